From an optimization exercise on the open Yosys and OpenROAD flow, aimed at small area, a short achievable clock period and few clock cycles per item; shortcuts taken in it are not production practice. Where RTL was checked, it was by simulation tests only, not by an equivalence proof against the original. The runs stand in the order in which they began. Some may have run side by side, so a run need not build on the results above it, and the first need not be the original design. The series may have gaps, and a smaller design here may also do less where the tests do not look. Function not checked in runs 2 to 9, 13, 22 and 23: the RTL went through the layout flow alone. Power and IR drop assume default switching activity.

**flow/run.sh**
```bash
#!/bin/bash
# synth_recipe.tcl (not shown) runs the flow's synth.tcl, then flattens the netlist and writes it again
# the make line also repeats each setting of config.mk as NAME=value (left out here)
make -C /OpenROAD-flow-scripts/flow DESIGN_CONFIG=/design/flow/config.mk WORK_HOME=/design/flow/orfs CLKGATE_MAP_FILE= SYNTH_SCRIPT=/design/flow/synth_recipe.tcl finish
```
**flow/config.mk**
```make
export PLATFORM = sky130hd
export DESIGN_NAME = cordic_top
export DESIGN_NICKNAME = cordic_top
export VERILOG_FILES = /design/flow/design.v
export SDC_FILE = /design/flow/constraint.sdc
export NUM_CORES = 4
export LEC_CHECK = 0
export CAP_MARGIN = 20
export CORE_MARGIN = 2
export CORE_UTILIZATION = 40
export PLACE_DENSITY = 0.6
export SLEW_MARGIN = 20
```
**flow/constraint.sdc**
```tcl
create_clock -name core_clock -period 6.0 [get_ports {clk}]
set_input_delay 1.2000 -clock core_clock [delete_from_list [all_inputs] [get_ports {clk}]]
set_output_delay 1.2000 -clock core_clock [all_outputs]
set_load 0.01 [all_outputs]
```
**flow/design.v**
```verilog
module fifo #(
	parameter FIFO_DATA_WIDTH = 32,
	parameter FIFO_BUFFER_SIZE = 1024) 
(
	input  logic reset,
	input  logic wr_clk,
	input  logic wr_en,
	input  logic [FIFO_DATA_WIDTH-1:0] din,
	output logic full,
	input  logic rd_clk,
	input  logic rd_en,
	output logic [FIFO_DATA_WIDTH-1:0] dout,
	output logic empty
);
	function automatic logic [FIFO_DATA_WIDTH-1:0] to01( input logic [FIFO_DATA_WIDTH-1:0] data );
		logic [FIFO_DATA_WIDTH-1:0] result;
		for ( int i=0; i < $bits(data); i++ ) begin
			case ( data[i] )  
				0: result[i] = 1'b0;
				1: result[i] = 1'b1;
				default: result[i] = 1'b0;
			endcase
		end
		to01 = result;
	endfunction
	localparam FIFO_ADDR_WIDTH = $clog2(FIFO_BUFFER_SIZE) + 1;
	logic [FIFO_DATA_WIDTH-1:0] fifo_buf [FIFO_BUFFER_SIZE-1:0];
	logic [FIFO_ADDR_WIDTH-1:0] wr_addr, wr_addr_c;
	logic [FIFO_ADDR_WIDTH-1:0] rd_addr, rd_addr_c;
	logic full_c, empty_c;
	always_ff @(posedge wr_clk) 
	begin : p_write_buffer
		if ( (wr_en == 1'b1) && (full_c == 1'b0) ) begin
			fifo_buf[$unsigned(wr_addr[FIFO_ADDR_WIDTH-2:0])] <= din;
		end
	end
	always_ff @(posedge wr_clk, posedge reset) 
	begin : p_wr_addr
		if ( reset == 1'b1 ) 
			wr_addr <= '0;
		else
			wr_addr <= wr_addr_c;
	end
	always_ff @(posedge rd_clk) 
	begin : p_rd_buffer
		dout <= to01(fifo_buf[$unsigned(rd_addr_c[FIFO_ADDR_WIDTH-2:0])]);
	end
	always_ff @(posedge rd_clk, posedge reset) 
	begin : p_rd_addr
		if ( reset == 1'b1 ) 
			rd_addr <= '0;
		else
			rd_addr <= rd_addr_c;
	end
	always_ff @(posedge rd_clk, posedge reset) 
	begin : p_empty
		if ( reset == 1'b1 ) 
			empty <= '1;
		else
			empty <= (wr_addr == rd_addr_c) ? 1'b1 : 1'b0;
	end
	assign rd_addr_c = (rd_en == 1'b1 && empty_c == 1'b0) ? ($unsigned(rd_addr) + 'h1) : rd_addr;
	assign wr_addr_c = (wr_en == 1'b1 && full_c == 1'b0) ? ($unsigned(wr_addr) + 'h1) : wr_addr;
	assign empty_c = (wr_addr == rd_addr) ? 1'b1 : 1'b0;
	assign full_c = (wr_addr[FIFO_ADDR_WIDTH-2:0] == rd_addr[FIFO_ADDR_WIDTH-2:0]) &&
		(wr_addr[FIFO_ADDR_WIDTH-1] != rd_addr[FIFO_ADDR_WIDTH-1]) ? 1'b1 : 1'b0;
	assign full = full_c;
endmodule
module cordic_stage
(
	input logic clk,
	input logic rst,
	input logic sh_en,
	input logic signed [ 15:0 ] x_in,
	input logic signed [ 15:0 ] y_in,
	input logic signed [ 15:0 ] z_in,
	input logic signed [ 15:0 ] k,
	input logic signed [ 15:0 ] c,
	output logic signed [ 15:0 ] x_out,
	output logic signed [ 15:0 ] y_out,
	output logic signed [ 15:0 ] z_out
);
	logic signed [ 15:0 ] x_c, y_c, z_c;
	logic sgn;
	logic signed [ 15:0 ] xtanc, ytanc;
	logic [ 15:0 ] sgnmsk;
	always_ff @ ( posedge clk, posedge rst )
	begin
		if ( rst )
		begin
			x_out <= 'h0;
			y_out <= 'h0;
			z_out <= 'h0;
		end
		else if ( sh_en )
		begin
			x_out <= x_c;
			y_out <= y_c;
			z_out <= z_c;
		end
	end
	always_comb
	begin
		sgn = z_in[ 15 ];
		sgnmsk = { 16{ sgn } };
		xtanc = x_in >>> k;
		ytanc = y_in >>> k;
		x_c = x_in - ( ( ytanc ^ sgnmsk ) + ( sgn ) );
		y_c = y_in + ( ( xtanc ^ sgnmsk ) + ( sgn ) ) ;
		z_c = z_in - ( ( c     ^ sgnmsk ) + ( sgn ) ) ;
	end
endmodule
module cordic #(
	parameter FRAC_WIDTH = 16'd14,
	parameter PI = 32'sd51472,  
	parameter K  = 32'sd26981   
)
(
	input clk,
	input rst,
	input logic signed [ 31:0 ] in_dout,
	input logic in_empty,
	input logic out_full,
	output logic in_re,
	output logic signed [ 1:0 ] [ 15:0 ] out_din,
	output logic out_we
);
	localparam STAGE_CNT = 16;
	localparam I_SIN = 0;
	localparam I_COS = 1;
	localparam logic signed [ 31:0 ]
		TWO_PI  = PI << 1,
		HALF_PI = PI >> 1,
		K_INV   = ( ( 32'sd01<<FRAC_WIDTH ) << FRAC_WIDTH ) / K;
	typedef enum logic { FALSE = 1'b0, TRUE = 1'b1 } bool_t;
	logic [ 0:STAGE_CNT-1 ] [ 15:0 ] CORDIC_TABLE;
	assign CORDIC_TABLE =
		{
			16'h3243, 16'h1DAC, 16'h0FAD, 16'h07F5,
			16'h03FE, 16'h01FF, 16'h00FF, 16'h007F, 
			16'h003F, 16'h001F, 16'h000F, 16'h0007,
			16'h0003, 16'h0001, 16'h0000, 16'h0000
		};
	bool_t sh_en;
	logic signed [ 31:0 ] rad, rad_c;
	bool_t rad_large, rad_small;
	logic signed [ STAGE_CNT-1:0 ] [ 15:0 ] x_out, y_out, z_out;
	logic signed [ 15:0 ] 
		x_in, x_in_c,
		y_in;
	logic signed [ STAGE_CNT-1:0 ] [ 15:0 ] x_stg_in, y_stg_in, z_stg_in;
	genvar i;
	generate
		for ( i=0; i<STAGE_CNT; i=i+1 )
		begin : g_stage
			localparam logic signed [ 15:0 ] STG_K = i;
			logic signed [ 15:0 ] stg_c;
			assign stg_c = CORDIC_TABLE[i];
			if ( i==0 )
			begin : g_first
				assign x_stg_in[i] = x_in;
				assign y_stg_in[i] = y_in;
				assign z_stg_in[i] = rad[ 15:0 ];
			end
			else
			begin : g_rest
				assign x_stg_in[i] = x_out[i-1];
				assign y_stg_in[i] = y_out[i-1];
				assign z_stg_in[i] = z_out[i-1];
			end
			cordic_stage
			cordic_stage_inst (
				.clk( clk ),
				.rst( rst ),
				.sh_en( sh_en ),
				.x_in( x_stg_in[i] ),
				.y_in( y_stg_in[i] ),
				.z_in( z_stg_in[i] ),
				.k( STG_K ),
				.c( stg_c ),
				.x_out( x_out[i] ),
				.y_out( y_out[i] ),
				.z_out( z_out[i] )
			);
		end
	endgenerate
	always_ff @ ( posedge clk, posedge rst )
	begin
		if ( rst )
		begin
			rad <= 'h0;
			x_in <= K_INV;
		end
		else
		begin
			rad <= rad_c;
			x_in <= x_in_c;
		end
	end
	always_comb
	begin
		out_din[ I_COS ] = x_out[ STAGE_CNT-1 ];
		out_din[ I_SIN ] = y_out[ STAGE_CNT-1 ];
		in_re = FALSE;
		out_we = FALSE;
		x_in_c = x_in;
		y_in = 'h0;
		rad_c = rad;
		rad_large = rad > HALF_PI ? TRUE : FALSE;
		rad_small = rad < -HALF_PI ? TRUE : FALSE;
		sh_en = ( | { rad_large, rad_small, in_empty, out_full } ) ? FALSE : TRUE;
		if ( sh_en )
		begin
			rad_c = in_dout;
			x_in_c = K_INV;
			in_re = TRUE;
			out_we = TRUE;
		end
		if ( rad_c > PI )
		begin
			rad_c -= TWO_PI;
		end
		else if ( rad_c < -PI )
		begin
			rad_c += TWO_PI;
		end
		else if ( rad_c > HALF_PI )
		begin
			rad_c -= PI;
			x_in_c = -x_in_c;
		end
		else if ( rad_c < -HALF_PI )
		begin
			rad_c += PI;
			x_in_c = -x_in_c;
		end
	end
endmodule
module cordic_top (
	input logic clk,
	input logic rst,
	input logic signed [ 31:0 ] in_din,
	input logic in_we,
	input logic out_re,
	output logic in_full,
	output logic signed [ 1:0 ] [ 15:0 ] out_dout,
	output logic out_empty
);
	logic signed [ 31:0 ] in_dout;
	logic in_empty;
	logic out_full;
	logic in_re;
	logic signed [ 1:0 ] [ 15:0 ] out_din;
	logic out_we;
	localparam FIFO_DEPTH = 32;
	cordic
	cordic_inst(
		.clk( clk ),
		.rst( rst ),
		.in_dout( in_dout ),
		.in_empty( in_empty ),
		.out_full( out_full ),
		.in_re( in_re ),
		.out_din( out_din ),
		.out_we( out_we )
	);
	fifo #(
		.FIFO_DATA_WIDTH( 32 ),
		.FIFO_BUFFER_SIZE( FIFO_DEPTH )
	)
	rad_fifo_inst(
		.reset( rst ),
		.wr_clk( clk ),
		.wr_en( in_we ),
		.din( in_din ),
		.full( in_full ),
		.rd_clk( clk ),
		.rd_en( in_re ),
		.dout( in_dout ),
		.empty( in_empty )
	);
	fifo #(
		.FIFO_DATA_WIDTH( 32 ),
		.FIFO_BUFFER_SIZE( FIFO_DEPTH )
	)
	sincos_fifo_inst(
		.reset( rst ),
		.wr_clk( clk ),
		.wr_en( out_we ),
		.din( out_din ),
		.full( out_full ),
		.rd_clk( clk ),
		.rd_en( out_re ),
		.dout( out_dout ),
		.empty( out_empty )
	);
endmodule
```
==> flow_summary.toml, run 1 <==
[setup_path]
critPathMaxStageDelay_ns = 0.58
cp.required_ns = 6.76
cp_slowest_cell = "mux2i_1"
worstSetupEndpointType = "flip-flop"
r2r-start = "cordic_inst.rad[20]"
rrSetupSlack_ns = 0.39
timing.rr.end = "cordic_inst.rad[24]"
path_buf_inv = 2
reg2reg_depth = 18
crit_top_cell = "a21oi_1"
cpLargestDelayFamily = "compound AO/OA/AOI/OAI gates"
crit_chain = "or4_4 -> or3_1 -> a211o_1 -> o21ai_2 -> a21oi_1 -> a21oi_1 -> inv_1 -> ha_1 -> a31oi_1 -> or3_1 -> a21oi_1 -> o31ai_1 -> o31ai_1 -> mux2i_1 -> buf_4 -> nor2_1 -> o32a_1 -> xor2_1"
path_max_fanout = 8
critPathKind = "reg -> reg"
worstPathArrival_ns = 6.37
cp-start-kind = "flip-flop"

[pwr]
p_int_mw = 37.94
p_sw_share_pct = 28.49
seqPwrFrac_pct = 42.3
comb_power_share_pct = 20.0
p_per_area_mw_per_mm2 = 309.2
power_frac_clock_pct = 37.7
peakVddDrop_v = 0.0005048
p_sw_mw = 15.12
p_leak_nw = 68.74

[outcome]
outcome = "timing/DRC/antenna clean"

[cts]
post_cts_buffers = 0
clock_latency_ns = 0.95
ctsHtreeMaxLevel = 5
cts.reportedPaths.clkPinSlew_ns = 0.06
clockBufferDepth = 4
cts_buffers = 322
ctsResizeCount = 0
cts-root-buf = "clkbuf_16"
cts_tree = "done"
cts_num_sinks = 2921
holdBufCountCts = 0

[detailed_routing]
drt-vias-per-instance = 5.344
drtIter0Drc = 8420
dr.pass1.iters = 5
drc = 0
vias = 104400
drtAntennaViolNets = 0
wl_per_cell_um = 19.76
routed_wl_um = 385900

[die]
dieArea_mm2 = 0.3872
die_w_um = 622.2
core_mm2 = 0.3814
io-pin-count = 70
initial_core_util_pct = 40.08
row_count = 227
die_h_um = 622.2

[layout]
nNetsFinal = 15390
final_util_pct = 44.98
drive_above_1_share_pct = 7.248
nFillCells = 35300
areaGrowthSynthToFinish_pct = 12.24
finalInstanceArea_mm2 = 0.1716

[global_route]
grt_max_degree = 235
grt_pass1_vias = 100900
track_usage_pct = 19.46
grt_antenna_before_repair = 10
grt_pass1_wl_um = 595400
overflow = 0

[run]
drv_cap = 0

[synthesis]
syn_nets = 15400
synthDistinctLibCells = 95
ys_ff_latch = 2921
synth_warnings = 3
dominantRegCellSynth = "edfxtp_1"
synth-edff-count = 2048
synth-async-reset-ratio_pct = 27.70
syn_inst = 14230
syn-cell-area_mm2 = 0.1529
avgSynthCellArea_um2 = 10.75
synth_seq_area_share_pct = 54.32

[placed_design]
placement.io_buffers = 69
placed_area_mm2 = 0.1608
dp_hpwl_um = 236600
gp_congestion = 0.9051

[sta]
hold_violations = 0
fmax_mhz = 178.3
slew_viol_final = 0
setup_viol = 0
finalSetupTns_ns = 0
finalCriticalPeriod_ns = 5.607
maxSlewHeadroom_pct = 20.79
fin_skew_ns = 0.1026
post-route-period-util_pct = 93.45
max_slew.worst_pin.slew_ns = 1.188
rsz0062_at_grt = "false"
whs_ns = 0.4752

[hold_path]
hold_path.class = "reg -> reg"
hold_depth = 2
## layout by cell type (no fill, tap or decap), drive strengths merged, types with 365 or more instances in the layout
cell,n
nand2,2337
edfxtp,2048
inv,1416
ha,1093
o21ai,948
dfrtp,798
xor2,485
nor2,471
a21oi,455
clkbuf,449
a31oi,376
xnor2,365
## cell usage after synthesis (34+ instances only)
cell type,count,area (µm²)
o211ai_1,45,337.8
nand2_1,2334,8761
nor2_1,470,1764
a21oi_1,454,2272
or2_2,41,256.5
ha_1,1093,13680
o31ai_1,105,788.3
a32oi_1,189,1655
and3_1,353,2208
a21boi_0,42,315.3
mux4_2,64,1441
nand3_1,203,1016
buf_2,111,555.5
a21o_1,128,960.9
dfrtp_1,798,19970
nand3b_1,34,255.2
o21bai_1,77,578.1
fa_1,41,820.8
o22ai_1,272,1702
xnor2_1,364,3188
inv_1,1407,5281
a211oi_1,41,307.8
o21ai_0,946,4735
nor3_1,274,1371
dfxtp_1,64,1281
xor2_1,485,4248
buf_1,53,198.9
a31oi_1,376,2352
edfxtp_1,2048,61500
mux2_2,70,788.3
nand2b_1,86,538.0
or3_1,70,437.9
nor2b_1,65,406.6
o21a_1,69,518.0
clkbuf_1,448,1682
mux2i_1,184,1842
## worst register-to-register path, stage by stage (launching register included)
cell and delay (ns):
dfrtp_1 0.46, or4_4 0.55, or3_1 0.40, a211o_1 0.31, o21ai_2 0.18, a21oi_1 0.08, a21oi_1 0.39, inv_1 0.13
ha_1 0.32, a31oi_1 0.18, or3_1 0.12, a21oi_1 0.08, o31ai_1 0.49, o31ai_1 0.17, mux2i_1 0.58, buf_4 0.31
nor2_1 0.12, o32a_1 0.40, xor2_1 0.15
## stage by stage
| stage | power [mW] | setup slack, ns | instances |
|---|---|---|---|
| finish | 53.06 | 0.3929 | 19530 |
| global route | 55.29 | 0.1225 | 19530 |
| CTS | 53.53 | 0.5781 | 19520 |
| detailed placement | 33.52 | 0.6398 | 18930 |
| global placement | 33.38 | 0.5967 | 18930 |
| floorplan | 30.04 | -6.298 | 14230 |
## final cells by class
cell class | count | area [µm²] | share of cell area (%)
well taps | 5038 | 6304 | 3.674
repair buffers | 288 | 3336 | 1.944
multi-input cells | 9274 | 62740 | 36.56
flip-flops and latches | 2921 | 83050 | 48.40
clock buffers | 448 | 9126 | 5.319
diodes | 5 | 12.51 | 0.007292
inverters | 1411 | 5324 | 3.103
clock inverters | 144 | 1700 | 0.9909
## metal layers
layer  vias up  share of wire, %  GRT usage, %
li1      50510                 -             -
met1     50500                43         25.65
met2      2706                49         33.69
met3       649               5.7         2.412
met4         4               2.7         5.260
met5         -            0.0088             0
## cells by family (layout without fill, tap and decap cells)
logic type | count (synthesis) | after routing | synth area share, %
adder cells (fa/ha/maj) | 1134 | 1134 | 9.482
other | 0 | 5 | 0
AND/OR/NAND/NOR | 4058 | 4058 | 11.73
AO/OA/AOI/OAI | 2913 | 2913 | 11.82
multiplexers | 319 | 319 | 2.671
buffers and inverters | 2031 | 2291 | 5.105
flip-flops | 2921 | 2921 | 54.32
XOR/XNOR | 850 | 850 | 4.875
## power by group through the flow
stage / combinational (mW) / clock (mW) / sequential, mW
6_report: 10.6 / 20.0 / 22.4
5_1_grt: 11.7 / 21.2 / 22.5
4_1_cts: 10.7 / 20.4 / 22.4
3_5_place_dp: 10.7 / 0 / 22.8
3_3_place_gp: 10.6 / 0 / 22.8
2_1_floorplan: 7.34 / 0 / 22.7
## sequential cells by signal (all words and copies together) (netlist names)
signal / cells
sincos_fifo_inst.fifo_buf: 1024
rad_fifo_inst.fifo_buf: 1024
rad_fifo_inst.wr_addr: 6
cordic_inst.rad: 32
cordic_inst.g_stage.cordic_stage_inst.y_out: 256
sincos_fifo_inst.rd_addr: 6
rad_fifo_inst.empty: 1
rad_fifo_inst.dout: 32
sincos_fifo_inst.dout: 32
sincos_fifo_inst.wr_addr: 6
rad_fifo_inst.rd_addr: 6
cordic_inst.g_stage.cordic_stage_inst.x_out: 256
cordic_inst.g_stage.cordic_stage_inst.z_out: 223
sincos_fifo_inst.empty: 1
cordic_inst.x_in: 16
## worst max path at each step
stage / start / to / cells past startpoint
2_1_floorplan: rst / asynchronous set/reset pin / 1
3_3_place_gp: cordic_inst.rad[24] / cordic_inst.rad[15] / 19
3_5_place_dp: cordic_inst.rad[24] / cordic_inst.rad[15] / 19
4_1_cts: cordic_inst.rad[20] / cordic_inst.rad[24] / 18
5_1_grt: cordic_inst.rad[20] / cordic_inst.x_in[4] / 18
6_report: cordic_inst.rad[20] / cordic_inst.rad[24] / 18
Testbench counts, summed over its fixed seeds: cycles 10,279, items 8,192.
==> inputs of run 2 (changes only) <==
==> flow/design.v (replaced) <==
module fifo (
	input  logic clk,
	input  logic rst,
	input  logic put,           
	input  logic take,          
	input  logic [ 16:0 ] din,
	output logic [ 16:0 ] dout,
	output logic full,
	output logic full_c         
);
	always_ff @( posedge clk ) begin
		if ( put )
			dout <= din;
	end
	assign full_c = put | ( full & ~take );
	always_ff @( posedge clk, posedge rst ) begin
		if ( rst )
			full <= 1'b0;
		else
			full <= full_c;
	end
endmodule
module cordic_xy #(
	parameter SH = 0
)
(
	input  logic sgn,
	input  logic [ 15:0 ] x_in,
	input  logic [ 15:0 ] y_in,
	output logic [ 15:0 ] x_out,
	output logic [ 15:0 ] y_out
);
	logic signed [ 15:0 ] xt, yt;
	assign xt = $signed( x_in ) >>> SH;
	assign yt = $signed( y_in ) >>> SH;
	assign x_out = x_in + ( yt ^ { 16{ ~sgn } } ) + { 15'd0, ~sgn };
	assign y_out = y_in + ( xt ^ { 16{ sgn } } ) + { 15'd0, sgn };
endmodule
module cordic (
	input  logic clk,
	input  logic adv,
	input  logic in_f,
	input  logic [ 15:0 ] in_z,
	output logic [ 31:0 ] res
);
	logic [0:0] p1_f;
	logic [15:0] p1_z;
	logic c1_s0;
	logic [14:0] c1_z1;
	logic c1_s1;
	logic [13:0] c1_z2;
	logic [0:0] p2_f;
	logic [0:0] p2_s0;
	logic [0:0] p2_s1;
	logic [13:0] p2_z;
	logic c2_s2;
	logic [12:0] c2_z3;
	logic c2_s3;
	logic [11:0] c2_z4;
	logic [0:0] p3_f;
	logic [0:0] p3_s0;
	logic [0:0] p3_s1;
	logic [0:0] p3_s2;
	logic [0:0] p3_s3;
	logic [11:0] p3_z;
	logic c3_s4;
	logic [10:0] c3_z5;
	logic c3_s5;
	logic [9:0] c3_z6;
	logic [0:0] p4_f;
	logic [0:0] p4_s0;
	logic [0:0] p4_s1;
	logic [0:0] p4_s2;
	logic [0:0] p4_s3;
	logic [0:0] p4_s4;
	logic [0:0] p4_s5;
	logic [9:0] p4_z;
	logic c4_s6;
	logic [8:0] c4_z7;
	logic c4_s7;
	logic [8:0] c4_z8;
	logic [0:0] p5_f;
	logic [0:0] p5_s0;
	logic [0:0] p5_s1;
	logic [0:0] p5_s2;
	logic [0:0] p5_s3;
	logic [0:0] p5_s4;
	logic [0:0] p5_s5;
	logic [0:0] p5_s6;
	logic [0:0] p5_s7;
	logic [8:0] p5_z;
	logic c5_s8;
	logic [7:0] c5_z9;
	logic c5_s9;
	logic [6:0] c5_z10;
	logic [0:0] p6_f;
	logic [0:0] p6_s0;
	logic [0:0] p6_s1;
	logic [0:0] p6_s2;
	logic [0:0] p6_s3;
	logic [0:0] p6_s4;
	logic [0:0] p6_s5;
	logic [0:0] p6_s6;
	logic [0:0] p6_s7;
	logic [0:0] p6_s8;
	logic [0:0] p6_s9;
	logic [6:0] p6_z;
	logic c6_s10;
	logic [5:0] c6_z11;
	logic c6_s11;
	logic [4:0] c6_z12;
	logic [0:0] p7_f;
	logic [0:0] p7_s0;
	logic [0:0] p7_s1;
	logic [0:0] p7_s2;
	logic [0:0] p7_s3;
	logic [0:0] p7_s4;
	logic [0:0] p7_s5;
	logic [0:0] p7_s6;
	logic [0:0] p7_s7;
	logic [0:0] p7_s8;
	logic [0:0] p7_s9;
	logic [0:0] p7_s10;
	logic [0:0] p7_s11;
	logic [4:0] p7_z;
	logic c7_s12;
	logic [4:0] c7_z13;
	logic c7_s13;
	logic [4:0] c7_z14;
	logic c7_s14;
	logic [0:0] p8_f;
	logic [0:0] p8_s0;
	logic [0:0] p8_s1;
	logic [0:0] p8_s2;
	logic [0:0] p8_s3;
	logic [0:0] p8_s4;
	logic [0:0] p8_s5;
	logic [0:0] p8_s6;
	logic [0:0] p8_s7;
	logic [0:0] p8_s8;
	logic [0:0] p8_s9;
	logic [0:0] p8_s10;
	logic [0:0] p8_s11;
	logic [0:0] p8_s12;
	logic [0:0] p8_s13;
	logic [0:0] p8_s14;
	logic [0:0] p9_f;
	logic [0:0] p9_s0;
	logic [0:0] p9_s1;
	logic [0:0] p9_s2;
	logic [0:0] p9_s3;
	logic [0:0] p9_s4;
	logic [0:0] p9_s5;
	logic [0:0] p9_s6;
	logic [0:0] p9_s7;
	logic [0:0] p9_s8;
	logic [0:0] p9_s9;
	logic [0:0] p9_s10;
	logic [0:0] p9_s11;
	logic [0:0] p9_s12;
	logic [0:0] p9_s13;
	logic [0:0] p9_s14;
	logic [0:0] p10_f;
	logic [0:0] p10_s0;
	logic [0:0] p10_s1;
	logic [0:0] p10_s2;
	logic [0:0] p10_s3;
	logic [0:0] p10_s4;
	logic [0:0] p10_s5;
	logic [0:0] p10_s6;
	logic [0:0] p10_s7;
	logic [0:0] p10_s8;
	logic [0:0] p10_s9;
	logic [0:0] p10_s10;
	logic [0:0] p10_s11;
	logic [0:0] p10_s12;
	logic [0:0] p10_s13;
	logic [0:0] p10_s14;
	logic [5:0] c10_rom_a;
	logic [31:0] c10_rom_d;
	logic [0:0] p11_s5;
	logic [0:0] p11_s6;
	logic [0:0] p11_s7;
	logic [0:0] p11_s8;
	logic [0:0] p11_s9;
	logic [0:0] p11_s10;
	logic [0:0] p11_s11;
	logic [0:0] p11_s12;
	logic [0:0] p11_s13;
	logic [0:0] p11_s14;
	logic [15:0] p11_x;
	logic [15:0] p11_y;
	logic [0:0] p12_s5;
	logic [0:0] p12_s6;
	logic [0:0] p12_s7;
	logic [0:0] p12_s8;
	logic [0:0] p12_s9;
	logic [0:0] p12_s10;
	logic [0:0] p12_s11;
	logic [0:0] p12_s12;
	logic [0:0] p12_s13;
	logic [0:0] p12_s14;
	logic [15:0] p12_x;
	logic [15:0] p12_y;
	logic [15:0] c12_x6, c12_y6;
	logic [15:0] c12_x7, c12_y7;
	logic [0:0] p13_s7;
	logic [0:0] p13_s8;
	logic [0:0] p13_s9;
	logic [0:0] p13_s10;
	logic [0:0] p13_s11;
	logic [0:0] p13_s12;
	logic [0:0] p13_s13;
	logic [0:0] p13_s14;
	logic [15:0] p13_x;
	logic [15:0] p13_y;
	logic [15:0] c13_x8, c13_y8;
	logic [15:0] c13_x9, c13_y9;
	logic [0:0] p14_s9;
	logic [0:0] p14_s10;
	logic [0:0] p14_s11;
	logic [0:0] p14_s12;
	logic [0:0] p14_s13;
	logic [0:0] p14_s14;
	logic [15:0] p14_x;
	logic [15:0] p14_y;
	logic [15:0] c14_x10, c14_y10;
	logic [15:0] c14_x11, c14_y11;
	logic [15:0] c14_x12, c14_y12;
	logic [0:0] p15_s12;
	logic [0:0] p15_s13;
	logic [0:0] p15_s14;
	logic [15:0] p15_x;
	logic [15:0] p15_y;
	logic [15:0] c15_x13, c15_y13;
	logic [15:0] c15_x14, c15_y14;
	logic [15:0] c15_x15, c15_y15;
	logic [0:0] p16_s14;
	logic [15:0] p16_x;
	logic [15:0] p16_y;
	logic [15:0] c16_x16, c16_y16;
	always_ff @( posedge clk ) if ( adv ) begin p1_f <= in_f; p1_z <= in_z; end
	assign c1_s0 = p1_z[15];
	assign c1_z1 = c1_s0 ? p1_z[14:0] + 15'd12867 : p1_z[14:0] - 15'd12867;
	assign c1_s1 = c1_z1[14];
	assign c1_z2 = c1_s1 ? c1_z1[13:0] + 14'd7596 : c1_z1[13:0] - 14'd7596;
	always_ff @( posedge clk ) if ( adv ) begin p2_f <= p1_f; p2_s0 <= c1_s0; p2_s1 <= c1_s1; p2_z <= c1_z2[13:0]; end
	assign c2_s2 = p2_z[13];
	assign c2_z3 = c2_s2 ? p2_z[12:0] + 13'd4013 : p2_z[12:0] - 13'd4013;
	assign c2_s3 = c2_z3[12];
	assign c2_z4 = c2_s3 ? c2_z3[11:0] + 12'd2037 : c2_z3[11:0] - 12'd2037;
	always_ff @( posedge clk ) if ( adv ) begin p3_f <= p2_f; p3_s0 <= p2_s0; p3_s1 <= p2_s1; p3_s2 <= c2_s2; p3_s3 <= c2_s3; p3_z <= c2_z4[11:0]; end
	assign c3_s4 = p3_z[11];
	assign c3_z5 = c3_s4 ? p3_z[10:0] + 11'd1022 : p3_z[10:0] - 11'd1022;
	assign c3_s5 = c3_z5[10];
	assign c3_z6 = c3_s5 ? c3_z5[9:0] + 10'd511 : c3_z5[9:0] - 10'd511;
	always_ff @( posedge clk ) if ( adv ) begin p4_f <= p3_f; p4_s0 <= p3_s0; p4_s1 <= p3_s1; p4_s2 <= p3_s2; p4_s3 <= p3_s3; p4_s4 <= c3_s4; p4_s5 <= c3_s5; p4_z <= c3_z6[9:0]; end
	assign c4_s6 = p4_z[9];
	assign c4_z7 = c4_s6 ? p4_z[8:0] + 9'd255 : p4_z[8:0] - 9'd255;
	assign c4_s7 = c4_z7[8];
	assign c4_z8 = c4_s7 ? c4_z7[8:0] + 9'd127 : c4_z7[8:0] - 9'd127;
	always_ff @( posedge clk ) if ( adv ) begin p5_f <= p4_f; p5_s0 <= p4_s0; p5_s1 <= p4_s1; p5_s2 <= p4_s2; p5_s3 <= p4_s3; p5_s4 <= p4_s4; p5_s5 <= p4_s5; p5_s6 <= c4_s6; p5_s7 <= c4_s7; p5_z <= c4_z8[8:0]; end
	assign c5_s8 = p5_z[8];
	assign c5_z9 = c5_s8 ? p5_z[7:0] + 8'd63 : p5_z[7:0] - 8'd63;
	assign c5_s9 = c5_z9[7];
	assign c5_z10 = c5_s9 ? c5_z9[6:0] + 7'd31 : c5_z9[6:0] - 7'd31;
	always_ff @( posedge clk ) if ( adv ) begin p6_f <= p5_f; p6_s0 <= p5_s0; p6_s1 <= p5_s1; p6_s2 <= p5_s2; p6_s3 <= p5_s3; p6_s4 <= p5_s4; p6_s5 <= p5_s5; p6_s6 <= p5_s6; p6_s7 <= p5_s7; p6_s8 <= c5_s8; p6_s9 <= c5_s9; p6_z <= c5_z10[6:0]; end
	assign c6_s10 = p6_z[6];
	assign c6_z11 = c6_s10 ? p6_z[5:0] + 6'd15 : p6_z[5:0] - 6'd15;
	assign c6_s11 = c6_z11[5];
	assign c6_z12 = c6_s11 ? c6_z11[4:0] + 5'd7 : c6_z11[4:0] - 5'd7;
	always_ff @( posedge clk ) if ( adv ) begin p7_f <= p6_f; p7_s0 <= p6_s0; p7_s1 <= p6_s1; p7_s2 <= p6_s2; p7_s3 <= p6_s3; p7_s4 <= p6_s4; p7_s5 <= p6_s5; p7_s6 <= p6_s6; p7_s7 <= p6_s7; p7_s8 <= p6_s8; p7_s9 <= p6_s9; p7_s10 <= c6_s10; p7_s11 <= c6_s11; p7_z <= c6_z12[4:0]; end
	assign c7_s12 = p7_z[4];
	assign c7_z13 = c7_s12 ? p7_z[4:0] + 5'd3 : p7_z[4:0] - 5'd3;
	assign c7_s13 = c7_z13[4];
	assign c7_z14 = c7_s13 ? c7_z13[4:0] + 5'd1 : c7_z13[4:0] - 5'd1;
	assign c7_s14 = c7_z14[4];
	always_ff @( posedge clk ) if ( adv ) begin p8_f <= p7_f; p8_s0 <= p7_s0; p8_s1 <= p7_s1; p8_s2 <= p7_s2; p8_s3 <= p7_s3; p8_s4 <= p7_s4; p8_s5 <= p7_s5; p8_s6 <= p7_s6; p8_s7 <= p7_s7; p8_s8 <= p7_s8; p8_s9 <= p7_s9; p8_s10 <= p7_s10; p8_s11 <= p7_s11; p8_s12 <= c7_s12; p8_s13 <= c7_s13; p8_s14 <= c7_s14; end
	always_ff @( posedge clk ) if ( adv ) begin p9_f <= p8_f; p9_s0 <= p8_s0; p9_s1 <= p8_s1; p9_s2 <= p8_s2; p9_s3 <= p8_s3; p9_s4 <= p8_s4; p9_s5 <= p8_s5; p9_s6 <= p8_s6; p9_s7 <= p8_s7; p9_s8 <= p8_s8; p9_s9 <= p8_s9; p9_s10 <= p8_s10; p9_s11 <= p8_s11; p9_s12 <= p8_s12; p9_s13 <= p8_s13; p9_s14 <= p8_s14; end
	always_ff @( posedge clk ) if ( adv ) begin p10_f <= p9_f; p10_s0 <= p9_s0; p10_s1 <= p9_s1; p10_s2 <= p9_s2; p10_s3 <= p9_s3; p10_s4 <= p9_s4; p10_s5 <= p9_s5; p10_s6 <= p9_s6; p10_s7 <= p9_s7; p10_s8 <= p9_s8; p10_s9 <= p9_s9; p10_s10 <= p9_s10; p10_s11 <= p9_s11; p10_s12 <= p9_s12; p10_s13 <= p9_s13; p10_s14 <= p9_s14; end
	assign c10_rom_a = { p10_s4, p10_s3, p10_s2, p10_s1, p10_s0, p10_f };
	always_comb
		case ( c10_rom_a )
			6'd0: c10_rom_d = 32'hf8fd3f90;
			6'd1: c10_rom_d = 32'h0707c06c;
			6'd2: c10_rom_d = 32'h3f940705;
			6'd3: c10_rom_d = 32'hc070f8f9;
			6'd4: c10_rom_d = 32'h2ea62bc2;
			6'd5: c10_rom_d = 32'hd15cd43e;
			6'd6: c10_rom_d = 32'h2bc2d15a;
			6'd7: c10_rom_d = 32'hd43e2ea4;
			6'd8: c10_rom_d = 32'h17b83b65;
			6'd9: c10_rom_d = 32'he849c499;
			6'd10: c10_rom_d = 32'h3b67e847;
			6'd11: c10_rom_d = 32'hc49b17b8;
			6'd12: c10_rom_d = 32'h3dbf10a9;
			6'd13: c10_rom_d = 32'hc240ef57;
			6'd14: c10_rom_d = 32'h10a9c241;
			6'd15: c10_rom_d = 32'hef573dbf;
			6'd16: c10_rom_d = 32'h08d93f57;
			6'd17: c10_rom_d = 32'hf729c0a8;
			6'd18: c10_rom_d = 32'h3f59f727;
			6'd19: c10_rom_d = 32'hc0a908d7;
			6'd20: c10_rom_d = 32'h37fb1eee;
			6'd21: c10_rom_d = 32'hc805e111;
			6'd22: c10_rom_d = 32'h1eeec805;
			6'd23: c10_rom_d = 32'he11137fb;
			6'd24: c10_rom_d = 32'h259c33ba;
			6'd25: c10_rom_d = 32'hda64cc46;
			6'd26: c10_rom_d = 32'h33bada62;
			6'd27: c10_rom_d = 32'hcc46259c;
			6'd28: c10_rom_d = 32'h3ff200f5;
			6'd29: c10_rom_d = 32'hc00cff0d;
			6'd30: c10_rom_d = 32'h00f3c00e;
			6'd31: c10_rom_d = 32'hff0d3ff4;
			6'd32: c10_rom_d = 32'h00f53ff2;
			6'd33: c10_rom_d = 32'hff0dc00c;
			6'd34: c10_rom_d = 32'h3ff4ff0d;
			6'd35: c10_rom_d = 32'hc00e00f3;
			6'd36: c10_rom_d = 32'h33ba259c;
			6'd37: c10_rom_d = 32'hcc46da64;
			6'd38: c10_rom_d = 32'h259ccc46;
			6'd39: c10_rom_d = 32'hda6233ba;
			6'd40: c10_rom_d = 32'h1eee37fb;
			6'd41: c10_rom_d = 32'he111c805;
			6'd42: c10_rom_d = 32'h37fbe111;
			6'd43: c10_rom_d = 32'hc8051eee;
			6'd44: c10_rom_d = 32'h3f5708d9;
			6'd45: c10_rom_d = 32'hc0a8f729;
			6'd46: c10_rom_d = 32'h08d7c0a9;
			6'd47: c10_rom_d = 32'hf7273f59;
			6'd48: c10_rom_d = 32'h10a93dbf;
			6'd49: c10_rom_d = 32'hef57c240;
			6'd50: c10_rom_d = 32'h3dbfef57;
			6'd51: c10_rom_d = 32'hc24110a9;
			6'd52: c10_rom_d = 32'h3b6517b8;
			6'd53: c10_rom_d = 32'hc499e849;
			6'd54: c10_rom_d = 32'h17b8c49b;
			6'd55: c10_rom_d = 32'he8473b67;
			6'd56: c10_rom_d = 32'h2bc22ea6;
			6'd57: c10_rom_d = 32'hd43ed15c;
			6'd58: c10_rom_d = 32'h2ea4d43e;
			6'd59: c10_rom_d = 32'hd15a2bc2;
			6'd60: c10_rom_d = 32'h3f90f8fd;
			6'd61: c10_rom_d = 32'hc06c0707;
			6'd62: c10_rom_d = 32'hf8f9c070;
			6'd63: c10_rom_d = 32'h07053f94;
			default: c10_rom_d = 32'h0;
		endcase
	always_ff @( posedge clk ) if ( adv ) begin p11_s5 <= p10_s5; p11_s6 <= p10_s6; p11_s7 <= p10_s7; p11_s8 <= p10_s8; p11_s9 <= p10_s9; p11_s10 <= p10_s10; p11_s11 <= p10_s11; p11_s12 <= p10_s12; p11_s13 <= p10_s13; p11_s14 <= p10_s14; p11_x <= c10_rom_d[31:16]; p11_y <= c10_rom_d[15:0]; end
	always_ff @( posedge clk ) if ( adv ) begin p12_s5 <= p11_s5; p12_s6 <= p11_s6; p12_s7 <= p11_s7; p12_s8 <= p11_s8; p12_s9 <= p11_s9; p12_s10 <= p11_s10; p12_s11 <= p11_s11; p12_s12 <= p11_s12; p12_s13 <= p11_s13; p12_s14 <= p11_s14; p12_x <= p11_x; p12_y <= p11_y; end
	cordic_xy #( .SH( 5 ) ) u_c12_xy5 ( .sgn( p12_s5 ), .x_in( p12_x ), .y_in( p12_y ), .x_out( c12_x6 ), .y_out( c12_y6 ) );
	cordic_xy #( .SH( 6 ) ) u_c12_xy6 ( .sgn( p12_s6 ), .x_in( c12_x6 ), .y_in( c12_y6 ), .x_out( c12_x7 ), .y_out( c12_y7 ) );
	always_ff @( posedge clk ) if ( adv ) begin p13_s7 <= p12_s7; p13_s8 <= p12_s8; p13_s9 <= p12_s9; p13_s10 <= p12_s10; p13_s11 <= p12_s11; p13_s12 <= p12_s12; p13_s13 <= p12_s13; p13_s14 <= p12_s14; p13_x <= c12_x7; p13_y <= c12_y7; end
	cordic_xy #( .SH( 7 ) ) u_c13_xy7 ( .sgn( p13_s7 ), .x_in( p13_x ), .y_in( p13_y ), .x_out( c13_x8 ), .y_out( c13_y8 ) );
	cordic_xy #( .SH( 8 ) ) u_c13_xy8 ( .sgn( p13_s8 ), .x_in( c13_x8 ), .y_in( c13_y8 ), .x_out( c13_x9 ), .y_out( c13_y9 ) );
	always_ff @( posedge clk ) if ( adv ) begin p14_s9 <= p13_s9; p14_s10 <= p13_s10; p14_s11 <= p13_s11; p14_s12 <= p13_s12; p14_s13 <= p13_s13; p14_s14 <= p13_s14; p14_x <= c13_x9; p14_y <= c13_y9; end
	cordic_xy #( .SH( 9 ) ) u_c14_xy9 ( .sgn( p14_s9 ), .x_in( p14_x ), .y_in( p14_y ), .x_out( c14_x10 ), .y_out( c14_y10 ) );
	cordic_xy #( .SH( 10 ) ) u_c14_xy10 ( .sgn( p14_s10 ), .x_in( c14_x10 ), .y_in( c14_y10 ), .x_out( c14_x11 ), .y_out( c14_y11 ) );
	cordic_xy #( .SH( 11 ) ) u_c14_xy11 ( .sgn( p14_s11 ), .x_in( c14_x11 ), .y_in( c14_y11 ), .x_out( c14_x12 ), .y_out( c14_y12 ) );
	always_ff @( posedge clk ) if ( adv ) begin p15_s12 <= p14_s12; p15_s13 <= p14_s13; p15_s14 <= p14_s14; p15_x <= c14_x12; p15_y <= c14_y12; end
	cordic_xy #( .SH( 12 ) ) u_c15_xy12 ( .sgn( p15_s12 ), .x_in( p15_x ), .y_in( p15_y ), .x_out( c15_x13 ), .y_out( c15_y13 ) );
	cordic_xy #( .SH( 13 ) ) u_c15_xy13 ( .sgn( p15_s13 ), .x_in( c15_x13 ), .y_in( c15_y13 ), .x_out( c15_x14 ), .y_out( c15_y14 ) );
	cordic_xy #( .SH( 14 ) ) u_c15_xy14 ( .sgn( p15_s14 ), .x_in( c15_x14 ), .y_in( c15_y14 ), .x_out( c15_x15 ), .y_out( c15_y15 ) );
	always_ff @( posedge clk ) if ( adv ) begin p16_s14 <= p15_s14; p16_x <= c15_x15; p16_y <= c15_y15; end
	cordic_xy #( .SH( 15 ) ) u_c16_xy15 ( .sgn( p16_s14 ), .x_in( p16_x ), .y_in( p16_y ), .x_out( c16_x16 ), .y_out( c16_y16 ) );
	assign res = { c16_x16, c16_y16 };
endmodule
module cordic_top (
	input logic clk,
	input logic rst,
	input logic signed [ 31:0 ] in_din,
	input logic in_we,
	input logic out_re,
	output logic in_full,
	output logic signed [ 1:0 ] [ 15:0 ] out_dout,
	output logic out_empty
);
	localparam logic signed [ 31:0 ]
		PI       = 32'sd51472,
		TWO_PI   = 32'sd102944,
		HALF_PI  = 32'sd25736,
		THREE_HALF_PI = 32'sd77208;
	localparam logic [ 15:0 ] PI_LO = 16'd51472, TWO_PI_LO = 16'd37408;  
	localparam logic [ 31:0 ] RES_ZERO = { 16'sd16383, 16'sd2 };
	logic accept, adv, stuck;
	logic signed [ 31:0 ] r, r_step;
	logic busy, busy_c, far_in, far_step;
	assign r_step = r[ 31 ] ? r + TWO_PI : r - TWO_PI;
	assign far_in = ( in_din > TWO_PI ) || ( in_din < -TWO_PI );
	assign far_step = ( r_step > TWO_PI ) || ( r_step < -TWO_PI );
	always_ff @( posedge clk ) begin
		if ( accept )
			r <= in_din;
		else if ( busy )
			r <= r_step;
	end
	assign busy_c = accept ? far_in : ( busy & far_step );
	logic signed [ 17:0 ] rs;
	logic gt_h, lt_h, ge_3h, le_3h;
	logic [ 15:0 ] z_red;
	logic f_red;
	assign rs = r[ 17:0 ];
	assign gt_h  = rs > HALF_PI;
	assign lt_h  = rs < -HALF_PI;
	assign ge_3h = rs >= THREE_HALF_PI;
	assign le_3h = rs <= -THREE_HALF_PI;
	always_comb begin
		if ( ge_3h )
			z_red = r[ 15:0 ] - TWO_PI_LO;
		else if ( gt_h )
			z_red = r[ 15:0 ] - PI_LO;
		else if ( le_3h )
			z_red = r[ 15:0 ] + TWO_PI_LO;
		else if ( lt_h )
			z_red = r[ 15:0 ] + PI_LO;
		else
			z_red = r[ 15:0 ];
	end
	assign f_red = ( gt_h & ~ge_3h ) | ( lt_h & ~le_3h );
	logic [ 16:0 ] e_dout;
	logic e_full, e_full_c;
	logic p_f;
	logic [ 15:0 ] p_z;
	logic [ 31:0 ] res;
	assign stuck = ~out_empty & ~out_re;
	assign accept = in_we & ~in_full;
	assign adv = ( accept | e_full ) & ~stuck;
	fifo
	hold_inst (
		.clk( clk ),
		.rst( rst ),
		.put( accept & stuck ),
		.take( adv ),
		.din( { f_red, z_red } ),
		.dout( e_dout ),
		.full( e_full ),
		.full_c( e_full_c )
	);
	assign { p_f, p_z } = e_full ? e_dout : { f_red, z_red };
	cordic
	cordic_inst (
		.clk( clk ),
		.adv( adv ),
		.in_f( p_f ),
		.in_z( p_z ),
		.res( res )
	);
	logic [ 4:0 ] cnt;       
	logic word_zero, word_res0;
	always_ff @( posedge clk, posedge rst ) begin
		if ( rst )
			cnt <= 5'd0;
		else if ( adv && cnt != 5'd17 )
			cnt <= cnt + 5'd1;
	end
	assign word_zero = cnt < 5'd16;
	assign word_res0 = cnt == 5'd16;
	always_ff @( posedge clk ) begin
		if ( adv ) begin
			if ( word_zero )
				out_dout <= 32'h0;
			else if ( word_res0 )
				out_dout <= RES_ZERO;
			else
				out_dout <= res;
		end
	end
	always_ff @( posedge clk, posedge rst ) begin
		if ( rst ) begin
			out_empty <= 1'b1;
			busy <= 1'b0;
			in_full <= 1'b0;
		end
		else begin
			if ( adv )
				out_empty <= 1'b0;
			else if ( out_re )
				out_empty <= 1'b1;
			busy <= busy_c;
			in_full <= busy_c | e_full_c;
		end
	end
endmodule
==> run 2 against run 1 <==
  * The layout now fails its checks (negative setup slack)
  * Via count fell by 67%
  * Register-to-register slack got worse by 1.6 ns
  * Hold slack got worse by 0.094 ns
  * Non-clock buffer count rose by 616
  * Cell count fell by 67%
  * Critical endpoint is now cordic_inst.p16_x[9]
==> flow_summary.toml, run 2 <==
[outcome]
outcome = "complete, but fails checks"
violations = "negative setup slack"

[global_route]
track_usage_pct = 18.33
overflow = 0
grt_antenna_before_repair = 0
grt_pass1_vias = 33070
grt_max_degree = 148
grt_pass1_wl_um = 164100

[synthesis]
syn_nets = 4775
synth-edff-count = 477
synthTopCellsByArea = "edfxtp_1 (35%), ha_1 (13%), xnor2_1 (8.5%)"
synth_most_common_cell = "edfxtp_1"
dominantRegCellSynth = "edfxtp_1"
avgSynthCellArea_um2 = 9.684
syn_inst = 4272
ys_ff_latch = 486
synth_top_area_share_pct = 34.62
synth_warnings = 3
synth_seq_area_share_pct = 35.17
synth.largest_area_cell = "edfxtp_1"
synth_common_cells = "edfxtp_1 (477), ha_1 (436), xnor2_1 (401)"
synth-async-reset-ratio_pct = 1.852
syn-cell-area_mm2 = 0.04137
synthDistinctLibCells = 126

[cts]
clockBufferDepth = 3
cts-root-buf = "clkbuf_16"
cts_buffers = 58
ctsHtreeMaxLevel = 2
cts.reportedPaths.clkPinSlew_ns = 0.07
holdBufCountCts = 0
cts_num_sinks = 486
cts_tree = "done"
clock_latency_ns = 0.67

[layout]
instances_no_fill = 6530
final_cell_mix = "buf_4 (779), edfxtp_1 (477), ha_1 (414), xnor2_1 (357), a21oi_1 (307)"
drive_above_1_share_pct = 25.73
nNetsFinal = 5618
areaGrowthSynthToFinish_pct = 29.88
final_common_cell = "buf_4"
final_util_pct = 52.59
antenna_cells = 0

[setup_path]
startpoint = "cordic_inst.p15_s12"
reg2reg_depth = 39
timing.rr.end = "cordic_inst.p16_x[9]"
cp-start-kind = "flip-flop"
path_max_fanout = 8
rrSetupSlack_ns = -1.26
r2r-start = "cordic_inst.p15_s12"
cp.required_ns = 6.42
critPathKind = "reg -> reg"
worstPathArrival_ns = 7.68
critPathMaxStageDelay_ns = 0.42
cp-endpoint = "cordic_inst.p16_x[9]"
cp_slowest_cell = "edfxtp_1"
worstSetupEndpointType = "flip-flop"

[sta]
post-route-period-util_pct = 120.9
rsz0062_at_grt = "true"
fin_ws_ns = -1.256
fmax_mhz = 137.8
slew_viol_final = 0
finalCriticalPeriod_ns = 7.256
maxSlewHeadroom_pct = 33.92
fin_skew_ns = 0.05904
setup_viol = 55
hold_violations = 0
max_slew.worst_pin.slew_ns = 0.9881

[die]
die_w_um = 325.6
dieArea_mm2 = 0.1060
initial_core_util_pct = 40.49
core_mm2 = 0.1022
io-pin-count = 70
die_h_um = 325.6
row_count = 117

[detailed_routing]
drt-vias-per-instance = 5.251
drc = 0
drtIter0Drc = 2133
dr.pass1.iters = 6
wl_per_cell_um = 15.43
routed_wl_um = 100800
drtAntennaViolNets = 0
vias = 34290

[placed_design]
dp_hpwl_um = 74780
placement.io_buffers = 69
gp_congestion = 0.8772
dp.cells = 6295
preCtsSetupSlack_ns = -1.279

[run]
drv_cap = 0

[hold_path]
hold_depth = 0
hold_path.class = "reg -> reg"
-- run 2: cell families (layout without fill, tap and decap cells) --
family	after synthesis	count (layout)	share of synthesized area, %
multiplexers	48	48	1.261
flip-flops	486	486	35.17
AO/OA/AOI/OAI	1264	1264	20.43
buffers and inverters	368	1258	3.505
AND/OR/NAND/NOR	1056	1056	12.28
adder cells (fa/ha/maj)	478	478	14.96
XOR/XNOR	572	572	12.40
-- run 2: cell type report --
type,count,area (µm²)
Fill cell,9234,48450
Multi-Input combinational cell,3418,27220
Sequential cell,486,14550
Timing Repair Buffer,904,7283
Tap cell,1368,1712
Clock buffer,62,1466
Inverter,247,947.2
Clock inverter,45,558.0
-- run 2: critical path, delay by kind of cell (launching register included) --
kind	cells	cell delay, ns
and+or+nand+nor	7	0.97
adders and majority gates	3	0.86
AOI/OAI and AO/OA	19	3.39
xor gates and xnor gates	4	0.52
DFF	1	0.42
buffers and inverters	6	0.81
-- run 2: worst min-delay path by stage --
stage / from / endpoint
after floorplan: cordic_inst.p9_f / cordic_inst.p10_f
final: cordic_inst.p11_s11 / cordic_inst.p12_s11
after global routing: cordic_inst.p11_s11 / cordic_inst.p12_s11
after global placement: cordic_inst.p11_y[12] / cordic_inst.p12_y[12]
after detailed placement: cordic_inst.p9_s10 / cordic_inst.p10_s10
after CTS: cordic_inst.p11_s11 / cordic_inst.p12_s11
-- run 2: timing repair --
| item | 4_1_cts | 5_1_grt |
|---|---|---|
| endpoints found under the setup margin | 57 | 83 |
| cloned | 0 | 1 |
| resized for setup | 127 | 199 |
| setup buffers | 102 | 50 |
| pin swaps | 141 | 150 |
| endpoints found under the hold margin | 0 | 0 |
-- run 2: stage by stage --
stage	area, µm²	setup TNS, ns	hold WS (ns)
6_report	53730	-43.27	0.3815
5_1_grt	53730	-66.02	0.3770
4_1_cts	52500	-39.72	0.3719
3_5_place_dp	49220	-39.31	0.4045
3_3_place_gp	49220	-35.15	0.4005
2_1_floorplan	42030	-986.61	0.4003
-- run 2: per-layer routing --
metal | up-vias | GRT usage (%) | routed length, µm
li1 | 17450 | - | -
met1 | 16070 | 24.54 | 46220
met2 | 592 | 31.06 | 48270
met3 | 170 | 2.259 | 3520
met4 | 0 | 5.229 | 2768
met5 | - | 0 | 0
Power of run 2 is not shown: default switching activity piles up to over one toggle a cycle in this logic, so the estimate is an artifact.
==> inputs of run 3 (changes only) <==
==> flow/design.v (replaced) <==
module fifo (
	input  logic clk,
	input  logic rst,
	input  logic put,           
	input  logic take,          
	input  logic [ 16:0 ] din,
	output logic [ 16:0 ] dout,
	output logic full,
	output logic full_c         
);
	always_ff @( posedge clk ) begin
		if ( put )
			dout <= din;
	end
	assign full_c = put | ( full & ~take );
	always_ff @( posedge clk, posedge rst ) begin
		if ( rst )
			full <= 1'b0;
		else
			full <= full_c;
	end
endmodule
module cordic_xy #( parameter SH = 0 ) (
	input  logic sgn, input  logic [ 15:0 ] x_in, input  logic [ 15:0 ] y_in,
	output logic [ 15:0 ] x_out, output logic [ 15:0 ] y_out);
	logic signed [ 15:0 ] xt, yt;
	logic [ 16:0 ] xs, ys;
	assign xt = $signed( x_in ) >>> SH;
	assign yt = $signed( y_in ) >>> SH;
	assign xs = { x_in, 1'b1 } + { yt ^ { 16{ ~sgn } }, ~sgn };
	assign ys = { y_in, 1'b1 } + { xt ^ { 16{ sgn } }, sgn };
	assign x_out = xs[ 16:1 ];
	assign y_out = ys[ 16:1 ];
endmodule
module cordic (
	input  logic clk,
	input  logic adv,
	input  logic in_f,
	input  logic [ 15:0 ] in_z,
	output logic [ 31:0 ] res
);
	logic [0:0] p1_f;
	logic [15:0] p1_z;
	logic c1_s0;
	logic [14:0] c1_z1;
	logic [0:0] p2_f;
	logic [0:0] p2_s0;
	logic [14:0] p2_z;
	logic c2_s1;
	logic [13:0] c2_z2;
	logic [0:0] p3_f;
	logic [0:0] p3_s0;
	logic [0:0] p3_s1;
	logic [13:0] p3_z;
	logic c3_s2;
	logic [12:0] c3_z3;
	logic [0:0] p4_f;
	logic [0:0] p4_s0;
	logic [0:0] p4_s1;
	logic [0:0] p4_s2;
	logic [12:0] p4_z;
	logic c4_s3;
	logic [11:0] c4_z4;
	logic [0:0] p5_f;
	logic [0:0] p5_s0;
	logic [0:0] p5_s1;
	logic [0:0] p5_s2;
	logic [0:0] p5_s3;
	logic [11:0] p5_z;
	logic c5_s4;
	logic [10:0] c5_z5;
	logic [0:0] p6_f;
	logic [0:0] p6_s0;
	logic [0:0] p6_s1;
	logic [0:0] p6_s2;
	logic [0:0] p6_s3;
	logic [0:0] p6_s4;
	logic [10:0] p6_z;
	logic c6_s5;
	logic [9:0] c6_z6;
	logic [6:0] c6_rom_a;
	logic [31:0] c6_rom_d;
	logic [9:0] p7_z;
	logic [15:0] p7_x;
	logic [15:0] p7_y;
	logic c7_s6;
	logic [8:0] c7_z7;
	logic [15:0] c7_x7, c7_y7;
	logic [8:0] p8_z;
	logic [15:0] p8_x;
	logic [15:0] p8_y;
	logic c8_s7;
	logic [8:0] c8_z8;
	logic [15:0] c8_x8, c8_y8;
	logic [8:0] p9_z;
	logic [15:0] p9_x;
	logic [15:0] p9_y;
	logic c9_s8;
	logic [7:0] c9_z9;
	logic [15:0] c9_x9, c9_y9;
	logic [7:0] p10_z;
	logic [15:0] p10_x;
	logic [15:0] p10_y;
	logic c10_s9;
	logic [6:0] c10_z10;
	logic [15:0] c10_x10, c10_y10;
	logic [6:0] p11_z;
	logic [15:0] p11_x;
	logic [15:0] p11_y;
	logic c11_s10;
	logic [5:0] c11_z11;
	logic [15:0] c11_x11, c11_y11;
	logic [5:0] p12_z;
	logic [15:0] p12_x;
	logic [15:0] p12_y;
	logic c12_s11;
	logic [4:0] c12_z12;
	logic [15:0] c12_x12, c12_y12;
	logic [4:0] p13_z;
	logic [15:0] p13_x;
	logic [15:0] p13_y;
	logic c13_s12;
	logic [4:0] c13_z13;
	logic [15:0] c13_x13, c13_y13;
	logic [4:0] p14_z;
	logic [15:0] p14_x;
	logic [15:0] p14_y;
	logic c14_s13;
	logic [4:0] c14_z14;
	logic c14_s14;
	logic [15:0] c14_x14, c14_y14;
	logic [0:0] p15_s14;
	logic [15:0] p15_x;
	logic [15:0] p15_y;
	logic [15:0] c15_x15, c15_y15;
	logic [0:0] p16_s14;
	logic [15:0] p16_x;
	logic [15:0] p16_y;
	logic [15:0] c16_x16, c16_y16;
	always_ff @( posedge clk ) if ( adv ) begin p1_f <= in_f; p1_z <= in_z; end
	assign c1_s0 = p1_z[15];
	assign c1_z1 = c1_s0 ? p1_z[14:0] + 15'd12867 : p1_z[14:0] - 15'd12867;
	always_ff @( posedge clk ) if ( adv ) begin p2_f <= p1_f; p2_s0 <= c1_s0; p2_z <= c1_z1[14:0]; end
	assign c2_s1 = p2_z[14];
	assign c2_z2 = c2_s1 ? p2_z[13:0] + 14'd7596 : p2_z[13:0] - 14'd7596;
	always_ff @( posedge clk ) if ( adv ) begin p3_f <= p2_f; p3_s0 <= p2_s0; p3_s1 <= c2_s1; p3_z <= c2_z2[13:0]; end
	assign c3_s2 = p3_z[13];
	assign c3_z3 = c3_s2 ? p3_z[12:0] + 13'd4013 : p3_z[12:0] - 13'd4013;
	always_ff @( posedge clk ) if ( adv ) begin p4_f <= p3_f; p4_s0 <= p3_s0; p4_s1 <= p3_s1; p4_s2 <= c3_s2; p4_z <= c3_z3[12:0]; end
	assign c4_s3 = p4_z[12];
	assign c4_z4 = c4_s3 ? p4_z[11:0] + 12'd2037 : p4_z[11:0] - 12'd2037;
	always_ff @( posedge clk ) if ( adv ) begin p5_f <= p4_f; p5_s0 <= p4_s0; p5_s1 <= p4_s1; p5_s2 <= p4_s2; p5_s3 <= c4_s3; p5_z <= c4_z4[11:0]; end
	assign c5_s4 = p5_z[11];
	assign c5_z5 = c5_s4 ? p5_z[10:0] + 11'd1022 : p5_z[10:0] - 11'd1022;
	always_ff @( posedge clk ) if ( adv ) begin p6_f <= p5_f; p6_s0 <= p5_s0; p6_s1 <= p5_s1; p6_s2 <= p5_s2; p6_s3 <= p5_s3; p6_s4 <= c5_s4; p6_z <= c5_z5[10:0]; end
	assign c6_s5 = p6_z[10];
	assign c6_z6 = c6_s5 ? p6_z[9:0] + 10'd511 : p6_z[9:0] - 10'd511;
	assign c6_rom_a = { c6_s5, p6_s4, p6_s3, p6_s2, p6_s1, p6_s0, p6_f };
	localparam logic [ 4095:0 ] C6_ROM_TAB = {
		32'h09013f5c, 32'hf6fcc0a9, 32'hc0a40904, 32'h3f57f701,
		32'hd2b82d38, 32'h2d45d2c9, 32'hd2c8d2bb, 32'h2d372d48,
		32'hea223c25, 32'h15dcc3de, 32'hc3dbea25, 32'h3c2215dd,
		32'hc2c61297, 32'h3d39ed6a, 32'hed69c2c6, 32'h12963d3a,
		32'hf9213fa0, 32'h06dcc063, 32'hc061f924, 32'h3f9d06df,
		32'hc8fc20ae, 32'h3703df52, 32'hdf51c8fd, 32'h20ad3704,
		32'hdbff34e7, 32'h23fecb1a, 32'hcb19dc02, 32'h34e623ff,
		32'hc01502f3, 32'h3fecfd0e, 32'hfd0dc014, 32'h02f43feb,
		32'h010c3ffc, 32'hfef3c007, 32'hc004010d, 32'h3ff9fef6,
		32'hcd72273a, 32'h328dd8c5, 32'hd8c6cd73, 32'h2739328e,
		32'he2d038f3, 32'h1d2ec70e, 32'hc70de2d1, 32'h38f21d2f,
		32'hc0ef0ad2, 32'h3f12f52d, 32'hf52ec0ef, 32'h0ad33f11,
		32'hf1443e45, 32'h0ebbc1bc, 32'hc1baf145, 32'h3e440ebc,
		32'hc5581994, 32'h3aa9e66c, 32'he66dc557, 32'h19933aa8,
		32'hd5b33003, 32'h2a4ccffc, 32'hcffdd5b4, 32'h30042a4d,
		32'hc037faf6, 32'h3fcc0509, 32'h050ac034, 32'hfaf93fc9,
		32'h05093fcc, 32'hfaf6c037, 32'hc034050a, 32'h3fc9faf9,
		32'hcffc2a4c, 32'h3003d5b3, 32'hd5b4cffd, 32'h2a4d3004,
		32'he66c3aa9, 32'h1994c558, 32'hc557e66d, 32'h3aa81993,
		32'hc1bc0ebb, 32'h3e45f144, 32'hf145c1ba, 32'h0ebc3e44,
		32'hf52d3f12, 32'h0ad2c0ef, 32'hc0eff52e, 32'h3f110ad3,
		32'hc70e1d2e, 32'h38f3e2d0, 32'he2d1c70d, 32'h1d2f38f2,
		32'hd8c5328d, 32'h273acd72, 32'hcd73d8c6, 32'h328e2739,
		32'hc007fef3, 32'h3ffc010c, 32'h010dc004, 32'hfef63ff9,
		32'hfd0e3fec, 32'h02f3c015, 32'hc014fd0d, 32'h3feb02f4,
		32'hcb1a23fe, 32'h34e7dbff, 32'hdc02cb19, 32'h23ff34e6,
		32'hdf523703, 32'h20aec8fc, 32'hc8fddf51, 32'h370420ad,
		32'hc06306dc, 32'h3fa0f921, 32'hf924c061, 32'h06df3f9d,
		32'hed6a3d39, 32'h1297c2c6, 32'hc2c6ed69, 32'h3d3a1296,
		32'hc3de15dc, 32'h3c25ea22, 32'hea25c3db, 32'h15dd3c22,
		32'hd2c92d45, 32'h2d38d2b8, 32'hd2bbd2c8, 32'h2d482d37,
		32'hc0a9f6fc, 32'h3f5c0901, 32'h0904c0a4, 32'hf7013f57
	};
	assign c6_rom_d = C6_ROM_TAB[ c6_rom_a * 32 +: 32 ];
	always_ff @( posedge clk ) if ( adv ) begin p7_z <= c6_z6[9:0]; p7_x <= c6_rom_d[31:16]; p7_y <= c6_rom_d[15:0]; end
	assign c7_s6 = p7_z[9];
	assign c7_z7 = c7_s6 ? p7_z[8:0] + 9'd255 : p7_z[8:0] - 9'd255;
	cordic_xy #( .SH( 6 ) ) u_c7_xy6 ( .sgn( c7_s6 ), .x_in( p7_x ), .y_in( p7_y ), .x_out( c7_x7 ), .y_out( c7_y7 ) );
	always_ff @( posedge clk ) if ( adv ) begin p8_z <= c7_z7[8:0]; p8_x <= c7_x7; p8_y <= c7_y7; end
	assign c8_s7 = p8_z[8];
	assign c8_z8 = c8_s7 ? p8_z[8:0] + 9'd127 : p8_z[8:0] - 9'd127;
	cordic_xy #( .SH( 7 ) ) u_c8_xy7 ( .sgn( c8_s7 ), .x_in( p8_x ), .y_in( p8_y ), .x_out( c8_x8 ), .y_out( c8_y8 ) );
	always_ff @( posedge clk ) if ( adv ) begin p9_z <= c8_z8[8:0]; p9_x <= c8_x8; p9_y <= c8_y8; end
	assign c9_s8 = p9_z[8];
	assign c9_z9 = c9_s8 ? p9_z[7:0] + 8'd63 : p9_z[7:0] - 8'd63;
	cordic_xy #( .SH( 8 ) ) u_c9_xy8 ( .sgn( c9_s8 ), .x_in( p9_x ), .y_in( p9_y ), .x_out( c9_x9 ), .y_out( c9_y9 ) );
	always_ff @( posedge clk ) if ( adv ) begin p10_z <= c9_z9[7:0]; p10_x <= c9_x9; p10_y <= c9_y9; end
	assign c10_s9 = p10_z[7];
	assign c10_z10 = c10_s9 ? p10_z[6:0] + 7'd31 : p10_z[6:0] - 7'd31;
	cordic_xy #( .SH( 9 ) ) u_c10_xy9 ( .sgn( c10_s9 ), .x_in( p10_x ), .y_in( p10_y ), .x_out( c10_x10 ), .y_out( c10_y10 ) );
	always_ff @( posedge clk ) if ( adv ) begin p11_z <= c10_z10[6:0]; p11_x <= c10_x10; p11_y <= c10_y10; end
	assign c11_s10 = p11_z[6];
	assign c11_z11 = c11_s10 ? p11_z[5:0] + 6'd15 : p11_z[5:0] - 6'd15;
	cordic_xy #( .SH( 10 ) ) u_c11_xy10 ( .sgn( c11_s10 ), .x_in( p11_x ), .y_in( p11_y ), .x_out( c11_x11 ), .y_out( c11_y11 ) );
	always_ff @( posedge clk ) if ( adv ) begin p12_z <= c11_z11[5:0]; p12_x <= c11_x11; p12_y <= c11_y11; end
	assign c12_s11 = p12_z[5];
	assign c12_z12 = c12_s11 ? p12_z[4:0] + 5'd7 : p12_z[4:0] - 5'd7;
	cordic_xy #( .SH( 11 ) ) u_c12_xy11 ( .sgn( c12_s11 ), .x_in( p12_x ), .y_in( p12_y ), .x_out( c12_x12 ), .y_out( c12_y12 ) );
	always_ff @( posedge clk ) if ( adv ) begin p13_z <= c12_z12[4:0]; p13_x <= c12_x12; p13_y <= c12_y12; end
	assign c13_s12 = p13_z[4];
	assign c13_z13 = c13_s12 ? p13_z[4:0] + 5'd3 : p13_z[4:0] - 5'd3;
	cordic_xy #( .SH( 12 ) ) u_c13_xy12 ( .sgn( c13_s12 ), .x_in( p13_x ), .y_in( p13_y ), .x_out( c13_x13 ), .y_out( c13_y13 ) );
	always_ff @( posedge clk ) if ( adv ) begin p14_z <= c13_z13[4:0]; p14_x <= c13_x13; p14_y <= c13_y13; end
	assign c14_s13 = p14_z[4];
	assign c14_z14 = c14_s13 ? p14_z[4:0] + 5'd1 : p14_z[4:0] - 5'd1;
	assign c14_s14 = c14_z14[4];
	cordic_xy #( .SH( 13 ) ) u_c14_xy13 ( .sgn( c14_s13 ), .x_in( p14_x ), .y_in( p14_y ), .x_out( c14_x14 ), .y_out( c14_y14 ) );
	always_ff @( posedge clk ) if ( adv ) begin p15_s14 <= c14_s14; p15_x <= c14_x14; p15_y <= c14_y14; end
	cordic_xy #( .SH( 14 ) ) u_c15_xy14 ( .sgn( p15_s14 ), .x_in( p15_x ), .y_in( p15_y ), .x_out( c15_x15 ), .y_out( c15_y15 ) );
	always_ff @( posedge clk ) if ( adv ) begin p16_s14 <= p15_s14; p16_x <= c15_x15; p16_y <= c15_y15; end
	cordic_xy #( .SH( 15 ) ) u_c16_xy15 ( .sgn( p16_s14 ), .x_in( p16_x ), .y_in( p16_y ), .x_out( c16_x16 ), .y_out( c16_y16 ) );
	assign res = { c16_x16, c16_y16 };
endmodule
module cordic_top (
	input logic clk,
	input logic rst,
	input logic signed [ 31:0 ] in_din,
	input logic in_we,
	input logic out_re,
	output logic in_full,
	output logic signed [ 1:0 ] [ 15:0 ] out_dout,
	output logic out_empty
);
	localparam logic signed [ 31:0 ]
		PI       = 32'sd51472,
		TWO_PI   = 32'sd102944,
		HALF_PI  = 32'sd25736,
		THREE_HALF_PI = 32'sd77208;
	localparam logic [ 15:0 ] PI_LO = 16'd51472, TWO_PI_LO = 16'd37408;  
	localparam logic [ 31:0 ] RES_ZERO = { 16'sd16383, 16'sd2 };
	logic accept, adv, stuck;
	logic signed [ 31:0 ] r, r_step;
	logic busy, busy_c, far_in, far_step;
	assign r_step = r[ 31 ] ? r + TWO_PI : r - TWO_PI;
	assign far_in = ( in_din > TWO_PI ) || ( in_din < -TWO_PI );
	assign far_step = ( r_step > TWO_PI ) || ( r_step < -TWO_PI );
	always_ff @( posedge clk ) begin
		if ( accept )
			r <= in_din;
		else if ( busy )
			r <= r_step;
	end
	assign busy_c = accept ? far_in : ( busy & far_step );
	logic signed [ 17:0 ] rs;
	logic gt_h, lt_h, ge_3h, le_3h;
	logic [ 15:0 ] z_red;
	logic f_red;
	assign rs = r[ 17:0 ];
	assign gt_h  = rs > HALF_PI;
	assign lt_h  = rs < -HALF_PI;
	assign ge_3h = rs >= THREE_HALF_PI;
	assign le_3h = rs <= -THREE_HALF_PI;
	always_comb begin
		if ( ge_3h )
			z_red = r[ 15:0 ] - TWO_PI_LO;
		else if ( gt_h )
			z_red = r[ 15:0 ] - PI_LO;
		else if ( le_3h )
			z_red = r[ 15:0 ] + TWO_PI_LO;
		else if ( lt_h )
			z_red = r[ 15:0 ] + PI_LO;
		else
			z_red = r[ 15:0 ];
	end
	assign f_red = ( gt_h & ~ge_3h ) | ( lt_h & ~le_3h );
	logic [ 16:0 ] e_dout;
	logic e_full, e_full_c;
	logic p_f;
	logic [ 15:0 ] p_z;
	logic [ 31:0 ] res;
	assign stuck = ~out_empty & ~out_re;
	assign accept = in_we & ~in_full;
	assign adv = ( accept | e_full ) & ~stuck;
	fifo
	hold_inst (
		.clk( clk ),
		.rst( rst ),
		.put( accept & stuck ),
		.take( adv ),
		.din( { f_red, z_red } ),
		.dout( e_dout ),
		.full( e_full ),
		.full_c( e_full_c )
	);
	assign { p_f, p_z } = e_full ? e_dout : { f_red, z_red };
	cordic
	cordic_inst (
		.clk( clk ),
		.adv( adv ),
		.in_f( p_f ),
		.in_z( p_z ),
		.res( res )
	);
	logic [ 4:0 ] cnt;       
	logic word_zero, word_res0;
	always_ff @( posedge clk, posedge rst ) begin
		if ( rst )
			cnt <= 5'd0;
		else if ( adv && cnt != 5'd17 )
			cnt <= cnt + 5'd1;
	end
	assign word_zero = cnt < 5'd16;
	assign word_res0 = cnt == 5'd16;
	always_ff @( posedge clk ) begin
		if ( adv ) begin
			if ( word_zero )
				out_dout <= 32'h0;
			else if ( word_res0 )
				out_dout <= RES_ZERO;
			else
				out_dout <= res;
		end
	end
	always_ff @( posedge clk, posedge rst ) begin
		if ( rst ) begin
			out_empty <= 1'b1;
			busy <= 1'b0;
			in_full <= 1'b0;
		end
		else begin
			if ( adv )
				out_empty <= 1'b0;
			else if ( out_re )
				out_empty <= 1'b1;
			busy <= busy_c;
			in_full <= busy_c | e_full_c;
		end
	end
endmodule
--- a/flow/config.mk
+++ b/flow/config.mk
@@ -11,2 +11,3 @@
 export PLACE_DENSITY = 0.6
+export SETUP_SLACK_MARGIN = 3.0
 export SLEW_MARGIN = 20
==> run 3 against run 2 <==
  * Now clean on timing, DRC and antenna
  * Worst setup slack gained 3.7 ns
  * Count of clock-buffer cells in the layout grew 26
  * Register-to-register slack gained 3.7 ns
  * Via count grew 2.7%
  * Die area increased by 3.2%
  * Non-clock buffer count fell by 349
  * Cell count shrank 4.6%
  * Critical path depth down 25
  * Flip-flop and latch count increased by 85
  * Clock skew is 0.020 ns lower
  * Cell area up 2.4%
  * First-iteration DRC count grew 41%
==> flow_summary.toml, run 3 <==
[outcome]
outcome = "timing/DRC/antenna clean"

[die]
row_count = 119
initial_core_util_pct = 40.46
core_mm2 = 0.1056
die_w_um = 330.8
die_h_um = 330.8
io-pin-count = 70
dieArea_mm2 = 0.1094

[layout]
nNetsFinal = 5278
instances_no_fill = 6231
areaGrowthSynthToFinish_pct = 28.87
drive_above_1_share_pct = 23.93
antenna_cells = 0
final_common_cell = "edfxtp_1"
final_cell_mix = "edfxtp_1 (562), ha_1 (364), buf_4 (364), xnor2_1 (352), nor2_1 (350)"

[synthesis]
synthTopCellsByArea = "edfxtp_1 (40%), ha_1 (13%), xnor2_1 (8.0%)"
synth_warnings = 3
syn-cell-area_mm2 = 0.04271
synth_xor_area_share_pct = 10.77
synth_common_cells = "edfxtp_1 (562), ha_1 (440), xnor2_1 (392)"
synth-async-reset-ratio_pct = 1.576
synthDistinctLibCells = 96
syn_nets = 4795
synth_seq_area_share_pct = 40.05
avgSynthCellArea_um2 = 9.921
synth_most_common_cell = "edfxtp_1"
dominantRegCellSynth = "edfxtp_1"
synth_top_family_by_area = "compound AO/OA/AOI/OAI gates"
synthAdderAreaFrac_pct = 13.59
synth_compound_area_share_pct = 18.66
synthSimpleGateAreaFrac_pct = 12.71
syn_inst = 4305
synth.largest_area_cell = "edfxtp_1"
synth_top_area_share_pct = 39.51
ys_ff_latch = 571
synthMuxAreaShare_pct = 1.266
synth-edff-count = 562

[sta]
fin_skew_ns = 0.03912
hold_violations = 0
whs_ns = 0.4158
rsz0062_at_grt = "true"
finalSetupTns_ns = 0
max_slew.worst_pin.slew_ns = 0.8920
slew_viol_final = 0
setup_viol = 0
maxSlewHeadroom_pct = 40.32
finalCriticalPeriod_ns = 3.545
fmax_mhz = 282.1
post-route-period-util_pct = 59.08

[setup_path]
critPathKind = "reg -> reg"
timing.rr.end = "in_full"
crit_top_cell = "o211ai_1"
crit_chain = "clkinvlp_4 -> buf_6 -> ha_4 -> o211ai_1 -> o211ai_1 -> a211oi_2 -> buf_4 -> nor3_2 -> o211ai_1 -> a311oi_2 -> nor3_2 -> and4_1 -> o31ai_2 -> or2_1"
worstSetupEndpointType = "flip-flop"
rrSetupSlack_ns = 2.45
cpLargestDelayFamily = "compound AO/OA/AOI/OAI gates"
cp_slowest_cell = "edfxtp_1"
cp-start-kind = "flip-flop"
reg2reg_depth = 14
cp_num_cells = 14
path_max_fanout = 9
cp.required_ns = 6.52
r2r-start = "r[31]"
path_buf_inv = 3
critPathMaxStageDelay_ns = 0.43
worstPathArrival_ns = 4.06

[detailed_routing]
drtAntennaViolNets = 0
vias = 35200
drc = 0
drtIter0Drc = 3017
routed_wl_um = 120000
dr.pass1.iters = 6
drt-vias-per-instance = 5.649
wl_per_cell_um = 19.26

[placed_design]
gp_congestion = 0.9488
placement.io_buffers = 69
dp_hpwl_um = 78540
dp.cells = 5676

[cts]
cts_num_sinks = 571
clockBufferDepth = 3
ctsHtreeMaxLevel = 3
cts-root-buf = "clkbuf_16"
cts_buffers = 71
cts.reportedPaths.clkPinSlew_ns = 0.06
clock_latency_ns = 0.65
cts_tree = "done"

[hold_path]
hold_path.class = "reg -> reg"
whs_endpoint = "cordic_inst.p2_f"
hold_depth = 0
hold_start = "cordic_inst.p1_f"

[global_route]
grt_antenna_before_repair = 0
grt_max_degree = 101
grt_pass1_wl_um = 183800
track_usage_pct = 20.83
overflow = 0
grt_pass1_vias = 34130

[run]
drv_cap = 0
run 3: cell count changes after synthesis, moves of 24 or more:
cell,before,now
a21o_1,115,82
clkbuf_1,86,110
edfxtp_1,477,562
inv_1,234,180
nand3_1,74,116
nor2_1,301,372
o21bai_1,93,59
xor2_1,162,133
run 3: layout make-up:
class / count / area, µm²
clock buffers: 88 / 1841
clock inverters: 37 / 445.4
fillers: 9146 / 50530
inverters: 181 / 711.9
multi-input cells: 3406 / 27990
flip-flops and latches: 571 / 17100
well taps: 1391 / 1740
repair buffers: 555 / 5190
repair inverters: 2 / 15.01
run 3: cell families after synthesis:
logic type	after synthesis
AOI/OAI and AO/OA	1217
and+or+nand+nor	1164
DFF	571
xor gates and xnor gates	525
adders and majority gates	456
buffers and inverters	329
muxes	43
run 3: metrics by stage:
step | util, % | cell area (µm²) | setup WS [ns]
final | 52.14 | 55040 | 2.455
after global routing | 52.14 | 55040 | 2.356
after CTS | 48.96 | 51680 | 2.610
after detailed placement | 42.85 | 45240 | 1.766
after global placement | 42.85 | 45240 | 1.774
after floorplan | - | 42970 | -4.027
run 3: worst reg2reg max path: stages, from the launching register on:
cell	delay (ns)
edfxtp_1	0.43
clkinvlp_4	0.16
buf_6	0.18
ha_4	0.24
o211ai_1	0.21
o211ai_1	0.17
a211oi_2	0.35
buf_4	0.18
nor3_2	0.05
o211ai_1	0.35
a311oi_2	0.19
nor3_2	0.34
and4_1	0.28
o31ai_2	0.08
or2_1	0.21
run 3: how the worst max path moves through the flow:
stage / start / to / slack, ns
2_1_floorplan: in_we / cnt[1] / -4.03
3_5_place_dp: in_we / cordic_inst.p2_z[11] / 1.77
5_1_grt: r[31] / in_full / 2.36
4_1_cts: r[13] / in_full / 2.61
6_report: r[31] / in_full / 2.45
3_3_place_gp: in_we / cordic_inst.p2_z[11] / 1.77
run 3: timing repair:
item / in CTS / in global routing
pin swaps: 237 / 248
gates resized for setup: 415 / 409
gates cloned: 4 / 8
setup buffers: 268 / 150
hold buffers: 0 / 0
endpoints found under the setup margin: 727 / 396
run 3: layer usage:
layer	share of wire (%)	global-route usage [%]
met5	0	0
met4	3.6	7.525
met3	4.8	2.988
met2	47	34.19
met1	44	27.97
Power of run 3 is left out for the same reason.
==> inputs of run 4 (changes only) <==
--- a/flow/config.mk
+++ b/flow/config.mk
@@ -11,3 +11,2 @@
 export PLACE_DENSITY = 0.6
-export SETUP_SLACK_MARGIN = 3.0
 export SLEW_MARGIN = 20
==> run 4 against run 3 <==
  * Count of clock-buffer cells in the layout decreased by 5
  * Die area unchanged
  * Clock skew decreased by 0.010 ns
  * Maximum frequency decreased by 22%
  * Hold slack got worse by 0.0048 ns
  * Via count decreased by 7.2%
  * Utilization decreased by 7.3 points
  * Cell area decreased by 14%
  * Critical path depth decreased by 6
  * Synthesized cell count unchanged
  * Synthesized area unchanged
  * Routed wire length decreased by 12%
  * Critical path type unchanged
==> flow_summary.toml, run 4 <==
[synthesis]
synth_most_common_cell = "edfxtp_1"
syn-cell-area_mm2 = 0.04271
synth_warnings = 3
synth_common_cells = "edfxtp_1 (562), ha_1 (440), xnor2_1 (392)"
syn_inst = 4305
syn_nets = 4795
avgSynthCellArea_um2 = 9.921
synth-edff-count = 562
synth.largest_area_cell = "edfxtp_1"
synth_top_area_share_pct = 39.51
synthSimpleGateAreaFrac_pct = 12.71
synthDistinctLibCells = 96
synth_compound_area_share_pct = 18.66
synth_top_family_by_area = "compound AO/OA/AOI/OAI gates"
ys_ff_latch = 571
synthMuxAreaShare_pct = 1.266
synth_xor_area_share_pct = 10.77
synthAdderAreaFrac_pct = 13.59
synth-async-reset-ratio_pct = 1.576
dominantRegCellSynth = "edfxtp_1"
synthTopCellsByArea = "edfxtp_1 (40%), ha_1 (13%), xnor2_1 (8.0%)"
synth_seq_area_share_pct = 40.05

[detailed_routing]
drtAntennaViolNets = 0
drc = 0
drt-vias-per-instance = 5.640
wl_per_cell_um = 18.19
routed_wl_um = 105400
drtIter0Drc = 2837
dr.pass1.iters = 7
vias = 32680

[sta]
fin_ws_ns = 1.465
post-route-period-util_pct = 75.59
rsz0062_at_grt = "false"
slew_viol_final = 0
setup_viol = 0
fin_skew_ns = 0.02899
finalSetupTns_ns = 0
max_slew.worst_pin.slew_ns = 1.056
finalCriticalPeriod_ns = 4.535
hold_violations = 0
maxSlewHeadroom_pct = 29.37
fmax_mhz = 220.5

[die]
die_w_um = 330.8
io-pin-count = 70
initial_core_util_pct = 40.46
core_mm2 = 0.1056
die_h_um = 330.8
dieArea_mm2 = 0.1094
row_count = 119

[layout]
areaGrowthSynthToFinish_pct = 10.78
nNetsFinal = 4837
instances_no_fill = 5794
antenna_cells = 0
drive_above_1_share_pct = 5.496
final_cell_mix = "edfxtp_1 (562), ha_1 (439), xnor2_1 (392), nor2_1 (370), a21oi_1 (365)"
regArea_mm2 = 0.01710
final_common_cell = "edfxtp_1"
multi_input_area_mm2 = 0.02437
nFillCells = 9925
final_util_pct = 44.82

[cts]
cts_tree = "done"
cts.reportedPaths.clkPinSlew_ns = 0.06
clockBufferDepth = 3
cts_buffers = 71
cts-root-buf = "clkbuf_16"
holdBufCountCts = 0
cts_num_sinks = 571
post_cts_buffers = 0
ctsHtreeMaxLevel = 3
clock_latency_ns = 0.64
ctsResizeCount = 0

[setup_path]
critPathMaxStageDelay_ns = 1.05
cp_slowest_cell = "edfxtp_1"
cp-start-kind = "flip-flop"
reg2reg_depth = 8
timing.rr.end = "cordic_inst.p7_x[10]"
cpLargestDelayFamily = "flip-flops"
worstSetupEndpointType = "flip-flop"
path_max_fanout = 36
crit_chain = "inv_1 -> ha_2 -> and2_0 -> nor2_1 -> a211oi_1 -> a211oi_1 -> a31oi_1 -> o21ai_0"
startpoint = "cordic_inst.p6_f"
critPathKind = "reg -> reg"
r2r-start = "cordic_inst.p6_f"
path_buf_inv = 1
crit_top_cell = "a211oi_1"
rrSetupSlack_ns = 1.46
cp.required_ns = 6.35
worstPathArrival_ns = 4.89

[placed_design]
placement.io_buffers = 69
gp_congestion = 0.9840
dp.cells = 5665
dp_hpwl_um = 76410
preCtsSetupSlack_ns = 1.740

[global_route]
track_usage_pct = 19.02
grt_pass1_wl_um = 168100
grt_pass1_vias = 30930
overflow = 0
grt_antenna_before_repair = 1
grt_max_degree = 122

[hold_path]
whs_endpoint = "cordic_inst.p2_f"
hold_depth = 0
hold_path.class = "reg -> reg"
hold_start = "cordic_inst.p1_f"

[outcome]
outcome = "timing/DRC/antenna clean"

[run]
drv_cap = 0
run 4: cell types whose count changed in the layout (fill, tap and decap cells not counted), sizes merged:
cell	before	now
buf	478	48
bufbuf	2	0
clkinv	25	32
clkinvlp	6	8
clkbuf	93	83
nand2b	50	49
clkdlybuf4s50	68	69
bufinv	8	3
dlygate4sd2	1	0
inv	181	184
clkdlybuf4s15	1	0
run 4: final cells by class:
type | instances | share of cell area, %
well taps | 1391 | 3.679
multi-input cells | 3405 | 51.51
clock buffers | 83 | 3.980
flip-flops and latches | 571 | 36.15
clock inverters | 46 | 0.8938
repair buffers | 117 | 2.354
inverters | 181 | 1.436
run 4: how the worst max path moves through the flow:
stage / to / slack [ns] / cells past startpoint
detailed placement: cordic_inst.p9_z[8] / 1.74 / 7
global placement: cordic_inst.p9_z[8] / 1.74 / 7
global route: cordic_inst.p7_x[10] / 1.43 / 8
finish: cordic_inst.p7_x[10] / 1.46 / 8
CTS: cordic_inst.p7_x[10] / 1.79 / 8
floorplan: cnt[1] / -4.03 / 6
run 4: layer usage:
| metal | up-vias | GRT usage (%) | routed length, µm |
|---|---|---|---|
| met4 | 2 | 6.148 | 3346 |
| met3 | 239 | 2.923 | 6036 |
| met1 | 15240 | 26.46 | 48610 |
| met5 | - | 0 | 12 |
| met2 | 1069 | 30.30 | 47410 |
| li1 | 16130 | - | - |
run 4: kinds of logic (layout without fill, tap and decap cells):
| family | count (synthesis) | count (layout) |
|---|---|---|
| AOI/OAI and AO/OA | 1217 | 1217 |
| buffers and inverters | 329 | 427 |
| xor gates and xnor gates | 525 | 525 |
| DFF | 571 | 571 |
| and+or+nand+nor | 1164 | 1164 |
| adders and majority gates | 456 | 456 |
| muxes | 43 | 43 |
run 4: metrics by stage:
step	area [µm²]	hold WS, ns
after detailed placement	45010	0.4045
after global placement	45000	0.4014
final	47310	0.4110
after floorplan	42730	0.4003
after global routing	47310	0.4071
after CTS	47310	0.3999
Power of run 4 is left out for the same reason.
==> inputs of run 5 (changes only) <==
--- a/flow/design.v
+++ b/flow/design.v
@@ -250,3 +250,3 @@
 	logic accept, adv, stuck;
-	logic signed [ 31:0 ] r, r_step;
+	logic signed [ 31:0 ] r, r_step, src;
 	logic busy, busy_c, far_in, far_step;
@@ -254,3 +254,3 @@
 	assign far_in = ( in_din > TWO_PI ) || ( in_din < -TWO_PI );
-	assign far_step = ( r_step > TWO_PI ) || ( r_step < -TWO_PI );
+	assign far_step = r[ 31 ] ? ( r < -( TWO_PI <<< 1 ) ) : ( r > ( TWO_PI <<< 1 ) );
 	always_ff @( posedge clk ) begin
@@ -263,23 +263,17 @@
 	logic signed [ 17:0 ] rs;
-	logic gt_h, lt_h, ge_3h, le_3h;
-	logic [ 15:0 ] z_red;
+	logic sub2, sub1, add2, add1;
+	logic [ 15:0 ] z_k, z_red;
 	logic f_red;
-	assign rs = r[ 17:0 ];
-	assign gt_h  = rs > HALF_PI;
-	assign lt_h  = rs < -HALF_PI;
-	assign ge_3h = rs >= THREE_HALF_PI;
-	assign le_3h = rs <= -THREE_HALF_PI;
-	always_comb begin
-		if ( ge_3h )
-			z_red = r[ 15:0 ] - TWO_PI_LO;
-		else if ( gt_h )
-			z_red = r[ 15:0 ] - PI_LO;
-		else if ( le_3h )
-			z_red = r[ 15:0 ] + TWO_PI_LO;
-		else if ( lt_h )
-			z_red = r[ 15:0 ] + PI_LO;
-		else
-			z_red = r[ 15:0 ];
+	assign src = accept ? in_din : r;
+	assign rs = src[ 17:0 ];
+	always_ff @( posedge clk ) begin
+		sub2 <= rs >= THREE_HALF_PI;
+		sub1 <= ( rs > HALF_PI ) && ( rs < THREE_HALF_PI );
+		add2 <= rs <= -THREE_HALF_PI;
+		add1 <= ( rs < -HALF_PI ) && ( rs > -THREE_HALF_PI );
 	end
-	assign f_red = ( gt_h & ~ge_3h ) | ( lt_h & ~le_3h );
+	assign z_k = ( { 16{ sub2 } } & ( -TWO_PI_LO ) ) | ( { 16{ sub1 } } & ( -PI_LO ) ) |
+		( { 16{ add2 } } & TWO_PI_LO ) | ( { 16{ add1 } } & PI_LO );
+	assign z_red = r[ 15:0 ] + z_k;
+	assign f_red = sub1 | add1;
 	logic [ 16:0 ] e_dout;
@@ -344,3 +338,3 @@
 			busy <= busy_c;
-			in_full <= busy_c | e_full_c;
+			in_full <= busy_c | busy | e_full_c;
 		end
--- a/flow/config.mk
+++ b/flow/config.mk
@@ -11,2 +11,3 @@
 export PLACE_DENSITY = 0.6
+export SETUP_SLACK_MARGIN = 3.5
 export SLEW_MARGIN = 20
==> run 5 against run 4 <==
  * First-iteration DRC count rose by 10%
  * Critical path type unchanged
  * Synthesized cell count is 2.4% higher
  * Count of clock-buffer cells in the layout stayed put
  * Critical endpoint is now cordic_inst.p9_x[15]
  * Routed wire length increased by 25%
  * Die area is 1.8% higher
==> flow_summary.toml, run 5 <==
[run]
drv_cap = 0

[die]
die_w_um = 333.7
die_h_um = 333.7
core_mm2 = 0.1075
io-pin-count = 70
dieArea_mm2 = 0.1114
row_count = 120
initial_core_util_pct = 40.45

[detailed_routing]
drtIter0Drc = 3125
drc = 0
drt-vias-per-instance = 5.707
vias = 37960
wl_per_cell_um = 19.80
dr.pass1.iters = 7
routed_wl_um = 131700
drtAntennaViolNets = 0

[cts]
cts.reportedPaths.clkPinSlew_ns = 0.06
cts_tree = "done"
clockBufferDepth = 3
cts_buffers = 72
cts-root-buf = "clkbuf_16"
holdBufCountCts = 0
clock_latency_ns = 0.63
cts_num_sinks = 575
ctsHtreeMaxLevel = 3

[setup_path]
critPathMaxStageDelay_ns = 0.39
cp_slowest_cell = "edfxtp_1"
crit_chain = "buf_6 -> buf_6 -> buf_6 -> xnor2_4 -> ha_4 -> o21a_1 -> o21ai_2 -> a31oi_4 -> o31ai_4 -> a21oi_2 -> a41o_1 -> o41ai_4 -> xnor2_1"
crit_top_cell = "buf_6"
cp.required_ns = 6.36
critPathKind = "reg -> reg"
worstPathArrival_ns = 3.39
worstSetupEndpointType = "flip-flop"
cpLargestDelayFamily = "compound AO/OA/AOI/OAI gates"
path_buf_inv = 3
cp-start-kind = "flip-flop"
path_max_fanout = 6

[synthesis]
avgSynthCellArea_um2 = 9.866
dominantRegCellSynth = "edfxtp_1"
synth_xor_area_share_pct = 9.768
synth_warnings = 3
synth_top_area_share_pct = 38.81
syn-cell-area_mm2 = 0.04349
synthTopCellsByArea = "edfxtp_1 (39%), ha_1 (13%), xnor2_1 (6.6%)"
synthSimpleGateAreaFrac_pct = 12.89
synth_top_family_by_area = "compound AO/OA/AOI/OAI gates"
synth-async-reset-ratio_pct = 1.565
synthAdderAreaFrac_pct = 13.69
synthMuxAreaShare_pct = 1.476
ys_ff_latch = 575
synth_most_common_cell = "edfxtp_1"
syn_nets = 4911
syn_inst = 4408
synth_seq_area_share_pct = 39.51
synth-edff-count = 562
synth.largest_area_cell = "edfxtp_1"
synth_compound_area_share_pct = 19.82
synth_common_cells = "edfxtp_1 (562), ha_1 (452), a21oi_1 (379)"
synthDistinctLibCells = 94

[sta]
fin_skew_ns = 0.02795
setup_viol = 0
rsz0062_at_grt = "true"
maxSlewHeadroom_pct = 36.80
max_slew.worst_pin.slew_ns = 0.9480
hold_violations = 0
slew_viol_final = 0
finalCriticalPeriod_ns = 3.029
fmax_mhz = 330.2
post-route-period-util_pct = 50.48

[layout]
final_common_cell = "edfxtp_1"
finalInstanceArea_mm2 = 0.06171
drive_above_1_share_pct = 34.81
areaGrowthSynthToFinish_pct = 41.89
final_cell_mix = "edfxtp_1 (562), buf_4 (502), nor2_1 (301), ha_1 (290), xnor2_1 (275)"
nFillCells = 8685
nNetsFinal = 5698
antenna_cells = 0

[placed_design]
placed_area_mm2 = 0.04663
placement.io_buffers = 69
gp_congestion = 0.9584
dp_hpwl_um = 79770

[outcome]
outcome = "timing/DRC/antenna clean"

[global_route]
grt_pass1_wl_um = 196100
grt_pass1_vias = 36440
track_usage_pct = 21.60
overflow = 0
grt_max_degree = 92
grt_antenna_before_repair = 0

[hold_path]
hold_path.class = "reg -> reg"
-- run 5: cell types whose count changed in the layout (fill, tap and decap cells not counted), sizes merged, moves of 32 or more --
| cell | delta |
|---|---|
| nand2 | -32 |
| xnor2 | -62 |
| buf | +708 |
| a21o | +39 |
| clkdlybuf4s50 | -47 |
| o21ai | +40 |
-- run 5: kinds of logic (layout without fill, tap and decap cells) --
| family | count (synthesis) | after routing |
|---|---|---|
| AND/OR/NAND/NOR | 1173 | 1175 |
| adder cells (fa/ha/maj) | 467 | 467 |
| XOR/XNOR | 485 | 485 |
| AO/OA/AOI/OAI | 1334 | 1334 |
| multiplexers | 53 | 53 |
| buffers and inverters | 321 | 1160 |
| flip-flops | 575 | 575 |
-- run 5: metrics by stage --
stage / hold slack [ns] / utilization (%) / worst slack (ns) / TNS (ns) / cells
detailed placement: 0.4065 / 43.38 / 1.914 / 0 / 5816
CTS: 0.4163 / 52.44 / 3.027 / 0 / 6383
finish: 0.4158 / 57.40 / 2.971 / 0 / 6652
global route: 0.4141 / 57.40 / 2.888 / 0 / 6652
floorplan: 0.4003 / - / -4.509 / -1884.03 / 4408
global placement: 0.4027 / 43.38 / 1.924 / 0 / 5816
-- run 5: cell type report --
type / count / area (µm²) / share of cell area [%]
well taps: 1403 / 1755 / 2.845
multi-input cells: 3514 / 31330 / 50.77
clock buffers: 83 / 1928 / 3.125
repair inverters: 1 / 5.005 / 0.008111
flip-flops and latches: 575 / 17190 / 27.85
repair buffers: 838 / 8278 / 13.42
clock inverters: 45 / 456.7 / 0.7401
inverters: 193 / 769.5 / 1.247
-- run 5: timing repair --
action | CTS | global route
pin swaps | 396 | 488
setup buffers | 422 | 262
gates resized for setup | 874 | 648
endpoints found under the setup margin | 877 | 277
gates cloned | 17 | 7
-- run 5: worst register-to-register path: stages (launching register included) --
cell      delay [ns]
edfxtp_1        0.39
buf_6           0.17
buf_6           0.12
buf_6           0.11
xnor2_4         0.17
ha_4            0.23
o21a_1          0.18
o21ai_2         0.23
a31oi_4         0.07
o31ai_4         0.30
a21oi_2         0.11
a41o_1          0.26
o41ai_4         0.30
xnor2_1         0.12
-- run 5: worst paths after layout --
check                                     from                   end  slack, ns  cells after the start
max                        cordic_inst.p8_z[8]  cordic_inst.p9_x[15]       2.97                     13
min                        cordic_inst.p5_z[0]   cordic_inst.p6_z[0]       0.42                      0
max reg2reg                cordic_inst.p8_z[8]  cordic_inst.p9_x[15]       2.97                     13
min reg2reg                cordic_inst.p5_z[0]   cordic_inst.p6_z[0]       0.42                      0
max in group asynchronous                  rst               in_full       4.74                      2
min in group asynchronous                  rst        hold_inst.full       0.90                      2
-- run 5: routing by layer --
layer  global-route usage [%]  wire length, µm
met3                    2.673             6535
met2                    37.34            65030
met1                    27.73            54820
met5                        0                0
met4                    7.782             5303
Power of run 5 is left out for the same reason.
==> inputs of run 6 (changes only) <==
--- a/flow/config.mk
+++ b/flow/config.mk
@@ -9,4 +9,4 @@
 export CORE_MARGIN = 2
-export CORE_UTILIZATION = 40
-export PLACE_DENSITY = 0.6
+export CORE_UTILIZATION = 60
+export PLACE_DENSITY = 0.75
 export SETUP_SLACK_MARGIN = 3.5
==> run 6 against run 5 <==
  * Largest cell class unchanged
  * Worst setup slack lost 0.51 ns
  * Hold slack lost 0.0023 ns
  * Die area shrank 33%
  * Global-route usage grew 14 points
  * Non-clock buffer count grew 33
  * Highest routed layer is now met5
  * Register-to-register slack lost 0.51 ns
  * Synthesized cell count is the same
  * Cell count shrank 6.3%
  * Count of clock-buffer cells in the layout grew 1
  * Utilization grew 29 points
  * Clock skew shrank 0.0018 ns
==> flow_summary.toml, run 6 <==
[outcome]
outcome = "timing/DRC/antenna clean"

[synthesis]
synth_seq_area_share_pct = 39.51
syn_inst = 4408
synth_most_common_cell = "edfxtp_1"
synthTopCellsByArea = "edfxtp_1 (39%), ha_1 (13%), xnor2_1 (6.6%)"
synthDistinctLibCells = 94
syn_nets = 4911
ys_ff_latch = 575
synth-edff-count = 562
synth.largest_area_cell = "edfxtp_1"
syn-cell-area_mm2 = 0.04349
synth-async-reset-ratio_pct = 1.565
synth_warnings = 3
avgSynthCellArea_um2 = 9.866
synth_top_area_share_pct = 38.81
synth_common_cells = "edfxtp_1 (562), ha_1 (452), a21oi_1 (379)"
dominantRegCellSynth = "edfxtp_1"

[layout]
final_common_cell = "edfxtp_1"
areaGrowthSynthToFinish_pct = 41.60
final_cell_mix = "edfxtp_1 (562), buf_4 (526), nor2_1 (300), ha_1 (293), xnor2_1 (271)"
nNetsFinal = 5731
instances_no_fill = 6234
drive_above_1_share_pct = 35.70
finalInstanceArea_mm2 = 0.06158

[run]
drv_cap = 0

[detailed_routing]
routed_wl_um = 185500
drt-vias-per-instance = 7.310
met3_length_um = 22620
routed.top_layer = "met5"
drc = 0
wl_met1_um = 62560
drtIter0Drc = 7481
wl_per_cell_um = 29.76
vias = 45570
wl_met2_um = 83310
dr.pass1.iters = 9
drtAntennaViolNets = 0

[die]
dieArea_mm2 = 0.07465
row_count = 98
core_mm2 = 0.07161
die_w_um = 273.2
io-pin-count = 70
initial_core_util_pct = 60.73
die_h_um = 273.2

[setup_path]
path_buf_inv = 4
cp_slowest_cell = "o21ai_0"
cp.required_ns = 6.24
worstPathArrival_ns = 3.78
crit_chain = "buf_12 -> buf_12 -> xor2_4 -> buf_6 -> buf_4 -> ha_1 -> o21ai_0 -> nor3_1 -> a21oi_1 -> nand4_1"
cp_num_cells = 10
startpoint = "cordic_inst.p13_z[4]"
crit_top_cell = "buf_12"
critPathKind = "reg -> reg"
cp-start-kind = "flip-flop"
worstSetupEndpointType = "flip-flop"
reg2reg_depth = 10
cpLargestDelayFamily = "compound AO/OA/AOI/OAI gates"
r2r-start = "cordic_inst.p13_z[4]"
path_max_fanout = 8
critPathMaxStageDelay_ns = 0.63

[cts]
ctsHtreeMaxLevel = 3
cts.reportedPaths.clkPinSlew_ns = 0.07
holdBufCountCts = 0
clock_latency_ns = 0.68
clockBufferDepth = 3
cts_buffers = 68
cts-root-buf = "clkbuf_16"
cts_num_sinks = 575
cts_tree = "done"

[sta]
post-route-period-util_pct = 58.99
slew_viol_final = 0
fmax_mhz = 282.6
rsz0062_at_grt = "true"
setup_viol = 0
max_slew.worst_pin.slew_ns = 1.114
fin_skew_ns = 0.02616
finalCriticalPeriod_ns = 3.539
hold_violations = 0
maxSlewHeadroom_pct = 25.77

[global_route]
grt_pass1_vias = 39180
grt_max_degree = 75
track_usage_pct = 35.28
grt_antenna_before_repair = 2
overflow = 0
grt_pass1_wl_um = 211400

[placed_design]
placed_area_mm2 = 0.04602
gp_congestion = 0.9788
dp_hpwl_um = 76730
placement.io_buffers = 69
dp.cells = 5351

[hold_path]
hold_path.class = "reg -> reg"
hold_start = "cordic_inst.p4_s2"
hold_depth = 0
[run 6: cell counts after synthesis]
Identical to the previous run, type by type.
[run 6: worst paths after layout]
check	end	slack (ns)
setup reg to reg	cordic_inst.p14_y[14]	2.46
hold / removal	cordic_inst.p5_s2	0.41
max in group asynchronous	out_empty	4.78
hold reg to reg	cordic_inst.p5_s2	0.41
setup / recovery	cordic_inst.p14_y[14]	2.46
min in group asynchronous	cnt[1]	0.88
[run 6: logic make-up after synthesis]
logic type | share of synthesized area, %
AO/OA/AOI/OAI | 19.82
AND/OR/NAND/NOR | 12.89
flip-flops | 39.51
XOR/XNOR | 9.768
adder cells (fa/ha/maj) | 13.69
buffers and inverters | 2.840
multiplexers | 1.476
[run 6: repair_timing]
action | CTS | global route
resized for setup | 782 | 771
pin swaps | 365 | 514
cloned | 24 | 3
setup endpoints to repair | 870 | 457
buffers inserted | 467 | 263
[run 6: through the flow]
step / hold slack (ns) / TNS, ns / setup WS [ns] / utilization, %
finish: 0.4135 / 0 / 2.461 / 86.00
detailed placement: 0.4066 / 0 / 1.960 / 64.27
global route: 0.4296 / 0 / 2.401 / 85.99
global placement: 0.4027 / 0 / 1.447 / 64.20
CTS: 0.4179 / 0 / 3.033 / 77.94
floorplan: 0.4003 / -1884.03 / -4.509 / -
[run 6: layout make-up]
type,count,area [µm²]
Multi-Input combinational cell,3515,31610
Sequential cell,575,17190
Fill cell,2858,10030
Timing Repair Buffer,871,8463
Clock buffer,84,1804
Tap cell,950,1189
Inverter,193,772.0
Clock inverter,41,521.8
Timing Repair inverter,4,28.78
Antenna cell,1,2.502
[run 6: worst register-to-register path, cell delays in order, from the launching register on]
cell and delay, ns:
edfxtp_1 0.44, buf_12 0.20, buf_12 0.15, xor2_4 0.20, buf_6 0.17, buf_4 0.17, ha_1 0.32, o21ai_0 0.63
nor3_1 0.18, a21oi_1 0.22, nand4_1 0.45
[run 6: metal layers]
metal | track usage (%) | vias up
met5 | 0 | -
met4 | 15.43 | 2
met3 | 5.342 | 1630
met2 | 58.64 | 4507
met1 | 45.84 | 21230
li1 | - | 18200
Power of run 6 is left out for the same reason.
==> inputs of run 7 (changes only) <==
--- a/flow/design.v
+++ b/flow/design.v
@@ -22,13 +22,56 @@
 endmodule
-module cordic_xy #( parameter SH = 0 ) (
-	input  logic sgn, input  logic [ 15:0 ] x_in, input  logic [ 15:0 ] y_in,
-	output logic [ 15:0 ] x_out, output logic [ 15:0 ] y_out);
+module cordic_xy #(
+	parameter SH = 0
+)
+(
+	input  logic sgn,
+	input  logic nsgn,
+	input  logic [ 15:0 ] x_in,
+	input  logic [ 15:0 ] y_in,
+	output logic [ 15:0 ] x_out,
+	output logic [ 15:0 ] y_out
+);
 	logic signed [ 15:0 ] xt, yt;
-	logic [ 16:0 ] xs, ys;
 	assign xt = $signed( x_in ) >>> SH;
 	assign yt = $signed( y_in ) >>> SH;
-	assign xs = { x_in, 1'b1 } + { yt ^ { 16{ ~sgn } }, ~sgn };
-	assign ys = { y_in, 1'b1 } + { xt ^ { 16{ sgn } }, sgn };
-	assign x_out = xs[ 16:1 ];
-	assign y_out = ys[ 16:1 ];
+	cordic_add #( .W( 16 ) ) u_x ( .a( x_in ), .b( yt ^ { 16{ nsgn } } ), .cin( nsgn ), .s( x_out ) );
+	cordic_add #( .W( 16 ) ) u_y ( .a( y_in ), .b( xt ^ { 16{ sgn } } ), .cin( sgn ), .s( y_out ) );
+endmodule
+module cordic_add #(
+	parameter W = 16
+)
+(
+	input  logic [ W-1:0 ] a,
+	input  logic [ W-1:0 ] b,
+	input  logic cin,
+	output logic [ W-1:0 ] s
+);
+	localparam L = $clog2( W );
+	logic [ W-1:0 ] g0, p0;
+	logic [ W-1:0 ] g [ 0:L ];
+	logic [ W-1:0 ] p [ 0:L ];
+	assign p0 = a ^ b;
+	assign g0 = a & b;
+	assign g[ 0 ] = { g0[ W-1:1 ], g0[ 0 ] | ( p0[ 0 ] & cin ) };
+	assign p[ 0 ] = p0;
+	genvar l, i;
+	for ( l = 0; l < L; l = l + 1 ) begin : g_lvl
+		for ( i = 0; i < W; i = i + 1 ) begin : g_bit
+			if ( i & ( 1 << l ) ) begin : g_op
+				localparam int J = ( ( i >> l ) << l ) - 1;
+				assign g[ l + 1 ][ i ] = g[ l ][ i ] | ( p[ l ][ i ] & g[ l ][ J ] );
+				assign p[ l + 1 ][ i ] = p[ l ][ i ] & p[ l ][ J ];
+			end
+			else begin : g_pass
+				assign g[ l + 1 ][ i ] = g[ l ][ i ];
+				assign p[ l + 1 ][ i ] = p[ l ][ i ];
+			end
+		end
+	end
+	if ( W > 1 ) begin : g_sum
+		assign s = p0 ^ { g[ L ][ W-2:0 ], cin };
+	end
+	else begin : g_sum1
+		assign s = p0 ^ cin;
+	end
 endmodule
@@ -85,2 +128,3 @@
 	logic [15:0] p7_y;
+	logic [0:0] p7_n;
 	logic c7_s6;
@@ -91,2 +135,3 @@
 	logic [15:0] p8_y;
+	logic [0:0] p8_n;
 	logic c8_s7;
@@ -97,2 +142,3 @@
 	logic [15:0] p9_y;
+	logic [0:0] p9_n;
 	logic c9_s8;
@@ -103,2 +149,3 @@
 	logic [15:0] p10_y;
+	logic [0:0] p10_n;
 	logic c10_s9;
@@ -109,2 +156,3 @@
 	logic [15:0] p11_y;
+	logic [0:0] p11_n;
 	logic c11_s10;
@@ -115,2 +163,3 @@
 	logic [15:0] p12_y;
+	logic [0:0] p12_n;
 	logic c12_s11;
@@ -121,2 +170,3 @@
 	logic [15:0] p13_y;
+	logic [0:0] p13_n;
 	logic c13_s12;
@@ -127,2 +177,3 @@
 	logic [15:0] p14_y;
+	logic [0:0] p14_n;
 	logic c14_s13;
@@ -134,2 +185,3 @@
 	logic [15:0] p15_y;
+	logic [0:0] p15_n;
 	logic [15:0] c15_x15, c15_y15;
@@ -138,2 +190,3 @@
 	logic [15:0] p16_y;
+	logic [0:0] p16_n;
 	logic [15:0] c16_x16, c16_y16;
@@ -141,18 +194,18 @@
 	assign c1_s0 = p1_z[15];
-	assign c1_z1 = c1_s0 ? p1_z[14:0] + 15'd12867 : p1_z[14:0] - 15'd12867;
+	cordic_add #( .W( 15 ) ) u_c1_z1 ( .a( p1_z[14:0] ), .b( 15'd12867 ^ { 15{ ~c1_s0 } } ), .cin( ~c1_s0 ), .s( c1_z1 ) );
 	always_ff @( posedge clk ) if ( adv ) begin p2_f <= p1_f; p2_s0 <= c1_s0; p2_z <= c1_z1[14:0]; end
 	assign c2_s1 = p2_z[14];
-	assign c2_z2 = c2_s1 ? p2_z[13:0] + 14'd7596 : p2_z[13:0] - 14'd7596;
+	cordic_add #( .W( 14 ) ) u_c2_z2 ( .a( p2_z[13:0] ), .b( 14'd7596 ^ { 14{ ~c2_s1 } } ), .cin( ~c2_s1 ), .s( c2_z2 ) );
 	always_ff @( posedge clk ) if ( adv ) begin p3_f <= p2_f; p3_s0 <= p2_s0; p3_s1 <= c2_s1; p3_z <= c2_z2[13:0]; end
 	assign c3_s2 = p3_z[13];
-	assign c3_z3 = c3_s2 ? p3_z[12:0] + 13'd4013 : p3_z[12:0] - 13'd4013;
+	cordic_add #( .W( 13 ) ) u_c3_z3 ( .a( p3_z[12:0] ), .b( 13'd4013 ^ { 13{ ~c3_s2 } } ), .cin( ~c3_s2 ), .s( c3_z3 ) );
 	always_ff @( posedge clk ) if ( adv ) begin p4_f <= p3_f; p4_s0 <= p3_s0; p4_s1 <= p3_s1; p4_s2 <= c3_s2; p4_z <= c3_z3[12:0]; end
 	assign c4_s3 = p4_z[12];
-	assign c4_z4 = c4_s3 ? p4_z[11:0] + 12'd2037 : p4_z[11:0] - 12'd2037;
+	cordic_add #( .W( 12 ) ) u_c4_z4 ( .a( p4_z[11:0] ), .b( 12'd2037 ^ { 12{ ~c4_s3 } } ), .cin( ~c4_s3 ), .s( c4_z4 ) );
 	always_ff @( posedge clk ) if ( adv ) begin p5_f <= p4_f; p5_s0 <= p4_s0; p5_s1 <= p4_s1; p5_s2 <= p4_s2; p5_s3 <= c4_s3; p5_z <= c4_z4[11:0]; end
 	assign c5_s4 = p5_z[11];
-	assign c5_z5 = c5_s4 ? p5_z[10:0] + 11'd1022 : p5_z[10:0] - 11'd1022;
+	cordic_add #( .W( 11 ) ) u_c5_z5 ( .a( p5_z[10:0] ), .b( 11'd1022 ^ { 11{ ~c5_s4 } } ), .cin( ~c5_s4 ), .s( c5_z5 ) );
 	always_ff @( posedge clk ) if ( adv ) begin p6_f <= p5_f; p6_s0 <= p5_s0; p6_s1 <= p5_s1; p6_s2 <= p5_s2; p6_s3 <= p5_s3; p6_s4 <= c5_s4; p6_z <= c5_z5[10:0]; end
 	assign c6_s5 = p6_z[10];
-	assign c6_z6 = c6_s5 ? p6_z[9:0] + 10'd511 : p6_z[9:0] - 10'd511;
+	cordic_add #( .W( 10 ) ) u_c6_z6 ( .a( p6_z[9:0] ), .b( 10'd511 ^ { 10{ ~c6_s5 } } ), .cin( ~c6_s5 ), .s( c6_z6 ) );
 	assign c6_rom_a = { c6_s5, p6_s4, p6_s3, p6_s2, p6_s1, p6_s0, p6_f };
@@ -193,39 +246,39 @@
 	assign c6_rom_d = C6_ROM_TAB[ c6_rom_a * 32 +: 32 ];
-	always_ff @( posedge clk ) if ( adv ) begin p7_z <= c6_z6[9:0]; p7_x <= c6_rom_d[31:16]; p7_y <= c6_rom_d[15:0]; end
+	always_ff @( posedge clk ) if ( adv ) begin p7_z <= c6_z6[9:0]; p7_x <= c6_rom_d[31:16]; p7_y <= c6_rom_d[15:0]; p7_n <= ~c6_z6[9]; end
 	assign c7_s6 = p7_z[9];
-	assign c7_z7 = c7_s6 ? p7_z[8:0] + 9'd255 : p7_z[8:0] - 9'd255;
-	cordic_xy #( .SH( 6 ) ) u_c7_xy6 ( .sgn( c7_s6 ), .x_in( p7_x ), .y_in( p7_y ), .x_out( c7_x7 ), .y_out( c7_y7 ) );
-	always_ff @( posedge clk ) if ( adv ) begin p8_z <= c7_z7[8:0]; p8_x <= c7_x7; p8_y <= c7_y7; end
+	cordic_add #( .W( 9 ) ) u_c7_z7 ( .a( p7_z[8:0] ), .b( 9'd255 ^ { 9{ ~c7_s6 } } ), .cin( ~c7_s6 ), .s( c7_z7 ) );
+	cordic_xy #( .SH( 6 ) ) u_c7_xy6 ( .sgn( c7_s6 ), .nsgn( p7_n ), .x_in( p7_x ), .y_in( p7_y ), .x_out( c7_x7 ), .y_out( c7_y7 ) );
+	always_ff @( posedge clk ) if ( adv ) begin p8_z <= c7_z7[8:0]; p8_x <= c7_x7; p8_y <= c7_y7; p8_n <= ~c7_z7[8]; end
 	assign c8_s7 = p8_z[8];
-	assign c8_z8 = c8_s7 ? p8_z[8:0] + 9'd127 : p8_z[8:0] - 9'd127;
-	cordic_xy #( .SH( 7 ) ) u_c8_xy7 ( .sgn( c8_s7 ), .x_in( p8_x ), .y_in( p8_y ), .x_out( c8_x8 ), .y_out( c8_y8 ) );
-	always_ff @( posedge clk ) if ( adv ) begin p9_z <= c8_z8[8:0]; p9_x <= c8_x8; p9_y <= c8_y8; end
+	cordic_add #( .W( 9 ) ) u_c8_z8 ( .a( p8_z[8:0] ), .b( 9'd127 ^ { 9{ ~c8_s7 } } ), .cin( ~c8_s7 ), .s( c8_z8 ) );
+	cordic_xy #( .SH( 7 ) ) u_c8_xy7 ( .sgn( c8_s7 ), .nsgn( p8_n ), .x_in( p8_x ), .y_in( p8_y ), .x_out( c8_x8 ), .y_out( c8_y8 ) );
+	always_ff @( posedge clk ) if ( adv ) begin p9_z <= c8_z8[8:0]; p9_x <= c8_x8; p9_y <= c8_y8; p9_n <= ~c8_z8[8]; end
 	assign c9_s8 = p9_z[8];
-	assign c9_z9 = c9_s8 ? p9_z[7:0] + 8'd63 : p9_z[7:0] - 8'd63;
-	cordic_xy #( .SH( 8 ) ) u_c9_xy8 ( .sgn( c9_s8 ), .x_in( p9_x ), .y_in( p9_y ), .x_out( c9_x9 ), .y_out( c9_y9 ) );
-	always_ff @( posedge clk ) if ( adv ) begin p10_z <= c9_z9[7:0]; p10_x <= c9_x9; p10_y <= c9_y9; end
+	cordic_add #( .W( 8 ) ) u_c9_z9 ( .a( p9_z[7:0] ), .b( 8'd63 ^ { 8{ ~c9_s8 } } ), .cin( ~c9_s8 ), .s( c9_z9 ) );
+	cordic_xy #( .SH( 8 ) ) u_c9_xy8 ( .sgn( c9_s8 ), .nsgn( p9_n ), .x_in( p9_x ), .y_in( p9_y ), .x_out( c9_x9 ), .y_out( c9_y9 ) );
+	always_ff @( posedge clk ) if ( adv ) begin p10_z <= c9_z9[7:0]; p10_x <= c9_x9; p10_y <= c9_y9; p10_n <= ~c9_z9[7]; end
 	assign c10_s9 = p10_z[7];
-	assign c10_z10 = c10_s9 ? p10_z[6:0] + 7'd31 : p10_z[6:0] - 7'd31;
-	cordic_xy #( .SH( 9 ) ) u_c10_xy9 ( .sgn( c10_s9 ), .x_in( p10_x ), .y_in( p10_y ), .x_out( c10_x10 ), .y_out( c10_y10 ) );
-	always_ff @( posedge clk ) if ( adv ) begin p11_z <= c10_z10[6:0]; p11_x <= c10_x10; p11_y <= c10_y10; end
+	cordic_add #( .W( 7 ) ) u_c10_z10 ( .a( p10_z[6:0] ), .b( 7'd31 ^ { 7{ ~c10_s9 } } ), .cin( ~c10_s9 ), .s( c10_z10 ) );
+	cordic_xy #( .SH( 9 ) ) u_c10_xy9 ( .sgn( c10_s9 ), .nsgn( p10_n ), .x_in( p10_x ), .y_in( p10_y ), .x_out( c10_x10 ), .y_out( c10_y10 ) );
+	always_ff @( posedge clk ) if ( adv ) begin p11_z <= c10_z10[6:0]; p11_x <= c10_x10; p11_y <= c10_y10; p11_n <= ~c10_z10[6]; end
 	assign c11_s10 = p11_z[6];
-	assign c11_z11 = c11_s10 ? p11_z[5:0] + 6'd15 : p11_z[5:0] - 6'd15;
-	cordic_xy #( .SH( 10 ) ) u_c11_xy10 ( .sgn( c11_s10 ), .x_in( p11_x ), .y_in( p11_y ), .x_out( c11_x11 ), .y_out( c11_y11 ) );
-	always_ff @( posedge clk ) if ( adv ) begin p12_z <= c11_z11[5:0]; p12_x <= c11_x11; p12_y <= c11_y11; end
+	cordic_add #( .W( 6 ) ) u_c11_z11 ( .a( p11_z[5:0] ), .b( 6'd15 ^ { 6{ ~c11_s10 } } ), .cin( ~c11_s10 ), .s( c11_z11 ) );
+	cordic_xy #( .SH( 10 ) ) u_c11_xy10 ( .sgn( c11_s10 ), .nsgn( p11_n ), .x_in( p11_x ), .y_in( p11_y ), .x_out( c11_x11 ), .y_out( c11_y11 ) );
+	always_ff @( posedge clk ) if ( adv ) begin p12_z <= c11_z11[5:0]; p12_x <= c11_x11; p12_y <= c11_y11; p12_n <= ~c11_z11[5]; end
 	assign c12_s11 = p12_z[5];
-	assign c12_z12 = c12_s11 ? p12_z[4:0] + 5'd7 : p12_z[4:0] - 5'd7;
-	cordic_xy #( .SH( 11 ) ) u_c12_xy11 ( .sgn( c12_s11 ), .x_in( p12_x ), .y_in( p12_y ), .x_out( c12_x12 ), .y_out( c12_y12 ) );
-	always_ff @( posedge clk ) if ( adv ) begin p13_z <= c12_z12[4:0]; p13_x <= c12_x12; p13_y <= c12_y12; end
+	cordic_add #( .W( 5 ) ) u_c12_z12 ( .a( p12_z[4:0] ), .b( 5'd7 ^ { 5{ ~c12_s11 } } ), .cin( ~c12_s11 ), .s( c12_z12 ) );
+	cordic_xy #( .SH( 11 ) ) u_c12_xy11 ( .sgn( c12_s11 ), .nsgn( p12_n ), .x_in( p12_x ), .y_in( p12_y ), .x_out( c12_x12 ), .y_out( c12_y12 ) );
+	always_ff @( posedge clk ) if ( adv ) begin p13_z <= c12_z12[4:0]; p13_x <= c12_x12; p13_y <= c12_y12; p13_n <= ~c12_z12[4]; end
 	assign c13_s12 = p13_z[4];
-	assign c13_z13 = c13_s12 ? p13_z[4:0] + 5'd3 : p13_z[4:0] - 5'd3;
-	cordic_xy #( .SH( 12 ) ) u_c13_xy12 ( .sgn( c13_s12 ), .x_in( p13_x ), .y_in( p13_y ), .x_out( c13_x13 ), .y_out( c13_y13 ) );
-	always_ff @( posedge clk ) if ( adv ) begin p14_z <= c13_z13[4:0]; p14_x <= c13_x13; p14_y <= c13_y13; end
+	cordic_add #( .W( 5 ) ) u_c13_z13 ( .a( p13_z[4:0] ), .b( 5'd3 ^ { 5{ ~c13_s12 } } ), .cin( ~c13_s12 ), .s( c13_z13 ) );
+	cordic_xy #( .SH( 12 ) ) u_c13_xy12 ( .sgn( c13_s12 ), .nsgn( p13_n ), .x_in( p13_x ), .y_in( p13_y ), .x_out( c13_x13 ), .y_out( c13_y13 ) );
+	always_ff @( posedge clk ) if ( adv ) begin p14_z <= c13_z13[4:0]; p14_x <= c13_x13; p14_y <= c13_y13; p14_n <= ~c13_z13[4]; end
 	assign c14_s13 = p14_z[4];
-	assign c14_z14 = c14_s13 ? p14_z[4:0] + 5'd1 : p14_z[4:0] - 5'd1;
+	cordic_add #( .W( 5 ) ) u_c14_z14 ( .a( p14_z[4:0] ), .b( 5'd1 ^ { 5{ ~c14_s13 } } ), .cin( ~c14_s13 ), .s( c14_z14 ) );
 	assign c14_s14 = c14_z14[4];
-	cordic_xy #( .SH( 13 ) ) u_c14_xy13 ( .sgn( c14_s13 ), .x_in( p14_x ), .y_in( p14_y ), .x_out( c14_x14 ), .y_out( c14_y14 ) );
-	always_ff @( posedge clk ) if ( adv ) begin p15_s14 <= c14_s14; p15_x <= c14_x14; p15_y <= c14_y14; end
-	cordic_xy #( .SH( 14 ) ) u_c15_xy14 ( .sgn( p15_s14 ), .x_in( p15_x ), .y_in( p15_y ), .x_out( c15_x15 ), .y_out( c15_y15 ) );
-	always_ff @( posedge clk ) if ( adv ) begin p16_s14 <= p15_s14; p16_x <= c15_x15; p16_y <= c15_y15; end
-	cordic_xy #( .SH( 15 ) ) u_c16_xy15 ( .sgn( p16_s14 ), .x_in( p16_x ), .y_in( p16_y ), .x_out( c16_x16 ), .y_out( c16_y16 ) );
+	cordic_xy #( .SH( 13 ) ) u_c14_xy13 ( .sgn( c14_s13 ), .nsgn( p14_n ), .x_in( p14_x ), .y_in( p14_y ), .x_out( c14_x14 ), .y_out( c14_y14 ) );
+	always_ff @( posedge clk ) if ( adv ) begin p15_s14 <= c14_s14; p15_x <= c14_x14; p15_y <= c14_y14; p15_n <= ~c14_s14; end
+	cordic_xy #( .SH( 14 ) ) u_c15_xy14 ( .sgn( p15_s14 ), .nsgn( p15_n ), .x_in( p15_x ), .y_in( p15_y ), .x_out( c15_x15 ), .y_out( c15_y15 ) );
+	always_ff @( posedge clk ) if ( adv ) begin p16_s14 <= p15_s14; p16_x <= c15_x15; p16_y <= c15_y15; p16_n <= ~p15_s14; end
+	cordic_xy #( .SH( 15 ) ) u_c16_xy15 ( .sgn( p16_s14 ), .nsgn( p16_n ), .x_in( p16_x ), .y_in( p16_y ), .x_out( c16_x16 ), .y_out( c16_y16 ) );
 	assign res = { c16_x16, c16_y16 };
@@ -252,3 +305,3 @@
 	logic busy, busy_c, far_in, far_step;
-	assign r_step = r[ 31 ] ? r + TWO_PI : r - TWO_PI;
+	cordic_add #( .W( 32 ) ) u_step ( .a( r ), .b( r[ 31 ] ? TWO_PI : -TWO_PI ), .cin( 1'b0 ), .s( r_step ) );
 	assign far_in = ( in_din > TWO_PI ) || ( in_din < -TWO_PI );
@@ -276,3 +329,3 @@
 		( { 16{ add2 } } & TWO_PI_LO ) | ( { 16{ add1 } } & PI_LO );
-	assign z_red = r[ 15:0 ] + z_k;
+	cordic_add #( .W( 16 ) ) u_red ( .a( r[ 15:0 ] ), .b( z_k ), .cin( 1'b0 ), .s( z_red ) );
 	assign f_red = sub1 | add1;
--- a/flow/config.mk
+++ b/flow/config.mk
@@ -9,4 +9,4 @@
 export CORE_MARGIN = 2
-export CORE_UTILIZATION = 60
-export PLACE_DENSITY = 0.75
+export CORE_UTILIZATION = 40
+export PLACE_DENSITY = 0.6
 export SETUP_SLACK_MARGIN = 3.5
==> run 7 against run 6 <==
  * Count of clock-buffer cells in the layout increased by 6
  * Cell area down 13%
  * Die area grew 39%
  * Hold slack better by 0.0038 ns
  * Routed wire length down 42%
  * Utilization down 32 points
  * Register-to-register slack better by 0.47 ns
  * First-iteration DRC count fell by 71%
  * Critical path type unchanged
==> flow_summary.toml, run 7 <==
[outcome]
outcome = "timing/DRC/antenna clean"

[global_route]
grt_max_degree = 75
track_usage_pct = 20.12
grt_antenna_before_repair = 1
grt_pass1_vias = 29430
grt_pass1_wl_um = 163800
overflow = 0

[die]
io-pin-count = 70
die_w_um = 322.1
row_count = 116
core_mm2 = 0.1001
dieArea_mm2 = 0.1037
initial_core_util_pct = 40.40
die_h_um = 322.1

[synthesis]
syn_nets = 4237
synth.largest_area_cell = "edfxtp_1"
synthDistinctLibCells = 85
synth_seq_area_share_pct = 43.21
syn-cell-area_mm2 = 0.04046
synth_top_area_share_pct = 42.45
synthTopCellsByArea = "edfxtp_1 (42%), ha_1 (13%), fa_1 (6.2%)"
synth_common_cells = "edfxtp_1 (572), ha_1 (411), inv_1 (319)"
synth_most_common_cell = "edfxtp_1"
ys_ff_latch = 585
syn_inst = 3664
synth-async-reset-ratio_pct = 1.538
synth-edff-count = 572
dominantRegCellSynth = "edfxtp_1"
synth_warnings = 42
avgSynthCellArea_um2 = 11.04

[layout]
finalInstanceArea_mm2 = 0.05358
nNetsFinal = 4730
drive_above_1_share_pct = 30.61
areaGrowthSynthToFinish_pct = 32.41
instances_no_fill = 5510
final_cell_mix = "edfxtp_1 (572), ha_1 (325), inv_1 (291), buf_4 (281), xnor2_1 (204)"
final_common_cell = "edfxtp_1"

[setup_path]
worstPathArrival_ns = 3.43
cp.required_ns = 6.36
critPathKind = "reg -> reg"
worstSetupEndpointType = "flip-flop"
cp-start-kind = "flip-flop"
path_max_fanout = 5

[placed_design]
placed_area_mm2 = 0.04337
gp_congestion = 0.9174
placement.io_buffers = 69
dp.cells = 4953
dp_hpwl_um = 68290

[cts]
cts_buffers = 71
cts_num_sinks = 585
clock_latency_ns = 0.64
clockBufferDepth = 3
cts_tree = "done"
ctsHtreeMaxLevel = 3
cts-root-buf = "clkbuf_16"
cts.reportedPaths.clkPinSlew_ns = 0.06

[detailed_routing]
drt-vias-per-instance = 5.421
dr.pass1.iters = 6
vias = 29870
drtAntennaViolNets = 0
drtIter0Drc = 2166
routed_wl_um = 107700
wl_per_cell_um = 19.54
drc = 0

[sta]
finalCriticalPeriod_ns = 3.072
finalSetupTns_ns = 0
slew_viol_final = 0
post-route-period-util_pct = 51.20
setup_viol = 0
maxSlewHeadroom_pct = 38.35
fmax_mhz = 325.5
hold_violations = 0
rsz0062_at_grt = "true"
fin_skew_ns = 0.03566
max_slew.worst_pin.slew_ns = 0.9248

[hold_path]
hold_path.class = "reg -> reg"

[run]
drv_cap = 0
==> run 7: cell types whose count changed in the layout (fill, tap and decap cells not counted), sizes merged, moves of 40 or more <==
cell    before  now
a21o       121   52
a21oi      381  194
buf        792  456
fa          15  126
ha         452  411
inv        191  320
nand2      251  192
nand3      101   48
nor2       367  245
nor3       123   63
o21ai      293  207
o21bai      51   11
xnor2      331  241
xor2       155  203
==> run 7: area by class of cell <==
cell class / instances / area [µm²]
diodes: 1 / 2.502
repair buffers: 527 / 5430
repair inverters: 4 / 33.78
multi-input cells: 2646 / 25410
clock inverters: 37 / 392.9
clock buffers: 90 / 1891
well taps: 1298 / 1624
fillers: 8513 / 46570
inverters: 322 / 1311
flip-flops and latches: 585 / 17490
==> run 7: cell families (layout without fill, tap and decap cells) <==
group           Yosys count  count (layout)  share of synthesized area (%)
xor+xnor                444             444                          9.610
buf+inv                 435             980                          4.094
mux                      59              59                          1.855
compound gates          799             799                          12.72
simple gates            805             807                          9.567
flops                   585             585                          43.21
other cells               0               1                              0
fa+ha+maj               537             537                          18.94
==> run 7: repair_timing <==
item	in CTS	in global routing
buffers inserted	276	130
resized for setup	740	405
hold buffers	0	0
pin swaps	293	310
gates cloned	17	6
setup endpoints to repair	945	440
==> run 7: through the flow <==
stage	hold WS [ns]	util (%)	setup WS (ns)
floorplan	0.4003	-	-4.744
global placement	0.4009	43.31	1.726
detailed placement	0.4045	43.31	1.649
CTS	0.4187	50.72	2.975
global route	0.4211	53.50	2.869
finish	0.4173	53.50	2.928
==> run 7: worst paths after layout <==
path,end,cells after the start,slack (ns),startpoint
min in group asynchronous,cnt[3],2,0.87,rst
hold reg to reg,cordic_inst.p3_s0,0,0.42,cordic_inst.p2_s0
max in group asynchronous,out_empty,2,4.77,rst
setup / recovery,r[23],12,2.93,r[31]
hold / removal,cordic_inst.p3_s0,0,0.42,cordic_inst.p2_s0
setup reg to reg,r[23],12,2.93,r[31]
==> run 7: layer usage <==
metal	track usage, %	wire length, µm	vias to the layer above
li1	-	-	14160
met1	26.35	45210	14530
met2	33.33	51840	904
met3	2.899	6038	274
met4	8.453	4555	2
met5	0	8	-
==> run 7: critical path, stage by stage (launching register included) <==
cell        delay, ns
edfxtp_1         0.47
clkinvlp_4       0.17
buf_6            0.15
buf_4            0.13
ha_1             0.17
or2_2            0.30
a211o_4          0.30
and3_4           0.19
or2_4            0.26
a41oi_4          0.22
o21bai_1         0.14
xnor2_1          0.21
a21oi_1          0.09
Power of run 7 is left out for the same reason.
==> inputs of run 8 (changes only) <==
--- a/flow/design.v
+++ b/flow/design.v
@@ -304,4 +304,15 @@
 	logic signed [ 31:0 ] r, r_step, src;
+	logic [ 16:0 ] e_dout;
+	logic e_full, e_full_c;
 	logic busy, busy_c, far_in, far_step;
-	cordic_add #( .W( 32 ) ) u_step ( .a( r ), .b( r[ 31 ] ? TWO_PI : -TWO_PI ), .cin( 1'b0 ), .s( r_step ) );
+	logic [ 17:0 ] step_lo;
+	logic [ 14:0 ] hi_inc, hi_dec;
+	localparam logic [ 16:0 ] TWO_PI_17 = 17'd102944, M_TWO_PI_17 = 17'd28128;  
+	cordic_add #( .W( 18 ) ) u_step ( .a( { 1'b0, r[ 16:0 ] } ), .b( { 1'b0, r[ 31 ] ? TWO_PI_17 : M_TWO_PI_17 } ),
+		.cin( 1'b0 ), .s( step_lo ) );
+	assign hi_inc = r[ 31:17 ] + 15'd1;
+	assign hi_dec = r[ 31:17 ] - 15'd1;
+	assign r_step[ 16:0 ] = step_lo[ 16:0 ];
+	assign r_step[ 31:17 ] = r[ 31 ] ? ( step_lo[ 17 ] ? hi_inc : r[ 31:17 ] )
+		: ( step_lo[ 17 ] ? r[ 31:17 ] : hi_dec );
 	assign far_in = ( in_din > TWO_PI ) || ( in_din < -TWO_PI );
@@ -329,6 +340,5 @@
 		( { 16{ add2 } } & TWO_PI_LO ) | ( { 16{ add1 } } & PI_LO );
-	cordic_add #( .W( 16 ) ) u_red ( .a( r[ 15:0 ] ), .b( z_k ), .cin( 1'b0 ), .s( z_red ) );
-	assign f_red = sub1 | add1;
-	logic [ 16:0 ] e_dout;
-	logic e_full, e_full_c;
+	cordic_add #( .W( 16 ) ) u_red ( .a( e_full ? e_dout[ 15:0 ] : r[ 15:0 ] ), .b( e_full ? 16'd0 : z_k ),
+		.cin( 1'b0 ), .s( z_red ) );
+	assign f_red = e_full ? e_dout[ 16 ] : ( sub1 | add1 );
 	logic p_f;
@@ -350,3 +360,3 @@
 	);
-	assign { p_f, p_z } = e_full ? e_dout : { f_red, z_red };
+	assign { p_f, p_z } = { f_red, z_red };
 	cordic
==> run 8 against run 7 <==
  * Die area up 1.5%
  * Critical path depth up 1
  * Count of clock-buffer cells in the layout down 3
  * Critical path type unchanged
  * Synthesized area up 1.5%
  * First-iteration DRC count up 2.9%
  * Critical endpoint is now r[20]
==> flow_summary.toml, run 8 <==
[outcome]
outcome = "timing/DRC/antenna clean"

[placed_design]
placed_area_mm2 = 0.04388
placement.io_buffers = 69
preCtsSetupSlack_ns = 1.575
dp_hpwl_um = 65190
gp_congestion = 0.9365

[cts]
ctsHtreeMaxLevel = 3
clock_latency_ns = 0.63
cts_num_sinks = 585
cts-root-buf = "clkbuf_16"
cts.reportedPaths.clkPinSlew_ns = 0.06
cts_buffers = 72
holdBufCountCts = 0
cts_tree = "done"
clockBufferDepth = 3

[synthesis]
synthDistinctLibCells = 88
dominantRegCellSynth = "edfxtp_1"
syn-cell-area_mm2 = 0.04108
synth-async-reset-ratio_pct = 1.538
synthTopCellsByArea = "edfxtp_1 (42%), ha_1 (12%), fa_1 (6.1%)"
ys_ff_latch = 585
synth_common_cells = "edfxtp_1 (572), ha_1 (389), inv_1 (341)"
synth.largest_area_cell = "edfxtp_1"
avgSynthCellArea_um2 = 10.84
synth-edff-count = 572
synth_warnings = 42
syn_nets = 4342
synth_top_area_share_pct = 41.81
syn_inst = 3791
synth_most_common_cell = "edfxtp_1"
synth_seq_area_share_pct = 42.55

[detailed_routing]
wl_per_cell_um = 18.69
routed_wl_um = 107200
drt-vias-per-instance = 5.438
dr.pass1.iters = 6
drc = 0
drtIter0Drc = 2228
vias = 31180
drtAntennaViolNets = 0

[sta]
finalSetupTns_ns = 0
hold_violations = 0
maxSlewHeadroom_pct = 41.92
fin_skew_ns = 0.02647
max_slew.worst_pin.slew_ns = 0.8681
slew_viol_final = 0
fmax_mhz = 271.0
fin_ws_ns = 2.309
setup_viol = 0
post-route-period-util_pct = 61.51
finalCriticalPeriod_ns = 3.691
rsz0062_at_grt = "true"

[die]
dieArea_mm2 = 0.1053
die_w_um = 324.5
core_mm2 = 0.1019
io-pin-count = 70
row_count = 117
die_h_um = 324.5
initial_core_util_pct = 40.32

[run]
drv_cap = 0

[global_route]
grt_max_degree = 124
grt_antenna_before_repair = 0
grt_pass1_wl_um = 163300
overflow = 0
grt_pass1_vias = 31180
track_usage_pct = 19.15

[hold_path]
hold_depth = 0
whs_endpoint = "cordic_inst.p3_z[1]"
hold_start = "cordic_inst.p2_z[1]"
hold_path.class = "reg -> reg"

[setup_path]
crit_chain = "inv_8 -> ha_4 -> a21o_1 -> a21o_1 -> a2111oi_4 -> o21ai_1 -> a31oi_1 -> o21bai_1 -> fa_2 -> or2_4 -> or3_1 -> mux4_2 -> a31oi_1"
cpLargestDelayFamily = "compound AO/OA/AOI/OAI gates"
timing.rr.end = "r[20]"
critPathMaxStageDelay_ns = 0.49
path_max_fanout = 4
worstPathArrival_ns = 4.17
startpoint = "r[31]"
cp.required_ns = 6.48
cp_slowest_cell = "edfxtp_1"
reg2reg_depth = 13
r2r-start = "r[31]"
rrSetupSlack_ns = 2.31
cp-start-kind = "flip-flop"
critPathKind = "reg -> reg"
worstSetupEndpointType = "flip-flop"
path_buf_inv = 1

[layout]
finalInstanceArea_mm2 = 0.05503
areaGrowthSynthToFinish_pct = 33.95
final_common_cell = "edfxtp_1"
nFillCells = 8656
final_cell_mix = "edfxtp_1 (572), inv_1 (312), buf_4 (311), ha_1 (294), xnor2_1 (222)"
drive_above_1_share_pct = 31.82
nNetsFinal = 4858
run 8: metal layers:
| layer | wire length, µm | track usage [%] | part of all wire (%) |
|---|---|---|---|
| met1 | 39940 | 21.42 | 37 |
| met2 | 55570 | 35.01 | 52 |
| met3 | 6116 | 3.462 | 5.7 |
| met4 | 5540 | 9.118 | 5.2 |
| met5 | 0 | 0 | 0 |
run 8: kinds of logic (layout without fill, tap and decap cells):
family                     count (synthesis)  count (layout)  share of synthesized area, %
adders and majority gates                515             515                         17.99
DFF                                      585             585                         42.55
buffers and inverters                    485            1056                         4.510
muxes                                     48              48                         1.313
xor gates and xnor gates                 433             433                         9.231
and+or+nand+nor                          788             791                         9.511
other                                      0               1                             0
AOI/OAI and AO/OA                        937             937                         14.90
run 8: final cells by class:
cell class	count	area (µm²)	share of cell area (%)
Timing Repair Buffer	578	5796	10.53
Clock buffer	87	1879	3.415
Sequential cell	585	17480	31.77
Clock inverter	45	404.1	0.7343
Inverter	345	1376	2.501
Tap cell	1368	1712	3.110
Timing Repair inverter	1	8.758	0.01591
Antenna cell	1	2.502	0.004547
Multi-Input combinational cell	2724	26370	47.92
run 8: repair_timing:
item                                    CTS  global route
gates resized for setup                 735           470
pin swaps                               310           325
endpoints found under the setup margin  950           515
gates cloned                             14             6
setup buffers                           307           150
run 8: through the flow:
step / hold slack [ns] / utilization [%] / instances
after floorplan: 0.4003 / - / 3791
after global placement: 0.4033 / 43.06 / 5123
after detailed placement: 0.4045 / 43.07 / 5124
after CTS: 0.4226 / 50.84 / 5577
after global routing: 0.4300 / 54.01 / 5733
final: 0.4206 / 54.01 / 5734
run 8: worst max path at each step:
stage          slack (ns)  cells after the start           end
6_report             2.31                     13         r[20]
5_1_grt              2.15                     13         r[20]
4_1_cts              2.36                     13         r[20]
3_5_place_dp         1.57                      7  out_dout[21]
3_3_place_gp         1.58                      7  out_dout[21]
2_1_floorplan       -4.69                      8        cnt[1]
Power of run 8 is left out for the same reason.
==> inputs of run 9 (changes only) <==
--- a/flow/design.v
+++ b/flow/design.v
@@ -303,25 +303,41 @@
 	logic accept, adv, stuck;
-	logic signed [ 31:0 ] r, r_step, src;
+	logic signed [ 31:0 ] r, src;
 	logic [ 16:0 ] e_dout;
 	logic e_full, e_full_c;
-	logic busy, busy_c, far_in, far_step;
-	logic [ 17:0 ] step_lo;
-	logic [ 14:0 ] hi_inc, hi_dec;
-	localparam logic [ 16:0 ] TWO_PI_17 = 17'd102944, M_TWO_PI_17 = 17'd28128;  
-	cordic_add #( .W( 18 ) ) u_step ( .a( { 1'b0, r[ 16:0 ] } ), .b( { 1'b0, r[ 31 ] ? TWO_PI_17 : M_TWO_PI_17 } ),
-		.cin( 1'b0 ), .s( step_lo ) );
-	assign hi_inc = r[ 31:17 ] + 15'd1;
-	assign hi_dec = r[ 31:17 ] - 15'd1;
-	assign r_step[ 16:0 ] = step_lo[ 16:0 ];
-	assign r_step[ 31:17 ] = r[ 31 ] ? ( step_lo[ 17 ] ? hi_inc : r[ 31:17 ] )
-		: ( step_lo[ 17 ] ? r[ 31:17 ] : hi_dec );
+	logic busy, busy_c, far_in, far_r, ph, big, cy, step_lo_en;
+	logic [ 20:0 ] lo_sum;
+	logic [ 19:0 ] k_lo;
+	localparam logic [ 19:0 ]
+		K2  = 20'd102944,      
+		K8  = 20'd411776,      
+		K2N = 20'd945632,      
+		K8N = 20'd636800;      
 	assign far_in = ( in_din > TWO_PI ) || ( in_din < -TWO_PI );
-	assign far_step = r[ 31 ] ? ( r < -( TWO_PI <<< 1 ) ) : ( r > ( TWO_PI <<< 1 ) );
+	assign far_r = ( r > TWO_PI ) || ( r < -TWO_PI );
+	assign big = r[ 31 ] ? ( r[ 30:20 ] != 11'h7ff ) : ( r[ 30:20 ] != 11'h0 );
+	assign k_lo = r[ 31 ] ? ( big ? K8 : K2 ) : ( big ? K8N : K2N );
+	cordic_add #( .W( 21 ) ) u_step ( .a( { 1'b0, r[ 19:0 ] } ), .b( { 1'b0, k_lo } ), .cin( 1'b0 ), .s( lo_sum ) );
+	assign step_lo_en = busy & ~ph & far_r;
 	always_ff @( posedge clk ) begin
 		if ( accept )
-			r <= in_din;
-		else if ( busy )
-			r <= r_step;
+			r[ 19:0 ] <= in_din[ 19:0 ];
+		else if ( step_lo_en )
+			r[ 19:0 ] <= lo_sum[ 19:0 ];
 	end
-	assign busy_c = accept ? far_in : ( busy & far_step );
+	always_ff @( posedge clk ) begin
+		if ( accept )
+			r[ 31:20 ] <= in_din[ 31:20 ];
+		else if ( busy & ph )
+			r[ 31:20 ] <= r[ 31 ] ? r[ 31:20 ] + { 11'd0, cy } : r[ 31:20 ] - { 11'd0, ~cy };
+	end
+	always_ff @( posedge clk ) begin
+		cy <= lo_sum[ 20 ];
+	end
+	always_ff @( posedge clk, posedge rst ) begin
+		if ( rst )
+			ph <= 1'b0;
+		else
+			ph <= step_lo_en;
+	end
+	assign busy_c = accept ? far_in : ( busy & ( ph | far_r ) );
 	logic signed [ 17:0 ] rs;
@@ -346,4 +362,2 @@
 	logic [ 31:0 ] res;
-	assign stuck = ~out_empty & ~out_re;
-	assign accept = in_we & ~in_full;
 	assign adv = ( accept | e_full ) & ~stuck;
@@ -389,2 +403,5 @@
 	end
+	logic out_valid, in_open;
+	assign stuck = out_valid & ~out_re;
+	assign accept = in_we & in_open;
 	always_ff @( posedge clk, posedge rst ) begin
@@ -392,12 +409,19 @@
 			out_empty <= 1'b1;
+			out_valid <= 1'b0;
 			busy <= 1'b0;
 			in_full <= 1'b0;
+			in_open <= 1'b1;
 		end
 		else begin
-			if ( adv )
+			if ( adv ) begin
 				out_empty <= 1'b0;
-			else if ( out_re )
+				out_valid <= 1'b1;
+			end
+			else if ( out_re ) begin
 				out_empty <= 1'b1;
+				out_valid <= 1'b0;
+			end
 			busy <= busy_c;
 			in_full <= busy_c | busy | e_full_c;
+			in_open <= ~( busy_c | busy | e_full_c );
 		end
==> run 9 against run 8 <==
  * Routed wire length shrank 3.4%
  * Non-clock buffer count shrank 30
  * Cell area shrank 0.25%
  * Hold slack lost 0.027 ns
  * Utilization shrank 1.0 points
  * Clock skew grew 0.0020 ns
  * Maximum frequency grew 14%
  * Critical path depth grew 1
  * Cell count grew 2.8%
  * Largest cell class unchanged
==> flow_summary.toml, run 9 <==
[sta]
whs_ns = 0.3938
rsz0062_at_grt = "true"
fin_skew_ns = 0.02845
maxSlewHeadroom_pct = 43.39
finalCriticalPeriod_ns = 3.224
post-route-period-util_pct = 53.73
setup_viol = 0
max_slew.worst_pin.slew_ns = 0.8491
hold_violations = 0
fmax_mhz = 310.2
slew_viol_final = 0
fin_ws_ns = 2.776

[detailed_routing]
drc = 0
drt-vias-per-instance = 5.391
routed_wl_um = 103500
wl_per_cell_um = 17.57
dr.pass1.iters = 6
vias = 31760
drtIter0Drc = 2168
drtAntennaViolNets = 0

[synthesis]
syn_nets = 4528
dominantRegCellSynth = "edfxtp_1"
synthDistinctLibCells = 85
synth_warnings = 42
synthTopCellsByArea = "edfxtp_1 (41%), ha_1 (12%), fa_1 (6.1%)"
synth_common_cells = "edfxtp_1 (572), ha_1 (414), inv_1 (353)"
synth-edff-count = 572
syn-cell-area_mm2 = 0.04184
synth_most_common_cell = "edfxtp_1"
avgSynthCellArea_um2 = 10.59
synth.largest_area_cell = "edfxtp_1"
ys_ff_latch = 589
synth-async-reset-ratio_pct = 2.037
synth_top_area_share_pct = 41.05
synth_seq_area_share_pct = 42.01
syn_inst = 3951

[hold_path]
hold_path.class = "reg -> reg"
hold_depth = 0

[cts]
clockBufferDepth = 3
ctsHtreeMaxLevel = 3
clock_latency_ns = 0.65
holdBufCountCts = 0
cts.reportedPaths.clkPinSlew_ns = 0.07
cts_tree = "done"
cts_buffers = 72
cts_num_sinks = 589
cts-root-buf = "clkbuf_16"

[setup_path]
cp_slowest_cell = "edfxtp_1"
cp-start-kind = "flip-flop"
cp.required_ns = 6.38
crit_chain = "buf_4 -> nor4_4 -> nand3_2 -> o21ai_4 -> ha_4 -> ha_4 -> a21oi_4 -> o21ai_4 -> a2111oi_4 -> o31a_1 -> o22ai_2 -> or3_1 -> nand2_1 -> o21ai_1"
critPathKind = "reg -> reg"
path_max_fanout = 3
worstSetupEndpointType = "flip-flop"
worstPathArrival_ns = 3.61
cpLargestDelayFamily = "compound AO/OA/AOI/OAI gates"
critPathMaxStageDelay_ns = 0.41
reg2reg_depth = 14
path_buf_inv = 1
cp_num_cells = 14

[placed_design]
preCtsSetupSlack_ns = 1.681
dp.cells = 5313
dp_hpwl_um = 66320
placement.io_buffers = 69
gp_congestion = 0.9241
placed_area_mm2 = 0.04476

[layout]
nNetsFinal = 5032
final_cell_mix = "edfxtp_1 (572), ha_1 (351), inv_1 (319), buf_4 (304), nor2_1 (267)"
nFillCells = 8875
final_common_cell = "edfxtp_1"
finalInstanceArea_mm2 = 0.05490
instances_no_fill = 5892
antenna_cells = 0
drive_above_1_share_pct = 28.30
areaGrowthSynthToFinish_pct = 31.20

[die]
dieArea_mm2 = 0.1072
die_w_um = 327.4
io-pin-count = 70
core_mm2 = 0.1036
initial_core_util_pct = 40.37
die_h_um = 327.4
row_count = 118

[global_route]
grt_antenna_before_repair = 0
grt_max_degree = 148
track_usage_pct = 18.57
grt_pass1_wl_um = 161500
overflow = 0
grt_pass1_vias = 31290

[run]
drv_cap = 0

[pwr]
p_leak_nw = 21.69
power.total_mw = 17.45
p_per_area_mw_per_mm2 = 317.8
peakVddDrop_v = 0.0002287

[outcome]
outcome = "timing/DRC/antenna clean"
[run 9: changes by cell type in the layout (fill, tap and decap cells not counted), sizes merged, moves of 19 or more]
| cell | delta |
|---|---|
| o211ai | -21 |
| nand2 | +71 |
| nor4 | +23 |
| buf | -22 |
| nor2 | +97 |
| and2 | -38 |
| nor3 | +19 |
| xnor2 | -21 |
| ha | +25 |
| or2 | -20 |
| a21oi | +77 |
[run 9: worst paths after layout]
path,from,end,slack [ns]
worst max-delay path,r[26],r[19],2.78
worst min-delay path,cordic_inst.p5_s2,cordic_inst.p6_s2,0.39
min in group asynchronous,rst,ph,0.94
worst max register to register,r[26],r[19],2.78
max in group asynchronous,rst,hold_inst.full,4.59
worst min register to register,cordic_inst.p5_s2,cordic_inst.p6_s2,0.39
[run 9: area by class of cell]
cell class / count / area (µm²) / area share (%)
inverter: 358 / 1436 / 2.616
multi-input combinational: 2886 / 26540 / 48.35
timing repair buffer: 548 / 5419 / 9.871
sequential: 589 / 17580 / 32.03
tap: 1380 / 1727 / 3.145
clock inverter: 37 / 242.7 / 0.4422
clock buffer: 94 / 1948 / 3.549
[run 9: per-stage QoR]
stage / setup TNS [ns] / utilization [%]
after floorplan: -1899.64 / -
after detailed placement: 0 / 43.19
after global placement: 0 / 43.19
after global routing: 0 / 52.97
after CTS: 0 / 50.28
final: 0 / 52.97
[run 9: report_power, final]
part           internal (mW)  switching (mW)  leakage (nW)
Clock                   2.37            1.75          1.08
Sequential              5.42           0.377          5.39
Combinational           3.60            3.93          15.2
[run 9: routing by layer]
metal	global-route usage [%]	routed length, µm	vias to the layer above
li1	-	-	15290
met1	21.58	40330	15280
met2	33.22	52990	853
met3	2.955	5010	332
met4	9.015	5202	0
met5	0	0	-
[run 9: logic make-up after synthesis]
| kind of cell | Yosys count | synth area share [%] |
|---|---|---|
| AO/OA/AOI/OAI | 944 | 14.54 |
| AND/OR/NAND/NOR | 943 | 10.67 |
| flip-flops | 589 | 42.01 |
| adder cells (fa/ha/maj) | 541 | 18.46 |
| buffers and inverters | 478 | 4.425 |
| XOR/XNOR | 401 | 8.393 |
| multiplexers | 55 | 1.507 |
[run 9: timing repair]
action	CTS	global route
resized for setup	633	406
setup endpoints to repair	915	757
buffers inserted	314	122
pin swaps	294	234
hold endpoints to repair	0	0
gates cloned	9	3
==> inputs of run 10 (changes only) <==
--- a/flow/design.v
+++ b/flow/design.v
@@ -33,5 +33,7 @@
 );
-	logic signed [ 15:0 ] xt, yt;
-	assign xt = $signed( x_in ) >>> SH;
-	assign yt = $signed( y_in ) >>> SH;
+	logic signed [ 15:0 ] xi, yi, xt, yt;
+	assign xi = x_in;
+	assign yi = y_in;
+	assign xt = xi >>> SH;
+	assign yt = yi >>> SH;
 	cordic_add #( .W( 16 ) ) u_x ( .a( x_in ), .b( yt ^ { 16{ nsgn } } ), .cin( nsgn ), .s( x_out ) );
@@ -303,41 +305,14 @@
 	logic accept, adv, stuck;
-	logic signed [ 31:0 ] r, src;
-	logic [ 16:0 ] e_dout;
-	logic e_full, e_full_c;
-	logic busy, busy_c, far_in, far_r, ph, big, cy, step_lo_en;
-	logic [ 20:0 ] lo_sum;
-	logic [ 19:0 ] k_lo;
-	localparam logic [ 19:0 ]
-		K2  = 20'd102944,      
-		K8  = 20'd411776,      
-		K2N = 20'd945632,      
-		K8N = 20'd636800;      
+	logic signed [ 31:0 ] r, r_step, src;
+	logic busy, busy_c, far_in, far_step;
+	cordic_add #( .W( 32 ) ) u_step ( .a( r ), .b( r[ 31 ] ? TWO_PI : -TWO_PI ), .cin( 1'b0 ), .s( r_step ) );
 	assign far_in = ( in_din > TWO_PI ) || ( in_din < -TWO_PI );
-	assign far_r = ( r > TWO_PI ) || ( r < -TWO_PI );
-	assign big = r[ 31 ] ? ( r[ 30:20 ] != 11'h7ff ) : ( r[ 30:20 ] != 11'h0 );
-	assign k_lo = r[ 31 ] ? ( big ? K8 : K2 ) : ( big ? K8N : K2N );
-	cordic_add #( .W( 21 ) ) u_step ( .a( { 1'b0, r[ 19:0 ] } ), .b( { 1'b0, k_lo } ), .cin( 1'b0 ), .s( lo_sum ) );
-	assign step_lo_en = busy & ~ph & far_r;
+	assign far_step = r[ 31 ] ? ( r < -( TWO_PI <<< 1 ) ) : ( r > ( TWO_PI <<< 1 ) );
 	always_ff @( posedge clk ) begin
 		if ( accept )
-			r[ 19:0 ] <= in_din[ 19:0 ];
-		else if ( step_lo_en )
-			r[ 19:0 ] <= lo_sum[ 19:0 ];
-	end
-	always_ff @( posedge clk ) begin
-		if ( accept )
-			r[ 31:20 ] <= in_din[ 31:20 ];
-		else if ( busy & ph )
-			r[ 31:20 ] <= r[ 31 ] ? r[ 31:20 ] + { 11'd0, cy } : r[ 31:20 ] - { 11'd0, ~cy };
-	end
-	always_ff @( posedge clk ) begin
-		cy <= lo_sum[ 20 ];
+			r <= in_din;
+		else if ( busy )
+			r <= r_step;
 	end
-	always_ff @( posedge clk, posedge rst ) begin
-		if ( rst )
-			ph <= 1'b0;
-		else
-			ph <= step_lo_en;
-	end
-	assign busy_c = accept ? far_in : ( busy & ( ph | far_r ) );
+	assign busy_c = accept ? far_in : ( busy & far_step );
 	logic signed [ 17:0 ] rs;
@@ -356,5 +331,6 @@
 		( { 16{ add2 } } & TWO_PI_LO ) | ( { 16{ add1 } } & PI_LO );
-	cordic_add #( .W( 16 ) ) u_red ( .a( e_full ? e_dout[ 15:0 ] : r[ 15:0 ] ), .b( e_full ? 16'd0 : z_k ),
-		.cin( 1'b0 ), .s( z_red ) );
-	assign f_red = e_full ? e_dout[ 16 ] : ( sub1 | add1 );
+	cordic_add #( .W( 16 ) ) u_red ( .a( r[ 15:0 ] ), .b( z_k ), .cin( 1'b0 ), .s( z_red ) );
+	assign f_red = sub1 | add1;
+	logic [ 16:0 ] e_dout;
+	logic e_full, e_full_c;
 	logic p_f;
@@ -362,2 +338,4 @@
 	logic [ 31:0 ] res;
+	assign stuck = ~out_empty & ~out_re;
+	assign accept = in_we & ~in_full;
 	assign adv = ( accept | e_full ) & ~stuck;
@@ -374,3 +352,3 @@
 	);
-	assign { p_f, p_z } = { f_red, z_red };
+	assign { p_f, p_z } = e_full ? e_dout : { f_red, z_red };
 	cordic
@@ -403,5 +381,2 @@
 	end
-	logic out_valid, in_open;
-	assign stuck = out_valid & ~out_re;
-	assign accept = in_we & in_open;
 	always_ff @( posedge clk, posedge rst ) begin
@@ -409,19 +384,12 @@
 			out_empty <= 1'b1;
-			out_valid <= 1'b0;
 			busy <= 1'b0;
 			in_full <= 1'b0;
-			in_open <= 1'b1;
 		end
 		else begin
-			if ( adv ) begin
+			if ( adv )
 				out_empty <= 1'b0;
-				out_valid <= 1'b1;
-			end
-			else if ( out_re ) begin
+			else if ( out_re )
 				out_empty <= 1'b1;
-				out_valid <= 1'b0;
-			end
 			busy <= busy_c;
 			in_full <= busy_c | busy | e_full_c;
-			in_open <= ~( busy_c | busy | e_full_c );
 		end
==> run 10 against run 9 <==
  * Routed wire length is 4.0% higher
  * Maximum frequency up 5.0%
  * Worst setup slack improved by 0.15 ns
  * Clock skew rose by 0.0072 ns
  * Sequential share of layout area increased by 0.61 points
  * Highest routed layer is now met5
==> flow_summary.toml, run 10 <==
[outcome]
outcome = "timing/DRC/antenna clean"

[placed_design]
placement.io_buffers = 69
dp_hpwl_um = 68290
gp_congestion = 0.9174

[cts]
ctsHtreeMaxLevel = 3
clock_latency_ns = 0.64
cts.reportedPaths.clkPinSlew_ns = 0.06
cts_tree = "done"
cts_num_sinks = 585
cts-root-buf = "clkbuf_16"
cts_buffers = 71
clockBufferDepth = 3
holdBufCountCts = 0

[hold_path]
hold_depth = 0
whs_endpoint = "cordic_inst.p3_s0"
hold_start = "cordic_inst.p2_s0"
hold_path.class = "reg -> reg"

[sta]
maxSlewHeadroom_pct = 38.35
fmax_mhz = 325.5
post-route-period-util_pct = 51.20
finalSetupTns_ns = 0
finalCriticalPeriod_ns = 3.072
fin_skew_ns = 0.03566
rsz0062_at_grt = "true"
max_slew.worst_pin.slew_ns = 0.9248
setup_viol = 0
hold_violations = 0
slew_viol_final = 0

[setup_path]
worstPathArrival_ns = 3.43
cp-start-kind = "flip-flop"
timing.rr.end = "r[23]"
worstSetupEndpointType = "flip-flop"
r2r-start = "r[31]"
path_max_fanout = 5
reg2reg_depth = 12
cp.required_ns = 6.36
critPathKind = "reg -> reg"
rrSetupSlack_ns = 2.93

[synthesis]
synth_most_common_cell = "edfxtp_1"
synth-async-reset-ratio_pct = 1.538
dominantRegCellSynth = "edfxtp_1"
syn-cell-area_mm2 = 0.04046
ys_ff_latch = 585
avgSynthCellArea_um2 = 11.04
synth-edff-count = 572
synth_common_cells = "edfxtp_1 (572), ha_1 (411), inv_1 (319)"
synth_seq_area_share_pct = 43.21
synth.largest_area_cell = "edfxtp_1"
synth_warnings = 42
synth_top_area_share_pct = 42.45
synthTopCellsByArea = "edfxtp_1 (42%), ha_1 (13%), fa_1 (6.2%)"
syn_nets = 4237
syn_inst = 3664
synthDistinctLibCells = 85

[detailed_routing]
drt-vias-per-instance = 5.421
wl_per_cell_um = 19.54
routed_wl_um = 107700
drtIter0Drc = 2166
vias = 29870
drtAntennaViolNets = 0
dr.pass1.iters = 6
drc = 0

[global_route]
grt_pass1_wl_um = 163800
overflow = 0
grt_antenna_before_repair = 1
grt_pass1_vias = 29430
grt_max_degree = 75
track_usage_pct = 20.12

[run]
drv_cap = 0

[layout]
nNetsFinal = 4730
drive_above_1_share_pct = 30.61
final_util_pct = 53.50
areaGrowthSynthToFinish_pct = 32.41
final_common_cell = "edfxtp_1"
final_cell_mix = "edfxtp_1 (572), ha_1 (325), inv_1 (291), buf_4 (281), xnor2_1 (204)"

[die]
initial_core_util_pct = 40.40
core_mm2 = 0.1001
dieArea_mm2 = 0.1037
die_h_um = 322.1
row_count = 116
io-pin-count = 70
die_w_um = 322.1
[run 10: cell count changes in the layout (fill, tap and decap cells not counted), sizes merged, moves of 26 or more]
cell / before / now
nor4: 39 / 13
inv: 354 / 320
a21oi: 275 / 194
and2: 13 / 43
nand2: 229 / 192
nor2: 323 / 245
o21ai: 237 / 207
[run 10: worst max-delay path by stage]
stage               start              endpoint  slack, ns
floorplan           in_we                cnt[1]      -4.74
global placement    in_we                cnt[1]       1.73
detailed placement  in_we                cnt[1]       1.65
CTS                  sub1  cordic_inst.p1_z[15]       2.98
global route        r[31]                 r[23]       2.87
finish              r[31]                 r[23]       2.93
[run 10: worst max-delay path: stages, from the launching register on]
cell and delay (ns):
edfxtp_1 0.47, clkinvlp_4 0.17, buf_6 0.15, buf_4 0.13, ha_1 0.17, or2_2 0.30
a211o_4 0.30, and3_4 0.19, or2_4 0.26, a41oi_4 0.22, o21bai_1 0.14, xnor2_1 0.21
a21oi_1 0.09
[run 10: stage by stage]
step	area, µm²	hold slack (ns)	worst slack (ns)	instances
after floorplan	41270	0.4003	-4.744	3664
after global placement	43370	0.4009	1.726	4953
after detailed placement	43370	0.4045	1.649	4953
after CTS	50800	0.4187	2.975	5373
after global routing	53580	0.4211	2.869	5509
final	53580	0.4173	2.928	5510
[run 10: layout make-up]
class / count / area [µm²]
diodes: 1 / 2.502
fillers: 8513 / 46570
inverters: 322 / 1311
clock inverters: 37 / 392.9
repair buffers: 527 / 5430
well taps: 1298 / 1624
multi-input cells: 2646 / 25410
clock buffers: 90 / 1891
flip-flops and latches: 585 / 17490
repair inverters: 4 / 33.78
[run 10: layer usage]
| metal | vias up | track usage, % | part of all wire, % |
|---|---|---|---|
| met5 | - | 0 | 0.0074 |
| met4 | 2 | 8.453 | 4.2 |
| met2 | 904 | 33.33 | 48 |
| met1 | 14530 | 26.35 | 42 |
| li1 | 14160 | - | - |
| met3 | 274 | 2.899 | 5.6 |
[run 10: cell families after synthesis]
logic type	share of synthesized area (%)
compound gates	12.72
xor+xnor	9.610
fa+ha+maj	18.94
buf+inv	4.094
flops	43.21
mux	1.855
simple gates	9.567
[run 10: timing repair]
| item | CTS | global route |
|---|---|---|
| setup buffers | 276 | 130 |
| endpoints found under the setup margin | 945 | 440 |
| pin swaps | 293 | 310 |
| cloned | 17 | 6 |
| hold endpoints to repair | 0 | 0 |
| resized for setup | 740 | 405 |
Testbench counts for the RTL of run 10, summed over its fixed seeds: cycles 8,192, items 8,192.
Power of run 10 is left out: the tool's default activity adds up to more than one toggle a clock period on the data nets, which glitch-free logic cannot reach.
==> inputs of run 11 (changes only) <==
--- a/flow/design.v
+++ b/flow/design.v
@@ -305,14 +305,50 @@
 	logic accept, adv, stuck;
-	logic signed [ 31:0 ] r, r_step, src;
-	logic busy, busy_c, far_in, far_step;
-	cordic_add #( .W( 32 ) ) u_step ( .a( r ), .b( r[ 31 ] ? TWO_PI : -TWO_PI ), .cin( 1'b0 ), .s( r_step ) );
+	logic signed [ 31:0 ] r, src;
+	logic [ 16:0 ] e_dout;
+	logic e_full, e_full_c;
+	logic busy, busy_c, far_in, far_q, big_q, cy, step_lo_en;
+	logic [ 1:0 ] ph;
+	logic [ 20:0 ] lo_sum;
+	logic [ 19:0 ] k_lo;
+	localparam logic [ 19:0 ]
+		K2  = 20'd102944,      
+		K8  = 20'd411776,      
+		K2N = 20'd945632,      
+		K8N = 20'd636800;      
 	assign far_in = ( in_din > TWO_PI ) || ( in_din < -TWO_PI );
-	assign far_step = r[ 31 ] ? ( r < -( TWO_PI <<< 1 ) ) : ( r > ( TWO_PI <<< 1 ) );
+	assign k_lo = r[ 31 ] ? ( big_q ? K8 : K2 ) : ( big_q ? K8N : K2N );
+	cordic_add #( .W( 21 ) ) u_step ( .a( { 1'b0, r[ 19:0 ] } ), .b( { 1'b0, k_lo } ), .cin( 1'b0 ), .s( lo_sum ) );
+	assign step_lo_en = busy & ( ph == 2'd0 ) & far_q;
 	always_ff @( posedge clk ) begin
 		if ( accept )
-			r <= in_din;
-		else if ( busy )
-			r <= r_step;
+			r[ 19:0 ] <= in_din[ 19:0 ];
+		else if ( step_lo_en )
+			r[ 19:0 ] <= lo_sum[ 19:0 ];
+	end
+	always_ff @( posedge clk ) begin
+		if ( accept )
+			r[ 31:20 ] <= in_din[ 31:20 ];
+		else if ( busy && ph == 2'd1 )
+			r[ 31:20 ] <= r[ 31 ] ? r[ 31:20 ] + { 11'd0, cy } : r[ 31:20 ] - { 11'd0, ~cy };
+	end
+	always_ff @( posedge clk ) begin
+		cy <= lo_sum[ 20 ];
+		if ( accept ) begin
+			far_q <= far_in;
+			big_q <= ( in_din >= 32'sd1048576 ) || ( in_din < -32'sd1048576 );
+		end
+		else if ( ph == 2'd2 ) begin
+			far_q <= ( r > TWO_PI ) || ( r < -TWO_PI );
+			big_q <= ( r >= 32'sd1048576 ) || ( r < -32'sd1048576 );
+		end
 	end
-	assign busy_c = accept ? far_in : ( busy & far_step );
+	always_ff @( posedge clk, posedge rst ) begin
+		if ( rst )
+			ph <= 2'd0;
+		else if ( accept )
+			ph <= 2'd0;
+		else if ( step_lo_en || ph != 2'd0 )
+			ph <= ( ph == 2'd2 ) ? 2'd0 : ph + 2'd1;
+	end
+	assign busy_c = accept ? far_in : ( busy & ( ph != 2'd0 || far_q ) );
 	logic signed [ 17:0 ] rs;
@@ -331,6 +367,5 @@
 		( { 16{ add2 } } & TWO_PI_LO ) | ( { 16{ add1 } } & PI_LO );
-	cordic_add #( .W( 16 ) ) u_red ( .a( r[ 15:0 ] ), .b( z_k ), .cin( 1'b0 ), .s( z_red ) );
-	assign f_red = sub1 | add1;
-	logic [ 16:0 ] e_dout;
-	logic e_full, e_full_c;
+	cordic_add #( .W( 16 ) ) u_red ( .a( e_full ? e_dout[ 15:0 ] : r[ 15:0 ] ), .b( e_full ? 16'd0 : z_k ),
+		.cin( 1'b0 ), .s( z_red ) );
+	assign f_red = e_full ? e_dout[ 16 ] : ( sub1 | add1 );
 	logic p_f;
@@ -338,4 +373,2 @@
 	logic [ 31:0 ] res;
-	assign stuck = ~out_empty & ~out_re;
-	assign accept = in_we & ~in_full;
 	assign adv = ( accept | e_full ) & ~stuck;
@@ -352,3 +385,3 @@
 	);
-	assign { p_f, p_z } = e_full ? e_dout : { f_red, z_red };
+	assign { p_f, p_z } = { f_red, z_red };
 	cordic
@@ -381,2 +414,5 @@
 	end
+	logic out_valid, in_open;
+	assign stuck = out_valid & ~out_re;
+	assign accept = in_we & in_open;
 	always_ff @( posedge clk, posedge rst ) begin
@@ -384,12 +420,19 @@
 			out_empty <= 1'b1;
+			out_valid <= 1'b0;
 			busy <= 1'b0;
 			in_full <= 1'b0;
+			in_open <= 1'b1;
 		end
 		else begin
-			if ( adv )
+			if ( adv ) begin
 				out_empty <= 1'b0;
-			else if ( out_re )
+				out_valid <= 1'b1;
+			end
+			else if ( out_re ) begin
 				out_empty <= 1'b1;
+				out_valid <= 1'b0;
+			end
 			busy <= busy_c;
 			in_full <= busy_c | busy | e_full_c;
+			in_open <= ~( busy_c | busy | e_full_c );
 		end
==> run 11 against run 10 <==
  * Still clean on timing, DRC and antenna
  * Global-route usage decreased by 0.19 points
  * Non-clock buffer count increased by 15
  * Worst setup slack improved by 0.13 ns
  * Sequential share of layout area about the same
  * Critical path depth unchanged
  * Clock skew decreased by 0.012 ns
  * Synthesized area decreased by 0.48%
  * Via count decreased by 0.41%
  * Flip-flop and latch count increased by 7
  * Routed wire length decreased by 0.98%
  * Hold slack got worse by 0.0024 ns
  * Synthesized cell count decreased by 3.2%
  * Critical endpoint is now cordic_inst.p1_z[12]
==> flow_summary.toml, run 11 <==
[outcome]
outcome = "timing/DRC/antenna clean"

[cts]
cts.reportedPaths.clkPinSlew_ns = 0.06
cts_buffers = 70
cts-root-buf = "clkbuf_16"
clockBufferDepth = 3
cts_tree = "done"
ctsHtreeMaxLevel = 3
clock_latency_ns = 0.64
cts_num_sinks = 592

[synthesis]
avgSynthCellArea_um2 = 11.36
syn_inst = 3546
ys_ff_latch = 592
synth_seq_area_share_pct = 43.86
synth_top_area_share_pct = 42.80
synthTopCellsByArea = "edfxtp_1 (43%), ha_1 (13%), fa_1 (6.3%)"
synth-edff-count = 574
synth_most_common_cell = "edfxtp_1"
syn-cell-area_mm2 = 0.04027
synth_common_cells = "edfxtp_1 (574), ha_1 (414), xor2_1 (278)"
synth-async-reset-ratio_pct = 2.196
synth.largest_area_cell = "edfxtp_1"
synthDistinctLibCells = 88
synth_warnings = 42
syn_nets = 4123
dominantRegCellSynth = "edfxtp_1"

[setup_path]
cp-start-kind = "flip-flop"
cp.required_ns = 6.36
path_max_fanout = 4
worstPathArrival_ns = 3.31
worstSetupEndpointType = "flip-flop"
timing.rr.end = "cordic_inst.p1_z[12]"
rrSetupSlack_ns = 3.05
cp-endpoint = "cordic_inst.p1_z[12]"
reg2reg_depth = 12
critPathKind = "reg -> reg"
startpoint = "hold_inst.full"
r2r-start = "hold_inst.full"

[die]
dieArea_mm2 = 0.1032
die_w_um = 321.3
core_mm2 = 0.1000
io-pin-count = 70
die_h_um = 321.3
initial_core_util_pct = 40.27
row_count = 116

[sta]
hold_violations = 0
post-route-period-util_pct = 49.11
slew_viol_final = 0
rsz0062_at_grt = "true"
maxSlewHeadroom_pct = 50.42
fmax_mhz = 339.4
max_slew.worst_pin.slew_ns = 0.7419
fin_skew_ns = 0.02397
finalCriticalPeriod_ns = 2.946
setup_viol = 0

[detailed_routing]
wl_per_cell_um = 19.70
dr.pass1.iters = 7
drc = 0
vias = 29750
routed_wl_um = 106600
drtAntennaViolNets = 0
drt-vias-per-instance = 5.498
drtIter0Drc = 1930

[layout]
antenna_cells = 0
nNetsFinal = 4633
areaGrowthSynthToFinish_pct = 34.45
final_common_cell = "edfxtp_1"
final_cell_mix = "edfxtp_1 (574), ha_1 (315), buf_4 (287), xor2_1 (223), inv_1 (174)"
finalInstanceArea_mm2 = 0.05414
instances_no_fill = 5410
drive_above_1_share_pct = 32.73

[global_route]
overflow = 0
grt_antenna_before_repair = 0
grt_pass1_vias = 29570
grt_max_degree = 101
track_usage_pct = 19.93
grt_pass1_wl_um = 162900

[run]
drv_cap = 0

[placed_design]
gp_congestion = 0.9489
placement.io_buffers = 69
dp.cells = 4851
placed_area_mm2 = 0.04317
dp_hpwl_um = 69230

[hold_path]
hold_path.class = "reg -> reg"
run 11: cell types whose count changed after synthesis, moves of 18 or more:
cell | before | now
inv_1 | 319 | 202
xor2_1 | 203 | 278
xnor2_1 | 241 | 179
nor2_1 | 245 | 210
nor2b_1 | 75 | 40
a21oi_1 | 194 | 227
nand2b_1 | 32 | 65
and2_1 | 42 | 17
a21boi_0 | 41 | 17
o21ai_0 | 203 | 181
a31oi_1 | 27 | 46
o31a_1 | 2 | 20
run 11: cells by family (layout without fill, tap and decap cells):
family,Yosys count,after routing,share of synthesized area [%]
AND/OR/NAND/NOR,745,748,8.898
adder cells (fa/ha/maj),541,541,19.18
multiplexers,53,53,1.647
XOR/XNOR,457,457,9.939
flip-flops,592,592,43.86
AO/OA/AOI/OAI,844,844,13.43
buffers and inverters,314,877,3.042
run 11: area by class of cell:
| class | count | area [µm²] |
|---|---|---|
| timing repair buffer | 542 | 5351 |
| clock buffer | 87 | 1878 |
| fill | 8233 | 45860 |
| timing repair inverter | 2 | 16.27 |
| clock inverter | 41 | 454.2 |
| tap | 1298 | 1624 |
| inverter | 205 | 842.1 |
| multi-input combinational | 2643 | 26310 |
| sequential | 592 | 17670 |
run 11: worst max-delay path: stages, from the launching register on:
cell and delay (ns):
dfrtp_2 0.42, buf_12 0.14, mux2_4 0.30, ha_4 0.16, fa_2 0.33, a21o_1 0.18
a21o_1 0.20, a2111oi_4 0.36, buf_4 0.17, nor2_2 0.04, a21oi_2 0.16, buf_4 0.14
xnor2_2 0.07
run 11: routing by layer:
layer	vias to the layer above	track usage [%]	part of all wire, %
met4	0	8.152	4.1
li1	13990	-	-
met1	14590	25.40	41
met5	-	0	0
met3	291	3.362	5.3
met2	871	33.61	49
run 11: timing repair:
action                     CTS  global route
hold buffers                 0             0
gates cloned                 8             4
setup endpoints to repair  957           733
setup buffers              297           122
gates resized for setup    714           504
pin swaps                  272           311
run 11: per-stage QoR:
stage               hold WS [ns]  setup WS [ns]  util [%]  TNS [ns]
finish                    0.4149          3.054     54.14         0
CTS                       0.4171          3.026     50.88         0
floorplan                 0.4003         -4.402         -  -2057.60
global placement          0.4011          1.541     43.17         0
detailed placement        0.4045          1.499     43.17         0
global route              0.4254          2.948     54.14         0
run 11: worst min-delay path by stage:
stage                                to  slack [ns]                start  cells past startpoint
floorplan              cordic_inst.p2_f        0.40     cordic_inst.p1_f                      0
global placement    cordic_inst.p3_z[0]        0.40  cordic_inst.p2_z[0]                      0
detailed placement     cordic_inst.p2_f        0.40     cordic_inst.p1_f                      0
CTS                 cordic_inst.p3_z[1]        0.42  cordic_inst.p2_z[1]                      0
global route          cordic_inst.p5_s2        0.43    cordic_inst.p4_s2                      0
finish              cordic_inst.p3_z[1]        0.41  cordic_inst.p2_z[1]                      0
Testbench counts for the RTL of run 11, summed over its fixed seeds: cycles 8,192, items 8,192.
Power of run 11 is left out for the same reason.
==> inputs of run 12 (changes only) <==
--- a/flow/config.mk
+++ b/flow/config.mk
@@ -11,3 +11,3 @@
 export PLACE_DENSITY = 0.6
-export SETUP_SLACK_MARGIN = 3.5
+export SETUP_SLACK_MARGIN = 2.7
 export SLEW_MARGIN = 20
==> run 12 against run 11 <==
  * Synthesized area did not move
  * Synthesized cell count is the same
  * Via count fell by 9.4%
  * Flip-flop and latch count unchanged
  * Die area did not move
  * Largest cell class unchanged
  * Highest routed layer unchanged
==> flow_summary.toml, run 12 <==
[outcome]
outcome = "timing/DRC/antenna clean"

[sta]
hold_violations = 0
setup_viol = 0
post-route-period-util_pct = 54.57
max_slew.worst_pin.slew_ns = 0.9773
slew_viol_final = 0
fin_ws_ns = 2.726
fmax_mhz = 305.4
whs_ns = 0.4171
fin_skew_ns = 0.05185
maxSlewHeadroom_pct = 34.62
rsz0062_at_grt = "true"
finalCriticalPeriod_ns = 3.274

[cts]
cts_tree = "done"
ctsHtreeMaxLevel = 3
cts-root-buf = "clkbuf_16"
cts_num_sinks = 592
cts_buffers = 72
clock_latency_ns = 0.64
clockBufferDepth = 3
cts.reportedPaths.clkPinSlew_ns = 0.06

[synthesis]
synth-edff-count = 574
syn_nets = 4123
avgSynthCellArea_um2 = 11.36
synth_seq_area_share_pct = 43.86
syn-cell-area_mm2 = 0.04027
synthDistinctLibCells = 88
syn_inst = 3546
synth-async-reset-ratio_pct = 2.196
synth_most_common_cell = "edfxtp_1"
synth_top_area_share_pct = 42.80
ys_ff_latch = 592
synthTopCellsByArea = "edfxtp_1 (43%), ha_1 (13%), fa_1 (6.3%)"
synth.largest_area_cell = "edfxtp_1"
dominantRegCellSynth = "edfxtp_1"
synth_common_cells = "edfxtp_1 (574), ha_1 (414), xor2_1 (278)"
synth_warnings = 42

[run]
drv_cap = 0

[detailed_routing]
dr.pass1.iters = 7
drtAntennaViolNets = 0
routed_wl_um = 89580
drtIter0Drc = 1932
drt-vias-per-instance = 5.362
drc = 0
vias = 26940
wl_per_cell_um = 17.83

[placed_design]
placement.io_buffers = 69
dp_hpwl_um = 66300
gp_congestion = 0.9946
preCtsSetupSlack_ns = 1.836

[global_route]
grt_pass1_wl_um = 143500
overflow = 0
grt_antenna_before_repair = 1
grt_max_degree = 86
track_usage_pct = 17.36
grt_pass1_vias = 26930

[setup_path]
critPathKind = "reg -> reg"
path_max_fanout = 25
cp.required_ns = 6.39
worstPathArrival_ns = 3.67
cp-start-kind = "flip-flop"
worstSetupEndpointType = "flip-flop"

[layout]
final_cell_mix = "edfxtp_1 (574), ha_1 (411), xor2_1 (265), a21oi_1 (224), nor2_1 (204)"
final_common_cell = "edfxtp_1"
regArea_mm2 = 0.01767
drive_above_1_share_pct = 7.705
multi_input_area_mm2 = 0.02163
nNetsFinal = 4246
nFillCells = 9137
areaGrowthSynthToFinish_pct = 13.16

[die]
row_count = 116
initial_core_util_pct = 40.27
die_w_um = 321.3
die_h_um = 321.3
dieArea_mm2 = 0.1032
core_mm2 = 0.1000
io-pin-count = 70

[hold_path]
hold_path.class = "reg -> reg"
==> run 12: changes by cell type in the layout (fill, tap and decap cells not counted), moves of 66 or more <==
cell / previous run / this run
ha_1: 315 / 411
ha_4: 68 / 1
o21ai_0: 114 / 180
a21oi_2: 83 / 3
a21oi_1: 134 / 224
buf_4: 287 / 73
buf_6: 137 / 4
==> run 12: final cells by class <==
class                   count  area share, %
flip-flops and latches    592          38.77
multi-input cells        2640          47.47
clock buffers              89          4.094
repair buffers            158          3.339
inverters                 205          1.702
clock inverters            41          1.054
well taps                1298          3.564
diodes                      1       0.005491
==> run 12: what timing repair did <==
item | 4_1_cts | 5_1_grt
resized for setup | 19 | 25
hold endpoints to repair | 0 | 0
endpoints found under the setup margin | 499 | 231
hold buffers | 0 | 0
pin swaps | 1 | 4
setup buffers | 21 | 23
==> run 12: kinds of logic (layout without fill, tap and decap cells) <==
family | Yosys count | after routing | share of synthesized area (%)
muxes | 53 | 53 | 1.647
adders and majority gates | 541 | 541 | 19.18
DFF | 592 | 592 | 43.86
and+or+nand+nor | 745 | 745 | 8.898
AOI/OAI and AO/OA | 844 | 844 | 13.43
buffers and inverters | 314 | 493 | 3.042
xor gates and xnor gates | 457 | 457 | 9.939
other | 0 | 1 | 0
==> run 12: worst paths after layout <==
kind	start	end	slack, ns	cells after the start
setup / recovery	cordic_inst.p6_f	cordic_inst.p7_x[7]	2.73	9
hold / removal	cordic_inst.p2_s0	cordic_inst.p3_s0	0.42	0
setup reg to reg	cordic_inst.p6_f	cordic_inst.p7_x[7]	2.73	9
hold reg to reg	cordic_inst.p2_s0	cordic_inst.p3_s0	0.42	0
max in group asynchronous	rst	hold_inst.full	4.54	2
min in group asynchronous	rst	out_valid	0.97	2
==> run 12: per-stage QoR <==
step	TNS, ns	util, %	cell area (µm²)	cells
final	0	45.57	45570	5024
after global routing	0	45.57	45570	5023
after CTS	0	45.28	45280	5000
after detailed placement	0	42.67	42670	4849
after global placement	0	42.67	42670	4849
after floorplan	-2065.25	-	40360	3546
==> run 12: metal layers <==
metal / global-route usage (%) / part of all wire [%]
met4: 6.989 / 4.1
met1: 21.93 / 43
met2: 29.73 / 48
met5: 0 / 0
met3: 2.682 / 5.1
==> run 12: worst max-delay path: stages (launching register included) <==
cell and delay, ns:
edfxtp_1 0.32, buf_4 0.30, inv_1 0.25, ha_4 0.45
and2_2 0.33, nor2_1 0.07, nor2_1 0.38, nor2_1 0.13
mux4_2 0.47, o21ai_0 0.34
Power of run 12 is left out for the same reason.
==> inputs of run 13 (changes only) <==
--- a/flow/design.v
+++ b/flow/design.v
@@ -130,3 +130,2 @@
 	logic [15:0] p7_y;
-	logic [0:0] p7_n;
 	logic c7_s6;
@@ -137,3 +136,2 @@
 	logic [15:0] p8_y;
-	logic [0:0] p8_n;
 	logic c8_s7;
@@ -144,3 +142,2 @@
 	logic [15:0] p9_y;
-	logic [0:0] p9_n;
 	logic c9_s8;
@@ -151,3 +148,2 @@
 	logic [15:0] p10_y;
-	logic [0:0] p10_n;
 	logic c10_s9;
@@ -158,3 +154,2 @@
 	logic [15:0] p11_y;
-	logic [0:0] p11_n;
 	logic c11_s10;
@@ -165,3 +160,2 @@
 	logic [15:0] p12_y;
-	logic [0:0] p12_n;
 	logic c12_s11;
@@ -172,3 +166,2 @@
 	logic [15:0] p13_y;
-	logic [0:0] p13_n;
 	logic c13_s12;
@@ -179,3 +172,2 @@
 	logic [15:0] p14_y;
-	logic [0:0] p14_n;
 	logic c14_s13;
@@ -187,3 +179,2 @@
 	logic [15:0] p15_y;
-	logic [0:0] p15_n;
 	logic [15:0] c15_x15, c15_y15;
@@ -192,3 +183,2 @@
 	logic [15:0] p16_y;
-	logic [0:0] p16_n;
 	logic [15:0] c16_x16, c16_y16;
@@ -248,31 +238,31 @@
 	assign c6_rom_d = C6_ROM_TAB[ c6_rom_a * 32 +: 32 ];
-	always_ff @( posedge clk ) if ( adv ) begin p7_z <= c6_z6[9:0]; p7_x <= c6_rom_d[31:16]; p7_y <= c6_rom_d[15:0]; p7_n <= ~c6_z6[9]; end
+	always_ff @( posedge clk ) if ( adv ) begin p7_z <= c6_z6[9:0]; p7_x <= c6_rom_d[31:16]; p7_y <= c6_rom_d[15:0]; end
 	assign c7_s6 = p7_z[9];
 	cordic_add #( .W( 9 ) ) u_c7_z7 ( .a( p7_z[8:0] ), .b( 9'd255 ^ { 9{ ~c7_s6 } } ), .cin( ~c7_s6 ), .s( c7_z7 ) );
-	cordic_xy #( .SH( 6 ) ) u_c7_xy6 ( .sgn( c7_s6 ), .nsgn( p7_n ), .x_in( p7_x ), .y_in( p7_y ), .x_out( c7_x7 ), .y_out( c7_y7 ) );
-	always_ff @( posedge clk ) if ( adv ) begin p8_z <= c7_z7[8:0]; p8_x <= c7_x7; p8_y <= c7_y7; p8_n <= ~c7_z7[8]; end
+	cordic_xy #( .SH( 6 ) ) u_c7_xy6 ( .sgn( c7_s6 ), .nsgn( ~c7_s6 ), .x_in( p7_x ), .y_in( p7_y ), .x_out( c7_x7 ), .y_out( c7_y7 ) );
+	always_ff @( posedge clk ) if ( adv ) begin p8_z <= c7_z7[8:0]; p8_x <= c7_x7; p8_y <= c7_y7; end
 	assign c8_s7 = p8_z[8];
 	cordic_add #( .W( 9 ) ) u_c8_z8 ( .a( p8_z[8:0] ), .b( 9'd127 ^ { 9{ ~c8_s7 } } ), .cin( ~c8_s7 ), .s( c8_z8 ) );
-	cordic_xy #( .SH( 7 ) ) u_c8_xy7 ( .sgn( c8_s7 ), .nsgn( p8_n ), .x_in( p8_x ), .y_in( p8_y ), .x_out( c8_x8 ), .y_out( c8_y8 ) );
-	always_ff @( posedge clk ) if ( adv ) begin p9_z <= c8_z8[8:0]; p9_x <= c8_x8; p9_y <= c8_y8; p9_n <= ~c8_z8[8]; end
+	cordic_xy #( .SH( 7 ) ) u_c8_xy7 ( .sgn( c8_s7 ), .nsgn( ~c8_s7 ), .x_in( p8_x ), .y_in( p8_y ), .x_out( c8_x8 ), .y_out( c8_y8 ) );
+	always_ff @( posedge clk ) if ( adv ) begin p9_z <= c8_z8[8:0]; p9_x <= c8_x8; p9_y <= c8_y8; end
 	assign c9_s8 = p9_z[8];
 	cordic_add #( .W( 8 ) ) u_c9_z9 ( .a( p9_z[7:0] ), .b( 8'd63 ^ { 8{ ~c9_s8 } } ), .cin( ~c9_s8 ), .s( c9_z9 ) );
-	cordic_xy #( .SH( 8 ) ) u_c9_xy8 ( .sgn( c9_s8 ), .nsgn( p9_n ), .x_in( p9_x ), .y_in( p9_y ), .x_out( c9_x9 ), .y_out( c9_y9 ) );
-	always_ff @( posedge clk ) if ( adv ) begin p10_z <= c9_z9[7:0]; p10_x <= c9_x9; p10_y <= c9_y9; p10_n <= ~c9_z9[7]; end
+	cordic_xy #( .SH( 8 ) ) u_c9_xy8 ( .sgn( c9_s8 ), .nsgn( ~c9_s8 ), .x_in( p9_x ), .y_in( p9_y ), .x_out( c9_x9 ), .y_out( c9_y9 ) );
+	always_ff @( posedge clk ) if ( adv ) begin p10_z <= c9_z9[7:0]; p10_x <= c9_x9; p10_y <= c9_y9; end
 	assign c10_s9 = p10_z[7];
 	cordic_add #( .W( 7 ) ) u_c10_z10 ( .a( p10_z[6:0] ), .b( 7'd31 ^ { 7{ ~c10_s9 } } ), .cin( ~c10_s9 ), .s( c10_z10 ) );
-	cordic_xy #( .SH( 9 ) ) u_c10_xy9 ( .sgn( c10_s9 ), .nsgn( p10_n ), .x_in( p10_x ), .y_in( p10_y ), .x_out( c10_x10 ), .y_out( c10_y10 ) );
-	always_ff @( posedge clk ) if ( adv ) begin p11_z <= c10_z10[6:0]; p11_x <= c10_x10; p11_y <= c10_y10; p11_n <= ~c10_z10[6]; end
+	cordic_xy #( .SH( 9 ) ) u_c10_xy9 ( .sgn( c10_s9 ), .nsgn( ~c10_s9 ), .x_in( p10_x ), .y_in( p10_y ), .x_out( c10_x10 ), .y_out( c10_y10 ) );
+	always_ff @( posedge clk ) if ( adv ) begin p11_z <= c10_z10[6:0]; p11_x <= c10_x10; p11_y <= c10_y10; end
 	assign c11_s10 = p11_z[6];
 	cordic_add #( .W( 6 ) ) u_c11_z11 ( .a( p11_z[5:0] ), .b( 6'd15 ^ { 6{ ~c11_s10 } } ), .cin( ~c11_s10 ), .s( c11_z11 ) );
-	cordic_xy #( .SH( 10 ) ) u_c11_xy10 ( .sgn( c11_s10 ), .nsgn( p11_n ), .x_in( p11_x ), .y_in( p11_y ), .x_out( c11_x11 ), .y_out( c11_y11 ) );
-	always_ff @( posedge clk ) if ( adv ) begin p12_z <= c11_z11[5:0]; p12_x <= c11_x11; p12_y <= c11_y11; p12_n <= ~c11_z11[5]; end
+	cordic_xy #( .SH( 10 ) ) u_c11_xy10 ( .sgn( c11_s10 ), .nsgn( ~c11_s10 ), .x_in( p11_x ), .y_in( p11_y ), .x_out( c11_x11 ), .y_out( c11_y11 ) );
+	always_ff @( posedge clk ) if ( adv ) begin p12_z <= c11_z11[5:0]; p12_x <= c11_x11; p12_y <= c11_y11; end
 	assign c12_s11 = p12_z[5];
 	cordic_add #( .W( 5 ) ) u_c12_z12 ( .a( p12_z[4:0] ), .b( 5'd7 ^ { 5{ ~c12_s11 } } ), .cin( ~c12_s11 ), .s( c12_z12 ) );
-	cordic_xy #( .SH( 11 ) ) u_c12_xy11 ( .sgn( c12_s11 ), .nsgn( p12_n ), .x_in( p12_x ), .y_in( p12_y ), .x_out( c12_x12 ), .y_out( c12_y12 ) );
-	always_ff @( posedge clk ) if ( adv ) begin p13_z <= c12_z12[4:0]; p13_x <= c12_x12; p13_y <= c12_y12; p13_n <= ~c12_z12[4]; end
+	cordic_xy #( .SH( 11 ) ) u_c12_xy11 ( .sgn( c12_s11 ), .nsgn( ~c12_s11 ), .x_in( p12_x ), .y_in( p12_y ), .x_out( c12_x12 ), .y_out( c12_y12 ) );
+	always_ff @( posedge clk ) if ( adv ) begin p13_z <= c12_z12[4:0]; p13_x <= c12_x12; p13_y <= c12_y12; end
 	assign c13_s12 = p13_z[4];
 	cordic_add #( .W( 5 ) ) u_c13_z13 ( .a( p13_z[4:0] ), .b( 5'd3 ^ { 5{ ~c13_s12 } } ), .cin( ~c13_s12 ), .s( c13_z13 ) );
-	cordic_xy #( .SH( 12 ) ) u_c13_xy12 ( .sgn( c13_s12 ), .nsgn( p13_n ), .x_in( p13_x ), .y_in( p13_y ), .x_out( c13_x13 ), .y_out( c13_y13 ) );
-	always_ff @( posedge clk ) if ( adv ) begin p14_z <= c13_z13[4:0]; p14_x <= c13_x13; p14_y <= c13_y13; p14_n <= ~c13_z13[4]; end
+	cordic_xy #( .SH( 12 ) ) u_c13_xy12 ( .sgn( c13_s12 ), .nsgn( ~c13_s12 ), .x_in( p13_x ), .y_in( p13_y ), .x_out( c13_x13 ), .y_out( c13_y13 ) );
+	always_ff @( posedge clk ) if ( adv ) begin p14_z <= c13_z13[4:0]; p14_x <= c13_x13; p14_y <= c13_y13; end
 	assign c14_s13 = p14_z[4];
@@ -280,7 +270,7 @@
 	assign c14_s14 = c14_z14[4];
-	cordic_xy #( .SH( 13 ) ) u_c14_xy13 ( .sgn( c14_s13 ), .nsgn( p14_n ), .x_in( p14_x ), .y_in( p14_y ), .x_out( c14_x14 ), .y_out( c14_y14 ) );
-	always_ff @( posedge clk ) if ( adv ) begin p15_s14 <= c14_s14; p15_x <= c14_x14; p15_y <= c14_y14; p15_n <= ~c14_s14; end
-	cordic_xy #( .SH( 14 ) ) u_c15_xy14 ( .sgn( p15_s14 ), .nsgn( p15_n ), .x_in( p15_x ), .y_in( p15_y ), .x_out( c15_x15 ), .y_out( c15_y15 ) );
-	always_ff @( posedge clk ) if ( adv ) begin p16_s14 <= p15_s14; p16_x <= c15_x15; p16_y <= c15_y15; p16_n <= ~p15_s14; end
-	cordic_xy #( .SH( 15 ) ) u_c16_xy15 ( .sgn( p16_s14 ), .nsgn( p16_n ), .x_in( p16_x ), .y_in( p16_y ), .x_out( c16_x16 ), .y_out( c16_y16 ) );
+	cordic_xy #( .SH( 13 ) ) u_c14_xy13 ( .sgn( c14_s13 ), .nsgn( ~c14_s13 ), .x_in( p14_x ), .y_in( p14_y ), .x_out( c14_x14 ), .y_out( c14_y14 ) );
+	always_ff @( posedge clk ) if ( adv ) begin p15_s14 <= c14_s14; p15_x <= c14_x14; p15_y <= c14_y14; end
+	cordic_xy #( .SH( 14 ) ) u_c15_xy14 ( .sgn( p15_s14 ), .nsgn( ~p15_s14 ), .x_in( p15_x ), .y_in( p15_y ), .x_out( c15_x15 ), .y_out( c15_y15 ) );
+	always_ff @( posedge clk ) if ( adv ) begin p16_s14 <= p15_s14; p16_x <= c15_x15; p16_y <= c15_y15; end
+	cordic_xy #( .SH( 15 ) ) u_c16_xy15 ( .sgn( p16_s14 ), .nsgn( ~p16_s14 ), .x_in( p16_x ), .y_in( p16_y ), .x_out( c16_x16 ), .y_out( c16_y16 ) );
 	assign res = { c16_x16, c16_y16 };
--- a/flow/config.mk
+++ b/flow/config.mk
@@ -11,3 +11,3 @@
 export PLACE_DENSITY = 0.6
-export SETUP_SLACK_MARGIN = 2.7
+export SETUP_SLACK_MARGIN = 3.0
 export SLEW_MARGIN = 20
==> run 13 against run 12 <==
  * Still clean on timing, DRC and antenna
  * Via count is 7.4% higher
  * Worst setup slack better by 0.075 ns
  * Global-route usage grew 1.1 points
  * Register-to-register slack better by 0.08 ns
  * Count of clock-buffer cells in the layout decreased by 5
  * Non-clock buffer count increased by 123
  * Utilization grew 2.7 points
==> flow_summary.toml, run 13 <==
[outcome]
outcome = "timing/DRC/antenna clean"

[sta]
hold_violations = 0
setup_viol = 0
finalCriticalPeriod_ns = 3.199
fin_skew_ns = 0.03769
max_slew.worst_pin.slew_ns = 0.9567
maxSlewHeadroom_pct = 36.15
rsz0062_at_grt = "true"
post-route-period-util_pct = 53.31
slew_viol_final = 0
fmax_mhz = 312.6
whs_ns = 0.4170

[layout]
final_common_cell = "edfxtp_1"
areaGrowthSynthToFinish_pct = 19.49
final_cell_mix = "edfxtp_1 (564), ha_1 (394), a21oi_1 (230), nor2_1 (229), nand2_1 (213)"
regArea_mm2 = 0.01737
nFillCells = 9069
drive_above_1_share_pct = 15.24
antenna_cells = 0
multi_input_area_mm2 = 0.02342
final_util_pct = 48.27
finalInstanceArea_mm2 = 0.04834
nNetsFinal = 4485

[setup_path]
path_buf_inv = 2
path_max_fanout = 5
cp-start-kind = "flip-flop"
crit_chain = "buf_6 -> xor2_4 -> clkinvlp_4 -> ha_4 -> or4_4 -> o2111ai_4 -> a21oi_4 -> o31a_1 -> nor2_2 -> xor2_1 -> nor2_1"
worstPathArrival_ns = 3.55
timing.rr.end = "out_dout[30]"
reg2reg_depth = 11
cp_slowest_cell = "or4_4"
cp.required_ns = 6.35
r2r-start = "cordic_inst.p16_s14"
critPathKind = "reg -> reg"
worstSetupEndpointType = "flip-flop"
cpLargestDelayFamily = "simple AND/OR/NAND/NOR gates"
rrSetupSlack_ns = 2.80
critPathMaxStageDelay_ns = 0.55

[detailed_routing]
drt-vias-per-instance = 5.498
drtIter0Drc = 2152
vias = 28920
dr.pass1.iters = 6
wl_per_cell_um = 18.40
routed_wl_um = 96810
drtAntennaViolNets = 0
drc = 0

[die]
dieArea_mm2 = 0.1037
row_count = 116
core_mm2 = 0.1001
io-pin-count = 70
die_w_um = 322.0
initial_core_util_pct = 40.39
die_h_um = 322.0

[global_route]
grt_pass1_wl_um = 152200
track_usage_pct = 18.41
grt_max_degree = 146
overflow = 0
grt_pass1_vias = 28330
grt_antenna_before_repair = 0

[cts]
cts_buffers = 69
cts_tree = "done"
holdBufCountCts = 0
clock_latency_ns = 0.63
ctsHtreeMaxLevel = 3
clockBufferDepth = 3
cts_num_sinks = 582
cts.reportedPaths.clkPinSlew_ns = 0.06
cts-root-buf = "clkbuf_16"

[synthesis]
dominantRegCellSynth = "edfxtp_1"
synth_top_area_share_pct = 41.87
syn-cell-area_mm2 = 0.04045
synth-edff-count = 564
synth_most_common_cell = "edfxtp_1"
synth.largest_area_cell = "edfxtp_1"
synth-async-reset-ratio_pct = 2.234
syn_nets = 4245
ys_ff_latch = 582
synthTopCellsByArea = "edfxtp_1 (42%), ha_1 (13%), fa_1 (6.3%)"
synth_common_cells = "edfxtp_1 (564), ha_1 (414), a21oi_1 (259)"
synth_warnings = 42
synth_seq_area_share_pct = 42.92
syn_inst = 3668
avgSynthCellArea_um2 = 11.03
synthDistinctLibCells = 83

[hold_path]
hold_path.class = "reg -> reg"
hold_start = "cordic_inst.p2_z[1]"
whs_endpoint = "cordic_inst.p3_z[1]"
hold_depth = 0

[run]
drv_cap = 0

[placed_design]
placed_area_mm2 = 0.04298
gp_congestion = 0.9314
dp_hpwl_um = 66880
placement.io_buffers = 69
run 13: cell types whose count changed after synthesis, moves of 23 or more:
cell | before | now
xor2_1 | 278 | 223
a21oi_1 | 227 | 259
a211oi_1 | 32 | 55
nor2_1 | 210 | 236
o21ai_0 | 181 | 228
run 13: worst max-delay path by stage:
stage | depth (start not counted) | end | startpoint | slack, ns
final | 11 | out_dout[30] | cordic_inst.p16_s14 | 2.80
after global placement | 7 | cordic_inst.p11_z[1] | in_we | 1.73
after floorplan | 8 | cnt[3] | in_we | -4.06
after CTS | 11 | out_dout[30] | cordic_inst.p16_s14 | 2.83
after global routing | 11 | out_dout[30] | cordic_inst.p16_s14 | 2.71
after detailed placement | 7 | cordic_inst.p13_z[2] | in_we | 1.65
run 13: cells by family (layout without fill, tap and decap cells):
| logic type | count (synthesis) | in the layout | share of synthesized area, % |
|---|---|---|---|
| and+or+nand+nor | 800 | 801 | 9.325 |
| xor gates and xnor gates | 408 | 408 | 8.833 |
| adders and majority gates | 541 | 541 | 19.09 |
| DFF | 582 | 582 | 42.92 |
| muxes | 41 | 41 | 1.280 |
| AOI/OAI and AO/OA | 962 | 962 | 15.40 |
| buffers and inverters | 334 | 627 | 3.145 |
run 13: timing repair:
action                     in CTS  in global routing
setup buffers                 104                 72
pin swaps                      48                 96
gates resized for setup       156                176
setup endpoints to repair     710                303
gates cloned                    7                  2
run 13: final cells by class:
class	count	area share [%]
Timing Repair inverter	2	0.03365
Clock buffer	84	3.865
Inverter	219	1.802
Timing Repair Buffer	281	5.659
Clock inverter	41	0.8930
Sequential cell	582	35.93
Multi-Input combinational cell	2753	48.46
Tap cell	1298	3.360
run 13: metal layers:
layer | wire [µm] | GRT usage (%) | vias up
li1 | - | - | 13960
met1 | 41300 | 24.00 | 13960
met2 | 47100 | 30.77 | 788
met3 | 4664 | 2.540 | 218
met4 | 3753 | 7.622 | 0
met5 | 0 | 0 | -
run 13: metrics by stage:
stage               std cells  setup WS, ns  TNS [ns]
CTS                      5186         2.835         0
global placement         4950         1.732         0
detailed placement       4950         1.649         0
floorplan                3668        -4.064  -1889.72
finish                   5260         2.801         0
global route             5260         2.707         0
Power of run 13 is left out for the same reason.
==> inputs of run 14 (changes only) <==
==> flow/design.v: back to that of run 11 <==
==> run 14 against run 13 <==
  * Non-clock buffer count decreased by 57
  * Worst setup slack better by 0.24 ns
  * Die area is 0.45% lower
  * Sequential share of layout area is 1.9 points higher
  * Hold slack barely moved
  * Flip-flop and latch count increased by 10
  * Cell area down 3.5%
  * Routed wire length decreased by 5.3%
  * Utilization shrank 1.6 points
  * Cell count down 3.3%
==> flow_summary.toml, run 14 <==
[synthesis]
dominantRegCellSynth = "edfxtp_1"
synth_warnings = 42
synth_seq_area_share_pct = 43.86
synth-async-reset-ratio_pct = 2.196
avgSynthCellArea_um2 = 11.36
synth_common_cells = "edfxtp_1 (574), ha_1 (414), xor2_1 (278)"
syn_inst = 3546
synth_most_common_cell = "edfxtp_1"
synthTopCellsByArea = "edfxtp_1 (43%), ha_1 (13%), fa_1 (6.3%)"
ys_ff_latch = 592
syn-cell-area_mm2 = 0.04027
syn_nets = 4123
synth-edff-count = 574
synth_top_area_share_pct = 42.80
synthDistinctLibCells = 88
synth.largest_area_cell = "edfxtp_1"

[placed_design]
placement.io_buffers = 69
dp_hpwl_um = 66320
placed_area_mm2 = 0.04272
gp_congestion = 0.9204
dp.cells = 4845

[sta]
fin_skew_ns = 0.02152
slew_viol_final = 0
finalSetupTns_ns = 0
fmax_mhz = 337.4
whs_ns = 0.4165
post-route-period-util_pct = 49.39
max_slew.worst_pin.slew_ns = 0.8974
maxSlewHeadroom_pct = 39.95
rsz0062_at_grt = "true"
setup_viol = 0
finalCriticalPeriod_ns = 2.964
hold_violations = 0

[global_route]
gr-usage-met3_pct = 2.632
grt_pass1_wl_um = 146900
overflow = 0
grt_pass1_vias = 27610
top_usage_layer = "met2"
grt_max_degree = 102
grt_antenna_before_repair = 2
track_usage_pct = 17.77
grtUsageMet2_pct = 31.23
grt_util_met1_pct = 22.27

[setup_path]
crit_chain = "buf_12 -> clkinvlp_4 -> ha_4 -> nor2b_1 -> o21ai_0 -> a31oi_1 -> mux4_2"
critPathKind = "reg -> reg"
path_buf_inv = 2
worstPathArrival_ns = 3.31
path_max_fanout = 13
cp_slowest_cell = "o21ai_0"
cpLargestDelayFamily = "compound AO/OA/AOI/OAI gates"
startpoint = "cordic_inst.p6_f"
critPathMaxStageDelay_ns = 0.63
cp.required_ns = 6.35
worstSetupEndpointType = "flip-flop"
r2r-start = "cordic_inst.p6_f"
cp-start-kind = "flip-flop"

[die]
die_w_um = 321.3
initial_core_util_pct = 40.27
die_h_um = 321.3
core_mm2 = 0.1000
io-pin-count = 70
row_count = 116
dieArea_mm2 = 0.1032

[layout]
finalInstanceArea_mm2 = 0.04665
final_cell_mix = "edfxtp_1 (574), ha_1 (402), xor2_1 (256), a21oi_1 (216), nand2_1 (201)"
nNetsFinal = 4311
areaGrowthSynthToFinish_pct = 15.85
instances_no_fill = 5084
nFillCells = 8969
drive_above_1_share_pct = 11.62
final_common_cell = "edfxtp_1"

[cts]
ctsHtreeMaxLevel = 3
cts-root-buf = "clkbuf_16"
cts_num_sinks = 592
cts_buffers = 71
clock_latency_ns = 0.62
cts_tree = "done"
cts.reportedPaths.clkPinSlew_ns = 0.06
clockBufferDepth = 3

[hold_path]
hold_path.class = "reg -> reg"
hold_start = "cordic_inst.p2_f"

[run]
drv_cap = 0

[detailed_routing]
wl_per_cell_um = 18.04
drc = 0
routed_wl_um = 91700
vias = 27420
drtIter0Drc = 1946
drt-vias-per-instance = 5.393
drtAntennaViolNets = 0
dr.pass1.iters = 5

[outcome]
outcome = "timing/DRC/antenna clean"
-- run 14: changes by cell type after synthesis, moves of 18 or more --
| cell | change |
|---|---|
| xor2_1 | +55 |
| o21ai_0 | -47 |
| a21oi_1 | -32 |
| nor2_1 | -26 |
| a211oi_1 | -23 |
| a21o_1 | -21 |
| a31oi_1 | +21 |
| nand2_1 | -18 |
-- run 14: what timing repair did --
item / in CTS / in global routing
hold buffers: 0 / 0
hold endpoints to repair: 0 / 0
buffers inserted: 74 / 39
pin swaps: 10 / 40
cloned: 0 / 1
endpoints found under the setup margin: 692 / 79
gates resized for setup: 54 / 103
-- run 14: worst paths after layout --
check	endpoint	slack, ns	cells past startpoint
max in group asynchronous	hold_inst.full	4.57	2
hold / removal	cordic_inst.p3_f	0.42	0
min in group asynchronous	cnt[4]	0.96	2
setup reg to reg	cordic_inst.p7_y[10]	3.04	7
hold reg to reg	cordic_inst.p3_f	0.42	0
setup / recovery	cordic_inst.p7_y[10]	3.04	7
-- run 14: through the flow --
step,setup WS [ns],utilization [%]
2_1_floorplan,-4.408,-
3_3_place_gp,1.733,42.72
3_5_place_dp,1.709,42.72
4_1_cts,2.909,45.85
5_1_grt,2.901,46.65
6_report,3.036,46.65
-- run 14: cell type report --
type / instances / area [µm²] / share of cell area [%]
inverters: 205 / 793.3 / 1.700
well taps: 1298 / 1624 / 3.481
diodes: 1 / 2.502 / 0.005364
clock inverters: 36 / 349.1 / 0.7483
flip-flops and latches: 592 / 17670 / 37.87
repair buffers: 224 / 2133 / 4.573
clock buffers: 88 / 1862 / 3.991
multi-input cells: 2640 / 22220 / 47.63
-- run 14: per-layer routing --
metal / wire length, µm / vias to the layer above
met2: 45780 / 700
met4: 3130 / 2
met5: 16 / -
li1: - / 13350
met1: 38260 / 13160
met3: 4504 / 205
-- run 14: cells by family (layout without fill, tap and decap cells) --
kind of cell	count (synthesis)	in the layout	share of synthesized area (%)
AO/OA/AOI/OAI	844	844	13.43
other	0	1	0
AND/OR/NAND/NOR	745	745	8.898
flip-flops	592	592	43.86
XOR/XNOR	457	457	9.939
buffers and inverters	314	553	3.042
multiplexers	53	53	1.647
adder cells (fa/ha/maj)	541	541	19.18
-- run 14: worst reg2reg max path, cell delays in order (launching register included) --
cell,delay (ns)
edfxtp_1,0.40
buf_12,0.17
clkinvlp_4,0.17
ha_4,0.37
nor2b_1,0.16
o21ai_0,0.63
a31oi_1,0.27
mux4_2,0.54
Testbench counts for the RTL of run 14, summed over its fixed seeds: cycles 8,192, items 8,192.
Power of run 14 is left out for the same reason.
==> inputs of run 15 (changes only) <==
--- a/flow/config.mk
+++ b/flow/config.mk
@@ -11,3 +11,3 @@
 export PLACE_DENSITY = 0.6
-export SETUP_SLACK_MARGIN = 3.0
+export SETUP_SLACK_MARGIN = 3.2
 export SLEW_MARGIN = 20
==> run 15 against run 14 <==
  * Largest cell class unchanged
  * Utilization grew 2.0 points
  * Maximum frequency grew 1.9%
  * Sequential share of layout area shrank 1.5 points
  * Hold slack gained 0.0015 ns
  * Flip-flop and latch count is the same
  * First-iteration DRC count shrank 0.26%
  * Still clean
==> flow_summary.toml, run 15 <==
[cts]
cts_num_sinks = 592
cts_tree = "done"
clockBufferDepth = 3
ctsHtreeMaxLevel = 3
clock_latency_ns = 0.63
cts_buffers = 72
cts-root-buf = "clkbuf_16"
cts.reportedPaths.clkPinSlew_ns = 0.06
holdBufCountCts = 0

[die]
dieArea_mm2 = 0.1032
core_mm2 = 0.1000
die_w_um = 321.3
row_count = 116
die_h_um = 321.3
initial_core_util_pct = 40.27
io-pin-count = 70

[hold_path]
hold_path.class = "reg -> reg"

[global_route]
grt_pass1_wl_um = 145800
overflow = 0
grt_pass1_vias = 27710
track_usage_pct = 17.70
grt_max_degree = 115
grt_util_met1_pct = 21.62
grt_antenna_before_repair = 1
grtUsageMet2_pct = 31.06
gr-usage-met3_pct = 2.563
top_usage_layer = "met2"

[setup_path]
cp_slowest_cell = "edfxtp_1"
crit_top_cell = "buf_6"
cp.required_ns = 6.36
cp-start-kind = "flip-flop"
path_max_fanout = 4
path_buf_inv = 3
worstSetupEndpointType = "flip-flop"
critPathMaxStageDelay_ns = 0.50
crit_chain = "xor2_4 -> buf_6 -> ha_4 -> nor2b_4 -> o31a_1 -> buf_4 -> buf_6 -> o41ai_4 -> a31oi_4 -> a31o_2 -> xnor2_1 -> nor2_1"
critPathKind = "reg -> reg"
worstPathArrival_ns = 3.27
cpLargestDelayFamily = "compound AO/OA/AOI/OAI gates"

[detailed_routing]
drtAntennaViolNets = 0
vias = 27700
routed_wl_um = 92610
drtIter0Drc = 1941
drt-vias-per-instance = 5.371
wl_per_cell_um = 17.96
dr.pass1.iters = 6
drc = 0

[synthesis]
synth_most_common_cell = "edfxtp_1"
synthDistinctLibCells = 88
avgSynthCellArea_um2 = 11.36
dominantRegCellSynth = "edfxtp_1"
syn_inst = 3546
synth_top_area_share_pct = 42.80
synth_warnings = 42
synth_xor_area_share_pct = 9.939
syn-cell-area_mm2 = 0.04027
synth_seq_area_share_pct = 43.86
synth_top_family_by_area = "adder cells"
synthAdderAreaFrac_pct = 19.18
synth-async-reset-ratio_pct = 2.196
synthTopCellsByArea = "edfxtp_1 (43%), ha_1 (13%), fa_1 (6.3%)"
synth-edff-count = 574
synth_common_cells = "edfxtp_1 (574), ha_1 (414), xor2_1 (278)"
synth.largest_area_cell = "edfxtp_1"
syn_nets = 4123
synthMuxAreaShare_pct = 1.647
ys_ff_latch = 592
synth_compound_area_share_pct = 13.43
synthSimpleGateAreaFrac_pct = 8.898

[sta]
fmax_mhz = 343.9
maxSlewHeadroom_pct = 45.37
rsz0062_at_grt = "true"
slew_viol_final = 0
setup_viol = 0
fin_skew_ns = 0.02748
post-route-period-util_pct = 48.47
max_slew.worst_pin.slew_ns = 0.8132
hold_violations = 0
whs_ns = 0.4180
finalCriticalPeriod_ns = 2.908
fin_ws_ns = 3.092

[outcome]
outcome = "timing/DRC/antenna clean"

[layout]
areaGrowthSynthToFinish_pct = 20.71
final_common_cell = "edfxtp_1"
drive_above_1_share_pct = 17.06
antenna_cells = 0
final_cell_mix = "edfxtp_1 (574), ha_1 (378), xor2_1 (243), a21oi_1 (198), nand2_1 (196)"
nFillCells = 8822
nNetsFinal = 4378

[placed_design]
preCtsSetupSlack_ns = 1.780
gp_congestion = 0.9731
placement.io_buffers = 69
dp_hpwl_um = 65600

[run]
drv_cap = 0
==> run 15: worst register-to-register path, cell delays in order (launching register included) <==
cell	delay (ns)
edfxtp_1	0.50
xor2_4	0.28
buf_6	0.14
ha_4	0.18
nor2b_4	0.12
o31a_1	0.27
buf_4	0.14
buf_6	0.11
o41ai_4	0.29
a31oi_4	0.18
a31o_2	0.24
xnor2_1	0.14
nor2_1	0.05
==> run 15: repair_timing <==
| action | in CTS | in global routing |
|---|---|---|
| gates cloned | 1 | 2 |
| pin swaps | 65 | 122 |
| endpoints found under the setup margin | 761 | 131 |
| setup buffers | 110 | 67 |
| gates resized for setup | 154 | 188 |
==> run 15: kinds of logic (layout without fill, tap and decap cells) <==
logic type,Yosys count,in the layout
xor+xnor,457,457
mux,53,53
simple gates,745,746
buf+inv,314,625
compound gates,844,844
flops,592,592
fa+ha+maj,541,541
==> run 15: layer usage <==
metal | up-vias | share of wire [%]
li1 | 13480 | -
met5 | - | 0.012
met1 | 13240 | 41
met4 | 2 | 4.0
met2 | 756 | 50
met3 | 215 | 5.0
==> run 15: path summary, 6_finish.rpt <==
kind                                startpoint                  end  slack [ns]  depth (start not counted)
hold / removal             cordic_inst.p2_z[0]  cordic_inst.p3_z[0]        0.42                          0
setup reg to reg             cordic_inst.p16_n         out_dout[30]        3.09                         12
min in group asynchronous                  rst               cnt[1]        0.95                          2
max in group asynchronous                  rst       hold_inst.full        4.59                          2
hold reg to reg            cordic_inst.p2_z[0]  cordic_inst.p3_z[0]        0.42                          0
setup / recovery             cordic_inst.p16_n         out_dout[30]        3.09                         12
==> run 15: metrics by stage <==
| stage | setup TNS (ns) | cell area, µm² | util, % | cells |
|---|---|---|---|---|
| 2_1_floorplan | -2057.60 | 40760 | - | 3546 |
| 3_3_place_gp | 0 | 42950 | 42.95 | 4845 |
| 3_5_place_dp | 0 | 42950 | 42.95 | 4845 |
| 4_1_cts | 0 | 47150 | 47.15 | 5087 |
| 5_1_grt | 0 | 48610 | 48.61 | 5156 |
| 6_report | 0 | 48610 | 48.61 | 5156 |
==> run 15: final cells by class <==
type	instances	area (µm²)	area share, %
Sequential cell	592	17670	36.35
Multi-Input combinational cell	2641	23300	47.93
Tap cell	1298	1624	3.341
Clock buffer	85	1913	3.936
Inverter	205	805.8	1.658
Timing Repair Buffer	289	2765	5.688
Clock inverter	46	533.0	1.096
Power of run 15 is left out for the same reason.
==> inputs of run 16 (changes only) <==
--- a/flow/config.mk
+++ b/flow/config.mk
@@ -7,2 +7,3 @@
 export LEC_CHECK = 0
+export ABC_AREA = 1
 export CAP_MARGIN = 20
@@ -11,3 +12,3 @@
 export PLACE_DENSITY = 0.6
-export SETUP_SLACK_MARGIN = 3.2
+export SETUP_SLACK_MARGIN = 3.0
 export SLEW_MARGIN = 20
==> run 16 against run 15 <==
  * Still clean on timing, DRC and antenna
  * Hold slack worse by 0.013 ns
  * First-iteration DRC count rose by 2.0%
  * Die area increased by 3.7%
  * Highest routed layer is now met4
==> flow_summary.toml, run 16 <==
[outcome]
outcome = "timing/DRC/antenna clean"

[layout]
areaGrowthSynthToFinish_pct = 13.54
drive_above_1_share_pct = 6.845
final_cell_mix = "nand2_1 (1065), edfxtp_1 (574), inv_1 (550), ha_1 (410), nand3_1 (362)"
nNetsFinal = 5268
final_util_pct = 45.81
finalInstanceArea_mm2 = 0.04741
antenna_cells = 0
final_common_cell = "nand2_1"

[die]
die_h_um = 327.1
io-pin-count = 70
core_mm2 = 0.1035
row_count = 118
die_w_um = 327.1
dieArea_mm2 = 0.1070
initial_core_util_pct = 40.35

[setup_path]
cp_slowest_cell = "ha_1"
critPathMaxStageDelay_ns = 0.60
r2r-start = "cordic_inst.p6_s1"
cpLargestDelayFamily = "buffers and inverters"
path_max_fanout = 29
crit_chain = "buf_4 -> inv_2 -> ha_1 -> nor2_1 -> nor2_2 -> inv_1 -> o21ai_0 -> a21oi_1 -> a21oi_1 -> o2111ai_1"
crit_top_cell = "a21oi_1"
reg2reg_depth = 10
worstSetupEndpointType = "flip-flop"
path_buf_inv = 3
timing.rr.end = "cordic_inst.p7_x[11]"
worstPathArrival_ns = 3.28
critPathKind = "reg -> reg"
rrSetupSlack_ns = 3.03
cp-start-kind = "flip-flop"
cp.required_ns = 6.31

[cts]
cts-root-buf = "clkbuf_16"
cts_buffers = 72
cts_num_sinks = 592
ctsHtreeMaxLevel = 3
cts_tree = "done"
holdBufCountCts = 0
cts.reportedPaths.clkPinSlew_ns = 0.06
clock_latency_ns = 0.64
clockBufferDepth = 3

[synthesis]
synth_xor_area_share_pct = 6.670
syn_nets = 5092
synth-edff-count = 574
synth_common_cells = "nand2_1 (1079), edfxtp_1 (574), inv_1 (560)"
synth_warnings = 42
synth_top_area_share_pct = 41.28
synth_top_family_by_area = "simple AND/OR/NAND/NOR gates"
synthAdderAreaFrac_pct = 18.49
synth.largest_area_cell = "edfxtp_1"
synth-async-reset-ratio_pct = 2.196
synthDistinctLibCells = 57
ys_ff_latch = 592
synthTopCellsByArea = "edfxtp_1 (41%), ha_1 (12%), nand2_1 (9.7%)"
synthSimpleGateAreaFrac_pct = 18.62
synth_compound_area_share_pct = 7.512
synthMuxAreaShare_pct = 0.4315
synth_seq_area_share_pct = 42.30
synth_most_common_cell = "nand2_1"
syn-cell-area_mm2 = 0.04176
avgSynthCellArea_um2 = 9.249
syn_inst = 4515
dominantRegCellSynth = "edfxtp_1"

[detailed_routing]
dr.pass1.iters = 6
routed_wl_um = 90970
vias = 30750
drtIter0Drc = 1980
drtAntennaViolNets = 0
drt-vias-per-instance = 5.018
drc = 0
wl_per_cell_um = 14.85

[sta]
rsz0062_at_grt = "true"
max_slew.worst_pin.slew_ns = 1.024
finalSetupTns_ns = 0
fmax_mhz = 336.3
finalCriticalPeriod_ns = 2.974
maxSlewHeadroom_pct = 31.68
fin_skew_ns = 0.03708
slew_viol_final = 0
setup_viol = 0
post-route-period-util_pct = 49.56
hold_violations = 0

[global_route]
grt_antenna_before_repair = 0
grt_pass1_vias = 29820
overflow = 0
track_usage_pct = 17.02
grt_pass1_wl_um = 149200
grt_max_degree = 113

[hold_path]
hold_depth = 0
hold_path.class = "reg -> reg"
whs_endpoint = "cordic_inst.p6_s3"
hold_start = "cordic_inst.p5_s3"

[placed_design]
gp_congestion = 0.9555
placement.io_buffers = 69
dp_hpwl_um = 67330
placed_area_mm2 = 0.04412

[run]
drv_cap = 0
[run 16: area by class of cell]
class / count / area [µm²]
Fill cell: 9735 / 56080
Multi-Input combinational cell: 3278 / 21890
Sequential cell: 592 / 17660
Inverter: 575 / 2195
Clock buffer: 91 / 1934
Tap cell: 1380 / 1727
Timing Repair Buffer: 172 / 1689
Clock inverter: 40 / 311.5
[run 16: per-stage QoR]
stage	std cells	setup WS, ns	hold slack, ns
6_report	6128	3.026	0.4046
5_1_grt	6128	2.957	0.4224
4_1_cts	6093	3.000	0.3991
3_5_place_dp	5916	1.328	0.4045
3_3_place_gp	5916	1.359	0.4019
2_1_floorplan	4515	-3.791	0.4003
[run 16: layer usage]
layer | global-route usage [%] | vias up | routed length [µm]
li1 | - | 15510 | -
met1 | 20.10 | 14240 | 37140
met2 | 31.07 | 770 | 46250
met3 | 2.852 | 238 | 4392
met4 | 5.884 | 0 | 3187
met5 | 0 | - | 0
[run 16: timing repair]
action / 4_1_cts / 5_1_grt
pin swaps: 1 / 6
setup endpoints to repair: 631 / 279
setup buffers: 44 / 34
gates cloned: 2 / 1
resized for setup: 28 / 38
[run 16: logic make-up (layout without fill, tap and decap cells)]
logic type | after synthesis | in the layout
flip-flops | 592 | 592
adder cells (fa/ha/maj) | 541 | 541
XOR/XNOR | 318 | 318
AO/OA/AOI/OAI | 552 | 552
buffers and inverters | 645 | 878
AND/OR/NAND/NOR | 1849 | 1849
multiplexers | 18 | 18
[run 16: how the worst max path moves through the flow]
stage          cells after the start              endpoint  slack [ns]             startpoint
2_1_floorplan                      5     cordic_inst.p10_n       -3.79                  in_we
3_3_place_gp                       7  cordic_inst.p7_y[11]        1.36                  in_we
3_5_place_dp                       7  cordic_inst.p7_x[13]        1.33                  in_we
4_1_cts                           10  cordic_inst.p15_x[9]        3.00  cordic_inst.p14_y[15]
5_1_grt                           10  cordic_inst.p7_x[11]        2.96      cordic_inst.p6_s1
6_report                          10  cordic_inst.p7_x[11]        3.03      cordic_inst.p6_s1
Power of run 16 is left out for the same reason.
==> inputs of run 17 (changes only) <==
--- a/flow/config.mk
+++ b/flow/config.mk
@@ -7,3 +7,2 @@
 export LEC_CHECK = 0
-export ABC_AREA = 1
 export CAP_MARGIN = 20
@@ -11,2 +10,4 @@
 export CORE_UTILIZATION = 40
+export CTS_CLUSTER_DIAMETER = 60
+export CTS_CLUSTER_SIZE = 20
 export PLACE_DENSITY = 0.6
==> run 17 against run 16 <==
  * Routed wire length up 1.2%
  * Non-clock buffer count up 51
  * Hold slack better by 0.0088 ns
  * Cell count down 17%
  * First-iteration DRC count down 3.1%
  * Synthesized area down 3.6%
  * Worst setup slack worse by 0.055 ns
  * Count of clock-buffer cells in the layout down 23
  * Flip-flop and latch count unchanged
  * Highest routed layer is now met5
==> flow_summary.toml, run 17 <==
[cts]
clock_latency_ns = 0.64
clockBufferDepth = 3
ctsHtreeMaxLevel = 3
cts_buffers = 66
cts_tree = "done"
cts_num_sinks = 592
cts-root-buf = "clkbuf_16"
holdBufCountCts = 0
cts.reportedPaths.clkPinSlew_ns = 0.07

[sta]
hold_violations = 0
whs_ns = 0.4134
fin_skew_ns = 0.03933
rsz0062_at_grt = "true"
maxSlewHeadroom_pct = 39.46
fmax_mhz = 330.2
slew_viol_final = 0
max_slew.worst_pin.slew_ns = 0.9048
finalCriticalPeriod_ns = 3.029
setup_viol = 0
post-route-period-util_pct = 50.48
fin_ws_ns = 2.971

[detailed_routing]
drtAntennaViolNets = 0
drtIter0Drc = 1918
drt-vias-per-instance = 5.421
vias = 27530
dr.pass1.iters = 6
wl_per_cell_um = 18.13
drc = 0
routed_wl_um = 92060

[synthesis]
synth_top_area_share_pct = 42.80
synth_warnings = 42
ys_ff_latch = 592
synthTopCellsByArea = "edfxtp_1 (43%), ha_1 (13%), fa_1 (6.3%)"
synth.largest_area_cell = "edfxtp_1"
synth-async-reset-ratio_pct = 2.196
synthDistinctLibCells = 88
synth_seq_area_share_pct = 43.86
syn-cell-area_mm2 = 0.04027
synth-edff-count = 574
syn_inst = 3546
avgSynthCellArea_um2 = 11.36
syn_nets = 4123
synth_most_common_cell = "edfxtp_1"
synth_common_cells = "edfxtp_1 (574), ha_1 (414), xor2_1 (278)"
dominantRegCellSynth = "edfxtp_1"

[hold_path]
hold_depth = 0
hold_path.class = "reg -> reg"

[layout]
nFillCells = 8941
drive_above_1_share_pct = 12.09
nNetsFinal = 4305
areaGrowthSynthToFinish_pct = 16.40
final_common_cell = "edfxtp_1"
final_cell_mix = "edfxtp_1 (574), ha_1 (402), xor2_1 (256), a21oi_1 (220), nand2_1 (201)"

[global_route]
grt_pass1_vias = 27610
overflow = 0
grt_max_degree = 84
grt_pass1_wl_um = 146900
grt_antenna_before_repair = 2
track_usage_pct = 17.79

[setup_path]
cp-start-kind = "flip-flop"
r2r-start = "r[31]"
reg2reg_depth = 14
worstPathArrival_ns = 3.40
path_max_fanout = 4
startpoint = "r[31]"
rrSetupSlack_ns = 2.97
timing.rr.end = "r[16]"
worstSetupEndpointType = "flip-flop"
cp.required_ns = 6.37
cp-endpoint = "r[16]"
critPathKind = "reg -> reg"

[die]
initial_core_util_pct = 40.27
dieArea_mm2 = 0.1032
die_h_um = 321.3
die_w_um = 321.3
io-pin-count = 70
core_mm2 = 0.1000
row_count = 116

[placed_design]
gp_congestion = 0.9204
placement.io_buffers = 69
dp_hpwl_um = 66320
preCtsSetupSlack_ns = 1.709

[run]
drv_cap = 0

[outcome]
outcome = "timing/DRC/antenna clean"
## run 17: cell count changes after synthesis, sizes merged, moves of 51 or more
cell | before | now
a21oi | 279 | 228
nand3 | 368 | 45
inv | 573 | 204
nand2 | 1102 | 202
o21a | 4 | 58
nand2b | 0 | 66
nor2 | 276 | 210
o21ai | 126 | 198
xnor2 | 70 | 179
## run 17: per-stage QoR
stage,std cells,setup TNS (ns),instance area (µm²),util [%]
after global placement,4845,0,42720,42.72
final,5079,0,46880,46.88
after global routing,5078,0,46870,46.87
after detailed placement,4845,0,42720,42.72
after floorplan,3546,-2060.69,40530,-
after CTS,5034,0,45970,45.97
## run 17: logic make-up (layout without fill, tap and decap cells)
logic type      Yosys count  in the layout  synth area share (%)
compound gates          844            844                 13.43
xor+xnor                457            457                 9.939
fa+ha+maj               541            541                 19.18
buf+inv                 314            548                 3.042
flops                   592            592                 43.86
mux                      53             53                 1.647
other cells               0              1                     0
simple gates            745            745                 8.898
## run 17: metal layers
metal	share of wire [%]	vias to the layer above	GRT usage (%)	wire (µm)
met5	0.013	-	0	12
met4	3.6	2	6.760	3305
met3	4.4	216	2.405	4056
met2	50	667	31.28	45900
met1	42	13280	22.15	38790
li1	-	13370	-	-
## run 17: what timing repair did
| item | CTS | global route |
|---|---|---|
| pin swaps | 8 | 44 |
| resized for setup | 51 | 110 |
| gates cloned | 1 | 2 |
| setup buffers | 68 | 42 |
| endpoints found under the setup margin | 693 | 78 |
## run 17: worst min-delay path by stage
stage	startpoint	end	slack, ns
2_1_floorplan	cordic_inst.p1_f	cordic_inst.p2_f	0.40
5_1_grt	cordic_inst.p2_f	cordic_inst.p3_f	0.44
3_5_place_dp	cordic_inst.p2_s0	cordic_inst.p3_s0	0.41
3_3_place_gp	cordic_inst.p4_s0	cordic_inst.p5_s0	0.40
6_report	cordic_inst.p2_f	cordic_inst.p3_f	0.41
4_1_cts	cordic_inst.p2_f	cordic_inst.p3_f	0.41
## run 17: worst max-delay path: stages, from the launching register on
cell and delay [ns]:
edfxtp_1 0.40, clkinvlp_4 0.11, buf_4 0.14, buf_6 0.11
ha_4 0.30, inv_6 0.04, ha_4 0.27, o211ai_1 0.08
nand2_1 0.14, a41oi_2 0.15, nor2b_2 0.16, o21a_1 0.18
nor2_2 0.05, fa_2 0.58, a21oi_2 0.05
## run 17: cell type report
type / count / area, µm² / area share, %
Multi-Input combinational cell: 2640 / 22240 / 47.44
Sequential cell: 592 / 17670 / 37.69
Timing Repair Buffer: 223 / 2201 / 4.695
Clock buffer: 68 / 1659 / 3.539
Tap cell: 1298 / 1624 / 3.465
Inverter: 205 / 795.8 / 1.698
Clock inverter: 52 / 688.2 / 1.468
Antenna cell: 1 / 2.502 / 0.005338
Power of run 17 is left out for the same reason.
==> inputs of run 18 (changes only) <==
--- a/flow/config.mk
+++ b/flow/config.mk
@@ -9,6 +9,4 @@
 export CORE_MARGIN = 2
-export CORE_UTILIZATION = 40
-export CTS_CLUSTER_DIAMETER = 60
-export CTS_CLUSTER_SIZE = 20
-export PLACE_DENSITY = 0.6
+export CORE_UTILIZATION = 50
+export PLACE_DENSITY = 0.65
 export SETUP_SLACK_MARGIN = 3.0
==> run 18 against run 17 <==
  * Still clean
  * Cell area decreased by 0.57%
  * Die area decreased by 20%
  * Routed wire length decreased by 1.4%
  * Utilization increased by 11 points
  * Non-clock buffer count increased by 19
  * Global-route usage increased by 4.0 points
  * Worst setup slack improved by 0.055 ns
  * Synthesized area unchanged
  * Maximum frequency increased by 1.8%
  * Register-to-register slack improved by 0.05 ns
  * Hold slack improved by 0.0059 ns
  * Via count decreased by 0.73%
  * Critical path type unchanged
  * Largest cell class unchanged
==> flow_summary.toml, run 18 <==
[outcome]
outcome = "timing/DRC/antenna clean"

[die]
initial_core_util_pct = 50.24
dieArea_mm2 = 0.08283
die_h_um = 287.8
row_count = 104
io-pin-count = 70
core_mm2 = 0.08016
die_w_um = 287.8

[synthesis]
dominantRegCellSynth = "edfxtp_1"
ys_ff_latch = 592
syn_nets = 4123
synthDistinctLibCells = 88
synth-edff-count = 574
syn_inst = 3546
synth_warnings = 42
avgSynthCellArea_um2 = 11.36
synth_seq_area_share_pct = 43.86
synth_most_common_cell = "edfxtp_1"
syn-cell-area_mm2 = 0.04027
synth_common_cells = "edfxtp_1 (574), ha_1 (414), xor2_1 (278)"
synthTopCellsByArea = "edfxtp_1 (43%), ha_1 (13%), fa_1 (6.3%)"
synth.largest_area_cell = "edfxtp_1"
synth_top_area_share_pct = 42.80
synth-async-reset-ratio_pct = 2.196

[layout]
nNetsFinal = 4327
areaGrowthSynthToFinish_pct = 15.74
final_cell_mix = "edfxtp_1 (574), ha_1 (402), xor2_1 (256), a21oi_1 (220), nand2_1 (199)"
multi_input_area_mm2 = 0.02224
instances_no_fill = 4863
regArea_mm2 = 0.01767
drive_above_1_share_pct = 11.96
antenna_cells = 0
nFillCells = 6685
final_common_cell = "edfxtp_1"

[detailed_routing]
drc = 0
vias = 27330
drt-vias-per-instance = 5.620
dr.pass1.iters = 5
wl_per_cell_um = 18.66
routed_wl_um = 90730
drtIter0Drc = 1949
drtAntennaViolNets = 0

[run]
drv_cap = 0

[setup_path]
startpoint = "cordic_inst.p16_n"
path_max_fanout = 5
rrSetupSlack_ns = 3.03
cp-start-kind = "flip-flop"
critPathKind = "reg -> reg"
cp.required_ns = 6.38
cp-endpoint = "out_dout[24]"
worstSetupEndpointType = "flip-flop"
worstPathArrival_ns = 3.35
timing.rr.end = "out_dout[24]"
r2r-start = "cordic_inst.p16_n"
reg2reg_depth = 11

[cts]
cts_tree = "done"
cts.reportedPaths.clkPinSlew_ns = 0.06
ctsHtreeMaxLevel = 3
cts-root-buf = "clkbuf_16"
cts_buffers = 68
clockBufferDepth = 3
clock_latency_ns = 0.62
cts_num_sinks = 592

[hold_path]
hold_path.class = "reg -> reg"

[global_route]
grt_antenna_before_repair = 0
grt_max_degree = 85
grt_pass1_wl_um = 143500
track_usage_pct = 21.83
grt_pass1_vias = 26780
overflow = 0

[sta]
slew_viol_final = 0
fmax_mhz = 336.3
max_slew.worst_pin.slew_ns = 0.9850
post-route-period-util_pct = 49.57
setup_viol = 0
finalCriticalPeriod_ns = 2.974
maxSlewHeadroom_pct = 34.33
fin_skew_ns = 0.02680
hold_violations = 0
rsz0062_at_grt = "true"

[placed_design]
dp.cells = 4610
gp_congestion = 0.9920
dp_hpwl_um = 65330
placement.io_buffers = 69
-- run 18: changes by cell type in the layout (fill, tap and decap cells not counted), moves of 4 or more --
| cell | before | now |
|---|---|---|
| clkinv_1 | 2 | 9 |
| inv_1 | 194 | 190 |
| clkinv_4 | 8 | 0 |
| clkbuf_1 | 2 | 15 |
| inv_2 | 4 | 8 |
| nor2_1 | 194 | 198 |
| clkbuf_8 | 0 | 7 |
| clkinvlp_4 | 9 | 5 |
| inv_8 | 6 | 0 |
| buf_4 | 122 | 145 |
| clkinv_2 | 1 | 12 |
| inv_6 | 13 | 1 |
| clkinv_8 | 9 | 0 |
-- run 18: stage by stage --
step           cell area (µm²)  setup slack [ns]  hold WS [ns]  utilization (%)  TNS [ns]
3_5_place_dp             42470             1.751        0.4057            52.98         0
5_1_grt                  46610             2.900        0.4236            58.15         0
4_1_cts                  45720             2.955        0.4205            57.03         0
2_1_floorplan            40530            -4.408        0.4003                -  -2060.69
3_3_place_gp             42470             1.779        0.4028            52.98         0
6_report                 46610             3.026        0.4193            58.15         0
-- run 18: layout make-up --
cell class | instances | area share [%]
Clock buffer | 92 | 4.086
Inverter | 205 | 1.697
Sequential cell | 592 | 37.91
Timing Repair Buffer | 242 | 4.939
Clock inverter | 31 | 0.7919
Tap cell | 1060 | 2.845
Timing Repair inverter | 1 | 0.01074
Multi-Input combinational cell | 2640 | 47.72
-- run 18: layer usage --
layer  global-route usage [%]  part of all wire (%)
met5                        0                     0
met4                    9.313                   4.0
met3                    2.948                   5.2
met2                    35.70                    47
met1                    29.22                    44
-- run 18: repair_timing --
item	in CTS	in global routing
setup endpoints to repair	698	78
hold buffers	0	0
buffers inserted	73	54
gates resized for setup	67	94
gates cloned	2	1
pin swaps	8	45
-- run 18: logic make-up after synthesis --
logic type,after synthesis,share of synthesized area (%)
AO/OA/AOI/OAI,844,13.43
AND/OR/NAND/NOR,745,8.898
flip-flops,592,43.86
adder cells (fa/ha/maj),541,19.18
XOR/XNOR,457,9.939
buffers and inverters,314,3.042
multiplexers,53,1.647
-- run 18: worst min path at each step --
stage                        start                   to  cells after the start
2_1_floorplan     cordic_inst.p1_f     cordic_inst.p2_f                      0
3_3_place_gp      cordic_inst.p3_f     cordic_inst.p4_f                      0
3_5_place_dp     cordic_inst.p4_s0    cordic_inst.p5_s0                      0
4_1_cts        cordic_inst.p2_z[1]  cordic_inst.p3_z[1]                      0
5_1_grt           cordic_inst.p3_f     cordic_inst.p4_f                      0
6_report          cordic_inst.p3_f     cordic_inst.p4_f                      0
-- run 18: critical path: stages (launching register included) --
cell	delay [ns]
edfxtp_1	0.48
xor2_4	0.30
inv_2	0.09
fa_2	0.43
nor2b_4	0.14
o31a_1	0.21
o21ai_1	0.10
nand2b_1	0.11
a21oi_2	0.07
o21bai_1	0.16
fa_2	0.45
o21a_1	0.19
Power of run 18 is left out for the same reason.
==> inputs of run 19 (changes only) <==
--- a/flow/config.mk
+++ b/flow/config.mk
@@ -9,5 +9,5 @@
 export CORE_MARGIN = 2
-export CORE_UTILIZATION = 50
-export PLACE_DENSITY = 0.65
-export SETUP_SLACK_MARGIN = 3.0
+export CORE_UTILIZATION = 40
+export PLACE_DENSITY = 0.6
+export SETUP_SLACK_MARGIN = 3.1
 export SLEW_MARGIN = 20
==> run 19 against run 18 <==
  * Maximum frequency increased by 0.86%
  * Worst setup slack improved by 0.025 ns
  * Non-clock buffer count grew 19
  * Cell count rose by 5.3%
  * Die area is 25% higher
  * Largest cell class unchanged
  * Critical path type unchanged
  * Global-route usage fell by 4.1 points
  * Synthesized cell count unchanged
==> flow_summary.toml, run 19 <==
[synthesis]
synth_common_cells = "edfxtp_1 (574), ha_1 (414), xor2_1 (278)"
synth_most_common_cell = "edfxtp_1"
synth-async-reset-ratio_pct = 2.196
syn_inst = 3546
synth.largest_area_cell = "edfxtp_1"
ys_ff_latch = 592
synth_top_area_share_pct = 42.80
syn_nets = 4123
synth_seq_area_share_pct = 43.86
synthDistinctLibCells = 88
synthTopCellsByArea = "edfxtp_1 (43%), ha_1 (13%), fa_1 (6.3%)"
dominantRegCellSynth = "edfxtp_1"
synth_warnings = 42
synth-edff-count = 574
syn-cell-area_mm2 = 0.04027
avgSynthCellArea_um2 = 11.36

[die]
die_w_um = 321.3
dieArea_mm2 = 0.1032
die_h_um = 321.3
io-pin-count = 70
row_count = 116
core_mm2 = 0.1000
initial_core_util_pct = 40.27

[detailed_routing]
dr.pass1.iters = 6
drtAntennaViolNets = 0
routed_wl_um = 92120
drc = 0
drtIter0Drc = 1935
wl_per_cell_um = 17.99
vias = 27590
drt-vias-per-instance = 5.387

[setup_path]
cp-start-kind = "flip-flop"
rrSetupSlack_ns = 3.05
worstSetupEndpointType = "flip-flop"
critPathKind = "reg -> reg"
path_max_fanout = 3
worstPathArrival_ns = 3.32
cp.required_ns = 6.37

[placed_design]
placement.io_buffers = 69
gp_congestion = 0.9577
dp.cells = 4840
dp_hpwl_um = 65280

[global_route]
track_usage_pct = 17.70
overflow = 0
grt_pass1_vias = 27540
grt_pass1_wl_um = 146300
grt_antenna_before_repair = 0
grt_max_degree = 152

[sta]
hold_violations = 0
max_slew.worst_pin.slew_ns = 0.9626
setup_viol = 0
fin_skew_ns = 0.06062
maxSlewHeadroom_pct = 35.76
rsz0062_at_grt = "true"
finalCriticalPeriod_ns = 2.949
slew_viol_final = 0
post-route-period-util_pct = 49.14
fmax_mhz = 339.1

[layout]
instances_no_fill = 5122
final_common_cell = "edfxtp_1"
areaGrowthSynthToFinish_pct = 18.74
drive_above_1_share_pct = 14.44
final_cell_mix = "edfxtp_1 (574), ha_1 (390), xor2_1 (246), a21oi_1 (210), nand2_1 (197)"
antenna_cells = 0
nNetsFinal = 4349

[cts]
ctsHtreeMaxLevel = 3
clock_latency_ns = 0.65
clockBufferDepth = 3
cts_tree = "done"
cts.reportedPaths.clkPinSlew_ns = 0.06
cts_buffers = 70
holdBufCountCts = 0
cts-root-buf = "clkbuf_16"
cts_num_sinks = 592

[outcome]
outcome = "timing/DRC/antenna clean"

[hold_path]
hold_path.class = "reg -> reg"

[run]
drv_cap = 0
==> run 19: changes by cell type in the layout (fill, tap and decap cells not counted), moves of 8 or more <==
cell,delta
a21oi_1,-10
a21oi_2,+8
buf_6,+13
fa_1,-9
fa_2,+9
ha_1,-12
ha_4,+9
xor2_1,-10
xor2_4,+9
==> run 19: metrics by stage <==
stage | hold slack [ns] | util, % | area [µm²] | worst slack, ns | setup TNS (ns)
after floorplan | 0.4003 | - | 40610 | -4.402 | -2057.60
after global placement | 0.4036 | 42.78 | 42780 | 1.754 | 0
after detailed placement | 0.4045 | 42.78 | 42780 | 1.684 | 0
after CTS | 0.4123 | 46.45 | 46450 | 3.020 | 0
after global routing | 0.4273 | 47.82 | 47820 | 2.951 | 0
final | 0.4176 | 47.82 | 47820 | 3.051 | 0
==> run 19: critical path: stages, from the launching register on <==
cell,delay (ns)
edfxtp_1,0.44
inv_4,0.08
buf_12,0.13
ha_4,0.24
inv_1,0.05
ha_4,0.17
fa_2,0.41
a21o_1,0.18
a21oi_2,0.17
o21a_1,0.18
o21ai_1,0.10
a31oi_1,0.23
xor2_1,0.22
o21ai_0,0.09
==> run 19: cells by family after synthesis <==
kind of cell | Yosys count | share of synthesized area, %
buf+inv | 314 | 3.042
simple gates | 745 | 8.898
fa+ha+maj | 541 | 19.18
xor+xnor | 457 | 9.939
compound gates | 844 | 13.43
flops | 592 | 43.86
mux | 53 | 1.647
==> run 19: layout make-up <==
cell class	count	area (µm²)
clock buffers	90	1848
clock inverters	34	394.1
fillers	8962	52180
inverters	205	795.8
multi-input cells	2641	22950
flip-flops and latches	592	17670
well taps	1298	1624
repair buffers	261	2529
repair inverters	1	5.005
==> run 19: final timing paths <==
path	endpoint	from	cells after the start
max	r[30]	r[31]	13
min	cordic_inst.p3_z[0]	cordic_inst.p2_z[0]	0
max reg2reg	r[30]	r[31]	13
min reg2reg	cordic_inst.p3_z[0]	cordic_inst.p2_z[0]	0
max in group asynchronous	hold_inst.full	rst	2
min in group asynchronous	cnt[0]	rst	2
==> run 19: what timing repair did <==
action,in CTS,in global routing
pin swaps,45,79
buffers inserted,101,53
cloned,3,1
endpoints found under the setup margin,731,229
gates resized for setup,105,167
==> run 19: per-layer routing <==
metal	global-route usage, %	part of all wire, %
met2	30.69	50
met4	6.490	3.2
met5	0	0
met1	22.15	42
met3	2.966	5.4
Power of run 19 is left out for the same reason.
==> inputs of run 20 (changes only) <==
--- a/flow/config.mk
+++ b/flow/config.mk
@@ -9,5 +9,6 @@
 export CORE_MARGIN = 2
-export CORE_UTILIZATION = 40
-export PLACE_DENSITY = 0.6
-export SETUP_SLACK_MARGIN = 3.1
+export CORE_UTILIZATION = 50
+export PLACE_DENSITY = 0.65
+export SETUP_SLACK_MARGIN = 3.2
 export SLEW_MARGIN = 20
+export TNS_END_PERCENT = 40
==> run 20 against run 19 <==
  * First-iteration DRC count up 28%
  * Critical path depth is 1 lower
  * Non-clock buffer count is 36 higher
  * Flip-flop and latch count unchanged
  * Register-to-register slack about the same
  * Maximum frequency decreased by 0.20%
  * Utilization is 12 points higher
  * Cell count fell by 3.8%
  * Still clean
  * Clock skew decreased by 0.034 ns
  * Sequential share of layout area fell by 0.12 points
==> flow_summary.toml, run 20 <==
[outcome]
outcome = "timing/DRC/antenna clean"

[hold_path]
hold_path.class = "reg -> reg"
whs_endpoint = "cordic_inst.p4_f"
hold_start = "cordic_inst.p3_f"
hold_depth = 0

[setup_path]
cp-start-kind = "flip-flop"
r2r-start = "cordic_inst.p16_n"
timing.rr.end = "out_dout[24]"
critPathKind = "reg -> reg"
rrSetupSlack_ns = 3.05
worstSetupEndpointType = "flip-flop"
path_max_fanout = 5
cp.required_ns = 6.37
worstPathArrival_ns = 3.33
reg2reg_depth = 12

[synthesis]
synth_most_common_cell = "edfxtp_1"
synthMuxAreaShare_pct = 1.647
synthTopCellsByArea = "edfxtp_1 (43%), ha_1 (13%), fa_1 (6.3%)"
dominantRegCellSynth = "edfxtp_1"
synth_common_cells = "edfxtp_1 (574), ha_1 (414), xor2_1 (278)"
synth_xor_area_share_pct = 9.939
synth_top_family_by_area = "adder cells"
synth-edff-count = 574
syn-cell-area_mm2 = 0.04027
syn_inst = 3546
synth_seq_area_share_pct = 43.86
synthDistinctLibCells = 88
avgSynthCellArea_um2 = 11.36
syn_nets = 4123
ys_ff_latch = 592
synth-async-reset-ratio_pct = 2.196
synthAdderAreaFrac_pct = 19.18
synth.largest_area_cell = "edfxtp_1"
synth_warnings = 42
synth_compound_area_share_pct = 13.43
synth_top_area_share_pct = 42.80
synthSimpleGateAreaFrac_pct = 8.898

[cts]
clock_latency_ns = 0.63
cts_tree = "done"
cts_buffers = 71
cts_num_sinks = 592
ctsHtreeMaxLevel = 3
cts-root-buf = "clkbuf_16"
holdBufCountCts = 0
clockBufferDepth = 3
cts.reportedPaths.clkPinSlew_ns = 0.06

[global_route]
grt_antenna_before_repair = 0
grt_pass1_wl_um = 143400
grt_max_degree = 107
track_usage_pct = 21.87
overflow = 0
grt_pass1_vias = 26770

[layout]
antenna_cells = 0
nNetsFinal = 4385
areaGrowthSynthToFinish_pct = 19.11
final_cell_mix = "edfxtp_1 (574), ha_1 (388), xor2_1 (249), a21oi_1 (208), nand2_1 (198)"
final_common_cell = "edfxtp_1"
drive_above_1_share_pct = 16.17
nFillCells = 6585
instances_no_fill = 4925

[detailed_routing]
drtIter0Drc = 2481
dr.pass1.iters = 6
routed_wl_um = 94650
drtAntennaViolNets = 0
drc = 0
wl_per_cell_um = 19.22
drt-vias-per-instance = 5.705
vias = 28100

[sta]
slew_viol_final = 0
max_slew.worst_pin.slew_ns = 0.9697
setup_viol = 0
whs_ns = 0.4042
finalCriticalPeriod_ns = 2.955
fmax_mhz = 338.5
maxSlewHeadroom_pct = 35.28
post-route-period-util_pct = 49.24
fin_skew_ns = 0.02691
hold_violations = 0
rsz0062_at_grt = "true"

[die]
io-pin-count = 70
initial_core_util_pct = 50.24
dieArea_mm2 = 0.08283
die_h_um = 287.8
core_mm2 = 0.08016
die_w_um = 287.8
row_count = 104

[placed_design]
placement.io_buffers = 69
dp.cells = 4605
gp_congestion = 1.007
dp_hpwl_um = 65020

[run]
drv_cap = 0
## run 20: stage by stage
| step | setup TNS (ns) | setup slack, ns | util, % | instance area, µm² |
|---|---|---|---|---|
| after floorplan | -2082.20 | -4.449 | - | 40320 |
| after global placement | 0 | 1.651 | 52.66 | 42210 |
| after detailed placement | 0 | 1.605 | 52.66 | 42210 |
| after CTS | 0 | 2.909 | 56.59 | 45360 |
| after global routing | 0 | 2.843 | 59.84 | 47970 |
| final | 0 | 3.046 | 59.84 | 47970 |
## run 20: layout make-up
type	count	area, µm²	area share, %
inverter	205	815.8	1.701
clock buffer	85	1872	3.902
sequential	592	17670	36.83
clock inverter	45	456.7	0.9521
multi-input combinational	2641	23000	47.94
tap	1060	1326	2.765
timing repair buffer	297	2835	5.911
## run 20: worst max-delay path by stage
| stage | to | cells past startpoint | startpoint |
|---|---|---|---|
| after CTS | cordic_inst.p10_y[15] | 10 | cordic_inst.p9_z[8] |
| after global routing | out_dout[25] | 12 | cordic_inst.p16_y[15] |
| after floorplan | cnt[2] | 11 | in_we |
| after global placement | cordic_inst.p10_z[1] | 7 | in_we |
| after detailed placement | cordic_inst.p10_z[1] | 7 | in_we |
| final | out_dout[24] | 12 | cordic_inst.p16_n |
## run 20: timing repair
item                                    CTS  global route
buffers inserted                         50           130
gates cloned                              3             7
hold endpoints to repair                  0             0
endpoints found under the setup margin  764           489
pin swaps                                12           134
gates resized for setup                  83           309
## run 20: per-layer routing
metal	wire, µm	GRT usage [%]	share of wire (%)	up-vias
met2	43960	34.65	46	852
li1	-	-	-	13500
met3	5646	3.431	6.0	263
met4	3760	8.873	4.0	0
met5	0	0	0	-
met1	41280	30.11	44	13480
## run 20: worst max-delay path: stages (launching register included)
cell	delay [ns]
edfxtp_1	0.43
xor2_2	0.21
buf_6	0.18
inv_6	0.04
fa_2	0.41
nor2b_4	0.13
o31a_1	0.23
o21ai_1	0.10
nand2b_1	0.12
a21oi_2	0.08
o21bai_2	0.17
fa_2	0.44
o21a_1	0.17
## run 20: cell families (layout without fill, tap and decap cells)
logic type | after synthesis | count (layout)
xor gates and xnor gates | 457 | 457
adders and majority gates | 541 | 541
and+or+nand+nor | 745 | 746
AOI/OAI and AO/OA | 844 | 844
buffers and inverters | 314 | 632
muxes | 53 | 53
DFF | 592 | 592
Power of run 20 is left out for the same reason.
==> inputs of run 21 (changes only) <==
--- a/flow/config.mk
+++ b/flow/config.mk
@@ -7,3 +7,3 @@
 export LEC_CHECK = 0
-export CAP_MARGIN = 20
+export CAP_MARGIN = 5
 export CORE_MARGIN = 2
@@ -11,4 +11,3 @@
 export PLACE_DENSITY = 0.65
-export SETUP_SLACK_MARGIN = 3.2
-export SLEW_MARGIN = 20
-export TNS_END_PERCENT = 40
+export SETUP_SLACK_MARGIN = 3.0
+export SLEW_MARGIN = 5
==> run 21 against run 20 <==
  * Die area stayed put
  * Routed wire length is 4.1% lower
  * Critical path depth fell by 1
  * Synthesized area unchanged
  * Count of clock-buffer cells in the layout up 7
  * Global-route usage about the same
  * Hold slack improved by 0.015 ns
  * Largest cell class unchanged
  * Sequential share of layout area grew 1.1 points
  * Cell area down 2.8%
  * Still clean on timing, DRC and antenna
  * Worst setup slack got worse by 0.019 ns
==> flow_summary.toml, run 21 <==
[layout]
final_common_cell = "edfxtp_1"
nNetsFinal = 4327
finalInstanceArea_mm2 = 0.04661
areaGrowthSynthToFinish_pct = 15.74
final_cell_mix = "edfxtp_1 (574), ha_1 (402), xor2_1 (256), a21oi_1 (220), nand2_1 (199)"
antenna_cells = 0
instances_no_fill = 4863
drive_above_1_share_pct = 11.96

[synthesis]
synthSimpleGateAreaFrac_pct = 8.898
syn-cell-area_mm2 = 0.04027
synth_top_area_share_pct = 42.80
synth_compound_area_share_pct = 13.43
syn_nets = 4123
synth_warnings = 42
synthAdderAreaFrac_pct = 19.18
synth-edff-count = 574
syn_inst = 3546
synthTopCellsByArea = "edfxtp_1 (43%), ha_1 (13%), fa_1 (6.3%)"
synth-async-reset-ratio_pct = 2.196
synth_seq_area_share_pct = 43.86
avgSynthCellArea_um2 = 11.36
dominantRegCellSynth = "edfxtp_1"
synth_most_common_cell = "edfxtp_1"
synthMuxAreaShare_pct = 1.647
synthDistinctLibCells = 88
synth_top_family_by_area = "adder cells"
synth_common_cells = "edfxtp_1 (574), ha_1 (414), xor2_1 (278)"
ys_ff_latch = 592
synth.largest_area_cell = "edfxtp_1"
synth_xor_area_share_pct = 9.939

[cts]
cts.reportedPaths.clkPinSlew_ns = 0.06
cts_num_sinks = 592
cts-root-buf = "clkbuf_16"
cts_tree = "done"
cts_buffers = 68
ctsHtreeMaxLevel = 3
clock_latency_ns = 0.62
clockBufferDepth = 3

[die]
core_mm2 = 0.08016
row_count = 104
initial_core_util_pct = 50.24
die_h_um = 287.8
io-pin-count = 70
die_w_um = 287.8
dieArea_mm2 = 0.08283

[setup_path]
worstSetupEndpointType = "flip-flop"
worstPathArrival_ns = 3.35
path_max_fanout = 5
critPathKind = "reg -> reg"
cp.required_ns = 6.38
cp-start-kind = "flip-flop"

[detailed_routing]
drtIter0Drc = 1949
drt-vias-per-instance = 5.620
routed_wl_um = 90730
vias = 27330
drtAntennaViolNets = 0
wl_per_cell_um = 18.66
drc = 0
dr.pass1.iters = 5

[outcome]
outcome = "timing/DRC/antenna clean"

[global_route]
overflow = 0
track_usage_pct = 21.83
grt_pass1_wl_um = 143500
grt_antenna_before_repair = 0
grt_pass1_vias = 26780
grt_max_degree = 85

[placed_design]
placement.io_buffers = 69
dp_hpwl_um = 65330
dp.cells = 4610
preCtsSetupSlack_ns = 1.751
placed_area_mm2 = 0.04247
gp_congestion = 0.9920

[sta]
post-route-period-util_pct = 49.57
fin_ws_ns = 3.026
slew_viol_final = 0
hold_violations = 0
fmax_mhz = 336.3
maxSlewHeadroom_pct = 34.33
max_slew.worst_pin.slew_ns = 0.9850
rsz0062_at_grt = "true"
finalCriticalPeriod_ns = 2.974
setup_viol = 0
fin_skew_ns = 0.02680

[run]
drv_cap = 0

[hold_path]
hold_path.class = "reg -> reg"
run 21: cells by family (layout without fill, tap and decap cells):
logic type | after synthesis | after routing
AO/OA/AOI/OAI | 844 | 844
adder cells (fa/ha/maj) | 541 | 541
XOR/XNOR | 457 | 457
buffers and inverters | 314 | 571
flip-flops | 592 | 592
AND/OR/NAND/NOR | 745 | 745
multiplexers | 53 | 53
run 21: final timing paths:
check,startpoint,endpoint,slack [ns],depth (start not counted)
worst max-delay path,cordic_inst.p16_n,out_dout[24],3.03,11
worst min-delay path,cordic_inst.p3_f,cordic_inst.p4_f,0.42,0
worst max register to register,cordic_inst.p16_n,out_dout[24],3.03,11
worst min register to register,cordic_inst.p3_f,cordic_inst.p4_f,0.42,0
max in group asynchronous,rst,hold_inst.full,4.64,2
min in group asynchronous,rst,cnt[0],0.93,2
run 21: critical path, cell delays in order (launching register included):
cell and delay [ns]:
edfxtp_1 0.48, xor2_4 0.30, inv_2 0.09, fa_2 0.43, nor2b_4 0.14, o31a_1 0.21
o21ai_1 0.10, nand2b_1 0.11, a21oi_2 0.07, o21bai_1 0.16, fa_2 0.45, o21a_1 0.19
run 21: area by class of cell:
class                      instances  area [µm²]
clock buffer                      92        1904
clock inverter                    31       369.1
fill                            6685       33550
inverter                         205       790.8
multi-input combinational       2640       22240
sequential                       592       17670
tap                             1060        1326
timing repair buffer             242        2302
timing repair inverter             1       5.005
run 21: stage by stage:
step | hold slack, ns | utilization (%) | setup TNS [ns]
floorplan | 0.4003 | - | -2060.69
global placement | 0.4028 | 52.98 | 0
detailed placement | 0.4057 | 52.98 | 0
CTS | 0.4205 | 57.03 | 0
global route | 0.4236 | 58.15 | 0
finish | 0.4193 | 58.15 | 0
run 21: repair_timing:
| action | 4_1_cts | 5_1_grt |
|---|---|---|
| hold buffers | 0 | 0 |
| hold endpoints to repair | 0 | 0 |
| buffers inserted | 73 | 54 |
| cloned | 2 | 1 |
| resized for setup | 67 | 94 |
| pin swaps | 8 | 45 |
| endpoints found under the setup margin | 698 | 78 |
run 21: metal layers:
metal / vias up / part of all wire, % / GRT usage (%) / routed length [µm]
li1: 13390 / - / - / -
met3: 221 / 5.2 / 2.948 / 4682
met5: - / 0 / 0 / 0
met2: 749 / 47 / 35.70 / 42670
met4: 0 / 4.0 / 9.313 / 3645
met1: 12970 / 44 / 29.22 / 39730
Power of run 21 is left out for the same reason.
==> inputs of run 22 (changes only) <==
--- a/flow/design.v
+++ b/flow/design.v
@@ -79,2 +79,49 @@
 endmodule
+module cordic_xy2 (
+	input  logic sgn,             
+	input  logic nsgn,            
+	input  logic [ 15:0 ] x_in,   
+	input  logic [ 15:0 ] y_in,   
+	output logic [ 15:0 ] x_out,  
+	output logic [ 15:0 ] y_out   
+);
+	logic signed [ 2:0 ] xs, ys;       
+	logic signed [ 3:0 ] dx, dy;       
+	logic sx15, sy15;                  
+	logic signed [ 3:0 ] kx, ky;
+	assign xs = { x_in[ 15 ], x_in[ 15:14 ] };
+	assign ys = { y_in[ 15 ], y_in[ 15:14 ] };
+	assign dx = nsgn ? -{ ys[ 2 ], ys } : { ys[ 2 ], ys };   
+	assign dy = sgn ? -{ xs[ 2 ], xs } : { xs[ 2 ], xs };    
+	cordic_sign_near u_sx ( .v( x_in ), .d( dx ), .neg( sx15 ) );
+	cordic_sign_near u_sy ( .v( y_in ), .d( dy ), .neg( sy15 ) );
+	assign kx = dx + ( nsgn ? { 3'd0, sy15 } : -{ 3'd0, sy15 } );
+	assign ky = dy + ( sgn ? { 3'd0, sx15 } : -{ 3'd0, sx15 } );
+	cordic_add_small u_ax ( .a( x_in ), .k( kx ), .s( x_out ) );
+	cordic_add_small u_ay ( .a( y_in ), .k( ky ), .s( y_out ) );
+endmodule
+module cordic_sign_near (
+	input  logic [ 15:0 ] v,
+	input  logic signed [ 3:0 ] d,
+	output logic neg
+);
+	logic near;
+	logic signed [ 4:0 ] s;
+	assign near = ( &v[ 15:2 ] ) | ~( |v[ 15:2 ] );
+	assign s = { v[ 15 ], v[ 15 ], v[ 2:0 ] } + { d[ 3 ], d };
+	assign neg = near ? s[ 4 ] : v[ 15 ];
+endmodule
+module cordic_add_small (
+	input  logic [ 15:0 ] a,
+	input  logic signed [ 3:0 ] k,
+	output logic [ 15:0 ] s
+);
+	logic [ 3:0 ] lo;
+	logic [ 12:0 ] hi_inc, hi_dec;
+	assign lo = { 1'b0, a[ 2:0 ] } + { 1'b0, k[ 2:0 ] };
+	cordic_add #( .W( 13 ) ) u_inc ( .a( a[ 15:3 ] ), .b( 13'd0 ), .cin( 1'b1 ), .s( hi_inc ) );
+	cordic_add #( .W( 13 ) ) u_dec ( .a( a[ 15:3 ] ), .b( 13'h1fff ), .cin( 1'b0 ), .s( hi_dec ) );
+	assign s[ 2:0 ] = lo[ 2:0 ];
+	assign s[ 15:3 ] = ( lo[ 3 ] == k[ 3 ] ) ? a[ 15:3 ] : ( lo[ 3 ] ? hi_inc : hi_dec );
+endmodule
 module cordic (
@@ -125,12 +172,13 @@
 	logic [9:0] c6_z6;
-	logic [6:0] c6_rom_a;
-	logic [31:0] c6_rom_d;
+	logic [0:0] p7_f;
+	logic [0:0] p7_s0;
+	logic [0:0] p7_s1;
+	logic [0:0] p7_s2;
+	logic [0:0] p7_s3;
+	logic [0:0] p7_s4;
+	logic [0:0] p7_s5;
 	logic [9:0] p7_z;
-	logic [15:0] p7_x;
-	logic [15:0] p7_y;
-	logic [0:0] p7_n;
-	logic c7_s6;
-	logic [8:0] c7_z7;
-	logic [15:0] c7_x7, c7_y7;
-	logic [8:0] p8_z;
+	logic [6:0] c7_rom_a;
+	logic [31:0] c7_rom_d;
+	logic [9:0] p8_z;
 	logic [15:0] p8_x;
@@ -138,5 +186,5 @@
 	logic [0:0] p8_n;
-	logic c8_s7;
-	logic [8:0] c8_z8;
-	logic [15:0] c8_x8, c8_y8;
+	logic c8_s6;
+	logic [8:0] c8_z7;
+	logic [15:0] c8_x7, c8_y7;
 	logic [8:0] p9_z;
@@ -145,6 +193,6 @@
 	logic [0:0] p9_n;
-	logic c9_s8;
-	logic [7:0] c9_z9;
-	logic [15:0] c9_x9, c9_y9;
-	logic [7:0] p10_z;
+	logic c9_s7;
+	logic [8:0] c9_z8;
+	logic [15:0] c9_x8, c9_y8;
+	logic [8:0] p10_z;
 	logic [15:0] p10_x;
@@ -152,6 +200,6 @@
 	logic [0:0] p10_n;
-	logic c10_s9;
-	logic [6:0] c10_z10;
-	logic [15:0] c10_x10, c10_y10;
-	logic [6:0] p11_z;
+	logic c10_s8;
+	logic [7:0] c10_z9;
+	logic [15:0] c10_x9, c10_y9;
+	logic [7:0] p11_z;
 	logic [15:0] p11_x;
@@ -159,6 +207,6 @@
 	logic [0:0] p11_n;
-	logic c11_s10;
-	logic [5:0] c11_z11;
-	logic [15:0] c11_x11, c11_y11;
-	logic [5:0] p12_z;
+	logic c11_s9;
+	logic [6:0] c11_z10;
+	logic [15:0] c11_x10, c11_y10;
+	logic [6:0] p12_z;
 	logic [15:0] p12_x;
@@ -166,6 +214,6 @@
 	logic [0:0] p12_n;
-	logic c12_s11;
-	logic [4:0] c12_z12;
-	logic [15:0] c12_x12, c12_y12;
-	logic [4:0] p13_z;
+	logic c12_s10;
+	logic [5:0] c12_z11;
+	logic [15:0] c12_x11, c12_y11;
+	logic [5:0] p13_z;
 	logic [15:0] p13_x;
@@ -173,5 +221,5 @@
 	logic [0:0] p13_n;
-	logic c13_s12;
-	logic [4:0] c13_z13;
-	logic [15:0] c13_x13, c13_y13;
+	logic c13_s11;
+	logic [4:0] c13_z12;
+	logic [15:0] c13_x12, c13_y12;
 	logic [4:0] p14_z;
@@ -180,7 +228,6 @@
 	logic [0:0] p14_n;
-	logic c14_s13;
-	logic [4:0] c14_z14;
-	logic c14_s14;
-	logic [15:0] c14_x14, c14_y14;
-	logic [0:0] p15_s14;
+	logic c14_s12;
+	logic [4:0] c14_z13;
+	logic [15:0] c14_x13, c14_y13;
+	logic [4:0] p15_z;
 	logic [15:0] p15_x;
@@ -188,3 +235,6 @@
 	logic [0:0] p15_n;
-	logic [15:0] c15_x15, c15_y15;
+	logic c15_s13;
+	logic [4:0] c15_z14;
+	logic c15_s14;
+	logic [15:0] c15_x14, c15_y14;
 	logic [0:0] p16_s14;
@@ -212,4 +262,5 @@
 	cordic_add #( .W( 10 ) ) u_c6_z6 ( .a( p6_z[9:0] ), .b( 10'd511 ^ { 10{ ~c6_s5 } } ), .cin( ~c6_s5 ), .s( c6_z6 ) );
-	assign c6_rom_a = { c6_s5, p6_s4, p6_s3, p6_s2, p6_s1, p6_s0, p6_f };
-	localparam logic [ 4095:0 ] C6_ROM_TAB = {
+	always_ff @( posedge clk ) if ( adv ) begin p7_f <= p6_f; p7_s0 <= p6_s0; p7_s1 <= p6_s1; p7_s2 <= p6_s2; p7_s3 <= p6_s3; p7_s4 <= p6_s4; p7_s5 <= c6_s5; p7_z <= c6_z6[9:0]; end
+	assign c7_rom_a = { p7_s5, p7_s4, p7_s3, p7_s2, p7_s1, p7_s0, p7_f };
+	localparam logic [ 4095:0 ] C7_ROM_TAB = {
 		32'h09013f5c, 32'hf6fcc0a9, 32'hc0a40904, 32'h3f57f701,
@@ -247,40 +298,38 @@
 	};
-	assign c6_rom_d = C6_ROM_TAB[ c6_rom_a * 32 +: 32 ];
-	always_ff @( posedge clk ) if ( adv ) begin p7_z <= c6_z6[9:0]; p7_x <= c6_rom_d[31:16]; p7_y <= c6_rom_d[15:0]; p7_n <= ~c6_z6[9]; end
-	assign c7_s6 = p7_z[9];
-	cordic_add #( .W( 9 ) ) u_c7_z7 ( .a( p7_z[8:0] ), .b( 9'd255 ^ { 9{ ~c7_s6 } } ), .cin( ~c7_s6 ), .s( c7_z7 ) );
-	cordic_xy #( .SH( 6 ) ) u_c7_xy6 ( .sgn( c7_s6 ), .nsgn( p7_n ), .x_in( p7_x ), .y_in( p7_y ), .x_out( c7_x7 ), .y_out( c7_y7 ) );
-	always_ff @( posedge clk ) if ( adv ) begin p8_z <= c7_z7[8:0]; p8_x <= c7_x7; p8_y <= c7_y7; p8_n <= ~c7_z7[8]; end
-	assign c8_s7 = p8_z[8];
-	cordic_add #( .W( 9 ) ) u_c8_z8 ( .a( p8_z[8:0] ), .b( 9'd127 ^ { 9{ ~c8_s7 } } ), .cin( ~c8_s7 ), .s( c8_z8 ) );
-	cordic_xy #( .SH( 7 ) ) u_c8_xy7 ( .sgn( c8_s7 ), .nsgn( p8_n ), .x_in( p8_x ), .y_in( p8_y ), .x_out( c8_x8 ), .y_out( c8_y8 ) );
-	always_ff @( posedge clk ) if ( adv ) begin p9_z <= c8_z8[8:0]; p9_x <= c8_x8; p9_y <= c8_y8; p9_n <= ~c8_z8[8]; end
-	assign c9_s8 = p9_z[8];
-	cordic_add #( .W( 8 ) ) u_c9_z9 ( .a( p9_z[7:0] ), .b( 8'd63 ^ { 8{ ~c9_s8 } } ), .cin( ~c9_s8 ), .s( c9_z9 ) );
-	cordic_xy #( .SH( 8 ) ) u_c9_xy8 ( .sgn( c9_s8 ), .nsgn( p9_n ), .x_in( p9_x ), .y_in( p9_y ), .x_out( c9_x9 ), .y_out( c9_y9 ) );
-	always_ff @( posedge clk ) if ( adv ) begin p10_z <= c9_z9[7:0]; p10_x <= c9_x9; p10_y <= c9_y9; p10_n <= ~c9_z9[7]; end
-	assign c10_s9 = p10_z[7];
-	cordic_add #( .W( 7 ) ) u_c10_z10 ( .a( p10_z[6:0] ), .b( 7'd31 ^ { 7{ ~c10_s9 } } ), .cin( ~c10_s9 ), .s( c10_z10 ) );
-	cordic_xy #( .SH( 9 ) ) u_c10_xy9 ( .sgn( c10_s9 ), .nsgn( p10_n ), .x_in( p10_x ), .y_in( p10_y ), .x_out( c10_x10 ), .y_out( c10_y10 ) );
-	always_ff @( posedge clk ) if ( adv ) begin p11_z <= c10_z10[6:0]; p11_x <= c10_x10; p11_y <= c10_y10; p11_n <= ~c10_z10[6]; end
-	assign c11_s10 = p11_z[6];
-	cordic_add #( .W( 6 ) ) u_c11_z11 ( .a( p11_z[5:0] ), .b( 6'd15 ^ { 6{ ~c11_s10 } } ), .cin( ~c11_s10 ), .s( c11_z11 ) );
-	cordic_xy #( .SH( 10 ) ) u_c11_xy10 ( .sgn( c11_s10 ), .nsgn( p11_n ), .x_in( p11_x ), .y_in( p11_y ), .x_out( c11_x11 ), .y_out( c11_y11 ) );
-	always_ff @( posedge clk ) if ( adv ) begin p12_z <= c11_z11[5:0]; p12_x <= c11_x11; p12_y <= c11_y11; p12_n <= ~c11_z11[5]; end
-	assign c12_s11 = p12_z[5];
-	cordic_add #( .W( 5 ) ) u_c12_z12 ( .a( p12_z[4:0] ), .b( 5'd7 ^ { 5{ ~c12_s11 } } ), .cin( ~c12_s11 ), .s( c12_z12 ) );
-	cordic_xy #( .SH( 11 ) ) u_c12_xy11 ( .sgn( c12_s11 ), .nsgn( p12_n ), .x_in( p12_x ), .y_in( p12_y ), .x_out( c12_x12 ), .y_out( c12_y12 ) );
-	always_ff @( posedge clk ) if ( adv ) begin p13_z <= c12_z12[4:0]; p13_x <= c12_x12; p13_y <= c12_y12; p13_n <= ~c12_z12[4]; end
-	assign c13_s12 = p13_z[4];
-	cordic_add #( .W( 5 ) ) u_c13_z13 ( .a( p13_z[4:0] ), .b( 5'd3 ^ { 5{ ~c13_s12 } } ), .cin( ~c13_s12 ), .s( c13_z13 ) );
-	cordic_xy #( .SH( 12 ) ) u_c13_xy12 ( .sgn( c13_s12 ), .nsgn( p13_n ), .x_in( p13_x ), .y_in( p13_y ), .x_out( c13_x13 ), .y_out( c13_y13 ) );
-	always_ff @( posedge clk ) if ( adv ) begin p14_z <= c13_z13[4:0]; p14_x <= c13_x13; p14_y <= c13_y13; p14_n <= ~c13_z13[4]; end
-	assign c14_s13 = p14_z[4];
-	cordic_add #( .W( 5 ) ) u_c14_z14 ( .a( p14_z[4:0] ), .b( 5'd1 ^ { 5{ ~c14_s13 } } ), .cin( ~c14_s13 ), .s( c14_z14 ) );
-	assign c14_s14 = c14_z14[4];
-	cordic_xy #( .SH( 13 ) ) u_c14_xy13 ( .sgn( c14_s13 ), .nsgn( p14_n ), .x_in( p14_x ), .y_in( p14_y ), .x_out( c14_x14 ), .y_out( c14_y14 ) );
-	always_ff @( posedge clk ) if ( adv ) begin p15_s14 <= c14_s14; p15_x <= c14_x14; p15_y <= c14_y14; p15_n <= ~c14_s14; end
-	cordic_xy #( .SH( 14 ) ) u_c15_xy14 ( .sgn( p15_s14 ), .nsgn( p15_n ), .x_in( p15_x ), .y_in( p15_y ), .x_out( c15_x15 ), .y_out( c15_y15 ) );
-	always_ff @( posedge clk ) if ( adv ) begin p16_s14 <= p15_s14; p16_x <= c15_x15; p16_y <= c15_y15; p16_n <= ~p15_s14; end
-	cordic_xy #( .SH( 15 ) ) u_c16_xy15 ( .sgn( p16_s14 ), .nsgn( p16_n ), .x_in( p16_x ), .y_in( p16_y ), .x_out( c16_x16 ), .y_out( c16_y16 ) );
+	assign c7_rom_d = C7_ROM_TAB[ c7_rom_a * 32 +: 32 ];
+	always_ff @( posedge clk ) if ( adv ) begin p8_z <= p7_z; p8_x <= c7_rom_d[31:16]; p8_y <= c7_rom_d[15:0]; p8_n <= ~p7_z[9]; end
+	assign c8_s6 = p8_z[9];
+	cordic_add #( .W( 9 ) ) u_c8_z7 ( .a( p8_z[8:0] ), .b( 9'd255 ^ { 9{ ~c8_s6 } } ), .cin( ~c8_s6 ), .s( c8_z7 ) );
+	cordic_xy #( .SH( 6 ) ) u_c8_xy6 ( .sgn( c8_s6 ), .nsgn( p8_n ), .x_in( p8_x ), .y_in( p8_y ), .x_out( c8_x7 ), .y_out( c8_y7 ) );
+	always_ff @( posedge clk ) if ( adv ) begin p9_z <= c8_z7[8:0]; p9_x <= c8_x7; p9_y <= c8_y7; p9_n <= ~c8_z7[8]; end
+	assign c9_s7 = p9_z[8];
+	cordic_add #( .W( 9 ) ) u_c9_z8 ( .a( p9_z[8:0] ), .b( 9'd127 ^ { 9{ ~c9_s7 } } ), .cin( ~c9_s7 ), .s( c9_z8 ) );
+	cordic_xy #( .SH( 7 ) ) u_c9_xy7 ( .sgn( c9_s7 ), .nsgn( p9_n ), .x_in( p9_x ), .y_in( p9_y ), .x_out( c9_x8 ), .y_out( c9_y8 ) );
+	always_ff @( posedge clk ) if ( adv ) begin p10_z <= c9_z8[8:0]; p10_x <= c9_x8; p10_y <= c9_y8; p10_n <= ~c9_z8[8]; end
+	assign c10_s8 = p10_z[8];
+	cordic_add #( .W( 8 ) ) u_c10_z9 ( .a( p10_z[7:0] ), .b( 8'd63 ^ { 8{ ~c10_s8 } } ), .cin( ~c10_s8 ), .s( c10_z9 ) );
+	cordic_xy #( .SH( 8 ) ) u_c10_xy8 ( .sgn( c10_s8 ), .nsgn( p10_n ), .x_in( p10_x ), .y_in( p10_y ), .x_out( c10_x9 ), .y_out( c10_y9 ) );
+	always_ff @( posedge clk ) if ( adv ) begin p11_z <= c10_z9[7:0]; p11_x <= c10_x9; p11_y <= c10_y9; p11_n <= ~c10_z9[7]; end
+	assign c11_s9 = p11_z[7];
+	cordic_add #( .W( 7 ) ) u_c11_z10 ( .a( p11_z[6:0] ), .b( 7'd31 ^ { 7{ ~c11_s9 } } ), .cin( ~c11_s9 ), .s( c11_z10 ) );
+	cordic_xy #( .SH( 9 ) ) u_c11_xy9 ( .sgn( c11_s9 ), .nsgn( p11_n ), .x_in( p11_x ), .y_in( p11_y ), .x_out( c11_x10 ), .y_out( c11_y10 ) );
+	always_ff @( posedge clk ) if ( adv ) begin p12_z <= c11_z10[6:0]; p12_x <= c11_x10; p12_y <= c11_y10; p12_n <= ~c11_z10[6]; end
+	assign c12_s10 = p12_z[6];
+	cordic_add #( .W( 6 ) ) u_c12_z11 ( .a( p12_z[5:0] ), .b( 6'd15 ^ { 6{ ~c12_s10 } } ), .cin( ~c12_s10 ), .s( c12_z11 ) );
+	cordic_xy #( .SH( 10 ) ) u_c12_xy10 ( .sgn( c12_s10 ), .nsgn( p12_n ), .x_in( p12_x ), .y_in( p12_y ), .x_out( c12_x11 ), .y_out( c12_y11 ) );
+	always_ff @( posedge clk ) if ( adv ) begin p13_z <= c12_z11[5:0]; p13_x <= c12_x11; p13_y <= c12_y11; p13_n <= ~c12_z11[5]; end
+	assign c13_s11 = p13_z[5];
+	cordic_add #( .W( 5 ) ) u_c13_z12 ( .a( p13_z[4:0] ), .b( 5'd7 ^ { 5{ ~c13_s11 } } ), .cin( ~c13_s11 ), .s( c13_z12 ) );
+	cordic_xy #( .SH( 11 ) ) u_c13_xy11 ( .sgn( c13_s11 ), .nsgn( p13_n ), .x_in( p13_x ), .y_in( p13_y ), .x_out( c13_x12 ), .y_out( c13_y12 ) );
+	always_ff @( posedge clk ) if ( adv ) begin p14_z <= c13_z12[4:0]; p14_x <= c13_x12; p14_y <= c13_y12; p14_n <= ~c13_z12[4]; end
+	assign c14_s12 = p14_z[4];
+	cordic_add #( .W( 5 ) ) u_c14_z13 ( .a( p14_z[4:0] ), .b( 5'd3 ^ { 5{ ~c14_s12 } } ), .cin( ~c14_s12 ), .s( c14_z13 ) );
+	cordic_xy #( .SH( 12 ) ) u_c14_xy12 ( .sgn( c14_s12 ), .nsgn( p14_n ), .x_in( p14_x ), .y_in( p14_y ), .x_out( c14_x13 ), .y_out( c14_y13 ) );
+	always_ff @( posedge clk ) if ( adv ) begin p15_z <= c14_z13[4:0]; p15_x <= c14_x13; p15_y <= c14_y13; p15_n <= ~c14_z13[4]; end
+	assign c15_s13 = p15_z[4];
+	cordic_add #( .W( 5 ) ) u_c15_z14 ( .a( p15_z[4:0] ), .b( 5'd1 ^ { 5{ ~c15_s13 } } ), .cin( ~c15_s13 ), .s( c15_z14 ) );
+	assign c15_s14 = c15_z14[4];
+	cordic_xy #( .SH( 13 ) ) u_c15_xy13 ( .sgn( c15_s13 ), .nsgn( p15_n ), .x_in( p15_x ), .y_in( p15_y ), .x_out( c15_x14 ), .y_out( c15_y14 ) );
+	always_ff @( posedge clk ) if ( adv ) begin p16_s14 <= c15_s14; p16_x <= c15_x14; p16_y <= c15_y14; p16_n <= ~c15_s14; end
+	cordic_xy2 u_c16_xy14 ( .sgn( p16_s14 ), .nsgn( p16_n ), .x_in( p16_x ), .y_in( p16_y ), .x_out( c16_x16 ), .y_out( c16_y16 ) );
 	assign res = { c16_x16, c16_y16 };
--- a/flow/config.mk
+++ b/flow/config.mk
@@ -7,3 +7,3 @@
 export LEC_CHECK = 0
-export CAP_MARGIN = 5
+export CAP_MARGIN = 20
 export CORE_MARGIN = 2
@@ -12,2 +12,2 @@
 export SETUP_SLACK_MARGIN = 3.0
-export SLEW_MARGIN = 5
+export SLEW_MARGIN = 20
==> run 22 against run 21 <==
  * Still clean
  * Worst setup slack got worse by 1.2 ns
  * First-iteration DRC count rose by 20%
  * Critical path depth grew 6
  * Non-clock buffer count fell by 22
  * Register-to-register slack worse by 1.2 ns
  * Flip-flop and latch count down 17
  * Clock skew grew 0.0014 ns
  * Synthesized cell count is 3.4% higher
  * Critical endpoint is now out_dout[21]
==> flow_summary.toml, run 22 <==
[outcome]
outcome = "timing/DRC/antenna clean"

[global_route]
grt_antenna_before_repair = 0
grt_pass1_vias = 27190
grt_max_degree = 68
track_usage_pct = 21.83
overflow = 0
grt_pass1_wl_um = 144100

[synthesis]
ys_ff_latch = 575
syn_nets = 4213
synth_most_common_cell = "edfxtp_1"
synth.largest_area_cell = "edfxtp_1"
syn_inst = 3667
dominantRegCellSynth = "edfxtp_1"
synthSimpleGateAreaFrac_pct = 9.755
synth_top_family_by_area = "adder cells"
synth_top_area_share_pct = 42.01
synth-edff-count = 557
avgSynthCellArea_um2 = 10.86
synth-async-reset-ratio_pct = 2.261
synth_common_cells = "edfxtp_1 (557), ha_1 (395), inv_1 (316)"
synthAdderAreaFrac_pct = 18.20
syn-cell-area_mm2 = 0.03981
synth_xor_area_share_pct = 8.778
synth_seq_area_share_pct = 43.09
synthTopCellsByArea = "edfxtp_1 (42%), ha_1 (12%), fa_1 (5.8%)"
synth_compound_area_share_pct = 14.37
synth_warnings = 42
synthDistinctLibCells = 83
synthMuxAreaShare_pct = 1.505

[layout]
final_common_cell = "edfxtp_1"
finalInstanceArea_mm2 = 0.04583
areaGrowthSynthToFinish_pct = 15.12
drive_above_1_share_pct = 11.62
nNetsFinal = 4378
antenna_cells = 0
final_cell_mix = "edfxtp_1 (557), ha_1 (380), inv_1 (303), a21oi_1 (226), nor2_1 (202)"

[detailed_routing]
routed_wl_um = 90260
drtAntennaViolNets = 0
drt-vias-per-instance = 5.709
dr.pass1.iters = 6
met3_length_um = 4913
drtIter0Drc = 2340
wl_per_cell_um = 18.31
drc = 0
vias = 28140
routed.top_layer = "met4"
wl_met2_um = 41720
wl_met1_um = 40530

[setup_path]
path_max_fanout = 4
crit_chain = "or4_4 -> or3_4 -> nor3_4 -> a31oi_4 -> nor2_2 -> a21oi_2 -> ha_2 -> fa_2 -> ha_4 -> a21o_1 -> a21oi_4 -> buf_6 -> nor2_4 -> buf_12 -> or2_4 -> o221ai_2 -> a21boi_1"
cp_slowest_cell = "fa_2"
cpLargestDelayFamily = "simple AND/OR/NAND/NOR gates"
timing.rr.end = "out_dout[21]"
r2r-start = "cordic_inst.p16_y[10]"
worstPathArrival_ns = 4.52
critPathMaxStageDelay_ns = 0.58
cp.required_ns = 6.35
critPathKind = "reg -> reg"
path_buf_inv = 2
worstSetupEndpointType = "flip-flop"
cp-start-kind = "flip-flop"
reg2reg_depth = 17
rrSetupSlack_ns = 1.82

[sta]
post-route-period-util_pct = 69.61
max_slew.worst_pin.slew_ns = 0.9617
fmax_mhz = 239.4
maxSlewHeadroom_pct = 35.82
fin_skew_ns = 0.02823
slew_viol_final = 0
hold_violations = 0
setup_viol = 0
rsz0062_at_grt = "true"
finalCriticalPeriod_ns = 4.176

[cts]
clock_latency_ns = 0.62
clockBufferDepth = 3
cts.reportedPaths.clkPinSlew_ns = 0.05
cts_tree = "done"
cts-root-buf = "clkbuf_16"
cts_buffers = 69
cts_num_sinks = 575
ctsHtreeMaxLevel = 3
holdBufCountCts = 0

[hold_path]
hold_depth = 0
hold_path.class = "reg -> reg"
whs_endpoint = "cordic_inst.p2_f"
hold_start = "cordic_inst.p1_f"

[placed_design]
dp_hpwl_um = 64390
placed_area_mm2 = 0.04201
placement.io_buffers = 69
gp_congestion = 0.9951

[die]
die_h_um = 286.2
dieArea_mm2 = 0.08189
initial_core_util_pct = 50.48
die_w_um = 286.2
io-pin-count = 70
core_mm2 = 0.07887
row_count = 103

[run]
drv_cap = 0
## run 22: changes by cell type after synthesis, moves of 17 or more
cell	before	now
nor2b_1	40	59
xor2_1	278	204
edfxtp_1	574	557
ha_1	414	395
nand2b_1	65	42
nor3_1	60	84
or3_1	8	26
inv_1	202	316
## run 22: per-stage QoR
stage / setup TNS, ns / setup slack (ns) / instances / util (%) / hold slack, ns
after floorplan: -1813.73 / -3.962 / 3667 / - / 0.4003
after global placement: 0 / 1.223 / 4695 / 53.27 / 0.4018
after detailed placement: 0 / 1.197 / 4695 / 53.27 / 0.4045
after CTS: 0 / 1.894 / 4905 / 57.29 / 0.4182
after global routing: 0 / 1.664 / 4930 / 58.11 / 0.4264
final: 0 / 1.824 / 4930 / 58.11 / 0.4164
## run 22: cell type report
class | count | area [µm²]
clock inverter | 25 | 249.0
tap | 1050 | 1314
timing repair buffer | 220 | 2064
sequential | 575 | 17160
fill | 6633 | 33040
multi-input combinational | 2649 | 21950
clock buffer | 94 | 1882
inverter | 317 | 1211
## run 22: worst max-delay path by stage
stage	from	to	slack, ns	depth (start not counted)
2_1_floorplan	in_we	cnt[3]	-3.96	8
3_3_place_gp	cordic_inst.p16_y[14]	out_dout[10]	1.22	19
3_5_place_dp	cordic_inst.p16_y[14]	out_dout[10]	1.20	19
4_1_cts	cordic_inst.p16_y[14]	out_dout[15]	1.89	19
5_1_grt	cordic_inst.p16_y[10]	out_dout[31]	1.66	16
6_report	cordic_inst.p16_y[10]	out_dout[21]	1.82	17
## run 22: logic make-up (layout without fill, tap and decap cells)
group                    count (synthesis)  after routing
multiplexers                            50             50
XOR/XNOR                               399            399
AO/OA/AOI/OAI                          884            884
flip-flops                             575            575
adder cells (fa/ha/maj)                510            510
buffers and inverters                  444            656
AND/OR/NAND/NOR                        805            806
## run 22: routing by layer
| layer | GRT usage [%] | vias up |
|---|---|---|
| li1 | - | 13660 |
| met1 | 30.34 | 13490 |
| met2 | 34.93 | 803 |
| met3 | 3.084 | 195 |
| met4 | 8.024 | 0 |
| met5 | 0 | - |
## run 22: worst register-to-register path: stages, from the launching register on
cell,delay [ns]
edfxtp_1,0.39
or4_4,0.55
or3_4,0.36
nor3_4,0.16
a31oi_4,0.06
nor2_2,0.13
a21oi_2,0.05
ha_2,0.21
fa_2,0.58
ha_4,0.21
a21o_1,0.18
a21oi_4,0.20
buf_6,0.13
nor2_4,0.04
buf_12,0.13
or2_4,0.28
o221ai_2,0.14
a21boi_1,0.08
## run 22: what timing repair did
item,CTS,global route
endpoints found under the setup margin,678,170
pin swaps,42,35
gates resized for setup,75,104
cloned,2,0
setup buffers,89,25
Power of run 22 is left out for the same reason.
==> inputs of run 23 (changes only) <==
--- a/flow/design.v
+++ b/flow/design.v
@@ -90,13 +90,10 @@
 	logic sx15, sy15;                  
-	logic signed [ 3:0 ] kx, ky;
 	assign xs = { x_in[ 15 ], x_in[ 15:14 ] };
 	assign ys = { y_in[ 15 ], y_in[ 15:14 ] };
-	assign dx = nsgn ? -{ ys[ 2 ], ys } : { ys[ 2 ], ys };   
-	assign dy = sgn ? -{ xs[ 2 ], xs } : { xs[ 2 ], xs };    
+	assign dx = nsgn ? -{ ys[ 2 ], ys } : { ys[ 2 ], ys };
+	assign dy = sgn ? -{ xs[ 2 ], xs } : { xs[ 2 ], xs };
 	cordic_sign_near u_sx ( .v( x_in ), .d( dx ), .neg( sx15 ) );
 	cordic_sign_near u_sy ( .v( y_in ), .d( dy ), .neg( sy15 ) );
-	assign kx = dx + ( nsgn ? { 3'd0, sy15 } : -{ 3'd0, sy15 } );
-	assign ky = dy + ( sgn ? { 3'd0, sx15 } : -{ 3'd0, sx15 } );
-	cordic_add_small u_ax ( .a( x_in ), .k( kx ), .s( x_out ) );
-	cordic_add_small u_ay ( .a( y_in ), .k( ky ), .s( y_out ) );
+	cordic_add_sel #( .KW( 5 ) ) u_ax ( .a( x_in ), .k( { dx[ 3 ], dx } ), .up( nsgn ), .sel( sy15 ), .s( x_out ) );
+	cordic_add_sel #( .KW( 5 ) ) u_ay ( .a( y_in ), .k( { dy[ 3 ], dy } ), .up( sgn ), .sel( sx15 ), .s( y_out ) );
 endmodule
@@ -113,14 +110,112 @@
 endmodule
-module cordic_add_small (
+module cordic_add_sel #(
+	parameter KW = 5
+)
+(
 	input  logic [ 15:0 ] a,
-	input  logic signed [ 3:0 ] k,
+	input  logic signed [ KW-1:0 ] k,
+	input  logic up,
+	input  logic sel,
 	output logic [ 15:0 ] s
 );
-	logic [ 3:0 ] lo;
-	logic [ 12:0 ] hi_inc, hi_dec;
-	assign lo = { 1'b0, a[ 2:0 ] } + { 1'b0, k[ 2:0 ] };
-	cordic_add #( .W( 13 ) ) u_inc ( .a( a[ 15:3 ] ), .b( 13'd0 ), .cin( 1'b1 ), .s( hi_inc ) );
-	cordic_add #( .W( 13 ) ) u_dec ( .a( a[ 15:3 ] ), .b( 13'h1fff ), .cin( 1'b0 ), .s( hi_dec ) );
-	assign s[ 2:0 ] = lo[ 2:0 ];
-	assign s[ 15:3 ] = ( lo[ 3 ] == k[ 3 ] ) ? a[ 15:3 ] : ( lo[ 3 ] ? hi_inc : hi_dec );
+	localparam LW = KW - 1;
+	logic signed [ KW-1:0 ] k1;
+	logic [ 15:0 ] s0, s1;
+	logic [ 15-LW:0 ] hi_inc, hi_dec;
+	assign k1 = up ? k + 1 : k - 1;
+	cordic_add #( .W( 16 - LW ) ) u_inc ( .a( a[ 15:LW ] ), .b( { ( 16 - LW ){ 1'b0 } } ), .cin( 1'b1 ), .s( hi_inc ) );
+	cordic_add #( .W( 16 - LW ) ) u_dec ( .a( a[ 15:LW ] ), .b( { ( 16 - LW ){ 1'b1 } } ), .cin( 1'b0 ), .s( hi_dec ) );
+	cordic_add_hi #( .KW( KW ) ) u_s0 ( .a( a ), .k( k ), .hi_inc( hi_inc ), .hi_dec( hi_dec ), .s( s0 ) );
+	cordic_add_hi #( .KW( KW ) ) u_s1 ( .a( a ), .k( k1 ), .hi_inc( hi_inc ), .hi_dec( hi_dec ), .s( s1 ) );
+	assign s = sel ? s1 : s0;
+endmodule
+module cordic_add_hi #(
+	parameter KW = 4
+)
+(
+	input  logic [ 15:0 ] a,
+	input  logic signed [ KW-1:0 ] k,
+	input  logic [ 16-KW:0 ] hi_inc,
+	input  logic [ 16-KW:0 ] hi_dec,
+	output logic [ 15:0 ] s
+);
+	localparam LW = KW - 1;
+	logic [ LW:0 ] lo;
+	assign lo = { 1'b0, a[ LW-1:0 ] } + { 1'b0, k[ LW-1:0 ] };
+	assign s[ LW-1:0 ] = lo[ LW-1:0 ];
+	assign s[ 15:LW ] = ( lo[ LW ] == k[ KW-1 ] ) ? a[ 15:LW ] : ( lo[ LW ] ? hi_inc : hi_dec );
+endmodule
+module cordic_xy_pair #(
+	parameter SH = 12
+)
+(
+	input  logic sga,             
+	input  logic sgb,             
+	input  logic [ 15:0 ] x_in,
+	input  logic [ 15:0 ] y_in,
+	output logic [ 15:0 ] x_out,
+	output logic [ 15:0 ] y_out
+);
+	localparam XW = 16 - SH;      
+	localparam KW = XW + 3;       
+	logic signed [ XW-1:0 ] xa, ya;       
+	logic signed [ XW-2:0 ] xb, yb;       
+	logic signed [ XW:0 ] ex, ey;         
+	logic signed [ 1:0 ] cx, cy;          
+	logic signed [ KW-1:0 ] kx, ky;       
+	logic signed [ 1:0 ] ax, ay;          
+	assign xa = x_in[ 15:SH ];
+	assign ya = y_in[ 15:SH ];
+	assign xb = x_in[ 15:SH+1 ];
+	assign yb = y_in[ 15:SH+1 ];
+	assign ex = sga ? ya : -ya;
+	assign ey = sga ? -xa : xa;
+	cordic_shift_carry #( .SH( SH ), .EW( XW + 1 ) ) u_cx ( .v( x_in ), .e( ex ), .c( cx ) );
+	cordic_shift_carry #( .SH( SH ), .EW( XW + 1 ) ) u_cy ( .v( y_in ), .e( ey ), .c( cy ) );
+	assign kx = ex + ( sgb ? yb : -yb );
+	assign ky = ey + ( sgb ? -xb : xb );
+	assign ax = sgb ? cy : -cy;
+	assign ay = sgb ? -cx : cx;
+	cordic_add_sel3 #( .KW( KW ) ) u_ax ( .a( x_in ), .k( kx ), .sel( ax ), .s( x_out ) );
+	cordic_add_sel3 #( .KW( KW ) ) u_ay ( .a( y_in ), .k( ky ), .sel( ay ), .s( y_out ) );
+endmodule
+module cordic_shift_carry #(
+	parameter SH = 12,
+	parameter EW = 5
+)
+(
+	input  logic [ 15:0 ] v,
+	input  logic signed [ EW-1:0 ] e,
+	output logic signed [ 1:0 ] c
+);
+	localparam LB = ( 15 - SH > 4 ) ? 15 - SH : 4;
+	logic hi1, hi0;
+	logic signed [ LB+1:0 ] vl, t;
+	assign hi1 = &v[ SH:LB ];
+	assign hi0 = ~( |v[ SH:LB ] );
+	assign vl = { 2'b00, v[ LB-1:0 ] };
+	assign t = vl + e;
+	assign c = ( hi1 && t[ LB+1:LB ] == 2'b01 ) ? 2'sd1 : ( ( hi0 && t[ LB+1 ] ) ? -2'sd1 : 2'sd0 );
+endmodule
+module cordic_add_sel3 #(
+	parameter KW = 6
+)
+(
+	input  logic [ 15:0 ] a,
+	input  logic signed [ KW-1:0 ] k,
+	input  logic signed [ 1:0 ] sel,
+	output logic [ 15:0 ] s
+);
+	localparam LW = KW - 1;
+	logic signed [ KW-1:0 ] kp, km;
+	logic [ 15:0 ] s0, sp, sm;
+	logic [ 15-LW:0 ] hi_inc, hi_dec;
+	assign kp = k + 1;
+	assign km = k - 1;
+	cordic_add #( .W( 16 - LW ) ) u_inc ( .a( a[ 15:LW ] ), .b( { ( 16 - LW ){ 1'b0 } } ), .cin( 1'b1 ), .s( hi_inc ) );
+	cordic_add #( .W( 16 - LW ) ) u_dec ( .a( a[ 15:LW ] ), .b( { ( 16 - LW ){ 1'b1 } } ), .cin( 1'b0 ), .s( hi_dec ) );
+	cordic_add_hi #( .KW( KW ) ) u_s0 ( .a( a ), .k( k ), .hi_inc( hi_inc ), .hi_dec( hi_dec ), .s( s0 ) );
+	cordic_add_hi #( .KW( KW ) ) u_sp ( .a( a ), .k( kp ), .hi_inc( hi_inc ), .hi_dec( hi_dec ), .s( sp ) );
+	cordic_add_hi #( .KW( KW ) ) u_sm ( .a( a ), .k( km ), .hi_inc( hi_inc ), .hi_dec( hi_dec ), .s( sm ) );
+	assign s = sel[ 1 ] ? sm : ( sel[ 0 ] ? sp : s0 );
 endmodule
@@ -180,12 +275,13 @@
 	logic [9:0] p7_z;
-	logic [6:0] c7_rom_a;
-	logic [31:0] c7_rom_d;
+	logic [0:0] p8_f;
+	logic [0:0] p8_s0;
+	logic [0:0] p8_s1;
+	logic [0:0] p8_s2;
+	logic [0:0] p8_s3;
+	logic [0:0] p8_s4;
+	logic [0:0] p8_s5;
 	logic [9:0] p8_z;
-	logic [15:0] p8_x;
-	logic [15:0] p8_y;
-	logic [0:0] p8_n;
-	logic c8_s6;
-	logic [8:0] c8_z7;
-	logic [15:0] c8_x7, c8_y7;
-	logic [8:0] p9_z;
+	logic [6:0] c8_rom_a;
+	logic [31:0] c8_rom_d;
+	logic [9:0] p9_z;
 	logic [15:0] p9_x;
@@ -193,5 +289,5 @@
 	logic [0:0] p9_n;
-	logic c9_s7;
-	logic [8:0] c9_z8;
-	logic [15:0] c9_x8, c9_y8;
+	logic c9_s6;
+	logic [8:0] c9_z7;
+	logic [15:0] c9_x7, c9_y7;
 	logic [8:0] p10_z;
@@ -200,6 +296,6 @@
 	logic [0:0] p10_n;
-	logic c10_s8;
-	logic [7:0] c10_z9;
-	logic [15:0] c10_x9, c10_y9;
-	logic [7:0] p11_z;
+	logic c10_s7;
+	logic [8:0] c10_z8;
+	logic [15:0] c10_x8, c10_y8;
+	logic [8:0] p11_z;
 	logic [15:0] p11_x;
@@ -207,6 +303,6 @@
 	logic [0:0] p11_n;
-	logic c11_s9;
-	logic [6:0] c11_z10;
-	logic [15:0] c11_x10, c11_y10;
-	logic [6:0] p12_z;
+	logic c11_s8;
+	logic [7:0] c11_z9;
+	logic [15:0] c11_x9, c11_y9;
+	logic [7:0] p12_z;
 	logic [15:0] p12_x;
@@ -214,6 +310,6 @@
 	logic [0:0] p12_n;
-	logic c12_s10;
-	logic [5:0] c12_z11;
-	logic [15:0] c12_x11, c12_y11;
-	logic [5:0] p13_z;
+	logic c12_s9;
+	logic [6:0] c12_z10;
+	logic [15:0] c12_x10, c12_y10;
+	logic [6:0] p13_z;
 	logic [15:0] p13_x;
@@ -221,6 +317,6 @@
 	logic [0:0] p13_n;
-	logic c13_s11;
-	logic [4:0] c13_z12;
-	logic [15:0] c13_x12, c13_y12;
-	logic [4:0] p14_z;
+	logic c13_s10;
+	logic [5:0] c13_z11;
+	logic [15:0] c13_x11, c13_y11;
+	logic [5:0] p14_z;
 	logic [15:0] p14_x;
@@ -228,5 +324,5 @@
 	logic [0:0] p14_n;
-	logic c14_s12;
-	logic [4:0] c14_z13;
-	logic [15:0] c14_x13, c14_y13;
+	logic c14_s11;
+	logic [4:0] c14_z12;
+	logic [15:0] c14_x12, c14_y12;
 	logic [4:0] p15_z;
@@ -235,2 +331,4 @@
 	logic [0:0] p15_n;
+	logic c15_s12;
+	logic [4:0] c15_z13;
 	logic c15_s13;
@@ -263,4 +361,5 @@
 	always_ff @( posedge clk ) if ( adv ) begin p7_f <= p6_f; p7_s0 <= p6_s0; p7_s1 <= p6_s1; p7_s2 <= p6_s2; p7_s3 <= p6_s3; p7_s4 <= p6_s4; p7_s5 <= c6_s5; p7_z <= c6_z6[9:0]; end
-	assign c7_rom_a = { p7_s5, p7_s4, p7_s3, p7_s2, p7_s1, p7_s0, p7_f };
-	localparam logic [ 4095:0 ] C7_ROM_TAB = {
+	always_ff @( posedge clk ) if ( adv ) begin p8_f <= p7_f; p8_s0 <= p7_s0; p8_s1 <= p7_s1; p8_s2 <= p7_s2; p8_s3 <= p7_s3; p8_s4 <= p7_s4; p8_s5 <= p7_s5; p8_z <= p7_z; end
+	assign c8_rom_a = { p8_s5, p8_s4, p8_s3, p8_s2, p8_s1, p8_s0, p8_f };
+	localparam logic [ 4095:0 ] C8_ROM_TAB = {
 		32'h09013f5c, 32'hf6fcc0a9, 32'hc0a40904, 32'h3f57f701,
@@ -298,36 +397,34 @@
 	};
-	assign c7_rom_d = C7_ROM_TAB[ c7_rom_a * 32 +: 32 ];
-	always_ff @( posedge clk ) if ( adv ) begin p8_z <= p7_z; p8_x <= c7_rom_d[31:16]; p8_y <= c7_rom_d[15:0]; p8_n <= ~p7_z[9]; end
-	assign c8_s6 = p8_z[9];
-	cordic_add #( .W( 9 ) ) u_c8_z7 ( .a( p8_z[8:0] ), .b( 9'd255 ^ { 9{ ~c8_s6 } } ), .cin( ~c8_s6 ), .s( c8_z7 ) );
-	cordic_xy #( .SH( 6 ) ) u_c8_xy6 ( .sgn( c8_s6 ), .nsgn( p8_n ), .x_in( p8_x ), .y_in( p8_y ), .x_out( c8_x7 ), .y_out( c8_y7 ) );
-	always_ff @( posedge clk ) if ( adv ) begin p9_z <= c8_z7[8:0]; p9_x <= c8_x7; p9_y <= c8_y7; p9_n <= ~c8_z7[8]; end
-	assign c9_s7 = p9_z[8];
-	cordic_add #( .W( 9 ) ) u_c9_z8 ( .a( p9_z[8:0] ), .b( 9'd127 ^ { 9{ ~c9_s7 } } ), .cin( ~c9_s7 ), .s( c9_z8 ) );
-	cordic_xy #( .SH( 7 ) ) u_c9_xy7 ( .sgn( c9_s7 ), .nsgn( p9_n ), .x_in( p9_x ), .y_in( p9_y ), .x_out( c9_x8 ), .y_out( c9_y8 ) );
-	always_ff @( posedge clk ) if ( adv ) begin p10_z <= c9_z8[8:0]; p10_x <= c9_x8; p10_y <= c9_y8; p10_n <= ~c9_z8[8]; end
-	assign c10_s8 = p10_z[8];
-	cordic_add #( .W( 8 ) ) u_c10_z9 ( .a( p10_z[7:0] ), .b( 8'd63 ^ { 8{ ~c10_s8 } } ), .cin( ~c10_s8 ), .s( c10_z9 ) );
-	cordic_xy #( .SH( 8 ) ) u_c10_xy8 ( .sgn( c10_s8 ), .nsgn( p10_n ), .x_in( p10_x ), .y_in( p10_y ), .x_out( c10_x9 ), .y_out( c10_y9 ) );
-	always_ff @( posedge clk ) if ( adv ) begin p11_z <= c10_z9[7:0]; p11_x <= c10_x9; p11_y <= c10_y9; p11_n <= ~c10_z9[7]; end
-	assign c11_s9 = p11_z[7];
-	cordic_add #( .W( 7 ) ) u_c11_z10 ( .a( p11_z[6:0] ), .b( 7'd31 ^ { 7{ ~c11_s9 } } ), .cin( ~c11_s9 ), .s( c11_z10 ) );
-	cordic_xy #( .SH( 9 ) ) u_c11_xy9 ( .sgn( c11_s9 ), .nsgn( p11_n ), .x_in( p11_x ), .y_in( p11_y ), .x_out( c11_x10 ), .y_out( c11_y10 ) );
-	always_ff @( posedge clk ) if ( adv ) begin p12_z <= c11_z10[6:0]; p12_x <= c11_x10; p12_y <= c11_y10; p12_n <= ~c11_z10[6]; end
-	assign c12_s10 = p12_z[6];
-	cordic_add #( .W( 6 ) ) u_c12_z11 ( .a( p12_z[5:0] ), .b( 6'd15 ^ { 6{ ~c12_s10 } } ), .cin( ~c12_s10 ), .s( c12_z11 ) );
-	cordic_xy #( .SH( 10 ) ) u_c12_xy10 ( .sgn( c12_s10 ), .nsgn( p12_n ), .x_in( p12_x ), .y_in( p12_y ), .x_out( c12_x11 ), .y_out( c12_y11 ) );
-	always_ff @( posedge clk ) if ( adv ) begin p13_z <= c12_z11[5:0]; p13_x <= c12_x11; p13_y <= c12_y11; p13_n <= ~c12_z11[5]; end
-	assign c13_s11 = p13_z[5];
-	cordic_add #( .W( 5 ) ) u_c13_z12 ( .a( p13_z[4:0] ), .b( 5'd7 ^ { 5{ ~c13_s11 } } ), .cin( ~c13_s11 ), .s( c13_z12 ) );
-	cordic_xy #( .SH( 11 ) ) u_c13_xy11 ( .sgn( c13_s11 ), .nsgn( p13_n ), .x_in( p13_x ), .y_in( p13_y ), .x_out( c13_x12 ), .y_out( c13_y12 ) );
-	always_ff @( posedge clk ) if ( adv ) begin p14_z <= c13_z12[4:0]; p14_x <= c13_x12; p14_y <= c13_y12; p14_n <= ~c13_z12[4]; end
-	assign c14_s12 = p14_z[4];
-	cordic_add #( .W( 5 ) ) u_c14_z13 ( .a( p14_z[4:0] ), .b( 5'd3 ^ { 5{ ~c14_s12 } } ), .cin( ~c14_s12 ), .s( c14_z13 ) );
-	cordic_xy #( .SH( 12 ) ) u_c14_xy12 ( .sgn( c14_s12 ), .nsgn( p14_n ), .x_in( p14_x ), .y_in( p14_y ), .x_out( c14_x13 ), .y_out( c14_y13 ) );
-	always_ff @( posedge clk ) if ( adv ) begin p15_z <= c14_z13[4:0]; p15_x <= c14_x13; p15_y <= c14_y13; p15_n <= ~c14_z13[4]; end
-	assign c15_s13 = p15_z[4];
-	cordic_add #( .W( 5 ) ) u_c15_z14 ( .a( p15_z[4:0] ), .b( 5'd1 ^ { 5{ ~c15_s13 } } ), .cin( ~c15_s13 ), .s( c15_z14 ) );
+	assign c8_rom_d = C8_ROM_TAB[ c8_rom_a * 32 +: 32 ];
+	always_ff @( posedge clk ) if ( adv ) begin p9_z <= p8_z; p9_x <= c8_rom_d[31:16]; p9_y <= c8_rom_d[15:0]; p9_n <= ~p8_z[9]; end
+	assign c9_s6 = p9_z[9];
+	cordic_add #( .W( 9 ) ) u_c9_z7 ( .a( p9_z[8:0] ), .b( 9'd255 ^ { 9{ ~c9_s6 } } ), .cin( ~c9_s6 ), .s( c9_z7 ) );
+	cordic_xy #( .SH( 6 ) ) u_c9_xy6 ( .sgn( c9_s6 ), .nsgn( p9_n ), .x_in( p9_x ), .y_in( p9_y ), .x_out( c9_x7 ), .y_out( c9_y7 ) );
+	always_ff @( posedge clk ) if ( adv ) begin p10_z <= c9_z7[8:0]; p10_x <= c9_x7; p10_y <= c9_y7; p10_n <= ~c9_z7[8]; end
+	assign c10_s7 = p10_z[8];
+	cordic_add #( .W( 9 ) ) u_c10_z8 ( .a( p10_z[8:0] ), .b( 9'd127 ^ { 9{ ~c10_s7 } } ), .cin( ~c10_s7 ), .s( c10_z8 ) );
+	cordic_xy #( .SH( 7 ) ) u_c10_xy7 ( .sgn( c10_s7 ), .nsgn( p10_n ), .x_in( p10_x ), .y_in( p10_y ), .x_out( c10_x8 ), .y_out( c10_y8 ) );
+	always_ff @( posedge clk ) if ( adv ) begin p11_z <= c10_z8[8:0]; p11_x <= c10_x8; p11_y <= c10_y8; p11_n <= ~c10_z8[8]; end
+	assign c11_s8 = p11_z[8];
+	cordic_add #( .W( 8 ) ) u_c11_z9 ( .a( p11_z[7:0] ), .b( 8'd63 ^ { 8{ ~c11_s8 } } ), .cin( ~c11_s8 ), .s( c11_z9 ) );
+	cordic_xy #( .SH( 8 ) ) u_c11_xy8 ( .sgn( c11_s8 ), .nsgn( p11_n ), .x_in( p11_x ), .y_in( p11_y ), .x_out( c11_x9 ), .y_out( c11_y9 ) );
+	always_ff @( posedge clk ) if ( adv ) begin p12_z <= c11_z9[7:0]; p12_x <= c11_x9; p12_y <= c11_y9; p12_n <= ~c11_z9[7]; end
+	assign c12_s9 = p12_z[7];
+	cordic_add #( .W( 7 ) ) u_c12_z10 ( .a( p12_z[6:0] ), .b( 7'd31 ^ { 7{ ~c12_s9 } } ), .cin( ~c12_s9 ), .s( c12_z10 ) );
+	cordic_xy #( .SH( 9 ) ) u_c12_xy9 ( .sgn( c12_s9 ), .nsgn( p12_n ), .x_in( p12_x ), .y_in( p12_y ), .x_out( c12_x10 ), .y_out( c12_y10 ) );
+	always_ff @( posedge clk ) if ( adv ) begin p13_z <= c12_z10[6:0]; p13_x <= c12_x10; p13_y <= c12_y10; p13_n <= ~c12_z10[6]; end
+	assign c13_s10 = p13_z[6];
+	cordic_add #( .W( 6 ) ) u_c13_z11 ( .a( p13_z[5:0] ), .b( 6'd15 ^ { 6{ ~c13_s10 } } ), .cin( ~c13_s10 ), .s( c13_z11 ) );
+	cordic_xy #( .SH( 10 ) ) u_c13_xy10 ( .sgn( c13_s10 ), .nsgn( p13_n ), .x_in( p13_x ), .y_in( p13_y ), .x_out( c13_x11 ), .y_out( c13_y11 ) );
+	always_ff @( posedge clk ) if ( adv ) begin p14_z <= c13_z11[5:0]; p14_x <= c13_x11; p14_y <= c13_y11; p14_n <= ~c13_z11[5]; end
+	assign c14_s11 = p14_z[5];
+	cordic_add #( .W( 5 ) ) u_c14_z12 ( .a( p14_z[4:0] ), .b( 5'd7 ^ { 5{ ~c14_s11 } } ), .cin( ~c14_s11 ), .s( c14_z12 ) );
+	cordic_xy #( .SH( 11 ) ) u_c14_xy11 ( .sgn( c14_s11 ), .nsgn( p14_n ), .x_in( p14_x ), .y_in( p14_y ), .x_out( c14_x12 ), .y_out( c14_y12 ) );
+	always_ff @( posedge clk ) if ( adv ) begin p15_z <= c14_z12[4:0]; p15_x <= c14_x12; p15_y <= c14_y12; p15_n <= ~c14_z12[4]; end
+	assign c15_s12 = p15_z[4];
+	cordic_add #( .W( 5 ) ) u_c15_z13 ( .a( p15_z[4:0] ), .b( 5'd3 ^ { 5{ ~c15_s12 } } ), .cin( ~c15_s12 ), .s( c15_z13 ) );
+	assign c15_s13 = c15_z13[4];
+	cordic_add #( .W( 5 ) ) u_c15_z14 ( .a( c15_z13[4:0] ), .b( 5'd1 ^ { 5{ ~c15_s13 } } ), .cin( ~c15_s13 ), .s( c15_z14 ) );
 	assign c15_s14 = c15_z14[4];
-	cordic_xy #( .SH( 13 ) ) u_c15_xy13 ( .sgn( c15_s13 ), .nsgn( p15_n ), .x_in( p15_x ), .y_in( p15_y ), .x_out( c15_x14 ), .y_out( c15_y14 ) );
+	cordic_xy_pair #( .SH( 12 ) ) u_c15_xy12 ( .sga( c15_s12 ), .sgb( c15_s13 ), .x_in( p15_x ), .y_in( p15_y ), .x_out( c15_x14 ), .y_out( c15_y14 ) );
 	always_ff @( posedge clk ) if ( adv ) begin p16_s14 <= c15_s14; p16_x <= c15_x14; p16_y <= c15_y14; p16_n <= ~c15_s14; end
==> run 23 against run 22 <==
  * Critical path type unchanged
  * Global-route usage rose by 3.3 points
  * Count of clock-buffer cells in the layout fell by 15
  * Utilization increased by 4.4 points
  * Via count is 17% higher
  * Register-to-register slack worse by 0.66 ns
==> flow_summary.toml, run 23 <==
[outcome]
outcome = "timing/DRC/antenna clean"

[setup_path]
worstSetupEndpointType = "flip-flop"
worstPathArrival_ns = 5.18
path_max_fanout = 5
cp-start-kind = "flip-flop"
cp.required_ns = 6.35
critPathKind = "reg -> reg"

[layout]
antenna_cells = 0
drive_above_1_share_pct = 22.28
final_cell_mix = "edfxtp_1 (535), ha_1 (370), nor2_1 (325), inv_1 (304), buf_4 (271)"
nFillCells = 6550
final_util_pct = 62.53
areaGrowthSynthToFinish_pct = 24.48
nNetsFinal = 5090
instances_no_fill = 5654
final_common_cell = "edfxtp_1"

[sta]
finalCriticalPeriod_ns = 4.832
max_slew.worst_pin.slew_ns = 1.186
maxSlewHeadroom_pct = 20.64
hold_violations = 0
fmax_mhz = 206.9
fin_skew_ns = 0.02169
fin_ws_ns = 1.168
slew_viol_final = 0
post-route-period-util_pct = 80.54
rsz0062_at_grt = "true"
finalSetupTns_ns = 0
setup_viol = 0

[cts]
cts-root-buf = "clkbuf_16"
cts_tree = "done"
cts.reportedPaths.clkPinSlew_ns = 0.06
cts_buffers = 68
ctsHtreeMaxLevel = 3
clock_latency_ns = 0.61
cts_num_sinks = 553
clockBufferDepth = 3

[synthesis]
synth_top_family_by_area = "adder cells"
synth_common_cells = "edfxtp_1 (535), ha_1 (424), nor2_1 (360)"
synth_warnings = 42
synth_most_common_cell = "edfxtp_1"
synth_compound_area_share_pct = 15.84
syn_nets = 4734
synth-edff-count = 535
syn-cell-area_mm2 = 0.04184
avgSynthCellArea_um2 = 10.04
synth_top_area_share_pct = 38.40
synthSimpleGateAreaFrac_pct = 12.22
synth.largest_area_cell = "edfxtp_1"
syn_inst = 4167
synth_xor_area_share_pct = 8.739
synthAdderAreaFrac_pct = 17.80
synth_seq_area_share_pct = 39.42
synthMuxAreaShare_pct = 1.546
ys_ff_latch = 553
synth-async-reset-ratio_pct = 2.351
synthTopCellsByArea = "edfxtp_1 (38%), ha_1 (13%), fa_1 (5.1%)"
dominantRegCellSynth = "edfxtp_1"
synthDistinctLibCells = 107

[die]
core_mm2 = 0.08329
initial_core_util_pct = 50.23
die_h_um = 293.3
dieArea_mm2 = 0.08600
die_w_um = 293.3
io-pin-count = 70
row_count = 106

[placed_design]
dp_hpwl_um = 75280
placement.io_buffers = 69
gp_congestion = 1.011
preCtsSetupSlack_ns = 0.3489
dp.cells = 5230

[detailed_routing]
wl_per_cell_um = 19.77
dr.pass1.iters = 7
drtAntennaViolNets = 0
drtIter0Drc = 2770
routed_wl_um = 111800
drt-vias-per-instance = 5.827
drc = 0
vias = 32950

[global_route]
grt_antenna_before_repair = 1
grtUsageMet2_pct = 41.30
track_usage_pct = 25.12
grt_pass1_wl_um = 172900
top_usage_layer = "met2"
grt_pass1_vias = 31810
grt_util_met1_pct = 33.97
overflow = 0
grt_max_degree = 115
gr-usage-met3_pct = 3.540

[run]
drv_cap = 0

[hold_path]
hold_path.class = "reg -> reg"
==> run 23: cell types whose count changed in the layout (fill, tap and decap cells not counted), sizes merged, moves of 26 or more <==
cell / change
a21oi: +47
buf: +211
ha: +29
nand2: +100
nor2: +147
o21ai: +49
o31a: -26
xnor2: +41
xor2: -26
==> run 23: stage by stage <==
stage,instance area (µm²),hold WS [ns]
2_1_floorplan,42680,0.4003
3_3_place_gp,44620,0.4021
3_5_place_dp,44620,0.4045
4_1_cts,50000,0.4018
5_1_grt,52080,0.4165
6_report,52080,0.4039
==> run 23: path summary, 6_finish.rpt <==
kind                                            from                    end  slack (ns)  depth (start not counted)
min in group asynchronous                        rst                 cnt[0]        0.98                          2
max in group asynchronous                        rst         hold_inst.full        4.58                          2
worst min-delay path             cordic_inst.p8_z[7]    cordic_inst.p9_z[7]        0.40                          0
worst max-delay path            cordic_inst.p15_z[4]  cordic_inst.p16_x[12]        1.17                         24
worst min register to register   cordic_inst.p8_z[7]    cordic_inst.p9_z[7]        0.40                          0
worst max register to register  cordic_inst.p15_z[4]  cordic_inst.p16_x[12]        1.17                         24
==> run 23: cell families (layout without fill, tap and decap cells) <==
kind of cell / after synthesis / in the layout
xor+xnor: 414 / 414
flops: 553 / 553
mux: 60 / 62
fa+ha+maj: 531 / 531
compound gates: 1030 / 1030
simple gates: 1093 / 1096
buf+inv: 486 / 888
==> run 23: final cells by class <==
type	count	area (µm²)	share of cell area, %
Inverter	335	1324	2.542
Multi-Input combinational cell	3133	26740	51.35
Clock inverter	42	385.4	0.7400
Tap cell	1080	1351	2.595
Timing Repair Buffer	432	3996	7.674
Clock buffer	79	1785	3.428
Sequential cell	553	16490	31.67
==> run 23: repair_timing <==
action	4_1_cts	5_1_grt
pin swaps	191	191
hold buffers	0	0
setup endpoints to repair	688	126
gates resized for setup	368	277
setup buffers	198	97
gates cloned	5	3
==> run 23: worst max-delay path, cell delays in order (launching register included) <==
cell and delay [ns]:
edfxtp_1 0.44, buf_6 0.17, inv_8 0.06, ha_4 0.19
a21o_1 0.17, a21oi_4 0.18, clkinv_4 0.09, buf_12 0.14
o21ai_4 0.17, ha_4 0.23, a211oi_4 0.30, nor2_4 0.08
xor2_4 0.28, xor2_1 0.22, ha_2 0.33, o21ai_2 0.14
o21bai_1 0.10, a21oi_2 0.16, buf_4 0.13, inv_2 0.04
and4_1 0.19, a311oi_2 0.38, o21a_1 0.18, o22ai_2 0.08
xnor2_1 0.12
==> run 23: per-layer routing <==
metal / vias to the layer above / part of all wire (%)
li1: 15780 / -
met1: 15800 / 43
met2: 1109 / 48
met3: 260 / 5.9
met4: 0 / 3.5
met5: - / 0
Power of run 23 is left out for the same reason.

[what the ideal ports hide]
The results above use ideal ports. As a check the final layouts listed here were re-extracted and re-timed, cells and wires unchanged.
Step 1: set_driving_cell puts a clkbuf_16 on clk and a buf_2 on each other input, an assumption about the parent block.
Step 2 times the ports against the registers' clock, not the clock port: input delays grow and output delays shrink by t, the midpoint of the rising clock arrivals with the driver on.
Slacks: no drivers / after step 1 / after step 2; pairs: no drivers / after step 1.
run | t (ns) | setup slack, ns | latest minus earliest clock arrival (ns) | worst data-port slew with drivers (ns)
run 1 | 1.018 | 0.393 / 0.393 / 0.393 | 0.112 / 0.113 | 0.21
run 2 | 0.705 | -1.256 / -1.256 / -1.256 | 0.060 / 0.060 | 0.06
run 3 | 0.707 | 2.455 / 2.455 / 2.400 | 0.039 / 0.039 | 0.05
run 4 | 0.704 | 1.465 / 1.465 / 1.465 | 0.036 / 0.035 | 0.05
run 5 | 0.679 | 2.971 / 2.971 / 2.882 | 0.028 / 0.028 | 0.05
run 6 | 0.735 | 2.461 / 2.461 / 2.461 | 0.026 / 0.026 | 0.07
run 7 | 0.686 | 2.928 / 2.928 / 2.905 | 0.036 / 0.037 | 0.05
run 8 | 0.693 | 2.309 / 2.309 / 2.309 | 0.032 / 0.032 | 0.04
run 9 | 0.704 | 2.776 / 2.776 / 2.776 | 0.032 / 0.032 | 0.04
run 10 | 0.686 | 2.928 / 2.928 / 2.905 | 0.036 / 0.037 | 0.05
run 11 | 0.692 | 3.054 / 3.054 / 2.923 | 0.032 / 0.032 | 0.06
run 12 | 0.681 | 2.726 / 2.726 / 2.561 | 0.056 / 0.056 | 0.05
run 13 | 0.680 | 2.801 / 2.801 / 2.484 | 0.038 / 0.038 | 0.07
run 14 | 0.683 | 3.036 / 3.036 / 2.527 | 0.023 / 0.024 | 0.08
run 15 | 0.689 | 3.092 / 3.092 / 2.713 | 0.030 / 0.030 | 0.06
run 16 | 0.688 | 3.026 / 3.021 / 2.442 | 0.038 / 0.037 | 0.04
run 17 | 0.692 | 2.971 / 2.971 / 2.508 | 0.046 / 0.046 | 0.08
run 18 | 0.666 | 3.026 / 3.026 / 2.557 | 0.031 / 0.032 | 0.03
run 19 | 0.686 | 3.051 / 3.051 / 2.696 | 0.063 / 0.062 | 0.06
run 20 | 0.682 | 3.045 / 3.045 / 2.625 | 0.028 / 0.028 | 0.06
run 21 | 0.666 | 3.026 / 3.026 / 2.557 | 0.031 / 0.032 | 0.03
run 22 | 0.675 | 1.824 / 1.824 / 1.824 | 0.034 / 0.034 | 0.04
run 23 | 0.671 | 1.168 / 1.168 / 1.168 | 0.026 / 0.025 | 0.06
For run 16, which loses most, drivers alone change the setup slack by -0.005 ns; drivers and shift together by -0.584 ns.
